What follows belongs to an exercise in optimizing a design on an open flow for small area and a short achievable clock period; a production flow would make more cautious choices. At most, simulation tests tie the RTL to the original design; equivalence was not proved. The runs stand in the order in which they began. Some may have run side by side, so a run need not build on the results above it, and the first need not be the original design. Some runs may be left out. An edit can pass the tests and still lose a function that they never use. For runs 13, 15, 16, 18, 19, 30, 32 and 44, only the layout was checked, not whether the RTL still works.

$ cat flow/config.mk
export PLATFORM = sky130hd
export DESIGN_NAME = Horner
export DESIGN_NICKNAME = Horner
export VERILOG_FILES = /design/flow/design.v
export SDC_FILE = /design/flow/constraint.sdc
export NUM_CORES = 4
export LEC_CHECK = 0
export CAP_MARGIN = 20
export CORE_MARGIN = 2
export CORE_UTILIZATION = 40
export PLACE_DENSITY = 0.6
export SLEW_MARGIN = 20
$ cat flow/constraint.sdc
create_clock -name core_clock -period 8.5 [get_ports {clk}]
set_input_delay 1.7000 -clock core_clock [delete_from_list [all_inputs] [get_ports {clk}]]
set_output_delay 1.7000 -clock core_clock [all_outputs]
set_load 0.01 [all_outputs]
$ cat flow/design.v
module Horner(input clk,
              input rst,
              input [31:0] x,
              input [31:0] cn,
              output wire [31:0] z);
    reg  [31:0] out;
    wire [31:0] prod;
    wire [31:0] b;
    assign prod = out * x;    
    assign b    = prod + cn;  
    assign z    = out;
    always @(posedge clk) begin
        if (rst)
            out <= 32'h0;
        else
            out <= b;
    end
endmodule
$ cat flow/run.sh
#!/bin/bash
# synth_recipe.tcl (not shown) runs the flow's synth.tcl, then flattens the netlist and writes it again
# the make line also repeats each setting of config.mk as NAME=value (left out here)
make -C /OpenROAD-flow-scripts/flow DESIGN_CONFIG=/design/flow/config.mk WORK_HOME=/design/flow/orfs CLKGATE_MAP_FILE= SYNTH_SCRIPT=/design/flow/synth_recipe.tcl finish
==> results.toml, run 1 <==
[outcome]
status = "timing/DRC/antenna clean"

[finish]
stdcell_count = 2652
drive_gt1_frac = 0.0816
largest_register_ff_count = 32
regMostFlops = "out"
reg_top3 = "out: 32 flops"
antenna_cells = 0
mostFrequentLayoutCell = "inv_1"
area_growth_pct = 14.4
final_cell_mix = "inv_1, fa_1, and2_1"
fill_cells = 4322
finalNetCount = 2688

[routing]
drt-wirelength-per-cell_um = 19.2
via_count = 12900
firstDrtPassIters = 7
drtAntennaViolNets = 0
routed_wirelength_mm = 50.9
vias_per_cell = 4.86
drt_iter0_drc = 774
drc = 0

[grt]
globalRouteOverflowTotal = 0
globalRouteTotalUtil = 0.232
grt_pass1_wl_mm = 82.3
grt_pass1_vias = 14500
antenna_found_initial = 1
grt_max_degree = 39

[sta]
relSlewSlack = 0.268
finalSetupViolations = 0
hold_violations = 0
fin_crit_sh = 0.975
finClkSkew_ns = 0.00984
finalMaxSlewViolations = 0
max_freq_mhz = 121
min_period_ns = 8.29
worst_pin_slew_ns = 1.10

[synth]
synth_cell_types = 53
postSynthAreaPerCell_sq_um = 9.18
ys.flop_type = "dfxtp_1"
netlist_area_sq_um = 17700
ys_seq_elements = 32
async_reset_ff_frac = 0
syn_inst = 1930
synth-edff-count = 0
yosysWarningCount = 1
synth_nets = 2558
seq_area_frac_synth = 0.0362

[floorplan]
die_w_um = 214
die_y_um = 214
initial_utilization = 0.403
dieArea_sq_um = 46000
ioPinCount = 98
fp-row-count = 77
core_sq_um = 43900

[cts]
cts_root_buffer = "clkbuf_16"
cts_tree = "yes"
cts_buffers = 5
clkTransAtPathRegs_ns = 0.06
h-tree-depth = 2
holdBufCountCts = 0
clk_latency_ns = 0.28
cts_buffer_depth = 2
numClockSinks = 32

[setup_path]
worst-endpoint-arrival_ns = 8.46
crit_slowest_cell = "fa_1"
critPathBufInv = 8
crit_top_cell = "fa_1"
crit_fanout = 6
critPathKind = "in -> reg"
crit_path_start_kind = "input port"
cp_top_family = "adder cells"
endpoint_kind = "flip-flop"
crit_path_max_incr_delay_ns = 0.57
crit_required_ns = 8.67

[placed_design]
portBuffers = 97
gp_congestion = 0.906
place_inst = 2641
dp_hpwl_mm = 42.5

[job]
max_cap_viol_count = 0

[min_path]
hp-class = "reg -> reg"
[Yosys cell counts, types with 10 or more instances]
cell type | n | share of area
inv_1 | 483 | 0.10
fa_1 | 438 | 0.49
and2_1 | 365 | 0.13
nand2_1 | 177 | 0.037
ha_1 | 124 | 0.088
clkbuf_1 | 80 | 0.017
xnor2_1 | 58 | 0.029
dfxtp_1 | 32 | 0.036
nor2_1 | 29 | 0.0061
a21oi_1 | 23 | 0.0065
xor2_1 | 21 | 0.010
a21o_1 | 11 | 0.0047
nor2b_1 | 10 | 0.0035
[worst reg2reg max path: stages (launching register included)]
cell,delay (ns)
dfxtp_1,1.04
and2_4,0.30
fa_1,0.41
fa_1,0.53
fa_1,0.57
inv_2,0.05
fa_1,0.49
inv_2,0.04
fa_1,0.50
inv_1,0.05
fa_1,0.49
inv_2,0.04
fa_1,0.54
inv_2,0.05
fa_1,0.51
inv_2,0.06
ha_4,0.28
a21oi_4,0.06
a21boi_2,0.16
a31o_2,0.24
o31ai_4,0.31
nand2_1,0.09
nand2_1,0.10
a221oi_2,0.08
mux2_1,0.31
[path summary, 6_finish.rpt]
check	cells after the start	end	startpoint	slack, ns
setup / recovery	26	out[29]	x[3]	0.21
hold / removal	4	out[0]	out[0]	1.45
setup reg to reg	24	out[29]	out[14]	1.11
hold reg to reg	4	out[0]	out[0]	1.45
[cell type report]
type                    count  area, sq um  area share
clock buffers               5          125     0.00617
clock inverters             2         12.5    0.000617
inverters                 483         1810      0.0894
multi-input cells        1329        15000       0.740
flip-flops and latches     32          642      0.0317
well taps                 592          741      0.0365
repair buffers            209         1930      0.0952
[cells by family (layout without fill, tap and decap cells)]
| family | after synthesis | in the layout | synth area share |
|---|---|---|---|
| adders and majority gates | 562 | 562 | 0.582 |
| AOI/OAI and AO/OA | 75 | 75 | 0.0306 |
| muxes | 4 | 4 | 0.00268 |
| and+or+nand+nor | 608 | 608 | 0.186 |
| xor gates and xnor gates | 80 | 80 | 0.0403 |
| DFF | 32 | 32 | 0.0362 |
| buffers and inverters | 569 | 699 | 0.121 |
[what timing repair did]
item | 4_1_cts | 5_1_grt
gates resized for setup | 2 | 45
endpoints found under the setup margin | 2 | 11
setup buffers | 0 | 4
pin swaps | 0 | 21
[stage by stage]
stage	hold slack [ns]	setup TNS, ns	cell area, sq um	util	setup slack [ns]
2_1_floorplan	1.01	0	17700	-	0.310
3_3_place_gp	1.39	-1.22	20000	0.454	-0.234
3_5_place_dp	1.41	-1.53	20000	0.454	-0.299
4_1_cts	1.43	0	20100	0.457	0.0107
5_1_grt	1.49	-0.0223	20300	0.462	-0.0223
6_report	1.45	0	20300	0.462	0.213
[per-layer routing]
layer	global-route usage	vias to the layer above	part of all wire	wire length, um
li1	-	5748	-	-
met1	0.328	6698	0.45	22800
met2	0.365	394	0.45	22800
met3	0.0519	57	0.077	3940
met4	0.0535	2	0.025	1260
met5	0	-	0.00026	13
Power of run 1 is left out: the tool's default activity adds up to more than one toggle a clock period on the data nets, which glitch-free logic cannot reach.
## Run 2: large edit since run 1, in outline
flow/design.v: 18 -> 866 lines; modules unchanged: 0
  Horner: edited, 18 -> 866 lines, shown in part
==> module Horner, changes in run 2, first 34 of 872 lines <==
@@ -5,13 +5,861 @@
               output wire [31:0] z);
-    reg  [31:0] out;
-    wire [31:0] prod;
-    wire [31:0] b;
-    assign prod = out * x;    
-    assign b    = prod + cn;  
-    assign z    = out;
+    reg  [31:0] hs;
+    reg  [13:0] hc;
+    wire [31:0] hcw = {hc[13], hc[12], hc[11], hc[10], hc[9], hc[8], hc[7], 1'b0, hc[6], 1'b0, hc[5], 1'b0, hc[4], 1'b0, hc[3], 1'b0, 1'b0, hc[2], 1'b0, 1'b0, hc[1], 1'b0, 1'b0, 1'b0, hc[0], 1'b0, 1'b0, 1'b0, 1'b0, 1'b0, 1'b0, 1'b0};
+    wire [31:0] acc = hs + hcw;
+    wire [31:0] cq = cn & {32{~rst}};
+    assign z = acc;
+    wire one0 = ~rst & (acc[0] ^ 1'b0);
+    wire two0 = ~rst & ((acc[1] & ~acc[0] & ~1'b0) | (~acc[1] & acc[0] & 1'b0));
+    wire neg0 = ~rst & acc[1] & ~(acc[0] & 1'b0);
+    wire pp0_0 = ((one0 & x[0]) | (two0 & 1'b0)) ^ neg0;
+    wire pp0_1 = ((one0 & x[1]) | (two0 & x[0])) ^ neg0;
+    wire pp0_2 = ((one0 & x[2]) | (two0 & x[1])) ^ neg0;
+    wire pp0_3 = ((one0 & x[3]) | (two0 & x[2])) ^ neg0;
+    wire pp0_4 = ((one0 & x[4]) | (two0 & x[3])) ^ neg0;
+    wire pp0_5 = ((one0 & x[5]) | (two0 & x[4])) ^ neg0;
+    wire pp0_6 = ((one0 & x[6]) | (two0 & x[5])) ^ neg0;
+    wire pp0_7 = ((one0 & x[7]) | (two0 & x[6])) ^ neg0;
+    wire pp0_8 = ((one0 & x[8]) | (two0 & x[7])) ^ neg0;
+    wire pp0_9 = ((one0 & x[9]) | (two0 & x[8])) ^ neg0;
+    wire pp0_10 = ((one0 & x[10]) | (two0 & x[9])) ^ neg0;
+    wire pp0_11 = ((one0 & x[11]) | (two0 & x[10])) ^ neg0;
+    wire pp0_12 = ((one0 & x[12]) | (two0 & x[11])) ^ neg0;
+    wire pp0_13 = ((one0 & x[13]) | (two0 & x[12])) ^ neg0;
+    wire pp0_14 = ((one0 & x[14]) | (two0 & x[13])) ^ neg0;
+    wire pp0_15 = ((one0 & x[15]) | (two0 & x[14])) ^ neg0;
+    wire pp0_16 = ((one0 & x[16]) | (two0 & x[15])) ^ neg0;
==> run 2 against run 1 <==
Sequential share of layout area rose by 2.4 points. Via count fell by 4.8%. Core utilization fell by 0.53 points. Cell count fell by 18%. Largest cell class unchanged.
==> results.toml, run 2 <==
[grt]
grt_pass1_vias = 12700
grt_pass1_wl_mm = 76.9
globalRouteTotalUtil = 0.266
globalRouteOverflowTotal = 0
grt_max_degree = 44
antenna_found_initial = 0

[sta]
finalSetupViolations = 0
finClkSkew_ns = 0.0106
relSlewSlack = 0.380
fin_tns_setup_ns = 0
max_freq_mhz = 126
min_period_ns = 7.93
worst_pin_slew_ns = 0.916
hold_violations = 0
fin_crit_sh = 0.933
finalMaxSlewViolations = 0
rsz0062_at_grt = "no"

[finish]
area_growth_pct = 13.1
largest_register_ff_count = 32
drive_gt1_frac = 0.101
mostFrequentLayoutCell = "fa_1"
reg_top3 = "hs: 32 flops, hc: 14 flops"
antenna_cells = 0
finalNetCount = 2044
final_cell_mix = "fa_1, inv_1, xnor2_1"
regMostFlops = "hs"

[synth]
synth_nets = 1981
synth_cell_types = 82
seq_area_frac_synth = 0.0628
synth-edff-count = 0
async_reset_ff_frac = 0
syn_inst = 1631
postSynthAreaPerCell_sq_um = 8.99
netlist.area_leader.share = 0.330
synth_most_common_cell = "fa_1"
yosysWarningCount = 1
ys_seq_elements = 46
synth_common_cells = "fa_1, inv_1, xnor2_1, a22oi_1, clkbuf_1"
yosysTopAreaCell = "fa_1"
synth.area.top_cells = "fa_1, xnor2_1, a22oi_1"
ys.flop_type = "dfxtp_1"
netlist_area_sq_um = 14700

[floorplan]
die_y_um = 195
core_sq_um = 36300
initial_utilization = 0.404
die_w_um = 195
fp-row-count = 70
dieArea_sq_um = 38200
ioPinCount = 98

[setup_path]
crit_path_start_kind = "flip-flop"
critPathKind = "reg -> reg"
crit_slowest_cell = "fa_1"
crit_top_cell = "xnor2_1"
worst-endpoint-arrival_ns = 8.15
crit_required_ns = 8.72
endpoint_kind = "flip-flop"
crit_fanout = 5
crit_path_max_incr_delay_ns = 0.58

[cts]
cts_buffer_depth = 2
cts_root_buffer = "clkbuf_16"
holdBufCountCts = 0
clk_latency_ns = 0.34
clkTransAtPathRegs_ns = 0.07
cts_buffers = 5
h-tree-depth = 2
cts_tree = "yes"
numClockSinks = 46

[job]
max_cap_viol_count = 0

[routing]
firstDrtPassIters = 7
vias_per_cell = 5.68
drt_iter0_drc = 1356
drt-wirelength-per-cell_um = 22.7
routed_wirelength_mm = 49.2
drtAntennaViolNets = 0
drc = 0
via_count = 12300

[placed_design]
gp_congestion = 0.919
dp_hpwl_mm = 40.3
portBuffers = 97

[outcome]
status = "timing/DRC/antenna clean"

[min_path]
hp-class = "reg -> reg"
==> run 2: logic make-up after synthesis <==
kind of cell    after synthesis  share of synthesized area
buf+inv                     398                      0.117
compound gates              337                      0.168
xor+xnor                    317                      0.195
fa+ha+maj                   284                      0.366
simple gates                244                     0.0878
flops                        46                     0.0628
mux                           5                    0.00350
==> run 2: layer usage <==
metal / share of wire / wire, um / GRT usage / vias up
met5: 0 / 0 / 0 / -
li1: - / - / - / 5431
met1: 0.43 / 21100 / 0.372 / 6182
met3: 0.081 / 4000 / 0.0420 / 71
met4: 0.032 / 1560 / 0.0899 / 0
met2: 0.46 / 22600 / 0.420 / 598
==> run 2: area by class of cell <==
class | count | area, sq um
multi-input combinational | 1187 | 12100
inverter | 240 | 901
sequential | 46 | 923
timing repair buffer | 214 | 1880
tap | 468 | 586
clock inverter | 3 | 43.8
clock buffer | 5 | 125
fill | 3523 | 19800
==> run 2: path summary, 6_finish.rpt <==
check                           start      to  slack, ns  cells after the start
worst min register to register  hs[0]   hs[0]       0.79                      3
worst min-delay path            hs[0]   hs[0]       0.79                      3
worst max-delay path            hs[7]  hc[13]       0.57                     27
worst max register to register  hs[7]  hc[13]       0.57                     27
==> run 2: through the flow <==
stage | hold slack (ns) | cells | setup WS, ns | utilization | instance area (sq um)
after detailed placement | 0.782 | 2154 | 0.199 | 0.450 | 16300
after floorplan | 0.774 | 1631 | 0.117 | - | 14700
after global routing | 0.858 | 2163 | 0.0862 | 0.456 | 16600
after CTS | 0.799 | 2162 | 0.174 | 0.454 | 16500
after global placement | 0.764 | 2154 | 0.291 | 0.450 | 16300
final | 0.787 | 2163 | 0.573 | 0.456 | 16600
==> run 2: what timing repair did <==
action                     in CTS  in global routing
setup buffers                   0                  1
setup endpoints to repair       0                  1
gates resized for setup         0                 14
==> run 2: critical path: cells and delay by family, from the launching register on <==
family	cells	cell delay (ns)
xor gates and xnor gates	13	2.91
and+or+nand+nor	1	0.41
DFF	1	0.32
adders and majority gates	7	2.93
AOI/OAI and AO/OA	5	1.02
buffers and inverters	1	0.23
Power of run 2 is left out for the same reason.
--- run 3: outline of the changes from run 2 ---
flow/design.v: 866 -> 1266 lines; modules unchanged: 0
  Horner: edited, 866 -> 1266 lines, shown in part
==> module Horner, changes in run 3, first 76 of 2118 lines <==
@@ -5,861 +5,1261 @@
               output wire [31:0] z);
-    reg  [31:0] hs;
-    reg  [13:0] hc;
-    wire [31:0] hcw = {hc[13], hc[12], hc[11], hc[10], hc[9], hc[8], hc[7], 1'b0, hc[6], 1'b0, hc[5], 1'b0, hc[4], 1'b0, hc[3], 1'b0, 1'b0, hc[2], 1'b0, 1'b0, hc[1], 1'b0, 1'b0, 1'b0, hc[0], 1'b0, 1'b0, 1'b0, 1'b0, 1'b0, 1'b0, 1'b0};
-    wire [31:0] acc = hs + hcw;
+    reg  a0_0;
+    reg  a1_0;
+    reg  a2_0;
+    reg  a3_0;
+    reg  a4_0;
+    reg  a5_0;
+    reg  a6_0;
+    reg  a6_1;
+    reg  a7_0;
+    reg  a8_0;
+    reg  a9_0;
+    reg  a10_0;
+    reg  a10_1;
+    reg  a11_0;
+    reg  a12_0;
+    reg  a13_0;
+    reg  a13_1;
+    reg  a14_0;
+    reg  a15_0;
+    reg  a16_0;
+    reg  a16_1;
+    reg  a17_0;
+    reg  a18_0;
+    reg  a18_1;
+    reg  a19_0;
+    reg  a20_0;
+    reg  a20_1;
+    reg  a21_0;
+    reg  a22_0;
+    reg  a22_1;
+    reg  a23_0;
+    reg  a23_1;
+    reg  a24_0;
+    reg  a24_1;
+    reg  a25_0;
+    reg  a25_1;
+    reg  a26_0;
+    reg  a26_1;
+    reg  a27_0;
+    reg  a27_1;
+    reg  a28_0;
+    reg  a28_1;
+    reg  a29_0;
+    reg  a29_1;
+    reg  a30_0;
+    reg  a30_1;
+    reg  a31_0;
+    reg  a31_1;
+    reg  a31_2;
+    reg  a31_3;
+    reg  a31_4;
+    reg  a31_5;
+    reg  a31_6;
+    reg  a31_7;
+    reg  a31_8;
+    reg  a31_9;
+    reg  a31_10;
+    reg  a31_11;
+    reg  a31_12;
+    reg  a31_13;
+    reg  a31_14;
+    reg  a31_15;
+    reg  a31_16;
+    wire [31:0] acc;
     wire [31:0] cq = cn & {32{~rst}};
     assign z = acc;
-    wire one0 = ~rst & (acc[0] ^ 1'b0);
-    wire two0 = ~rst & ((acc[1] & ~acc[0] & ~1'b0) | (~acc[1] & acc[0] & 1'b0));
-    wire neg0 = ~rst & acc[1] & ~(acc[0] & 1'b0);
-    wire pp0_0 = ((one0 & x[0]) | (two0 & 1'b0)) ^ neg0;
==> run 3 against run 2 <==
Still clean. Global-route usage is essentially flat. Flip-flop and latch count grew 17. Core utilization up 0.27 points. Synthesized area down 0.53%. Non-clock buffer count decreased by 54. Critical endpoint is now a28_1.
==> results.toml, run 3 <==
[setup_path]
critPathKind = "in -> reg"
cp-endpoint = "a28_1"
crit_required_ns = 8.75
endpoint_kind = "flip-flop"
crit_start = "x[5]"
crit_slowest_cell = "a21oi_2"
reg2reg_slack_ns = 1.79
crit_fanout = 15
crit_top_cell = "fa_1"
crit_path_max_incr_delay_ns = 0.72
worst-endpoint-arrival_ns = 7.21
crit_path_start_kind = "input port"
reg2reg_depth = 22
path_cells = "clkdlybuf4s50_1 > or3b_2 > a21oi_2 > a22oi_1 > xnor2_1 > fa_1 > fa_1 > fa_1 > fa_1 > fa_1 > fa_1 > inv_1 > ha_1"
r2r_end = "a30_1"
worstReg2RegStart = "a6_0"

[sta]
hold_violations = 0
finalMaxSlewViolations = 0
finalSetupViolations = 0
fin_crit_sh = 0.818
max_freq_mhz = 144
min_period_ns = 6.95
rsz0062_at_grt = "no"
worst_pin_slew_ns = 1.21
relSlewSlack = 0.191
fin_tns_setup_ns = 0
finClkSkew_ns = 0.0124

[routing]
drc = 0
drtAntennaViolNets = 0
drt-wirelength-per-cell_um = 23.5
drt_iter0_drc = 1274
firstDrtPassIters = 6
vias_per_cell = 5.73
via_count = 11900
routed_wirelength_mm = 49.0

[cts]
clk_latency_ns = 0.37
post_cts_buffers = 0
cts_buffers = 9
cts_tree = "yes"
ctsResizeCount = 0
numClockSinks = 63
cts_root_buffer = "clkbuf_16"
clkTransAtPathRegs_ns = 0.07
cts_buffer_depth = 2
h-tree-depth = 3
holdBufCountCts = 0

[synth]
async_reset_ff_frac = 0
ys.flop_type = "dfxtp_1"
synth_most_common_cell = "fa_1"
synth.area.top_cells = "fa_1, xnor2_1, a22oi_1"
synth_nets = 1941
synth-edff-count = 0
netlist.area_leader.share = 0.329
postSynthAreaPerCell_sq_um = 9.18
ys_seq_elements = 63
yosysWarningCount = 1
seq_area_frac_synth = 0.0864
syn_inst = 1589
synth_cell_types = 70
netlist_area_sq_um = 14600
yosysTopAreaCell = "fa_1"
synth_common_cells = "fa_1, xnor2_1, inv_1, a22oi_1, clkbuf_1"

[finish]
area_growth_pct = 12.4
finalNetCount = 1969
drive_gt1_frac = 0.0826
mostFrequentLayoutCell = "fa_1"
antenna_cells = 0
final_cell_mix = "fa_1, xnor2_1, inv_1"

[floorplan]
initial_utilization = 0.408
fp-row-count = 69
core_sq_um = 35700
ioPinCount = 98
die_w_um = 195
die_y_um = 195
dieArea_sq_um = 38000

[min_path]
hp-class = "reg -> reg"

[job]
max_cap_viol_count = 0

[outcome]
status = "timing/DRC/antenna clean"

[grt]
antenna_found_initial = 0
grt_max_degree = 39
grt_pass1_vias = 12600
globalRouteOverflowTotal = 0
globalRouteTotalUtil = 0.266
grt_pass1_wl_mm = 76.4

[placed_design]
portBuffers = 97
dp_hpwl_mm = 37.8
gp_congestion = 0.935
[run 3: changes by cell type after synthesis, sizes merged, moves of 13 or more]
cell	previous run	this run
clkbuf	119	102
dfxtp	46	63
mux2i	4	24
nand2	78	65
nor2	46	32
o21ai	13	54
xor2	73	46
[run 3: final cells by class]
class	count	area [sq um]
Multi-Input combinational cell	1142	11900
Clock inverter	7	121
Inverter	241	905
Tap cell	461	577
Timing Repair Buffer	160	1430
Sequential cell	63	1260
Fill cell	3500	19300
Clock buffer	9	225
[run 3: metal layers]
layer	GRT usage	share of wire	up-vias
met5	0	0	-
met4	0.111	0.037	0
met3	0.0565	0.088	123
met2	0.424	0.46	649
met1	0.352	0.42	5969
li1	-	-	5187
[run 3: worst min-delay path by stage]
stage                     startpoint   end  cells past startpoint
after global routing            a0_0  a0_0                      4
after floorplan                 a0_0  a0_0                      5
after CTS                       a0_0  a0_0                      4
after global placement          a0_0  a0_0                      4
after detailed placement        a0_0  a0_0                      4
final                           a0_0  a0_0                      4
[run 3: logic make-up after synthesis]
family / share of synthesized area
xor gates and xnor gates: 0.183
adders and majority gates: 0.369
buffers and inverters: 0.104
and+or+nand+nor: 0.0708
muxes: 0.0188
AOI/OAI and AO/OA: 0.168
DFF: 0.0864
[run 3: worst max-delay path, delay by kind of cell]
kind	cells	cell delay (ns)
AOI/OAI and AO/OA	2	0.95
xor gates and xnor gates	1	0.19
adders and majority gates	7	3.19
buffers and inverters	2	0.66
and+or+nand+nor	1	0.49
[run 3: through the flow]
stage,setup slack (ns),utilization,std cells,hold slack [ns],area (sq um)
2_1_floorplan,1.65,-,1589,0.880,14600
3_5_place_dp,1.20,0.449,2067,0.774,16000
3_3_place_gp,1.27,0.449,2067,0.761,16000
4_1_cts,1.58,0.459,2083,0.788,16400
5_1_grt,1.31,0.459,2083,0.841,16400
6_report,1.55,0.459,2083,0.792,16400
Power of run 3 is left out for the same reason.
==> run 4: changes to the inputs <==
--- a/flow/config.mk
+++ b/flow/config.mk
@@ -11,2 +11,3 @@
 export PLACE_DENSITY = 0.6
+export SETUP_SLACK_MARGIN = 2
 export SLEW_MARGIN = 20
==> run 4 against run 3 <==
Non-clock buffer count increased by 37. Sequential share of layout area fell by 0.31 points. Still clean on timing, DRC and antenna. Worst hold slack better by 0.0036 ns. Clock skew shrank 0.0010 ns. Count of clock-buffer cells in the layout rose by 1. Critical path depth grew 3. Global-route usage increased by 0.13 points. Register-to-register slack better by 0.50 ns. Cell count rose by 1.8%. Core utilization is 1.9 points higher. Fmax rose by 8.8%. Synthesized area is the same.
==> results.toml, run 4 <==
[outcome]
status = "timing/DRC/antenna clean"

[synth]
synth_common_cells = "fa_1, xnor2_1, inv_1, a22oi_1, clkbuf_1"
yosysTopAreaCell = "fa_1"
synth_cell_types = 70
yosysWarningCount = 1
ys_seq_elements = 63
synth.area.top_cells = "fa_1, xnor2_1, a22oi_1"
async_reset_ff_frac = 0
synth_most_common_cell = "fa_1"
syn_inst = 1589
seq_area_frac_synth = 0.0864
synth_nets = 1941
postSynthAreaPerCell_sq_um = 9.18
ys.flop_type = "dfxtp_1"
netlist_area_sq_um = 14600
synth-edff-count = 0
netlist.area_leader.share = 0.329

[cts]
h-tree-depth = 3
clk_latency_ns = 0.36
numClockSinks = 63
cts_buffers = 9
cts_root_buffer = "clkbuf_16"
cts_buffer_depth = 2
cts_tree = "yes"
clkTransAtPathRegs_ns = 0.06

[placed_design]
place_area_sq_um = 16100
portBuffers = 97
place_ws_ns = 1.23
dp_hpwl_mm = 37.9
gp_congestion = 0.953

[routing]
drt-wirelength-per-cell_um = 23.8
firstDrtPassIters = 7
vias_per_cell = 5.71
routed_wirelength_mm = 50.4
via_count = 12100
drtAntennaViolNets = 0
drc = 0
drt_iter0_drc = 1102

[finish]
stdcell_area_sq_um = 17100
finalNetCount = 2006
final_cell_mix = "fa_1, inv_1, xnor2_1"
mostFrequentLayoutCell = "fa_1"
utilization = 0.478
fill_cells = 3444
area_growth_pct = 17.1
drive_gt1_frac = 0.128

[sta]
fin_tns_setup_ns = 0
max_freq_mhz = 156
hold_violations = 0
finClkSkew_ns = 0.0113
min_period_ns = 6.39
rsz0062_at_grt = "yes"
finalSetupViolations = 0
finalMaxSlewViolations = 0
worst_pin_slew_ns = 1.04
worst_slack_ns = 2.11
fin_crit_sh = 0.752
relSlewSlack = 0.306

[floorplan]
die_y_um = 195
core_sq_um = 35700
initial_utilization = 0.408
fp-row-count = 69
die_w_um = 195
ioPinCount = 98
dieArea_sq_um = 38000

[grt]
grt_pass1_vias = 12700
antenna_found_initial = 1
globalRouteTotalUtil = 0.268
grt_max_degree = 67
grt_pass1_wl_mm = 76.3
globalRouteOverflowTotal = 0

[setup_path]
crit_path_start_kind = "input port"
reg2reg_depth = 20
reg2reg_slack_ns = 2.29
crit_required_ns = 8.73
worstReg2RegStart = "a13_0"
endpoint_kind = "flip-flop"
critPathKind = "in -> reg"
worst-endpoint-arrival_ns = 6.62
r2r_end = "a29_1"
crit_fanout = 41

[min_path]
whs_path_depth = 4
hp-class = "reg -> reg"
hold_end = "a0_0"
worstHoldStart = "a0_0"

[job]
max_cap_viol_count = 0
## run 4: area by class of cell
class | count | area [sq um] | share of cell area
Clock inverter | 6 | 92.6 | 0.00542
Inverter | 241 | 920 | 0.0538
Tap cell | 461 | 577 | 0.0338
Clock buffer | 10 | 239 | 0.0140
Timing Repair Buffer | 197 | 1860 | 0.109
Sequential cell | 63 | 1260 | 0.0738
Antenna cell | 1 | 2.50 | 0.000146
Multi-Input combinational cell | 1142 | 12100 | 0.710
## run 4: metal layers
metal,part of all wire,track usage,up-vias
met5,0,0,-
met3,0.098,0.0627,113
met4,0.040,0.100,0
met2,0.46,0.432,684
met1,0.40,0.350,6041
li1,-,-,5275
## run 4: metrics by stage
step,hold slack [ns],cells
final,0.795,2121
after CTS,0.801,2096
after global placement,0.753,2067
after detailed placement,0.782,2067
after floorplan,0.880,1589
after global routing,0.875,2121
## run 4: critical path, stage by stage
cell and delay, ns:
buf_4 0.35, nor2_2 0.61, buf_4 0.43, mux2i_1 0.12, nor2_1 0.13, a21oi_1 0.08
fa_1 0.56, inv_1 0.06, fa_1 0.44, fa_1 0.40, inv_1 0.08, fa_1 0.43
fa_1 0.49, inv_1 0.04, ha_1 0.20, fa_1 0.47
## run 4: cell families (layout without fill, tap and decap cells)
family,count (synthesis),count (layout),synth area share
flip-flops,63,63,0.0864
AO/OA/AOI/OAI,347,347,0.168
XOR/XNOR,291,291,0.183
buffers and inverters,384,454,0.104
AND/OR/NAND/NOR,191,191,0.0708
multiplexers,27,27,0.0188
adder cells (fa/ha/maj),286,286,0.369
other,0,1,0
## run 4: how the worst max path moves through the flow
| stage | slack, ns | end | start |
|---|---|---|---|
| global placement | 1.33 | a28_1 | x[5] |
| floorplan | 2.03 | a29_1 | rst |
| global route | 1.99 | a30_1 | x[6] |
| finish | 2.11 | a21_0 | rst |
| CTS | 1.98 | a28_1 | x[19] |
| detailed placement | 1.23 | a28_1 | x[15] |
## run 4: what timing repair did
| action | 4_1_cts | 5_1_grt |
|---|---|---|
| hold buffers | 0 | 0 |
| pin swaps | 6 | 12 |
| endpoints found under the setup margin | 28 | 18 |
| gates resized for setup | 36 | 54 |
| buffers inserted | 13 | 22 |
| cloned | 0 | 2 |
Power of run 4 is left out for the same reason.
==> run 5: changes to the inputs <==
--- a/flow/config.mk
+++ b/flow/config.mk
@@ -9,4 +9,4 @@
 export CORE_MARGIN = 2
-export CORE_UTILIZATION = 40
-export PLACE_DENSITY = 0.6
+export CORE_UTILIZATION = 60
+export PLACE_DENSITY = 0.7
 export SETUP_SLACK_MARGIN = 2
==> run 5 against run 4 <==
Count of clock-buffer cells in the layout down 1. Synthesized area unchanged. Critical endpoint is now a29_1. Sequential share of layout area up 0.14 points. Fmax increased by 0.12%. Via count grew 1.6%. Register-to-register slack worse by 0.05 ns. Die area down 33%. Cell count is 6.7% lower. Highest routed layer unchanged. Non-clock buffer count shrank 4. First-iteration DRC count up 25%. Global-route usage grew 10 points.
==> results.toml, run 5 <==
[outcome]
status = "timing/DRC/antenna clean"

[grt]
globalRouteOverflowTotal = 0
grt_pass1_vias = 12700
antenna_found_initial = 0
globalRouteTotalUtil = 0.372
grt_pass1_wl_mm = 72.3
grt_max_degree = 41

[setup_path]
cp_top_family = "adder cells"
critPathBufInv = 5
crit_required_ns = 8.74
crit_fanout = 33
crit_top_cell = "fa_1"
endpoint_kind = "flip-flop"
path_cells = "buf_2 > buf_8 > nor2_1 > buf_4 > mux2i_1 > o21ai_0 > fa_1 > inv_1 > fa_1 > fa_1 > fa_1 > fa_1 > fa_1 > inv_1 > ha_1"
critPathKind = "in -> reg"
crit_cells = 15
worst-endpoint-arrival_ns = 6.62
crit_slowest_cell = "fa_1"
reg2reg_depth = 20
crit_path_start_kind = "input port"
crit_path_max_incr_delay_ns = 0.54

[placed_design]
place_area_sq_um = 15900
portBuffers = 97
place_inst = 1935
dp_hpwl_mm = 34.8
gp_congestion = 1.01

[floorplan]
die_y_um = 160
dieArea_sq_um = 25600
ioPinCount = 98
initial_utilization = 0.605
core_sq_um = 24100
die_w_um = 160
fp-row-count = 57

[synth]
ys_seq_elements = 63
syn_inst = 1589
synth-edff-count = 0
synth_common_cells = "fa_1, xnor2_1, inv_1, a22oi_1, clkbuf_1"
synth_nets = 1941
async_reset_ff_frac = 0
yosysWarningCount = 1
synth.area.top_cells = "fa_1, xnor2_1, a22oi_1"
synth_cell_types = 70
ys.flop_type = "dfxtp_1"
netlist.area_leader.share = 0.329
netlist_area_sq_um = 14600
seq_area_frac_synth = 0.0864
synth_most_common_cell = "fa_1"
postSynthAreaPerCell_sq_um = 9.18
yosysTopAreaCell = "fa_1"

[finish]
utilization = 0.696
mostFrequentLayoutCell = "fa_1"
stdcell_area_sq_um = 16800
area_growth_pct = 15.0
finalNetCount = 2002
stdcell_count = 1979
final_cell_mix = "fa_1, inv_1, xnor2_1"
fill_cells = 1965
multi_input_area_sq_um = 12100
regArea_sq_um = 1260
antenna_cells = 0
drive_gt1_frac = 0.120

[cts]
clk_latency_ns = 0.35
cts_tree = "yes"
h-tree-depth = 3
holdBufCountCts = 0
cts_buffer_depth = 2
cts_buffers = 9
clkTransAtPathRegs_ns = 0.06
cts_root_buffer = "clkbuf_16"
numClockSinks = 63

[routing]
drt-wirelength-per-cell_um = 23.6
drtAntennaViolNets = 0
via_count = 12300
vias_per_cell = 6.22
drc = 0
drt_iter0_drc = 1383
routed_wirelength_mm = 46.7
firstDrtPassIters = 8

[sta]
fin_crit_sh = 0.751
max_freq_mhz = 157
rsz0062_at_grt = "yes"
fin_tns_setup_ns = 0
worst_pin_slew_ns = 1.14
hold_violations = 0
relSlewSlack = 0.234
min_period_ns = 6.38
finalMaxSlewViolations = 0
finClkSkew_ns = 0.00840
finalSetupViolations = 0

[min_path]
hp-class = "reg -> reg"
whs_path_depth = 4

[job]
max_cap_viol_count = 0
## run 5: cell counts after synthesis
Identical to the previous run, type by type.
## run 5: cell families after synthesis
logic type | after synthesis | share of synthesized area
buffers and inverters | 384 | 0.104
AOI/OAI and AO/OA | 347 | 0.168
xor gates and xnor gates | 291 | 0.183
adders and majority gates | 286 | 0.369
and+or+nand+nor | 191 | 0.0708
DFF | 63 | 0.0864
muxes | 27 | 0.0188
## run 5: routing by layer
layer / track usage / wire length [um] / up-vias
met5: 0 / 0 / -
met4: 0.177 / 2770 / 0
met3: 0.0857 / 4750 / 195
met2: 0.606 / 21500 / 770
met1: 0.471 / 17700 / 6083
li1: - / - / 5261
## run 5: worst reg2reg max path, delay by kind of cell, from the launching register on
family / cells / cell delay, ns
AO/OA/AOI/OAI: 6 / 1.40
AND/OR/NAND/NOR: 2 / 0.34
XOR/XNOR: 1 / 0.29
flip-flops: 1 / 0.31
multiplexers: 1 / 0.21
adder cells (fa/ha/maj): 8 / 3.51
buffers and inverters: 2 / 0.10
## run 5: path summary, 6_finish.rpt
kind / slack, ns / start / endpoint
max: 2.12 / rst / a29_1
min: 0.78 / a0_0 / a0_0
max reg2reg: 2.24 / a6_1 / a30_1
min reg2reg: 0.78 / a0_0 / a0_0
## run 5: timing repair
action                                  in CTS  in global routing
gates resized for setup                     26                 50
endpoints found under the setup margin      28                 20
pin swaps                                    3                 13
setup buffers                               11                 17
hold endpoints to repair                     0                  0
## run 5: stage by stage
stage | hold WS (ns) | setup WS (ns)
after floorplan | 0.880 | 2.03
final | 0.784 | 2.12
after global placement | 0.744 | 1.28
after global routing | 0.874 | 1.91
after CTS | 0.796 | 2.01
after detailed placement | 0.781 | 1.19
## run 5: final cells by class
type,count,area share
clock buffers,9,0.0134
clock inverters,7,0.00612
inverters,241,0.0545
multi-input cells,1142,0.719
flip-flops and latches,63,0.0752
repair buffers,193,0.107
well taps,324,0.0242
Power of run 5 is left out for the same reason.
==> run 6: changes to the inputs <==
--- a/flow/config.mk
+++ b/flow/config.mk
@@ -11,3 +11,3 @@
 export PLACE_DENSITY = 0.7
-export SETUP_SLACK_MARGIN = 2
+export SETUP_SLACK_MARGIN = 3
 export SLEW_MARGIN = 20
==> run 6 against run 5 <==
Die area is the same. Critical path type unchanged. Core utilization grew 10 points. Synthesized area is the same. Via count grew 11%. Critical path depth is the same. Cell count grew 5.1%.
==> results.toml, run 6 <==
[outcome]
status = "timing/DRC/antenna clean"

[synth]
synth_most_common_cell = "fa_1"
ys_seq_elements = 63
synth-edff-count = 0
synth_common_cells = "fa_1, xnor2_1, inv_1, a22oi_1, clkbuf_1"
async_reset_ff_frac = 0
yosysWarningCount = 1
ys.flop_type = "dfxtp_1"
synth_nets = 1941
postSynthAreaPerCell_sq_um = 9.18
netlist.area_leader.share = 0.329
netlist_area_sq_um = 14600
synth.area.top_cells = "fa_1, xnor2_1, a22oi_1"
seq_area_frac_synth = 0.0864
yosysTopAreaCell = "fa_1"
syn_inst = 1589
synth_cell_types = 70

[routing]
firstDrtPassIters = 7
vias_per_cell = 6.54
via_count = 13600
routed_wirelength_mm = 55.4
drc = 0
drtAntennaViolNets = 0
drt_iter0_drc = 1900
drt-wirelength-per-cell_um = 26.7

[sta]
finClkSkew_ns = 0.0114
hold_violations = 0
rsz0062_at_grt = "yes"
worst_slack_ns = 2.78
max_freq_mhz = 175
fin_tns_setup_ns = 0
min_period_ns = 5.72
finalMaxSlewViolations = 0
holdWs_ns = 1.01
fin_crit_sh = 0.673
relSlewSlack = 0.201
worst_pin_slew_ns = 1.20
finalSetupViolations = 0

[setup_path]
path_cells = "buf_8 > or3b_4 > a21oi_4 > buf_4 > buf_6 > a22oi_1 > xor2_1 > fa_2 > fa_1 > fa_2 > fa_2 > fa_2 > fa_1 > inv_1 > ha_2"
worstReg2RegStart = "a6_1"
cp_top_family = "adder cells"
critPathKind = "in -> reg"
worst-endpoint-arrival_ns = 5.97
crit_start = "x[20]"
crit_fanout = 3
endpoint_kind = "flip-flop"
crit_required_ns = 8.75
reg2reg_depth = 15
r2r_end = "a28_1"
crit_path_max_incr_delay_ns = 0.54
crit_slowest_cell = "fa_2"
reg2reg_slack_ns = 2.82
crit_cells = 15
critPathBufInv = 4
crit_path_start_kind = "input port"
crit_top_cell = "fa_2"

[floorplan]
dieArea_sq_um = 25600
core_sq_um = 24100
initial_utilization = 0.605
fp-row-count = 57
die_w_um = 160
die_y_um = 160
ioPinCount = 98

[min_path]
whs_path_depth = 3
hold_end = "a0_0"
hp-class = "reg -> reg"
worstHoldStart = "a0_0"

[grt]
globalRouteOverflowTotal = 0
grt_max_degree = 43
grt_pass1_wl_mm = 82.0
globalRouteTotalUtil = 0.426
grt_pass1_vias = 14000
antenna_found_initial = 0

[cts]
cts_root_buffer = "clkbuf_16"
clk_latency_ns = 0.36
holdBufCountCts = 0
cts_buffer_depth = 2
h-tree-depth = 3
cts_buffers = 9
clkTransAtPathRegs_ns = 0.07
numClockSinks = 63
cts_tree = "yes"

[placed_design]
gp_congestion = 0.946
portBuffers = 97
dp_hpwl_mm = 33.6
place_ws_ns = 1.35

[job]
max_cap_viol_count = 0

[finish]
drive_gt1_frac = 0.322
mostFrequentLayoutCell = "xnor2_1"
final_cell_mix = "xnor2_1, inv_1, a22oi_1"
area_growth_pct = 32.2
finalNetCount = 2103
fill_cells = 1518
antenna_cells = 0
## run 6: cell counts after synthesis
Identical to the previous run, type by type.
## run 6: through the flow
step / area (sq um) / utilization / instances
after detailed placement: 16000 / 0.665 / 1913
after global routing: 19300 / 0.800 / 2080
after global placement: 16000 / 0.665 / 1913
after CTS: 18500 / 0.769 / 2042
after floorplan: 15200 / - / 1589
final: 19300 / 0.800 / 2080
## run 6: cells by family after synthesis
logic type / synth area share
adder cells (fa/ha/maj): 0.369
flip-flops: 0.0864
XOR/XNOR: 0.183
AO/OA/AOI/OAI: 0.168
buffers and inverters: 0.104
multiplexers: 0.0188
AND/OR/NAND/NOR: 0.0708
## run 6: per-layer routing
layer | track usage | up-vias | part of all wire
met5 | 0.00379 | - | 0
met4 | 0.279 | 0 | 0.086
met3 | 0.103 | 385 | 0.12
met2 | 0.665 | 1107 | 0.45
met1 | 0.531 | 6635 | 0.35
li1 | - | 5480 | -
## run 6: worst register-to-register path, cell delays in order (launching register included)
cell and delay (ns):
dfxtp_2 0.34, ha_4 0.19, ha_4 0.18, buf_4 0.15, xnor2_1 0.49, inv_1 0.70, a22oi_2 0.41, xnor2_1 0.15
fa_2 0.43, fa_1 0.51, fa_2 0.42, fa_2 0.34, fa_2 0.54, fa_1 0.41, inv_1 0.07, ha_2 0.25
## run 6: how the worst max path moves through the flow
stage | endpoint | slack, ns
2_1_floorplan | a29_1 | 2.66
3_3_place_gp | a29_1 | 1.38
3_5_place_dp | a26_1 | 1.35
4_1_cts | a26_1 | 2.88
5_1_grt | a28_1 | 2.73
6_report | a28_1 | 2.78
## run 6: cell type report
| type | count | area (sq um) | area share |
|---|---|---|---|
| clock buffers | 10 | 229 | 0.0119 |
| clock inverters | 6 | 61.3 | 0.00318 |
| inverters | 241 | 943 | 0.0489 |
| multi-input cells | 1145 | 13200 | 0.685 |
| flip-flops and latches | 63 | 1270 | 0.0656 |
| well taps | 324 | 405 | 0.0210 |
| repair buffers | 291 | 3160 | 0.164 |
## run 6: what timing repair did
item | 4_1_cts | 5_1_grt
buffers inserted | 102 | 38
setup endpoints to repair | 49 | 28
pin swaps | 155 | 101
gates cloned | 11 | 0
resized for setup | 372 | 107
Power of run 6 is left out for the same reason.
==> run 7: changes to the inputs <==
--- a/flow/config.mk
+++ b/flow/config.mk
@@ -11,3 +11,3 @@
 export PLACE_DENSITY = 0.7
-export SETUP_SLACK_MARGIN = 3
+export SETUP_SLACK_MARGIN = 4
 export SLEW_MARGIN = 20
==> run 7 against run 6 <==
Count of clock-buffer cells in the layout unchanged. Register-to-register slack improved by 0.04 ns. Critical path type unchanged. Clock skew is 0.00065 ns lower. Final area rose by 5.4%. Die area unchanged. First-iteration DRC count up 30%.
==> results.toml, run 7 <==
[finish]
stdcell_count = 2163
multi_input_area_sq_um = 13500
drive_gt1_frac = 0.380
antenna_cells = 0
area_growth_pct = 39.4
fill_cells = 1284
regArea_sq_um = 1270
mostFrequentLayoutCell = "xnor2_1"
final_cell_mix = "xnor2_1, inv_1, a22oi_1"
finalNetCount = 2186

[grt]
busiest_layer = "met2"
gr-usage-met3 = 0.142
globalRouteTotalUtil = 0.451
grt_max_degree = 67
antenna_found_initial = 1
gr-usage-met1 = 0.548
grt_util_met2 = 0.688
grt_pass1_wl_mm = 85.9
globalRouteOverflowTotal = 0
grt_pass1_vias = 14200

[setup_path]
crit_top_cell = "fa_2"
path_cells = "buf_8 > buf_16 > buf_4 > nor2b_4 > buf_8 > a22oi_1 > xnor2_1 > fa_1 > fa_1 > fa_2 > fa_2 > inv_1 > fa_2 > ha_4"
critPathKind = "in -> reg"
crit_slowest_cell = "a22oi_1"
worst-endpoint-arrival_ns = 6.37
crit_path_max_incr_delay_ns = 0.68
critPathBufInv = 5
endpoint_kind = "flip-flop"
cp_top_family = "adder cells"
crit_fanout = 17
crit_required_ns = 8.75
crit_path_start_kind = "input port"

[sta]
finClkSkew_ns = 0.0107
relSlewSlack = 0.350
min_period_ns = 6.12
fin_crit_sh = 0.720
finalSetupViolations = 0
hold_violations = 0
worst_pin_slew_ns = 0.973
fin_tns_setup_ns = 0
finalMaxSlewViolations = 0
max_freq_mhz = 163
rsz0062_at_grt = "yes"

[floorplan]
dieArea_sq_um = 25600
initial_utilization = 0.605
fp-row-count = 57
die_y_um = 160
ioPinCount = 98
die_w_um = 160
core_sq_um = 24100

[routing]
drc = 0
drt_iter0_drc = 2474
routed_wirelength_mm = 63.0
firstDrtPassIters = 8
drtAntennaViolNets = 0
via_count = 14500
vias_per_cell = 6.69
drt-wirelength-per-cell_um = 29.1

[cts]
holdBufCountCts = 0
numClockSinks = 63
cts_buffers = 9
h-tree-depth = 3
cts_buffer_depth = 2
cts_root_buffer = "clkbuf_16"
cts_tree = "yes"
clkTransAtPathRegs_ns = 0.07
clk_latency_ns = 0.36

[synth]
netlist.area_leader.share = 0.329
ys.flop_type = "dfxtp_1"
synth_cell_types = 70
synth.area.top_cells = "fa_1, xnor2_1, a22oi_1"
yosysWarningCount = 1
synth_common_cells = "fa_1, xnor2_1, inv_1, a22oi_1, clkbuf_1"
synth_most_common_cell = "fa_1"
syn_inst = 1589
netlist_area_sq_um = 14600
yosysTopAreaCell = "fa_1"
ys_seq_elements = 63
postSynthAreaPerCell_sq_um = 9.18
seq_area_frac_synth = 0.0864
synth-edff-count = 0
synth_nets = 1941
async_reset_ff_frac = 0

[min_path]
hp-class = "reg -> reg"

[placed_design]
dp_hpwl_mm = 34.7
place_inst = 1921
portBuffers = 97
gp_congestion = 0.942

[outcome]
status = "timing/DRC/antenna clean"

[job]
max_cap_viol_count = 0
==> run 7: cell counts after synthesis <==
Identical to the previous run, type by type.
==> run 7: final timing paths <==
check        startpoint  slack, ns  endpoint  cells after the start
min                a0_0       1.08      a0_0                      3
max reg2reg        a6_1       2.86     a30_1                     16
min reg2reg        a0_0       1.08      a0_0                      3
max                 rst       2.38     a30_1                     14
==> run 7: cells by family (layout without fill, tap and decap cells) <==
| group | count (synthesis) | count (layout) | share of synthesized area |
|---|---|---|---|
| adder cells (fa/ha/maj) | 286 | 286 | 0.369 |
| AO/OA/AOI/OAI | 347 | 349 | 0.168 |
| multiplexers | 27 | 27 | 0.0188 |
| XOR/XNOR | 291 | 291 | 0.183 |
| buffers and inverters | 384 | 630 | 0.104 |
| flip-flops | 63 | 63 | 0.0864 |
| AND/OR/NAND/NOR | 191 | 193 | 0.0708 |
==> run 7: per-layer routing <==
layer  routed length [um]  up-vias
met5                    8        -
met4                 6370        2
met3                 9090      521
met2                26900     1374
met1                20600     6917
li1                     -     5646
==> run 7: timing repair <==
| action | in CTS | in global routing |
|---|---|---|
| resized for setup | 478 | 102 |
| pin swaps | 192 | 96 |
| endpoints found under the setup margin | 73 | 60 |
| buffers inserted | 154 | 59 |
| gates cloned | 13 | 0 |
==> run 7: cell type report <==
| cell class | count | share of cell area |
|---|---|---|
| Inverter | 241 | 0.0463 |
| Timing Repair Buffer | 372 | 0.192 |
| Clock inverter | 6 | 0.00455 |
| Sequential cell | 63 | 0.0625 |
| Timing Repair inverter | 1 | 0.000369 |
| Multi-Input combinational cell | 1146 | 0.663 |
| Tap cell | 324 | 0.0199 |
| Clock buffer | 10 | 0.0118 |
==> run 7: worst min-delay path: cells and delay by family, from the launching register on <==
kind / cells / cell delay [ns]
flops: 1 / 0.63
simple gates: 2 / 0.33
xor+xnor: 1 / 0.07
==> run 7: through the flow <==
step | util | setup WS [ns] | instance area [sq um] | hold slack [ns]
floorplan | - | 2.66 | 15300 | 0.880
global placement | 0.669 | 1.52 | 16100 | 0.905
detailed placement | 0.669 | 1.47 | 16100 | 0.920
CTS | 0.806 | 2.86 | 19400 | 0.960
global route | 0.844 | 2.41 | 20300 | 1.05
finish | 0.844 | 2.38 | 20300 | 1.08
Power of run 7 is left out for the same reason.
==> run 8: changes to the inputs <==
==> flow/flow/run.sh (new file) <==
#!/bin/bash
# Standard layout, with one netlist clean-up between synthesis and floorplan:
# fixinv.py removes the inverters synthesis leaves between full adders
# (a full adder is self-dual, so flipping its polarity needs no inverters).
set -euo pipefail
R=orfs/results/$FLOW_PLATFORM/Horner/base
bash standard.sh synth > synth.log 2>&1
cp $R/1_2_yosys.v $R/1_2_yosys.std.v
python3 flow/fixinv.py $R/1_2_yosys.std.v $R/1_2_yosys.v > fixinv.log 2>&1
rm -f $R/1_synth.odb $R/1_synth.sdc
bash standard.sh finish > layout.log 2>&1
==> flow/flow/fixinv.py (new file) <==
#!/usr/bin/env python3
"""Remove the inverters that synthesis leaves between full adders.

A full adder is self-dual: FA(~a, ~b, ~c) = (~cout, ~sum).  Each full adder
may therefore be flipped (take complemented inputs, give complemented
outputs) without changing what the circuit computes.  This chooses flips
that minimise the inverters needed, removes the plain inverters and adds
back one inverter per signal that still needs its complement.

usage: fixinv.py IN.v OUT.v
"""
import re, sys, collections, os
NOXOR = os.environ.get("NOXOR") == "1"   # debugging: flip full adders only

INV = "sky130_fd_sc_hd__inv_1"
FA = re.compile(r"sky130_fd_sc_hd__fa_\d+$")
FA_IN, FA_OUT = ("A", "B", "CIN"), ("COUT", "SUM")
OUT_PINS = {"X", "Y", "Q", "Q_N", "SUM", "COUT", "HI", "LO"}

src = open(sys.argv[1]).read()
src = re.sub(r"\(\*.*?\*\)", "", src, flags=re.S)
m = re.search(r"\bmodule\b.*?\bendmodule\b", src, re.S)
body = m.group(0)

inst_re = re.compile(r"^\s*(sky130_fd_sc_hd__\w+)\s+(\S+)\s*\((.*?)\);\s*$", re.S | re.M)
pin_re = re.compile(r"\.(\w+)\(\s*([^()]*?)\s*\)")
cells = []
for im in inst_re.finditer(body):
    pins = [(p, n) for p, n in pin_re.findall(im.group(3))]
    cells.append({"type": im.group(1), "name": im.group(2), "pins": pins, "span": im.span()})

locked = set()
for am in re.finditer(r"^\s*assign\s+(.*?);", body, re.M | re.S):
    for tok in re.findall(r"\\\S+|[A-Za-z_][\w$]*(?:\s*\[\d+\])?", am.group(1)):
        locked.add(re.sub(r"\s+", "", tok))
for dm in re.finditer(r"^\s*(input|output|inout)\b(.*?);", body, re.M | re.S):
    for tok in re.findall(r"\\\S+|[A-Za-z_][\w$]*", dm.group(2)):
        locked.add(tok)
def base(n):
    return re.sub(r"\s*\[\d+\]$", "", n)
def is_locked(n):
    return n in locked or base(n) in locked

driver = {}
for c in cells:
    for p, n in c["pins"]:
        if p in OUT_PINS:
            driver[n] = (c, p)

# removable inverters: plain inverters whose nets are not locked
removable = set()
for c in cells:
    if c["type"] == INV:
        d = dict(c["pins"])
        if not is_locked(d["Y"]) and not is_locked(d["A"]):
            removable.add(c["name"])
inv_in = {}
for c in cells:
    if c["name"] in removable:
        d = dict(c["pins"])
        inv_in[d["Y"]] = d["A"]

def trace(n):
    p = 0
    while n in inv_in:
        n = inv_in[n]; p ^= 1
    return n, p

XO = re.compile(r"sky130_fd_sc_hd__x(n?)or2_(\d+)$")
fas = [c for c in cells if FA.match(c["type"]) or (XO.match(c["type"]) and not NOXOR)]
fa_idx = {c["name"]: i for i, c in enumerate(fas)}
flip = [0] * len(fas)
lockfa = [0] * len(fas)
root_fa = {}
for i, c in enumerate(fas):
    for p, n in c["pins"]:
        if p in FA_OUT or (p in ("X", "Y") and XO.match(c["type"])):
            root_fa[n] = i
            if is_locked(n):
                lockfa[i] = 1

# consumers: (cell index, pin index, root, parity, fa index or -1)
cons = []
by_root = collections.defaultdict(list)
fa_cons = collections.defaultdict(list)
for ci, c in enumerate(cells):
    if c["name"] in removable:
        continue
    for pi, (p, n) in enumerate(c["pins"]):
        if p in OUT_PINS or n == "" or n.startswith("1'"):
            continue
        r, par = trace(n)
        j = fa_idx.get(c["name"], -1) if (p in FA_IN and FA.match(c["type"])) else -1
        k = len(cons)
        cons.append((ci, pi, r, par, j))
        by_root[r].append(k)
        if j >= 0:
            fa_cons[j].append(k)

def need(k):
    ci, pi, r, par, j = cons[k]
    q = par
    if r in root_fa:
        q ^= flip[root_fa[r]]
    if j >= 0:
        q ^= flip[j]
    return q

def root_cost(r):
    return 1 if any(need(k) for k in by_root[r]) else 0

def fa_roots(i):
    rs = set(cons[k][2] for k in fa_cons[i])
    for p, n in fas[i]["pins"]:
        if p in FA_OUT or (p in ("X", "Y") and XO.match(fas[i]["type"])):
            rs.add(n)
    return rs

import random
random.seed(1)
before = sum(root_cost(r) for r in by_root)
order = [i for i in range(len(fas)) if not lockfa[i]]
cur = before
best = (cur, list(flip))
T = 1.0
for it in range(60000):
    i = random.choice(order)
    rs = fa_roots(i)
    old = sum(root_cost(r) for r in rs)
    flip[i] ^= 1
    new = sum(root_cost(r) for r in rs)
    d = new - old
    if d <= 0 or random.random() < pow(2.718, -d / T):
        cur += d
        if cur < best[0]:
            best = (cur, list(flip))
    else:
        flip[i] ^= 1
    T = max(0.05, T * 0.9999)
flip = best[1]
improved = True
passes = 0
while improved and passes < 50:
    improved = False; passes += 1
    for i in range(len(fas)):
        if lockfa[i]:
            continue
        rs = fa_roots(i)
        old = sum(root_cost(r) for r in rs)
        flip[i] ^= 1
        new = sum(root_cost(r) for r in rs)
        if new < old:
            improved = True
        else:
            flip[i] ^= 1
after = sum(root_cost(r) for r in by_root)

# rewrite
newpins = {ci: list(c["pins"]) for ci, c in enumerate(cells)}
invnet = {}
for k in range(len(cons)):
    ci, pi, r, par, j = cons[k]
    if need(k):
        if r not in invnet:
            invnet[r] = f"fixinv_{len(invnet)}"
        net = invnet[r]
    else:
        net = r
    p, _ = newpins[ci][pi]
    newpins[ci][pi] = (p, net)
# flipped full adders need no pin change: their outputs keep their nets,
# which now carry the complement, and consumers were resolved above.

out = []
pos = 0
for ci, c in enumerate(cells):
    s, e = c["span"]
    out.append(body[pos:s])
    pos = e
    if c["name"] in removable:
        continue
    pins = ",\n".join(f"    .{p}({n})" for p, n in newpins[ci])
    ty = c["type"]
    xm = XO.match(ty)
    if xm and c["name"] in fa_idx and flip[fa_idx[c["name"]]]:
        ty = f"sky130_fd_sc_hd__x{'' if xm.group(1) else 'n'}or2_{xm.group(2)}"
        opin = "X" if xm.group(1) else "Y"     # xor2 drives X, xnor2 drives Y
        pins = ",\n".join(f"    .{opin if p in ('X', 'Y') else p}({n})" for p, n in newpins[ci])
    out.append(f"  {ty} {c['name']} (\n{pins}\n  );\n")
rest = body[pos:]
extra = []
for r, n in invnet.items():
    extra.append(f"  wire {n};\n")
for r, n in invnet.items():
    extra.append(f"  {INV} {n}_cell (\n    .A({r}),\n    .Y({n})\n  );\n")
rest = rest.replace("endmodule", "".join(extra) + "endmodule", 1)
newbody = "".join(out) + rest
open(sys.argv[2], "w").write(src[:m.start()] + newbody + src[m.end():])
print(f"fixinv: {len(fas)} full adders/xors, {sum(flip)} flipped; "
      f"{len(removable)} inverters removed, {len(invnet)} added "
      f"(cost {before} -> {after}, {passes} passes)")
==> flow/standard.sh (new file) <==
#!/bin/bash
# synth_recipe.tcl (not shown) runs the flow's synth.tcl, then flattens the netlist and writes it again
# the make line also repeats each setting of config.mk as NAME=value (left out here)
make -C /OpenROAD-flow-scripts/flow DESIGN_CONFIG=/design/flow/config.mk WORK_HOME=/design/flow/orfs CLKGATE_MAP_FILE= SYNTH_SCRIPT=/design/flow/synth_recipe.tcl "${@:-finish}"
--- a/flow/config.mk
+++ b/flow/config.mk
@@ -11,3 +11,3 @@
 export PLACE_DENSITY = 0.7
-export SETUP_SLACK_MARGIN = 4
+export SETUP_SLACK_MARGIN = 2
 export SLEW_MARGIN = 20
removed: flow/run.sh
==> run 8 against run 7 <==
Still clean. Highest routed layer is now met4. Fmax shrank 4.3%. Synthesized cell count decreased by 9.1%. Flip-flop and latch count stayed put. Final area down 20%. Routed wire length fell by 27%. Sequential share of layout area increased by 1.5 points. Register-to-register slack got worse by 0.64 ns. Via count down 20%.
==> results.toml, run 8 <==
[outcome]
status = "timing/DRC/antenna clean"

[cts]
cts_tree = "yes"
cts_buffers = 9
cts_buffer_depth = 2
holdBufCountCts = 0
h-tree-depth = 3
cts_root_buffer = "clkbuf_16"
clk_latency_ns = 0.36
numClockSinks = 63
clkTransAtPathRegs_ns = 0.06

[sta]
hold_violations = 0
relSlewSlack = 0.290
fin_crit_sh = 0.752
worst_pin_slew_ns = 1.06
rsz0062_at_grt = "yes"
fin_tns_setup_ns = 0
max_freq_mhz = 156
finClkSkew_ns = 0.0128
finalSetupViolations = 0
finalMaxSlewViolations = 0
min_period_ns = 6.39

[finish]
area_growth_pct = 15.5
mostFrequentLayoutCell = "fa_1"
finalNetCount = 1863
drive_gt1_frac = 0.137
final_cell_mix = "fa_1, a22oi_1, xnor2_1"

[setup_path]
crit_start = "x[8]"
critPathKind = "in -> reg"
worst-endpoint-arrival_ns = 6.63
worstReg2RegStart = "a6_1"
crit_path_start_kind = "input port"
endpoint_kind = "flip-flop"
cp-endpoint = "a28_1"
reg2reg_depth = 17
reg2reg_slack_ns = 2.22
r2r_end = "a28_1"
crit_fanout = 12
crit_required_ns = 8.74

[floorplan]
core_sq_um = 22800
initial_utilization = 0.615
fp-row-count = 55
die_y_um = 157
dieArea_sq_um = 24700
ioPinCount = 98
die_w_um = 157

[routing]
drt_iter0_drc = 1218
vias_per_cell = 6.36
drc = 0
routed_wirelength_mm = 46.1
drtAntennaViolNets = 0
drt-wirelength-per-cell_um = 25.2
via_count = 11600
firstDrtPassIters = 8

[placed_design]
gp_congestion = 0.929
dp_hpwl_mm = 33.5
portBuffers = 97

[grt]
grt_pass1_wl_mm = 72.0
grt_pass1_vias = 12200
globalRouteTotalUtil = 0.392
grt_max_degree = 39
antenna_found_initial = 3
globalRouteOverflowTotal = 0

[synth]
synth_nets = 1797
syn_inst = 1445
yosysWarningCount = 1
postSynthAreaPerCell_sq_um = 9.72
netlist_area_sq_um = 14000

[job]
max_cap_viol_count = 0

[min_path]
hp-class = "reg -> reg"
## run 8: layout make-up
type,instances,area (sq um)
Antenna cell,2,5.00
Clock buffer,10,239
Clock inverter,6,93.8
Fill cell,1826,6620
Inverter,97,374
Multi-Input combinational cell,1142,12100
Sequential cell,63,1260
Tap cell,313,392
Timing Repair Buffer,198,1780
## run 8: worst min path at each step
stage | start | endpoint | slack [ns] | cells past startpoint
6_report | a0_0 | a0_0 | 0.97 | 3
5_1_grt | a0_0 | a0_0 | 1.01 | 3
4_1_cts | a0_0 | a0_0 | 0.94 | 3
3_5_place_dp | a0_0 | a0_0 | 0.92 | 3
3_3_place_gp | a0_0 | a0_0 | 0.91 | 3
2_1_floorplan | a0_0 | a0_0 | 0.88 | 5
## run 8: critical path, stage by stage
cell and delay, ns:
clkdlybuf4s50_1 0.45, or3b_2 0.49, a21oi_4 0.19, buf_12 0.18
a22oi_1 0.10, xnor2_1 0.32, fa_1 0.50, fa_1 0.47
fa_2 0.36, fa_1 0.45, fa_1 0.51, fa_1 0.56
inv_1 0.05, ha_1 0.28
## run 8: what timing repair did
item                                    4_1_cts  5_1_grt
pin swaps                                    10       15
setup buffers                                15       23
endpoints found under the setup margin       18       14
gates resized for setup                      39       38
cloned                                        2        0
## run 8: per-stage QoR
stage | std cells | worst slack, ns | cell area [sq um] | hold WS, ns | utilization
detailed placement | 1773 | 1.27 | 15300 | 0.924 | 0.670
CTS | 1806 | 1.99 | 15900 | 0.943 | 0.697
global placement | 1772 | 1.39 | 15300 | 0.908 | 0.669
floorplan | 1445 | 2.01 | 14100 | 0.880 | -
finish | 1831 | 2.11 | 16200 | 0.965 | 0.710
global route | 1831 | 1.98 | 16200 | 1.01 | 0.710
## run 8: layer usage
metal  track usage  up-vias  wire length, um  share of wire
met2         0.622      733            21400           0.46
met1         0.505     5739            17200           0.37
met4         0.213        0             2820          0.061
met5        0.0166        -                0              0
met3        0.0823      176             4730           0.10
li1              -     4989                -              -
Power of run 8 is left out for the same reason.
==> run 9: changes to the inputs <==
==> flow/run.sh (new file) <==
#!/bin/bash
# synth_recipe.tcl (not shown) runs the flow's synth.tcl, then flattens the netlist and writes it again
# the make line also repeats each setting of config.mk as NAME=value (left out here)
make -C /OpenROAD-flow-scripts/flow DESIGN_CONFIG=/design/flow/config.mk WORK_HOME=/design/flow/orfs CLKGATE_MAP_FILE= SYNTH_SCRIPT=/design/flow/synth_recipe.tcl finish
--- a/flow/config.mk
+++ b/flow/config.mk
@@ -11,3 +11,3 @@
 export PLACE_DENSITY = 0.7
-export SETUP_SLACK_MARGIN = 2
+export SETUP_SLACK_MARGIN = 2.5
 export SLEW_MARGIN = 20
removed: flow/flow/run.sh
removed: flow/flow/fixinv.py
removed: flow/standard.sh
==> run 9 against run 8 <==
Count of clock-buffer cells in the layout up 1. Routed wire length up 7.9%. Synthesized area grew 3.8%. First-iteration DRC count increased by 29%. Register-to-register slack better by 0.49 ns. Sequential share of layout area decreased by 0.62 points. Non-clock buffer count grew 47. Die area up 3.7%. Worst hold slack better by 0.039 ns. Clock skew down 0.00064 ns. Critical path type unchanged.
==> results.toml, run 9 <==
[routing]
m1WireLength_mm = 18.0
dr_wl_met2_mm = 22.6
top_layer_used = "met4"
drtAntennaViolNets = 0
drt_iter0_drc = 1567
via_count = 12700
wl_met3_mm = 5.54
drt-wirelength-per-cell_um = 24.5
firstDrtPassIters = 6
routed_wirelength_mm = 49.8
drc = 0
vias_per_cell = 6.24

[setup_path]
crit_path_start_kind = "input port"
crit_path_max_incr_delay_ns = 0.53
worstReg2RegStart = "a13_0"
cp_top_family = "adder cells"
critPathBufInv = 5
crit_required_ns = 8.74
crit_slowest_cell = "fa_1"
critPathKind = "in -> reg"
endpoint_kind = "flip-flop"
crit_start = "x[14]"
worst-endpoint-arrival_ns = 6.15
path_cells = "dlygate4sd2_1 > ha_1 > and2b_2 > clkinv_4 > xnor2_2 > fa_2 > fa_2 > fa_1 > inv_2 > fa_1 > inv_1 > fa_1 > inv_1 > ha_1 > ha_1"
crit_fanout = 13

[placed_design]
dp_hpwl_mm = 33.7
gp_congestion = 0.966
place_area_sq_um = 15900
portBuffers = 97

[synth]
async_reset_ff_frac = 0
synth_most_common_cell = "fa_1"
ys_seq_elements = 63
seq_area_frac_synth = 0.0864
yosysTopAreaCell = "fa_1"
synth-edff-count = 0
synth_cell_types = 70
syn_inst = 1589
ys.flop_type = "dfxtp_1"
yosysWarningCount = 1
netlist.area_leader.share = 0.329
synth.area.top_cells = "fa_1, xnor2_1, a22oi_1"
netlist_area_sq_um = 14600
synth_nets = 1941
postSynthAreaPerCell_sq_um = 9.18
synth_common_cells = "fa_1, xnor2_1, inv_1, a22oi_1, clkbuf_1"

[finish]
final_cell_mix = "xnor2_1, inv_1, fa_1"
drive_gt1_frac = 0.196
area_growth_pct = 21.0
antenna_cells = 0
fill_cells = 1825
finalNetCount = 2055
utilization = 0.732
stdcell_area_sq_um = 17700

[cts]
cts_root_buffer = "clkbuf_16"
clkTransAtPathRegs_ns = 0.06
h-tree-depth = 3
cts_tree = "yes"
cts_buffer_depth = 2
numClockSinks = 63
cts_buffers = 9
clk_latency_ns = 0.36

[grt]
globalRouteTotalUtil = 0.398
globalRouteOverflowTotal = 0
antenna_found_initial = 0
grt_pass1_vias = 13400
grt_max_degree = 56
grt_pass1_wl_mm = 77.2

[sta]
hold_violations = 0
fin_tns_setup_ns = 0
relSlewSlack = 0.275
finalSetupViolations = 0
fin_crit_sh = 0.696
rsz0062_at_grt = "yes"
holdWs_ns = 1.00
min_period_ns = 5.92
max_freq_mhz = 169
finalMaxSlewViolations = 0
worst_pin_slew_ns = 1.09
finClkSkew_ns = 0.0122

[floorplan]
fp-row-count = 57
ioPinCount = 98
core_sq_um = 24100
die_w_um = 160
initial_utilization = 0.605
dieArea_sq_um = 25600
die_y_um = 160

[min_path]
worstHoldStart = "a0_0"
hp-class = "reg -> reg"

[job]
max_cap_viol_count = 0

[outcome]
status = "timing/DRC/antenna clean"
-- run 9: worst min-delay path, delay by kind of cell, from the launching register on --
kind,cells,cell delay (ns)
xor gates and xnor gates,1,0.06
DFF,1,0.60
and+or+nand+nor,2,0.29
-- run 9: through the flow --
| step | std cells | setup slack [ns] |
|---|---|---|
| floorplan | 1589 | 2.50 |
| global placement | 1923 | 1.27 |
| detailed placement | 1923 | 1.15 |
| CTS | 2013 | 2.50 |
| global route | 2031 | 2.47 |
| finish | 2031 | 2.58 |
-- run 9: final cells by class --
cell class	instances	area, sq um	area share
inverters	241	935	0.0529
repair buffers	245	2300	0.130
well taps	324	405	0.0230
clock inverters	4	22.5	0.00128
clock buffers	11	243	0.0138
flip-flops and latches	63	1260	0.0715
multi-input cells	1143	12500	0.707
-- run 9: routing by layer --
metal	vias to the layer above	global-route usage
met5	-	0
met4	0	0.248
met3	248	0.0979
met2	884	0.631
met1	6167	0.492
li1	5368	-
-- run 9: timing repair --
| item | 4_1_cts | 5_1_grt |
|---|---|---|
| endpoints found under the setup margin | 38 | 21 |
| buffers inserted | 70 | 18 |
| pin swaps | 57 | 56 |
| gates cloned | 5 | 0 |
| hold buffers | 0 | 0 |
| gates resized for setup | 152 | 82 |
| hold endpoints to repair | 0 | 0 |
-- run 9: cell families (layout without fill, tap and decap cells) --
group	Yosys count	in the layout	share of synthesized area
simple gates	191	191	0.0708
fa+ha+maj	286	286	0.369
flops	63	63	0.0864
compound gates	347	348	0.168
mux	27	27	0.0188
buf+inv	384	501	0.104
xor+xnor	291	291	0.183
-- run 9: final timing paths --
kind / end / slack [ns] / depth (start not counted)
worst max-delay path: a26_1 / 2.58 / 15
worst min-delay path: a0_0 / 1.00 / 3
worst min register to register: a0_0 / 1.00 / 3
worst max register to register: a28_1 / 2.71 / 21
Power of run 9 is left out for the same reason.
==> run 10: changes to the inputs <==
==> flow/flow/run.sh (new file) <==
#!/bin/bash
# Standard layout, with one netlist clean-up between synthesis and floorplan:
# fixinv.py removes the inverters synthesis leaves between full adders
# (a full adder is self-dual, so flipping its polarity needs no inverters).
set -euo pipefail
R=orfs/results/$FLOW_PLATFORM/Horner/base
bash standard.sh synth > synth.log 2>&1
cp $R/1_2_yosys.v $R/1_2_yosys.std.v
python3 flow/fixinv.py $R/1_2_yosys.std.v $R/1_2_yosys.v > fixinv.log 2>&1
rm -f $R/1_synth.odb $R/1_synth.sdc
bash standard.sh finish > layout.log 2>&1
==> flow/flow/fixinv.py: back to that of run 8 <==
==> flow/standard.sh (new file) <==
#!/bin/bash
# synth_recipe.tcl (not shown) runs the flow's synth.tcl, then flattens the netlist and writes it again
# the make line also repeats each setting of config.mk as NAME=value (left out here)
make -C /OpenROAD-flow-scripts/flow DESIGN_CONFIG=/design/flow/config.mk WORK_HOME=/design/flow/orfs CLKGATE_MAP_FILE= SYNTH_SCRIPT=/design/flow/synth_recipe.tcl "${@:-finish}"
removed: flow/run.sh
==> run 10 against run 9 <==
Routed wire length down 3.5%. Synthesized cell count fell by 9.1%. Critical endpoint is now a29_1. Flip-flop and latch count unchanged. First-iteration DRC count rose by 4.9%. Worst setup slack worse by 0.013 ns. Die area down 3.6%. Fmax decreased by 0.22%. Clock skew down 0.0023 ns. Non-clock buffer count fell by 13. Count of clock-buffer cells in the layout is 2 lower.
==> results.toml, run 10 <==
[outcome]
status = "timing/DRC/antenna clean"

[sta]
rsz0062_at_grt = "yes"
max_freq_mhz = 169
finalMaxSlewViolations = 0
min_period_ns = 5.93
fin_tns_setup_ns = 0
relSlewSlack = 0.375
finClkSkew_ns = 0.00991
hold_violations = 0
finalSetupViolations = 0
fin_crit_sh = 0.698
worst_pin_slew_ns = 0.937

[floorplan]
die_w_um = 157
fp-row-count = 55
ioPinCount = 98
dieArea_sq_um = 24700
die_y_um = 157
core_sq_um = 22800
initial_utilization = 0.615

[cts]
clk_latency_ns = 0.35
numClockSinks = 63
cts_root_buffer = "clkbuf_16"
cts_tree = "yes"
holdBufCountCts = 0
h-tree-depth = 3
cts_buffer_depth = 2
cts_buffers = 9
clkTransAtPathRegs_ns = 0.07

[routing]
dr_wl_met2_mm = 21.9
m1WireLength_mm = 17.6
via_count = 12100
wl_met3_mm = 5.28
drt_iter0_drc = 1644
drtAntennaViolNets = 0
top_layer_used = "met5"
drt-wirelength-per-cell_um = 25.8
firstDrtPassIters = 7
routed_wirelength_mm = 48.1
drc = 0
vias_per_cell = 6.48

[placed_design]
gp_congestion = 0.967
place_area_sq_um = 15300
portBuffers = 97
dp_hpwl_mm = 33.3
place_inst = 1762

[synth]
synth_nets = 1797
yosysWarningCount = 1
postSynthAreaPerCell_sq_um = 9.72
netlist_area_sq_um = 14000
syn_inst = 1445

[min_path]
whs_path_depth = 4
hp-class = "reg -> reg"

[grt]
globalRouteOverflowTotal = 0
globalRouteTotalUtil = 0.407
grt_pass1_vias = 12500
grt_pass1_wl_mm = 74.4
grt_max_degree = 40
antenna_found_initial = 1

[setup_path]
crit_path_start_kind = "input port"
crit_required_ns = 8.74
reg2reg_depth = 17
worst-endpoint-arrival_ns = 6.17
critPathKind = "in -> reg"
endpoint_kind = "flip-flop"
crit_fanout = 4

[finish]
finalNetCount = 1898
area_growth_pct = 21.9
mostFrequentLayoutCell = "a22oi_1"
final_cell_mix = "a22oi_1, fa_1, xnor2_1"
utilization = 0.750
antenna_cells = 0
stdcell_area_sq_um = 17100
stdcell_count = 1864
drive_gt1_frac = 0.211

[job]
max_cap_viol_count = 0
## run 10: layout make-up
class,instances,area (sq um)
clock inverter,7,80.1
inverter,97,389
multi-input combinational,1143,12600
tap,313,392
timing repair buffer,232,2220
clock buffer,9,225
sequential,63,1260
fill,1647,5710
## run 10: per-layer routing
| metal | global-route usage | vias up |
|---|---|---|
| li1 | - | 5060 |
| met1 | 0.526 | 5941 |
| met2 | 0.631 | 848 |
| met3 | 0.0980 | 223 |
| met4 | 0.225 | 2 |
| met5 | 0 | - |
## run 10: stage by stage
step / hold WS [ns] / setup slack, ns
final: 0.890 / 2.57
after global routing: 0.931 / 2.43
after CTS: 0.871 / 2.49
after detailed placement: 0.854 / 1.35
after global placement: 0.864 / 1.42
after floorplan: 0.880 / 2.50
## run 10: worst max-delay path, stage by stage
cell and delay [ns]:
dlygate4sd2_1 0.26, or3b_4 0.39, a21oi_4 0.26, clkbuf_16 0.19, a22oi_1 0.10, xnor2_2 0.21, fa_2 0.41, fa_1 0.51
fa_2 0.39, fa_2 0.37, fa_1 0.55, inv_1 0.06, fa_1 0.47, ha_1 0.29
## run 10: final timing paths
kind / slack, ns / from / to
min reg2reg: 0.89 / a0_0 / a0_0
max: 2.57 / x[8] / a29_1
max reg2reg: 2.68 / a13_1 / a29_1
min: 0.89 / a0_0 / a0_0
## run 10: repair_timing
| action | CTS | global route |
|---|---|---|
| endpoints found under the hold margin | 0 | 0 |
| resized for setup | 134 | 92 |
| setup buffers | 55 | 28 |
| endpoints found under the setup margin | 35 | 23 |
| gates cloned | 2 | 1 |
| pin swaps | 58 | 54 |
Power of run 10 is left out for the same reason.
==> run 11: changes to the inputs <==
--- a/flow/config.mk
+++ b/flow/config.mk
@@ -9,4 +9,4 @@
 export CORE_MARGIN = 2
-export CORE_UTILIZATION = 60
-export PLACE_DENSITY = 0.7
+export CORE_UTILIZATION = 75
+export PLACE_DENSITY = 0.8
 export SETUP_SLACK_MARGIN = 2.5
==> run 11 against run 10 <==
The flow now stops in global routing (5_1_grt). Synthesized cell count unchanged. Synthesized area unchanged.
==> results.toml, run 11 <==
[cts]
cts_buffer_depth = 2
h-tree-depth = 3
cts_root_buffer = "clkbuf_16"
cts_buffers = 9

[placed_design]
dp_hpwl_mm = 33.2
gp_congestion = 0.982
portBuffers = 97

[sta]
worstEndpointType = "register data pin"
worstEndpointGrtRepair = "a27_1$_DFF_P_/D"

[floorplan]
die_y_um = 141
ioPinCount = 98
die_w_um = 141
initial_utilization = 0.759
fp-row-count = 50

[synth]
yosysWarningCount = 1
netlist_area_sq_um = 14000
syn_inst = 1445
postSynthAreaPerCell_sq_um = 9.72
synth_nets = 1797

[grt]
globalRouteOverflowTotal = 5
globalRouteTotalUtil = 0.743
grt_max_degree = 40

[outcome]
firstError = "[ERROR GRT-0232] Routing congestion too high. Check the congestion heatmap in the GUI."
status = "did not finish"
stop_stage = "global routing (5_1_grt)"
## run 11: how the worst max path moves through the flow
stage | from | end | slack, ns | cells after the start
2_1_floorplan | rst | a27_1 | 2.50 | 15
3_3_place_gp | x[13] | a27_1 | 1.42 | 14
3_5_place_dp | x[13] | a27_1 | 1.32 | 14
4_1_cts | a10_0 | a28_1 | 2.48 | 20
## run 11: per-layer routing
metal  GRT overflow  GRT usage
met3              0      0.552
met2              0      0.928
met1              0      0.774
met5              0      0.168
met4              5      0.711
## run 11: per-stage QoR
step	util	setup WS (ns)	instances	area, sq um
floorplan	-	2.50	1445	14300
CTS	0.911	2.48	1790	16900
detailed placement	0.822	1.32	1685	15200
global placement	0.822	1.42	1685	15200
## run 11: what timing repair did
item	CTS
hold buffers	0
cloned	6
resized for setup	158
setup buffers	83
endpoints found under the setup margin	34
pin swaps	57
==> run 12: changes to the inputs <==
--- a/flow/design.v
+++ b/flow/design.v
@@ -61,9 +61,2 @@
     reg  a31_9;
-    reg  a31_10;
-    reg  a31_11;
-    reg  a31_12;
-    reg  a31_13;
-    reg  a31_14;
-    reg  a31_15;
-    reg  a31_16;
     wire [31:0] acc;
@@ -71,2 +64,3 @@
     assign z = acc;
+    wire [31:0] am = acc & {32{~rst}};
     wire p6 = a6_0 ^ a6_1;
@@ -101,3 +95,3 @@
     wire g30 = a30_0 & a30_1;
-    wire p31 = a31_0 ^ a31_1 ^ a31_2 ^ a31_3 ^ a31_4 ^ a31_5 ^ a31_6 ^ a31_7 ^ a31_8 ^ a31_9 ^ a31_10 ^ a31_11 ^ a31_12 ^ a31_13 ^ a31_14 ^ a31_15 ^ a31_16;
+    wire p31 = a31_0 ^ a31_1 ^ a31_2 ^ a31_3 ^ a31_4 ^ a31_5 ^ a31_6 ^ a31_7 ^ a31_8 ^ a31_9;
     wire G1_1 = 1'b0 | (a1_0 & 1'b0);
@@ -352,322 +346,322 @@
     assign acc[31] = p31 ^ G5_30;
-    wire one0 = ~rst & x[0];
-    wire two0 = ~rst & x[1] & ~x[0];
+    wire one0 = x[0];
+    wire two0 = x[1] & ~x[0];
     wire neg0 = x[1];
-    wire pp0_0 = (one0 & acc[0]) ^ neg0;
-    wire pp0_1 = ((one0 & acc[1]) | (two0 & acc[0])) ^ neg0;
-    wire pp0_2 = ((one0 & acc[2]) | (two0 & acc[1])) ^ neg0;
-    wire pp0_3 = ((one0 & acc[3]) | (two0 & acc[2])) ^ neg0;
-    wire pp0_4 = ((one0 & acc[4]) | (two0 & acc[3])) ^ neg0;
-    wire pp0_5 = ((one0 & acc[5]) | (two0 & acc[4])) ^ neg0;
-    wire pp0_6 = ((one0 & acc[6]) | (two0 & acc[5])) ^ neg0;
-    wire pp0_7 = ((one0 & acc[7]) | (two0 & acc[6])) ^ neg0;
-    wire pp0_8 = ((one0 & acc[8]) | (two0 & acc[7])) ^ neg0;
-    wire pp0_9 = ((one0 & acc[9]) | (two0 & acc[8])) ^ neg0;
-    wire pp0_10 = ((one0 & acc[10]) | (two0 & acc[9])) ^ neg0;
-    wire pp0_11 = ((one0 & acc[11]) | (two0 & acc[10])) ^ neg0;
-    wire pp0_12 = ((one0 & acc[12]) | (two0 & acc[11])) ^ neg0;
-    wire pp0_13 = ((one0 & acc[13]) | (two0 & acc[12])) ^ neg0;
-    wire pp0_14 = ((one0 & acc[14]) | (two0 & acc[13])) ^ neg0;
-    wire pp0_15 = ((one0 & acc[15]) | (two0 & acc[14])) ^ neg0;
-    wire pp0_16 = ((one0 & acc[16]) | (two0 & acc[15])) ^ neg0;
-    wire pp0_17 = ((one0 & acc[17]) | (two0 & acc[16])) ^ neg0;
-    wire pp0_18 = ((one0 & acc[18]) | (two0 & acc[17])) ^ neg0;
-    wire pp0_19 = ((one0 & acc[19]) | (two0 & acc[18])) ^ neg0;
-    wire pp0_20 = ((one0 & acc[20]) | (two0 & acc[19])) ^ neg0;
-    wire pp0_21 = ((one0 & acc[21]) | (two0 & acc[20])) ^ neg0;
-    wire pp0_22 = ((one0 & acc[22]) | (two0 & acc[21])) ^ neg0;
-    wire pp0_23 = ((one0 & acc[23]) | (two0 & acc[22])) ^ neg0;
-    wire pp0_24 = ((one0 & acc[24]) | (two0 & acc[23])) ^ neg0;
-    wire pp0_25 = ((one0 & acc[25]) | (two0 & acc[24])) ^ neg0;
-    wire pp0_26 = ((one0 & acc[26]) | (two0 & acc[25])) ^ neg0;
-    wire pp0_27 = ((one0 & acc[27]) | (two0 & acc[26])) ^ neg0;
-    wire pp0_28 = ((one0 & acc[28]) | (two0 & acc[27])) ^ neg0;
-    wire pp0_29 = ((one0 & acc[29]) | (two0 & acc[28])) ^ neg0;
-    wire pp0_30 = ((one0 & acc[30]) | (two0 & acc[29])) ^ neg0;
-    wire pp0_31 = ((one0 & acc[31]) | (two0 & acc[30])) ^ neg0;
-    wire one1 = ~rst & (x[2] ^ x[1]);
-    wire two1 = ~rst & ((x[3] & ~x[2] & ~x[1]) | (~x[3] & x[2] & x[1]));
+    wire pp0_0 = (one0 & am[0]) ^ neg0;
+    wire pp0_1 = ((one0 & am[1]) | (two0 & am[0])) ^ neg0;
+    wire pp0_2 = ((one0 & am[2]) | (two0 & am[1])) ^ neg0;
+    wire pp0_3 = ((one0 & am[3]) | (two0 & am[2])) ^ neg0;
+    wire pp0_4 = ((one0 & am[4]) | (two0 & am[3])) ^ neg0;
+    wire pp0_5 = ((one0 & am[5]) | (two0 & am[4])) ^ neg0;
+    wire pp0_6 = ((one0 & am[6]) | (two0 & am[5])) ^ neg0;
+    wire pp0_7 = ((one0 & am[7]) | (two0 & am[6])) ^ neg0;
+    wire pp0_8 = ((one0 & am[8]) | (two0 & am[7])) ^ neg0;
+    wire pp0_9 = ((one0 & am[9]) | (two0 & am[8])) ^ neg0;
+    wire pp0_10 = ((one0 & am[10]) | (two0 & am[9])) ^ neg0;
+    wire pp0_11 = ((one0 & am[11]) | (two0 & am[10])) ^ neg0;
+    wire pp0_12 = ((one0 & am[12]) | (two0 & am[11])) ^ neg0;
+    wire pp0_13 = ((one0 & am[13]) | (two0 & am[12])) ^ neg0;
+    wire pp0_14 = ((one0 & am[14]) | (two0 & am[13])) ^ neg0;
+    wire pp0_15 = ((one0 & am[15]) | (two0 & am[14])) ^ neg0;
+    wire pp0_16 = ((one0 & am[16]) | (two0 & am[15])) ^ neg0;
+    wire pp0_17 = ((one0 & am[17]) | (two0 & am[16])) ^ neg0;
+    wire pp0_18 = ((one0 & am[18]) | (two0 & am[17])) ^ neg0;
+    wire pp0_19 = ((one0 & am[19]) | (two0 & am[18])) ^ neg0;
+    wire pp0_20 = ((one0 & am[20]) | (two0 & am[19])) ^ neg0;
+    wire pp0_21 = ((one0 & am[21]) | (two0 & am[20])) ^ neg0;
+    wire pp0_22 = ((one0 & am[22]) | (two0 & am[21])) ^ neg0;
+    wire pp0_23 = ((one0 & am[23]) | (two0 & am[22])) ^ neg0;
+    wire pp0_24 = ((one0 & am[24]) | (two0 & am[23])) ^ neg0;
+    wire pp0_25 = ((one0 & am[25]) | (two0 & am[24])) ^ neg0;
+    wire pp0_26 = ((one0 & am[26]) | (two0 & am[25])) ^ neg0;
+    wire pp0_27 = ((one0 & am[27]) | (two0 & am[26])) ^ neg0;
+    wire pp0_28 = ((one0 & am[28]) | (two0 & am[27])) ^ neg0;
+    wire pp0_29 = ((one0 & am[29]) | (two0 & am[28])) ^ neg0;
+    wire pp0_30 = ((one0 & am[30]) | (two0 & am[29])) ^ neg0;
+    wire pp0_31 = ((one0 & am[31]) | (two0 & am[30])) ^ neg0;
+    wire one1 = (x[2] ^ x[1]);
+    wire two1 = ((x[3] & ~x[2] & ~x[1]) | (~x[3] & x[2] & x[1]));
     wire neg1 = x[3] & ~(x[2] & x[1]);
-    wire pp1_0 = (one1 & acc[0]) ^ neg1;
-    wire pp1_1 = ((one1 & acc[1]) | (two1 & acc[0])) ^ neg1;
-    wire pp1_2 = ((one1 & acc[2]) | (two1 & acc[1])) ^ neg1;
-    wire pp1_3 = ((one1 & acc[3]) | (two1 & acc[2])) ^ neg1;
-    wire pp1_4 = ((one1 & acc[4]) | (two1 & acc[3])) ^ neg1;
-    wire pp1_5 = ((one1 & acc[5]) | (two1 & acc[4])) ^ neg1;
-    wire pp1_6 = ((one1 & acc[6]) | (two1 & acc[5])) ^ neg1;
-    wire pp1_7 = ((one1 & acc[7]) | (two1 & acc[6])) ^ neg1;
-    wire pp1_8 = ((one1 & acc[8]) | (two1 & acc[7])) ^ neg1;
-    wire pp1_9 = ((one1 & acc[9]) | (two1 & acc[8])) ^ neg1;
-    wire pp1_10 = ((one1 & acc[10]) | (two1 & acc[9])) ^ neg1;
-    wire pp1_11 = ((one1 & acc[11]) | (two1 & acc[10])) ^ neg1;
-    wire pp1_12 = ((one1 & acc[12]) | (two1 & acc[11])) ^ neg1;
-    wire pp1_13 = ((one1 & acc[13]) | (two1 & acc[12])) ^ neg1;
-    wire pp1_14 = ((one1 & acc[14]) | (two1 & acc[13])) ^ neg1;
-    wire pp1_15 = ((one1 & acc[15]) | (two1 & acc[14])) ^ neg1;
-    wire pp1_16 = ((one1 & acc[16]) | (two1 & acc[15])) ^ neg1;
-    wire pp1_17 = ((one1 & acc[17]) | (two1 & acc[16])) ^ neg1;
-    wire pp1_18 = ((one1 & acc[18]) | (two1 & acc[17])) ^ neg1;
-    wire pp1_19 = ((one1 & acc[19]) | (two1 & acc[18])) ^ neg1;
-    wire pp1_20 = ((one1 & acc[20]) | (two1 & acc[19])) ^ neg1;
-    wire pp1_21 = ((one1 & acc[21]) | (two1 & acc[20])) ^ neg1;
-    wire pp1_22 = ((one1 & acc[22]) | (two1 & acc[21])) ^ neg1;
-    wire pp1_23 = ((one1 & acc[23]) | (two1 & acc[22])) ^ neg1;
-    wire pp1_24 = ((one1 & acc[24]) | (two1 & acc[23])) ^ neg1;
-    wire pp1_25 = ((one1 & acc[25]) | (two1 & acc[24])) ^ neg1;
-    wire pp1_26 = ((one1 & acc[26]) | (two1 & acc[25])) ^ neg1;
-    wire pp1_27 = ((one1 & acc[27]) | (two1 & acc[26])) ^ neg1;
-    wire pp1_28 = ((one1 & acc[28]) | (two1 & acc[27])) ^ neg1;
-    wire pp1_29 = ((one1 & acc[29]) | (two1 & acc[28])) ^ neg1;
-    wire one2 = ~rst & (x[4] ^ x[3]);
-    wire two2 = ~rst & ((x[5] & ~x[4] & ~x[3]) | (~x[5] & x[4] & x[3]));
+    wire pp1_0 = (one1 & am[0]) ^ neg1;
+    wire pp1_1 = ((one1 & am[1]) | (two1 & am[0])) ^ neg1;
+    wire pp1_2 = ((one1 & am[2]) | (two1 & am[1])) ^ neg1;
+    wire pp1_3 = ((one1 & am[3]) | (two1 & am[2])) ^ neg1;
+    wire pp1_4 = ((one1 & am[4]) | (two1 & am[3])) ^ neg1;
+    wire pp1_5 = ((one1 & am[5]) | (two1 & am[4])) ^ neg1;
+    wire pp1_6 = ((one1 & am[6]) | (two1 & am[5])) ^ neg1;
+    wire pp1_7 = ((one1 & am[7]) | (two1 & am[6])) ^ neg1;
+    wire pp1_8 = ((one1 & am[8]) | (two1 & am[7])) ^ neg1;
+    wire pp1_9 = ((one1 & am[9]) | (two1 & am[8])) ^ neg1;
+    wire pp1_10 = ((one1 & am[10]) | (two1 & am[9])) ^ neg1;
+    wire pp1_11 = ((one1 & am[11]) | (two1 & am[10])) ^ neg1;
+    wire pp1_12 = ((one1 & am[12]) | (two1 & am[11])) ^ neg1;
+    wire pp1_13 = ((one1 & am[13]) | (two1 & am[12])) ^ neg1;
+    wire pp1_14 = ((one1 & am[14]) | (two1 & am[13])) ^ neg1;
+    wire pp1_15 = ((one1 & am[15]) | (two1 & am[14])) ^ neg1;
+    wire pp1_16 = ((one1 & am[16]) | (two1 & am[15])) ^ neg1;
+    wire pp1_17 = ((one1 & am[17]) | (two1 & am[16])) ^ neg1;
+    wire pp1_18 = ((one1 & am[18]) | (two1 & am[17])) ^ neg1;
+    wire pp1_19 = ((one1 & am[19]) | (two1 & am[18])) ^ neg1;
+    wire pp1_20 = ((one1 & am[20]) | (two1 & am[19])) ^ neg1;
+    wire pp1_21 = ((one1 & am[21]) | (two1 & am[20])) ^ neg1;
+    wire pp1_22 = ((one1 & am[22]) | (two1 & am[21])) ^ neg1;
+    wire pp1_23 = ((one1 & am[23]) | (two1 & am[22])) ^ neg1;
+    wire pp1_24 = ((one1 & am[24]) | (two1 & am[23])) ^ neg1;
+    wire pp1_25 = ((one1 & am[25]) | (two1 & am[24])) ^ neg1;
+    wire pp1_26 = ((one1 & am[26]) | (two1 & am[25])) ^ neg1;
+    wire pp1_27 = ((one1 & am[27]) | (two1 & am[26])) ^ neg1;
+    wire pp1_28 = ((one1 & am[28]) | (two1 & am[27])) ^ neg1;
+    wire pp1_29 = ((one1 & am[29]) | (two1 & am[28])) ^ neg1;
+    wire one2 = (x[4] ^ x[3]);
+    wire two2 = ((x[5] & ~x[4] & ~x[3]) | (~x[5] & x[4] & x[3]));
     wire neg2 = x[5] & ~(x[4] & x[3]);
-    wire pp2_0 = (one2 & acc[0]) ^ neg2;
-    wire pp2_1 = ((one2 & acc[1]) | (two2 & acc[0])) ^ neg2;
-    wire pp2_2 = ((one2 & acc[2]) | (two2 & acc[1])) ^ neg2;
-    wire pp2_3 = ((one2 & acc[3]) | (two2 & acc[2])) ^ neg2;
-    wire pp2_4 = ((one2 & acc[4]) | (two2 & acc[3])) ^ neg2;
-    wire pp2_5 = ((one2 & acc[5]) | (two2 & acc[4])) ^ neg2;
-    wire pp2_6 = ((one2 & acc[6]) | (two2 & acc[5])) ^ neg2;
-    wire pp2_7 = ((one2 & acc[7]) | (two2 & acc[6])) ^ neg2;
-    wire pp2_8 = ((one2 & acc[8]) | (two2 & acc[7])) ^ neg2;
-    wire pp2_9 = ((one2 & acc[9]) | (two2 & acc[8])) ^ neg2;
-    wire pp2_10 = ((one2 & acc[10]) | (two2 & acc[9])) ^ neg2;
-    wire pp2_11 = ((one2 & acc[11]) | (two2 & acc[10])) ^ neg2;
-    wire pp2_12 = ((one2 & acc[12]) | (two2 & acc[11])) ^ neg2;
-    wire pp2_13 = ((one2 & acc[13]) | (two2 & acc[12])) ^ neg2;
-    wire pp2_14 = ((one2 & acc[14]) | (two2 & acc[13])) ^ neg2;
-    wire pp2_15 = ((one2 & acc[15]) | (two2 & acc[14])) ^ neg2;
-    wire pp2_16 = ((one2 & acc[16]) | (two2 & acc[15])) ^ neg2;
-    wire pp2_17 = ((one2 & acc[17]) | (two2 & acc[16])) ^ neg2;
-    wire pp2_18 = ((one2 & acc[18]) | (two2 & acc[17])) ^ neg2;
-    wire pp2_19 = ((one2 & acc[19]) | (two2 & acc[18])) ^ neg2;
-    wire pp2_20 = ((one2 & acc[20]) | (two2 & acc[19])) ^ neg2;
-    wire pp2_21 = ((one2 & acc[21]) | (two2 & acc[20])) ^ neg2;
-    wire pp2_22 = ((one2 & acc[22]) | (two2 & acc[21])) ^ neg2;
-    wire pp2_23 = ((one2 & acc[23]) | (two2 & acc[22])) ^ neg2;
-    wire pp2_24 = ((one2 & acc[24]) | (two2 & acc[23])) ^ neg2;
-    wire pp2_25 = ((one2 & acc[25]) | (two2 & acc[24])) ^ neg2;
-    wire pp2_26 = ((one2 & acc[26]) | (two2 & acc[25])) ^ neg2;
-    wire pp2_27 = ((one2 & acc[27]) | (two2 & acc[26])) ^ neg2;
-    wire one3 = ~rst & (x[6] ^ x[5]);
-    wire two3 = ~rst & ((x[7] & ~x[6] & ~x[5]) | (~x[7] & x[6] & x[5]));
+    wire pp2_0 = (one2 & am[0]) ^ neg2;
+    wire pp2_1 = ((one2 & am[1]) | (two2 & am[0])) ^ neg2;
+    wire pp2_2 = ((one2 & am[2]) | (two2 & am[1])) ^ neg2;
+    wire pp2_3 = ((one2 & am[3]) | (two2 & am[2])) ^ neg2;
+    wire pp2_4 = ((one2 & am[4]) | (two2 & am[3])) ^ neg2;
+    wire pp2_5 = ((one2 & am[5]) | (two2 & am[4])) ^ neg2;
+    wire pp2_6 = ((one2 & am[6]) | (two2 & am[5])) ^ neg2;
+    wire pp2_7 = ((one2 & am[7]) | (two2 & am[6])) ^ neg2;
+    wire pp2_8 = ((one2 & am[8]) | (two2 & am[7])) ^ neg2;
+    wire pp2_9 = ((one2 & am[9]) | (two2 & am[8])) ^ neg2;
+    wire pp2_10 = ((one2 & am[10]) | (two2 & am[9])) ^ neg2;
+    wire pp2_11 = ((one2 & am[11]) | (two2 & am[10])) ^ neg2;
+    wire pp2_12 = ((one2 & am[12]) | (two2 & am[11])) ^ neg2;
+    wire pp2_13 = ((one2 & am[13]) | (two2 & am[12])) ^ neg2;
+    wire pp2_14 = ((one2 & am[14]) | (two2 & am[13])) ^ neg2;
+    wire pp2_15 = ((one2 & am[15]) | (two2 & am[14])) ^ neg2;
+    wire pp2_16 = ((one2 & am[16]) | (two2 & am[15])) ^ neg2;
+    wire pp2_17 = ((one2 & am[17]) | (two2 & am[16])) ^ neg2;
+    wire pp2_18 = ((one2 & am[18]) | (two2 & am[17])) ^ neg2;
+    wire pp2_19 = ((one2 & am[19]) | (two2 & am[18])) ^ neg2;
+    wire pp2_20 = ((one2 & am[20]) | (two2 & am[19])) ^ neg2;
+    wire pp2_21 = ((one2 & am[21]) | (two2 & am[20])) ^ neg2;
+    wire pp2_22 = ((one2 & am[22]) | (two2 & am[21])) ^ neg2;
+    wire pp2_23 = ((one2 & am[23]) | (two2 & am[22])) ^ neg2;
+    wire pp2_24 = ((one2 & am[24]) | (two2 & am[23])) ^ neg2;
+    wire pp2_25 = ((one2 & am[25]) | (two2 & am[24])) ^ neg2;
+    wire pp2_26 = ((one2 & am[26]) | (two2 & am[25])) ^ neg2;
+    wire pp2_27 = ((one2 & am[27]) | (two2 & am[26])) ^ neg2;
+    wire one3 = (x[6] ^ x[5]);
+    wire two3 = ((x[7] & ~x[6] & ~x[5]) | (~x[7] & x[6] & x[5]));
     wire neg3 = x[7] & ~(x[6] & x[5]);
-    wire pp3_0 = (one3 & acc[0]) ^ neg3;
-    wire pp3_1 = ((one3 & acc[1]) | (two3 & acc[0])) ^ neg3;
-    wire pp3_2 = ((one3 & acc[2]) | (two3 & acc[1])) ^ neg3;
-    wire pp3_3 = ((one3 & acc[3]) | (two3 & acc[2])) ^ neg3;
-    wire pp3_4 = ((one3 & acc[4]) | (two3 & acc[3])) ^ neg3;
-    wire pp3_5 = ((one3 & acc[5]) | (two3 & acc[4])) ^ neg3;
-    wire pp3_6 = ((one3 & acc[6]) | (two3 & acc[5])) ^ neg3;
-    wire pp3_7 = ((one3 & acc[7]) | (two3 & acc[6])) ^ neg3;
-    wire pp3_8 = ((one3 & acc[8]) | (two3 & acc[7])) ^ neg3;
-    wire pp3_9 = ((one3 & acc[9]) | (two3 & acc[8])) ^ neg3;
-    wire pp3_10 = ((one3 & acc[10]) | (two3 & acc[9])) ^ neg3;
-    wire pp3_11 = ((one3 & acc[11]) | (two3 & acc[10])) ^ neg3;
-    wire pp3_12 = ((one3 & acc[12]) | (two3 & acc[11])) ^ neg3;
-    wire pp3_13 = ((one3 & acc[13]) | (two3 & acc[12])) ^ neg3;
-    wire pp3_14 = ((one3 & acc[14]) | (two3 & acc[13])) ^ neg3;
-    wire pp3_15 = ((one3 & acc[15]) | (two3 & acc[14])) ^ neg3;
-    wire pp3_16 = ((one3 & acc[16]) | (two3 & acc[15])) ^ neg3;
-    wire pp3_17 = ((one3 & acc[17]) | (two3 & acc[16])) ^ neg3;
-    wire pp3_18 = ((one3 & acc[18]) | (two3 & acc[17])) ^ neg3;
-    wire pp3_19 = ((one3 & acc[19]) | (two3 & acc[18])) ^ neg3;
-    wire pp3_20 = ((one3 & acc[20]) | (two3 & acc[19])) ^ neg3;
-    wire pp3_21 = ((one3 & acc[21]) | (two3 & acc[20])) ^ neg3;
-    wire pp3_22 = ((one3 & acc[22]) | (two3 & acc[21])) ^ neg3;
-    wire pp3_23 = ((one3 & acc[23]) | (two3 & acc[22])) ^ neg3;
-    wire pp3_24 = ((one3 & acc[24]) | (two3 & acc[23])) ^ neg3;
-    wire pp3_25 = ((one3 & acc[25]) | (two3 & acc[24])) ^ neg3;
-    wire one4 = ~rst & (x[8] ^ x[7]);
-    wire two4 = ~rst & ((x[9] & ~x[8] & ~x[7]) | (~x[9] & x[8] & x[7]));
+    wire pp3_0 = (one3 & am[0]) ^ neg3;
+    wire pp3_1 = ((one3 & am[1]) | (two3 & am[0])) ^ neg3;
+    wire pp3_2 = ((one3 & am[2]) | (two3 & am[1])) ^ neg3;
+    wire pp3_3 = ((one3 & am[3]) | (two3 & am[2])) ^ neg3;
+    wire pp3_4 = ((one3 & am[4]) | (two3 & am[3])) ^ neg3;
+    wire pp3_5 = ((one3 & am[5]) | (two3 & am[4])) ^ neg3;
+    wire pp3_6 = ((one3 & am[6]) | (two3 & am[5])) ^ neg3;
+    wire pp3_7 = ((one3 & am[7]) | (two3 & am[6])) ^ neg3;
+    wire pp3_8 = ((one3 & am[8]) | (two3 & am[7])) ^ neg3;
+    wire pp3_9 = ((one3 & am[9]) | (two3 & am[8])) ^ neg3;
+    wire pp3_10 = ((one3 & am[10]) | (two3 & am[9])) ^ neg3;
+    wire pp3_11 = ((one3 & am[11]) | (two3 & am[10])) ^ neg3;
+    wire pp3_12 = ((one3 & am[12]) | (two3 & am[11])) ^ neg3;
+    wire pp3_13 = ((one3 & am[13]) | (two3 & am[12])) ^ neg3;
+    wire pp3_14 = ((one3 & am[14]) | (two3 & am[13])) ^ neg3;
+    wire pp3_15 = ((one3 & am[15]) | (two3 & am[14])) ^ neg3;
+    wire pp3_16 = ((one3 & am[16]) | (two3 & am[15])) ^ neg3;
+    wire pp3_17 = ((one3 & am[17]) | (two3 & am[16])) ^ neg3;
+    wire pp3_18 = ((one3 & am[18]) | (two3 & am[17])) ^ neg3;
+    wire pp3_19 = ((one3 & am[19]) | (two3 & am[18])) ^ neg3;
+    wire pp3_20 = ((one3 & am[20]) | (two3 & am[19])) ^ neg3;
+    wire pp3_21 = ((one3 & am[21]) | (two3 & am[20])) ^ neg3;
+    wire pp3_22 = ((one3 & am[22]) | (two3 & am[21])) ^ neg3;
+    wire pp3_23 = ((one3 & am[23]) | (two3 & am[22])) ^ neg3;
+    wire pp3_24 = ((one3 & am[24]) | (two3 & am[23])) ^ neg3;
+    wire pp3_25 = ((one3 & am[25]) | (two3 & am[24])) ^ neg3;
+    wire one4 = (x[8] ^ x[7]);
+    wire two4 = ((x[9] & ~x[8] & ~x[7]) | (~x[9] & x[8] & x[7]));
     wire neg4 = x[9] & ~(x[8] & x[7]);
-    wire pp4_0 = (one4 & acc[0]) ^ neg4;
-    wire pp4_1 = ((one4 & acc[1]) | (two4 & acc[0])) ^ neg4;
-    wire pp4_2 = ((one4 & acc[2]) | (two4 & acc[1])) ^ neg4;
-    wire pp4_3 = ((one4 & acc[3]) | (two4 & acc[2])) ^ neg4;
-    wire pp4_4 = ((one4 & acc[4]) | (two4 & acc[3])) ^ neg4;
-    wire pp4_5 = ((one4 & acc[5]) | (two4 & acc[4])) ^ neg4;
-    wire pp4_6 = ((one4 & acc[6]) | (two4 & acc[5])) ^ neg4;
-    wire pp4_7 = ((one4 & acc[7]) | (two4 & acc[6])) ^ neg4;
-    wire pp4_8 = ((one4 & acc[8]) | (two4 & acc[7])) ^ neg4;
-    wire pp4_9 = ((one4 & acc[9]) | (two4 & acc[8])) ^ neg4;
-    wire pp4_10 = ((one4 & acc[10]) | (two4 & acc[9])) ^ neg4;
-    wire pp4_11 = ((one4 & acc[11]) | (two4 & acc[10])) ^ neg4;
-    wire pp4_12 = ((one4 & acc[12]) | (two4 & acc[11])) ^ neg4;
-    wire pp4_13 = ((one4 & acc[13]) | (two4 & acc[12])) ^ neg4;
-    wire pp4_14 = ((one4 & acc[14]) | (two4 & acc[13])) ^ neg4;
-    wire pp4_15 = ((one4 & acc[15]) | (two4 & acc[14])) ^ neg4;
-    wire pp4_16 = ((one4 & acc[16]) | (two4 & acc[15])) ^ neg4;
-    wire pp4_17 = ((one4 & acc[17]) | (two4 & acc[16])) ^ neg4;
-    wire pp4_18 = ((one4 & acc[18]) | (two4 & acc[17])) ^ neg4;
-    wire pp4_19 = ((one4 & acc[19]) | (two4 & acc[18])) ^ neg4;
-    wire pp4_20 = ((one4 & acc[20]) | (two4 & acc[19])) ^ neg4;
-    wire pp4_21 = ((one4 & acc[21]) | (two4 & acc[20])) ^ neg4;
-    wire pp4_22 = ((one4 & acc[22]) | (two4 & acc[21])) ^ neg4;
-    wire pp4_23 = ((one4 & acc[23]) | (two4 & acc[22])) ^ neg4;
-    wire one5 = ~rst & (x[10] ^ x[9]);
-    wire two5 = ~rst & ((x[11] & ~x[10] & ~x[9]) | (~x[11] & x[10] & x[9]));
+    wire pp4_0 = (one4 & am[0]) ^ neg4;
+    wire pp4_1 = ((one4 & am[1]) | (two4 & am[0])) ^ neg4;
+    wire pp4_2 = ((one4 & am[2]) | (two4 & am[1])) ^ neg4;
+    wire pp4_3 = ((one4 & am[3]) | (two4 & am[2])) ^ neg4;
+    wire pp4_4 = ((one4 & am[4]) | (two4 & am[3])) ^ neg4;
+    wire pp4_5 = ((one4 & am[5]) | (two4 & am[4])) ^ neg4;
+    wire pp4_6 = ((one4 & am[6]) | (two4 & am[5])) ^ neg4;
+    wire pp4_7 = ((one4 & am[7]) | (two4 & am[6])) ^ neg4;
+    wire pp4_8 = ((one4 & am[8]) | (two4 & am[7])) ^ neg4;
+    wire pp4_9 = ((one4 & am[9]) | (two4 & am[8])) ^ neg4;
+    wire pp4_10 = ((one4 & am[10]) | (two4 & am[9])) ^ neg4;
+    wire pp4_11 = ((one4 & am[11]) | (two4 & am[10])) ^ neg4;
+    wire pp4_12 = ((one4 & am[12]) | (two4 & am[11])) ^ neg4;
+    wire pp4_13 = ((one4 & am[13]) | (two4 & am[12])) ^ neg4;
+    wire pp4_14 = ((one4 & am[14]) | (two4 & am[13])) ^ neg4;
+    wire pp4_15 = ((one4 & am[15]) | (two4 & am[14])) ^ neg4;
+    wire pp4_16 = ((one4 & am[16]) | (two4 & am[15])) ^ neg4;
+    wire pp4_17 = ((one4 & am[17]) | (two4 & am[16])) ^ neg4;
+    wire pp4_18 = ((one4 & am[18]) | (two4 & am[17])) ^ neg4;
+    wire pp4_19 = ((one4 & am[19]) | (two4 & am[18])) ^ neg4;
+    wire pp4_20 = ((one4 & am[20]) | (two4 & am[19])) ^ neg4;
+    wire pp4_21 = ((one4 & am[21]) | (two4 & am[20])) ^ neg4;
+    wire pp4_22 = ((one4 & am[22]) | (two4 & am[21])) ^ neg4;
+    wire pp4_23 = ((one4 & am[23]) | (two4 & am[22])) ^ neg4;
+    wire one5 = (x[10] ^ x[9]);
+    wire two5 = ((x[11] & ~x[10] & ~x[9]) | (~x[11] & x[10] & x[9]));
     wire neg5 = x[11] & ~(x[10] & x[9]);
-    wire pp5_0 = (one5 & acc[0]) ^ neg5;
-    wire pp5_1 = ((one5 & acc[1]) | (two5 & acc[0])) ^ neg5;
-    wire pp5_2 = ((one5 & acc[2]) | (two5 & acc[1])) ^ neg5;
-    wire pp5_3 = ((one5 & acc[3]) | (two5 & acc[2])) ^ neg5;
-    wire pp5_4 = ((one5 & acc[4]) | (two5 & acc[3])) ^ neg5;
-    wire pp5_5 = ((one5 & acc[5]) | (two5 & acc[4])) ^ neg5;
-    wire pp5_6 = ((one5 & acc[6]) | (two5 & acc[5])) ^ neg5;
-    wire pp5_7 = ((one5 & acc[7]) | (two5 & acc[6])) ^ neg5;
-    wire pp5_8 = ((one5 & acc[8]) | (two5 & acc[7])) ^ neg5;
-    wire pp5_9 = ((one5 & acc[9]) | (two5 & acc[8])) ^ neg5;
-    wire pp5_10 = ((one5 & acc[10]) | (two5 & acc[9])) ^ neg5;
-    wire pp5_11 = ((one5 & acc[11]) | (two5 & acc[10])) ^ neg5;
-    wire pp5_12 = ((one5 & acc[12]) | (two5 & acc[11])) ^ neg5;
-    wire pp5_13 = ((one5 & acc[13]) | (two5 & acc[12])) ^ neg5;
-    wire pp5_14 = ((one5 & acc[14]) | (two5 & acc[13])) ^ neg5;
-    wire pp5_15 = ((one5 & acc[15]) | (two5 & acc[14])) ^ neg5;
-    wire pp5_16 = ((one5 & acc[16]) | (two5 & acc[15])) ^ neg5;
-    wire pp5_17 = ((one5 & acc[17]) | (two5 & acc[16])) ^ neg5;
-    wire pp5_18 = ((one5 & acc[18]) | (two5 & acc[17])) ^ neg5;
-    wire pp5_19 = ((one5 & acc[19]) | (two5 & acc[18])) ^ neg5;
-    wire pp5_20 = ((one5 & acc[20]) | (two5 & acc[19])) ^ neg5;
-    wire pp5_21 = ((one5 & acc[21]) | (two5 & acc[20])) ^ neg5;
-    wire one6 = ~rst & (x[12] ^ x[11]);
-    wire two6 = ~rst & ((x[13] & ~x[12] & ~x[11]) | (~x[13] & x[12] & x[11]));
+    wire pp5_0 = (one5 & am[0]) ^ neg5;
+    wire pp5_1 = ((one5 & am[1]) | (two5 & am[0])) ^ neg5;
+    wire pp5_2 = ((one5 & am[2]) | (two5 & am[1])) ^ neg5;
+    wire pp5_3 = ((one5 & am[3]) | (two5 & am[2])) ^ neg5;
+    wire pp5_4 = ((one5 & am[4]) | (two5 & am[3])) ^ neg5;
+    wire pp5_5 = ((one5 & am[5]) | (two5 & am[4])) ^ neg5;
+    wire pp5_6 = ((one5 & am[6]) | (two5 & am[5])) ^ neg5;
+    wire pp5_7 = ((one5 & am[7]) | (two5 & am[6])) ^ neg5;
+    wire pp5_8 = ((one5 & am[8]) | (two5 & am[7])) ^ neg5;
+    wire pp5_9 = ((one5 & am[9]) | (two5 & am[8])) ^ neg5;
+    wire pp5_10 = ((one5 & am[10]) | (two5 & am[9])) ^ neg5;
+    wire pp5_11 = ((one5 & am[11]) | (two5 & am[10])) ^ neg5;
+    wire pp5_12 = ((one5 & am[12]) | (two5 & am[11])) ^ neg5;
+    wire pp5_13 = ((one5 & am[13]) | (two5 & am[12])) ^ neg5;
+    wire pp5_14 = ((one5 & am[14]) | (two5 & am[13])) ^ neg5;
+    wire pp5_15 = ((one5 & am[15]) | (two5 & am[14])) ^ neg5;
+    wire pp5_16 = ((one5 & am[16]) | (two5 & am[15])) ^ neg5;
+    wire pp5_17 = ((one5 & am[17]) | (two5 & am[16])) ^ neg5;
+    wire pp5_18 = ((one5 & am[18]) | (two5 & am[17])) ^ neg5;
+    wire pp5_19 = ((one5 & am[19]) | (two5 & am[18])) ^ neg5;
+    wire pp5_20 = ((one5 & am[20]) | (two5 & am[19])) ^ neg5;
+    wire pp5_21 = ((one5 & am[21]) | (two5 & am[20])) ^ neg5;
+    wire one6 = (x[12] ^ x[11]);
+    wire two6 = ((x[13] & ~x[12] & ~x[11]) | (~x[13] & x[12] & x[11]));
     wire neg6 = x[13] & ~(x[12] & x[11]);
-    wire pp6_0 = (one6 & acc[0]) ^ neg6;
-    wire pp6_1 = ((one6 & acc[1]) | (two6 & acc[0])) ^ neg6;
-    wire pp6_2 = ((one6 & acc[2]) | (two6 & acc[1])) ^ neg6;
-    wire pp6_3 = ((one6 & acc[3]) | (two6 & acc[2])) ^ neg6;
-    wire pp6_4 = ((one6 & acc[4]) | (two6 & acc[3])) ^ neg6;
-    wire pp6_5 = ((one6 & acc[5]) | (two6 & acc[4])) ^ neg6;
-    wire pp6_6 = ((one6 & acc[6]) | (two6 & acc[5])) ^ neg6;
-    wire pp6_7 = ((one6 & acc[7]) | (two6 & acc[6])) ^ neg6;
-    wire pp6_8 = ((one6 & acc[8]) | (two6 & acc[7])) ^ neg6;
-    wire pp6_9 = ((one6 & acc[9]) | (two6 & acc[8])) ^ neg6;
-    wire pp6_10 = ((one6 & acc[10]) | (two6 & acc[9])) ^ neg6;
-    wire pp6_11 = ((one6 & acc[11]) | (two6 & acc[10])) ^ neg6;
-    wire pp6_12 = ((one6 & acc[12]) | (two6 & acc[11])) ^ neg6;
-    wire pp6_13 = ((one6 & acc[13]) | (two6 & acc[12])) ^ neg6;
-    wire pp6_14 = ((one6 & acc[14]) | (two6 & acc[13])) ^ neg6;
-    wire pp6_15 = ((one6 & acc[15]) | (two6 & acc[14])) ^ neg6;
-    wire pp6_16 = ((one6 & acc[16]) | (two6 & acc[15])) ^ neg6;
-    wire pp6_17 = ((one6 & acc[17]) | (two6 & acc[16])) ^ neg6;
-    wire pp6_18 = ((one6 & acc[18]) | (two6 & acc[17])) ^ neg6;
-    wire pp6_19 = ((one6 & acc[19]) | (two6 & acc[18])) ^ neg6;
-    wire one7 = ~rst & (x[14] ^ x[13]);
-    wire two7 = ~rst & ((x[15] & ~x[14] & ~x[13]) | (~x[15] & x[14] & x[13]));
+    wire pp6_0 = (one6 & am[0]) ^ neg6;
+    wire pp6_1 = ((one6 & am[1]) | (two6 & am[0])) ^ neg6;
+    wire pp6_2 = ((one6 & am[2]) | (two6 & am[1])) ^ neg6;
+    wire pp6_3 = ((one6 & am[3]) | (two6 & am[2])) ^ neg6;
+    wire pp6_4 = ((one6 & am[4]) | (two6 & am[3])) ^ neg6;
+    wire pp6_5 = ((one6 & am[5]) | (two6 & am[4])) ^ neg6;
+    wire pp6_6 = ((one6 & am[6]) | (two6 & am[5])) ^ neg6;
+    wire pp6_7 = ((one6 & am[7]) | (two6 & am[6])) ^ neg6;
+    wire pp6_8 = ((one6 & am[8]) | (two6 & am[7])) ^ neg6;
+    wire pp6_9 = ((one6 & am[9]) | (two6 & am[8])) ^ neg6;
+    wire pp6_10 = ((one6 & am[10]) | (two6 & am[9])) ^ neg6;
+    wire pp6_11 = ((one6 & am[11]) | (two6 & am[10])) ^ neg6;
+    wire pp6_12 = ((one6 & am[12]) | (two6 & am[11])) ^ neg6;
+    wire pp6_13 = ((one6 & am[13]) | (two6 & am[12])) ^ neg6;
+    wire pp6_14 = ((one6 & am[14]) | (two6 & am[13])) ^ neg6;
+    wire pp6_15 = ((one6 & am[15]) | (two6 & am[14])) ^ neg6;
+    wire pp6_16 = ((one6 & am[16]) | (two6 & am[15])) ^ neg6;
+    wire pp6_17 = ((one6 & am[17]) | (two6 & am[16])) ^ neg6;
+    wire pp6_18 = ((one6 & am[18]) | (two6 & am[17])) ^ neg6;
+    wire pp6_19 = ((one6 & am[19]) | (two6 & am[18])) ^ neg6;
+    wire one7 = (x[14] ^ x[13]);
+    wire two7 = ((x[15] & ~x[14] & ~x[13]) | (~x[15] & x[14] & x[13]));
     wire neg7 = x[15] & ~(x[14] & x[13]);
-    wire pp7_0 = (one7 & acc[0]) ^ neg7;
-    wire pp7_1 = ((one7 & acc[1]) | (two7 & acc[0])) ^ neg7;
-    wire pp7_2 = ((one7 & acc[2]) | (two7 & acc[1])) ^ neg7;
-    wire pp7_3 = ((one7 & acc[3]) | (two7 & acc[2])) ^ neg7;
-    wire pp7_4 = ((one7 & acc[4]) | (two7 & acc[3])) ^ neg7;
-    wire pp7_5 = ((one7 & acc[5]) | (two7 & acc[4])) ^ neg7;
-    wire pp7_6 = ((one7 & acc[6]) | (two7 & acc[5])) ^ neg7;
-    wire pp7_7 = ((one7 & acc[7]) | (two7 & acc[6])) ^ neg7;
-    wire pp7_8 = ((one7 & acc[8]) | (two7 & acc[7])) ^ neg7;
-    wire pp7_9 = ((one7 & acc[9]) | (two7 & acc[8])) ^ neg7;
-    wire pp7_10 = ((one7 & acc[10]) | (two7 & acc[9])) ^ neg7;
-    wire pp7_11 = ((one7 & acc[11]) | (two7 & acc[10])) ^ neg7;
-    wire pp7_12 = ((one7 & acc[12]) | (two7 & acc[11])) ^ neg7;
-    wire pp7_13 = ((one7 & acc[13]) | (two7 & acc[12])) ^ neg7;
-    wire pp7_14 = ((one7 & acc[14]) | (two7 & acc[13])) ^ neg7;
-    wire pp7_15 = ((one7 & acc[15]) | (two7 & acc[14])) ^ neg7;
-    wire pp7_16 = ((one7 & acc[16]) | (two7 & acc[15])) ^ neg7;
-    wire pp7_17 = ((one7 & acc[17]) | (two7 & acc[16])) ^ neg7;
-    wire one8 = ~rst & (x[16] ^ x[15]);
-    wire two8 = ~rst & ((x[17] & ~x[16] & ~x[15]) | (~x[17] & x[16] & x[15]));
+    wire pp7_0 = (one7 & am[0]) ^ neg7;
+    wire pp7_1 = ((one7 & am[1]) | (two7 & am[0])) ^ neg7;
+    wire pp7_2 = ((one7 & am[2]) | (two7 & am[1])) ^ neg7;
+    wire pp7_3 = ((one7 & am[3]) | (two7 & am[2])) ^ neg7;
+    wire pp7_4 = ((one7 & am[4]) | (two7 & am[3])) ^ neg7;
+    wire pp7_5 = ((one7 & am[5]) | (two7 & am[4])) ^ neg7;
+    wire pp7_6 = ((one7 & am[6]) | (two7 & am[5])) ^ neg7;
+    wire pp7_7 = ((one7 & am[7]) | (two7 & am[6])) ^ neg7;
+    wire pp7_8 = ((one7 & am[8]) | (two7 & am[7])) ^ neg7;
+    wire pp7_9 = ((one7 & am[9]) | (two7 & am[8])) ^ neg7;
+    wire pp7_10 = ((one7 & am[10]) | (two7 & am[9])) ^ neg7;
+    wire pp7_11 = ((one7 & am[11]) | (two7 & am[10])) ^ neg7;
+    wire pp7_12 = ((one7 & am[12]) | (two7 & am[11])) ^ neg7;
+    wire pp7_13 = ((one7 & am[13]) | (two7 & am[12])) ^ neg7;
+    wire pp7_14 = ((one7 & am[14]) | (two7 & am[13])) ^ neg7;
+    wire pp7_15 = ((one7 & am[15]) | (two7 & am[14])) ^ neg7;
+    wire pp7_16 = ((one7 & am[16]) | (two7 & am[15])) ^ neg7;
+    wire pp7_17 = ((one7 & am[17]) | (two7 & am[16])) ^ neg7;
+    wire one8 = (x[16] ^ x[15]);
+    wire two8 = ((x[17] & ~x[16] & ~x[15]) | (~x[17] & x[16] & x[15]));
     wire neg8 = x[17] & ~(x[16] & x[15]);
-    wire pp8_0 = (one8 & acc[0]) ^ neg8;
-    wire pp8_1 = ((one8 & acc[1]) | (two8 & acc[0])) ^ neg8;
-    wire pp8_2 = ((one8 & acc[2]) | (two8 & acc[1])) ^ neg8;
-    wire pp8_3 = ((one8 & acc[3]) | (two8 & acc[2])) ^ neg8;
-    wire pp8_4 = ((one8 & acc[4]) | (two8 & acc[3])) ^ neg8;
-    wire pp8_5 = ((one8 & acc[5]) | (two8 & acc[4])) ^ neg8;
-    wire pp8_6 = ((one8 & acc[6]) | (two8 & acc[5])) ^ neg8;
-    wire pp8_7 = ((one8 & acc[7]) | (two8 & acc[6])) ^ neg8;
-    wire pp8_8 = ((one8 & acc[8]) | (two8 & acc[7])) ^ neg8;
-    wire pp8_9 = ((one8 & acc[9]) | (two8 & acc[8])) ^ neg8;
-    wire pp8_10 = ((one8 & acc[10]) | (two8 & acc[9])) ^ neg8;
-    wire pp8_11 = ((one8 & acc[11]) | (two8 & acc[10])) ^ neg8;
-    wire pp8_12 = ((one8 & acc[12]) | (two8 & acc[11])) ^ neg8;
-    wire pp8_13 = ((one8 & acc[13]) | (two8 & acc[12])) ^ neg8;
-    wire pp8_14 = ((one8 & acc[14]) | (two8 & acc[13])) ^ neg8;
-    wire pp8_15 = ((one8 & acc[15]) | (two8 & acc[14])) ^ neg8;
-    wire one9 = ~rst & (x[18] ^ x[17]);
-    wire two9 = ~rst & ((x[19] & ~x[18] & ~x[17]) | (~x[19] & x[18] & x[17]));
+    wire pp8_0 = (one8 & am[0]) ^ neg8;
+    wire pp8_1 = ((one8 & am[1]) | (two8 & am[0])) ^ neg8;
+    wire pp8_2 = ((one8 & am[2]) | (two8 & am[1])) ^ neg8;
+    wire pp8_3 = ((one8 & am[3]) | (two8 & am[2])) ^ neg8;
+    wire pp8_4 = ((one8 & am[4]) | (two8 & am[3])) ^ neg8;
+    wire pp8_5 = ((one8 & am[5]) | (two8 & am[4])) ^ neg8;
+    wire pp8_6 = ((one8 & am[6]) | (two8 & am[5])) ^ neg8;
+    wire pp8_7 = ((one8 & am[7]) | (two8 & am[6])) ^ neg8;
+    wire pp8_8 = ((one8 & am[8]) | (two8 & am[7])) ^ neg8;
+    wire pp8_9 = ((one8 & am[9]) | (two8 & am[8])) ^ neg8;
+    wire pp8_10 = ((one8 & am[10]) | (two8 & am[9])) ^ neg8;
+    wire pp8_11 = ((one8 & am[11]) | (two8 & am[10])) ^ neg8;
+    wire pp8_12 = ((one8 & am[12]) | (two8 & am[11])) ^ neg8;
+    wire pp8_13 = ((one8 & am[13]) | (two8 & am[12])) ^ neg8;
+    wire pp8_14 = ((one8 & am[14]) | (two8 & am[13])) ^ neg8;
+    wire pp8_15 = ((one8 & am[15]) | (two8 & am[14])) ^ neg8;
+    wire one9 = (x[18] ^ x[17]);
+    wire two9 = ((x[19] & ~x[18] & ~x[17]) | (~x[19] & x[18] & x[17]));
     wire neg9 = x[19] & ~(x[18] & x[17]);
-    wire pp9_0 = (one9 & acc[0]) ^ neg9;
-    wire pp9_1 = ((one9 & acc[1]) | (two9 & acc[0])) ^ neg9;
-    wire pp9_2 = ((one9 & acc[2]) | (two9 & acc[1])) ^ neg9;
-    wire pp9_3 = ((one9 & acc[3]) | (two9 & acc[2])) ^ neg9;
-    wire pp9_4 = ((one9 & acc[4]) | (two9 & acc[3])) ^ neg9;
-    wire pp9_5 = ((one9 & acc[5]) | (two9 & acc[4])) ^ neg9;
-    wire pp9_6 = ((one9 & acc[6]) | (two9 & acc[5])) ^ neg9;
-    wire pp9_7 = ((one9 & acc[7]) | (two9 & acc[6])) ^ neg9;
-    wire pp9_8 = ((one9 & acc[8]) | (two9 & acc[7])) ^ neg9;
-    wire pp9_9 = ((one9 & acc[9]) | (two9 & acc[8])) ^ neg9;
-    wire pp9_10 = ((one9 & acc[10]) | (two9 & acc[9])) ^ neg9;
-    wire pp9_11 = ((one9 & acc[11]) | (two9 & acc[10])) ^ neg9;
-    wire pp9_12 = ((one9 & acc[12]) | (two9 & acc[11])) ^ neg9;
-    wire pp9_13 = ((one9 & acc[13]) | (two9 & acc[12])) ^ neg9;
-    wire one10 = ~rst & (x[20] ^ x[19]);
-    wire two10 = ~rst & ((x[21] & ~x[20] & ~x[19]) | (~x[21] & x[20] & x[19]));
+    wire pp9_0 = (one9 & am[0]) ^ neg9;
+    wire pp9_1 = ((one9 & am[1]) | (two9 & am[0])) ^ neg9;
+    wire pp9_2 = ((one9 & am[2]) | (two9 & am[1])) ^ neg9;
+    wire pp9_3 = ((one9 & am[3]) | (two9 & am[2])) ^ neg9;
+    wire pp9_4 = ((one9 & am[4]) | (two9 & am[3])) ^ neg9;
+    wire pp9_5 = ((one9 & am[5]) | (two9 & am[4])) ^ neg9;
+    wire pp9_6 = ((one9 & am[6]) | (two9 & am[5])) ^ neg9;
+    wire pp9_7 = ((one9 & am[7]) | (two9 & am[6])) ^ neg9;
+    wire pp9_8 = ((one9 & am[8]) | (two9 & am[7])) ^ neg9;
+    wire pp9_9 = ((one9 & am[9]) | (two9 & am[8])) ^ neg9;
+    wire pp9_10 = ((one9 & am[10]) | (two9 & am[9])) ^ neg9;
+    wire pp9_11 = ((one9 & am[11]) | (two9 & am[10])) ^ neg9;
+    wire pp9_12 = ((one9 & am[12]) | (two9 & am[11])) ^ neg9;
+    wire pp9_13 = ((one9 & am[13]) | (two9 & am[12])) ^ neg9;
+    wire one10 = (x[20] ^ x[19]);
+    wire two10 = ((x[21] & ~x[20] & ~x[19]) | (~x[21] & x[20] & x[19]));
     wire neg10 = x[21] & ~(x[20] & x[19]);
-    wire pp10_0 = (one10 & acc[0]) ^ neg10;
-    wire pp10_1 = ((one10 & acc[1]) | (two10 & acc[0])) ^ neg10;
-    wire pp10_2 = ((one10 & acc[2]) | (two10 & acc[1])) ^ neg10;
-    wire pp10_3 = ((one10 & acc[3]) | (two10 & acc[2])) ^ neg10;
-    wire pp10_4 = ((one10 & acc[4]) | (two10 & acc[3])) ^ neg10;
-    wire pp10_5 = ((one10 & acc[5]) | (two10 & acc[4])) ^ neg10;
-    wire pp10_6 = ((one10 & acc[6]) | (two10 & acc[5])) ^ neg10;
-    wire pp10_7 = ((one10 & acc[7]) | (two10 & acc[6])) ^ neg10;
-    wire pp10_8 = ((one10 & acc[8]) | (two10 & acc[7])) ^ neg10;
-    wire pp10_9 = ((one10 & acc[9]) | (two10 & acc[8])) ^ neg10;
-    wire pp10_10 = ((one10 & acc[10]) | (two10 & acc[9])) ^ neg10;
-    wire pp10_11 = ((one10 & acc[11]) | (two10 & acc[10])) ^ neg10;
-    wire one11 = ~rst & (x[22] ^ x[21]);
-    wire two11 = ~rst & ((x[23] & ~x[22] & ~x[21]) | (~x[23] & x[22] & x[21]));
+    wire pp10_0 = (one10 & am[0]) ^ neg10;
+    wire pp10_1 = ((one10 & am[1]) | (two10 & am[0])) ^ neg10;
+    wire pp10_2 = ((one10 & am[2]) | (two10 & am[1])) ^ neg10;
+    wire pp10_3 = ((one10 & am[3]) | (two10 & am[2])) ^ neg10;
+    wire pp10_4 = ((one10 & am[4]) | (two10 & am[3])) ^ neg10;
+    wire pp10_5 = ((one10 & am[5]) | (two10 & am[4])) ^ neg10;
+    wire pp10_6 = ((one10 & am[6]) | (two10 & am[5])) ^ neg10;
+    wire pp10_7 = ((one10 & am[7]) | (two10 & am[6])) ^ neg10;
+    wire pp10_8 = ((one10 & am[8]) | (two10 & am[7])) ^ neg10;
+    wire pp10_9 = ((one10 & am[9]) | (two10 & am[8])) ^ neg10;
+    wire pp10_10 = ((one10 & am[10]) | (two10 & am[9])) ^ neg10;
+    wire pp10_11 = ((one10 & am[11]) | (two10 & am[10])) ^ neg10;
+    wire one11 = (x[22] ^ x[21]);
+    wire two11 = ((x[23] & ~x[22] & ~x[21]) | (~x[23] & x[22] & x[21]));
     wire neg11 = x[23] & ~(x[22] & x[21]);
-    wire pp11_0 = (one11 & acc[0]) ^ neg11;
-    wire pp11_1 = ((one11 & acc[1]) | (two11 & acc[0])) ^ neg11;
-    wire pp11_2 = ((one11 & acc[2]) | (two11 & acc[1])) ^ neg11;
-    wire pp11_3 = ((one11 & acc[3]) | (two11 & acc[2])) ^ neg11;
-    wire pp11_4 = ((one11 & acc[4]) | (two11 & acc[3])) ^ neg11;
-    wire pp11_5 = ((one11 & acc[5]) | (two11 & acc[4])) ^ neg11;
-    wire pp11_6 = ((one11 & acc[6]) | (two11 & acc[5])) ^ neg11;
-    wire pp11_7 = ((one11 & acc[7]) | (two11 & acc[6])) ^ neg11;
-    wire pp11_8 = ((one11 & acc[8]) | (two11 & acc[7])) ^ neg11;
-    wire pp11_9 = ((one11 & acc[9]) | (two11 & acc[8])) ^ neg11;
-    wire one12 = ~rst & (x[24] ^ x[23]);
-    wire two12 = ~rst & ((x[25] & ~x[24] & ~x[23]) | (~x[25] & x[24] & x[23]));
+    wire pp11_0 = (one11 & am[0]) ^ neg11;
+    wire pp11_1 = ((one11 & am[1]) | (two11 & am[0])) ^ neg11;
+    wire pp11_2 = ((one11 & am[2]) | (two11 & am[1])) ^ neg11;
+    wire pp11_3 = ((one11 & am[3]) | (two11 & am[2])) ^ neg11;
+    wire pp11_4 = ((one11 & am[4]) | (two11 & am[3])) ^ neg11;
+    wire pp11_5 = ((one11 & am[5]) | (two11 & am[4])) ^ neg11;
+    wire pp11_6 = ((one11 & am[6]) | (two11 & am[5])) ^ neg11;
+    wire pp11_7 = ((one11 & am[7]) | (two11 & am[6])) ^ neg11;
+    wire pp11_8 = ((one11 & am[8]) | (two11 & am[7])) ^ neg11;
+    wire pp11_9 = ((one11 & am[9]) | (two11 & am[8])) ^ neg11;
+    wire one12 = (x[24] ^ x[23]);
+    wire two12 = ((x[25] & ~x[24] & ~x[23]) | (~x[25] & x[24] & x[23]));
     wire neg12 = x[25] & ~(x[24] & x[23]);
-    wire pp12_0 = (one12 & acc[0]) ^ neg12;
-    wire pp12_1 = ((one12 & acc[1]) | (two12 & acc[0])) ^ neg12;
-    wire pp12_2 = ((one12 & acc[2]) | (two12 & acc[1])) ^ neg12;
-    wire pp12_3 = ((one12 & acc[3]) | (two12 & acc[2])) ^ neg12;
-    wire pp12_4 = ((one12 & acc[4]) | (two12 & acc[3])) ^ neg12;
-    wire pp12_5 = ((one12 & acc[5]) | (two12 & acc[4])) ^ neg12;
-    wire pp12_6 = ((one12 & acc[6]) | (two12 & acc[5])) ^ neg12;
-    wire pp12_7 = ((one12 & acc[7]) | (two12 & acc[6])) ^ neg12;
-    wire one13 = ~rst & (x[26] ^ x[25]);
-    wire two13 = ~rst & ((x[27] & ~x[26] & ~x[25]) | (~x[27] & x[26] & x[25]));
+    wire pp12_0 = (one12 & am[0]) ^ neg12;
+    wire pp12_1 = ((one12 & am[1]) | (two12 & am[0])) ^ neg12;
+    wire pp12_2 = ((one12 & am[2]) | (two12 & am[1])) ^ neg12;
+    wire pp12_3 = ((one12 & am[3]) | (two12 & am[2])) ^ neg12;
+    wire pp12_4 = ((one12 & am[4]) | (two12 & am[3])) ^ neg12;
+    wire pp12_5 = ((one12 & am[5]) | (two12 & am[4])) ^ neg12;
+    wire pp12_6 = ((one12 & am[6]) | (two12 & am[5])) ^ neg12;
+    wire pp12_7 = ((one12 & am[7]) | (two12 & am[6])) ^ neg12;
+    wire one13 = (x[26] ^ x[25]);
+    wire two13 = ((x[27] & ~x[26] & ~x[25]) | (~x[27] & x[26] & x[25]));
     wire neg13 = x[27] & ~(x[26] & x[25]);
-    wire pp13_0 = (one13 & acc[0]) ^ neg13;
-    wire pp13_1 = ((one13 & acc[1]) | (two13 & acc[0])) ^ neg13;
-    wire pp13_2 = ((one13 & acc[2]) | (two13 & acc[1])) ^ neg13;
-    wire pp13_3 = ((one13 & acc[3]) | (two13 & acc[2])) ^ neg13;
-    wire pp13_4 = ((one13 & acc[4]) | (two13 & acc[3])) ^ neg13;
-    wire pp13_5 = ((one13 & acc[5]) | (two13 & acc[4])) ^ neg13;
-    wire one14 = ~rst & (x[28] ^ x[27]);
-    wire two14 = ~rst & ((x[29] & ~x[28] & ~x[27]) | (~x[29] & x[28] & x[27]));
+    wire pp13_0 = (one13 & am[0]) ^ neg13;
+    wire pp13_1 = ((one13 & am[1]) | (two13 & am[0])) ^ neg13;
+    wire pp13_2 = ((one13 & am[2]) | (two13 & am[1])) ^ neg13;
+    wire pp13_3 = ((one13 & am[3]) | (two13 & am[2])) ^ neg13;
+    wire pp13_4 = ((one13 & am[4]) | (two13 & am[3])) ^ neg13;
+    wire pp13_5 = ((one13 & am[5]) | (two13 & am[4])) ^ neg13;
+    wire one14 = (x[28] ^ x[27]);
+    wire two14 = ((x[29] & ~x[28] & ~x[27]) | (~x[29] & x[28] & x[27]));
     wire neg14 = x[29] & ~(x[28] & x[27]);
-    wire pp14_0 = (one14 & acc[0]) ^ neg14;
-    wire pp14_1 = ((one14 & acc[1]) | (two14 & acc[0])) ^ neg14;
-    wire pp14_2 = ((one14 & acc[2]) | (two14 & acc[1])) ^ neg14;
-    wire pp14_3 = ((one14 & acc[3]) | (two14 & acc[2])) ^ neg14;
-    wire one15 = ~rst & (x[30] ^ x[29]);
-    wire two15 = ~rst & ((x[31] & ~x[30] & ~x[29]) | (~x[31] & x[30] & x[29]));
+    wire pp14_0 = (one14 & am[0]) ^ neg14;
+    wire pp14_1 = ((one14 & am[1]) | (two14 & am[0])) ^ neg14;
+    wire pp14_2 = ((one14 & am[2]) | (two14 & am[1])) ^ neg14;
+    wire pp14_3 = ((one14 & am[3]) | (two14 & am[2])) ^ neg14;
+    wire one15 = (x[30] ^ x[29]);
+    wire two15 = ((x[31] & ~x[30] & ~x[29]) | (~x[31] & x[30] & x[29]));
     wire neg15 = x[31] & ~(x[30] & x[29]);
-    wire pp15_0 = (one15 & acc[0]) ^ neg15;
-    wire pp15_1 = ((one15 & acc[1]) | (two15 & acc[0])) ^ neg15;
+    wire pp15_0 = (one15 & am[0]) ^ neg15;
+    wire pp15_1 = ((one15 & am[1]) | (two15 & am[0])) ^ neg15;
     wire fs0 = cq[0] ^ neg0 ^ pp0_0;
@@ -1200,2 +1194,9 @@
     wire t15 = t13 ^ t14;
+    wire t16 = fc226 ^ fc227;
+    wire t17 = fc228 ^ fc229;
+    wire t18 = fc230 ^ fc231;
+    wire t19 = fc232 ^ fc233;
+    wire t20 = fc234 ^ fc235;
+    wire t21 = fc236 ^ fc237;
+    wire t22 = fc238 ^ fc239;
     always @(posedge clk) begin
@@ -1247,19 +1248,12 @@
         a30_1 <= hs14;
-        a31_0 <= fc226;
-        a31_1 <= fc227;
-        a31_2 <= fc228;
-        a31_3 <= fc229;
-        a31_4 <= fc230;
-        a31_5 <= fc231;
-        a31_6 <= fc232;
-        a31_7 <= fc233;
-        a31_8 <= fc234;
-        a31_9 <= t15;
-        a31_10 <= fc235;
-        a31_11 <= fc236;
-        a31_12 <= fc237;
-        a31_13 <= fc238;
-        a31_14 <= fc239;
-        a31_15 <= fc240;
-        a31_16 <= hc14;
+        a31_0 <= t16;
+        a31_1 <= t17;
+        a31_2 <= t18;
+        a31_3 <= t15;
+        a31_4 <= t19;
+        a31_5 <= t20;
+        a31_6 <= t21;
+        a31_7 <= t22;
+        a31_8 <= fc240;
+        a31_9 <= hc14;
     end
--- a/flow/config.mk
+++ b/flow/config.mk
@@ -9,4 +9,4 @@
 export CORE_MARGIN = 2
-export CORE_UTILIZATION = 75
-export PLACE_DENSITY = 0.8
+export CORE_UTILIZATION = 60
+export PLACE_DENSITY = 0.7
 export SETUP_SLACK_MARGIN = 2.5
==> run 12 against run 11 <==
Synthesized area decreased by 2.8%. Synthesized cell count down 0.62%. Now clean on timing, DRC and antenna.
==> results.toml, run 12 <==
[cts]
numClockSinks = 56
h-tree-depth = 2
clk_latency_ns = 0.32
cts_tree = "yes"
holdBufCountCts = 0
clkTransAtPathRegs_ns = 0.09
cts_root_buffer = "clkbuf_16"
cts_buffers = 5
cts_buffer_depth = 2

[sta]
finClkSkew_ns = 0.0104
relSlewSlack = 0.324
worst_pin_slew_ns = 1.01
hold_violations = 0
rsz0062_at_grt = "yes"
min_period_ns = 5.98
fin_crit_sh = 0.704
finalMaxSlewViolations = 0
finalSetupViolations = 0
fin_tns_setup_ns = 0
max_freq_mhz = 167

[floorplan]
die_w_um = 155
initial_utilization = 0.607
fp-row-count = 55
core_sq_um = 22500
dieArea_sq_um = 24000
ioPinCount = 98
die_y_um = 155

[routing]
firstDrtPassIters = 6
drtAntennaViolNets = 0
drt_iter0_drc = 1474
drt-wirelength-per-cell_um = 25.1
via_count = 11700
drc = 0
routed_wirelength_mm = 45.3
vias_per_cell = 6.48

[grt]
grt_pass1_vias = 11800
globalRouteTotalUtil = 0.378
grt_pass1_wl_mm = 68.0
globalRouteOverflowTotal = 0
antenna_found_initial = 0
grt_max_degree = 65

[placed_design]
gp_congestion = 0.942
dp_hpwl_mm = 32.9
portBuffers = 97

[setup_path]
reg2reg_slack_ns = 2.52
worst-endpoint-arrival_ns = 6.19
endpoint_kind = "flip-flop"
critPathKind = "reg -> reg"
crit_path_start_kind = "flip-flop"
crit_fanout = 4
crit_required_ns = 8.71
reg2reg_depth = 20

[outcome]
status = "timing/DRC/antenna clean"

[min_path]
hp-class = "reg -> reg"
whs_path_depth = 3

[synth]
yosysWarningCount = 1
netlist_area_sq_um = 13700
synth_nets = 1788
postSynthAreaPerCell_sq_um = 9.51
syn_inst = 1436

[finish]
fill_cells = 1666
antenna_cells = 0
area_growth_pct = 20.0
final_cell_mix = "fa_1, a22oi_1, xnor2_1"
mostFrequentLayoutCell = "fa_1"
drive_gt1_frac = 0.179
finalNetCount = 1869

[job]
max_cap_viol_count = 0
==> run 12: worst max-delay path, cell delays in order (launching register included) <==
cell and delay [ns]:
dfxtp_2 0.35, ha_4 0.30, nand4_4 0.15, buf_4 0.19, o21ai_4 0.25, nand3_4 0.13
a21oi_4 0.22, o21ai_1 0.12, a21boi_2 0.25, or3_4 0.20, and2_4 0.17, mux2_2 0.34
a22oi_2 0.17, fa_1 0.47, fa_1 0.49, fa_2 0.41, fa_2 0.39, fa_1 0.48
inv_1 0.05, fa_1 0.44, ha_1 0.29
==> run 12: area by class of cell <==
class | count | area [sq um] | area share
multi-input combinational | 1144 | 12400 | 0.756
timing repair buffer | 219 | 1990 | 0.122
clock buffer | 5 | 125 | 0.00763
tap | 285 | 357 | 0.0218
clock inverter | 3 | 46.3 | 0.00282
inverter | 91 | 360 | 0.0220
sequential | 56 | 1120 | 0.0686
==> run 12: through the flow <==
| stage | setup WS [ns] | utilization | hold slack (ns) | std cells | instance area, sq um |
|---|---|---|---|---|---|
| 3_5_place_dp | 1.49 | 0.660 | 0.575 | 1726 | 14900 |
| 6_report | 2.52 | 0.728 | 0.595 | 1803 | 16400 |
| 4_1_cts | 2.46 | 0.711 | 0.600 | 1780 | 16000 |
| 3_3_place_gp | 1.56 | 0.660 | 0.566 | 1726 | 14900 |
| 5_1_grt | 2.37 | 0.728 | 0.644 | 1803 | 16400 |
| 2_1_floorplan | 2.50 | - | 0.539 | 1436 | 13800 |
==> run 12: worst paths after layout <==
kind	start	end
worst max-delay path	a13_0	a30_1
worst min-delay path	a0_0	a0_0
worst max register to register	a13_0	a30_1
worst min register to register	a0_0	a0_0
==> run 12: repair_timing <==
item,in CTS,in global routing
cloned,2,2
pin swaps,38,52
setup buffers,44,21
gates resized for setup,136,57
setup endpoints to repair,35,21
==> run 12: metal layers <==
layer	vias to the layer above	routed length [um]	global-route usage
met4	0	2450	0.158
met5	-	0	0
li1	4928	-	-
met2	761	21100	0.619
met3	154	4290	0.0568
met1	5838	17400	0.504
Power of run 12 is left out for the same reason.
==> run 13: changes to the inputs <==
--- a/flow/design.v
+++ b/flow/design.v
@@ -54,9 +54,2 @@
     reg  a31_2;
-    reg  a31_3;
-    reg  a31_4;
-    reg  a31_5;
-    reg  a31_6;
-    reg  a31_7;
-    reg  a31_8;
-    reg  a31_9;
     wire [31:0] acc;
@@ -95,3 +88,3 @@
     wire g30 = a30_0 & a30_1;
-    wire p31 = a31_0 ^ a31_1 ^ a31_2 ^ a31_3 ^ a31_4 ^ a31_5 ^ a31_6 ^ a31_7 ^ a31_8 ^ a31_9;
+    wire p31 = a31_0 ^ a31_1 ^ a31_2;
     wire G1_1 = 1'b0 | (a1_0 & 1'b0);
@@ -1197,6 +1190,13 @@
     wire t18 = fc230 ^ fc231;
-    wire t19 = fc232 ^ fc233;
-    wire t20 = fc234 ^ fc235;
-    wire t21 = fc236 ^ fc237;
-    wire t22 = fc238 ^ fc239;
+    wire t19 = t16 ^ t17;
+    wire t20 = t18 ^ t19;
+    wire t21 = fc232 ^ fc233;
+    wire t22 = fc234 ^ t20;
+    wire t23 = t21 ^ t22;
+    wire t24 = fc235 ^ fc236;
+    wire t25 = t23 ^ t24;
+    wire t26 = t25 ^ fc237;
+    wire t27 = fc238 ^ t26;
+    wire t28 = t27 ^ fc239;
+    wire t29 = t28 ^ fc240;
     always @(posedge clk) begin
@@ -1248,12 +1248,5 @@
         a30_1 <= hs14;
-        a31_0 <= t16;
-        a31_1 <= t17;
-        a31_2 <= t18;
-        a31_3 <= t15;
-        a31_4 <= t19;
-        a31_5 <= t20;
-        a31_6 <= t21;
-        a31_7 <= t22;
-        a31_8 <= fc240;
-        a31_9 <= hc14;
+        a31_0 <= t15;
+        a31_1 <= t29;
+        a31_2 <= hc14;
     end
==> run 13 against run 12 <==
Still clean. Die area increased by 0.36%. Synthesized area is 0.37% higher. Worst setup slack got worse by 0.034 ns. Non-clock buffer count decreased by 12. Count of clock-buffer cells in the layout unchanged. Highest routed layer unchanged.
==> results.toml, run 13 <==
[outcome]
status = "timing/DRC/antenna clean"

[setup_path]
crit_path_start_kind = "flip-flop"
crit_top_cell = "fa_2"
crit_fanout = 5
crit_path_max_incr_delay_ns = 0.50
crit_required_ns = 8.71
worst-endpoint-arrival_ns = 6.22
critPathKind = "reg -> reg"
crit_slowest_cell = "fa_2"
cp_top_family = "adder cells"
path_cells = "ha_4 > ha_4 > nand4_1 > a221oi_4 > o311a_1 > a21o_1 > a21oi_1 > xnor2_1 > buf_4 > nor2b_4 > buf_4 > buf_4 > a22oi_2 > xor2_1 > fa_2 > fa_2 > fa_2 > fa_2 > fa_2 > fa_2 > xnor2_2 > xnor2_2 > xnor2_1 > xnor2_1"
critPathBufInv = 3
endpoint_kind = "flip-flop"

[synth]
netlist_area_sq_um = 13700
postSynthAreaPerCell_sq_um = 9.41
syn_inst = 1457
yosysWarningCount = 1
synth_nets = 1809

[sta]
min_period_ns = 6.01
finClkSkew_ns = 0.0104
holdWs_ns = 0.600
finalMaxSlewViolations = 0
rsz0062_at_grt = "yes"
fin_crit_sh = 0.708
finalSetupViolations = 0
hold_violations = 0
relSlewSlack = 0.461
worst_pin_slew_ns = 0.805
fin_tns_setup_ns = 0
max_freq_mhz = 166
worst_slack_ns = 2.49

[routing]
drt_iter0_drc = 1247
firstDrtPassIters = 6
vias_per_cell = 6.47
drt-wirelength-per-cell_um = 25.0
drtAntennaViolNets = 0
drc = 0
via_count = 11700
routed_wirelength_mm = 45.4

[job]
max_cap_viol_count = 0

[finish]
final_cell_mix = "fa_1, a22oi_1, xnor2_1"
antenna_cells = 0
area_growth_pct = 20.5
mostFrequentLayoutCell = "fa_1"
drive_gt1_frac = 0.177
fill_cells = 1642
finalNetCount = 1883

[cts]
cts_root_buffer = "clkbuf_16"
clk_latency_ns = 0.31
cts_tree = "yes"
clkTransAtPathRegs_ns = 0.08
holdBufCountCts = 0
numClockSinks = 49
cts_buffers = 5
h-tree-depth = 2
cts_buffer_depth = 2

[floorplan]
fp-row-count = 55
die_y_um = 155
initial_utilization = 0.608
die_w_um = 155
core_sq_um = 22600
ioPinCount = 98
dieArea_sq_um = 24100

[placed_design]
dp_hpwl_mm = 31.6
portBuffers = 97
place_ws_ns = 1.45
gp_congestion = 0.939

[grt]
grt_max_degree = 43
grt_pass1_vias = 12100
globalRouteTotalUtil = 0.384
grt_pass1_wl_mm = 70.6
globalRouteOverflowTotal = 0
antenna_found_initial = 0

[min_path]
hp-class = "reg -> reg"
-- run 13: changes by cell type in the layout (fill, tap and decap cells not counted), sizes merged, moves of 7 or more --
cell	delta
nand2	-9
xnor2	+27
buf	-12
and3	+8
nor3	+11
a21oi	+9
dfxtp	-7
xor2	-23
a21o	+9
-- run 13: what timing repair did --
item                                    4_1_cts  5_1_grt
pin swaps                                    23       41
gates resized for setup                     161       64
buffers inserted                             37       19
endpoints found under the hold margin         0        0
endpoints found under the setup margin       32       20
cloned                                        6        2
-- run 13: worst paths after layout --
path | slack [ns] | end | from | cells after the start
worst max-delay path | 2.49 | a31_1 | a6_1 | 24
worst min-delay path | 0.60 | a0_0 | a0_0 | 3
worst max register to register | 2.49 | a31_1 | a6_1 | 24
worst min register to register | 0.60 | a0_0 | a0_0 | 3
-- run 13: metal layers --
layer,routed length [um],global-route usage
met2,20200,0.597
met1,17600,0.538
met5,0,0
met3,5050,0.0655
met4,2550,0.161
-- run 13: final cells by class --
class	count	area, sq um	area share
clock inverter	3	65.1	0.00394
multi-input combinational	1177	12600	0.763
clock buffer	5	125	0.00757
tap	285	357	0.0216
timing repair buffer	207	2030	0.123
inverter	91	357	0.0216
sequential	49	983	0.0595
-- run 13: metrics by stage --
stage / util / area, sq um / instances
2_1_floorplan: - / 13900 / 1457
6_report: 0.732 / 16500 / 1817
5_1_grt: 0.732 / 16500 / 1817
3_3_place_gp: 0.661 / 14900 / 1745
3_5_place_dp: 0.661 / 14900 / 1745
4_1_cts: 0.715 / 16100 / 1796
-- run 13: worst reg2reg max path, stage by stage, from the launching register on --
cell and delay, ns:
dfxtp_2 0.35, ha_4 0.15, ha_4 0.16, nand4_1 0.26, a221oi_4 0.41, o311a_1 0.25, a21o_1 0.13, a21oi_1 0.07
xnor2_1 0.17, buf_4 0.17, nor2b_4 0.24, buf_4 0.15, buf_4 0.11, a22oi_2 0.06, xor2_1 0.24, fa_2 0.51
fa_2 0.38, fa_2 0.37, fa_2 0.39, fa_2 0.36, fa_2 0.41, xnor2_2 0.16, xnor2_2 0.15, xnor2_1 0.14
xnor2_1 0.12
Power of run 13 is left out for the same reason.
--- run 14: outline of the changes from run 13 ---
flow/design.v: 1253 -> 1253 lines; modules unchanged: 0
  Horner: edited, 1253 -> 1253 lines, shown in part
==> module Horner, changes in run 14, first 35 of 831 lines <==
@@ -663,26 +663,26 @@
     wire fc1 = (cq[1] & pp0_1) | (cq[1] & fc0) | (pp0_1 & fc0);
-    wire fs2 = cq[2] ^ neg1 ^ pp0_2;
-    wire fc2 = (cq[2] & neg1) | (cq[2] & pp0_2) | (neg1 & pp0_2);
-    wire fs3 = pp1_0 ^ fs2 ^ fc1;
-    wire fc3 = (pp1_0 & fs2) | (pp1_0 & fc1) | (fs2 & fc1);
-    wire fs4 = cq[3] ^ pp0_3 ^ pp1_1;
-    wire fc4 = (cq[3] & pp0_3) | (cq[3] & pp1_1) | (pp0_3 & pp1_1);
+    wire fs2 = cq[2] ^ neg1 ^ pp1_0;
+    wire fc2 = (cq[2] & neg1) | (cq[2] & pp1_0) | (neg1 & pp1_0);
+    wire fs3 = pp0_2 ^ fs2 ^ fc1;
+    wire fc3 = (pp0_2 & fs2) | (pp0_2 & fc1) | (fs2 & fc1);
+    wire fs4 = cq[3] ^ pp1_1 ^ pp0_3;
+    wire fc4 = (cq[3] & pp1_1) | (cq[3] & pp0_3) | (pp1_1 & pp0_3);
     wire fs5 = fc2 ^ fs4 ^ fc3;
     wire fc5 = (fc2 & fs4) | (fc2 & fc3) | (fs4 & fc3);
-    wire fs6 = cq[4] ^ neg2 ^ pp0_4;
-    wire fc6 = (cq[4] & neg2) | (cq[4] & pp0_4) | (neg2 & pp0_4);
-    wire fs7 = pp1_2 ^ pp2_0 ^ fc4;
-    wire fc7 = (pp1_2 & pp2_0) | (pp1_2 & fc4) | (pp2_0 & fc4);
+    wire fs6 = cq[4] ^ neg2 ^ pp2_0;
+    wire fc6 = (cq[4] & neg2) | (cq[4] & pp2_0) | (neg2 & pp2_0);
+    wire fs7 = pp1_2 ^ pp0_4 ^ fc4;
+    wire fc7 = (pp1_2 & pp0_4) | (pp1_2 & fc4) | (pp0_4 & fc4);
     wire fs8 = fs6 ^ fs7 ^ fc5;
     wire fc8 = (fs6 & fs7) | (fs6 & fc5) | (fs7 & fc5);
-    wire fs9 = cq[5] ^ pp0_5 ^ pp1_3;
-    wire fc9 = (cq[5] & pp0_5) | (cq[5] & pp1_3) | (pp0_5 & pp1_3);
-    wire fs10 = pp2_1 ^ fc6 ^ fs9;
-    wire fc10 = (pp2_1 & fc6) | (pp2_1 & fs9) | (fc6 & fs9);
+    wire fs9 = cq[5] ^ pp2_1 ^ pp1_3;
+    wire fc9 = (cq[5] & pp2_1) | (cq[5] & pp1_3) | (pp2_1 & pp1_3);
+    wire fs10 = pp0_5 ^ fc6 ^ fs9;
+    wire fc10 = (pp0_5 & fc6) | (pp0_5 & fs9) | (fc6 & fs9);
     wire fs11 = fc7 ^ fs10 ^ fc8;
==> run 14 against run 13 <==
Register-to-register slack improved by 0.10 ns. Worst setup slack worse by 0.021 ns. Count of clock-buffer cells in the layout unchanged. Clock skew shrank 0.0014 ns. First-iteration DRC count increased by 25%. Non-clock buffer count increased by 34. Critical path depth is 10 lower. Routed wire length increased by 7.4%. Global-route usage increased by 1.7 points. Flip-flop and latch count stayed put. Die area fell by 1.6%. Synthesized area fell by 1.7%.
==> results.toml, run 14 <==
[outcome]
status = "timing/DRC/antenna clean"

[cts]
cts_tree = "yes"
clkTransAtPathRegs_ns = 0.07
clk_latency_ns = 0.31
cts_root_buffer = "clkbuf_16"
numClockSinks = 49
cts_buffers = 5
h-tree-depth = 2
holdBufCountCts = 0
cts_buffer_depth = 2

[finish]
area_growth_pct = 22.6
mostFrequentLayoutCell = "fa_1"
finalNetCount = 1883
final_cell_mix = "fa_1, a22oi_1, xnor2_1"
fill_cells = 1586
antenna_cells = 0
drive_gt1_frac = 0.204

[placed_design]
gp_congestion = 0.951
portBuffers = 97
dp_hpwl_mm = 34.0

[floorplan]
die_w_um = 154
die_y_um = 154
fp-row-count = 54
dieArea_sq_um = 23700
core_sq_um = 22000
ioPinCount = 98
initial_utilization = 0.614

[grt]
globalRouteTotalUtil = 0.401
grt_max_degree = 67
grt_pass1_wl_mm = 71.8
antenna_found_initial = 0
globalRouteOverflowTotal = 0
grt_pass1_vias = 12000

[synth]
netlist_area_sq_um = 13500
postSynthAreaPerCell_sq_um = 9.31
yosysWarningCount = 1
syn_inst = 1449
synth_nets = 1786

[sta]
finClkSkew_ns = 0.00891
finalSetupViolations = 0
hold_violations = 0
rsz0062_at_grt = "yes"
worst_pin_slew_ns = 0.661
max_freq_mhz = 166
finalMaxSlewViolations = 0
fin_tns_setup_ns = 0
min_period_ns = 6.04
relSlewSlack = 0.558
fin_crit_sh = 0.710

[setup_path]
endpoint_kind = "flip-flop"
crit_required_ns = 8.69
crit_fanout = 21
worst-endpoint-arrival_ns = 6.22
critPathKind = "in -> reg"
crit_path_start_kind = "input port"

[routing]
drc = 0
via_count = 12300
drt-wirelength-per-cell_um = 26.7
firstDrtPassIters = 9
drtAntennaViolNets = 0
routed_wirelength_mm = 48.8
vias_per_cell = 6.73
drt_iter0_drc = 1557

[min_path]
hp-class = "reg -> reg"

[job]
max_cap_viol_count = 0
-- run 14: cell type report --
type	instances	area, sq um	share of cell area
timing repair inverter	1	11.3	0.000681
tap	280	350	0.0212
inverter	69	288	0.0174
clock buffer	5	125	0.00757
multi-input combinational	1179	12500	0.755
clock inverter	3	21.3	0.00129
sequential	49	981	0.0593
timing repair buffer	241	2270	0.138
-- run 14: per-layer routing --
metal | vias up | part of all wire | global-route usage
li1 | 5117 | - | -
met1 | 6068 | 0.36 | 0.527
met2 | 917 | 0.45 | 0.622
met3 | 199 | 0.13 | 0.0944
met4 | 0 | 0.066 | 0.209
met5 | - | 0 | 0
-- run 14: path summary, 6_finish.rpt --
| kind | start | to | slack, ns | cells past startpoint |
|---|---|---|---|---|
| min reg2reg | a0_0 | a0_0 | 0.79 | 4 |
| max reg2reg | a6_0 | a31_1 | 2.59 | 20 |
| max | rst | a26_1 | 2.46 | 14 |
| min | a0_0 | a0_0 | 0.79 | 4 |
-- run 14: timing repair --
item / in CTS / in global routing
pin swaps: 27 / 54
setup endpoints to repair: 32 / 17
cloned: 5 / 5
resized for setup: 159 / 104
setup buffers: 36 / 48
-- run 14: stage by stage --
| stage | std cells | setup slack, ns | util | hold WS, ns | cell area [sq um] |
|---|---|---|---|---|---|
| floorplan | 1449 | 2.51 | - | 0.676 | 13600 |
| global placement | 1725 | 1.56 | 0.668 | 0.772 | 14700 |
| detailed placement | 1725 | 1.50 | 0.668 | 0.786 | 14700 |
| CTS | 1774 | 2.45 | 0.717 | 0.801 | 15700 |
| global route | 1827 | 2.39 | 0.753 | 0.837 | 16500 |
| finish | 1827 | 2.46 | 0.753 | 0.793 | 16500 |
-- run 14: worst max-delay path, stage by stage --
cell and delay, ns:
buf_16 0.14, buf_16 0.16, buf_4 0.14, nor2b_4 0.30, buf_4 0.36, a22oi_1 0.16
xnor2_1 0.20, fa_1 0.50, fa_1 0.42, fa_1 0.60, fa_1 0.48, fa_1 0.49
ha_1 0.23, ha_1 0.30
Power of run 14 is left out for the same reason.
==> run 15: changes to the inputs <==
--- a/flow/design.v
+++ b/flow/design.v
@@ -54,2 +54,9 @@
     reg  a31_2;
+    reg  a31_3;
+    reg  a31_4;
+    reg  a31_5;
+    reg  a31_6;
+    reg  a31_7;
+    reg  a31_8;
+    reg  a31_9;
     wire [31:0] acc;
@@ -88,3 +95,3 @@
     wire g30 = a30_0 & a30_1;
-    wire p31 = a31_0 ^ a31_1 ^ a31_2;
+    wire p31 = a31_0 ^ a31_1 ^ a31_2 ^ a31_3 ^ a31_4 ^ a31_5 ^ a31_6 ^ a31_7 ^ a31_8 ^ a31_9;
     wire G1_1 = 1'b0 | (a1_0 & 1'b0);
@@ -1190,13 +1197,6 @@
     wire t18 = fc230 ^ fc231;
-    wire t19 = t16 ^ t17;
-    wire t20 = t18 ^ fc232;
-    wire t21 = t19 ^ fc233;
-    wire t22 = fc234 ^ t20;
-    wire t23 = t21 ^ t22;
-    wire t24 = fc235 ^ fc236;
-    wire t25 = t23 ^ t24;
-    wire t26 = fc237 ^ t25;
-    wire t27 = fc238 ^ t26;
-    wire t28 = t27 ^ fc239;
-    wire t29 = t28 ^ fc240;
+    wire t19 = fc232 ^ fc233;
+    wire t20 = fc234 ^ fc235;
+    wire t21 = fc236 ^ fc237;
+    wire t22 = fc238 ^ fc239;
     always @(posedge clk) begin
@@ -1248,5 +1248,12 @@
         a30_1 <= hs14;
-        a31_0 <= t15;
-        a31_1 <= t29;
-        a31_2 <= hc14;
+        a31_0 <= t16;
+        a31_1 <= t17;
+        a31_2 <= t18;
+        a31_3 <= t15;
+        a31_4 <= t19;
+        a31_5 <= t20;
+        a31_6 <= t21;
+        a31_7 <= t22;
+        a31_8 <= fc240;
+        a31_9 <= hc14;
     end
==> run 15 against run 14 <==
Still clean on timing, DRC and antenna. Via count decreased by 2.5%. Count of clock-buffer cells in the layout unchanged. Non-clock buffer count decreased by 41. Final area decreased by 1.8%. First-iteration DRC count decreased by 12%. Flip-flop and latch count increased by 7. Critical endpoint is now a30_1.
==> results.toml, run 15 <==
[outcome]
status = "timing/DRC/antenna clean"

[cts]
cts_buffers = 5
cts_buffer_depth = 2
cts_tree = "yes"
h-tree-depth = 2
holdBufCountCts = 0
clkTransAtPathRegs_ns = 0.08
numClockSinks = 56
cts_root_buffer = "clkbuf_16"
clk_latency_ns = 0.32

[floorplan]
dieArea_sq_um = 24000
ioPinCount = 98
core_sq_um = 22500
die_w_um = 155
initial_utilization = 0.607
fp-row-count = 55
die_y_um = 155

[routing]
routed_wirelength_mm = 46.8
vias_per_cell = 6.57
firstDrtPassIters = 6
drt-wirelength-per-cell_um = 25.6
via_count = 12000
drt_iter0_drc = 1366
drtAntennaViolNets = 0
drc = 0

[finish]
stdcell_area_sq_um = 16200
area_growth_pct = 18.8
final_cell_mix = "a22oi_1, fa_1, xnor2_1"
drive_gt1_frac = 0.151
finalNetCount = 1876
antenna_cells = 0
utilization = 0.722

[setup_path]
crit_required_ns = 8.70
critPathBufInv = 3
r2r_end = "a30_1"
reg2reg_slack_ns = 2.59
crit_top_cell = "fa_1"
endpoint_kind = "flip-flop"
crit_path_start_kind = "input port"
reg2reg_depth = 18
crit_slowest_cell = "fa_1"
path_cells = "clkdlybuf4s50_1 > nand2b_1 > o21ai_4 > buf_4 > a22oi_1 > xnor2_1 > fa_1 > fa_1 > fa_2 > fa_2 > fa_1 > fa_1 > inv_1 > ha_1"
cp_top_family = "adder cells"
critPathKind = "in -> reg"
worstReg2RegStart = "a10_1"
crit_path_max_incr_delay_ns = 0.54
crit_fanout = 5
worst-endpoint-arrival_ns = 6.18

[sta]
finalMaxSlewViolations = 0
finalSetupViolations = 0
worst_pin_slew_ns = 0.824
finClkSkew_ns = 0.0191
relSlewSlack = 0.449
fin_crit_sh = 0.704
rsz0062_at_grt = "yes"
fin_tns_setup_ns = 0
hold_violations = 0
min_period_ns = 5.98
max_freq_mhz = 167
holdWs_ns = 0.861

[placed_design]
gp_congestion = 0.971
dp_hpwl_mm = 33.4
place_area_sq_um = 14800
portBuffers = 97

[min_path]
worstHoldStart = "a0_0"
whs_path_depth = 4
hp-class = "reg -> reg"
hold_end = "a0_0"

[synth]
synth_nets = 1819
postSynthAreaPerCell_sq_um = 9.22
yosysWarningCount = 1
netlist_area_sq_um = 13700
syn_inst = 1482

[grt]
globalRouteTotalUtil = 0.383
grt_pass1_wl_mm = 69.8
grt_pass1_vias = 11900
globalRouteOverflowTotal = 0
antenna_found_initial = 1
grt_max_degree = 49

[job]
max_cap_viol_count = 0
==> run 15: changes by cell type in the layout (fill, tap and decap cells not counted), moves of 6 or more <==
| cell | change |
|---|---|
| buf_4 | -42 |
| inv_1 | +33 |
| xnor2_1 | +28 |
| xor2_1 | -24 |
| a21oi_1 | +14 |
| a22oi_1 | +11 |
| a22oi_2 | -10 |
| mux2i_1 | -10 |
| fa_1 | +9 |
| fa_2 | -9 |
| dfxtp_1 | +7 |
| and2_2 | -6 |
==> run 15: through the flow <==
stage,setup slack (ns),cells
floorplan,2.46,1482
global placement,1.49,1763
detailed placement,1.40,1763
CTS,2.48,1797
global route,2.38,1825
finish,2.52,1825
==> run 15: area by class of cell <==
type	count	area (sq um)
timing repair buffer	200	2020
clock buffer	5	125
tap	285	357
clock inverter	3	50.0
sequential	56	1120
fill	1712	6260
multi-input combinational	1174	12200
inverter	102	390
==> run 15: timing repair <==
action,4_1_cts,5_1_grt
cloned,3,3
endpoints found under the setup margin,33,18
gates resized for setup,139,76
setup buffers,23,25
pin swaps,20,34
==> run 15: metal layers <==
metal	wire length (um)	share of wire	track usage
met5	0	0	0
met4	2360	0.050	0.148
met3	5340	0.11	0.0671
met2	21400	0.46	0.614
met1	17700	0.38	0.524
==> run 15: worst register-to-register path, stage by stage (launching register included) <==
cell and delay (ns):
dfxtp_1 0.31, ha_2 0.38, and4_4 0.26, or2_1 0.19, a41o_1 0.25, nor2_1 0.08
or4b_1 0.57, a31oi_4 0.24, buf_4 0.15, a22oi_1 0.08, xnor2_1 0.19, fa_1 0.47
fa_1 0.47, fa_2 0.38, fa_2 0.40, fa_1 0.51, fa_1 0.54, inv_1 0.04
ha_1 0.28
==> run 15: worst max path at each step <==
stage | startpoint | endpoint | slack, ns | depth (start not counted)
2_1_floorplan | x[1] | a30_1 | 2.46 | 15
4_1_cts | a6_1 | a30_1 | 2.48 | 19
3_5_place_dp | x[11] | a30_1 | 1.40 | 13
3_3_place_gp | rst | a26_1 | 1.49 | 15
6_report | x[2] | a30_1 | 2.52 | 14
5_1_grt | a13_0 | a30_1 | 2.38 | 18
Power of run 15 is left out for the same reason.
==> run 16: changes to the inputs <==
==> flow/flow/run.sh (replaced) <==
#!/bin/bash
set -euo pipefail
R=orfs/results/$FLOW_PLATFORM/Horner/base
bash standard.sh synth > synth.log 2>&1
cp $R/1_2_yosys.v $R/1_2_yosys.std.v
python3 flow/mapnet.py "$FLOW_DESIGN" $R/1_2_yosys.map.v > mapnet.log 2>&1
regs() { grep -o 'dfxtp_1 \\[^ ]*' "$1" | sort; }
if [[ "$(regs $R/1_2_yosys.std.v)" == "$(regs $R/1_2_yosys.map.v)" ]]; then
  echo "registers match: using the mapped netlist" >> mapnet.log
  cp $R/1_2_yosys.map.v $R/1_2_yosys.v
else
  echo "registers differ: using the standard netlist" >> mapnet.log
  python3 flow/fixinv.py $R/1_2_yosys.std.v $R/1_2_yosys.v > fixinv.log 2>&1
fi
rm -f $R/1_synth.odb $R/1_synth.sdc
bash standard.sh finish > layout.log 2>&1
==> flow/flow/mapnet.py (new file) <==
#!/usr/bin/env python3
"""Map the generated Horner RTL (rtl/Horner1.v, written by gen/gen.py) straight
to sky130hd cells, one cell per operator of the RTL's structure: full and half
adders where the RTL has them, a22oi+xnor2 Booth selectors, a Kogge-Stone adder.
Registers keep the names and cell type the standard synthesis gives them
(\\<reg>$_DFF_P_, sky130_fd_sc_hd__dfxtp_1).

usage: mapnet.py RTL.v OUT.v"""
import re, sys

P = "sky130_fd_sc_hd__"
src = open(sys.argv[1]).read()
stmts = [s.strip() for s in re.sub(r"//[^\n]*", "", src).split(";")]

cells = []            # (type, instance, [(pin, net)])
alias = {}            # rtl name -> net
consts = {}           # rtl name -> constant value
nets = set()
regs = []             # (name, source)
counter = [0]

def net(s):
    s = s.strip()
    while s in alias:
        s = alias[s]
    m = re.match(r"(am|cq|acc)\[(\d+)\]$", s)
    if m:
        if m.group(1) == "acc":
            return net(f"acc_{m.group(2)}")
        return f"{m.group(1)}_{m.group(2)}"
    return s

def new(prefix="n"):
    counter[0] += 1
    return f"_{prefix}{counter[0]}_"

def cell(ty, pins):
    for p, n in pins:
        if not re.match(r"(x|cn|z)\[\d+\]$|clk$|rst$", n):
            nets.add(n)
    cells.append((P + ty, f"m{len(cells)}", pins))

# --- expression parsing with constant folding ---------------------------------
def tokens(e):
    return re.findall(r"1'b[01]|[A-Za-z_][\w]*(?:\[\d+\])?|[~&|^()]", e)

def parse(e):
    toks = tokens(e); pos = [0]
    def peek():
        return toks[pos[0]] if pos[0] < len(toks) else None
    def eat():
        pos[0] += 1; return toks[pos[0] - 1]
    def prim():
        t = eat()
        if t == "~":
            return ("not", prim())
        if t == "(":
            v = orr(); assert eat() == ")"; return v
        if t == "1'b0":
            return 0
        if t == "1'b1":
            return 1
        if t in consts:
            return consts[t]
        return t
    def band():
        v = prim()
        while peek() == "&":
            eat(); v = ("and", v, prim())
        return v
    def bxor():
        v = band()
        while peek() == "^":
            eat(); v = ("xor", v, band())
        return v
    def orr():
        v = bxor()
        while peek() == "|":
            eat(); v = ("or", v, bxor())
        return v
    v = orr(); assert pos[0] == len(toks), e
    return fold(v)

def fold(v):
    if not isinstance(v, tuple):
        return v
    if v[0] == "not":
        a = fold(v[1])
        return 1 - a if isinstance(a, int) else ("not", a)
    a, b = fold(v[1]), fold(v[2])
    if v[0] == "and":
        if a == 0 or b == 0: return 0
        if a == 1: return b
        if b == 1: return a
    if v[0] == "or":
        if a == 1 or b == 1: return 1
        if a == 0: return b
        if b == 0: return a
    if v[0] == "xor":
        if a == 0: return b
        if b == 0: return a
    return (v[0], a, b)

def emit(v, out=None):
    """Generic mapping of a folded expression; returns the net holding it."""
    if isinstance(v, str):
        n = net(v)
        if out is None:
            return n
        cell("buf_1", [("A", n), ("X", out)]); return out
    assert not isinstance(v, int), "constant"
    o = out or new()
    op = v[0]
    if op == "not":
        cell("inv_1", [("A", emit(v[1])), ("Y", o)]); return o
    # a | (b & c)  -> a21o
    if op == "or" and isinstance(v[2], tuple) and v[2][0] == "and":
        cell("a21o_1", [("A1", emit(v[2][1])), ("A2", emit(v[2][2])), ("B1", emit(v[1])), ("X", o)]); return o
    ty = {"and": "and2_1", "or": "or2_1", "xor": "xor2_1"}[op]
    cell(ty, [("A", emit(v[1])), ("B", emit(v[2])), ("X", o)])
    return o

def xor_tree(ins, out):
    ins = [net(i) for i in ins]
    while len(ins) > 2:
        o = new(); cell("xor2_1", [("A", ins[0]), ("B", ins[1]), ("X", o)])
        ins = ins[2:] + [o]
    cell("xor2_1", [("A", ins[0]), ("B", ins[1]), ("X", out)])

defs = {}
order = []
for s in stmts:
    m = re.match(r"(?:wire|assign)\s+(?:\[31:0\]\s+)?([\w\[\]]+)\s*=\s*(.*)$", s, re.S)
    if m:
        defs[m.group(1)] = m.group(2).strip(); order.append(m.group(1)); continue
    m = re.match(r"(?:always @\(posedge clk\) begin\s*)?(a\d+_\d+)\s*<=\s*(\S+)$", s)
    if m:
        regs.append((m.group(1), m.group(2)))

done = set()
for name in order:
    e = defs[name]
    if name in done:
        continue
    if name == "z":                       # assign z = acc
        continue
    if name in ("am", "cq"):              # X & {32{~rst}}
        srcn = e.split("&")[0].strip()
        if srcn == "acc":
            continue                       # after acc is mapped, below
        for k in range(32):
            s = net(f"acc[{k}]") if srcn == "acc" else f"cn[{k}]"
            cell("nor2b_1", [("A", "rst"), ("B_N", s), ("Y", f"{name}_{k}")])
        continue
    m = re.match(r"acc\[(\d+)\]$", name)
    if m:                                  # assign acc[k] = p ^ c
        k = int(m.group(1))
        v = parse(e)
        if isinstance(v, str):
            alias[f"acc_{k}"] = net(v)
        else:
            emit(v, f"z[{k}]"); alias[f"acc_{k}"] = f"z[{k}]"
        continue
    m = re.match(r"(fs|hs)(\d+)$", name)
    if m:                                  # full / half adder
        co = ("fc" if m.group(1) == "fs" else "hc") + m.group(2)
        ins = [t for t in tokens(e) if t not in "^"]
        if co in defs:
            if m.group(1) == "fs":
                cell("fa_1", [("A", net(ins[0])), ("B", net(ins[1])), ("CIN", net(ins[2])),
                              ("COUT", co), ("SUM", name)])
            else:
                cell("ha_1", [("A", net(ins[0])), ("B", net(ins[1])), ("COUT", co), ("SUM", name)])
            done.add(co)
        else:
            xor_tree(ins, name)
        continue
    if re.match(r"(fc|hc)\d+$", name):     # carry without its sum (never expected)
        emit(parse(e), name); continue
    m = re.match(r"one(\d+)$", name)
    if m:
        v = parse(e)
        if isinstance(v, str):
            alias[name] = net(v)
        else:
            cell("xor2_1", [("A", net(v[1])), ("B", net(v[2])), ("X", name)])
        continue
    m = re.match(r"two(\d+)$", name)
    if m:
        i = int(m.group(1))
        if i == 0:                         # b2 & ~b1
            v = parse(e)
            cell("nor2b_1", [("A", net(v[2][1])), ("B_N", net(v[1])), ("Y", name)])
        else:                              # two = ~(b1 ^ b0) & (b2 ^ b1) = nor(one, xnor(b2, b1))
            b2, b1 = f"x[{2*i+1}]", f"x[{2*i}]"
            t = new("tw")
            cell("xnor2_1", [("A", b2), ("B", b1), ("Y", t)])
            cell("nor2_1", [("A", net(f"one{i}")), ("B", t), ("Y", name)])
        continue
    m = re.match(r"neg(\d+)$", name)
    if m:
        i = int(m.group(1))
        v = parse(e)
        if isinstance(v, str):
            alias[name] = net(v)
        else:                              # b2 & ~(b1 & b0)
            cell("a21boi_0", [("A1", f"x[{2*i}]"), ("A2", f"x[{2*i-1}]"), ("B1_N", f"x[{2*i+1}]"), ("Y", name)])
        continue
    m = re.match(r"pp(\d+)_(\d+)$", name)
    if m:
        i, j = int(m.group(1)), int(m.group(2))
        y = new("sel")
        if j == 0:
            cell("nand2_1", [("A", net(f"one{i}")), ("B", net("am[0]")), ("Y", y)])
        else:
            cell("a22oi_1", [("A1", net(f"one{i}")), ("A2", net(f"am[{j}]")),
                             ("B1", net(f"two{i}")), ("B2", net(f"am[{j-1}]")), ("Y", y)])
        cell("xnor2_1", [("A", y), ("B", net(f"neg{i}")), ("Y", name)])
        continue
    m = re.match(r"p(\d+)$", name)
    if m:
        ins = [t for t in tokens(e) if t != "^"]
        if len(ins) > 2:
            xor_tree(ins, name); continue
    v = parse(e)
    if isinstance(v, int):
        consts[name] = v
    elif isinstance(v, str):
        alias[name] = net(v)
    else:
        emit(v, name)

if "am" in defs:
    for k in range(32):
        cell("nor2b_1", [("A", "rst"), ("B_N", net(f"acc[{k}]")), ("Y", f"am_{k}")])
for r, s in regs:
    cells.append((P + "dfxtp_1", f"\\{r}$_DFF_P_ ", [("CLK", "clk"), ("D", net(s)), ("Q", r)]))
    nets.add(r)
# outputs that ended up as aliases get a buffer
for k in range(32):
    n = net(f"acc_{k}")
    if n != f"z[{k}]":
        cell("buf_1", [("A", n), ("X", f"z[{k}]")])

o = ["module Horner(clk, rst, x, cn, z);", "  input clk;", "  input rst;", "  input [31:0] x;",
     "  input [31:0] cn;", "  output [31:0] z;"]
for n in sorted(nets):
    o.append(f"  wire {n};")
for ty, nm, pins in cells:
    o.append(f"  {ty} {nm} (" + ", ".join(f".{p}({n})" for p, n in pins) + ");")
o.append("endmodule")
open(sys.argv[2], "w").write("\n".join(o) + "\n")
print(f"mapnet: {len(cells)} cells, {len(regs)} registers")
==> run 16 against run 15 <==
Still clean on timing, DRC and antenna. Synthesized cell count is 17% lower. First-iteration DRC count is 24% lower. Cell count is 6.7% lower. Fmax is 0.51% higher. Count of clock-buffer cells in the layout stayed put. Worst setup slack better by 0.030 ns. Via count is 7.9% lower. Critical path type unchanged. Critical endpoint unchanged. Highest routed layer unchanged.
==> results.toml, run 16 <==
[setup_path]
reg2reg_depth = 17
endpoint_kind = "flip-flop"
crit_fanout = 29
crit_path_max_incr_delay_ns = 0.55
crit_required_ns = 8.70
worstReg2RegStart = "a23_0"
crit_slowest_cell = "fa_1"
crit_top_cell = "fa_1"
crit_path_start_kind = "input port"
cp_top_family = "adder cells"
reg2reg_slack_ns = 2.74
path_cells = "clkdlybuf4s15_1 > xor2_4 > buf_8 > nor2_4 > buf_12 > a22oi_1 > xnor2_1 > fa_1 > fa_1 > fa_1 > fa_1 > fa_1 > fa_1 > ha_1"
r2r_end = "a30_1"
critPathKind = "in -> reg"
critPathBufInv = 3
worst-endpoint-arrival_ns = 6.15

[routing]
vias_per_cell = 6.49
drt-wirelength-per-cell_um = 25.5
drc = 0
routed_wirelength_mm = 43.3
via_count = 11100
drt_iter0_drc = 1038
drtAntennaViolNets = 0
firstDrtPassIters = 6

[placed_design]
portBuffers = 97
dp_hpwl_mm = 31.9
gp_congestion = 0.909

[sta]
holdWs_ns = 0.853
rsz0062_at_grt = "yes"
relSlewSlack = 0.513
min_period_ns = 5.95
worst_pin_slew_ns = 0.727
max_freq_mhz = 168
finalSetupViolations = 0
fin_crit_sh = 0.700
finClkSkew_ns = 0.00920
hold_violations = 0
fin_tns_setup_ns = 0
finalMaxSlewViolations = 0

[floorplan]
die_w_um = 152
fp-row-count = 54
dieArea_sq_um = 23100
core_sq_um = 21600
ioPinCount = 98
die_y_um = 152
initial_utilization = 0.606

[grt]
grt_max_degree = 42
antenna_found_initial = 0
globalRouteTotalUtil = 0.377
grt_pass1_wl_mm = 67.2
globalRouteOverflowTotal = 0
grt_pass1_vias = 11800

[finish]
finalNetCount = 1743
mostFrequentLayoutCell = "xnor2_1"
area_growth_pct = 21.4
drive_gt1_frac = 0.113
antenna_cells = 0
final_cell_mix = "xnor2_1, a22oi_1, fa_1"

[cts]
cts_root_buffer = "clkbuf_16"
clkTransAtPathRegs_ns = 0.07
h-tree-depth = 2
clk_latency_ns = 0.31
cts_tree = "yes"
numClockSinks = 56
cts_buffer_depth = 2
cts_buffers = 5

[synth]
syn_inst = 1225
synth_nets = 1547
yosysWarningCount = 1
netlist_area_sq_um = 13100
postSynthAreaPerCell_sq_um = 10.7

[min_path]
whs_path_depth = 4
hold_end = "a0_0"
worstHoldStart = "a0_0"
hp-class = "reg -> reg"

[job]
max_cap_viol_count = 0

[outcome]
status = "timing/DRC/antenna clean"
==> run 16: cell type report <==
class	instances	area, sq um
clock buffer	5	125
clock inverter	3	47.5
fill	1635	5700
sequential	56	1120
tap	280	350
timing repair buffer	196	1910
multi-input combinational	1162	12400
==> run 16: worst max path at each step <==
stage / slack (ns) / cells after the start / from / to
2_1_floorplan: 2.46 / 10 / rst / a30_1
3_3_place_gp: 1.73 / 13 / x[19] / a30_1
3_5_place_dp: 1.67 / 14 / x[4] / a30_1
4_1_cts: 2.49 / 12 / x[22] / a30_1
5_1_grt: 2.47 / 14 / x[17] / a30_1
6_report: 2.55 / 14 / x[4] / a30_1
==> run 16: per-stage QoR <==
stage / setup slack [ns] / cell area (sq um) / util / std cells
3_3_place_gp: 1.73 / 15100 / 0.696 / 1657
2_1_floorplan: 2.46 / 13300 / - / 1225
3_5_place_dp: 1.67 / 15100 / 0.699 / 1659
4_1_cts: 2.49 / 15600 / 0.723 / 1684
5_1_grt: 2.47 / 15900 / 0.737 / 1702
6_report: 2.55 / 15900 / 0.737 / 1702
==> run 16: repair_timing <==
item / CTS / global route
hold buffers: 0 / 0
setup buffers: 16 / 17
resized for setup: 58 / 37
pin swaps: 9 / 10
gates cloned: 1 / 1
setup endpoints to repair: 32 / 18
==> run 16: routing by layer <==
| metal | global-route usage | part of all wire | routed length (um) |
|---|---|---|---|
| met2 | 0.623 | 0.49 | 21100 |
| met3 | 0.0876 | 0.096 | 4160 |
| met4 | 0.149 | 0.042 | 1820 |
| met1 | 0.484 | 0.38 | 16300 |
| met5 | 0 | 0 | 0 |
==> run 16: tightest hold or removal path, cell delays in order (launching register included) <==
cell and delay, ns:
dfxtp_1 0.31, nor2b_4 0.15, nand2_1 0.08, xnor2_1 0.13
fa_1 0.15
Power of run 16 is left out for the same reason.
==> run 17: changes to the inputs <==
--- a/flow/design.v
+++ b/flow/design.v
@@ -54,9 +54,2 @@
     reg  a31_2;
-    reg  a31_3;
-    reg  a31_4;
-    reg  a31_5;
-    reg  a31_6;
-    reg  a31_7;
-    reg  a31_8;
-    reg  a31_9;
     wire [31:0] acc;
@@ -95,3 +88,3 @@
     wire g30 = a30_0 & a30_1;
-    wire p31 = a31_0 ^ a31_1 ^ a31_2 ^ a31_3 ^ a31_4 ^ a31_5 ^ a31_6 ^ a31_7 ^ a31_8 ^ a31_9;
+    wire p31 = a31_0 ^ a31_1 ^ a31_2;
     wire G1_1 = 1'b0 | (a1_0 & 1'b0);
@@ -1197,6 +1190,13 @@
     wire t18 = fc230 ^ fc231;
-    wire t19 = fc232 ^ fc233;
-    wire t20 = fc234 ^ fc235;
-    wire t21 = fc236 ^ fc237;
-    wire t22 = fc238 ^ fc239;
+    wire t19 = t16 ^ t17;
+    wire t20 = t18 ^ fc232;
+    wire t21 = t19 ^ fc233;
+    wire t22 = fc234 ^ t20;
+    wire t23 = t21 ^ t22;
+    wire t24 = fc235 ^ fc236;
+    wire t25 = t23 ^ t24;
+    wire t26 = fc237 ^ t25;
+    wire t27 = fc238 ^ t26;
+    wire t28 = t27 ^ fc239;
+    wire t29 = t28 ^ fc240;
     always @(posedge clk) begin
@@ -1248,12 +1248,5 @@
         a30_1 <= hs14;
-        a31_0 <= t16;
-        a31_1 <= t17;
-        a31_2 <= t18;
-        a31_3 <= t15;
-        a31_4 <= t19;
-        a31_5 <= t20;
-        a31_6 <= t21;
-        a31_7 <= t22;
-        a31_8 <= fc240;
-        a31_9 <= hc14;
+        a31_0 <= t15;
+        a31_1 <= t29;
+        a31_2 <= hc14;
     end
==> run 17 against run 16 <==
Global-route usage is 1.4 points higher. Synthesized cell count fell by 0.57%. Flip-flop and latch count is 7 lower. First-iteration DRC count decreased by 14%. Final area is 0.28% lower. Register-to-register slack barely moved. Critical path type unchanged. Largest cell class unchanged. Highest routed layer unchanged.
==> results.toml, run 17 <==
[outcome]
status = "timing/DRC/antenna clean"

[cts]
h-tree-depth = 2
clk_latency_ns = 0.30
cts_root_buffer = "clkbuf_16"
cts_tree = "yes"
clkTransAtPathRegs_ns = 0.06
cts_buffer_depth = 2
holdBufCountCts = 0
numClockSinks = 49
cts_buffers = 5

[grt]
antenna_found_initial = 1
gr-usage-met1 = 0.477
grt_util_met2 = 0.650
busiest_layer = "met2"
globalRouteOverflowTotal = 0
grt_max_degree = 39
gr-usage-met3 = 0.101
globalRouteTotalUtil = 0.391
grt_pass1_wl_mm = 66.1
grt_pass1_vias = 11700

[floorplan]
core_sq_um = 21200
die_w_um = 151
fp-row-count = 53
dieArea_sq_um = 22800
ioPinCount = 98
die_y_um = 151
initial_utilization = 0.613

[synth]
synth_nets = 1540
netlist_area_sq_um = 13000
syn_inst = 1218
yosysWarningCount = 1
postSynthAreaPerCell_sq_um = 10.7

[finish]
finalNetCount = 1755
drive_gt1_frac = 0.128
antenna_cells = 0
final_cell_mix = "xnor2_1, a22oi_1, fa_1"
mostFrequentLayoutCell = "xnor2_1"
area_growth_pct = 22.4

[min_path]
hold_end = "a0_0"
worstHoldStart = "a0_0"
hp-class = "reg -> reg"
whs_path_depth = 5

[routing]
drt-wirelength-per-cell_um = 25.5
drtAntennaViolNets = 0
vias_per_cell = 6.52
routed_wirelength_mm = 43.5
drc = 0
via_count = 11100
drt_iter0_drc = 893
firstDrtPassIters = 6

[setup_path]
r2r_end = "a26_1"
crit_required_ns = 8.68
reg2reg_slack_ns = 2.74
worst-endpoint-arrival_ns = 6.10
endpoint_kind = "flip-flop"
critPathKind = "in -> reg"
crit_path_start_kind = "input port"
crit_fanout = 8
crit_path_max_incr_delay_ns = 0.51
worstReg2RegStart = "a16_1"
crit_top_cell = "fa_1"
path_cells = "clkdlybuf4s15_1 > xnor2_2 > nor2_4 > buf_4 > a22oi_1 > xnor2_1 > fa_1 > fa_1 > fa_1 > fa_1 > fa_1 > ha_1 > ha_1"
crit_slowest_cell = "fa_1"
reg2reg_depth = 16

[sta]
finalSetupViolations = 0
finClkSkew_ns = 0.00649
max_freq_mhz = 169
finalMaxSlewViolations = 0
rsz0062_at_grt = "yes"
hold_violations = 0
fin_crit_sh = 0.696
relSlewSlack = 0.335
min_period_ns = 5.92
worst_pin_slew_ns = 0.992
fin_tns_setup_ns = 0

[placed_design]
gp_congestion = 0.969
dp_hpwl_mm = 32.5
portBuffers = 97

[job]
max_cap_viol_count = 0
==> run 17: cell types whose count changed in the layout (fill, tap and decap cells not counted), sizes merged, moves of 2 or more <==
cell and delta:
clkinv -2, dlymetal6s2s +3, buf +18, dfxtp -7, clkdlybuf4s15 +3, clkbuf +2, dlygate4sd2 -4, clkdlybuf4s50 -3
==> run 17: cell type report <==
type / instances / area, sq um
flip-flops and latches: 49 / 981
clock buffers: 7 / 133
repair buffers: 213 / 2000
clock inverters: 1 / 7.51
fillers: 1529 / 5270
multi-input cells: 1164 / 12400
well taps: 275 / 344
==> run 17: stage by stage <==
step / cell area (sq um) / setup WS [ns] / std cells / hold slack [ns] / utilization
finish: 15900 / 2.58 / 1709 / 1.18 / 0.751
global route: 15900 / 2.47 / 1709 / 1.25 / 0.751
CTS: 15600 / 2.49 / 1695 / 1.17 / 0.740
detailed placement: 15000 / 1.44 / 1650 / 1.29 / 0.708
global placement: 14900 / 1.54 / 1649 / 1.28 / 0.707
floorplan: 13100 / 2.46 / 1218 / 0.974 / -
==> run 17: worst max-delay path: cells and delay by family <==
| kind | cells | cell delay (ns) |
|---|---|---|
| AOI/OAI and AO/OA | 1 | 0.17 |
| adders and majority gates | 7 | 2.79 |
| xor gates and xnor gates | 2 | 0.68 |
| buffers and inverters | 2 | 0.62 |
| and+or+nand+nor | 1 | 0.14 |
==> run 17: worst max path at each step <==
stage | start | cells after the start | slack (ns) | endpoint
after floorplan | rst | 10 | 2.46 | a30_1
after global placement | x[2] | 13 | 1.54 | a26_1
after detailed placement | x[2] | 13 | 1.44 | a26_1
after CTS | x[2] | 13 | 2.49 | a26_1
after global routing | x[16] | 15 | 2.47 | a21_0
final | x[2] | 13 | 2.58 | a26_1
==> run 17: what timing repair did <==
action	CTS	global route
gates cloned	2	0
pin swaps	8	14
resized for setup	66	41
endpoints found under the setup margin	34	19
setup buffers	35	14
==> run 17: per-layer routing <==
layer / vias to the layer above / wire length [um]
met5: - / 0
met4: 0 / 2350
met3: 153 / 4330
met2: 692 / 20900
met1: 5580 / 16000
li1: 4711 / -
Power of run 17 is left out for the same reason.
==> run 18: changes to the inputs <==
--- a/flow/design.v
+++ b/flow/design.v
@@ -53,3 +53,2 @@
     reg  a31_1;
-    reg  a31_2;
     wire [31:0] acc;
@@ -88,3 +87,3 @@
     wire g30 = a30_0 & a30_1;
-    wire p31 = a31_0 ^ a31_1 ^ a31_2;
+    wire p31 = a31_0 ^ a31_1;
     wire G1_1 = 1'b0 | (a1_0 & 1'b0);
@@ -1182,21 +1181,22 @@
     wire t10 = t3 ^ t4;
-    wire t11 = t5 ^ t6;
-    wire t12 = t7 ^ t8;
-    wire t13 = t9 ^ t10;
-    wire t14 = t11 ^ t12;
-    wire t15 = t13 ^ t14;
-    wire t16 = fc226 ^ fc227;
-    wire t17 = fc228 ^ fc229;
-    wire t18 = fc230 ^ fc231;
-    wire t19 = t16 ^ t17;
-    wire t20 = t18 ^ fc232;
-    wire t21 = t19 ^ fc233;
-    wire t22 = fc234 ^ t20;
-    wire t23 = t21 ^ t22;
-    wire t24 = fc235 ^ fc236;
-    wire t25 = t23 ^ t24;
-    wire t26 = fc237 ^ t25;
-    wire t27 = fc238 ^ t26;
-    wire t28 = t27 ^ fc239;
-    wire t29 = t28 ^ fc240;
+    wire t11 = t5 ^ fc226;
+    wire t12 = t6 ^ t7;
+    wire t13 = t8 ^ t9;
+    wire t14 = fc227 ^ t10;
+    wire t15 = fc228 ^ t11;
+    wire t16 = t12 ^ fc229;
+    wire t17 = fc230 ^ t13;
+    wire t18 = fc231 ^ t14;
+    wire t19 = t15 ^ t16;
+    wire t20 = t17 ^ t18;
+    wire t21 = fc232 ^ t19;
+    wire t22 = fc233 ^ t20;
+    wire t23 = fc234 ^ t21;
+    wire t24 = t22 ^ t23;
+    wire t25 = fc235 ^ fc236;
+    wire t26 = t24 ^ t25;
+    wire t27 = fc237 ^ t26;
+    wire t28 = fc238 ^ t27;
+    wire t29 = t28 ^ fc239;
+    wire t30 = t29 ^ fc240;
     always @(posedge clk) begin
@@ -1248,5 +1248,4 @@
         a30_1 <= hs14;
-        a31_0 <= t15;
-        a31_1 <= t29;
-        a31_2 <= hc14;
+        a31_0 <= t30;
+        a31_1 <= hc14;
     end
==> run 18 against run 17 <==
First-iteration DRC count up 30%. Register-to-register slack about the same. Synthesized area down 0.15%. Flip-flop and latch count down 1. Global-route usage up 0.59 points. Still clean on timing, DRC and antenna.
==> results.toml, run 18 <==
[outcome]
status = "timing/DRC/antenna clean"

[floorplan]
die_w_um = 151
ioPinCount = 98
dieArea_sq_um = 22800
core_sq_um = 21100
die_y_um = 151
initial_utilization = 0.614
fp-row-count = 53

[setup_path]
critPathBufInv = 1
worst-endpoint-arrival_ns = 6.09
endpoint_kind = "flip-flop"
crit_path_start_kind = "input port"
cp_top_family = "adder cells"
crit_path_max_incr_delay_ns = 0.56
path_cells = "clkdlybuf4s50_1 > xnor2_1 > nor2_4 > a22oi_1 > xnor2_1 > fa_1 > fa_1 > fa_1 > fa_1 > fa_1 > fa_1 > ha_1"
crit_required_ns = 8.69
crit_slowest_cell = "fa_1"
crit_fanout = 5
critPathKind = "in -> reg"
crit_top_cell = "fa_1"

[sta]
rsz0062_at_grt = "yes"
finalMaxSlewViolations = 0
fin_tns_setup_ns = 0
finalSetupViolations = 0
min_period_ns = 5.90
fin_crit_sh = 0.694
finClkSkew_ns = 0.0105
hold_violations = 0
max_freq_mhz = 170
worst_pin_slew_ns = 1.03
relSlewSlack = 0.307

[synth]
postSynthAreaPerCell_sq_um = 10.6
yosysWarningCount = 1
synth_nets = 1539
syn_inst = 1217
netlist_area_sq_um = 13000

[cts]
holdBufCountCts = 0
clk_latency_ns = 0.31
cts_buffers = 5
cts_buffer_depth = 2
clkTransAtPathRegs_ns = 0.07
cts_root_buffer = "clkbuf_16"
h-tree-depth = 2
numClockSinks = 48
cts_tree = "yes"

[grt]
globalRouteOverflowTotal = 0
grt_pass1_wl_mm = 67.2
grt_max_degree = 42
grt_pass1_vias = 11600
globalRouteTotalUtil = 0.397
antenna_found_initial = 0

[finish]
drive_gt1_frac = 0.132
finalNetCount = 1755
antenna_cells = 0
mostFrequentLayoutCell = "xnor2_1"
final_cell_mix = "xnor2_1, a22oi_1, fa_1"
area_growth_pct = 23.4

[job]
max_cap_viol_count = 0

[min_path]
hp-class = "reg -> reg"

[routing]
via_count = 11300
vias_per_cell = 6.62
drc = 0
drt-wirelength-per-cell_um = 25.7
drt_iter0_drc = 1158
routed_wirelength_mm = 44.0
drtAntennaViolNets = 0
firstDrtPassIters = 6

[placed_design]
portBuffers = 97
dp_hpwl_mm = 31.9
gp_congestion = 0.982
## run 18: worst register-to-register path, delay by kind of cell, from the launching register on
family	cells	cell delay (ns)
AOI/OAI and AO/OA	2	0.32
xor gates and xnor gates	3	0.86
adders and majority gates	7	2.93
DFF	1	0.38
and+or+nand+nor	4	1.18
## run 18: worst paths after layout
kind | end | slack [ns] | start | cells after the start
hold reg to reg | a1_0 | 1.14 | a1_0 | 4
setup / recovery | a28_1 | 2.60 | x[27] | 12
hold / removal | a1_0 | 1.14 | a1_0 | 4
setup reg to reg | a30_1 | 2.73 | a13_0 | 16
## run 18: metal layers
metal	GRT usage	share of wire	vias up	routed length [um]
met4	0.177	0.052	0	2270
li1	-	-	4728	-
met2	0.654	0.48	749	21000
met3	0.0883	0.10	167	4530
met1	0.505	0.37	5671	16200
met5	0	0	-	0
## run 18: cell type report
class | count | area (sq um)
fillers | 1537 | 5100
well taps | 275 | 344
flip-flops and latches | 48 | 961
multi-input cells | 1168 | 12600
clock buffers | 6 | 129
clock inverters | 2 | 35.0
repair buffers | 210 | 1960
## run 18: through the flow
step / setup slack (ns) / hold WS [ns] / cell area (sq um) / utilization / instances
6_report: 2.60 / 1.14 / 16000 / 0.758 / 1709
5_1_grt: 2.44 / 1.21 / 16000 / 0.758 / 1709
4_1_cts: 2.46 / 1.13 / 15700 / 0.745 / 1693
3_5_place_dp: 1.30 / 1.17 / 14800 / 0.702 / 1634
3_3_place_gp: 1.36 / 1.15 / 14800 / 0.702 / 1634
2_1_floorplan: 2.46 / 0.974 / 13100 / - / 1217
## run 18: what timing repair did
| action | CTS | global route |
|---|---|---|
| setup buffers | 46 | 15 |
| resized for setup | 67 | 46 |
| gates cloned | 5 | 1 |
| setup endpoints to repair | 37 | 24 |
| pin swaps | 15 | 12 |
Power of run 18 is left out for the same reason.
## Run 19: large edit since run 18, in outline
flow/design.v: 1252 -> 1249 lines; modules unchanged: 0
  Horner: edited, 1252 -> 1249 lines, shown in part
==> module Horner, changes in run 19, first 74 of 1134 lines <==
@@ -12,4 +12,4 @@
     reg  a6_0;
-    reg  a6_1;
     reg  a7_0;
+    reg  a7_1;
     reg  a8_0;
@@ -17,20 +17,19 @@
     reg  a10_0;
-    reg  a10_1;
     reg  a11_0;
+    reg  a11_1;
     reg  a12_0;
     reg  a13_0;
-    reg  a13_1;
     reg  a14_0;
+    reg  a14_1;
     reg  a15_0;
     reg  a16_0;
-    reg  a16_1;
     reg  a17_0;
+    reg  a17_1;
     reg  a18_0;
-    reg  a18_1;
     reg  a19_0;
+    reg  a19_1;
     reg  a20_0;
-    reg  a20_1;
     reg  a21_0;
+    reg  a21_1;
     reg  a22_0;
-    reg  a22_1;
     reg  a23_0;
@@ -53,2 +52,3 @@
     reg  a31_1;
+    reg  a31_2;
     wire [31:0] acc;
@@ -57,16 +57,14 @@
     wire [31:0] am = acc & {32{~rst}};
-    wire p6 = a6_0 ^ a6_1;
-    wire g6 = a6_0 & a6_1;
-    wire p10 = a10_0 ^ a10_1;
-    wire g10 = a10_0 & a10_1;
-    wire p13 = a13_0 ^ a13_1;
-    wire g13 = a13_0 & a13_1;
-    wire p16 = a16_0 ^ a16_1;
-    wire g16 = a16_0 & a16_1;
-    wire p18 = a18_0 ^ a18_1;
-    wire g18 = a18_0 & a18_1;
-    wire p20 = a20_0 ^ a20_1;
-    wire g20 = a20_0 & a20_1;
-    wire p22 = a22_0 ^ a22_1;
-    wire g22 = a22_0 & a22_1;
+    wire p7 = a7_0 ^ a7_1;
+    wire g7 = a7_0 & a7_1;
+    wire p11 = a11_0 ^ a11_1;
+    wire g11 = a11_0 & a11_1;
+    wire p14 = a14_0 ^ a14_1;
+    wire g14 = a14_0 & a14_1;
+    wire p17 = a17_0 ^ a17_1;
+    wire g17 = a17_0 & a17_1;
+    wire p19 = a19_0 ^ a19_1;
+    wire g19 = a19_0 & a19_1;
+    wire p21 = a21_0 ^ a21_1;
+    wire g21 = a21_0 & a21_1;
     wire p23 = a23_0 ^ a23_1;
@@ -87,3 +85,3 @@
     wire g30 = a30_0 & a30_1;
-    wire p31 = a31_0 ^ a31_1;
+    wire p31 = a31_0 ^ a31_1 ^ a31_2;
     wire G1_1 = 1'b0 | (a1_0 & 1'b0);
@@ -97,38 +95,38 @@
     wire P1_5 = a5_0 & a4_0;
-    wire G1_6 = g6 | (p6 & 1'b0);
-    wire P1_6 = p6 & a5_0;
==> run 19 against run 18 <==
Via count is 1.8% lower. Sequential share of layout area hardly changed. Synthesized cell count is 0.90% lower. Die area is 0.56% lower. Largest cell class unchanged. Synthesized area is 0.58% lower. Register-to-register slack better by 0.05 ns. Core utilization is 0.12 points higher. Cell count is 0.99% lower. Count of clock-buffer cells in the layout stayed put. First-iteration DRC count is 2.9% higher.
==> results.toml, run 19 <==
[setup_path]
crit_fanout = 14
worst-endpoint-arrival_ns = 6.13
crit_required_ns = 8.68
reg2reg_slack_ns = 2.78
endpoint_kind = "flip-flop"
r2r_end = "a28_1"
worstReg2RegStart = "a23_1"
reg2reg_depth = 17
critPathKind = "in -> reg"
crit_path_start_kind = "input port"

[min_path]
worstHoldStart = "a0_0"
whs_path_depth = 5
hp-class = "reg -> reg"
hold_end = "a0_0"

[finish]
finalNetCount = 1738
drive_gt1_frac = 0.133
antenna_cells = 0
mostFrequentLayoutCell = "xnor2_1"
final_cell_mix = "xnor2_1, a22oi_1, fa_1"
area_growth_pct = 24.0

[floorplan]
core_sq_um = 21000
initial_utilization = 0.613
ioPinCount = 98
fp-row-count = 53
dieArea_sq_um = 22700
die_y_um = 151
die_w_um = 151

[sta]
worst_pin_slew_ns = 0.727
finClkSkew_ns = 0.0103
rsz0062_at_grt = "no"
max_freq_mhz = 168
min_period_ns = 5.95
finalSetupViolations = 0
relSlewSlack = 0.514
fin_tns_setup_ns = 0
finalMaxSlewViolations = 0
hold_violations = 0
fin_crit_sh = 0.700

[grt]
gr-usage-met3 = 0.115
gr-usage-met1 = 0.514
grt_pass1_vias = 11400
busiest_layer = "met2"
grt_pass1_wl_mm = 67.2
globalRouteTotalUtil = 0.403
globalRouteOverflowTotal = 0
grt_util_met2 = 0.625
grt_max_degree = 33
antenna_found_initial = 0

[placed_design]
dp_hpwl_mm = 30.9
gp_congestion = 0.930
portBuffers = 97

[cts]
numClockSinks = 48
clkTransAtPathRegs_ns = 0.07
holdBufCountCts = 0
cts_tree = "yes"
cts_root_buffer = "clkbuf_16"
h-tree-depth = 2
clk_latency_ns = 0.31
cts_buffer_depth = 2
cts_buffers = 5

[job]
max_cap_viol_count = 0

[routing]
drt_iter0_drc = 1192
drt-wirelength-per-cell_um = 26.3
drtAntennaViolNets = 0
routed_wirelength_mm = 44.5
vias_per_cell = 6.56
via_count = 11100
drc = 0
firstDrtPassIters = 7

[synth]
yosysWarningCount = 1
netlist_area_sq_um = 12900
synth_nets = 1528
syn_inst = 1206
postSynthAreaPerCell_sq_um = 10.7

[outcome]
status = "timing/DRC/antenna clean"
## run 19: cell type report
cell class                      instances  area [sq um]
Timing Repair Buffer                  206          2080
Fill cell                            1511          5060
Multi-Input combinational cell       1155         12400
Tap cell                              275           344
Clock inverter                          2          38.8
Clock buffer                            6           139
Sequential cell                        48           961
## run 19: per-layer routing
metal | routed length, um | up-vias
met5 | 0 | -
met4 | 2690 | 0
met3 | 5190 | 181
met2 | 20300 | 787
li1 | - | 4660
met1 | 16400 | 5479
## run 19: how the worst max path moves through the flow
stage | from | end
global placement | x[11] | a29_1
CTS | x[1] | a30_1
detailed placement | x[3] | a30_1
finish | rst | a20_0
global route | x[5] | a20_0
floorplan | x[18] | a29_1
## run 19: what timing repair did
action                     4_1_cts  5_1_grt
cloned                           4        2
resized for setup               69       54
setup endpoints to repair       37       19
pin swaps                        8       11
buffers inserted                39       12
## run 19: worst max-delay path, cell delays in order
cell     delay, ns
buf_4         0.21
nor2b_4       0.52
buf_4         0.34
a22oi_1       0.13
xnor2_1       0.26
fa_1          0.49
fa_1          0.42
fa_1          0.40
fa_1          0.54
fa_1          0.44
ha_1          0.21
fa_1          0.44
## run 19: stage by stage
step	setup slack, ns	hold slack [ns]	area (sq um)	cells	util
floorplan	2.51	0.974	13000	1206	-
global placement	1.59	1.15	14800	1627	0.704
detailed placement	1.45	1.18	14800	1627	0.704
CTS	2.49	1.20	15700	1678	0.746
global route	2.50	1.28	16000	1692	0.759
finish	2.55	1.20	16000	1692	0.759
Power of run 19 is left out for the same reason.
==> run 20: changes to the inputs <==
==> flow/design.v: back to that of run 14 <==
--- a/flow/flow/run.sh
+++ b/flow/flow/run.sh
@@ -15,2 +15,4 @@
 rm -f $R/1_synth.odb $R/1_synth.sdc
+# port buffers: plain buffers rather than the delay cells buffer_ports picks by default
+export BUFFER_PORTS_ARGS="-buffer_cell sky130_fd_sc_hd__buf_2"
 bash standard.sh finish > layout.log 2>&1
==> run 20 against run 19 <==
Synthesized area increased by 0.74%. Sequential share of layout area up 0.60 points. Via count fell by 0.84%. Critical path type unchanged. Fmax increased by 0.91%.
==> results.toml, run 20 <==
[finish]
final_cell_mix = "xnor2_1, a22oi_1, fa_1"
drive_gt1_frac = 0.159
antenna_cells = 0
mostFrequentLayoutCell = "xnor2_1"
fill_cells = 1716
finalNetCount = 1709
area_growth_pct = 14.2

[synth]
syn_inst = 1218
netlist_area_sq_um = 13000
synth_nets = 1540
yosysWarningCount = 1
postSynthAreaPerCell_sq_um = 10.7

[setup_path]
path_cells = "buf_6 > nor2b_2 > buf_4 > a22oi_1 > xnor2_1 > fa_1 > fa_1 > fa_1 > fa_1 > fa_1 > fa_1 > ha_1"
crit_slowest_cell = "fa_1"
crit_path_start_kind = "input port"
reg2reg_slack_ns = 2.72
crit_fanout = 28
cp_top_family = "adder cells"
r2r_end = "a30_1"
crit_top_cell = "fa_1"
worstReg2RegStart = "a22_1"
worst-endpoint-arrival_ns = 6.09
crit_path_max_incr_delay_ns = 0.59
critPathKind = "in -> reg"
reg2reg_depth = 17
endpoint_kind = "flip-flop"
critPathBufInv = 2
crit_required_ns = 8.69

[grt]
grt_pass1_vias = 11700
globalRouteOverflowTotal = 0
grt_max_degree = 34
grt_pass1_wl_mm = 65.2
globalRouteTotalUtil = 0.385
antenna_found_initial = 0

[placed_design]
portBuffers = 97
dp_hpwl_mm = 31.1
gp_congestion = 0.918

[routing]
via_count = 11000
firstDrtPassIters = 6
drtAntennaViolNets = 0
routed_wirelength_mm = 42.7
drt-wirelength-per-cell_um = 25.7
vias_per_cell = 6.62
drc = 0
drt_iter0_drc = 1095

[sta]
worst_pin_slew_ns = 1.06
max_freq_mhz = 170
rsz0062_at_grt = "no"
finalMaxSlewViolations = 0
hold_violations = 0
fin_crit_sh = 0.693
finalSetupViolations = 0
min_period_ns = 5.89
relSlewSlack = 0.290
fin_tns_setup_ns = 0
finClkSkew_ns = 0.00605

[outcome]
status = "timing/DRC/antenna clean"

[min_path]
worstHoldStart = "a0_0"
hold_end = "a0_0"
hp-class = "reg -> reg"
whs_path_depth = 5

[floorplan]
initial_utilization = 0.613
ioPinCount = 98
fp-row-count = 53
core_sq_um = 21200
dieArea_sq_um = 22800
die_y_um = 151
die_w_um = 151

[cts]
cts_tree = "yes"
cts_root_buffer = "clkbuf_16"
clkTransAtPathRegs_ns = 0.07
cts_buffers = 5
holdBufCountCts = 0
h-tree-depth = 2
cts_buffer_depth = 2
clk_latency_ns = 0.30
numClockSinks = 49

[job]
max_cap_viol_count = 0
## run 20: cell types whose count changed in the layout (fill, tap and decap cells not counted), sizes merged, moves of 2 or more
cell | before | now
buf | 111 | 167
and2 | 90 | 95
dlymetal6s2s | 9 | 0
nor2b | 67 | 65
inv | 0 | 2
clkbuf | 11 | 5
a21o | 65 | 70
clkdlybuf4s50 | 70 | 0
dlygate4sd2 | 8 | 0
clkdlybuf4s15 | 3 | 0
## run 20: how the worst max path moves through the flow
stage	startpoint	endpoint	slack, ns	cells after the start
after floorplan	rst	a30_1	2.46	10
after global placement	rst	a28_1	1.77	11
after detailed placement	rst	a30_1	1.81	12
after CTS	x[15]	a30_1	2.45	13
after global routing	x[19]	a30_1	2.50	12
final	rst	a28_1	2.61	12
## run 20: worst register-to-register path, delay by kind of cell, from the launching register on
family                     cells  cell delay, ns
and+or+nand+nor                5            1.07
adders and majority gates      7            3.01
DFF                            1            0.36
xor gates and xnor gates       3            0.96
AOI/OAI and AO/OA              2            0.27
## run 20: cell type report
| type | instances | area (sq um) | share of cell area |
|---|---|---|---|
| flip-flops and latches | 49 | 981 | 0.0662 |
| clock buffers | 5 | 125 | 0.00845 |
| repair buffers | 167 | 1050 | 0.0707 |
| clock inverters | 3 | 25.0 | 0.00169 |
| multi-input cells | 1164 | 12300 | 0.830 |
| well taps | 275 | 344 | 0.0232 |
## run 20: layer usage
| metal | track usage | vias to the layer above | part of all wire |
|---|---|---|---|
| li1 | - | 4612 | - |
| met1 | 0.477 | 5474 | 0.37 |
| met3 | 0.0892 | 165 | 0.11 |
| met5 | 0 | - | 0 |
| met2 | 0.631 | 763 | 0.47 |
| met4 | 0.198 | 0 | 0.050 |
## run 20: what timing repair did
action | in CTS | in global routing
setup buffers | 0 | 11
gates resized for setup | 10 | 21
pin swaps | 0 | 4
setup endpoints to repair | 22 | 16
gates cloned | 0 | 2
## run 20: through the flow
| stage | worst slack, ns | instances | hold WS [ns] | util | cell area, sq um |
|---|---|---|---|---|---|
| after floorplan | 2.46 | 1218 | 0.974 | - | 13100 |
| after global placement | 1.77 | 1642 | 1.17 | 0.681 | 14400 |
| after detailed placement | 1.81 | 1642 | 1.16 | 0.681 | 14400 |
| after CTS | 2.45 | 1650 | 1.18 | 0.691 | 14600 |
| after global routing | 2.50 | 1663 | 1.24 | 0.700 | 14800 |
| final | 2.61 | 1663 | 1.21 | 0.700 | 14800 |
Power of run 20 is left out for the same reason.
==> run 21: changes to the inputs <==
--- a/flow/flow/run.sh
+++ b/flow/flow/run.sh
@@ -16,3 +16,3 @@
 # port buffers: plain buffers rather than the delay cells buffer_ports picks by default
-export BUFFER_PORTS_ARGS="-buffer_cell sky130_fd_sc_hd__buf_2"
+export BUFFER_PORTS_ARGS="-buffer_cell sky130_fd_sc_hd__buf_1"
 bash standard.sh finish > layout.log 2>&1
--- a/flow/flow/mapnet.py
+++ b/flow/flow/mapnet.py
@@ -17,2 +17,3 @@
 consts = {}           # rtl name -> constant value
+OWN_ADDER = True      # build the adder of the register bits here, in alternating polarity
 nets = set()
@@ -140,3 +141,90 @@
 done = set()
+CPA_NAMES = re.compile(r"(p\d+|g\d+|G\d+_\d+|P\d+_\d+|acc\[\d+\])$")
+
+def build_adder():
+    """acc = sum of the register bits a<k>_<i> (weight 2**k): Kogge-Stone
+    carries in alternating polarity (aoi/oai, nand/nor), xor/xnor sums."""
+    W = 32
+    bycol = [[] for _ in range(W)]
+    for r, _ in regs:
+        k = int(re.match(r"a(\d+)_", r).group(1))
+        bycol[k].append(r)
+    inv_cache = {}
+    def pol(sig, want_inv):
+        n, inv = sig
+        if inv == want_inv:
+            return n
+        if n not in inv_cache:
+            o = new("iv"); cell("inv_1", [("A", n), ("Y", o)]); inv_cache[n] = o
+        return inv_cache[n]
+    p = [None] * W; g = [None] * W
+    for k in range(W):
+        rb = bycol[k]
+        if not rb:
+            continue
+        if len(rb) == 1:
+            p[k] = (rb[0], False)
+        elif k == W - 1:
+            o = new("p"); xor_tree(rb, o); p[k] = (o, False)
+        else:
+            assert len(rb) == 2
+            o = new("p"); cell("xor2_1", [("A", rb[0]), ("B", rb[1]), ("X", o)]); p[k] = (o, False)
+            o = new("g"); cell("nand2_1", [("A", rb[0]), ("B", rb[1]), ("Y", o)]); g[k] = (o, True)
+    G = list(g); Pp = list(p)
+    d = 1
+    while d < W - 1:
+        nG = list(G); nP = list(Pp)
+        for k in range(d, W - 1):
+            j = k - d
+            if Pp[k] is not None and G[j] is not None:
+                if G[k] is None:                 # G = P & G'
+                    sigs = [Pp[k], G[j]]
+                    inv = sum(s[1] for s in sigs) * 2 > len(sigs)
+                    o = new("G")
+                    if not inv:
+                        cell("nand2_1", [("A", pol(Pp[k], False)), ("B", pol(G[j], False)), ("Y", o)]); nG[k] = (o, True)
+                    else:
+                        cell("nor2_1", [("A", pol(Pp[k], True)), ("B", pol(G[j], True)), ("Y", o)]); nG[k] = (o, False)
+                else:                            # G = G | P & G'
+                    sigs = [G[k], Pp[k], G[j]]
+                    inv = sum(s[1] for s in sigs) * 2 > len(sigs)
+                    o = new("G")
+                    if not inv:
+                        cell("a21oi_1", [("A1", pol(Pp[k], False)), ("A2", pol(G[j], False)), ("B1", pol(G[k], False)), ("Y", o)]); nG[k] = (o, True)
+                    else:
+                        cell("o21ai_0", [("A1", pol(Pp[k], True)), ("A2", pol(G[j], True)), ("B1", pol(G[k], True)), ("Y", o)]); nG[k] = (o, False)
+            if j >= d and Pp[k] is not None:     # group propagate still needed
+                if Pp[j] is None:
+                    nP[k] = None
+                else:
+                    sigs = [Pp[k], Pp[j]]
+                    inv = sum(s[1] for s in sigs) * 2 > len(sigs)
+                    o = new("P")
+                    if not inv:
+                        cell("nand2_1", [("A", pol(Pp[k], False)), ("B", pol(Pp[j], False)), ("Y", o)]); nP[k] = (o, True)
+                    else:
+                        cell("nor2_1", [("A", pol(Pp[k], True)), ("B", pol(Pp[j], True)), ("Y", o)]); nP[k] = (o, False)
+        G, Pp = nG, nP
+        d *= 2
+    for k in range(W):
+        c = G[k - 1] if k > 0 else None
+        if p[k] is None and c is None:
+            raise SystemExit("constant sum bit")
+        if c is None:
+            alias[f"acc_{k}"] = pol(p[k], False)
+        elif p[k] is None:
+            alias[f"acc_{k}"] = pol(c, False)
+        else:
+            pn = pol(p[k], False)
+            if c[1]:
+                cell("xnor2_1", [("A", pn), ("B", c[0]), ("Y", f"z[{k}]")])
+            else:
+                cell("xor2_1", [("A", pn), ("B", c[0]), ("X", f"z[{k}]")])
+            alias[f"acc_{k}"] = f"z[{k}]"
+
+if OWN_ADDER:
+    build_adder()
 for name in order:
+    if OWN_ADDER and CPA_NAMES.match(name):
+        continue
     e = defs[name]
==> run 21 against run 20 <==
Synthesized cell count increased by 3.6%. Flip-flop and latch count unchanged. Routed wire length decreased by 2.2%. Clock skew increased by 0.0013 ns. Cell count increased by 3.8%. Fmax decreased by 0.94%. Register-to-register slack got worse by 0.06 ns. Critical path depth unchanged. Count of clock-buffer cells in the layout increased by 2. Via count decreased by 0.64%. Critical endpoint is now a30_1. Worst setup slack got worse by 0.056 ns.
==> results.toml, run 21 <==
[routing]
routed_wirelength_mm = 41.8
drtAntennaViolNets = 0
drc = 0
via_count = 10900
firstDrtPassIters = 7
drt_iter0_drc = 1233
drt-wirelength-per-cell_um = 24.2
vias_per_cell = 6.34

[finish]
stdcell_area_sq_um = 14700
mostFrequentLayoutCell = "xnor2_1"
multi_input_area_sq_um = 11900
final_cell_mix = "xnor2_1, a22oi_1, fa_1"
antenna_cells = 0
fill_cells = 1683
area_growth_pct = 15.9
finalNetCount = 1773
utilization = 0.706
regArea_sq_um = 981
drive_gt1_frac = 0.105

[setup_path]
reg2reg_slack_ns = 2.66
critPathKind = "in -> reg"
endpoint_kind = "flip-flop"
crit_fanout = 20
crit_path_start_kind = "input port"
critPathBufInv = 2
worst-endpoint-arrival_ns = 6.14
path_cells = "buf_2 > xor2_4 > nor2_4 > buf_4 > a22oi_1 > xnor2_1 > fa_1 > fa_1 > fa_1 > fa_1 > fa_1 > ha_1"
crit_slowest_cell = "fa_1"
crit_required_ns = 8.69
crit_top_cell = "fa_1"
crit_path_max_incr_delay_ns = 0.53
cp_top_family = "adder cells"

[grt]
globalRouteTotalUtil = 0.379
antenna_found_initial = 0
globalRouteOverflowTotal = 0
grt_pass1_wl_mm = 63.7
grt_max_degree = 34
grt_pass1_vias = 11300

[sta]
rsz0062_at_grt = "yes"
fin_crit_sh = 0.700
hold_violations = 0
min_period_ns = 5.95
finalMaxSlewViolations = 0
worst_pin_slew_ns = 0.948
finClkSkew_ns = 0.00738
relSlewSlack = 0.362
max_freq_mhz = 168
fin_tns_setup_ns = 0
finalSetupViolations = 0

[synth]
postSynthAreaPerCell_sq_um = 10.1
netlist_area_sq_um = 12700
yosysWarningCount = 1
syn_inst = 1262
synth_nets = 1584

[placed_design]
gp_congestion = 0.963
portBuffers = 97
place_area_sq_um = 14000
dp_hpwl_mm = 32.0

[cts]
h-tree-depth = 2
cts_root_buffer = "clkbuf_16"
clkTransAtPathRegs_ns = 0.07
numClockSinks = 49
clk_latency_ns = 0.29
cts_buffers = 5
cts_tree = "yes"
cts_buffer_depth = 2

[outcome]
status = "timing/DRC/antenna clean"

[floorplan]
fp-row-count = 53
ioPinCount = 98
core_sq_um = 20900
die_y_um = 150
initial_utilization = 0.609
dieArea_sq_um = 22400
die_w_um = 150

[min_path]
hp-class = "reg -> reg"

[job]
max_cap_viol_count = 0
==> run 21: layout make-up <==
cell class	count	share of cell area
well taps	275	0.0233
clock inverters	1	0.000339
clock buffers	7	0.0104
repair buffers	185	0.0786
inverters	44	0.0112
flip-flops and latches	49	0.0665
multi-input cells	1166	0.810
==> run 21: repair_timing <==
| item | 4_1_cts | 5_1_grt |
|---|---|---|
| resized for setup | 31 | 19 |
| hold buffers | 0 | 0 |
| cloned | 3 | 1 |
| buffers inserted | 3 | 25 |
| hold endpoints to repair | 0 | 0 |
| endpoints found under the setup margin | 34 | 18 |
| pin swaps | 4 | 3 |
==> run 21: routing by layer <==
layer,routed length (um),track usage,vias up
li1,-,-,4737
met2,20000,0.621,668
met1,15700,0.485,5409
met5,0,0,-
met3,4370,0.0960,130
met4,1690,0.148,0
==> run 21: path summary, 6_finish.rpt <==
| check | cells past startpoint | from | endpoint |
|---|---|---|---|
| setup / recovery | 12 | x[2] | a30_1 |
| setup reg to reg | 17 | a23_1 | a30_1 |
| hold reg to reg | 5 | a0_0 | a0_0 |
| hold / removal | 5 | a0_0 | a0_0 |
==> run 21: through the flow <==
stage	hold slack (ns)	instances	setup slack, ns
2_1_floorplan	0.974	1262	2.46
3_3_place_gp	1.32	1686	1.77
3_5_place_dp	1.34	1686	1.65
4_1_cts	1.21	1700	2.47
5_1_grt	1.28	1727	2.44
6_report	1.23	1727	2.55
==> run 21: worst min-delay path, delay by kind of cell (launching register included) <==
| kind | cells | cell delay (ns) |
|---|---|---|
| XOR/XNOR | 1 | 0.13 |
| AND/OR/NAND/NOR | 2 | 0.33 |
| buffers and inverters | 1 | 0.24 |
| flip-flops | 1 | 0.34 |
| adder cells (fa/ha/maj) | 1 | 0.15 |
Power of run 21 is left out for the same reason.
==> run 22: changes to the inputs <==
--- a/flow/flow/run.sh
+++ b/flow/flow/run.sh
@@ -16,3 +16,3 @@
 # port buffers: plain buffers rather than the delay cells buffer_ports picks by default
-export BUFFER_PORTS_ARGS="-buffer_cell sky130_fd_sc_hd__buf_1"
+export BUFFER_PORTS_ARGS="-buffer_cell sky130_fd_sc_hd__buf_2"
 bash standard.sh finish > layout.log 2>&1
--- a/flow/flow/mapnet.py
+++ b/flow/flow/mapnet.py
@@ -17,2 +17,3 @@
 consts = {}           # rtl name -> constant value
+FAST_FA = float(__import__('os').environ.get('FAST_FA', '0.25'))   # split full adders with less model slack (ns)
 OWN_ADDER = True      # build the adder of the register bits here, in alternating polarity
@@ -332,2 +333,81 @@
 
+
+DELAY = {"fa_1": {("SUM", "A"): 0.53, ("SUM", "B"): 0.51, ("SUM", "CIN"): 0.48,
+                  ("COUT", "A"): 0.43, ("COUT", "B"): 0.41, ("COUT", "CIN"): 0.40},
+         "ha_1": {("SUM", None): 0.27, ("COUT", None): 0.20},
+         "xor2_1": 0.20, "xnor2_1": 0.20, "a22oi_1": 0.20, "nand2_1": 0.10, "nor2_1": 0.13,
+         "nor2b_1": 0.20, "a21oi_1": 0.15, "o21ai_0": 0.17, "a21boi_0": 0.20, "inv_1": 0.06,
+         "buf_1": 0.15, "a21o_1": 0.22, "and2_1": 0.18, "or2_1": 0.22, "dfxtp_1": 0.0}
+OUTS = ("X", "Y", "Q", "SUM", "COUT")
+T_IN, T_Q = 1.9, 0.65
+
+def timing():
+    drv = {}; loads = {}
+    for ci, (ty, nm, pins) in enumerate(cells):
+        for p, n in pins:
+            if p in OUTS:
+                drv[n] = (ci, p)
+            else:
+                loads.setdefault(n, []).append((ci, p))
+    def d(ci, ip, op, n_out):
+        ty = cells[ci][0][len(P):]
+        t = DELAY.get(ty, 0.2)
+        if isinstance(t, dict):
+            t = t.get((op, ip), t.get((op, None), 0.5))
+        return t + 0.03 * max(0, len(loads.get(n_out, [])) - 1)
+    arr = {}
+    def a(n):
+        if n in arr:
+            return arr[n]
+        if n not in drv:
+            arr[n] = T_IN; return T_IN
+        ci, op = drv[n]
+        ty, nm, pins = cells[ci]
+        if ty.endswith("dfxtp_1"):
+            arr[n] = T_Q; return T_Q
+        t = max((a(m) + d(ci, p, op, n)) for p, m in pins if p not in OUTS and p != "CLK")
+        arr[n] = t; return t
+    import sys as _s
+    _s.setrecursionlimit(100000)
+    ends = [dict(pins)["D"] for ty, nm, pins in cells if ty.endswith("dfxtp_1")]
+    tmax = max(a(n) for n in ends)
+    req = {}
+    def r(n):
+        if n in req:
+            return req[n]
+        t = tmax if n in ends else 99.0
+        for ci, p in loads.get(n, []):
+            ty, nm, pins = cells[ci]
+            if ty.endswith("dfxtp_1"):
+                continue
+            for op, m in pins:
+                if op in OUTS:
+                    t = min(t, r(m) - d(ci, p, op, m))
+        req[n] = t; return t
+    return a, r, tmax
+
+if FAST_FA > 0:
+    a, r, tmax = timing()
+    newcells = []
+    nfast = 0
+    for ty, nm, pins in cells:
+        if ty.endswith("fa_1"):
+            pd = dict(pins)
+            slack = min(r(pd["SUM"]) - a(pd["SUM"]), r(pd["COUT"]) - a(pd["COUT"]))
+            if slack < FAST_FA:
+                ins = sorted([pd["A"], pd["B"], pd["CIN"]], key=a)
+                x1 = new("fx"); n1 = new("fn"); n2 = new("fn")
+                for n in (x1, n1, n2):
+                    nets.add(n)
+                newcells.append((P + "xor2_1", nm + "x1", [("A", ins[0]), ("B", ins[1]), ("X", x1)]))
+                newcells.append((P + "xor2_1", nm + "x2", [("A", x1), ("B", ins[2]), ("X", pd["SUM"])]))
+                newcells.append((P + "nand2_1", nm + "n1", [("A", ins[0]), ("B", ins[1]), ("Y", n1)]))
+                newcells.append((P + "nand2_1", nm + "n2", [("A", x1), ("B", ins[2]), ("Y", n2)]))
+                newcells.append((P + "nand2_1", nm + "n3", [("A", n1), ("B", n2), ("Y", pd["COUT"])]))
+                nfast += 1
+                continue
+        newcells.append((ty, nm, pins))
+    cells[:] = newcells
+    print(f"mapnet: model delay {tmax:.2f}, {nfast} full adders split")
+
 o = ["module Horner(clk, rst, x, cn, z);", "  input clk;", "  input rst;", "  input [31:0] x;",
==> run 22 against run 21 <==
Synthesized area rose by 3.3%. Clock skew barely moved. Worst setup slack improved by 0.033 ns. Via count rose by 8.6%. Count of clock-buffer cells in the layout fell by 2.
==> results.toml, run 22 <==
[outcome]
status = "timing/DRC/antenna clean"

[placed_design]
dp_hpwl_mm = 32.9
gp_congestion = 0.945
portBuffers = 97
place_area_sq_um = 14500

[finish]
final_cell_mix = "xnor2_1, a22oi_1, nand2_1"
drive_gt1_frac = 0.124
antenna_cells = 0
area_growth_pct = 12.8
finalNetCount = 1880
mostFrequentLayoutCell = "xnor2_1"
stdcell_area_sq_um = 14800

[cts]
cts_tree = "yes"
cts_root_buffer = "clkbuf_16"
numClockSinks = 49
clk_latency_ns = 0.30
cts_buffer_depth = 2
h-tree-depth = 2
clkTransAtPathRegs_ns = 0.08
cts_buffers = 5

[setup_path]
crit_required_ns = 8.68
r2r_end = "a29_1"
crit_fanout = 30
reg2reg_depth = 16
crit_cells = 12
worstReg2RegStart = "a13_0"
critPathKind = "in -> reg"
crit_path_max_incr_delay_ns = 0.57
cp_top_family = "adder cells"
endpoint_kind = "flip-flop"
path_cells = "buf_4 > nor2b_2 > buf_4 > a22oi_1 > xnor2_1 > fa_1 > fa_1 > fa_1 > fa_1 > fa_1 > fa_1 > ha_1"
crit_slowest_cell = "fa_1"
reg2reg_slack_ns = 2.71
critPathBufInv = 2
worst-endpoint-arrival_ns = 6.10
crit_path_start_kind = "input port"
crit_top_cell = "fa_1"

[grt]
globalRouteOverflowTotal = 0
globalRouteTotalUtil = 0.379
grt_pass1_wl_mm = 68.7
grt_pass1_vias = 12100
grt_max_degree = 36
antenna_found_initial = 0

[sta]
relSlewSlack = 0.234
fin_crit_sh = 0.696
rsz0062_at_grt = "yes"
finalSetupViolations = 0
finClkSkew_ns = 0.00747
max_freq_mhz = 169
worst_pin_slew_ns = 1.15
min_period_ns = 5.92
hold_violations = 0
fin_tns_setup_ns = 0
finalMaxSlewViolations = 0

[floorplan]
dieArea_sq_um = 23100
initial_utilization = 0.606
fp-row-count = 54
die_y_um = 152
die_w_um = 152
core_sq_um = 21700
ioPinCount = 98

[min_path]
whs_path_depth = 5
worstHoldStart = "a0_0"
hold_end = "a0_0"
hp-class = "reg -> reg"

[synth]
synth_nets = 1728
postSynthAreaPerCell_sq_um = 9.04
syn_inst = 1454
netlist_area_sq_um = 13100
yosysWarningCount = 1

[routing]
m1WireLength_mm = 18.0
drt_iter0_drc = 1410
wl_met3_mm = 5.69
via_count = 11900
drc = 0
dr_wl_met2_mm = 18.5
vias_per_cell = 6.30
routed_wirelength_mm = 43.7
drt-wirelength-per-cell_um = 23.2
drtAntennaViolNets = 0
top_layer_used = "met4"
firstDrtPassIters = 7

[job]
max_cap_viol_count = 0
[run 22: final cells by class]
| type | instances | area [sq um] |
|---|---|---|
| fill | 1892 | 6860 |
| multi-input combinational | 1355 | 12300 |
| inverter | 44 | 165 |
| sequential | 49 | 981 |
| timing repair buffer | 151 | 907 |
| tap | 280 | 350 |
| clock inverter | 3 | 28.8 |
| clock buffer | 5 | 125 |
[run 22: layer usage]
metal,vias to the layer above,track usage
met5,-,0
met1,5737,0.546
met4,0,0.126
li1,5248,-
met3,106,0.0938
met2,790,0.560
[run 22: tightest hold or removal path: stages (launching register included)]
cell,delay [ns]
dfxtp_1,0.31
nor2b_4,0.19
buf_4,0.23
nand2_1,0.10
xnor2_1,0.13
fa_1,0.15
[run 22: what timing repair did]
action,in CTS,in global routing
pin swaps,0,2
gates cloned,0,1
buffers inserted,0,2
resized for setup,12,21
hold buffers,0,0
endpoints found under the setup margin,25,22
[run 22: worst max path at each step]
stage	start	to
final	rst	a29_1
after global placement	x[18]	a29_1
after global routing	rst	a29_1
after CTS	x[18]	a29_1
after floorplan	x[6]	a29_1
after detailed placement	x[18]	a29_1
[run 22: per-stage QoR]
| step | cells | hold slack (ns) | util | setup slack [ns] |
|---|---|---|---|---|
| after detailed placement | 1876 | 1.22 | 0.668 | 1.87 |
| final | 1887 | 1.14 | 0.684 | 2.58 |
| after CTS | 1884 | 1.13 | 0.678 | 2.50 |
| after global routing | 1887 | 1.19 | 0.684 | 2.46 |
| after floorplan | 1454 | 0.974 | - | 2.49 |
| after global placement | 1876 | 1.21 | 0.668 | 1.95 |
Power of run 22 is left out for the same reason.
==> run 23: changes to the inputs <==
==> flow/flow/mapnet.py: back to that of run 21 <==
--- a/flow/config.mk
+++ b/flow/config.mk
@@ -11,3 +11,3 @@
 export PLACE_DENSITY = 0.7
-export SETUP_SLACK_MARGIN = 2.5
+export SETUP_SLACK_MARGIN = 3
 export SLEW_MARGIN = 20
==> run 23 against run 22 <==
Sequential share of layout area shrank 1.1 points. Non-clock buffer count is 169 higher. Count of clock-buffer cells in the layout rose by 1. Register-to-register slack better by 0.17 ns. Via count rose by 12%. Worst hold slack worse by 0.060 ns. Flip-flop and latch count stayed put. Final area is 19% higher. Cell count down 0.69%. Synthesized cell count shrank 13%. Clock skew up 0.0012 ns. Critical path type unchanged. Largest cell class unchanged. Highest routed layer is now met5.
==> results.toml, run 23 <==
[outcome]
status = "timing/DRC/antenna clean"

[placed_design]
portBuffers = 97
place_inst = 1655
gp_congestion = 0.972
dp_hpwl_mm = 31.0

[synth]
netlist_area_sq_um = 12700
postSynthAreaPerCell_sq_um = 10.1
syn_inst = 1262
yosysWarningCount = 1
synth_nets = 1584

[routing]
drt_iter0_drc = 2005
routed_wirelength_mm = 58.0
drtAntennaViolNets = 0
via_count = 13300
vias_per_cell = 7.09
drc = 0
firstDrtPassIters = 7
drt-wirelength-per-cell_um = 31.0

[grt]
grt_pass1_wl_mm = 80.2
globalRouteOverflowTotal = 0
globalRouteTotalUtil = 0.491
grt_pass1_vias = 13400
antenna_found_initial = 0
grt_max_degree = 35

[setup_path]
crit_path_max_incr_delay_ns = 0.72
worst-endpoint-arrival_ns = 5.90
crit_required_ns = 8.68
endpoint_kind = "flip-flop"
crit_top_cell = "fa_1"
crit_slowest_cell = "fa_1"
critPathKind = "in -> reg"
reg2reg_depth = 17
path_cells = "clkbuf_16 > nor2b_4 > a22oi_1 > xnor2_1 > fa_1 > fa_1 > fa_1 > fa_1 > fa_1 > ha_1"
crit_path_start_kind = "input port"
crit_fanout = 12

[cts]
clk_latency_ns = 0.31
cts_root_buffer = "clkbuf_16"
cts_buffer_depth = 2
numClockSinks = 49
cts_buffers = 5
cts_tree = "yes"
clkTransAtPathRegs_ns = 0.08
h-tree-depth = 2

[finish]
mostFrequentLayoutCell = "xnor2_1"
area_growth_pct = 38.7
final_cell_mix = "xnor2_1, a22oi_1, fa_1"
utilization = 0.845
stdcell_count = 1874
finalNetCount = 1919
drive_gt1_frac = 0.298

[sta]
finalMaxSlewViolations = 0
fin_crit_sh = 0.673
finClkSkew_ns = 0.00865
max_freq_mhz = 175
rsz0062_at_grt = "yes"
finalSetupViolations = 0
hold_violations = 0
fin_tns_setup_ns = 0
worst_pin_slew_ns = 0.705
min_period_ns = 5.72
relSlewSlack = 0.529

[floorplan]
die_y_um = 150
core_sq_um = 20900
ioPinCount = 98
die_w_um = 150
fp-row-count = 53
initial_utilization = 0.609
dieArea_sq_um = 22400

[min_path]
hp-class = "reg -> reg"
whs_path_depth = 5

[job]
max_cap_viol_count = 0
-- run 23: layer usage --
layer | track usage | routed length [um] | share of wire
met5 | 0 | 60 | 0.0010
met4 | 0.340 | 6000 | 0.10
met3 | 0.160 | 8820 | 0.15
met2 | 0.749 | 24700 | 0.42
met1 | 0.589 | 18500 | 0.32
-- run 23: layout make-up --
class                      instances  area (sq um)
multi-input combinational       1177         12900
fill                            1145          3240
timing repair buffer             320          3070
sequential                        49           981
tap                              275           344
inverter                          44           165
clock buffer                       6           139
clock inverter                     2          37.5
antenna                            1          2.50
-- run 23: final timing paths --
path / start / end / slack [ns]
max: rst / a22_0 / 2.78
min reg2reg: a0_0 / a0_0 / 1.08
min: a0_0 / a0_0 / 1.08
max reg2reg: a10_0 / a26_1 / 2.88
-- run 23: stage by stage --
step	cell area [sq um]	hold slack (ns)	worst slack [ns]
3_3_place_gp	14300	1.14	2.04
5_1_grt	17600	1.15	2.74
2_1_floorplan	13300	0.871	2.89
4_1_cts	16700	1.09	2.99
6_report	17600	1.08	2.78
3_5_place_dp	14300	1.15	1.99
-- run 23: timing repair --
item | in CTS | in global routing
hold buffers | 0 | 0
pin swaps | 29 | 35
gates resized for setup | 80 | 99
buffers inserted | 147 | 44
cloned | 16 | 3
endpoints found under the setup margin | 37 | 28
-- run 23: worst max-delay path: cells and delay by family --
family | cells | cell delay [ns]
AO/OA/AOI/OAI | 1 | 0.21
XOR/XNOR | 1 | 0.18
adder cells (fa/ha/maj) | 6 | 3.10
buffers and inverters | 1 | 0.19
AND/OR/NAND/NOR | 1 | 0.50
Power of run 23 is left out for the same reason.
==> run 24: changes to the inputs <==
==> flow/flow/mapnet.py: back to that of run 22 <==
==> run 24 against run 23 <==
Die area up 3.2%. Flip-flop and latch count unchanged. Worst setup slack worse by 0.0081 ns. Non-clock buffer count down 45. Synthesized cell count up 15%. Synthesized area up 3.3%. Fmax down 0.14%. Final area down 2.4%. Register-to-register slack better by 0.20 ns. Count of clock-buffer cells in the layout down 1. Highest routed layer is now met4.
==> results.toml, run 24 <==
[outcome]
status = "timing/DRC/antenna clean"

[routing]
vias_per_cell = 6.63
drc = 0
drtAntennaViolNets = 0
firstDrtPassIters = 9
drt-wirelength-per-cell_um = 26.7
via_count = 13400
routed_wirelength_mm = 54.1
drt_iter0_drc = 2016

[setup_path]
endpoint_kind = "flip-flop"
path_cells = "buf_16 > clkbuf_16 > nor2b_4 > a22oi_1 > xnor2_1 > xor2_1 > xor2_1 > fa_1 > fa_1 > fa_1 > ha_1 > fa_1"
crit_path_start_kind = "input port"
crit_required_ns = 8.65
crit_slowest_cell = "fa_1"
crit_path_max_incr_delay_ns = 0.57
crit_top_cell = "fa_1"
critPathKind = "in -> reg"
cp_top_family = "adder cells"
worst-endpoint-arrival_ns = 5.87
crit_fanout = 12
critPathBufInv = 2

[finish]
utilization = 0.794
area_growth_pct = 30.9
mostFrequentLayoutCell = "xnor2_1"
multi_input_area_sq_um = 13100
antenna_cells = 0
finalNetCount = 2018
regArea_sq_um = 981
final_cell_mix = "xnor2_1, a22oi_1, nand2_1"
fill_cells = 1467
drive_gt1_frac = 0.235

[sta]
rsz0062_at_grt = "yes"
finalSetupViolations = 0
hold_violations = 0
fin_tns_setup_ns = 0
relSlewSlack = 0.568
finalMaxSlewViolations = 0
worst_slack_ns = 2.77
finClkSkew_ns = 0.0132
worst_pin_slew_ns = 0.643
min_period_ns = 5.73
max_freq_mhz = 175
fin_crit_sh = 0.674

[floorplan]
die_w_um = 152
dieArea_sq_um = 23100
fp-row-count = 54
core_sq_um = 21700
die_y_um = 152
ioPinCount = 98
initial_utilization = 0.606

[cts]
cts_tree = "yes"
cts_buffer_depth = 2
clkTransAtPathRegs_ns = 0.08
cts_buffers = 5
cts_root_buffer = "clkbuf_16"
numClockSinks = 49
clk_latency_ns = 0.31
h-tree-depth = 2

[min_path]
hp-class = "reg -> reg"

[placed_design]
portBuffers = 97
place_ws_ns = 1.95
gp_congestion = 0.988
dp_hpwl_mm = 32.6

[synth]
yosysWarningCount = 1
syn_inst = 1454
postSynthAreaPerCell_sq_um = 9.04
netlist_area_sq_um = 13100
synth_nets = 1728

[job]
max_cap_viol_count = 0

[grt]
globalRouteOverflowTotal = 0
antenna_found_initial = 1
grt_pass1_wl_mm = 75.7
grt_pass1_vias = 12800
grt_max_degree = 36
globalRouteTotalUtil = 0.419
run 24: timing repair:
action	CTS	global route
endpoints found under the setup margin	36	30
hold buffers	0	0
pin swaps	15	52
buffers inserted	80	62
gates resized for setup	47	115
cloned	12	7
run 24: layer usage:
metal	global-route usage	vias up	routed length, um
met4	0.204	0	3890
met1	0.562	6409	19500
met5	0	-	0
li1	-	5537	-
met3	0.131	314	7580
met2	0.619	1168	23100
run 24: cell type report:
type,count,share of cell area
Multi-Input combinational cell,1369,0.763
Tap cell,280,0.0204
Clock buffer,5,0.00727
Inverter,44,0.00960
Sequential cell,49,0.0570
Timing Repair Buffer,275,0.141
Clock inverter,3,0.00167
run 24: final timing paths:
| check | startpoint | end | slack (ns) | cells past startpoint |
|---|---|---|---|---|
| worst max-delay path | rst | a17_0 | 2.77 | 12 |
| worst min-delay path | a0_0 | a0_0 | 1.23 | 6 |
| worst max register to register | a6_1 | a17_0 | 3.08 | 14 |
| worst min register to register | a0_0 | a0_0 | 1.23 | 6 |
run 24: worst reg2reg max path: stages, from the launching register on:
cell and delay, ns:
dfxtp_1 0.36, nand2_1 0.15, inv_1 0.11, nand2_1 0.16
xnor2_1 0.57, nor2b_4 0.58, a22oi_1 0.23, xnor2_1 0.37
xor2_1 0.36, xor2_1 0.18, fa_1 0.46, fa_1 0.46
fa_1 0.51, ha_1 0.21, fa_1 0.57
run 24: per-stage QoR:
step	cells	hold slack (ns)	cell area, sq um
floorplan	1454	0.869	13600
global placement	1856	1.14	14600
detailed placement	1856	1.19	14600
CTS	1956	1.27	16000
global route	2025	1.28	17200
finish	2025	1.23	17200
Power of run 24 is left out for the same reason.
==> run 25: changes to the inputs <==
==> flow/flow/mapnet.py: back to that of run 21 <==
--- a/flow/config.mk
+++ b/flow/config.mk
@@ -11,3 +11,3 @@
 export PLACE_DENSITY = 0.7
-export SETUP_SLACK_MARGIN = 3
+export SETUP_SLACK_MARGIN = 2.5
 export SLEW_MARGIN = 20
==> run 25 against run 24 <==
Sequential share of layout area is 0.97 points higher. Synthesized cell count is 13% lower. Fmax is 2.4% lower. Critical path type unchanged. Highest routed layer unchanged.
==> results.toml, run 25 <==
[finish]
stdcell_area_sq_um = 14700
utilization = 0.704
finalNetCount = 1755
fill_cells = 1738
final_cell_mix = "xnor2_1, a22oi_1, fa_1"
antenna_cells = 0
mostFrequentLayoutCell = "xnor2_1"
drive_gt1_frac = 0.159
area_growth_pct = 15.6

[floorplan]
die_y_um = 150
dieArea_sq_um = 22400
fp-row-count = 53
die_w_um = 150
core_sq_um = 20900
ioPinCount = 98
initial_utilization = 0.609

[routing]
drt_iter0_drc = 1034
firstDrtPassIters = 8
via_count = 10800
drt-wirelength-per-cell_um = 24.7
drtAntennaViolNets = 0
drc = 0
routed_wirelength_mm = 42.2
vias_per_cell = 6.33

[grt]
grt_max_degree = 34
antenna_found_initial = 0
grt_pass1_wl_mm = 64.2
grt_pass1_vias = 11200
globalRouteOverflowTotal = 0
globalRouteTotalUtil = 0.385

[sta]
worst_pin_slew_ns = 0.993
min_period_ns = 5.87
fin_tns_setup_ns = 0
rsz0062_at_grt = "yes"
fin_crit_sh = 0.690
max_freq_mhz = 170
relSlewSlack = 0.332
holdWs_ns = 1.31
hold_violations = 0
finalMaxSlewViolations = 0
finalSetupViolations = 0
finClkSkew_ns = 0.00957

[setup_path]
crit_fanout = 33
critPathBufInv = 2
worst-endpoint-arrival_ns = 6.06
critPathKind = "in -> reg"
crit_path_max_incr_delay_ns = 0.54
cp_top_family = "adder cells"
crit_slowest_cell = "nor2b_4"
crit_path_start_kind = "input port"
crit_top_cell = "fa_1"
endpoint_kind = "flip-flop"
path_cells = "buf_2 > nor2b_4 > buf_4 > a22oi_1 > xnor2_1 > fa_1 > fa_1 > fa_1 > fa_1 > fa_1 > ha_1 > ha_1"
crit_required_ns = 8.69

[cts]
clkTransAtPathRegs_ns = 0.07
cts_buffers = 5
cts_tree = "yes"
numClockSinks = 49
cts_buffer_depth = 2
h-tree-depth = 2
cts_root_buffer = "clkbuf_16"
clk_latency_ns = 0.31

[placed_design]
place_area_sq_um = 14200
dp_hpwl_mm = 31.6
portBuffers = 97
gp_congestion = 0.975

[min_path]
hp-class = "reg -> reg"

[outcome]
status = "timing/DRC/antenna clean"

[synth]
netlist_area_sq_um = 12700
yosysWarningCount = 1
synth_nets = 1584
postSynthAreaPerCell_sq_um = 10.1
syn_inst = 1262

[job]
max_cap_viol_count = 0
run 25: tightest hold or removal path, delay by kind of cell, from the launching register on:
kind / cells / cell delay (ns)
buf+inv: 1 / 0.25
simple gates: 2 / 0.34
fa+ha+maj: 1 / 0.17
flops: 1 / 0.39
xor+xnor: 1 / 0.13
run 25: per-stage QoR:
step	setup slack (ns)	instances
finish	2.63	1708
global placement	1.80	1682
global route	2.47	1708
CTS	2.50	1692
detailed placement	1.80	1683
floorplan	2.46	1262
run 25: path summary, 6_finish.rpt:
path,from,endpoint,slack [ns],cells after the start
worst max register to register,a25_0,a30_1,2.71,17
worst min-delay path,a0_0,a0_0,1.31,5
worst max-delay path,x[0],a26_1,2.63,12
worst min register to register,a0_0,a0_0,1.31,5
run 25: repair_timing:
item                                    4_1_cts  5_1_grt
endpoints found under the setup margin       29       21
pin swaps                                     3        4
hold endpoints to repair                      0        0
hold buffers                                  0        0
gates cloned                                  1        2
gates resized for setup                      23       30
setup buffers                                 1       14
run 25: area by class of cell:
cell class                 count  area, sq um  share of cell area
clock buffer                   5          125             0.00851
clock inverter                 2         35.0             0.00238
inverter                      44          165              0.0112
multi-input combinational   1165        12000               0.814
sequential                    49          981              0.0667
tap                          275          344              0.0234
timing repair buffer         168         1090              0.0739
run 25: routing by layer:
metal	routed length (um)	global-route usage	up-vias
met5	0	0	-
met2	20100	0.631	650
met4	1740	0.165	0
met3	4030	0.0771	106
met1	16300	0.497	5358
li1	-	-	4705
Power of run 25 is left out for the same reason.
==> run 26: changes to the inputs <==
--- a/flow/config.mk
+++ b/flow/config.mk
@@ -11,3 +11,3 @@
 export PLACE_DENSITY = 0.7
-export SETUP_SLACK_MARGIN = 2.5
+export SETUP_SLACK_MARGIN = 2.2
 export SLEW_MARGIN = 20
==> run 26 against run 25 <==
Core utilization decreased by 1.9 points. Routed wire length decreased by 3.0%. Register-to-register slack got worse by 0.20 ns. Via count increased by 0.10%. Worst setup slack got worse by 0.27 ns. Worst hold slack got worse by 0.22 ns. First-iteration DRC count increased by 20%. Fmax decreased by 4.5%. Final area decreased by 2.6%.
==> results.toml, run 26 <==
[setup_path]
crit_fanout = 20
critPathKind = "in -> reg"
endpoint_kind = "flip-flop"
crit_required_ns = 8.70
worst-endpoint-arrival_ns = 6.34
crit_path_start_kind = "input port"

[cts]
h-tree-depth = 2
cts_buffer_depth = 2
cts_root_buffer = "clkbuf_16"
post_cts_buffers = 0
numClockSinks = 49
clk_latency_ns = 0.32
holdBufCountCts = 0
cts_tree = "yes"
clkTransAtPathRegs_ns = 0.09
cts_buffers = 5

[synth]
synth_nets = 1584
netlist_area_sq_um = 12700
yosysWarningCount = 1
syn_inst = 1262
postSynthAreaPerCell_sq_um = 10.1

[routing]
vias_per_cell = 6.39
drt_iter0_drc = 1240
via_count = 10800
routed_wirelength_mm = 40.9
drc = 0
drtAntennaViolNets = 0
drt-wirelength-per-cell_um = 24.1
firstDrtPassIters = 7

[floorplan]
core_sq_um = 20900
initial_utilization = 0.609
die_y_um = 150
ioPinCount = 98
die_w_um = 150
fp-row-count = 53
dieArea_sq_um = 22400

[grt]
grt_pass1_vias = 11400
globalRouteTotalUtil = 0.380
grt_pass1_wl_mm = 64.2
grt_max_degree = 34
antenna_found_initial = 0
globalRouteOverflowTotal = 0

[sta]
hold_violations = 0
max_freq_mhz = 163
fin_crit_sh = 0.723
finalMaxSlewViolations = 0
min_period_ns = 6.14
relSlewSlack = 0.326
worst_slack_ns = 2.36
fin_tns_setup_ns = 0
rsz0062_at_grt = "no"
finClkSkew_ns = 0.0154
worst_pin_slew_ns = 1.01
finalSetupViolations = 0

[finish]
area_growth_pct = 12.5
finalNetCount = 1741
antenna_cells = 0
mostFrequentLayoutCell = "xnor2_1"
final_cell_mix = "xnor2_1, a22oi_1, fa_1"
drive_gt1_frac = 0.138
fill_cells = 1733
regArea_sq_um = 981
multi_input_area_sq_um = 11700

[placed_design]
dp_hpwl_mm = 31.1
gp_congestion = 0.932
place_ws_ns = 1.85
portBuffers = 97

[min_path]
hp-class = "reg -> reg"

[outcome]
status = "timing/DRC/antenna clean"

[job]
max_cap_viol_count = 0
run 26: per-stage QoR:
| stage | cell area [sq um] | hold WS (ns) | util | std cells |
|---|---|---|---|---|
| 3_3_place_gp | 14100 | 1.06 | 0.676 | 1687 |
| 2_1_floorplan | 12800 | 1.10 | - | 1262 |
| 3_5_place_dp | 14100 | 1.07 | 0.676 | 1687 |
| 5_1_grt | 14300 | 1.16 | 0.685 | 1695 |
| 6_report | 14300 | 1.09 | 0.685 | 1695 |
| 4_1_cts | 14300 | 1.09 | 0.683 | 1695 |
run 26: worst max-delay path, cell delays in order:
cell and delay (ns):
buf_2 0.43, nor2b_2 0.69, buf_4 0.42, a22oi_1 0.16, xnor2_1 0.22, fa_1 0.44
fa_1 0.46, fa_1 0.47, fa_1 0.45, fa_1 0.42, ha_1 0.21, ha_1 0.27
run 26: metal layers:
metal / global-route usage / vias up / routed length, um
met5: 0 / - / 0
met4: 0.117 / 0 / 1150
met3: 0.110 / 98 / 4850
met2: 0.602 / 745 / 18600
met1: 0.509 / 5309 / 16300
li1: - / 4678 / -
run 26: path summary, 6_finish.rpt:
| check | start | depth (start not counted) | slack (ns) | end |
|---|---|---|---|---|
| max reg2reg | a6_1 | 17 | 2.51 | a30_1 |
| min | a0_0 | 5 | 1.09 | a0_0 |
| max | x[1] | 12 | 2.36 | a26_1 |
| min reg2reg | a0_0 | 5 | 1.09 | a0_0 |
run 26: area by class of cell:
class                      count  area share
tap                          275      0.0240
multi-input combinational   1162       0.820
sequential                    49      0.0685
inverter                      44      0.0115
clock buffer                   5     0.00874
clock inverter                 3     0.00184
timing repair buffer         157      0.0654
run 26: repair_timing:
action	in CTS	in global routing
endpoints found under the setup margin	7	13
pin swaps	0	0
resized for setup	2	10
Power of run 26 is left out for the same reason.
==> run 27: changes to the inputs <==
--- a/flow/config.mk
+++ b/flow/config.mk
@@ -11,3 +11,3 @@
 export PLACE_DENSITY = 0.7
-export SETUP_SLACK_MARGIN = 2.2
+export SETUP_SLACK_MARGIN = 2.7
 export SLEW_MARGIN = 20
==> run 27 against run 26 <==
Die area is the same. Sequential share of layout area down 0.56 points. Clock skew fell by 0.0077 ns. Via count rose by 7.3%. Flip-flop and latch count did not move. Fmax grew 6.2%.
==> results.toml, run 27 <==
[grt]
grt_max_degree = 34
antenna_found_initial = 1
grt_pass1_vias = 11800
globalRouteTotalUtil = 0.414
grt_pass1_wl_mm = 68.7
globalRouteOverflowTotal = 0

[finish]
finalNetCount = 1810
final_cell_mix = "xnor2_1, a22oi_1, fa_1"
drive_gt1_frac = 0.205
mostFrequentLayoutCell = "xnor2_1"
area_growth_pct = 22.6
utilization = 0.747
stdcell_area_sq_um = 15600

[routing]
drtAntennaViolNets = 0
vias_per_cell = 6.59
drt-wirelength-per-cell_um = 26.2
routed_wirelength_mm = 46.2
drt_iter0_drc = 1312
drc = 0
firstDrtPassIters = 7
via_count = 11600

[synth]
yosysWarningCount = 1
syn_inst = 1262
postSynthAreaPerCell_sq_um = 10.1
synth_nets = 1584
netlist_area_sq_um = 12700

[min_path]
worstHoldStart = "a0_0"
whs_path_depth = 4
hp-class = "reg -> reg"
hold_end = "a0_0"

[placed_design]
portBuffers = 97
gp_congestion = 0.966
place_area_sq_um = 14200
dp_hpwl_mm = 32.0

[setup_path]
crit_slowest_cell = "fa_1"
crit_top_cell = "fa_1"
reg2reg_depth = 19
worst-endpoint-arrival_ns = 5.98
crit_required_ns = 8.69
reg2reg_slack_ns = 2.86
path_cells = "buf_2 > xnor2_2 > nor2_4 > a22oi_1 > xnor2_1 > fa_1 > fa_1 > fa_1 > fa_1 > fa_1 > fa_1 > ha_1"
endpoint_kind = "flip-flop"
crit_path_max_incr_delay_ns = 0.52
worstReg2RegStart = "a23_0"
r2r_end = "a30_1"
crit_fanout = 13
cp_top_family = "adder cells"
crit_path_start_kind = "input port"
critPathKind = "in -> reg"
critPathBufInv = 1

[floorplan]
die_y_um = 150
core_sq_um = 20900
ioPinCount = 98
die_w_um = 150
fp-row-count = 53
initial_utilization = 0.609
dieArea_sq_um = 22400

[sta]
relSlewSlack = 0.280
fin_tns_setup_ns = 0
finalSetupViolations = 0
finalMaxSlewViolations = 0
worst_pin_slew_ns = 1.07
finClkSkew_ns = 0.00769
fin_crit_sh = 0.681
min_period_ns = 5.79
max_freq_mhz = 173
hold_violations = 0
rsz0062_at_grt = "yes"

[cts]
clk_latency_ns = 0.30
cts_buffer_depth = 2
cts_buffers = 5
cts_root_buffer = "clkbuf_16"
cts_tree = "yes"
h-tree-depth = 2
clkTransAtPathRegs_ns = 0.07
numClockSinks = 49
holdBufCountCts = 0

[job]
max_cap_viol_count = 0

[outcome]
status = "timing/DRC/antenna clean"
==> run 27: per-stage QoR <==
step,hold slack (ns),instances,setup slack [ns]
floorplan,0.869,1262,2.70
global placement,0.950,1675,1.87
detailed placement,1.02,1675,1.77
CTS,1.09,1719,2.68
global route,1.11,1764,2.63
finish,1.10,1765,2.71
==> run 27: how the worst max path moves through the flow <==
stage                from  endpoint  slack [ns]  cells after the start
floorplan           x[18]     a30_1        2.70                     11
global placement      rst     a21_0        1.87                     13
detailed placement    rst     a21_0        1.77                     13
CTS                   rst     a21_0        2.68                     12
global route          rst     a30_1        2.63                     13
finish               x[6]     a30_1        2.71                     12
==> run 27: layout make-up <==
cell class,instances,area (sq um)
repair buffers,217,1660
multi-input cells,1171,12300
flip-flops and latches,49,981
well taps,275,344
fillers,1555,5290
clock inverters,1,5.00
clock buffers,7,153
diodes,1,2.50
inverters,44,165
==> run 27: worst register-to-register path, delay by kind of cell (launching register included) <==
| family | cells | cell delay [ns] |
|---|---|---|
| DFF | 1 | 0.38 |
| and+or+nand+nor | 1 | 0.36 |
| buffers and inverters | 2 | 0.13 |
| xor gates and xnor gates | 3 | 0.96 |
| adders and majority gates | 7 | 2.91 |
| AOI/OAI and AO/OA | 6 | 0.80 |
==> run 27: timing repair <==
action / CTS / global route
endpoints found under the setup margin: 33 / 23
gates resized for setup: 39 / 46
cloned: 8 / 1
setup buffers: 28 / 44
pin swaps: 7 / 7
==> run 27: metal layers <==
| metal | GRT usage | wire, um |
|---|---|---|
| met5 | 0.0227 | 45 |
| met4 | 0.202 | 2590 |
| met3 | 0.105 | 5410 |
| met2 | 0.657 | 21300 |
| met1 | 0.529 | 16800 |
Power of run 27 is left out for the same reason.
==> run 28: changes to the inputs <==
--- a/flow/config.mk
+++ b/flow/config.mk
@@ -9,5 +9,5 @@
 export CORE_MARGIN = 2
-export CORE_UTILIZATION = 60
-export PLACE_DENSITY = 0.7
-export SETUP_SLACK_MARGIN = 2.7
+export CORE_UTILIZATION = 65
+export PLACE_DENSITY = 0.75
+export SETUP_SLACK_MARGIN = 2.5
 export SLEW_MARGIN = 20
==> run 28 against run 27 <==
Still clean on timing, DRC and antenna. Routed wire length decreased by 7.4%. Critical path depth increased by 1. Fmax decreased by 3.0%. First-iteration DRC count decreased by 2.8%. Synthesized cell count unchanged. Worst hold slack improved by 0.16 ns. Count of clock-buffer cells in the layout unchanged. Final area decreased by 5.9%. Flip-flop and latch count unchanged. Via count decreased by 3.3%. Synthesized area unchanged. Clock skew increased by 0.00067 ns.
==> results.toml, run 28 <==
[placed_design]
portBuffers = 97
dp_hpwl_mm = 31.0
gp_congestion = 0.989
place_area_sq_um = 14100
place_inst = 1670
place_ws_ns = 1.62

[cts]
numClockSinks = 49
clkTransAtPathRegs_ns = 0.07
holdBufCountCts = 0
cts_tree = "yes"
h-tree-depth = 2
clk_latency_ns = 0.31
cts_buffer_depth = 2
cts_root_buffer = "clkbuf_16"
cts_buffers = 5

[finish]
stdcell_count = 1697
final_cell_mix = "xnor2_1, a22oi_1, fa_1"
mostFrequentLayoutCell = "xnor2_1"
antenna_cells = 0
finalNetCount = 1753
drive_gt1_frac = 0.157
area_growth_pct = 15.4
stdcell_area_sq_um = 14700

[routing]
firstDrtPassIters = 6
vias_per_cell = 6.63
drtAntennaViolNets = 0
routed_wirelength_mm = 42.8
via_count = 11200
drt-wirelength-per-cell_um = 25.2
drc = 0
drt_iter0_drc = 1275

[sta]
fin_tns_setup_ns = 0
min_period_ns = 5.96
worst_slack_ns = 2.54
max_freq_mhz = 168
rsz0062_at_grt = "yes"
hold_violations = 0
relSlewSlack = 0.351
worst_pin_slew_ns = 0.971
finClkSkew_ns = 0.00836
finalSetupViolations = 0
finalMaxSlewViolations = 0
fin_crit_sh = 0.702

[grt]
antenna_found_initial = 0
grt_pass1_vias = 11600
grt_pass1_wl_mm = 64.7
globalRouteOverflowTotal = 0
grt_max_degree = 36
globalRouteTotalUtil = 0.418

[floorplan]
fp-row-count = 51
die_w_um = 144
initial_utilization = 0.658
core_sq_um = 19300
die_y_um = 144
dieArea_sq_um = 20700
ioPinCount = 98

[setup_path]
crit_top_cell = "fa_1"
worstReg2RegStart = "a23_1"
critPathBufInv = 2
reg2reg_slack_ns = 2.62
path_cells = "buf_2 > xor2_4 > nor2_4 > buf_4 > a22oi_1 > xnor2_1 > fa_1 > fa_1 > fa_1 > fa_1 > fa_1 > fa_1 > ha_1"
reg2reg_depth = 17
crit_path_max_incr_delay_ns = 0.52
endpoint_kind = "flip-flop"
crit_required_ns = 8.70
worst-endpoint-arrival_ns = 6.16
critPathKind = "in -> reg"
crit_path_start_kind = "input port"
r2r_end = "a30_1"
cp_top_family = "adder cells"
crit_slowest_cell = "fa_1"
crit_fanout = 17

[min_path]
hp-class = "reg -> reg"
hold_end = "a0_0"
worstHoldStart = "a0_0"
whs_path_depth = 5

[outcome]
status = "timing/DRC/antenna clean"

[job]
max_cap_viol_count = 0

[synth]
yosysWarningCount = 1
postSynthAreaPerCell_sq_um = 10.1
syn_inst = 1262
synth_nets = 1584
netlist_area_sq_um = 12700
## run 28: layer usage
layer,vias to the layer above,share of wire,global-route usage
met5,-,0,0
met4,0,0.055,0.237
met3,173,0.11,0.0936
met2,862,0.46,0.648
met1,5501,0.37,0.545
li1,4709,-,-
## run 28: how the worst max path moves through the flow
stage	start	to	slack [ns]	cells past startpoint
final	x[2]	a30_1	2.54	13
after global routing	x[2]	a30_1	2.45	13
after CTS	x[1]	a30_1	2.51	12
after detailed placement	rst	a28_1	1.62	12
after global placement	rst	a15_0	1.65	12
after floorplan	rst	a30_1	2.46	10
## run 28: through the flow
step / hold WS, ns / utilization
2_1_floorplan: 0.974 / -
3_3_place_gp: 1.19 / 0.729
3_5_place_dp: 1.22 / 0.730
4_1_cts: 1.22 / 0.745
5_1_grt: 1.26 / 0.760
6_report: 1.26 / 0.760
## run 28: tightest hold or removal path, delay by kind of cell (launching register included)
family / cells / cell delay, ns
buf+inv: 1 / 0.25
fa+ha+maj: 1 / 0.16
flops: 1 / 0.34
simple gates: 2 / 0.33
xor+xnor: 1 / 0.14
## run 28: repair_timing
action	CTS	global route
buffers inserted	4	11
gates cloned	0	3
setup endpoints to repair	35	19
pin swaps	1	5
gates resized for setup	23	25
## run 28: cell type report
cell class / instances / area [sq um]
Sequential cell: 49 / 981
Inverter: 44 / 165
Clock buffer: 7 / 153
Tap cell: 265 / 332
Fill cell: 1404 / 4650
Timing Repair Buffer: 166 / 1100
Clock inverter: 1 / 5.00
Multi-Input combinational cell: 1165 / 11900
Power of run 28 is left out for the same reason.
==> run 29: changes to the inputs <==
--- a/flow/config.mk
+++ b/flow/config.mk
@@ -9,4 +9,4 @@
 export CORE_MARGIN = 2
-export CORE_UTILIZATION = 65
-export PLACE_DENSITY = 0.75
+export CORE_UTILIZATION = 70
+export PLACE_DENSITY = 0.8
 export SETUP_SLACK_MARGIN = 2.5
==> run 29 against run 28 <==
Highest routed layer unchanged. Core utilization grew 5.4 points. Sequential share of layout area increased by 0.058 points. First-iteration DRC count rose by 12%. Cell count decreased by 2.2%. Worst setup slack better by 0.018 ns. Synthesized cell count unchanged. Clock skew shrank 0.0019 ns. Non-clock buffer count did not move. Synthesized area unchanged. Still clean. Critical endpoint is now a21_0. Via count increased by 2.5%. Count of clock-buffer cells in the layout fell by 2. Flip-flop and latch count is the same. Critical path type unchanged.
==> results.toml, run 29 <==
[setup_path]
critPathKind = "in -> reg"
crit_path_start_kind = "input port"
endpoint_kind = "flip-flop"
crit_fanout = 11
worst-endpoint-arrival_ns = 6.12
crit_required_ns = 8.68

[cts]
h-tree-depth = 2
clkTransAtPathRegs_ns = 0.07
holdBufCountCts = 0
cts_buffer_depth = 2
numClockSinks = 49
clk_latency_ns = 0.31
cts_tree = "yes"
cts_root_buffer = "clkbuf_16"
cts_buffers = 5

[routing]
vias_per_cell = 6.95
drt-wirelength-per-cell_um = 25.9
drc = 0
drt_iter0_drc = 1433
via_count = 11500
firstDrtPassIters = 8
drtAntennaViolNets = 0
routed_wirelength_mm = 43.0

[finish]
fill_cells = 1180
drive_gt1_frac = 0.154
final_cell_mix = "xnor2_1, a22oi_1, fa_1"
finalNetCount = 1752
mostFrequentLayoutCell = "xnor2_1"
area_growth_pct = 14.4
antenna_cells = 0

[placed_design]
gp_congestion = 0.978
dp_hpwl_mm = 30.9
portBuffers = 97

[floorplan]
die_y_um = 139
ioPinCount = 98
fp-row-count = 49
die_w_um = 139
dieArea_sq_um = 19300
initial_utilization = 0.711
core_sq_um = 17900

[sta]
fin_crit_sh = 0.700
finalMaxSlewViolations = 0
fin_tns_setup_ns = 0
rsz0062_at_grt = "no"
hold_violations = 0
worst_pin_slew_ns = 1.07
max_freq_mhz = 168
finClkSkew_ns = 0.00648
relSlewSlack = 0.279
min_period_ns = 5.95
finalSetupViolations = 0

[job]
max_cap_viol_count = 0

[synth]
netlist_area_sq_um = 12700
syn_inst = 1262
yosysWarningCount = 1
synth_nets = 1584
postSynthAreaPerCell_sq_um = 10.1

[grt]
grt_max_degree = 42
globalRouteOverflowTotal = 0
globalRouteTotalUtil = 0.448
grt_pass1_vias = 12100
grt_pass1_wl_mm = 66.5
antenna_found_initial = 0

[outcome]
status = "timing/DRC/antenna clean"

[min_path]
hp-class = "reg -> reg"
run 29: timing repair:
action / CTS / global route
cloned: 0 / 2
resized for setup: 15 / 26
pin swaps: 1 / 3
buffers inserted: 4 / 6
setup endpoints to repair: 32 / 22
run 29: metal layers:
layer | vias up | track usage | part of all wire | wire, um
li1 | 4692 | - | - | -
met1 | 5595 | 0.576 | 0.35 | 14900
met2 | 1008 | 0.726 | 0.47 | 20100
met3 | 228 | 0.115 | 0.13 | 5600
met4 | 0 | 0.191 | 0.056 | 2410
met5 | - | 0 | 0 | 0
run 29: area by class of cell:
cell class | count | area, sq um | area share
clock buffer | 5 | 125 | 0.00859
clock inverter | 2 | 35.0 | 0.00241
sequential | 49 | 981 | 0.0674
tap | 229 | 287 | 0.0197
inverter | 44 | 165 | 0.0113
multi-input combinational | 1164 | 11900 | 0.816
timing repair buffer | 166 | 1090 | 0.0749
run 29: worst paths after layout:
check / startpoint / slack, ns / depth (start not counted) / endpoint
max reg2reg: a10_1 / 2.75 / 18 / a30_1
min reg2reg: a2_0 / 1.08 / 4 / a2_0
max: x[7] / 2.55 / 12 / a21_0
min: a2_0 / 1.08 / 4 / a2_0
run 29: worst max-delay path, cell delays in order:
cell	delay [ns]
buf_2	0.15
xnor2_1	0.69
nor2_4	0.26
buf_4	0.24
a22oi_1	0.20
xnor2_1	0.18
fa_1	0.46
fa_1	0.40
fa_1	0.39
fa_1	0.52
fa_1	0.45
fa_1	0.47
run 29: metrics by stage:
step,setup slack (ns),cells,util,hold slack [ns],cell area (sq um)
3_5_place_dp,1.67,1639,0.787,1.06,14100
3_3_place_gp,1.79,1639,0.787,1.01,14100
2_1_floorplan,2.46,1262,-,0.974,12900
4_1_cts,2.49,1650,0.802,1.08,14400
6_report,2.55,1659,0.813,1.08,14600
5_1_grt,2.50,1659,0.813,1.16,14600
Power of run 29 is left out for the same reason.
==> run 30: too many edits to list; what changed since run 29 <==
flow/design.v: 1253 -> 1252 lines; modules unchanged: 0
  Horner: edited, 1253 -> 1252 lines, shown in part
==> module Horner, changes in run 30, first 35 of 631 lines <==
@@ -57,3 +57,2 @@
     assign z = acc;
-    wire [31:0] am = acc & {32{~rst}};
     wire p6 = a6_0 ^ a6_1;
@@ -339,322 +338,322 @@
     assign acc[31] = p31 ^ G5_30;
-    wire one0 = x[0];
-    wire two0 = x[1] & ~x[0];
+    wire one0 = ~rst & x[0];
+    wire two0 = ~rst & x[1] & ~x[0];
     wire neg0 = x[1];
-    wire pp0_0 = (one0 & am[0]) ^ neg0;
-    wire pp0_1 = ((one0 & am[1]) | (two0 & am[0])) ^ neg0;
-    wire pp0_2 = ((one0 & am[2]) | (two0 & am[1])) ^ neg0;
-    wire pp0_3 = ((one0 & am[3]) | (two0 & am[2])) ^ neg0;
-    wire pp0_4 = ((one0 & am[4]) | (two0 & am[3])) ^ neg0;
-    wire pp0_5 = ((one0 & am[5]) | (two0 & am[4])) ^ neg0;
-    wire pp0_6 = ((one0 & am[6]) | (two0 & am[5])) ^ neg0;
-    wire pp0_7 = ((one0 & am[7]) | (two0 & am[6])) ^ neg0;
-    wire pp0_8 = ((one0 & am[8]) | (two0 & am[7])) ^ neg0;
-    wire pp0_9 = ((one0 & am[9]) | (two0 & am[8])) ^ neg0;
-    wire pp0_10 = ((one0 & am[10]) | (two0 & am[9])) ^ neg0;
-    wire pp0_11 = ((one0 & am[11]) | (two0 & am[10])) ^ neg0;
-    wire pp0_12 = ((one0 & am[12]) | (two0 & am[11])) ^ neg0;
-    wire pp0_13 = ((one0 & am[13]) | (two0 & am[12])) ^ neg0;
-    wire pp0_14 = ((one0 & am[14]) | (two0 & am[13])) ^ neg0;
-    wire pp0_15 = ((one0 & am[15]) | (two0 & am[14])) ^ neg0;
-    wire pp0_16 = ((one0 & am[16]) | (two0 & am[15])) ^ neg0;
-    wire pp0_17 = ((one0 & am[17]) | (two0 & am[16])) ^ neg0;
-    wire pp0_18 = ((one0 & am[18]) | (two0 & am[17])) ^ neg0;
-    wire pp0_19 = ((one0 & am[19]) | (two0 & am[18])) ^ neg0;
-    wire pp0_20 = ((one0 & am[20]) | (two0 & am[19])) ^ neg0;
-    wire pp0_21 = ((one0 & am[21]) | (two0 & am[20])) ^ neg0;
-    wire pp0_22 = ((one0 & am[22]) | (two0 & am[21])) ^ neg0;
-    wire pp0_23 = ((one0 & am[23]) | (two0 & am[22])) ^ neg0;
changed, not shown: flow/flow/mapnet.py
--- a/flow/config.mk
+++ b/flow/config.mk
@@ -9,4 +9,4 @@
 export CORE_MARGIN = 2
-export CORE_UTILIZATION = 70
-export PLACE_DENSITY = 0.8
+export CORE_UTILIZATION = 60
+export PLACE_DENSITY = 0.7
 export SETUP_SLACK_MARGIN = 2.5
==> run 30 against run 29 <==
Via count decreased by 2.4%. Largest cell class unchanged. Global-route usage decreased by 6.0 points. Synthesized cell count about the same. Clock skew increased by 0.020 ns. Cell count increased by 3.2%. Fmax increased by 0.20%. Critical path depth decreased by 1. Sequential share of layout area decreased by 0.057 points.
==> results.toml, run 30 <==
[setup_path]
critPathBufInv = 1
endpoint_kind = "flip-flop"
critPathKind = "in -> reg"
reg2reg_slack_ns = 2.62
path_cells = "buf_4 > nor3b_4 > a22oi_1 > xnor2_1 > fa_1 > fa_1 > fa_1 > fa_1 > fa_1 > fa_1 > ha_1"
crit_path_start_kind = "input port"
crit_path_max_incr_delay_ns = 0.63
crit_slowest_cell = "nor3b_4"
worstReg2RegStart = "a6_0"
cp_top_family = "adder cells"
crit_required_ns = 8.69
r2r_end = "a30_1"
crit_fanout = 21
crit_top_cell = "fa_1"
reg2reg_depth = 15
worst-endpoint-arrival_ns = 6.13

[sta]
finalSetupViolations = 0
hold_violations = 0
fin_tns_setup_ns = 0
rsz0062_at_grt = "yes"
finClkSkew_ns = 0.0262
relSlewSlack = 0.267
finalMaxSlewViolations = 0
worst_pin_slew_ns = 1.09
min_period_ns = 5.93
max_freq_mhz = 169
fin_crit_sh = 0.698

[cts]
h-tree-depth = 2
clk_latency_ns = 0.32
cts_root_buffer = "clkbuf_16"
numClockSinks = 49
clkTransAtPathRegs_ns = 0.10
cts_tree = "yes"
cts_buffer_depth = 2
holdBufCountCts = 0
cts_buffers = 5

[floorplan]
core_sq_um = 21000
dieArea_sq_um = 22400
fp-row-count = 53
initial_utilization = 0.608
ioPinCount = 98
die_y_um = 150
die_w_um = 150

[finish]
fill_cells = 1696
mostFrequentLayoutCell = "xnor2_1"
drive_gt1_frac = 0.157
antenna_cells = 0
area_growth_pct = 15.3
final_cell_mix = "xnor2_1, a22oi_1, fa_1"
finalNetCount = 1758
regArea_sq_um = 981
multi_input_area_sq_um = 11900

[min_path]
worstHoldStart = "a0_0"
whs_path_depth = 3
hold_end = "a0_0"
hp-class = "reg -> reg"

[placed_design]
portBuffers = 97
gp_congestion = 0.953
dp_hpwl_mm = 30.7

[grt]
grt_pass1_wl_mm = 65.3
globalRouteTotalUtil = 0.388
globalRouteOverflowTotal = 0
grt_pass1_vias = 11300
antenna_found_initial = 0
grt_max_degree = 43

[synth]
postSynthAreaPerCell_sq_um = 10.1
syn_inst = 1261
synth_nets = 1583
yosysWarningCount = 1
netlist_area_sq_um = 12700

[routing]
firstDrtPassIters = 7
drc = 0
drt-wirelength-per-cell_um = 24.9
drt_iter0_drc = 1244
vias_per_cell = 6.57
via_count = 11200
routed_wirelength_mm = 42.7
drtAntennaViolNets = 0

[job]
max_cap_viol_count = 0

[outcome]
status = "timing/DRC/antenna clean"
-- run 30: layout make-up --
class,count,share of cell area
inverters,44,0.0112
clock buffers,5,0.00852
well taps,275,0.0234
multi-input cells,1163,0.812
repair buffers,173,0.0736
clock inverters,3,0.00469
flip-flops and latches,49,0.0668
-- run 30: timing repair --
action | 4_1_cts | 5_1_grt
pin swaps | 3 | 1
setup endpoints to repair | 29 | 21
resized for setup | 11 | 14
hold endpoints to repair | 0 | 0
cloned | 1 | 1
buffers inserted | 12 | 3
-- run 30: through the flow --
| stage | area [sq um] | hold slack [ns] | worst slack, ns | cells | util |
|---|---|---|---|---|---|
| final | 14700 | 1.13 | 2.57 | 1712 | 0.701 |
| after global placement | 14200 | 1.06 | 1.75 | 1687 | 0.678 |
| after detailed placement | 14200 | 1.08 | 1.62 | 1687 | 0.678 |
| after floorplan | 12900 | 1.00 | 2.49 | 1261 | - |
| after CTS | 14600 | 1.11 | 2.49 | 1708 | 0.696 |
| after global routing | 14700 | 1.16 | 2.44 | 1712 | 0.701 |
-- run 30: metal layers --
metal | up-vias | global-route usage | part of all wire
met2 | 795 | 0.629 | 0.46
met3 | 156 | 0.0744 | 0.11
met4 | 0 | 0.142 | 0.046
met5 | - | 0 | 0
li1 | 4725 | - | -
met1 | 5572 | 0.520 | 0.38
-- run 30: worst max-delay path by stage --
stage,depth (start not counted),end,from
4_1_cts,16,a30_1,a10_1
5_1_grt,13,a30_1,rst
6_report,11,a30_1,x[1]
3_5_place_dp,12,a30_1,x[1]
3_3_place_gp,12,a30_1,x[1]
2_1_floorplan,10,a30_1,rst
-- run 30: worst min-delay path, stage by stage, from the launching register on --
cell and delay, ns:
dfxtp_1 0.60, nand2_1 0.21, xnor2_1 0.14, fa_1 0.15
Power of run 30 is left out for the same reason.
==> run 31: changes to the inputs <==
==> flow/design.v: back to that of run 14 <==
--- a/flow/flow/mapnet.py
+++ b/flow/flow/mapnet.py
@@ -142,3 +142,2 @@
 
-MC = "am" if "am" in defs else "acc"
 done = set()
@@ -272,11 +271,2 @@
     if m:
-        i = int(m.group(1))
-        if "rst" in e:                     # reset on the Booth digits: one = ~rst & (b1 ^ b0)
-            if i == 0:
-                cell("nor2b_1", [("A", "rst"), ("B_N", "x[0]"), ("Y", name)])
-            else:
-                t = new("on")
-                cell("xnor2_1", [("A", f"x[{2*i}]"), ("B", f"x[{2*i-1}]"), ("Y", t)])
-                cell("nor2_1", [("A", "rst"), ("B", t), ("Y", name)])
-            continue
         v = parse(e)
@@ -290,12 +280,3 @@
         i = int(m.group(1))
-        if "rst" in e:                     # two = ~rst & ...
-            if i == 0:                     # ~rst & x1 & ~x0
-                cell("nor3b_1", [("A", "rst"), ("B", "x[0]"), ("C_N", "x[1]"), ("Y", name)])
-            else:
-                b2, b1, b0 = f"x[{2*i+1}]", f"x[{2*i}]", f"x[{2*i-1}]"
-                t = new("tw"); u = new("to")
-                cell("xnor2_1", [("A", b2), ("B", b1), ("Y", t)])
-                cell("xor2_1", [("A", b1), ("B", b0), ("X", u)])
-                cell("nor3_1", [("A", "rst"), ("B", u), ("C", t), ("Y", name)])
-        elif i == 0:                       # b2 & ~b1
+        if i == 0:                         # b2 & ~b1
             v = parse(e)
@@ -327,6 +308,6 @@
         if j == 0:
-            cell("nand2_1", [("A", net(f"one{i}")), ("B", net(f"{MC}[0]")), ("Y", y)])
+            cell("nand2_1", [("A", net(f"one{i}")), ("B", net("am[0]")), ("Y", y)])
         else:
-            cell("a22oi_1", [("A1", net(f"one{i}")), ("A2", net(f"{MC}[{j}]")),
-                             ("B1", net(f"two{i}")), ("B2", net(f"{MC}[{j-1}]")), ("Y", y)])
+            cell("a22oi_1", [("A1", net(f"one{i}")), ("A2", net(f"am[{j}]")),
+                             ("B1", net(f"two{i}")), ("B2", net(f"am[{j-1}]")), ("Y", y)])
         cell("xnor2_1", [("A", y), ("B", net(f"neg{i}")), ("Y", name)])
==> run 31 against run 30 <==
First-iteration DRC count down 20%. Critical path depth rose by 2. Via count fell by 2.1%. Final area rose by 0.37%. Synthesized area rose by 0.92%. Worst setup slack improved by 0.065 ns.
==> results.toml, run 31 <==
[grt]
grt_pass1_wl_mm = 65.0
grt_pass1_vias = 11300
globalRouteOverflowTotal = 0
globalRouteTotalUtil = 0.381
antenna_found_initial = 0
grt_max_degree = 36

[placed_design]
portBuffers = 97
gp_congestion = 0.950
place_area_sq_um = 14200
dp_hpwl_mm = 31.0

[synth]
netlist_area_sq_um = 12900
postSynthAreaPerCell_sq_um = 10.1
syn_inst = 1277
synth_nets = 1599
yosysWarningCount = 1

[job]
max_cap_viol_count = 0

[sta]
finalMaxSlewViolations = 0
min_period_ns = 5.87
fin_tns_setup_ns = 0
relSlewSlack = 0.226
hold_violations = 0
fin_crit_sh = 0.690
finClkSkew_ns = 0.00441
max_freq_mhz = 170
worst_pin_slew_ns = 1.16
rsz0062_at_grt = "yes"
finalSetupViolations = 0

[cts]
cts_buffers = 5
h-tree-depth = 2
cts_root_buffer = "clkbuf_16"
holdBufCountCts = 0
numClockSinks = 49
cts_tree = "yes"
cts_buffer_depth = 2
clk_latency_ns = 0.30
clkTransAtPathRegs_ns = 0.07

[floorplan]
core_sq_um = 21000
die_y_um = 150
fp-row-count = 53
initial_utilization = 0.612
dieArea_sq_um = 22600
ioPinCount = 98
die_w_um = 150

[outcome]
status = "timing/DRC/antenna clean"

[setup_path]
crit_path_start_kind = "input port"
endpoint_kind = "flip-flop"
crit_fanout = 16
critPathKind = "in -> reg"
crit_required_ns = 8.68
worst-endpoint-arrival_ns = 6.05

[routing]
firstDrtPassIters = 6
drtAntennaViolNets = 0
drt-wirelength-per-cell_um = 24.7
drt_iter0_drc = 999
drc = 0
vias_per_cell = 6.39
routed_wirelength_mm = 42.6
via_count = 11000

[finish]
final_cell_mix = "xnor2_1, a22oi_1, fa_1"
drive_gt1_frac = 0.147
antenna_cells = 0
finalNetCount = 1770
fill_cells = 1676
mostFrequentLayoutCell = "xnor2_1"
stdcell_area_sq_um = 14700
area_growth_pct = 14.6

[min_path]
hp-class = "reg -> reg"
run 31: per-stage QoR:
step	worst slack (ns)	utilization	hold WS [ns]	instances
after detailed placement	1.82	0.677	1.21	1698
after floorplan	2.50	-	0.974	1277
after global routing	2.47	0.701	1.16	1724
final	2.63	0.701	1.11	1724
after global placement	1.89	0.677	1.18	1698
after CTS	2.45	0.690	1.23	1710
run 31: worst max-delay path: stages:
cell,delay [ns]
buf_2,0.16
xor2_1,0.20
nor2_4,0.44
buf_4,0.32
a22oi_1,0.11
xnor2_1,0.19
fa_1,0.49
fa_1,0.46
fa_1,0.39
fa_1,0.51
fa_1,0.41
ha_1,0.20
fa_1,0.43
run 31: layer usage:
metal | global-route usage | routed length [um] | up-vias
li1 | - | - | 4749
met1 | 0.506 | 16700 | 5414
met2 | 0.601 | 19600 | 727
met3 | 0.105 | 4710 | 123
met4 | 0.137 | 1520 | 2
met5 | 0.00455 | 74 | -
run 31: worst paths after layout:
path,from,to,slack (ns),cells after the start
max reg2reg,a13_1,a30_1,2.74,19
min,a0_0,a0_0,1.11,5
max,x[4],a21_0,2.63,13
min reg2reg,a0_0,a0_0,1.11,5
run 31: layout make-up:
type | instances | area, sq um | area share
Multi-Input combinational cell | 1178 | 12000 | 0.811
Timing Repair Buffer | 170 | 1120 | 0.0762
Sequential cell | 49 | 981 | 0.0666
Clock inverter | 1 | 30.0 | 0.00204
Inverter | 44 | 165 | 0.0112
Clock buffer | 7 | 143 | 0.00968
Tap cell | 275 | 344 | 0.0233
run 31: repair_timing:
| item | CTS | global route |
|---|---|---|
| endpoints found under the setup margin | 29 | 18 |
| cloned | 0 | 1 |
| pin swaps | 1 | 0 |
| gates resized for setup | 15 | 20 |
| setup buffers | 4 | 13 |
Power of run 31 is left out for the same reason.
--- run 32: outline of the changes from run 31 ---
flow/design.v: 1253 -> 1253 lines; modules unchanged: 0
  Horner: edited, 1253 -> 1253 lines, shown in part
==> module Horner, changes in run 32, first 63 of 975 lines <==
@@ -12,4 +12,4 @@
     reg  a6_0;
-    reg  a6_1;
     reg  a7_0;
+    reg  a7_1;
     reg  a8_0;
@@ -17,8 +17,8 @@
     reg  a10_0;
-    reg  a10_1;
     reg  a11_0;
+    reg  a11_1;
     reg  a12_0;
     reg  a13_0;
-    reg  a13_1;
     reg  a14_0;
+    reg  a14_1;
     reg  a15_0;
@@ -58,8 +58,8 @@
     wire [31:0] am = acc & {32{~rst}};
-    wire p6 = a6_0 ^ a6_1;
-    wire g6 = a6_0 & a6_1;
-    wire p10 = a10_0 ^ a10_1;
-    wire g10 = a10_0 & a10_1;
-    wire p13 = a13_0 ^ a13_1;
-    wire g13 = a13_0 & a13_1;
+    wire p7 = a7_0 ^ a7_1;
+    wire g7 = a7_0 & a7_1;
+    wire p11 = a11_0 ^ a11_1;
+    wire g11 = a11_0 & a11_1;
+    wire p14 = a14_0 ^ a14_1;
+    wire g14 = a14_0 & a14_1;
     wire p16 = a16_0 ^ a16_1;
@@ -98,22 +98,22 @@
     wire P1_5 = a5_0 & a4_0;
-    wire G1_6 = g6 | (p6 & 1'b0);
-    wire P1_6 = p6 & a5_0;
-    wire G1_7 = 1'b0 | (a7_0 & g6);
-    wire P1_7 = a7_0 & p6;
-    wire G1_8 = 1'b0 | (a8_0 & 1'b0);
-    wire P1_8 = a8_0 & a7_0;
+    wire G1_6 = 1'b0 | (a6_0 & 1'b0);
+    wire P1_6 = a6_0 & a5_0;
+    wire G1_7 = g7 | (p7 & 1'b0);
+    wire P1_7 = p7 & a6_0;
+    wire G1_8 = 1'b0 | (a8_0 & g7);
+    wire P1_8 = a8_0 & p7;
     wire G1_9 = 1'b0 | (a9_0 & 1'b0);
     wire P1_9 = a9_0 & a8_0;
-    wire G1_10 = g10 | (p10 & 1'b0);
-    wire P1_10 = p10 & a9_0;
-    wire G1_11 = 1'b0 | (a11_0 & g10);
-    wire P1_11 = a11_0 & p10;
-    wire G1_12 = 1'b0 | (a12_0 & 1'b0);
-    wire P1_12 = a12_0 & a11_0;
-    wire G1_13 = g13 | (p13 & 1'b0);
-    wire P1_13 = p13 & a12_0;
-    wire G1_14 = 1'b0 | (a14_0 & g13);
-    wire P1_14 = a14_0 & p13;
-    wire G1_15 = 1'b0 | (a15_0 & 1'b0);
-    wire P1_15 = a15_0 & a14_0;
+    wire G1_10 = 1'b0 | (a10_0 & 1'b0);
+    wire P1_10 = a10_0 & a9_0;
+    wire G1_11 = g11 | (p11 & 1'b0);
==> run 32 against run 31 <==
Still clean on timing, DRC and antenna. Core utilization decreased by 0.62 points. Clock skew is 0.0021 ns lower. Worst setup slack got worse by 0.064 ns. Sequential share of layout area grew 0.059 points. Flip-flop and latch count is the same. Fmax down 1.1%. Final area decreased by 0.88%. First-iteration DRC count up 1.4%. Register-to-register slack better by 0.08 ns. Critical endpoint is now a30_1.
==> results.toml, run 32 <==
[floorplan]
initial_utilization = 0.610
dieArea_sq_um = 22500
core_sq_um = 21000
fp-row-count = 53
ioPinCount = 98
die_y_um = 150
die_w_um = 150

[cts]
h-tree-depth = 2
cts_buffers = 5
cts_root_buffer = "clkbuf_16"
cts_tree = "yes"
clk_latency_ns = 0.30
cts_buffer_depth = 2
numClockSinks = 49
clkTransAtPathRegs_ns = 0.07

[placed_design]
gp_congestion = 1.02
dp_hpwl_mm = 31.5
portBuffers = 97

[outcome]
status = "timing/DRC/antenna clean"

[finish]
area_growth_pct = 14.0
finalNetCount = 1749
mostFrequentLayoutCell = "xnor2_1"
final_cell_mix = "xnor2_1, a22oi_1, fa_1"
drive_gt1_frac = 0.144
antenna_cells = 0

[routing]
vias_per_cell = 6.49
routed_wirelength_mm = 42.9
drc = 0
drt_iter0_drc = 1013
via_count = 11100
firstDrtPassIters = 6
drtAntennaViolNets = 0
drt-wirelength-per-cell_um = 25.2

[sta]
finalSetupViolations = 0
min_period_ns = 5.93
fin_tns_setup_ns = 0
worst_pin_slew_ns = 1.07
finClkSkew_ns = 0.00229
max_freq_mhz = 169
rsz0062_at_grt = "yes"
fin_crit_sh = 0.698
finalMaxSlewViolations = 0
relSlewSlack = 0.284
hold_violations = 0

[setup_path]
crit_top_cell = "fa_1"
endpoint_kind = "flip-flop"
crit_required_ns = 8.69
path_cells = "buf_2 > xor2_1 > nor2_4 > buf_4 > a22oi_1 > xnor2_1 > fa_1 > fa_1 > fa_1 > fa_1 > fa_1 > fa_1 > ha_1"
critPathKind = "in -> reg"
crit_slowest_cell = "fa_1"
crit_fanout = 15
crit_path_max_incr_delay_ns = 0.51
crit_path_start_kind = "input port"
worst-endpoint-arrival_ns = 6.13

[synth]
syn_inst = 1269
netlist_area_sq_um = 12800
yosysWarningCount = 1
synth_nets = 1591
postSynthAreaPerCell_sq_um = 10.1

[grt]
globalRouteOverflowTotal = 0
antenna_found_initial = 0
globalRouteTotalUtil = 0.396
grt_max_degree = 37
grt_pass1_vias = 11700
grt_pass1_wl_mm = 66.5

[min_path]
hp-class = "reg -> reg"

[job]
max_cap_viol_count = 0
[run 32: critical path, delay by kind of cell]
kind	cells	cell delay (ns)
AOI/OAI and AO/OA	1	0.11
adders and majority gates	7	2.92
xor gates and xnor gates	2	0.40
buffers and inverters	2	0.50
and+or+nand+nor	1	0.45
[run 32: area by class of cell]
type / count / area, sq um
multi-input cells: 1169 / 11900
fillers: 1727 / 6410
repair buffers: 159 / 1020
flip-flops and latches: 49 / 981
well taps: 275 / 344
inverters: 43 / 161
clock buffers: 6 / 139
clock inverters: 2 / 37.5
[run 32: through the flow]
stage                     cell area [sq um]  cells   util  setup slack [ns]  hold WS, ns
after floorplan                       12900   1269      -              2.50        0.974
after global placement                14200   1692  0.676              1.93         1.15
after detailed placement              14200   1692  0.676              1.82         1.17
after CTS                             14400   1700  0.687              2.43         1.19
after global routing                  14600   1703  0.695              2.44         1.17
final                                 14600   1703  0.695              2.57         1.10
[run 32: worst paths after layout]
check / slack [ns] / end / cells after the start / start
worst min register to register: 1.10 / a0_0 / 5 / a0_0
worst max-delay path: 2.57 / a30_1 / 13 / x[4]
worst max register to register: 2.82 / a29_1 / 17 / a14_0
worst min-delay path: 1.10 / a0_0 / 5 / a0_0
[run 32: layer usage]
| layer | wire length, um | track usage | part of all wire |
|---|---|---|---|
| met2 | 19900 | 0.626 | 0.46 |
| met5 | 0 | 0 | 0 |
| met1 | 16300 | 0.513 | 0.38 |
| met4 | 1810 | 0.170 | 0.042 |
| met3 | 4850 | 0.110 | 0.11 |
[run 32: timing repair]
action / 4_1_cts / 5_1_grt
resized for setup: 12 / 28
buffers inserted: 0 / 2
cloned: 0 / 0
hold endpoints to repair: 0 / 0
hold buffers: 0 / 0
setup endpoints to repair: 28 / 14
Power of run 32 is left out for the same reason.
==> run 33: changes to the inputs <==
==> flow/design.v: back to that of run 14 <==
--- a/flow/config.mk
+++ b/flow/config.mk
@@ -7,3 +7,3 @@
 export LEC_CHECK = 0
-export CAP_MARGIN = 20
+export CAP_MARGIN = 5
 export CORE_MARGIN = 2
@@ -12,2 +12,2 @@
 export SETUP_SLACK_MARGIN = 2.5
-export SLEW_MARGIN = 20
+export SLEW_MARGIN = 5
==> run 33 against run 32 <==
Count of clock-buffer cells in the layout increased by 1. Synthesized area is 0.29% higher. Clock skew grew 0.0021 ns. Register-to-register slack got worse by 0.08 ns. Die area rose by 0.29%. Critical path depth is the same. Sequential share of layout area shrank 0.059 points. Cell count grew 1.2%. Final area up 0.89%. Critical path type unchanged. Largest cell class unchanged.
==> results.toml, run 33 <==
[outcome]
status = "timing/DRC/antenna clean"

[routing]
drt-wirelength-per-cell_um = 24.7
drt_iter0_drc = 999
firstDrtPassIters = 6
via_count = 11000
drc = 0
drtAntennaViolNets = 0
routed_wirelength_mm = 42.6
vias_per_cell = 6.39

[sta]
worst_pin_slew_ns = 1.16
max_freq_mhz = 170
finalMaxSlewViolations = 0
fin_tns_setup_ns = 0
fin_crit_sh = 0.690
relSlewSlack = 0.226
rsz0062_at_grt = "yes"
min_period_ns = 5.87
hold_violations = 0
finalSetupViolations = 0
finClkSkew_ns = 0.00441

[floorplan]
die_y_um = 150
die_w_um = 150
dieArea_sq_um = 22600
ioPinCount = 98
initial_utilization = 0.612
fp-row-count = 53
core_sq_um = 21000

[placed_design]
gp_congestion = 0.950
place_inst = 1698
dp_hpwl_mm = 31.0
portBuffers = 97

[finish]
area_growth_pct = 14.6
drive_gt1_frac = 0.147
fill_cells = 1676
stdcell_count = 1724
final_cell_mix = "xnor2_1, a22oi_1, fa_1"
finalNetCount = 1770
antenna_cells = 0
mostFrequentLayoutCell = "xnor2_1"

[cts]
holdBufCountCts = 0
clk_latency_ns = 0.30
cts_root_buffer = "clkbuf_16"
cts_buffers = 5
clkTransAtPathRegs_ns = 0.07
cts_tree = "yes"
numClockSinks = 49
cts_buffer_depth = 2
h-tree-depth = 2

[grt]
globalRouteTotalUtil = 0.381
antenna_found_initial = 0
globalRouteOverflowTotal = 0
grt_pass1_vias = 11300
grt_pass1_wl_mm = 65.0
grt_max_degree = 36

[setup_path]
crit_path_start_kind = "input port"
crit_required_ns = 8.68
worst-endpoint-arrival_ns = 6.05
cp-endpoint = "a21_0"
worstReg2RegStart = "a13_1"
crit_start = "x[4]"
reg2reg_depth = 19
crit_fanout = 16
endpoint_kind = "flip-flop"
reg2reg_slack_ns = 2.74
r2r_end = "a30_1"
critPathKind = "in -> reg"

[job]
max_cap_viol_count = 0

[synth]
netlist_area_sq_um = 12900
yosysWarningCount = 1
synth_nets = 1599
postSynthAreaPerCell_sq_um = 10.1
syn_inst = 1277

[min_path]
hp-class = "reg -> reg"
run 33: worst min-delay path by stage:
stage               slack (ns)  startpoint  depth (start not counted)    to
floorplan                 0.97        a0_0                          4  a0_0
global placement          1.18        a0_0                          5  a0_0
detailed placement        1.21        a0_0                          5  a0_0
CTS                       1.23        a0_0                          5  a0_0
global route              1.16        a0_0                          5  a0_0
finish                    1.11        a0_0                          5  a0_0
run 33: cell type report:
| class | instances | area (sq um) | area share |
|---|---|---|---|
| well taps | 275 | 344 | 0.0233 |
| multi-input cells | 1178 | 12000 | 0.811 |
| clock inverters | 1 | 30.0 | 0.00204 |
| clock buffers | 7 | 143 | 0.00968 |
| inverters | 44 | 165 | 0.0112 |
| repair buffers | 170 | 1120 | 0.0762 |
| flip-flops and latches | 49 | 981 | 0.0666 |
run 33: critical path, stage by stage:
cell and delay (ns):
buf_2 0.16, xor2_1 0.20, nor2_4 0.44, buf_4 0.32, a22oi_1 0.11, xnor2_1 0.19, fa_1 0.49, fa_1 0.46
fa_1 0.39, fa_1 0.51, fa_1 0.41, ha_1 0.20, fa_1 0.43
run 33: layer usage:
metal  track usage  routed length (um)
met2         0.601               19600
met3         0.105                4710
met4         0.137                1520
met5       0.00455                  74
met1         0.506               16700
run 33: repair_timing:
item	CTS	global route
endpoints found under the setup margin	29	18
pin swaps	1	0
gates cloned	0	1
setup buffers	4	13
resized for setup	15	20
run 33: metrics by stage:
step | utilization | cell area, sq um | hold slack (ns) | worst slack, ns
finish | 0.701 | 14700 | 1.11 | 2.63
global placement | 0.677 | 14200 | 1.18 | 1.89
CTS | 0.690 | 14500 | 1.23 | 2.45
floorplan | - | 13000 | 0.974 | 2.50
global route | 0.701 | 14700 | 1.16 | 2.47
detailed placement | 0.677 | 14200 | 1.21 | 1.82
Power of run 33 is left out for the same reason.
==> run 34: changes to the inputs <==
--- a/flow/config.mk
+++ b/flow/config.mk
@@ -7,3 +7,3 @@
 export LEC_CHECK = 0
-export CAP_MARGIN = 5
+export CAP_MARGIN = 20
 export CORE_MARGIN = 2
@@ -12,2 +12,3 @@
 export SETUP_SLACK_MARGIN = 2.5
-export SLEW_MARGIN = 5
+export SLEW_MARGIN = 20
+export TNS_END_PERCENT = 20
==> run 34 against run 33 <==
Core utilization stayed put. Critical endpoint is now a26_1. Largest cell class unchanged. Die area stayed put. Worst setup slack got worse by 0.00069 ns.
==> results.toml, run 34 <==
[finish]
mostFrequentLayoutCell = "xnor2_1"
stdcell_area_sq_um = 14700
final_cell_mix = "xnor2_1, a22oi_1, fa_1"
drive_gt1_frac = 0.147
antenna_cells = 0
finalNetCount = 1770
area_growth_pct = 14.6
fill_cells = 1676

[grt]
grt_pass1_wl_mm = 65.0
grt_pass1_vias = 11300
grt_max_degree = 36
globalRouteOverflowTotal = 0
antenna_found_initial = 0
globalRouteTotalUtil = 0.381

[setup_path]
worstReg2RegStart = "a13_1"
crit_path_max_incr_delay_ns = 0.92
reg2reg_slack_ns = 2.72
crit_top_cell = "fa_1"
path_cells = "buf_6 > nor2b_2 > a22oi_1 > xnor2_1 > fa_1 > fa_1 > fa_1 > fa_1 > fa_1 > ha_1 > ha_1"
crit_fanout = 26
critPathBufInv = 1
cp_top_family = "adder cells"
critPathKind = "in -> reg"
reg2reg_depth = 19
endpoint_kind = "flip-flop"
crit_start = "rst"
r2r_end = "a30_1"
cp-endpoint = "a26_1"
crit_cells = 11
crit_required_ns = 8.69
worst-endpoint-arrival_ns = 6.06
crit_slowest_cell = "nor2b_2"
crit_path_start_kind = "input port"

[synth]
synth_nets = 1599
syn_inst = 1277
postSynthAreaPerCell_sq_um = 10.1
yosysWarningCount = 1
netlist_area_sq_um = 12900

[floorplan]
core_sq_um = 21000
dieArea_sq_um = 22600
initial_utilization = 0.612
die_y_um = 150
ioPinCount = 98
die_w_um = 150
fp-row-count = 53

[routing]
top_layer_used = "met4"
drt-wirelength-per-cell_um = 24.7
m1WireLength_mm = 16.5
routed_wirelength_mm = 42.6
drc = 0
drt_iter0_drc = 1103
via_count = 11100
vias_per_cell = 6.42
dr_wl_met2_mm = 19.8
firstDrtPassIters = 6
drtAntennaViolNets = 0
wl_met3_mm = 4.83

[cts]
cts_buffer_depth = 2
holdBufCountCts = 0
numClockSinks = 49
h-tree-depth = 2
clk_latency_ns = 0.30
cts_buffers = 5
cts_root_buffer = "clkbuf_16"
cts_tree = "yes"
clkTransAtPathRegs_ns = 0.07

[placed_design]
dp_hpwl_mm = 31.0
gp_congestion = 0.950
place_area_sq_um = 14200
place_ws_ns = 1.82
portBuffers = 97

[sta]
worst_pin_slew_ns = 1.15
hold_violations = 0
finalSetupViolations = 0
min_period_ns = 5.87
rsz0062_at_grt = "yes"
fin_crit_sh = 0.691
finalMaxSlewViolations = 0
max_freq_mhz = 170
worst_slack_ns = 2.63
finClkSkew_ns = 0.00450
relSlewSlack = 0.232
fin_tns_setup_ns = 0

[outcome]
status = "timing/DRC/antenna clean"

[job]
max_cap_viol_count = 0

[min_path]
hp-class = "reg -> reg"
## run 34: repair_timing
item / CTS / global route
buffers inserted: 4 / 13
cloned: 0 / 1
pin swaps: 1 / 0
gates resized for setup: 13 / 22
setup endpoints to repair: 29 / 18
## run 34: per-layer routing
metal	track usage	vias up
li1	-	4750
met1	0.506	5467
met2	0.602	734
met3	0.104	119
met4	0.134	0
met5	0.00455	-
## run 34: cell type report
type	instances	area [sq um]	area share
sequential	49	981	0.0666
clock buffer	7	143	0.00968
inverter	44	165	0.0112
tap	275	344	0.0233
timing repair buffer	170	1120	0.0762
multi-input combinational	1178	12000	0.811
clock inverter	1	30.0	0.00204
## run 34: worst min path at each step
stage,start,cells after the start,end
after floorplan,a0_0,4,a0_0
after global placement,a0_0,5,a0_0
after detailed placement,a0_0,5,a0_0
after CTS,a0_0,5,a0_0
after global routing,a0_0,5,a0_0
final,a0_0,5,a0_0
## run 34: tightest hold or removal path, cell delays in order, from the launching register on
cell and delay (ns):
dfxtp_1 0.31, nor2b_4 0.19, buf_12 0.19, nand2_1 0.09
xnor2_1 0.13, fa_1 0.16
## run 34: stage by stage
stage               cells  utilization  hold slack (ns)
CTS                  1710        0.690             1.23
floorplan            1277            -            0.974
finish               1724        0.701             1.10
global route         1724        0.701             1.16
global placement     1698        0.677             1.18
detailed placement   1698        0.677             1.21
Power of run 34 is left out for the same reason.
==> run 35: changes to the inputs <==
--- a/flow/flow/mapnet.py
+++ b/flow/flow/mapnet.py
@@ -18,2 +18,3 @@
 FAST_FA = float(__import__('os').environ.get('FAST_FA', '0'))   # split full adders with less model slack (ns)
+CLONE_MIN = int(__import__('os').environ.get('CLONE_MIN', '20'))   # clone digit/multiplicand drivers with this many loads (0: never)
 SPLIT_ONE = True      # two gets its own b1 ^ b0 gate
@@ -142,2 +143,3 @@
 
+MC = "am" if "am" in defs else "acc"
 done = set()
@@ -271,2 +273,11 @@
     if m:
+        i = int(m.group(1))
+        if "rst" in e:                     # reset on the Booth digits: one = ~rst & (b1 ^ b0)
+            if i == 0:
+                cell("nor2b_1", [("A", "rst"), ("B_N", "x[0]"), ("Y", name)])
+            else:
+                t = new("on")
+                cell("xnor2_1", [("A", f"x[{2*i}]"), ("B", f"x[{2*i-1}]"), ("Y", t)])
+                cell("nor2_1", [("A", "rst"), ("B", t), ("Y", name)])
+            continue
         v = parse(e)
@@ -280,3 +291,12 @@
         i = int(m.group(1))
-        if i == 0:                         # b2 & ~b1
+        if "rst" in e:                     # two = ~rst & ...
+            if i == 0:                     # ~rst & x1 & ~x0
+                cell("nor3b_1", [("A", "rst"), ("B", "x[0]"), ("C_N", "x[1]"), ("Y", name)])
+            else:
+                b2, b1, b0 = f"x[{2*i+1}]", f"x[{2*i}]", f"x[{2*i-1}]"
+                t = new("tw"); u = new("to")
+                cell("xnor2_1", [("A", b2), ("B", b1), ("Y", t)])
+                cell("xor2_1", [("A", b1), ("B", b0), ("X", u)])
+                cell("nor3_1", [("A", "rst"), ("B", u), ("C", t), ("Y", name)])
+        elif i == 0:                       # b2 & ~b1
             v = parse(e)
@@ -308,6 +328,6 @@
         if j == 0:
-            cell("nand2_1", [("A", net(f"one{i}")), ("B", net("am[0]")), ("Y", y)])
+            cell("nand2_1", [("A", net(f"one{i}")), ("B", net(f"{MC}[0]")), ("Y", y)])
         else:
-            cell("a22oi_1", [("A1", net(f"one{i}")), ("A2", net(f"am[{j}]")),
-                             ("B1", net(f"two{i}")), ("B2", net(f"am[{j-1}]")), ("Y", y)])
+            cell("a22oi_1", [("A1", net(f"one{i}")), ("A2", net(f"{MC}[{j}]")),
+                             ("B1", net(f"two{i}")), ("B2", net(f"{MC}[{j-1}]")), ("Y", y)])
         cell("xnor2_1", [("A", y), ("B", net(f"neg{i}")), ("Y", name)])
@@ -340,2 +360,35 @@
 
+# --- cloning of heavily loaded Booth digit and multiplicand drivers ------------
+# one/two/neg of a Booth row and each gated multiplicand bit drive up to 32
+# selectors; a driver with at least CLONE_MIN loads gets a copy of itself that
+# takes the upper half of them (the selectors of the higher columns).
+def clone_drivers():
+    drv = {}; loads = {}
+    for ci, (ty, nm, pins) in enumerate(cells):
+        for pi, (p, n) in enumerate(pins):
+            if p in ("X", "Y", "Q", "SUM", "COUT"):
+                drv[n] = ci
+            else:
+                loads.setdefault(n, []).append((ci, pi))
+    added = 0
+    for n in list(loads):
+        if not re.match(r"(one|two|neg)\d+$|am_\d+$", n) or n not in drv:
+            continue
+        ls = loads[n]
+        if len(ls) < CLONE_MIN:
+            continue
+        ty, nm, pins = cells[drv[n]]
+        n2 = n + "_c"
+        nets.add(n2)
+        cells.append((ty, nm + "_c", [(p, n2 if m == n else m) for p, m in pins]))
+        for ci, pi in ls[len(ls) // 2:]:
+            t2, nm2, pins2 = cells[ci]
+            pins2 = list(pins2); pins2[pi] = (pins2[pi][0], n2)
+            cells[ci] = (t2, nm2, pins2)
+        added += 1
+    print(f"mapnet: {added} drivers cloned")
+
+if CLONE_MIN:
+    clone_drivers()
+
 DELAY = {"fa_1": {("SUM", "A"): 0.53, ("SUM", "B"): 0.51, ("SUM", "CIN"): 0.48,
--- a/flow/config.mk
+++ b/flow/config.mk
@@ -13,2 +13 @@
 export SLEW_MARGIN = 20
-export TNS_END_PERCENT = 20
==> run 35 against run 34 <==
Still clean. Synthesized cell count grew 2.4%. Die area is 1.5% higher. Non-clock buffer count is 13 lower. Final area is 0.18% lower. Clock skew up 0.015 ns. Register-to-register slack worse by 0.04 ns. Flip-flop and latch count unchanged. Core utilization shrank 0.78 points.
==> results.toml, run 35 <==
[outcome]
status = "timing/DRC/antenna clean"

[setup_path]
cp_top_family = "adder cells"
worst-endpoint-arrival_ns = 6.10
crit_slowest_cell = "nor2_2"
reg2reg_slack_ns = 2.68
critPathBufInv = 1
crit_fanout = 25
crit_start = "x[1]"
path_cells = "buf_4 > xor2_1 > nor2_2 > a22oi_1 > xnor2_1 > fa_1 > fa_1 > fa_1 > fa_1 > ha_1 > fa_1 > fa_1"
crit_path_start_kind = "input port"
r2r_end = "a30_1"
endpoint_kind = "flip-flop"
reg2reg_depth = 17
crit_top_cell = "fa_1"
critPathKind = "in -> reg"
worstReg2RegStart = "a6_0"
crit_path_max_incr_delay_ns = 0.54
crit_required_ns = 8.69

[routing]
drtAntennaViolNets = 0
vias_per_cell = 6.43
drc = 0
firstDrtPassIters = 8
routed_wirelength_mm = 41.2
via_count = 11200
drt-wirelength-per-cell_um = 23.7
drt_iter0_drc = 1343

[cts]
ctsResizeCount = 13
h-tree-depth = 2
post_cts_buffers = 0
numClockSinks = 49
clkTransAtPathRegs_ns = 0.09
cts_tree = "yes"
cts_buffer_depth = 2
clk_latency_ns = 0.32
cts_buffers = 5
holdBufCountCts = 0
cts_root_buffer = "clkbuf_16"

[floorplan]
core_sq_um = 21200
die_y_um = 152
dieArea_sq_um = 23000
initial_utilization = 0.615
fp-row-count = 53
ioPinCount = 98
die_w_um = 152

[sta]
max_freq_mhz = 169
hold_violations = 0
worst_pin_slew_ns = 1.13
finClkSkew_ns = 0.0198
finalSetupViolations = 0
finalMaxSlewViolations = 0
holdWs_ns = 1.09
rsz0062_at_grt = "yes"
fin_tns_setup_ns = 0
relSlewSlack = 0.245
fin_crit_sh = 0.696
min_period_ns = 5.92

[finish]
drive_gt1_frac = 0.143
antenna_cells = 0
mostFrequentLayoutCell = "xnor2_1"
finalNetCount = 1787
area_growth_pct = 12.6
final_cell_mix = "xnor2_1, a22oi_1, fa_1"

[grt]
grt_pass1_vias = 11100
grt_pass1_wl_mm = 64.2
grt_max_degree = 35
antenna_found_initial = 2
globalRouteTotalUtil = 0.372
globalRouteOverflowTotal = 0

[synth]
synth_nets = 1630
postSynthAreaPerCell_sq_um = 9.98
syn_inst = 1308
yosysWarningCount = 1
netlist_area_sq_um = 13100

[min_path]
worstHoldStart = "a0_0"
whs_path_depth = 5
hp-class = "reg -> reg"
hold_end = "a0_0"

[job]
max_cap_viol_count = 0

[placed_design]
gp_congestion = 0.985
dp_hpwl_mm = 32.5
portBuffers = 97
[run 35: changes by cell type in the layout (fill, tap and decap cells not counted), moves of 3 or more]
cell,previous run,this run
xor2_2,3,11
a21boi_1,2,9
a21boi_2,5,8
buf_4,65,59
a21boi_4,5,2
nor2b_4,13,7
nor2b_1,48,65
buf_12,6,0
nor2_2,1,9
[run 35: tightest hold or removal path, stage by stage, from the launching register on]
cell	delay [ns]
dfxtp_1	0.34
nor2b_1	0.13
buf_4	0.19
nand2_1	0.10
xnor2_1	0.14
fa_1	0.16
[run 35: final cells by class]
type | count | area (sq um)
inverter | 44 | 165
multi-input combinational | 1208 | 12100
sequential | 49 | 981
timing repair buffer | 157 | 960
tap | 275 | 344
clock buffer | 5 | 125
clock inverter | 3 | 21.3
fill | 1760 | 6510
[run 35: worst max-delay path by stage]
stage,slack (ns),depth (start not counted),endpoint
after global placement,1.94,11,a15_0
final,2.58,12,a15_0
after floorplan,2.47,9,a30_1
after detailed placement,1.72,11,a15_0
after global routing,2.46,12,a15_0
after CTS,2.50,12,a30_1
[run 35: through the flow]
stage | area [sq um] | setup WS (ns) | utilization | std cells
floorplan | 13100 | 2.47 | - | 1308
global placement | 14300 | 1.94 | 0.676 | 1732
detailed placement | 14300 | 1.72 | 0.676 | 1732
CTS | 14500 | 2.50 | 0.685 | 1740
global route | 14700 | 2.46 | 0.693 | 1741
finish | 14700 | 2.58 | 0.693 | 1741
[run 35: routing by layer]
layer	GRT usage	up-vias	routed length, um	part of all wire
li1	-	4819	-	-
met1	0.554	5556	17300	0.42
met2	0.553	751	17800	0.43
met3	0.0952	64	5310	0.13
met4	0.0801	0	790	0.019
met5	0	-	0	0
Power of run 35 is left out for the same reason.
==> run 36: changes to the inputs <==
--- a/flow/flow/mapnet.py
+++ b/flow/flow/mapnet.py
@@ -18,3 +18,3 @@
 FAST_FA = float(__import__('os').environ.get('FAST_FA', '0'))   # split full adders with less model slack (ns)
-CLONE_MIN = int(__import__('os').environ.get('CLONE_MIN', '20'))   # clone digit/multiplicand drivers with this many loads (0: never)
+CLONE_MIN = int(__import__('os').environ.get('CLONE_MIN', '28'))   # clone digit/multiplicand drivers with this many loads (0: never)
 SPLIT_ONE = True      # two gets its own b1 ^ b0 gate
==> run 36 against run 35 <==
Count of clock-buffer cells in the layout stayed put. Final area fell by 0.89%. Die area is 0.97% lower. Cell count shrank 1.1%. Flip-flop and latch count is the same. Global-route usage rose by 0.46 points.
==> results.toml, run 36 <==
[outcome]
status = "timing/DRC/antenna clean"

[routing]
drc = 0
firstDrtPassIters = 8
drt_iter0_drc = 1171
via_count = 11000
routed_wirelength_mm = 41.2
drtAntennaViolNets = 0
vias_per_cell = 6.37
drt-wirelength-per-cell_um = 24.0

[sta]
relSlewSlack = 0.307
finClkSkew_ns = 0.0114
fin_tns_setup_ns = 0
fin_crit_sh = 0.691
finalSetupViolations = 0
worst_slack_ns = 2.62
hold_violations = 0
max_freq_mhz = 170
rsz0062_at_grt = "yes"
worst_pin_slew_ns = 1.03
finalMaxSlewViolations = 0
min_period_ns = 5.88

[grt]
globalRouteTotalUtil = 0.377
antenna_found_initial = 0
grt_max_degree = 40
grt_pass1_wl_mm = 64.3
globalRouteOverflowTotal = 0
grt_pass1_vias = 11100

[min_path]
whs_path_depth = 5
worstHoldStart = "a0_0"
hold_end = "a0_0"
hp-class = "reg -> reg"

[placed_design]
place_inst = 1712
place_ws_ns = 1.68
gp_congestion = 0.914
dp_hpwl_mm = 31.7
portBuffers = 97

[cts]
cts_root_buffer = "clkbuf_16"
cts_tree = "yes"
numClockSinks = 49
cts_buffers = 5
cts_buffer_depth = 2
clk_latency_ns = 0.31
h-tree-depth = 2
clkTransAtPathRegs_ns = 0.08
post_cts_buffers = 0

[setup_path]
endpoint_kind = "flip-flop"
reg2reg_slack_ns = 2.80
worstReg2RegStart = "a22_1"
reg2reg_depth = 17
crit_path_start_kind = "input port"
crit_start = "x[1]"
r2r_end = "a30_1"
crit_required_ns = 8.70
worst-endpoint-arrival_ns = 6.08
crit_fanout = 21
critPathKind = "in -> reg"

[floorplan]
core_sq_um = 21100
ioPinCount = 98
fp-row-count = 53
dieArea_sq_um = 22700
initial_utilization = 0.613
die_y_um = 151
die_w_um = 151

[finish]
stdcell_count = 1721
area_growth_pct = 12.8
final_cell_mix = "xnor2_1, a22oi_1, fa_1"
antenna_cells = 0
finalNetCount = 1767
utilization = 0.691
mostFrequentLayoutCell = "xnor2_1"
drive_gt1_frac = 0.137

[synth]
syn_inst = 1288
synth_nets = 1610
postSynthAreaPerCell_sq_um = 10.0
netlist_area_sq_um = 12900
yosysWarningCount = 1

[job]
max_cap_viol_count = 0
-- run 36: worst max-delay path by stage --
stage	slack [ns]	end	cells after the start
after detailed placement	1.68	a19_0	12
after floorplan	2.52	a30_1	9
final	2.62	a30_1	13
after CTS	2.50	a30_1	12
after global routing	2.48	a30_1	13
after global placement	1.78	a19_0	12
-- run 36: what timing repair did --
action                                  4_1_cts  5_1_grt
hold buffers                                  0        0
resized for setup                            13       22
endpoints found under the setup margin       31       17
-- run 36: final cells by class --
type / count / area, sq um
clock inverters: 3 / 28.8
clock buffers: 5 / 125
fillers: 1703 / 6510
inverters: 44 / 165
well taps: 275 / 344
repair buffers: 157 / 967
multi-input cells: 1188 / 12000
flip-flops and latches: 49 / 981
-- run 36: through the flow --
step | hold WS [ns] | instance area (sq um)
floorplan | 0.945 | 13000
global placement | 1.06 | 14300
detailed placement | 1.06 | 14300
CTS | 1.09 | 14500
global route | 1.13 | 14600
finish | 1.09 | 14600
-- run 36: metal layers --
layer | wire length [um] | GRT usage
met1 | 17000 | 0.532
met2 | 18400 | 0.578
met3 | 4880 | 0.113
met4 | 959 | 0.0850
met5 | 0 | 0
-- run 36: critical path: stages --
cell	delay (ns)
buf_6	0.25
buf_6	0.32
nor2b_1	0.17
buf_4	0.25
a22oi_1	0.12
xnor2_1	0.31
fa_1	0.49
fa_1	0.42
fa_1	0.43
fa_1	0.39
fa_1	0.51
fa_1	0.41
ha_1	0.27
Power of run 36 is left out for the same reason.
==> run 37: changes to the inputs <==
--- a/flow/config.mk
+++ b/flow/config.mk
@@ -11,3 +11,3 @@
 export PLACE_DENSITY = 0.7
-export SETUP_SLACK_MARGIN = 2.5
+export SETUP_SLACK_MARGIN = 2.4
 export SLEW_MARGIN = 20
==> run 37 against run 36 <==
Synthesized area unchanged. Register-to-register slack worse by 0.16 ns. Clock skew up 0.0080 ns. Die area did not move. Worst setup slack worse by 0.097 ns. Via count is 0.33% lower. Flip-flop and latch count unchanged. Non-clock buffer count is 3 lower. Cell count down 0.12%. Worst hold slack worse by 0.0046 ns. First-iteration DRC count up 14%. Synthesized cell count stayed put. Critical endpoint unchanged.
==> results.toml, run 37 <==
[finish]
regArea_sq_um = 981
drive_gt1_frac = 0.134
multi_input_area_sq_um = 11900
mostFrequentLayoutCell = "xnor2_1"
fill_cells = 1741
finalNetCount = 1764
area_growth_pct = 12.6
final_cell_mix = "xnor2_1, a22oi_1, fa_1"

[cts]
post_cts_buffers = 0
clkTransAtPathRegs_ns = 0.08
numClockSinks = 49
cts_root_buffer = "clkbuf_16"
h-tree-depth = 2
cts_buffers = 5
clk_latency_ns = 0.31
cts_tree = "yes"
cts_buffer_depth = 2

[floorplan]
initial_utilization = 0.613
die_y_um = 151
ioPinCount = 98
die_w_um = 151
dieArea_sq_um = 22700
core_sq_um = 21100
fp-row-count = 53

[sta]
max_freq_mhz = 167
fin_tns_setup_ns = 0
rsz0062_at_grt = "yes"
relSlewSlack = 0.249
finalSetupViolations = 0
hold_violations = 0
worst_pin_slew_ns = 1.12
finClkSkew_ns = 0.0194
min_period_ns = 5.97
fin_crit_sh = 0.703
finalMaxSlewViolations = 0

[setup_path]
crit_required_ns = 8.70
reg2reg_depth = 17
worst-endpoint-arrival_ns = 6.17
crit_fanout = 12
worstReg2RegStart = "a6_1"
reg2reg_slack_ns = 2.64
crit_path_start_kind = "input port"
endpoint_kind = "flip-flop"
cp-endpoint = "a30_1"
crit_start = "x[13]"
critPathKind = "in -> reg"
r2r_end = "a30_1"

[routing]
drt-wirelength-per-cell_um = 23.6
via_count = 10900
drtAntennaViolNets = 0
firstDrtPassIters = 5
drt_iter0_drc = 1335
drc = 0
vias_per_cell = 6.35
routed_wirelength_mm = 40.5

[grt]
grt_pass1_wl_mm = 63.4
antenna_found_initial = 1
grt_pass1_vias = 10900
globalRouteOverflowTotal = 0
grt_max_degree = 46
globalRouteTotalUtil = 0.372

[job]
max_cap_viol_count = 0

[synth]
yosysWarningCount = 1
netlist_area_sq_um = 12900
syn_inst = 1288
synth_nets = 1610
postSynthAreaPerCell_sq_um = 10.0

[placed_design]
portBuffers = 97
gp_congestion = 0.966
dp_hpwl_mm = 31.8

[outcome]
status = "timing/DRC/antenna clean"

[min_path]
hp-class = "reg -> reg"
## run 37: changes by cell type in the layout (fill, tap and decap cells not counted), moves of 2 or more
cell       change
xor2_2         -2
nor2b_2        +3
xor2_1         +2
a21boi_2       +4
buf_8          -2
nor2_1         +3
nor2_2         -2
bufinv_16      +2
buf_4          -2
nor2b_1        -2
o21ai_1        -2
o21ai_0        +2
a21boi_4       -3
## run 37: layout make-up
type | count | share of cell area
Multi-Input combinational cell | 1188 | 0.819
Clock inverter | 3 | 0.00472
Clock buffer | 5 | 0.00859
Inverter | 44 | 0.0113
Sequential cell | 49 | 0.0673
Tap cell | 275 | 0.0236
Timing Repair Buffer | 154 | 0.0656
Antenna cell | 1 | 0.000172
## run 37: stage by stage
step / worst slack (ns) / hold slack [ns] / instances / instance area (sq um) / utilization
after floorplan: 2.41 / 0.945 / 1288 / 13000 / -
after global placement: 1.74 / 1.07 / 1709 / 14200 / 0.675
after detailed placement: 1.67 / 1.04 / 1709 / 14200 / 0.675
after CTS: 2.45 / 1.08 / 1717 / 14500 / 0.687
after global routing: 2.39 / 1.12 / 1718 / 14600 / 0.691
final: 2.53 / 1.09 / 1719 / 14600 / 0.691
## run 37: worst min path at each step
stage / cells after the start / end / from / slack [ns]
2_1_floorplan: 4 / a0_0 / a0_0 / 0.95
3_3_place_gp: 5 / a0_0 / a0_0 / 1.07
3_5_place_dp: 5 / a0_0 / a0_0 / 1.04
4_1_cts: 5 / a0_0 / a0_0 / 1.08
5_1_grt: 5 / a0_0 / a0_0 / 1.12
6_report: 5 / a0_0 / a0_0 / 1.09
## run 37: per-layer routing
metal	up-vias	GRT usage	wire length (um)
met1	5446	0.540	17300
li1	4761	-	-
met5	-	0	0
met2	650	0.563	18000
met3	67	0.0867	4230
met4	0	0.100	1020
## run 37: worst max-delay path: stages
cell	delay, ns
buf_2	0.16
a21boi_2	0.76
buf_4	0.39
xnor2_1	0.19
fa_1	0.48
fa_1	0.46
fa_1	0.43
fa_1	0.39
fa_1	0.51
fa_1	0.41
ha_1	0.27
## run 37: repair_timing
action                                  CTS  global route
gates cloned                              0             0
endpoints found under the setup margin   29            16
hold endpoints to repair                  0             0
gates resized for setup                  12            11
pin swaps                                 0             0
hold buffers                              0             0
Power of run 37 is left out for the same reason.
==> run 38: changes to the inputs <==
--- a/flow/config.mk
+++ b/flow/config.mk
@@ -11,3 +11,3 @@
 export PLACE_DENSITY = 0.7
-export SETUP_SLACK_MARGIN = 2.4
+export SETUP_SLACK_MARGIN = 2.6
 export SLEW_MARGIN = 20
==> run 38 against run 37 <==
Synthesized area unchanged. First-iteration DRC count is 13% lower. Global-route usage is 0.90 points lower. Fmax rose by 2.4%. Die area is the same. Critical path depth up 2. Routed wire length down 1.3%. Worst hold slack improved by 0.15 ns. Via count shrank 0.12%. Register-to-register slack better by 0.04 ns. Core utilization increased by 0.80 points. Still clean. Synthesized cell count did not move.
==> results.toml, run 38 <==
[outcome]
status = "timing/DRC/antenna clean"

[sta]
finalMaxSlewViolations = 0
finalSetupViolations = 0
relSlewSlack = 0.267
hold_violations = 0
fin_tns_setup_ns = 0
worst_pin_slew_ns = 1.09
min_period_ns = 5.83
finClkSkew_ns = 0.0127
rsz0062_at_grt = "yes"
holdWs_ns = 1.24
max_freq_mhz = 171
fin_crit_sh = 0.686

[synth]
postSynthAreaPerCell_sq_um = 10.0
syn_inst = 1288
netlist_area_sq_um = 12900
yosysWarningCount = 1
synth_nets = 1610

[finish]
final_cell_mix = "xnor2_1, a22oi_1, fa_1"
antenna_cells = 0
utilization = 0.699
mostFrequentLayoutCell = "xnor2_1"
fill_cells = 1667
drive_gt1_frac = 0.147
finalNetCount = 1767
stdcell_area_sq_um = 14700
area_growth_pct = 14.0

[routing]
drtAntennaViolNets = 0
via_count = 10900
firstDrtPassIters = 6
drt_iter0_drc = 1164
drt-wirelength-per-cell_um = 23.2
routed_wirelength_mm = 40.0
vias_per_cell = 6.34
drc = 0

[job]
max_cap_viol_count = 0

[cts]
cts_tree = "yes"
clk_latency_ns = 0.31
cts_root_buffer = "clkbuf_16"
numClockSinks = 49
cts_buffers = 5
h-tree-depth = 2
cts_buffer_depth = 2
clkTransAtPathRegs_ns = 0.08

[floorplan]
core_sq_um = 21100
fp-row-count = 53
ioPinCount = 98
initial_utilization = 0.613
die_w_um = 151
dieArea_sq_um = 22700
die_y_um = 151

[placed_design]
place_area_sq_um = 14300
dp_hpwl_mm = 31.2
gp_congestion = 0.943
portBuffers = 97

[grt]
grt_max_degree = 39
globalRouteOverflowTotal = 0
grt_pass1_wl_mm = 62.3
grt_pass1_vias = 11000
globalRouteTotalUtil = 0.363
antenna_found_initial = 0

[setup_path]
crit_path_start_kind = "input port"
crit_fanout = 23
worst-endpoint-arrival_ns = 6.02
crit_required_ns = 8.68
endpoint_kind = "flip-flop"
critPathKind = "in -> reg"

[min_path]
hp-class = "reg -> reg"
run 38: repair_timing:
item / CTS / global route
hold buffers: 0 / 0
cloned: 0 / 1
endpoints found under the setup margin: 34 / 18
buffers inserted: 0 / 2
pin swaps: 0 / 2
resized for setup: 31 / 31
run 38: layout make-up:
type	count	area, sq um	share of cell area
Inverter	44	165	0.0112
Clock buffer	6	129	0.00875
Tap cell	275	344	0.0234
Multi-Input combinational cell	1189	12100	0.823
Timing Repair Buffer	156	977	0.0663
Sequential cell	49	981	0.0666
Clock inverter	2	15.0	0.00102
run 38: per-layer routing:
metal,part of all wire,global-route usage,vias up
li1,-,-,4762
met1,0.42,0.529,5428
met2,0.45,0.556,660
met3,0.12,0.0864,61
met4,0.019,0.0771,0
met5,0,0,-
run 38: worst max-delay path: stages:
cell and delay [ns]:
buf_8 0.22, buf_8 0.26, nor2b_1 0.15, buf_4 0.24, a22oi_1 0.12, xnor2_1 0.30
fa_1 0.49, fa_1 0.40, fa_1 0.44, fa_1 0.39, fa_1 0.52, fa_1 0.43
ha_1 0.30
run 38: path summary, 6_finish.rpt:
path | start | endpoint | slack (ns) | cells past startpoint
setup / recovery | x[1] | a30_1 | 2.67 | 13
setup reg to reg | a6_1 | a30_1 | 2.68 | 15
hold / removal | a1_0 | a1_0 | 1.24 | 5
hold reg to reg | a1_0 | a1_0 | 1.24 | 5
run 38: metrics by stage:
step | instances | setup WS [ns]
floorplan | 1288 | 2.60
global placement | 1710 | 1.82
detailed placement | 1710 | 1.73
CTS | 1718 | 2.57
global route | 1721 | 2.55
finish | 1721 | 2.67
Power of run 38 is left out for the same reason.
==> run 39: changes to the inputs <==
--- a/flow/flow/mapnet.py
+++ b/flow/flow/mapnet.py
@@ -19,2 +19,3 @@
 CLONE_MIN = int(__import__('os').environ.get('CLONE_MIN', '28'))   # clone digit/multiplicand drivers with this many loads (0: never)
+CPA = __import__('os').environ.get('CPA', 'han-carlson')   # or han-carlson
 SPLIT_ONE = True      # two gets its own b1 ^ b0 gate
@@ -177,7 +178,21 @@
     G = list(g); Pp = list(p)
-    d = 1
-    while d < W - 1:
-        nG = list(G); nP = list(Pp)
-        for k in range(d, W - 1):
-            j = k - d
+    # schedule of prefix levels: lists of (k, j) combining span k with span j
+    if CPA == "han-carlson":
+        sched = [[(k, k - 1) for k in range(1, W - 1, 2)]]
+        d = 2
+        while d < W - 1:
+            sched.append([(k, k - d) for k in range(1, W - 1, 2) if k - d >= 1])
+            d *= 2
+        sched.append([(k, k - 1) for k in range(2, W - 1, 2)])
+    else:
+        sched = []
+        d = 1
+        while d < W - 1:
+            sched.append([(k, k - d) for k in range(d, W - 1)])
+            d *= 2
+    start = list(range(W))           # lowest bit of the span G[k], Pp[k] cover
+    for lvl in sched:
+        nG = list(G); nP = list(Pp); nstart = list(start)
+        for k, j in lvl:
+            nstart[k] = start[j]
             if Pp[k] is not None and G[j] is not None:
@@ -199,3 +214,3 @@
                         cell("o21ai_0", [("A1", pol(Pp[k], True)), ("A2", pol(G[j], True)), ("B1", pol(G[k], True)), ("Y", o)]); nG[k] = (o, False)
-            if j >= d and Pp[k] is not None:     # group propagate still needed
+            if start[j] > 0 and Pp[k] is not None:   # group propagate still needed
                 if Pp[j] is None:
@@ -210,4 +225,4 @@
                         cell("nor2_1", [("A", pol(Pp[k], True)), ("B", pol(Pp[j], True)), ("Y", o)]); nP[k] = (o, False)
-        G, Pp = nG, nP
-        d *= 2
+        G, Pp, start = nG, nP, nstart
+    assert all(start[k] == 0 for k in range(W - 1)), "prefix schedule incomplete"
     for k in range(W):
--- a/flow/config.mk
+++ b/flow/config.mk
@@ -11,3 +11,3 @@
 export PLACE_DENSITY = 0.7
-export SETUP_SLACK_MARGIN = 2.6
+export SETUP_SLACK_MARGIN = 2.5
 export SLEW_MARGIN = 20
==> run 39 against run 38 <==
First-iteration DRC count grew 7.3%. Synthesized area shrank 2.6%. Clock skew grew 0.0097 ns. Synthesized cell count shrank 6.2%. Routed wire length shrank 4.7%. Core utilization shrank 1.0 points. Highest routed layer is now met5. Fmax shrank 1.4%. Via count shrank 5.9%. Critical path depth is the same. Sequential share of layout area grew 0.19 points. Worst hold slack lost 0.18 ns. Worst setup slack lost 0.080 ns.
==> results.toml, run 39 <==
[outcome]
status = "timing/DRC/antenna clean"

[routing]
routed_wirelength_mm = 38.1
drtAntennaViolNets = 0
firstDrtPassIters = 6
vias_per_cell = 6.25
via_count = 10300
drc = 0
drt-wirelength-per-cell_um = 23.2
drt_iter0_drc = 1249

[placed_design]
gp_congestion = 0.939
dp_hpwl_mm = 29.6
portBuffers = 97

[cts]
cts_root_buffer = "clkbuf_16"
cts_buffers = 5
cts_buffer_depth = 2
h-tree-depth = 2
holdBufCountCts = 0
clk_latency_ns = 0.32
post_cts_buffers = 0
cts_tree = "yes"
numClockSinks = 49
clkTransAtPathRegs_ns = 0.09

[floorplan]
dieArea_sq_um = 22200
ioPinCount = 98
die_y_um = 149
fp-row-count = 53
die_w_um = 149
initial_utilization = 0.605
core_sq_um = 20800

[grt]
grt_pass1_wl_mm = 60.1
globalRouteTotalUtil = 0.358
grt_max_degree = 43
grt_pass1_vias = 10600
antenna_found_initial = 0
globalRouteOverflowTotal = 0

[setup_path]
crit_fanout = 21
critPathBufInv = 2
crit_path_max_incr_delay_ns = 0.56
endpoint_kind = "flip-flop"
crit_path_start_kind = "input port"
crit_required_ns = 8.68
crit_slowest_cell = "nor2_4"
crit_top_cell = "fa_1"
worst-endpoint-arrival_ns = 6.10
critPathKind = "in -> reg"
path_cells = "buf_2 > xor2_1 > nor2_4 > buf_4 > a22oi_1 > xnor2_1 > fa_1 > fa_1 > fa_1 > fa_1 > fa_1 > ha_1 > fa_1"
cp_top_family = "adder cells"

[synth]
syn_inst = 1208
netlist_area_sq_um = 12600
synth_nets = 1530
postSynthAreaPerCell_sq_um = 10.4
yosysWarningCount = 1

[job]
max_cap_viol_count = 0

[sta]
finalSetupViolations = 0
fin_crit_sh = 0.696
finalMaxSlewViolations = 0
max_freq_mhz = 169
finClkSkew_ns = 0.0224
hold_violations = 0
fin_tns_setup_ns = 0
relSlewSlack = 0.232
rsz0062_at_grt = "no"
worst_pin_slew_ns = 1.14
min_period_ns = 5.91

[min_path]
hp-class = "reg -> reg"

[finish]
fill_cells = 1678
regArea_sq_um = 981
drive_gt1_frac = 0.151
final_cell_mix = "xnor2_1, a22oi_1, fa_1"
multi_input_area_sq_um = 11700
mostFrequentLayoutCell = "xnor2_1"
antenna_cells = 0
area_growth_pct = 13.8
finalNetCount = 1690
## run 39: final cells by class
| type | count | share of cell area |
|---|---|---|
| multi-input cells | 1123 | 0.820 |
| repair buffers | 160 | 0.0698 |
| flip-flops and latches | 49 | 0.0684 |
| well taps | 275 | 0.0240 |
| clock buffers | 5 | 0.00873 |
| inverters | 29 | 0.00759 |
| clock inverters | 3 | 0.00183 |
## run 39: worst paths after layout
| check | start | endpoint | slack, ns | cells past startpoint |
|---|---|---|---|---|
| setup / recovery | x[6] | a21_0 | 2.59 | 13 |
| hold reg to reg | a0_0 | a0_0 | 1.06 | 5 |
| setup reg to reg | a10_1 | a30_1 | 2.78 | 18 |
| hold / removal | a0_0 | a0_0 | 1.06 | 5 |
## run 39: repair_timing
item | in CTS | in global routing
resized for setup | 15 | 28
setup endpoints to repair | 22 | 14
pin swaps | 0 | 0
## run 39: tightest hold or removal path: cells and delay by family, from the launching register on
family	cells	cell delay [ns]
fa+ha+maj	1	0.15
xor+xnor	1	0.13
buf+inv	1	0.20
simple gates	2	0.23
flops	1	0.33
## run 39: layer usage
| metal | global-route usage | vias up | share of wire |
|---|---|---|---|
| met5 | 0.0205 | - | 0.00037 |
| met4 | 0.0852 | 2 | 0.022 |
| met3 | 0.120 | 59 | 0.13 |
| met2 | 0.530 | 688 | 0.43 |
| met1 | 0.509 | 5010 | 0.41 |
| li1 | - | 4513 | - |
## run 39: per-stage QoR
step                area (sq um)  hold WS (ns)  instances  utilization  worst slack [ns]
global placement           14000          1.04       1635        0.670              1.84
floorplan                  12600         0.945       1208            -              2.52
detailed placement         14000          1.04       1636        0.671              1.80
global route               14300          1.10       1644        0.688              2.50
CTS                        14200          1.07       1644        0.682              2.50
finish                     14300          1.06       1644        0.688              2.59
Power of run 39 is left out for the same reason.
==> run 40: changes to the inputs <==
--- a/flow/flow/mapnet.py
+++ b/flow/flow/mapnet.py
@@ -19,3 +19,3 @@
 CLONE_MIN = int(__import__('os').environ.get('CLONE_MIN', '28'))   # clone digit/multiplicand drivers with this many loads (0: never)
-CPA = __import__('os').environ.get('CPA', 'han-carlson')   # or han-carlson
+CPA = __import__('os').environ.get('CPA', 'brent-kung')   # or han-carlson
 SPLIT_ONE = True      # two gets its own b1 ^ b0 gate
@@ -186,2 +186,18 @@
         sched.append([(k, k - 1) for k in range(2, W - 1, 2)])
+    elif CPA == "brent-kung":
+        sched = []
+        d = 1
+        while d < W - 1:
+            sched.append([(k, k - d) for k in range(2 * d - 1, W - 1, 2 * d)])
+            d *= 2
+        d //= 2
+        while d >= 1:
+            sched.append([(k, k - d) for k in range(3 * d - 1, W - 1, 2 * d)])
+            d //= 2
+    elif CPA == "sklansky":
+        sched = []
+        d = 1
+        while d < W - 1:
+            sched.append([(k, (k // d) * d - 1) for k in range(d, W - 1) if (k // d) % 2 == 1])
+            d *= 2
     else:
==> run 40 against run 39 <==
Count of clock-buffer cells in the layout up 1. Cell count down 2.6%. Worst setup slack better by 0.015 ns. Synthesized area down 1.1%. Die area down 1.1%. Flip-flop and latch count unchanged. Worst hold slack better by 0.0033 ns. Non-clock buffer count down 6. Sequential share of layout area up 0.13 points. Fmax up 0.25%. First-iteration DRC count down 13%. Global-route usage down 0.42 points.
==> results.toml, run 40 <==
[cts]
h-tree-depth = 2
post_cts_buffers = 0
numClockSinks = 49
cts_buffer_depth = 2
ctsResizeCount = 19
cts_buffers = 5
clk_latency_ns = 0.31
holdBufCountCts = 0
cts_tree = "yes"
clkTransAtPathRegs_ns = 0.08
cts_root_buffer = "clkbuf_16"

[sta]
holdWs_ns = 1.07
fin_crit_sh = 0.694
worst_pin_slew_ns = 1.06
relSlewSlack = 0.292
finalSetupViolations = 0
finalMaxSlewViolations = 0
finClkSkew_ns = 0.00881
hold_violations = 0
rsz0062_at_grt = "yes"
fin_tns_setup_ns = 0
min_period_ns = 5.90
max_freq_mhz = 170

[floorplan]
fp-row-count = 52
initial_utilization = 0.613
core_sq_um = 20300
ioPinCount = 98
die_w_um = 148
die_y_um = 148
dieArea_sq_um = 21900

[routing]
routed_wirelength_mm = 37.0
drtAntennaViolNets = 0
vias_per_cell = 6.32
drt-wirelength-per-cell_um = 23.1
drc = 0
via_count = 10100
drt_iter0_drc = 1092
firstDrtPassIters = 6

[synth]
netlist_area_sq_um = 12500
syn_inst = 1175
yosysWarningCount = 1
synth_nets = 1497
postSynthAreaPerCell_sq_um = 10.6

[grt]
grt_max_degree = 37
grt_pass1_wl_mm = 59.5
antenna_found_initial = 2
globalRouteOverflowTotal = 0
grt_pass1_vias = 10700
globalRouteTotalUtil = 0.354

[job]
max_cap_viol_count = 0

[setup_path]
critPathKind = "in -> reg"
crit_path_max_incr_delay_ns = 0.76
endpoint_kind = "flip-flop"
critPathBufInv = 1
crit_fanout = 14
cp_top_family = "adder cells"
crit_required_ns = 8.71
worst-endpoint-arrival_ns = 6.11
path_cells = "buf_2 > xor2_2 > a22oi_1 > xnor2_1 > fa_1 > fa_1 > fa_1 > fa_1 > fa_1 > fa_1 > ha_1"
crit_top_cell = "fa_1"
crit_path_start_kind = "input port"
crit_slowest_cell = "xor2_2"

[placed_design]
portBuffers = 97
place_inst = 1592
gp_congestion = 0.934
place_area_sq_um = 13800
dp_hpwl_mm = 28.1

[outcome]
status = "timing/DRC/antenna clean"

[finish]
area_growth_pct = 13.0
finalNetCount = 1651
stdcell_count = 1602
fill_cells = 1585
stdcell_area_sq_um = 14100
mostFrequentLayoutCell = "xnor2_1"
drive_gt1_frac = 0.150
final_cell_mix = "xnor2_1, a22oi_1, fa_1"

[min_path]
hp-class = "reg -> reg"
-- run 40: cell types whose count changed in the layout (fill, tap and decap cells not counted), moves of 3 or more --
cell	previous run	this run
xor2_2	2	5
nor2_2	3	6
nor2_4	7	3
a21oi_1	20	12
nor2_1	22	14
inv_1	29	25
xnor2_2	3	0
buf_4	60	55
o21ai_0	20	12
nand2_1	58	52
-- run 40: layout make-up --
cell class	count	area, sq um	share of cell area
diodes	2	5.00	0.000356
clock buffers	6	129	0.00916
clock inverters	2	10.0	0.000711
inverters	25	93.8	0.00667
multi-input cells	1094	11600	0.823
flip-flops and latches	49	981	0.0697
well taps	270	338	0.0240
repair buffers	154	933	0.0663
-- run 40: metal layers --
metal,routed length (um),global-route usage,share of wire
met2,16900,0.554,0.46
met1,15200,0.503,0.41
met5,0,0.00227,0
met3,3500,0.0583,0.095
met4,1300,0.126,0.035
-- run 40: through the flow --
step | util | setup WS (ns)
floorplan | - | 2.52
global placement | 0.679 | 1.86
detailed placement | 0.679 | 1.68
CTS | 0.690 | 2.45
global route | 0.693 | 2.46
finish | 0.693 | 2.60
-- run 40: final timing paths --
path | startpoint | endpoint | slack, ns | depth (start not counted)
min reg2reg | a0_0 | a0_0 | 1.07 | 5
max reg2reg | a13_1 | a30_1 | 2.73 | 18
min | a0_0 | a0_0 | 1.07 | 5
max | x[3] | a30_1 | 2.60 | 11
-- run 40: worst reg2reg max path: stages, from the launching register on --
cell and delay, ns:
dfxtp_1 0.35, xor2_1 0.21, nand2_1 0.09, nor2_1 0.14, nand2_1 0.11, o21ai_4 0.23
inv_1 0.11, o21ai_4 0.22, xor2_1 0.23, nor2b_1 0.59, a22oi_1 0.20, xnor2_1 0.26
fa_1 0.47, fa_1 0.43, fa_1 0.44, fa_1 0.40, fa_1 0.52, fa_1 0.42
ha_1 0.28
Power of run 40 is left out for the same reason.
==> run 41: changes to the inputs <==
--- a/flow/flow/mapnet.py
+++ b/flow/flow/mapnet.py
@@ -18,3 +18,3 @@
 FAST_FA = float(__import__('os').environ.get('FAST_FA', '0'))   # split full adders with less model slack (ns)
-CLONE_MIN = int(__import__('os').environ.get('CLONE_MIN', '28'))   # clone digit/multiplicand drivers with this many loads (0: never)
+CLONE_MIN = int(__import__('os').environ.get('CLONE_MIN', '0'))   # clone digit/multiplicand drivers with this many loads (0: never)
 CPA = __import__('os').environ.get('CPA', 'brent-kung')   # or han-carlson
==> run 41 against run 40 <==
Still clean. First-iteration DRC count rose by 8.3%. Worst setup slack better by 0.019 ns. Worst hold slack got worse by 0.24 ns. Routed wire length increased by 4.0%. Fmax is 0.32% higher. Non-clock buffer count increased by 22. Critical endpoint is now a15_0. Largest cell class unchanged.
==> results.toml, run 41 <==
[cts]
h-tree-depth = 2
cts_tree = "yes"
cts_buffer_depth = 2
clk_latency_ns = 0.31
numClockSinks = 49
cts_buffers = 5
cts_root_buffer = "clkbuf_16"
clkTransAtPathRegs_ns = 0.07

[finish]
fill_cells = 1568
finalNetCount = 1664
mostFrequentLayoutCell = "xnor2_1"
final_cell_mix = "xnor2_1, a22oi_1, fa_1"
antenna_cells = 0
stdcell_area_sq_um = 14400
regArea_sq_um = 981
area_growth_pct = 16.1
multi_input_area_sq_um = 11600
drive_gt1_frac = 0.171

[setup_path]
crit_required_ns = 8.69
worst-endpoint-arrival_ns = 6.07
crit_path_start_kind = "input port"
reg2reg_slack_ns = 2.73
critPathKind = "in -> reg"
crit_fanout = 14
endpoint_kind = "flip-flop"

[routing]
drc = 0
vias_per_cell = 6.35
routed_wirelength_mm = 38.4
firstDrtPassIters = 6
via_count = 10200
drt_iter0_drc = 1183
drtAntennaViolNets = 0
drt-wirelength-per-cell_um = 23.8

[sta]
worst_slack_ns = 2.62
finalSetupViolations = 0
fin_crit_sh = 0.692
holdWs_ns = 0.830
min_period_ns = 5.88
relSlewSlack = 0.353
worst_pin_slew_ns = 0.965
max_freq_mhz = 170
rsz0062_at_grt = "yes"
hold_violations = 0
finClkSkew_ns = 0.00524
finalMaxSlewViolations = 0
fin_tns_setup_ns = 0

[placed_design]
place_ws_ns = 1.69
gp_congestion = 0.920
portBuffers = 97
dp_hpwl_mm = 28.2
place_area_sq_um = 13700

[synth]
yosysWarningCount = 1
postSynthAreaPerCell_sq_um = 10.6
netlist_area_sq_um = 12400
syn_inst = 1164
synth_nets = 1486

[grt]
globalRouteTotalUtil = 0.357
grt_max_degree = 34
antenna_found_initial = 0
grt_pass1_vias = 10800
globalRouteOverflowTotal = 0
grt_pass1_wl_mm = 59.6

[floorplan]
dieArea_sq_um = 21800
initial_utilization = 0.612
core_sq_um = 20200
ioPinCount = 98
die_w_um = 148
fp-row-count = 52
die_y_um = 148

[outcome]
status = "timing/DRC/antenna clean"

[job]
max_cap_viol_count = 0

[min_path]
hp-class = "reg -> reg"
==> run 41: through the flow <==
stage                     utilization  cells
after floorplan                     -   1164
after global placement          0.679   1580
after detailed placement        0.679   1580
after CTS                       0.692   1588
after global routing            0.710   1613
final                           0.710   1613
==> run 41: routing by layer <==
metal | track usage | part of all wire | routed length, um
met1 | 0.480 | 0.40 | 15200
met3 | 0.0923 | 0.097 | 3740
met2 | 0.569 | 0.47 | 18200
met5 | 0 | 0 | 0
met4 | 0.122 | 0.032 | 1240
==> run 41: final timing paths <==
kind	start	end	depth (start not counted)
hold / removal	a0_0	a0_0	4
hold reg to reg	a0_0	a0_0	4
setup reg to reg	a10_1	a30_1	20
setup / recovery	x[5]	a15_0	12
==> run 41: worst max-delay path, cell delays in order <==
cell and delay [ns]:
buf_2 0.18, xor2_2 0.70, buf_4 0.32, a22oi_1 0.13, xnor2_1 0.18, fa_1 0.46
fa_1 0.44, fa_1 0.51, fa_1 0.41, ha_1 0.21, fa_1 0.38, fa_1 0.43
==> run 41: layout make-up <==
type	instances	share of cell area
clock buffer	6	0.00966
timing repair buffer	176	0.0821
tap	270	0.0235
clock inverter	2	0.00261
sequential	49	0.0683
multi-input combinational	1085	0.807
inverter	25	0.00653
==> run 41: repair_timing <==
action / CTS / global route
gates cloned: 0 / 2
pin swaps: 0 / 6
setup buffers: 0 / 22
gates resized for setup: 21 / 29
endpoints found under the setup margin: 32 / 17
hold buffers: 0 / 0
Power of run 41 is left out for the same reason.
==> run 42: changes to the inputs <==
--- a/flow/flow/mapnet.py
+++ b/flow/flow/mapnet.py
@@ -18,3 +18,3 @@
 FAST_FA = float(__import__('os').environ.get('FAST_FA', '0'))   # split full adders with less model slack (ns)
-CLONE_MIN = int(__import__('os').environ.get('CLONE_MIN', '0'))   # clone digit/multiplicand drivers with this many loads (0: never)
+CLONE_MIN = int(__import__('os').environ.get('CLONE_MIN', '28'))   # clone digit/multiplicand drivers with this many loads (0: never)
 CPA = __import__('os').environ.get('CPA', 'brent-kung')   # or han-carlson
--- a/flow/config.mk
+++ b/flow/config.mk
@@ -9,4 +9,4 @@
 export CORE_MARGIN = 2
-export CORE_UTILIZATION = 60
-export PLACE_DENSITY = 0.7
+export CORE_UTILIZATION = 70
+export PLACE_DENSITY = 0.8
 export SETUP_SLACK_MARGIN = 2.5
==> run 42 against run 41 <==
Via count rose by 3.2%. Flip-flop and latch count is the same. Global-route usage grew 6.3 points. Fmax decreased by 2.0%. First-iteration DRC count rose by 34%. Worst setup slack got worse by 0.12 ns. Non-clock buffer count decreased by 11. Highest routed layer is now met5. Core utilization rose by 11 points. Cell count down 2.9%. Critical path depth did not move.
==> results.toml, run 42 <==
[routing]
drtAntennaViolNets = 0
firstDrtPassIters = 7
drt_iter0_drc = 1586
routed_wirelength_mm = 37.8
drc = 0
drt-wirelength-per-cell_um = 24.1
via_count = 10600
vias_per_cell = 6.75

[finish]
utilization = 0.817
finalNetCount = 1662
drive_gt1_frac = 0.158
stdcell_area_sq_um = 14200
mostFrequentLayoutCell = "xnor2_1"
antenna_cells = 0
final_cell_mix = "xnor2_1, a22oi_1, fa_1"
area_growth_pct = 13.9

[sta]
fin_tns_setup_ns = 0
min_period_ns = 6.00
hold_violations = 0
fin_crit_sh = 0.706
worst_slack_ns = 2.50
relSlewSlack = 0.326
max_freq_mhz = 167
rsz0062_at_grt = "yes"
finalMaxSlewViolations = 0
worst_pin_slew_ns = 1.01
finClkSkew_ns = 0.0104
finalSetupViolations = 0

[outcome]
status = "timing/DRC/antenna clean"

[floorplan]
core_sq_um = 17400
die_w_um = 137
ioPinCount = 98
fp-row-count = 48
dieArea_sq_um = 18900
die_y_um = 137
initial_utilization = 0.717

[placed_design]
gp_congestion = 0.925
place_ws_ns = 1.77
place_area_sq_um = 13700
dp_hpwl_mm = 27.9
portBuffers = 97

[cts]
numClockSinks = 49
cts_buffers = 5
clk_latency_ns = 0.31
cts_buffer_depth = 2
cts_tree = "yes"
cts_root_buffer = "clkbuf_16"
h-tree-depth = 2
clkTransAtPathRegs_ns = 0.08

[setup_path]
worst-endpoint-arrival_ns = 6.21
critPathKind = "in -> reg"
crit_fanout = 34
endpoint_kind = "flip-flop"
crit_start = "x[0]"
crit_required_ns = 8.71
crit_path_start_kind = "input port"
worstReg2RegStart = "a10_0"

[min_path]
hp-class = "reg -> reg"
worstHoldStart = "a0_0"

[synth]
syn_inst = 1175
yosysWarningCount = 1
netlist_area_sq_um = 12500
postSynthAreaPerCell_sq_um = 10.6
synth_nets = 1497

[grt]
globalRouteTotalUtil = 0.420
grt_pass1_wl_mm = 59.1
antenna_found_initial = 2
grt_pass1_vias = 10900
globalRouteOverflowTotal = 0
grt_max_degree = 43

[job]
max_cap_viol_count = 0
run 42: cell types whose count changed in the layout (fill, tap and decap cells not counted), moves of 2 or more:
cell     before  now
o21ai_0      11   13
buf_8         2    0
nor2b_2      11    4
buf_12        4    1
nor2b_1      46   59
buf_4        71   67
nor2_2        1    4
run 42: cell type report:
class	instances	area [sq um]
Multi-Input combinational cell	1094	11600
Fill cell	1137	3170
Timing Repair Buffer	165	1020
Sequential cell	49	981
Tap cell	225	282
Clock buffer	6	139
Inverter	25	93.8
Clock inverter	2	37.5
run 42: worst max-delay path, cell delays in order:
cell and delay [ns]:
clkbuf_4 0.35, nor2b_1 0.58, buf_4 0.31, a22oi_1 0.11
xnor2_1 0.20, fa_1 0.47, fa_1 0.43, fa_1 0.44
fa_1 0.40, fa_1 0.50, fa_1 0.42, ha_1 0.27
run 42: what timing repair did:
action	CTS	global route
setup buffers	0	10
resized for setup	16	26
hold buffers	0	0
endpoints found under the setup margin	22	19
pin swaps	0	0
run 42: stage by stage:
stage | cells | hold slack (ns)
6_report | 1566 | 1.09
5_1_grt | 1566 | 1.11
4_1_cts | 1556 | 1.08
3_5_place_dp | 1548 | 1.05
3_3_place_gp | 1548 | 1.03
2_1_floorplan | 1175 | 0.945
run 42: final timing paths:
| kind | to | slack [ns] | cells after the start |
|---|---|---|---|
| max | a30_1 | 2.50 | 12 |
| max reg2reg | a30_1 | 2.76 | 21 |
| min | a0_0 | 1.09 | 5 |
| min reg2reg | a0_0 | 1.09 | 5 |
run 42: per-layer routing:
metal / GRT usage / vias to the layer above / wire, um
li1: - / 4404 / -
met1: 0.568 / 5107 / 13900
met3: 0.109 / 168 / 4960
met2: 0.640 / 887 / 17000
met5: 0 / - / 18
met4: 0.186 / 4 / 1900
Power of run 42 is left out for the same reason.
==> run 43: changes to the inputs <==
--- a/flow/config.mk
+++ b/flow/config.mk
@@ -9,5 +9,5 @@
 export CORE_MARGIN = 2
-export CORE_UTILIZATION = 70
-export PLACE_DENSITY = 0.8
-export SETUP_SLACK_MARGIN = 2.5
+export CORE_UTILIZATION = 60
+export PLACE_DENSITY = 0.7
+export SETUP_SLACK_MARGIN = 2.6
 export SLEW_MARGIN = 20
==> run 43 against run 42 <==
Still clean on timing, DRC and antenna. Via count fell by 2.0%. Worst hold slack got worse by 0.022 ns. Sequential share of layout area fell by 0.12 points. Critical path depth did not move. Worst setup slack improved by 0.18 ns. Non-clock buffer count rose by 15. Routed wire length rose by 2.0%. Synthesized cell count did not move. Cell count rose by 3.8%.
==> results.toml, run 43 <==
[routing]
routed_wirelength_mm = 38.5
drt-wirelength-per-cell_um = 23.7
drc = 0
drt_iter0_drc = 1138
drtAntennaViolNets = 0
vias_per_cell = 6.37
firstDrtPassIters = 6
via_count = 10400

[cts]
cts_buffer_depth = 2
clkTransAtPathRegs_ns = 0.07
h-tree-depth = 2
clk_latency_ns = 0.31
cts_root_buffer = "clkbuf_16"
cts_tree = "yes"
holdBufCountCts = 0
cts_buffers = 5
numClockSinks = 49

[sta]
fin_tns_setup_ns = 0
rsz0062_at_grt = "yes"
worst_pin_slew_ns = 0.937
relSlewSlack = 0.370
fin_crit_sh = 0.685
min_period_ns = 5.82
finalSetupViolations = 0
max_freq_mhz = 172
hold_violations = 0
finClkSkew_ns = 0.00662
finalMaxSlewViolations = 0

[setup_path]
cp-endpoint = "a21_0"
endpoint_kind = "flip-flop"
crit_required_ns = 8.69
r2r_end = "a30_1"
crit_fanout = 28
critPathKind = "in -> reg"
reg2reg_slack_ns = 2.88
reg2reg_depth = 20
worst-endpoint-arrival_ns = 6.01
crit_path_start_kind = "input port"
crit_start = "rst"
worstReg2RegStart = "a10_1"

[finish]
mostFrequentLayoutCell = "xnor2_1"
final_cell_mix = "xnor2_1, a22oi_1, fa_1"
antenna_cells = 0
finalNetCount = 1677
utilization = 0.711
area_growth_pct = 15.9
fill_cells = 1587
drive_gt1_frac = 0.173

[floorplan]
core_sq_um = 20300
ioPinCount = 98
die_y_um = 148
fp-row-count = 52
dieArea_sq_um = 21900
initial_utilization = 0.613
die_w_um = 148

[synth]
yosysWarningCount = 1
syn_inst = 1175
postSynthAreaPerCell_sq_um = 10.6
synth_nets = 1497
netlist_area_sq_um = 12500

[job]
max_cap_viol_count = 0

[min_path]
hp-class = "reg -> reg"

[grt]
globalRouteTotalUtil = 0.357
grt_pass1_wl_mm = 59.7
antenna_found_initial = 0
globalRouteOverflowTotal = 0
grt_max_degree = 35
grt_pass1_vias = 10600

[outcome]
status = "timing/DRC/antenna clean"

[placed_design]
portBuffers = 97
dp_hpwl_mm = 28.6
gp_congestion = 0.955
## run 43: final cells by class
type	count	area [sq um]	share of cell area
Timing Repair Buffer	180	1170	0.0813
Sequential cell	49	981	0.0680
Clock inverter	2	10.0	0.000694
Clock buffer	6	129	0.00893
Tap cell	270	338	0.0234
Inverter	25	93.8	0.00650
Multi-Input combinational cell	1094	11700	0.811
## run 43: layer usage
| layer | vias to the layer above | part of all wire | global-route usage | wire length [um] |
|---|---|---|---|---|
| met1 | 5162 | 0.41 | 0.507 | 15900 |
| met4 | 0 | 0.032 | 0.129 | 1250 |
| li1 | 4431 | - | - | - |
| met3 | 94 | 0.10 | 0.0739 | 3870 |
| met5 | - | 0 | 0 | 0 |
| met2 | 671 | 0.45 | 0.550 | 17500 |
## run 43: critical path: stages
cell and delay (ns):
buf_8 0.17, nor2b_2 0.53, buf_4 0.33, a22oi_1 0.10, xnor2_1 0.26, fa_1 0.47
fa_1 0.40, fa_1 0.43, fa_1 0.52, fa_1 0.42, ha_1 0.21, fa_1 0.42
## run 43: timing repair
action / in CTS / in global routing
gates cloned: 0 / 1
resized for setup: 23 / 32
pin swaps: 0 / 6
setup buffers: 0 / 27
endpoints found under the setup margin: 24 / 23
## run 43: per-stage QoR
step,setup slack [ns],cells,hold WS [ns],area [sq um]
6_report,2.68,1626,1.07,14400
5_1_grt,2.56,1626,1.14,14400
4_1_cts,2.53,1598,1.07,14000
3_5_place_dp,1.69,1590,1.04,13800
3_3_place_gp,1.74,1590,1.04,13800
2_1_floorplan,2.60,1175,0.945,12500
## run 43: worst min path at each step
stage          startpoint    to  slack (ns)  cells after the start
2_1_floorplan        a0_0  a0_0        0.95                      4
3_3_place_gp         a0_0  a0_0        1.04                      5
3_5_place_dp         a0_0  a0_0        1.04                      5
4_1_cts              a0_0  a0_0        1.07                      5
5_1_grt              a0_0  a0_0        1.14                      5
6_report             a0_0  a0_0        1.07                      5
Power of run 43 is left out for the same reason.
==> run 44: changes to the inputs <==
==> flow/design.v: back to that of run 30 <==
--- a/flow/config.mk
+++ b/flow/config.mk
@@ -11,3 +11,3 @@
 export PLACE_DENSITY = 0.7
-export SETUP_SLACK_MARGIN = 2.6
+export SETUP_SLACK_MARGIN = 2.5
 export SLEW_MARGIN = 20
==> run 44 against run 43 <==
Routed wire length grew 2.9%. Global-route usage grew 1.5 points. Fmax shrank 1.8%. Synthesized cell count shrank 1.7%. Sequential share of layout area grew 0.12 points. First-iteration DRC count shrank 3.3%. Core utilization shrank 0.81 points. Register-to-register slack lost 0.14 ns. Non-clock buffer count shrank 12. Die area shrank 1.2%. Worst hold slack lost 0.077 ns. Final area shrank 1.8%. Critical endpoint is now a30_1. Largest cell class unchanged.
==> results.toml, run 44 <==
[synth]
postSynthAreaPerCell_sq_um = 10.7
yosysWarningCount = 1
netlist_area_sq_um = 12300
syn_inst = 1155
synth_nets = 1477

[setup_path]
worst-endpoint-arrival_ns = 6.12
critPathKind = "in -> reg"
crit_required_ns = 8.70
endpoint_kind = "flip-flop"
crit_path_start_kind = "input port"
crit_fanout = 23

[placed_design]
dp_hpwl_mm = 28.4
place_inst = 1580
gp_congestion = 0.957
place_area_sq_um = 13800
portBuffers = 97

[finish]
mostFrequentLayoutCell = "xnor2_1"
final_cell_mix = "xnor2_1, a22oi_1, fa_1"
stdcell_area_sq_um = 14200
area_growth_pct = 15.2
drive_gt1_frac = 0.168
fill_cells = 1624
stdcell_count = 1597
finalNetCount = 1647

[sta]
min_period_ns = 5.92
holdWs_ns = 0.989
rsz0062_at_grt = "no"
hold_violations = 0
finalSetupViolations = 0
fin_tns_setup_ns = 0
finalMaxSlewViolations = 0
fin_crit_sh = 0.697
relSlewSlack = 0.242
worst_pin_slew_ns = 1.13
finClkSkew_ns = 0.0125
max_freq_mhz = 169

[cts]
h-tree-depth = 2
clkTransAtPathRegs_ns = 0.07
cts_root_buffer = "clkbuf_16"
cts_buffers = 5
numClockSinks = 49
cts_buffer_depth = 2
cts_tree = "yes"
clk_latency_ns = 0.31

[grt]
grt_pass1_vias = 10800
globalRouteTotalUtil = 0.372
globalRouteOverflowTotal = 0
grt_pass1_wl_mm = 61.4
antenna_found_initial = 1
grt_max_degree = 34

[routing]
vias_per_cell = 6.49
via_count = 10400
drt_iter0_drc = 1101
routed_wirelength_mm = 39.7
firstDrtPassIters = 6
drt-wirelength-per-cell_um = 24.8
drtAntennaViolNets = 0
drc = 0

[outcome]
status = "timing/DRC/antenna clean"

[floorplan]
core_sq_um = 20200
die_y_um = 147
dieArea_sq_um = 21700
die_w_um = 147
ioPinCount = 98
initial_utilization = 0.610
fp-row-count = 52

[min_path]
hp-class = "reg -> reg"

[job]
max_cap_viol_count = 0
run 44: cell count changes in the layout (fill, tap and decap cells not counted), moves of 5 or more:
cell	previous run	this run
buf_4	79	69
nor2b_1	54	34
nor2b_2	6	0
nor2b_4	11	0
nor3_1	0	5
nor3_2	0	8
xnor2_1	301	309
xnor2_2	0	7
xor2_1	81	68
run 44: critical path: stages:
cell      delay (ns)
buf_4           0.23
a21boi_2        0.59
buf_4           0.43
xnor2_1         0.21
fa_1            0.48
fa_1            0.40
fa_1            0.45
fa_1            0.40
fa_1            0.51
fa_1            0.42
ha_1            0.29
run 44: stage by stage:
stage                     utilization  setup slack, ns
after floorplan                     -             2.51
after global placement          0.683             1.83
after detailed placement        0.683             1.73
after CTS                       0.694             2.49
after global routing            0.703             2.52
final                           0.703             2.58
run 44: final cells by class:
class / count / area [sq um] / share of cell area
Tap cell: 270 / 338 / 0.0238
Clock buffer: 7 / 143 / 0.0101
Timing Repair Buffer: 168 / 1060 / 0.0750
Antenna cell: 1 / 2.50 / 0.000177
Inverter: 25 / 93.8 / 0.00662
Multi-Input combinational cell: 1076 / 11500 / 0.813
Clock inverter: 1 / 30.0 / 0.00212
Sequential cell: 49 / 981 / 0.0692
run 44: final timing paths:
check        startpoint     to  slack (ns)  cells after the start
max                x[1]  a30_1        2.58                     11
max reg2reg       a10_1  a30_1        2.74                     20
min reg2reg        a0_0   a0_0        0.99                      4
min                a0_0   a0_0        0.99                      4
run 44: layer usage:
layer  share of wire  global-route usage
met1            0.39               0.521
met2            0.45               0.571
met3            0.12              0.0798
met4           0.045               0.149
met5               0                   0
run 44: repair_timing:
| action | 4_1_cts | 5_1_grt |
|---|---|---|
| pin swaps | 3 | 4 |
| cloned | 0 | 2 |
| setup buffers | 2 | 3 |
| endpoints found under the setup margin | 25 | 16 |
| hold buffers | 0 | 0 |
| gates resized for setup | 13 | 17 |
Power of run 44 is left out for the same reason.

## static timing again, ports no longer ideal
No port has a modelled driver above. Below, the same layouts with a new extraction and two added sets of constraints. Step 1 assumes that a clkbuf_16 drives the clock port and a buf_2 every other input. Step 2, shift: input delay + t, output delay - t, t = (earliest + latest rising clock arrival at the registers) / 2. This alone moves slack from input paths to output paths. Three values: ideal, step 1, step 2; two values: the first two.
| run | shift t [ns] | setup slack, ns | worst data-port slew with drivers (ns) |
|---|---|---|---|
| run 1 | 0.318 | 0.213 / 0.217 / -0.101 | 0.07 |
| run 2 | 0.382 | 0.573 / 0.573 / 0.403 | 0.06 |
| run 3 | 0.413 | 1.550 / 1.575 / 1.161 | 0.06 |
| run 4 | 0.405 | 2.110 / 2.137 / 1.732 | 0.06 |
| run 5 | 0.402 | 2.117 / 2.151 / 1.750 | 0.06 |
| run 6 | 0.405 | 2.782 / 2.780 / 2.375 | 0.19 |
| run 7 | 0.404 | 2.383 / 2.382 / 1.978 | 0.07 |
| run 8 | 0.400 | 2.106 / 2.134 / 1.734 | 0.06 |
| run 9 | 0.401 | 2.582 / 2.612 / 2.211 | 0.04 |
| run 10 | 0.400 | 2.568 / 2.600 / 2.200 | 0.06 |
| run 12 | 0.365 | 2.519 / 2.519 / 2.208 | 0.06 |
| run 13 | 0.351 | 2.485 / 2.485 / 2.172 | 0.06 |
| run 14 | 0.349 | 2.465 / 2.386 / 2.037 | 0.20 |
| run 15 | 0.360 | 2.518 / 2.493 / 2.133 | 0.09 |
| run 16 | 0.348 | 2.548 / 2.566 / 2.218 | 0.08 |
| run 17 | 0.341 | 2.580 / 2.568 / 2.228 | 0.08 |
| run 18 | 0.349 | 2.604 / 2.622 / 2.273 | 0.08 |
| run 19 | 0.342 | 2.552 / 2.568 / 2.227 | 0.04 |
| run 20 | 0.349 | 2.605 / 2.622 / 2.273 | 0.04 |
| run 21 | 0.335 | 2.550 / 2.573 / 2.239 | 0.04 |
| run 22 | 0.335 | 2.582 / 2.590 / 2.255 | 0.05 |
| run 23 | 0.344 | 2.783 / 2.648 / 2.305 | 0.29 |
| run 24 | 0.343 | 2.774 / 2.685 / 2.342 | 0.21 |
| run 25 | 0.349 | 2.631 / 2.653 / 2.304 | 0.05 |
| run 26 | 0.354 | 2.356 / 2.377 / 2.022 | 0.04 |
| run 27 | 0.339 | 2.714 / 2.732 / 2.393 | 0.06 |
| run 28 | 0.350 | 2.536 / 2.558 / 2.207 | 0.05 |
| run 29 | 0.341 | 2.554 / 2.573 / 2.232 | 0.06 |
| run 30 | 0.354 | 2.566 / 2.583 / 2.229 | 0.05 |
| run 31 | 0.344 | 2.631 / 2.643 / 2.299 | 0.04 |
| run 32 | 0.340 | 2.567 / 2.587 / 2.247 | 0.05 |
| run 33 | 0.344 | 2.631 / 2.643 / 2.299 | 0.04 |
| run 34 | 0.343 | 2.631 / 2.639 / 2.296 | 0.04 |
| run 35 | 0.352 | 2.585 / 2.605 / 2.253 | 0.05 |
| run 36 | 0.355 | 2.625 / 2.634 / 2.279 | 0.05 |
| run 37 | 0.351 | 2.527 / 2.554 / 2.204 | 0.04 |
| run 38 | 0.346 | 2.666 / 2.660 / 2.315 | 0.06 |
| run 39 | 0.355 | 2.586 / 2.608 / 2.253 | 0.04 |
| run 40 | 0.355 | 2.601 / 2.626 / 2.271 | 0.06 |
| run 41 | 0.346 | 2.620 / 2.618 / 2.273 | 0.08 |
| run 42 | 0.353 | 2.497 / 2.521 / 2.168 | 0.05 |
| run 43 | 0.351 | 2.681 / 2.661 / 2.309 | 0.09 |
| run 44 | 0.350 | 2.576 / 2.598 / 2.247 | 0.07 |
With both steps, setup timing fails in run 1, where it was met with ideal ports. For run 23, which loses most, drivers alone change the setup slack by -0.135 ns; drivers and shift together by -0.478 ns.
